This design comes from an exercise in tuning for small area and a short achievable clock period on the open sky130 flow, not from production work. RTL that was checked went through simulation tests only; none was proved equivalent to the original. Order is by start time. A run may have started before the one above it ended, and the first run may already hold edits. Some runs may be left out. An edit can pass the tests and still lose a function that they never use. For runs 1 to 5, 12, 13 and 15, only the layout was checked, not whether the RTL still works. Power and IR drop assume default switching activity.

[flow/design.v]
module gte_unr_divide (
   input  wire        clk,
   input  wire        reset,
   input  wire        trigger,
   input  wire [15:0] lhs,
   input  wire [15:0] rhs,
   output reg  [16:0] result,
   output reg         div_error
);
   function [7:0] unr_table;
      input [8:0] idx;
      begin
         case (idx)
         9'd0: unr_table = 8'hFF;
         9'd1: unr_table = 8'hFD;
         9'd2: unr_table = 8'hFB;
         9'd3: unr_table = 8'hF9;
         9'd4: unr_table = 8'hF7;
         9'd5: unr_table = 8'hF5;
         9'd6: unr_table = 8'hF3;
         9'd7: unr_table = 8'hF1;
         9'd8: unr_table = 8'hEF;
         9'd9: unr_table = 8'hEE;
         9'd10: unr_table = 8'hEC;
         9'd11: unr_table = 8'hEA;
         9'd12: unr_table = 8'hE8;
         9'd13: unr_table = 8'hE6;
         9'd14: unr_table = 8'hE4;
         9'd15: unr_table = 8'hE3;
         9'd16: unr_table = 8'hE1;
         9'd17: unr_table = 8'hDF;
         9'd18: unr_table = 8'hDD;
         9'd19: unr_table = 8'hDC;
         9'd20: unr_table = 8'hDA;
         9'd21: unr_table = 8'hD8;
         9'd22: unr_table = 8'hD6;
         9'd23: unr_table = 8'hD5;
         9'd24: unr_table = 8'hD3;
         9'd25: unr_table = 8'hD1;
         9'd26: unr_table = 8'hD0;
         9'd27: unr_table = 8'hCE;
         9'd28: unr_table = 8'hCD;
         9'd29: unr_table = 8'hCB;
         9'd30: unr_table = 8'hC9;
         9'd31: unr_table = 8'hC8;
         9'd32: unr_table = 8'hC6;
         9'd33: unr_table = 8'hC5;
         9'd34: unr_table = 8'hC3;
         9'd35: unr_table = 8'hC1;
         9'd36: unr_table = 8'hC0;
         9'd37: unr_table = 8'hBE;
         9'd38: unr_table = 8'hBD;
         9'd39: unr_table = 8'hBB;
         9'd40: unr_table = 8'hBA;
         9'd41: unr_table = 8'hB8;
         9'd42: unr_table = 8'hB7;
         9'd43: unr_table = 8'hB5;
         9'd44: unr_table = 8'hB4;
         9'd45: unr_table = 8'hB2;
         9'd46: unr_table = 8'hB1;
         9'd47: unr_table = 8'hB0;
         9'd48: unr_table = 8'hAE;
         9'd49: unr_table = 8'hAD;
         9'd50: unr_table = 8'hAB;
         9'd51: unr_table = 8'hAA;
         9'd52: unr_table = 8'hA9;
         9'd53: unr_table = 8'hA7;
         9'd54: unr_table = 8'hA6;
         9'd55: unr_table = 8'hA4;
         9'd56: unr_table = 8'hA3;
         9'd57: unr_table = 8'hA2;
         9'd58: unr_table = 8'hA0;
         9'd59: unr_table = 8'h9F;
         9'd60: unr_table = 8'h9E;
         9'd61: unr_table = 8'h9C;
         9'd62: unr_table = 8'h9B;
         9'd63: unr_table = 8'h9A;
         9'd64: unr_table = 8'h99;
         9'd65: unr_table = 8'h97;
         9'd66: unr_table = 8'h96;
         9'd67: unr_table = 8'h95;
         9'd68: unr_table = 8'h94;
         9'd69: unr_table = 8'h92;
         9'd70: unr_table = 8'h91;
         9'd71: unr_table = 8'h90;
         9'd72: unr_table = 8'h8F;
         9'd73: unr_table = 8'h8D;
         9'd74: unr_table = 8'h8C;
         9'd75: unr_table = 8'h8B;
         9'd76: unr_table = 8'h8A;
         9'd77: unr_table = 8'h89;
         9'd78: unr_table = 8'h87;
         9'd79: unr_table = 8'h86;
         9'd80: unr_table = 8'h85;
         9'd81: unr_table = 8'h84;
         9'd82: unr_table = 8'h83;
         9'd83: unr_table = 8'h82;
         9'd84: unr_table = 8'h81;
         9'd85: unr_table = 8'h7F;
         9'd86: unr_table = 8'h7E;
         9'd87: unr_table = 8'h7D;
         9'd88: unr_table = 8'h7C;
         9'd89: unr_table = 8'h7B;
         9'd90: unr_table = 8'h7A;
         9'd91: unr_table = 8'h79;
         9'd92: unr_table = 8'h78;
         9'd93: unr_table = 8'h77;
         9'd94: unr_table = 8'h75;
         9'd95: unr_table = 8'h74;
         9'd96: unr_table = 8'h73;
         9'd97: unr_table = 8'h72;
         9'd98: unr_table = 8'h71;
         9'd99: unr_table = 8'h70;
         9'd100: unr_table = 8'h6F;
         9'd101: unr_table = 8'h6E;
         9'd102: unr_table = 8'h6D;
         9'd103: unr_table = 8'h6C;
         9'd104: unr_table = 8'h6B;
         9'd105: unr_table = 8'h6A;
         9'd106: unr_table = 8'h69;
         9'd107: unr_table = 8'h68;
         9'd108: unr_table = 8'h67;
         9'd109: unr_table = 8'h66;
         9'd110: unr_table = 8'h65;
         9'd111: unr_table = 8'h64;
         9'd112: unr_table = 8'h63;
         9'd113: unr_table = 8'h62;
         9'd114: unr_table = 8'h61;
         9'd115: unr_table = 8'h60;
         9'd116: unr_table = 8'h5F;
         9'd117: unr_table = 8'h5E;
         9'd118: unr_table = 8'h5D;
         9'd119: unr_table = 8'h5D;
         9'd120: unr_table = 8'h5C;
         9'd121: unr_table = 8'h5B;
         9'd122: unr_table = 8'h5A;
         9'd123: unr_table = 8'h59;
         9'd124: unr_table = 8'h58;
         9'd125: unr_table = 8'h57;
         9'd126: unr_table = 8'h56;
         9'd127: unr_table = 8'h55;
         9'd128: unr_table = 8'h54;
         9'd129: unr_table = 8'h53;
         9'd130: unr_table = 8'h53;
         9'd131: unr_table = 8'h52;
         9'd132: unr_table = 8'h51;
         9'd133: unr_table = 8'h50;
         9'd134: unr_table = 8'h4F;
         9'd135: unr_table = 8'h4E;
         9'd136: unr_table = 8'h4D;
         9'd137: unr_table = 8'h4D;
         9'd138: unr_table = 8'h4C;
         9'd139: unr_table = 8'h4B;
         9'd140: unr_table = 8'h4A;
         9'd141: unr_table = 8'h49;
         9'd142: unr_table = 8'h48;
         9'd143: unr_table = 8'h48;
         9'd144: unr_table = 8'h47;
         9'd145: unr_table = 8'h46;
         9'd146: unr_table = 8'h45;
         9'd147: unr_table = 8'h44;
         9'd148: unr_table = 8'h43;
         9'd149: unr_table = 8'h43;
         9'd150: unr_table = 8'h42;
         9'd151: unr_table = 8'h41;
         9'd152: unr_table = 8'h40;
         9'd153: unr_table = 8'h3F;
         9'd154: unr_table = 8'h3F;
         9'd155: unr_table = 8'h3E;
         9'd156: unr_table = 8'h3D;
         9'd157: unr_table = 8'h3C;
         9'd158: unr_table = 8'h3C;
         9'd159: unr_table = 8'h3B;
         9'd160: unr_table = 8'h3A;
         9'd161: unr_table = 8'h39;
         9'd162: unr_table = 8'h39;
         9'd163: unr_table = 8'h38;
         9'd164: unr_table = 8'h37;
         9'd165: unr_table = 8'h36;
         9'd166: unr_table = 8'h36;
         9'd167: unr_table = 8'h35;
         9'd168: unr_table = 8'h34;
         9'd169: unr_table = 8'h33;
         9'd170: unr_table = 8'h33;
         9'd171: unr_table = 8'h32;
         9'd172: unr_table = 8'h31;
         9'd173: unr_table = 8'h31;
         9'd174: unr_table = 8'h30;
         9'd175: unr_table = 8'h2F;
         9'd176: unr_table = 8'h2E;
         9'd177: unr_table = 8'h2E;
         9'd178: unr_table = 8'h2D;
         9'd179: unr_table = 8'h2C;
         9'd180: unr_table = 8'h2C;
         9'd181: unr_table = 8'h2B;
         9'd182: unr_table = 8'h2A;
         9'd183: unr_table = 8'h2A;
         9'd184: unr_table = 8'h29;
         9'd185: unr_table = 8'h28;
         9'd186: unr_table = 8'h28;
         9'd187: unr_table = 8'h27;
         9'd188: unr_table = 8'h26;
         9'd189: unr_table = 8'h26;
         9'd190: unr_table = 8'h25;
         9'd191: unr_table = 8'h24;
         9'd192: unr_table = 8'h24;
         9'd193: unr_table = 8'h23;
         9'd194: unr_table = 8'h22;
         9'd195: unr_table = 8'h22;
         9'd196: unr_table = 8'h21;
         9'd197: unr_table = 8'h20;
         9'd198: unr_table = 8'h20;
         9'd199: unr_table = 8'h1F;
         9'd200: unr_table = 8'h1E;
         9'd201: unr_table = 8'h1E;
         9'd202: unr_table = 8'h1D;
         9'd203: unr_table = 8'h1D;
         9'd204: unr_table = 8'h1C;
         9'd205: unr_table = 8'h1B;
         9'd206: unr_table = 8'h1B;
         9'd207: unr_table = 8'h1A;
         9'd208: unr_table = 8'h19;
         9'd209: unr_table = 8'h19;
         9'd210: unr_table = 8'h18;
         9'd211: unr_table = 8'h18;
         9'd212: unr_table = 8'h17;
         9'd213: unr_table = 8'h16;
         9'd214: unr_table = 8'h16;
         9'd215: unr_table = 8'h15;
         9'd216: unr_table = 8'h15;
         9'd217: unr_table = 8'h14;
         9'd218: unr_table = 8'h14;
         9'd219: unr_table = 8'h13;
         9'd220: unr_table = 8'h12;
         9'd221: unr_table = 8'h12;
         9'd222: unr_table = 8'h11;
         9'd223: unr_table = 8'h11;
         9'd224: unr_table = 8'h10;
         9'd225: unr_table = 8'h0F;
         9'd226: unr_table = 8'h0F;
         9'd227: unr_table = 8'h0E;
         9'd228: unr_table = 8'h0E;
         9'd229: unr_table = 8'h0D;
         9'd230: unr_table = 8'h0D;
         9'd231: unr_table = 8'h0C;
         9'd232: unr_table = 8'h0C;
         9'd233: unr_table = 8'h0B;
         9'd234: unr_table = 8'h0A;
         9'd235: unr_table = 8'h0A;
         9'd236: unr_table = 8'h09;
         9'd237: unr_table = 8'h09;
         9'd238: unr_table = 8'h08;
         9'd239: unr_table = 8'h08;
         9'd240: unr_table = 8'h07;
         9'd241: unr_table = 8'h07;
         9'd242: unr_table = 8'h06;
         9'd243: unr_table = 8'h06;
         9'd244: unr_table = 8'h05;
         9'd245: unr_table = 8'h05;
         9'd246: unr_table = 8'h04;
         9'd247: unr_table = 8'h04;
         9'd248: unr_table = 8'h03;
         9'd249: unr_table = 8'h03;
         9'd250: unr_table = 8'h02;
         9'd251: unr_table = 8'h02;
         9'd252: unr_table = 8'h01;
         9'd253: unr_table = 8'h01;
         9'd254: unr_table = 8'h00;
         9'd255: unr_table = 8'h00;
         9'd256: unr_table = 8'h00;
         default: unr_table = 8'h00;
         endcase
      end
   endfunction
   reg         trigger_1;
   reg         divError_1;
   reg  [15:0] lhs_1;
   reg  [15:0] rhs_1;
   reg  [3:0]  shiftcount;
   reg         trigger_2;
   reg         divError_2;
   reg  [15:0] lhs_2;
   reg  [3:0]  shiftcount_2;
   reg  [15:0] calc_rhs;
   reg         trigger_3;
   reg         divError_3;
   reg  [15:0] lhs_3;
   reg  [3:0]  shiftcount_3;
   reg  [7:0]  tableValue;
   reg  [16:0] divisor;
   reg         trigger_4;
   reg         divError_4;
   reg  [15:0] lhs_4;
   reg  [3:0]  shiftcount_4;
   reg  [16:0] divisor_4;
   reg  signed [10:0] calc_val_x;
   reg  signed [10:0] calc_val_xn;
   reg         trigger_5;
   reg         divError_5;
   reg  [15:0] lhs_5;
   reg  [3:0]  shiftcount_5;
   reg  signed [10:0] calc_val_x_5;
   reg  signed [19:0] calc_val_d;
   reg         trigger_6;
   reg         divError_6;
   reg  [31:0] calc_lhs;
   reg  [19:0] calc_val_r;
   reg  [3:0]  lz;
   integer     i;
   always @(*) begin
      lz = 4'd0;
      for (i = 0; i < 16; i = i + 1)
         if (rhs[i]) lz = 4'd15 - i[3:0];
   end
   wire [8:0]          tbl_idx    = ({1'b0, calc_rhs[14:0]} + 16'd64) >> 7;
   wire [10:0]         x_val      = {3'b000, tableValue} + 11'h101;
   wire signed [27:0]  var_calc_d = $signed(divisor_4) * calc_val_xn + 28'sd128;
   wire signed [30:0]  prod_r     = calc_val_x_5 * calc_val_d + 31'sd128;
   wire signed [27:0]  var_calc_r = {prod_r[30], prod_r[26:0]};
   wire [51:0]         prod_res   = calc_lhs * calc_val_r + 52'h8000;
   wire [31:0]         calc_result = prod_res[47:16];
   always @(posedge clk) begin
      lhs_1      <= lhs;
      divError_1 <= 1'b0;
      if (trigger) begin
         rhs_1      <= rhs;
         divError_1 <= ({rhs, 1'b0} <= {1'b0, lhs});
         shiftcount <= lz;
      end
      divError_2   <= divError_1;
      lhs_2        <= lhs_1;
      shiftcount_2 <= shiftcount;
      if (trigger_1)
         calc_rhs <= rhs_1 << shiftcount;
      divError_3   <= divError_2;
      lhs_3        <= lhs_2;
      shiftcount_3 <= shiftcount_2;
      if (trigger_2) begin
         tableValue <= unr_table(tbl_idx);
         divisor    <= {1'b0, 1'b1, calc_rhs[14:0]};
      end
      divError_4   <= divError_3;
      lhs_4        <= lhs_3;
      shiftcount_4 <= shiftcount_3;
      divisor_4    <= divisor;
      if (trigger_3) begin
         calc_val_x  <= $signed(x_val);
         calc_val_xn <= -$signed(x_val);
      end
      divError_5   <= divError_4;
      lhs_5        <= lhs_4;
      shiftcount_5 <= shiftcount_4;
      calc_val_x_5 <= calc_val_x;
      if (trigger_4)
         calc_val_d <= 20'sh20000 + var_calc_d[27:8];
      divError_6 <= divError_5;
      if (trigger_5) begin
         calc_val_r <= var_calc_r[27:8];
         calc_lhs   <= {16'd0, lhs_5} << shiftcount_5;
      end
      if (trigger_6) begin
         if (calc_result > 32'h1FFFF || divError_6)
            result <= 17'h1FFFF;
         else
            result <= calc_result[16:0];
      end
      if (reset) begin
         trigger_1 <= 1'b0;
         trigger_2 <= 1'b0;
         trigger_3 <= 1'b0;
         trigger_4 <= 1'b0;
         trigger_5 <= 1'b0;
         trigger_6 <= 1'b0;
         div_error <= 1'b0;
      end else begin
         trigger_1 <= trigger;
         trigger_2 <= trigger_1;
         trigger_3 <= trigger_2;
         trigger_4 <= trigger_3;
         trigger_5 <= trigger_4;
         trigger_6 <= trigger_5;
         div_error <= trigger_6 & divError_6;
      end
   end
endmodule
[flow/constraint.sdc]
create_clock -name core_clock -period 8.0 [get_ports {clk}]
set_input_delay 1.6000 -clock core_clock [delete_from_list [all_inputs] [get_ports {clk}]]
set_output_delay 1.6000 -clock core_clock [all_outputs]
set_load 0.01 [all_outputs]
[flow/run.sh]
#!/bin/bash
# synth_recipe.tcl (not shown) runs the flow's synth.tcl, then flattens the netlist and writes it again
# the make line also repeats each setting of config.mk as NAME=value (left out here)
make -C /OpenROAD-flow-scripts/flow DESIGN_CONFIG=/design/flow/config.mk WORK_HOME=/design/flow/orfs CLKGATE_MAP_FILE= SYNTH_SCRIPT=/design/flow/synth_recipe.tcl finish
[flow/config.mk]
export PLATFORM = sky130hd
export DESIGN_NAME = gte_unr_divide
export DESIGN_NICKNAME = gte_unr_divide
export VERILOG_FILES = /design/flow/design.v
export SDC_FILE = /design/flow/constraint.sdc
export NUM_CORES = 4
export LEC_CHECK = 0
export CAP_MARGIN = 20
export CORE_MARGIN = 2
export CORE_UTILIZATION = 40
export SLEW_MARGIN = 20
==> metrics.md, run 1 <==
| Metric | Value |
|---|---|
| Status | no timing/DRC/antenna violations |
| Total of max-cap violations | 0 |
| Reg2Reg Depth | 25 |
| Hold_buf cts | 0 |
| Post-layout min period | 7.748 ns |
| DRC | 0 |
| First-pass GRT wire length | 179.4 mm |
| Routed len/inst | 17.58 microns |
| M1 GR Usage | 0.2704 |
| Post-synthesis cell area | roughly 44,000 sq um |
| Pin count of the biggest net entering global routing | 53 |
| Critical-path top delay cell | edfxtp_1 |
| Clk root buf | clkbuf_16 |
| Post-Syn Instances | 4,672 |
| Register bit total from synthesis | ~300 |
| Slew Viols, Final | 0 |
| Area growth, synth to finish | 8.974% |
| Leak | around 0.023 uW |
| Final hold violations | 0 |
| Multi-input combinational cell area | ~32,000 sq um |
| N_diodes | 0 |
| WL final | 108.5 mm |
| Pwr per Cell Area | between 200 and 250 nW/um^2 |
| Post-Syn Area per Cell | between 9 and 10 sq um |
| Layout Nets | 5,861 |
| Min-delay src | shiftcount_3[2] |
| Clk Latency, worst-skew pair | around 0.59 ns |
| Die Ht | 336.9 microns |
| Max stage delay on crit path | 0.65 ns |
| Crit end category | flop |
| Peak supply drop | just over 300 uV |
| Core Rows | between 100 and 150 |
| Register area share after synthesis | 0.1722 |
| R2R Setup Slk | between 0.2 and 0.3 ns |
| Placed cell areas | 46,680 sq um |
| Final WS setup | 0.2522 ns |
| Worst-path clk slew | 0.06 ns |
| Synth Area in Compound Gates | 0.06541 |
| Clk sinks | 299 |
| Die Area | between 100,000 and 150,000 sq um |
| Number of fill cells in the layout | 10,690 |
| Fin Setup TNS | 0 ns |
| CTS buffer count | 35 |
| Final clock skew | 0.05113 ns |
| Initial antenna violation count | 1 |
| Critical Path Start Type | flop |
| FF/Latch Area | around 7600 sq um |
| CTS tree | done |
| Final Util | 0.4378 |
| Cell with the most instances after synthesis | inv_1 |
| Relative slew slack | 0.3327 |
| Antenna Violating Nets Remaining | 0 |
| Hold depth | 0 |
| Hpwl dp | 87.49 mm |
| Ys async rst share | 0 |
| Detailed Route Iter0 Violations | 2,099 |
| Simple-Gate Fraction of Synth Area | 0.1617 |
| Cell taking the most area after synthesis | fa_1 |
| Critical Path AT | 8.08 ns |
| Pre-antenna DRT Iters | 7 |
| Crit path required time | 8.33 ns |
| Synth Area in Adders | 0.4685 |
| CP max FO | 17 |
| Slew @ Worst Pin | 0.9995 ns |
| Ys Warns | 1 |
| Final setup fails | 0 |
| Core outline area | about 110,000 sq um |
| Cell area after layout | 48,320 sq um |
| Max H-tree Level | 2 |
| Routability Congestion | just under 0.9 |
| Place WS | -0.1873 ns |
| Largest family of logic cells by synthesized area | adder cells |
| Ports | 53 |
| Vias per cell | 5.024 |
| Hold endpoint | shiftcount_4[2] |
| Hold WC Path Type | flop to flop |
| Distinct cells, synth | 78 |
| CTS Buffer Depth | 3 |
| Tcrit/Tclk final | 0.9685 |
| Mux share of post-synthesis cell area | 0.01267 |
| Worst setup path category | flop to flop |
| Fmax achieved | 129.1 MHz |
| Synth Net Count | 5,876 |
| Initial Utilization | 0.4018 |
| GRT Max-Usage Layer | met2 |
| Top_reg_cell synth | edfxtp_1 |
| Commonest cells post-synth | inv_1 (937), fa_1 (819), nand2_1 (579) |
| Die X | 336.9 microns |
| Synth top area cells | fa_1 (37%), edfxtp_1 (11%), ha_1 (9.9%), inv_1 (7.9%), and2_1 (7.1%) |
| Total gr overflow | 0 |
| Vias | 31,010 |
| Vias in the first global route | 32,950 |
| Met2 Use GR | 0.3350 |
| Worst path most repeated cell | fa_1 |
| Ratio of cells with drive above 1 in the final layout | 0.05337 |
| GRT met3 Usage | 0.02910 |
| Worst reg2reg path endpoint | result[10] |
| PortBufs | 52 |
| XOR/XNOR Fraction of Synth Area | 0.01857 |
| Worst r2r src | calc_val_r[15] |
| EDFF count, synth | 165 |
| Synth top area share | 0.3698 |
| Total GRT Usage | 0.1994 |
| Hold WS | 0.2950 ns |
## stage by stage
stage	cells	power (uW)
after global placement	6068	8850
after global routing	6172	11610
final	6172	10580
after CTS	6153	10700
after detailed placement	6069	8876
after floorplan	4672	6935
## routing by layer
layer,wire (microns),vias to the layer above
met5,0,-
met4,2856,0
met3,6411,172
met2,52140,838
met1,47120,15680
li1,-,14320
## sequential cells by signal, summed over array words and instances (netlist names), 4 cells and up
name,flops
calc_val_d,20
calc_val_xn,11
shiftcount_2,4
shiftcount_4,4
shiftcount_3,4
lhs_3,16
lhs_5,16
calc_val_x_5,10
divisor_4,15
shiftcount_5,4
lhs_1,16
calc_rhs,15
result,17
lhs_2,16
divisor,15
calc_val_r,20
lhs_4,16
shiftcount,4
calc_val_x,9
tableValue,8
rhs_1,15
calc_lhs,31
## worst max-delay path: cells and delay by family (launching register included)
kind,cells,cell delay [ns]
AND/OR/NAND/NOR,7,1.57
adder cells (fa/ha/maj),8,3.79
buffers and inverters,6,0.70
XOR/XNOR,1,0.14
flip-flops,1,0.65
AO/OA/AOI/OAI,3,0.66
## what timing repair did
action / CTS / global route
buffers inserted: 20 / 19
gates resized for setup: 1 / 2
endpoints found under the hold margin: 0 / 0
setup endpoints to repair: 17 / 17
## cells by family (layout without fill, tap and decap cells)
logic type / count (synthesis) / count (layout)
AND/OR/NAND/NOR: 1432 / 1432
other: 1 / 1
AO/OA/AOI/OAI: 446 / 446
adder cells (fa/ha/maj): 1169 / 1169
buffers and inverters: 1186 / 1198
multiplexers: 45 / 45
XOR/XNOR: 94 / 94
flip-flops: 299 / 299
## cells in the final DEF, fill, tap and decap left out, types with 14 or more instances in the layout
| cell type | Yosys | layout |
|---|---|---|
| nor2_1 | 123 | 123 |
| ha_1 | 350 | 350 |
| nor3_1 | 41 | 40 |
| nand2_1 | 579 | 579 |
| clkbuf_16 | 0 | 36 |
| o21ai_0 | 85 | 84 |
| xor2_1 | 32 | 29 |
| a21o_1 | 35 | 35 |
| o21a_1 | 19 | 19 |
| xnor2_1 | 62 | 59 |
| a21oi_1 | 134 | 133 |
| inv_1 | 937 | 937 |
| nand3_1 | 50 | 50 |
| mux2i_1 | 28 | 28 |
| clkdlybuf4s50_1 | 0 | 52 |
| a211oi_1 | 28 | 28 |
| nand2b_1 | 30 | 30 |
| buf_4 | 1 | 132 |
| o211ai_1 | 25 | 25 |
| fa_1 | 819 | 819 |
| nor2b_1 | 25 | 25 |
| and3_1 | 14 | 14 |
| and2_1 | 502 | 502 |
| dfxtp_1 | 134 | 132 |
| edfxtp_1 | 165 | 165 |
| nand4_1 | 19 | 19 |
## power breakdown
group | switching, uW | internal, uW
logic | 4040 | 2850
clock network | 724 | 1030
registers | 98.3 | 1840
total | 4860 | 5720
## worst max-delay path by stage
stage | start | slack, ns | cells past startpoint | end
floorplan | calc_lhs[28] | 0.64 | 25 | result[12]
global placement | calc_lhs[18] | -0.17 | 24 | result[6]
detailed placement | calc_lhs[18] | -0.19 | 26 | result[15]
CTS | calc_lhs[16] | 0.05 | 22 | result[15]
global route | calc_val_r[8] | -0.008 | 27 | result[2]
finish | calc_val_r[15] | 0.25 | 25 | result[10]
## cell type report
| type | count | share of cell area |
|---|---|---|
| inverters | 939 | 0.07295 |
| repair buffers | 195 | 0.03584 |
| clock inverters | 24 | 0.006966 |
| multi-input cells | 3187 | 0.6682 |
| flip-flops and latches | 299 | 0.1581 |
| clock buffers | 40 | 0.01937 |
| well taps | 1488 | 0.03853 |
==> run 2, diff against run 1 <==
==> flow/design.v (replaced) <==
module gte_unr_divide (
   input  wire        clk,
   input  wire        reset,
   input  wire        trigger,
   input  wire [15:0] lhs,
   input  wire [15:0] rhs,
   output reg  [16:0] result,
   output reg         div_error
);
   function [9:0] unr_u;
      input [8:0] j;
      begin
         case (j)
         9'd0: unr_u = 10'h200;
         9'd1: unr_u = 10'h1FE;
         9'd2: unr_u = 10'h1FE;
         9'd3: unr_u = 10'h1FC;
         9'd4: unr_u = 10'h1FC;
         9'd5: unr_u = 10'h1FA;
         9'd6: unr_u = 10'h1FA;
         9'd7: unr_u = 10'h1F8;
         9'd8: unr_u = 10'h1F8;
         9'd9: unr_u = 10'h1F6;
         9'd10: unr_u = 10'h1F6;
         9'd11: unr_u = 10'h1F4;
         9'd12: unr_u = 10'h1F4;
         9'd13: unr_u = 10'h1F2;
         9'd14: unr_u = 10'h1F2;
         9'd15: unr_u = 10'h1F0;
         9'd16: unr_u = 10'h1F0;
         9'd17: unr_u = 10'h1EF;
         9'd18: unr_u = 10'h1EF;
         9'd19: unr_u = 10'h1ED;
         9'd20: unr_u = 10'h1ED;
         9'd21: unr_u = 10'h1EB;
         9'd22: unr_u = 10'h1EB;
         9'd23: unr_u = 10'h1E9;
         9'd24: unr_u = 10'h1E9;
         9'd25: unr_u = 10'h1E7;
         9'd26: unr_u = 10'h1E7;
         9'd27: unr_u = 10'h1E5;
         9'd28: unr_u = 10'h1E5;
         9'd29: unr_u = 10'h1E4;
         9'd30: unr_u = 10'h1E4;
         9'd31: unr_u = 10'h1E2;
         9'd32: unr_u = 10'h1E2;
         9'd33: unr_u = 10'h1E0;
         9'd34: unr_u = 10'h1E0;
         9'd35: unr_u = 10'h1DE;
         9'd36: unr_u = 10'h1DE;
         9'd37: unr_u = 10'h1DD;
         9'd38: unr_u = 10'h1DD;
         9'd39: unr_u = 10'h1DB;
         9'd40: unr_u = 10'h1DB;
         9'd41: unr_u = 10'h1D9;
         9'd42: unr_u = 10'h1D9;
         9'd43: unr_u = 10'h1D7;
         9'd44: unr_u = 10'h1D7;
         9'd45: unr_u = 10'h1D6;
         9'd46: unr_u = 10'h1D6;
         9'd47: unr_u = 10'h1D4;
         9'd48: unr_u = 10'h1D4;
         9'd49: unr_u = 10'h1D2;
         9'd50: unr_u = 10'h1D2;
         9'd51: unr_u = 10'h1D1;
         9'd52: unr_u = 10'h1D1;
         9'd53: unr_u = 10'h1CF;
         9'd54: unr_u = 10'h1CF;
         9'd55: unr_u = 10'h1CE;
         9'd56: unr_u = 10'h1CE;
         9'd57: unr_u = 10'h1CC;
         9'd58: unr_u = 10'h1CC;
         9'd59: unr_u = 10'h1CA;
         9'd60: unr_u = 10'h1CA;
         9'd61: unr_u = 10'h1C9;
         9'd62: unr_u = 10'h1C9;
         9'd63: unr_u = 10'h1C7;
         9'd64: unr_u = 10'h1C7;
         9'd65: unr_u = 10'h1C6;
         9'd66: unr_u = 10'h1C6;
         9'd67: unr_u = 10'h1C4;
         9'd68: unr_u = 10'h1C4;
         9'd69: unr_u = 10'h1C2;
         9'd70: unr_u = 10'h1C2;
         9'd71: unr_u = 10'h1C1;
         9'd72: unr_u = 10'h1C1;
         9'd73: unr_u = 10'h1BF;
         9'd74: unr_u = 10'h1BF;
         9'd75: unr_u = 10'h1BE;
         9'd76: unr_u = 10'h1BE;
         9'd77: unr_u = 10'h1BC;
         9'd78: unr_u = 10'h1BC;
         9'd79: unr_u = 10'h1BB;
         9'd80: unr_u = 10'h1BB;
         9'd81: unr_u = 10'h1B9;
         9'd82: unr_u = 10'h1B9;
         9'd83: unr_u = 10'h1B8;
         9'd84: unr_u = 10'h1B8;
         9'd85: unr_u = 10'h1B6;
         9'd86: unr_u = 10'h1B6;
         9'd87: unr_u = 10'h1B5;
         9'd88: unr_u = 10'h1B5;
         9'd89: unr_u = 10'h1B3;
         9'd90: unr_u = 10'h1B3;
         9'd91: unr_u = 10'h1B2;
         9'd92: unr_u = 10'h1B2;
         9'd93: unr_u = 10'h1B1;
         9'd94: unr_u = 10'h1B1;
         9'd95: unr_u = 10'h1AF;
         9'd96: unr_u = 10'h1AF;
         9'd97: unr_u = 10'h1AE;
         9'd98: unr_u = 10'h1AE;
         9'd99: unr_u = 10'h1AC;
         9'd100: unr_u = 10'h1AC;
         9'd101: unr_u = 10'h1AB;
         9'd102: unr_u = 10'h1AB;
         9'd103: unr_u = 10'h1AA;
         9'd104: unr_u = 10'h1AA;
         9'd105: unr_u = 10'h1A8;
         9'd106: unr_u = 10'h1A8;
         9'd107: unr_u = 10'h1A7;
         9'd108: unr_u = 10'h1A7;
         9'd109: unr_u = 10'h1A5;
         9'd110: unr_u = 10'h1A5;
         9'd111: unr_u = 10'h1A4;
         9'd112: unr_u = 10'h1A4;
         9'd113: unr_u = 10'h1A3;
         9'd114: unr_u = 10'h1A3;
         9'd115: unr_u = 10'h1A1;
         9'd116: unr_u = 10'h1A1;
         9'd117: unr_u = 10'h1A0;
         9'd118: unr_u = 10'h1A0;
         9'd119: unr_u = 10'h19F;
         9'd120: unr_u = 10'h19F;
         9'd121: unr_u = 10'h19D;
         9'd122: unr_u = 10'h19D;
         9'd123: unr_u = 10'h19C;
         9'd124: unr_u = 10'h19C;
         9'd125: unr_u = 10'h19B;
         9'd126: unr_u = 10'h19B;
         9'd127: unr_u = 10'h19A;
         9'd128: unr_u = 10'h19A;
         9'd129: unr_u = 10'h198;
         9'd130: unr_u = 10'h198;
         9'd131: unr_u = 10'h197;
         9'd132: unr_u = 10'h197;
         9'd133: unr_u = 10'h196;
         9'd134: unr_u = 10'h196;
         9'd135: unr_u = 10'h195;
         9'd136: unr_u = 10'h195;
         9'd137: unr_u = 10'h193;
         9'd138: unr_u = 10'h193;
         9'd139: unr_u = 10'h192;
         9'd140: unr_u = 10'h192;
         9'd141: unr_u = 10'h191;
         9'd142: unr_u = 10'h191;
         9'd143: unr_u = 10'h190;
         9'd144: unr_u = 10'h190;
         9'd145: unr_u = 10'h18E;
         9'd146: unr_u = 10'h18E;
         9'd147: unr_u = 10'h18D;
         9'd148: unr_u = 10'h18D;
         9'd149: unr_u = 10'h18C;
         9'd150: unr_u = 10'h18C;
         9'd151: unr_u = 10'h18B;
         9'd152: unr_u = 10'h18B;
         9'd153: unr_u = 10'h18A;
         9'd154: unr_u = 10'h18A;
         9'd155: unr_u = 10'h188;
         9'd156: unr_u = 10'h188;
         9'd157: unr_u = 10'h187;
         9'd158: unr_u = 10'h187;
         9'd159: unr_u = 10'h186;
         9'd160: unr_u = 10'h186;
         9'd161: unr_u = 10'h185;
         9'd162: unr_u = 10'h185;
         9'd163: unr_u = 10'h184;
         9'd164: unr_u = 10'h184;
         9'd165: unr_u = 10'h183;
         9'd166: unr_u = 10'h183;
         9'd167: unr_u = 10'h182;
         9'd168: unr_u = 10'h182;
         9'd169: unr_u = 10'h180;
         9'd170: unr_u = 10'h180;
         9'd171: unr_u = 10'h17F;
         9'd172: unr_u = 10'h17F;
         9'd173: unr_u = 10'h17E;
         9'd174: unr_u = 10'h17E;
         9'd175: unr_u = 10'h17D;
         9'd176: unr_u = 10'h17D;
         9'd177: unr_u = 10'h17C;
         9'd178: unr_u = 10'h17C;
         9'd179: unr_u = 10'h17B;
         9'd180: unr_u = 10'h17B;
         9'd181: unr_u = 10'h17A;
         9'd182: unr_u = 10'h17A;
         9'd183: unr_u = 10'h179;
         9'd184: unr_u = 10'h179;
         9'd185: unr_u = 10'h178;
         9'd186: unr_u = 10'h178;
         9'd187: unr_u = 10'h176;
         9'd188: unr_u = 10'h176;
         9'd189: unr_u = 10'h175;
         9'd190: unr_u = 10'h175;
         9'd191: unr_u = 10'h174;
         9'd192: unr_u = 10'h174;
         9'd193: unr_u = 10'h173;
         9'd194: unr_u = 10'h173;
         9'd195: unr_u = 10'h172;
         9'd196: unr_u = 10'h172;
         9'd197: unr_u = 10'h171;
         9'd198: unr_u = 10'h171;
         9'd199: unr_u = 10'h170;
         9'd200: unr_u = 10'h170;
         9'd201: unr_u = 10'h16F;
         9'd202: unr_u = 10'h16F;
         9'd203: unr_u = 10'h16E;
         9'd204: unr_u = 10'h16E;
         9'd205: unr_u = 10'h16D;
         9'd206: unr_u = 10'h16D;
         9'd207: unr_u = 10'h16C;
         9'd208: unr_u = 10'h16C;
         9'd209: unr_u = 10'h16B;
         9'd210: unr_u = 10'h16B;
         9'd211: unr_u = 10'h16A;
         9'd212: unr_u = 10'h16A;
         9'd213: unr_u = 10'h169;
         9'd214: unr_u = 10'h169;
         9'd215: unr_u = 10'h168;
         9'd216: unr_u = 10'h168;
         9'd217: unr_u = 10'h167;
         9'd218: unr_u = 10'h167;
         9'd219: unr_u = 10'h166;
         9'd220: unr_u = 10'h166;
         9'd221: unr_u = 10'h165;
         9'd222: unr_u = 10'h165;
         9'd223: unr_u = 10'h164;
         9'd224: unr_u = 10'h164;
         9'd225: unr_u = 10'h163;
         9'd226: unr_u = 10'h163;
         9'd227: unr_u = 10'h162;
         9'd228: unr_u = 10'h162;
         9'd229: unr_u = 10'h161;
         9'd230: unr_u = 10'h161;
         9'd231: unr_u = 10'h160;
         9'd232: unr_u = 10'h160;
         9'd233: unr_u = 10'h15F;
         9'd234: unr_u = 10'h15F;
         9'd235: unr_u = 10'h15E;
         9'd236: unr_u = 10'h15E;
         9'd237: unr_u = 10'h15E;
         9'd238: unr_u = 10'h15E;
         9'd239: unr_u = 10'h15D;
         9'd240: unr_u = 10'h15D;
         9'd241: unr_u = 10'h15C;
         9'd242: unr_u = 10'h15C;
         9'd243: unr_u = 10'h15B;
         9'd244: unr_u = 10'h15B;
         9'd245: unr_u = 10'h15A;
         9'd246: unr_u = 10'h15A;
         9'd247: unr_u = 10'h159;
         9'd248: unr_u = 10'h159;
         9'd249: unr_u = 10'h158;
         9'd250: unr_u = 10'h158;
         9'd251: unr_u = 10'h157;
         9'd252: unr_u = 10'h157;
         9'd253: unr_u = 10'h156;
         9'd254: unr_u = 10'h156;
         9'd255: unr_u = 10'h155;
         9'd256: unr_u = 10'h155;
         9'd257: unr_u = 10'h154;
         9'd258: unr_u = 10'h154;
         9'd259: unr_u = 10'h154;
         9'd260: unr_u = 10'h154;
         9'd261: unr_u = 10'h153;
         9'd262: unr_u = 10'h153;
         9'd263: unr_u = 10'h152;
         9'd264: unr_u = 10'h152;
         9'd265: unr_u = 10'h151;
         9'd266: unr_u = 10'h151;
         9'd267: unr_u = 10'h150;
         9'd268: unr_u = 10'h150;
         9'd269: unr_u = 10'h14F;
         9'd270: unr_u = 10'h14F;
         9'd271: unr_u = 10'h14E;
         9'd272: unr_u = 10'h14E;
         9'd273: unr_u = 10'h14E;
         9'd274: unr_u = 10'h14E;
         9'd275: unr_u = 10'h14D;
         9'd276: unr_u = 10'h14D;
         9'd277: unr_u = 10'h14C;
         9'd278: unr_u = 10'h14C;
         9'd279: unr_u = 10'h14B;
         9'd280: unr_u = 10'h14B;
         9'd281: unr_u = 10'h14A;
         9'd282: unr_u = 10'h14A;
         9'd283: unr_u = 10'h149;
         9'd284: unr_u = 10'h149;
         9'd285: unr_u = 10'h149;
         9'd286: unr_u = 10'h149;
         9'd287: unr_u = 10'h148;
         9'd288: unr_u = 10'h148;
         9'd289: unr_u = 10'h147;
         9'd290: unr_u = 10'h147;
         9'd291: unr_u = 10'h146;
         9'd292: unr_u = 10'h146;
         9'd293: unr_u = 10'h145;
         9'd294: unr_u = 10'h145;
         9'd295: unr_u = 10'h144;
         9'd296: unr_u = 10'h144;
         9'd297: unr_u = 10'h144;
         9'd298: unr_u = 10'h144;
         9'd299: unr_u = 10'h143;
         9'd300: unr_u = 10'h143;
         9'd301: unr_u = 10'h142;
         9'd302: unr_u = 10'h142;
         9'd303: unr_u = 10'h141;
         9'd304: unr_u = 10'h141;
         9'd305: unr_u = 10'h140;
         9'd306: unr_u = 10'h140;
         9'd307: unr_u = 10'h140;
         9'd308: unr_u = 10'h140;
         9'd309: unr_u = 10'h13F;
         9'd310: unr_u = 10'h13F;
         9'd311: unr_u = 10'h13E;
         9'd312: unr_u = 10'h13E;
         9'd313: unr_u = 10'h13D;
         9'd314: unr_u = 10'h13D;
         9'd315: unr_u = 10'h13D;
         9'd316: unr_u = 10'h13D;
         9'd317: unr_u = 10'h13C;
         9'd318: unr_u = 10'h13C;
         9'd319: unr_u = 10'h13B;
         9'd320: unr_u = 10'h13B;
         9'd321: unr_u = 10'h13A;
         9'd322: unr_u = 10'h13A;
         9'd323: unr_u = 10'h13A;
         9'd324: unr_u = 10'h13A;
         9'd325: unr_u = 10'h139;
         9'd326: unr_u = 10'h139;
         9'd327: unr_u = 10'h138;
         9'd328: unr_u = 10'h138;
         9'd329: unr_u = 10'h137;
         9'd330: unr_u = 10'h137;
         9'd331: unr_u = 10'h137;
         9'd332: unr_u = 10'h137;
         9'd333: unr_u = 10'h136;
         9'd334: unr_u = 10'h136;
         9'd335: unr_u = 10'h135;
         9'd336: unr_u = 10'h135;
         9'd337: unr_u = 10'h134;
         9'd338: unr_u = 10'h134;
         9'd339: unr_u = 10'h134;
         9'd340: unr_u = 10'h134;
         9'd341: unr_u = 10'h133;
         9'd342: unr_u = 10'h133;
         9'd343: unr_u = 10'h132;
         9'd344: unr_u = 10'h132;
         9'd345: unr_u = 10'h132;
         9'd346: unr_u = 10'h132;
         9'd347: unr_u = 10'h131;
         9'd348: unr_u = 10'h131;
         9'd349: unr_u = 10'h130;
         9'd350: unr_u = 10'h130;
         9'd351: unr_u = 10'h12F;
         9'd352: unr_u = 10'h12F;
         9'd353: unr_u = 10'h12F;
         9'd354: unr_u = 10'h12F;
         9'd355: unr_u = 10'h12E;
         9'd356: unr_u = 10'h12E;
         9'd357: unr_u = 10'h12D;
         9'd358: unr_u = 10'h12D;
         9'd359: unr_u = 10'h12D;
         9'd360: unr_u = 10'h12D;
         9'd361: unr_u = 10'h12C;
         9'd362: unr_u = 10'h12C;
         9'd363: unr_u = 10'h12B;
         9'd364: unr_u = 10'h12B;
         9'd365: unr_u = 10'h12B;
         9'd366: unr_u = 10'h12B;
         9'd367: unr_u = 10'h12A;
         9'd368: unr_u = 10'h12A;
         9'd369: unr_u = 10'h129;
         9'd370: unr_u = 10'h129;
         9'd371: unr_u = 10'h129;
         9'd372: unr_u = 10'h129;
         9'd373: unr_u = 10'h128;
         9'd374: unr_u = 10'h128;
         9'd375: unr_u = 10'h127;
         9'd376: unr_u = 10'h127;
         9'd377: unr_u = 10'h127;
         9'd378: unr_u = 10'h127;
         9'd379: unr_u = 10'h126;
         9'd380: unr_u = 10'h126;
         9'd381: unr_u = 10'h125;
         9'd382: unr_u = 10'h125;
         9'd383: unr_u = 10'h125;
         9'd384: unr_u = 10'h125;
         9'd385: unr_u = 10'h124;
         9'd386: unr_u = 10'h124;
         9'd387: unr_u = 10'h123;
         9'd388: unr_u = 10'h123;
         9'd389: unr_u = 10'h123;
         9'd390: unr_u = 10'h123;
         9'd391: unr_u = 10'h122;
         9'd392: unr_u = 10'h122;
         9'd393: unr_u = 10'h121;
         9'd394: unr_u = 10'h121;
         9'd395: unr_u = 10'h121;
         9'd396: unr_u = 10'h121;
         9'd397: unr_u = 10'h120;
         9'd398: unr_u = 10'h120;
         9'd399: unr_u = 10'h11F;
         9'd400: unr_u = 10'h11F;
         9'd401: unr_u = 10'h11F;
         9'd402: unr_u = 10'h11F;
         9'd403: unr_u = 10'h11E;
         9'd404: unr_u = 10'h11E;
         9'd405: unr_u = 10'h11E;
         9'd406: unr_u = 10'h11E;
         9'd407: unr_u = 10'h11D;
         9'd408: unr_u = 10'h11D;
         9'd409: unr_u = 10'h11C;
         9'd410: unr_u = 10'h11C;
         9'd411: unr_u = 10'h11C;
         9'd412: unr_u = 10'h11C;
         9'd413: unr_u = 10'h11B;
         9'd414: unr_u = 10'h11B;
         9'd415: unr_u = 10'h11A;
         9'd416: unr_u = 10'h11A;
         9'd417: unr_u = 10'h11A;
         9'd418: unr_u = 10'h11A;
         9'd419: unr_u = 10'h119;
         9'd420: unr_u = 10'h119;
         9'd421: unr_u = 10'h119;
         9'd422: unr_u = 10'h119;
         9'd423: unr_u = 10'h118;
         9'd424: unr_u = 10'h118;
         9'd425: unr_u = 10'h117;
         9'd426: unr_u = 10'h117;
         9'd427: unr_u = 10'h117;
         9'd428: unr_u = 10'h117;
         9'd429: unr_u = 10'h116;
         9'd430: unr_u = 10'h116;
         9'd431: unr_u = 10'h116;
         9'd432: unr_u = 10'h116;
         9'd433: unr_u = 10'h115;
         9'd434: unr_u = 10'h115;
         9'd435: unr_u = 10'h115;
         9'd436: unr_u = 10'h115;
         9'd437: unr_u = 10'h114;
         9'd438: unr_u = 10'h114;
         9'd439: unr_u = 10'h113;
         9'd440: unr_u = 10'h113;
         9'd441: unr_u = 10'h113;
         9'd442: unr_u = 10'h113;
         9'd443: unr_u = 10'h112;
         9'd444: unr_u = 10'h112;
         9'd445: unr_u = 10'h112;
         9'd446: unr_u = 10'h112;
         9'd447: unr_u = 10'h111;
         9'd448: unr_u = 10'h111;
         9'd449: unr_u = 10'h110;
         9'd450: unr_u = 10'h110;
         9'd451: unr_u = 10'h110;
         9'd452: unr_u = 10'h110;
         9'd453: unr_u = 10'h10F;
         9'd454: unr_u = 10'h10F;
         9'd455: unr_u = 10'h10F;
         9'd456: unr_u = 10'h10F;
         9'd457: unr_u = 10'h10E;
         9'd458: unr_u = 10'h10E;
         9'd459: unr_u = 10'h10E;
         9'd460: unr_u = 10'h10E;
         9'd461: unr_u = 10'h10D;
         9'd462: unr_u = 10'h10D;
         9'd463: unr_u = 10'h10D;
         9'd464: unr_u = 10'h10D;
         9'd465: unr_u = 10'h10C;
         9'd466: unr_u = 10'h10C;
         9'd467: unr_u = 10'h10B;
         9'd468: unr_u = 10'h10B;
         9'd469: unr_u = 10'h10B;
         9'd470: unr_u = 10'h10B;
         9'd471: unr_u = 10'h10A;
         9'd472: unr_u = 10'h10A;
         9'd473: unr_u = 10'h10A;
         9'd474: unr_u = 10'h10A;
         9'd475: unr_u = 10'h109;
         9'd476: unr_u = 10'h109;
         9'd477: unr_u = 10'h109;
         9'd478: unr_u = 10'h109;
         9'd479: unr_u = 10'h108;
         9'd480: unr_u = 10'h108;
         9'd481: unr_u = 10'h108;
         9'd482: unr_u = 10'h108;
         9'd483: unr_u = 10'h107;
         9'd484: unr_u = 10'h107;
         9'd485: unr_u = 10'h107;
         9'd486: unr_u = 10'h107;
         9'd487: unr_u = 10'h106;
         9'd488: unr_u = 10'h106;
         9'd489: unr_u = 10'h106;
         9'd490: unr_u = 10'h106;
         9'd491: unr_u = 10'h105;
         9'd492: unr_u = 10'h105;
         9'd493: unr_u = 10'h105;
         9'd494: unr_u = 10'h105;
         9'd495: unr_u = 10'h104;
         9'd496: unr_u = 10'h104;
         9'd497: unr_u = 10'h104;
         9'd498: unr_u = 10'h104;
         9'd499: unr_u = 10'h103;
         9'd500: unr_u = 10'h103;
         9'd501: unr_u = 10'h103;
         9'd502: unr_u = 10'h103;
         9'd503: unr_u = 10'h102;
         9'd504: unr_u = 10'h102;
         9'd505: unr_u = 10'h102;
         9'd506: unr_u = 10'h102;
         9'd507: unr_u = 10'h101;
         9'd508: unr_u = 10'h101;
         9'd509: unr_u = 10'h101;
         9'd510: unr_u = 10'h101;
         9'd511: unr_u = 10'h101;
         default: unr_u = 10'h000;
         endcase
      end
   endfunction
   reg  [3:0] z0;
   integer    i;
   always @(*) begin
      z0 = 4'd0;
      for (i = 0; i < 16; i = i + 1)
         if (rhs[i]) z0 = 4'd15 - i[3:0];
   end
   wire        err0 = ({1'b0, lhs} >= {rhs, 1'b0});
   wire [31:0] nsh0 = {16'd0, lhs} << z0;
   wire [31:0] dsh0 = {16'd0, rhs} << z0;
   reg         ve1;
   reg  [16:0] np1;
   reg  [14:0] dp1;
   always @(posedge clk) begin
      ve1 <= ~reset & trigger & err0;
      np1 <= nsh0[16:0];
      dp1 <= dsh0[14:0];
   end
   reg         ve2;
   reg  [16:0] np2;
   reg  [14:0] dp2;
   reg  [9:0]  u2;
   always @(posedge clk) begin
      ve2 <= ~reset & ve1;
      np2 <= np1;
      dp2 <= dp1;
      u2  <= unr_u(dp1[14:6]);
   end
   wire [16:0] tl2 = {1'b1, dp2} * u2;            
   wire [16:0] w2  = 17'h00080 - tl2;
   reg         ve3;
   reg  [16:0] np3;
   reg  [9:0]  u3;
   reg  [8:0]  dl3;
   always @(posedge clk) begin
      ve3 <= ~reset & ve2;
      np3 <= np2;
      u3  <= u2;
      dl3 <= w2[16:8];
   end
   wire signed [19:0] p3  = $signed(dl3) * $signed({1'b0, u3}) + 20'sd128;
   wire        [17:0] r3  = {u3, 8'd0} + {{6{p3[19]}}, p3[19:8]};
   reg         ve4;
   reg  [16:0] np4;
   reg  [16:0] rho4;
   always @(posedge clk) begin
      ve4  <= ~reset & ve3;
      np4  <= np3;
      rho4 <= {r3[17], r3[15:0]};                   
   end
   wire [25:0] a4 = np4 * rho4[7:0] + 26'h8000;
   reg         ve5;
   reg  [16:0] np5;
   reg  [8:0]  rh5;
   reg  [17:0] a5;
   always @(posedge clk) begin
      ve5 <= ~reset & ve4;
      np5 <= np4;
      rh5 <= rho4[16:8];
      a5  <= a4[25:8];
   end
   wire [26:0] t5 = np5 * rh5 + a5 + {np5, 8'd0};
   reg         ve6;
   reg  [17:0] s6;
   always @(posedge clk) begin
      ve6 <= ~reset & ve5;
      s6  <= t5[25:8];
   end
   always @(posedge clk) begin
      div_error <= ~reset & ve6;
      result    <= (s6[17] | ve6) ? 17'h1FFFF : s6[16:0];
   end
endmodule
==> metrics.md, run 2 <==
| Metric | Value |
|---|---|
| Last stage | synthesis (1_2_yosys) |
| Ys Warns | 1 (unchanged) |
| Tool error | ERROR: TCL interpreter returned an error: Source files actually used in the design: |
| Status | aborted with a tool error (was no timing/DRC/antenna violations) |
==> run 3, diff against run 2 <==
--- a/flow/config.mk
+++ b/flow/config.mk
@@ -9,3 +9,4 @@
 export CORE_MARGIN = 2
 export CORE_UTILIZATION = 40
 export SLEW_MARGIN = 20
+export SYNTH_MEMORY_MAX_BITS = 16384
==> metrics.md, run 3 <==
| Metric | Value |
|---|---|
| Tcrit/Tclk final | 0.9633 |
| CP max FO | 10 |
| Routability Congestion | a little under 0.9 |
| Slew Viols, Final | 0 |
| Post-Syn Instances | 2,658 |
| Cell with the most instances after synthesis | inv_1 |
| WL final | 54.73 mm |
| Max H-tree Level | 1 |
| Cell taking the most area after synthesis | fa_1 |
| Distinct cells, synth | 80 |
| Vias in the first global route | 18,770 |
| Clk root buf | clkbuf_16 |
| Commonest cells post-synth | inv_1 (383), fa_1 (363), nand2_1 (337) |
| Worst r2r src | u3[6] |
| N_diodes | 0 |
| Initial antenna violation count | 0 |
| PortBufs | between 50 and 60 |
| Core Rows | 90 |
| Relative slew slack | 0.3381 |
| Routed len/inst | 15.98 microns |
| Post-synthesis cell area | 24,520 sq um |
| Die X | 251.6 microns |
| Top_reg_cell synth | dfxtp_1 |
| Ports | 53 |
| Reg2Reg Depth | 26 |
| Detailed Route Iter0 Violations | about 1,100 |
| Synth Net Count | 3,292 |
| Min-delay src | np3[11] |
| Post-layout min period | about 7.7 ns |
| Worst Setup SP | u3[6] |
| EDFF count, synth | 0 |
| Final setup fails | 0 |
| Clk sinks | 230 |
| Total of max-cap violations | 0 |
| CP Depth | 26 |
| Fmax achieved | 129.8 MHz |
| Final hold violations | 0 |
| Worst-path clk slew | around 0.07 ns |
| Ys Warns | 1 (unchanged) |
| Hold WC Path Type | flop to flop |
| Commonest cells after routing, fill and taps aside | inv_1 (383), fa_1 (363), nand2_1 (337), and2_1 (252), ha_1 (236) |
| Hold WS | 0.3205 ns |
| Placed insts | 3,375 |
| Initial Utilization | 0.4056 |
| CTS Buffer Depth | 3 |
| Die Ht | ~250 microns |
| Core outline area | between 60,000 and 70,000 sq um |
| Post-Syn Area per Cell | 9.227 sq um |
| Worst reg2reg path endpoint | rho4[16] |
| Commonest non-fill, non-tap cell in the layout | inv_1 |
| Pre-antenna DRT Iters | 5 |
| Critical-path top delay cell | dfxtp_1 |
| Crit end category | flop |
| Final clock skew | 0.01657 ns |
| Antenna Violating Nets Remaining | 0 |
| Clk Latency, worst-skew pair | 0.56 ns |
| Number of fill cells in the layout | 5,815 |
| CTS tree | done |
| R2R Setup Slk | 0.29 ns |
| Die Area | 63,310 sq um |
| Setup crit end | rho4[16] |
| Crit path required time | 8.43 ns |
| Critical Path AT | 8.14 ns |
| CTS buffer count | 27 |
| Number of setup buffers added after CTS | 0 |
| Slew @ Worst Pin | 0.9929 ns |
| Worst setup path category | flop to flop |
| Total GRT Usage | 0.1766 |
| First-pass GRT wire length | 93.01 mm |
| Pin count of the biggest net entering global routing | 63 |
| Synth top area share | 0.2963 |
| Worst path most repeated cell | fa_1 |
| Synth top area cells | fa_1 (30%), dfxtp_1 (19%), ha_1 (12%), and2_1 (6.4%), inv_1 (5.9%) |
| Vias per cell | 5.174 |
| Total gr overflow | 0 |
| Register area share after synthesis | 0.1877 |
| Layout Nets | 3,256 |
| Fin Setup TNS | 0 ns |
| Critical Path Start Type | flop |
| Register bit total from synthesis | 230 |
| DRC | 0 |
| Critical path buffer and inverter count | 3 |
| Vias | 17,720 |
| Biggest regs | a5 (18), s6 (18) |
| Max stage delay on crit path | 0.56 ns |
| Hpwl dp | about 44 mm |
| Ys async rst share | 0 |
| Final Instance Count excl. Fillers | 3,425 |
| Cell family with most CP delay | adder cells |
| Area growth, synth to finish | 8.331% |
| Ratio of cells with drive above 1 in the final layout | 0.03746 |
| Status | no timing/DRC/antenna violations (was aborted with a tool error) |
run 3: per-stage QoR:
stage,util,cell area [sq um],setup WS [ns]
2_1_floorplan,-,24520,0.9425
3_3_place_gp,0.4236,25610,0.3656
3_5_place_dp,0.4236,25610,0.2211
4_1_cts,0.4390,26550,0.1393
5_1_grt,0.4394,26570,-0.1013
6_report,0.4394,26570,0.2939
run 3: worst min-delay path by stage:
stage	to	slack, ns	cells past startpoint
final	np4[11]	0.32	0
after global routing	dp2[5]	0.32	0
after CTS	np4[11]	0.32	0
after detailed placement	np2[10]	0.31	0
after global placement	np3[2]	0.31	0
after floorplan	dp2[0]	0.31	0
run 3: kinds of logic (layout without fill, tap and decap cells):
family	after synthesis	count (layout)	share of synthesized area
XOR/XNOR	79	79	0.02821
AND/OR/NAND/NOR	825	825	0.1666
flip-flops	230	230	0.1877
buffers and inverters	515	500	0.07959
adder cells (fa/ha/maj)	600	600	0.4171
multiplexers	46	46	0.02495
AO/OA/AOI/OAI	363	363	0.09576
run 3: worst reg2reg max path, delay by kind of cell, from the launching register on:
kind                     cells  cell delay, ns
flip-flops                   1            0.56
buffers and inverters        3            0.16
AO/OA/AOI/OAI               10            2.39
XOR/XNOR                     3            0.56
adder cells (fa/ha/maj)      7            3.21
AND/OR/NAND/NOR              3            0.70
run 3: timing repair:
item,in CTS,in global routing
hold buffers,0,0
resized for setup,0,2
setup endpoints to repair,0,1
endpoints found under the hold margin,0,0
run 3: metal layers:
| layer | vias to the layer above | global-route usage | wire length, microns |
|---|---|---|---|
| li1 | 8404 | - | - |
| met4 | 0 | 0.04507 | 1203 |
| met3 | 76 | 0.01630 | 1996 |
| met2 | 405 | 0.3193 | 27450 |
| met1 | 8836 | 0.2260 | 24070 |
| met5 | - | 0 | 0 |
run 3: cell type report:
class                           count  area [sq um]  share of cell area
Clock buffer                       34         721.9             0.02717
Clock inverter                     16         212.7            0.008006
Inverter                          386          1449             0.05454
Multi-Input combinational cell   1913         17990              0.6771
Sequential cell                   230          4607              0.1734
Tap cell                          782         978.4             0.03683
Timing Repair Buffer               64         610.6             0.02298
Power of run 3 is left out: the tool's default activity adds up to more than one toggle a clock period on the data nets, which glitch-free logic cannot reach.
==> run 4, diff against run 3 <==
--- a/flow/design.v
+++ b/flow/design.v
@@ -555,8 +555,7 @@
       dp2 <= dp1;
       u2  <= unr_u(dp1[14:6]);
    end
-   wire [16:0] tl2 = {1'b1, dp2} * u2;            
-   wire [16:0] w2  = 17'h00080 - tl2;
+   wire [16:0] w2  = 17'h00080 - {1'b1, dp2} * u2;    
    reg         ve3;
    reg  [16:0] np3;
    reg  [9:0]  u3;
@@ -567,8 +566,8 @@
       u3  <= u2;
       dl3 <= w2[16:8];
    end
-   wire signed [19:0] p3  = $signed(dl3) * $signed({1'b0, u3}) + 20'sd128;
-   wire        [17:0] r3  = {u3, 8'd0} + {{6{p3[19]}}, p3[19:8]};
+   wire [25:0] p3  = {u3, 16'd0} + dl3 * u3 - {u3 & {10{dl3[8]}}, 9'd0} + 26'd128;
+   wire [17:0] r3  = p3[25:8];
    reg         ve4;
    reg  [16:0] np4;
    reg  [16:0] rho4;
--- a/flow/config.mk
+++ b/flow/config.mk
@@ -8,5 +8,6 @@
 export CAP_MARGIN = 20
 export CORE_MARGIN = 2
 export CORE_UTILIZATION = 40
+export SETUP_SLACK_MARGIN = 2.5
 export SLEW_MARGIN = 20
 export SYNTH_MEMORY_MAX_BITS = 16384
==> metrics.md, run 4 <==
| Metric | Value |
|---|---|
| Status | no timing/DRC/antenna violations (unchanged) |
| Pre-antenna DRT Iters | 5 (unchanged) |
| Worst-path clk slew | 0.06 ns (was 0.07 ns) |
| Register area share after synthesis | 0.1806 (was 0.1877) |
| Vias | 18,960 (was 17,720) |
| Synth top area share | 0.2937 (was 0.2963) |
| Post-Syn Area per Cell | 8.905 sq um (was 9.227 sq um) |
| Max H-tree Level | 1 (unchanged) |
| Cell taking the most area after synthesis | fa_1 (unchanged) |
| Post-layout min period | 5.475 ns (was 7.706 ns) |
| Hold WC Path Type | flop to flop (unchanged) |
| Die Ht | 256.5 microns (was 251.6 microns) |
| Initial antenna violation count | 0 (unchanged) |
| Antenna Violating Nets Remaining | 0 (unchanged) |
| Slew Viols, Final | 0 (unchanged) |
| Final setup fails | 0 (unchanged) |
| Final Util | 0.4459 (was 0.4394) |
| Post-Syn Instances | 2,863 (was 2,658) |
| Hpwl dp | 44.60 mm (was 43.82 mm) |
| Synth Net Count | 3,513 (was 3,292) |
| First-pass GRT wire length | 98.08 mm (was 93.01 mm) |
| RSZ-0062 raised after global routing | yes |
| Die Area | 65,770 sq um (was 63,310 sq um) |
| Synth top area cells | fa_1 (29%), dfxtp_1 (18%), ha_1 (12%), inv_1 (7.8%), and2_1 (6.5%) (was fa_1 (30%), dfxtp_1 (19%), ha_1 (12%), and2_1 (6.4%), inv_1 (5.9%)) |
| Final clock skew | 0.01676 ns (was 0.01657 ns) |
| Distinct cells, synth | 67 (was 80) |
| Total GRT Usage | 0.1779 (was 0.1766) |
| Routed len/inst | 15.49 microns (was 15.98 microns) |
| Total gr overflow | 0 (unchanged) |
| DRC | 0 (unchanged) |
| Total of max-cap violations | 0 (unchanged) |
| Vias in the first global route | 20,030 (was 18,770) |
| Commonest non-fill, non-tap cell in the layout | inv_1 (unchanged) |
| Fmax achieved | 182.6 MHz (was 129.8 MHz) |
| Tcrit/Tclk final | 0.6844 (was 0.9633) |
| Vias per cell | 5.076 (was 5.174) |
| Die X | 256.5 microns (was 251.6 microns) |
| Worst setup path category | flop to flop (unchanged) |
| Crit path required time | 8.48 ns (was 8.43 ns) |
| Detailed Route Iter0 Violations | 1,077 (was 1,051) |
| Clk Latency, worst-skew pair | 0.55 ns (was 0.56 ns) |
| Ratio of cells with drive above 1 in the final layout | 0.06436 (was 0.03746) |
| Biggest regs | a5 (18), s6 (18) (unchanged) |
| EDFF count, synth | 0 (unchanged) |
| Post-synthesis cell area | 25,500 sq um (was 24,520 sq um) |
| Core Rows | 92 (was 90) |
| Fin Setup TNS | 0 ns (unchanged) |
| WL final | 57.88 mm (was 54.73 mm) |
| Hold_buf cts | 0 (unchanged) |
| CP max FO | 10 (unchanged) |
| CTS tree | done (unchanged) |
| Critical Path AT | 5.96 ns (was 8.14 ns) |
| CTS Buffer Depth | 3 (unchanged) |
| CTS buffer count | 26 (was 27) |
| Pin count of the biggest net entering global routing | 73 (was 63) |
| Routability Congestion | 0.9051 (was 0.8761) |
| Core outline area | 63,080 sq um (was 60,470 sq um) |
| Clk sinks | 230 (unchanged) |
| Ys Warns | 1 (unchanged) |
| Critical Path Start Type | flop (unchanged) |
| N_diodes | 0 (unchanged) |
| PortBufs | 52 (unchanged) |
| Clk root buf | clkbuf_16 (unchanged) |
| Ys async rst share | 0 (unchanged) |
| Register bit total from synthesis | 230 (unchanged) |
| Final hold violations | 0 (unchanged) |
| Crit end category | flop (unchanged) |
| Initial Utilization | 0.4042 (was 0.4056) |
| Number of fill cells in the layout | 6,150 (was 5,815) |
| Slew @ Worst Pin | 1.061 ns (was 0.9929 ns) |
| Commonest cells post-synth | inv_1 (531), fa_1 (374), nand2_1 (311) (was inv_1 (383), fa_1 (363), nand2_1 (337)) |
| Ports | 53 (unchanged) |
| Layout Nets | 3,520 (was 3,256) |
| Cell with the most instances after synthesis | inv_1 (unchanged) |
| Top_reg_cell synth | dfxtp_1 (unchanged) |
| Relative slew slack | 0.2918 (was 0.3381) |
| Area growth, synth to finish | 10.33% (was 8.331%) |
| Commonest cells after routing, fill and taps aside | inv_1 (527), fa_1 (372), nand2_1 (310), and2_1 (262), ha_1 (239) (was inv_1 (383), fa_1 (363), nand2_1 (337), and2_1 (252), ha_1 (236)) |
==> run 4: cell types whose count changed in the layout (fill, tap and decap cells not counted), moves of 10 or more <==
cell and delta:
nand2_1 -27, a21oi_1 -11, dfxtp_2 +24, mux2i_1 +24, inv_1 +144, and2_1 +10
dfxtp_4 +19, dfxtp_1 -43, nor2_1 +33, buf_4 +40, a31oi_1 +16
==> run 4: kinds of logic after synthesis <==
family                     count (synthesis)  share of synthesized area
and+or+nand+nor                          859                     0.1671
buffers and inverters                    661                    0.09776
adders and majority gates                616                     0.4123
AOI/OAI and AO/OA                        360                    0.08888
DFF                                      230                     0.1806
xor gates and xnor gates                  71                    0.02439
muxes                                     66                    0.02900
==> run 4: final timing paths <==
kind	from	slack [ns]	to	depth (start not counted)
hold reg to reg	rho4[15]	0.32	rh5[7]	0
hold / removal	rho4[15]	0.32	rh5[7]	0
setup reg to reg	np5[2]	2.52	s6[17]	17
setup / recovery	np5[2]	2.52	s6[17]	17
==> run 4: final cells by class <==
class / count / area (sq um) / share of cell area
well taps: 846 / 1059 / 0.03763
multi-input cells: 1972 / 18520 / 0.6583
repair buffers: 108 / 943.4 / 0.03354
inverters: 532 / 1997 / 0.07099
clock buffers: 36 / 759.5 / 0.02700
clock inverters: 12 / 143.9 / 0.005115
flip-flops and latches: 230 / 4708 / 0.1674
==> run 4: worst max-delay path: stages (launching register included) <==
cell and delay, ns:
dfxtp_4 0.38, and2_1 0.19, fa_1 0.48, fa_1 0.55, fa_1 0.44, fa_1 0.51
inv_2 0.04, fa_1 0.49, inv_2 0.05, ha_4 0.22, a21o_1 0.19, a2111o_1 0.42
a41oi_2 0.25, nand2_2 0.12, a32o_2 0.27, o41a_1 0.34, or4_1 0.40, nand3_1 0.07
==> run 4: what timing repair did <==
action | 4_1_cts | 5_1_grt
pin swaps | 11 | 17
resized for setup | 58 | 32
buffers inserted | 29 | 15
setup endpoints to repair | 18 | 20
==> run 4: layer usage <==
metal,vias up,GRT usage,share of wire
met1,9332,0.2268,0.44
met2,521,0.3219,0.50
met5,-,0,0
met3,93,0.02096,0.044
li1,9017,-,-
met4,0,0.03989,0.019
==> run 4: per-stage QoR <==
stage               setup slack (ns)  hold WS [ns]  cell area, sq um  cells
detailed placement             1.888        0.3121             26690   3644
floorplan                      2.505        0.3095             25560   2863
global route                   2.348        0.3264             28130   3736
CTS                            2.443        0.3211             27950   3721
finish                         2.525        0.3238             28130   3736
global placement               1.999        0.3099             26690   3644
Power of run 4 is left out for the same reason.
==> run 5, diff against run 4 <==
--- a/flow/config.mk
+++ b/flow/config.mk
@@ -8,6 +8,6 @@
 export CAP_MARGIN = 20
 export CORE_MARGIN = 2
 export CORE_UTILIZATION = 40
-export SETUP_SLACK_MARGIN = 2.5
+export SETUP_SLACK_MARGIN = 5
 export SLEW_MARGIN = 20
 export SYNTH_MEMORY_MAX_BITS = 16384
==> metrics.md, run 5 <==
| Metric | Value |
|---|---|
| Status | no timing/DRC/antenna violations (unchanged) |
| Final Util | 0.4947 (was 0.4459) |
| R2R Setup Slk | 2.54 ns (was 2.52 ns) |
| Hold_buf cts | 0 (unchanged) |
| Ys Warns | 1 (unchanged) |
| Final setup fails | 0 (unchanged) |
| First-pass GRT wire length | 106.9 mm (was 98.08 mm) |
| Critical path buffer and inverter count | 4 (was 2) |
| Layout Nets | 3,664 (was 3,520) |
| Max H-tree Level | 1 (unchanged) |
| Core outline area | 63,080 sq um (unchanged) |
| Pre-antenna DRT Iters | 6 (was 5) |
| Vias | 20,010 (was 18,960) |
| Critical Path Start Type | flop (unchanged) |
| N_diodes | 0 (unchanged) |
| Vias in the first global route | 21,270 (was 20,030) |
| Detailed Route Iter0 Violations | 1,439 (was 1,077) |
| Hpwl dp | 46.42 mm (was 44.60 mm) |
| Final hold violations | 0 (unchanged) |
| Die X | 256.5 microns (unchanged) |
| Cell with the most instances after synthesis | inv_1 (unchanged) |
| Worst-path clk slew | 0.07 ns (was 0.06 ns) |
| Area growth, synth to finish | 22.39% (was 10.33%) |
| Ports | 53 (unchanged) |
| CTS Buffer Depth | 3 (unchanged) |
| Total gr overflow | 0 (unchanged) |
| Crit path required time | 8.50 ns (was 8.48 ns) |
| Routed len/inst | 16.92 microns (was 15.49 microns) |
| DRC | 0 (unchanged) |
| Final clock skew | 0.02759 ns (was 0.01676 ns) |
| WL final | 65.66 mm (was 57.88 mm) |
| Fmax achieved | 183.3 MHz (was 182.6 MHz) |
| Max stage delay on crit path | 0.56 ns (was 0.55 ns) |
| CTS buffer count | 26 (unchanged) |
| CTS tree | done (unchanged) |
| Clk sinks | 230 (unchanged) |
| Critical Path AT | 5.95 ns (was 5.96 ns) |
| Ratio of cells with drive above 1 in the final layout | 0.2103 (was 0.06436) |
| Die Area | 65,770 sq um (unchanged) |
| CP max FO | 7 (was 10) |
| Pin count of the biggest net entering global routing | 73 (unchanged) |
| Relative slew slack | 0.3192 (was 0.2918) |
| Total GRT Usage | 0.1979 (was 0.1779) |
| Cell taking the most area after synthesis | fa_1 (unchanged) |
| Tcrit/Tclk final | 0.6819 (was 0.6844) |
| EDFF count, synth | 0 (unchanged) |
| Clk root buf | clkbuf_16 (unchanged) |
| Synth Net Count | 3,513 (unchanged) |
| Initial antenna violation count | 0 (unchanged) |
| Register area share after synthesis | 0.1806 (unchanged) |
| Number of fill cells in the layout | 5,767 (was 6,150) |
| Fin Setup TNS | 0 ns (unchanged) |
| Antenna Violating Nets Remaining | 0 (unchanged) |
| Worst setup path category | flop to flop (unchanged) |
| Routability Congestion | 0.8904 (was 0.9051) |
| Slew Viols, Final | 0 (unchanged) |
| Biggest regs | a5 (18), s6 (18) (unchanged) |
| Vias per cell | 5.157 (was 5.076) |
| PortBufs | 52 (unchanged) |
| Distinct cells, synth | 67 (unchanged) |
| Critical-path top delay cell | fa_2 (was fa_1) |
| Core Rows | 92 (unchanged) |
| Commonest cells after routing, fill and taps aside | inv_1 (500), fa_1 (362), nand2_1 (282), and2_1 (253), ha_1 (207) (was inv_1 (527), fa_1 (372), nand2_1 (310), and2_1 (262), ha_1 (239)) |
| Commonest non-fill, non-tap cell in the layout | inv_1 (unchanged) |
| Synth top area share | 0.2937 (unchanged) |
| Crit end category | flop (unchanged) |
| Clk Latency, worst-skew pair | 0.56 ns (was 0.55 ns) |
| Post-layout min period | 5.455 ns (was 5.475 ns) |
| Synth top area cells | fa_1 (29%), dfxtp_1 (18%), ha_1 (12%), inv_1 (7.8%), and2_1 (6.5%) (unchanged) |
| Hold WC Path Type | flop to flop (unchanged) |
| Ys async rst share | 0 (unchanged) |
| Initial Utilization | 0.4042 (unchanged) |
| Slew @ Worst Pin | 1.020 ns (was 1.061 ns) |
| Total of max-cap violations | 0 (unchanged) |
| Commonest cells post-synth | inv_1 (531), fa_1 (374), nand2_1 (311) (unchanged) |
| Cell family with most CP delay | adder cells (unchanged) |
| CP Cell Sequence | and2_4 > fa_1 > inv_2 > fa_2 > inv_2 > fa_2 > fa_1 > inv_1 > fa_1 > inv_2 > ha_4 > a21o_1 > a2111o_1 > a41oi_2 > nand2_2 > a32o_2 > o41a_1 > or4_1 > nand3_1 (was and2_1 > fa_1 > fa_1 > fa_1 > fa_1 > inv_2 > fa_1 > inv_2 > ha_4 > a21o_1 > a2111o_1 > a41oi_2 > nand2_2 > a32o_2 > o41a_1 > or4_1 > nand3_1) |
| Post-Syn Instances | 2,863 (unchanged) |
| Top_reg_cell synth | dfxtp_1 (unchanged) |
| RSZ-0062 raised after global routing | yes (unchanged) |
| Post-Syn Area per Cell | 8.905 sq um (unchanged) |
| Die Ht | 256.5 microns (unchanged) |
| Post-synthesis cell area | 25,500 sq um (unchanged) |
| Register bit total from synthesis | 230 (unchanged) |
## run 5: cell families (layout without fill, tap and decap cells)
logic type               Yosys count  in the layout  synth area share
AO/OA/AOI/OAI                    360            363           0.08888
XOR/XNOR                          71             71           0.02439
adder cells (fa/ha/maj)          616            616            0.4123
buffers and inverters            661            828           0.09776
flip-flops                       230            230            0.1806
multiplexers                      66             66           0.02900
AND/OR/NAND/NOR                  859            860            0.1671
## run 5: final cells by class
cell class | count | area (sq um) | share of cell area
inverters | 532 | 2003 | 0.06420
clock inverters | 17 | 231.5 | 0.007418
repair buffers | 248 | 2295 | 0.07354
flip-flops and latches | 230 | 4828 | 0.1547
multi-input cells | 1976 | 20080 | 0.6434
clock buffers | 31 | 709.4 | 0.02274
well taps | 846 | 1059 | 0.03392
## run 5: layer usage
metal	GRT usage	part of all wire	vias up
li1	-	-	9320
met1	0.2473	0.41	9865
met2	0.3485	0.50	652
met3	0.02679	0.053	172
met4	0.07187	0.036	0
met5	0	0	-
## run 5: stage by stage
stage / setup WS (ns) / cell area (sq um) / cells / hold slack, ns
global placement: 2.096 / 27100 / 3640 / 0.3112
detailed placement: 1.941 / 27100 / 3640 / 0.3121
global route: 2.404 / 31200 / 3880 / 0.3021
floorplan: 2.600 / 26300 / 2863 / 0.3095
CTS: 2.557 / 30380 / 3838 / 0.3028
finish: 2.545 / 31200 / 3880 / 0.3071
## run 5: worst paths after layout
check / to / from / cells after the start
setup / recovery: s6[17] / rh5[3] / 19
hold / removal: rh5[7] / rho4[15] / 0
hold reg to reg: rh5[7] / rho4[15] / 0
setup reg to reg: s6[17] / rh5[3] / 19
## run 5: timing repair
action / 4_1_cts / 5_1_grt
gates cloned: 6 / 0
buffers inserted: 144 / 42
pin swaps: 132 / 86
endpoints found under the setup margin: 108 / 107
resized for setup: 381 / 136
Power of run 5 is left out for the same reason.
==> run 6: too many edits to list; what changed since run 5 <==
flow/design.v: 601 -> 2760 lines; modules unchanged: 0
  gte_unr_divide: edited, 601 -> 2760 lines, shown in part
==> module gte_unr_divide as of run 6, first 106 of 2760 lines <==
module gte_unr_divide (
   input  wire        clk,
   input  wire        reset,
   input  wire        trigger,
   input  wire [15:0] lhs,
   input  wire [15:0] rhs,
   output reg  [16:0] result,
   output reg         div_error
);
   wire [9:0]  u1;
   wire tb_000;
   wire tb_001;
   wire tb_002;
   wire tb_003;
   wire tb_004;
   wire tb_005;
   wire tb_006;
   wire tb_007;
   wire tb_008;
   wire tb_009;
   wire tb_010;
   wire tb_011;
   wire tb_012;
   wire tb_013;
   wire tb_014;
   wire tb_015;
   wire tb_016;
   wire tb_017;
   wire tb_018;
   wire tb_019;
   wire tb_020;
   wire tb_021;
   wire tb_022;
   wire tb_023;
   wire tb_024;
   wire tb_025;
   wire tb_026;
   wire tb_027;
   wire tb_028;
   wire tb_029;
   wire tb_030;
   wire tb_031;
   wire tb_032;
   wire tb_033;
   wire tb_034;
   wire tb_035;
   wire tb_036;
   wire tb_037;
   wire tb_038;
   wire tb_039;
   wire tb_040;
   wire tb_041;
   wire tb_042;
   wire tb_043;
   wire tb_044;
   wire tb_045;
   wire tb_046;
   wire tb_047;
   wire tb_048;
   wire tb_049;
   wire tb_050;
   wire tb_051;
   wire tb_052;
   wire tb_053;
   wire tb_054;
   wire tb_055;
   wire tb_056;
   wire tb_057;
   wire tb_058;
   wire tb_059;
   wire tb_060;
   wire tb_061;
   wire tb_062;
   wire tb_063;
   wire tb_064;
   wire tb_065;
   wire tb_066;
   wire tb_067;
   wire tb_068;
   wire tb_069;
   wire tb_070;
   wire tb_071;
   wire tb_072;
   wire tb_073;
   wire tb_074;
   wire tb_075;
   wire tb_076;
   wire tb_077;
   wire tb_078;
   wire tb_079;
   wire tb_080;
   wire tb_081;
   wire tb_082;
   wire tb_083;
   wire tb_084;
   wire tb_085;
   wire tb_086;
   wire tb_087;
   wire tb_088;
   wire tb_089;
   wire tb_090;
   wire tb_091;
   wire tb_092;
   wire tb_093;
   wire tb_094;
   wire tb_095;
--- a/flow/config.mk
+++ b/flow/config.mk
@@ -8,6 +8,4 @@
 export CAP_MARGIN = 20
 export CORE_MARGIN = 2
 export CORE_UTILIZATION = 40
-export SETUP_SLACK_MARGIN = 5
 export SLEW_MARGIN = 20
-export SYNTH_MEMORY_MAX_BITS = 16384
==> metrics.md, run 6 <==
| Metric | Value |
|---|---|
| Worst-path clk slew | 0.06 ns (was 0.07 ns) |
| RSZ-0062 raised after global routing | no (was yes) |
| Hold depth | 0 (unchanged) |
| CTS buffer count | 35 (was 26) |
| CTS tree | done (unchanged) |
| Met2 Use GR | 0.3236 (was 0.3485) |
| Synth top area cells | dfxtp_1 (29%), fa_1 (14%), ha_1 (9.5%), a22oi_1 (7.7%), xnor2_1 (7.5%) (was fa_1 (29%), dfxtp_1 (18%), ha_1 (12%), inv_1 (7.8%), and2_1 (6.5%)) |
| Final hold violations | 0 (unchanged) |
| Ports | 53 (unchanged) |
| Max H-tree Level | 2 (was 1) |
| Routed len/inst | 17.58 microns (was 16.92 microns) |
| Register bit total from synthesis | 320 (was 230) |
| Routability Congestion | 0.8618 (was 0.8904) |
| Post-layout min period | 4.215 ns (was 5.455 ns) |
| Ys Warns | 1 (unchanged) |
| Hold_buf cts | 0 (unchanged) |
| Synth Net Count | 2,714 (was 3,513) |
| Pin count of the biggest net entering global routing | 60 (was 73) |
| Antenna Violating Nets Remaining | 0 (unchanged) |
| Vias | 16,650 (was 20,010) |
| Area growth, synth to finish | 9.295% (was 22.39%) |
| Final setup fails | 0 (unchanged) |
| CP max FO | 37 (was 7) |
| EDFF count, synth | 0 (unchanged) |
| Ys async rst share | 0 (unchanged) |
| FF/Latch Area | 6409 sq um (was 4828 sq um) |
| Post-Syn Area per Cell | 9.487 sq um (was 8.905 sq um) |
| Slew Viols, Final | 0 (unchanged) |
| Pre-antenna DRT Iters | 6 (unchanged) |
| Fmax achieved | 237.2 MHz (was 183.3 MHz) |
| Total of max-cap violations | 0 (unchanged) |
| Distinct cells, synth | 79 (was 67) |
| CTS Buffer Depth | 3 (unchanged) |
| Hold WC Path Type | flop to flop (unchanged) |
| Clk root buf | clkbuf_16 (unchanged) |
| Number of setup buffers added after CTS | 0 (was 144) |
| Cell taking the most area after synthesis | dfxtp_1 (was fa_1) |
| GRT Max-Usage Layer | met2 (unchanged) |
| Layout Nets | 2,627 (was 3,664) |
| Hold WS | 0.3173 ns (was 0.3071 ns) |
| PortBufs | 52 (unchanged) |
| Number of fill cells in the layout | 5,300 (was 5,767) |
| Status | no timing/DRC/antenna violations (unchanged) |
| Relative slew slack | 0.3288 (was 0.3192) |
| Vias per cell | 5.484 (was 5.157) |
| Total GRT Usage | 0.1867 (was 0.1979) |
| Register area share after synthesis | 0.2872 (was 0.1806) |
| GRT met3 Usage | 0.03020 (was 0.02679) |
| Core Rows | 86 (was 92) |
| Crit path required time | 8.39 ns (was 8.50 ns) |
| Crit end category | flop (unchanged) |
| N_diodes | 0 (unchanged) |
| Critical Path AT | 4.61 ns (was 5.95 ns) |
| Core outline area | 55,090 sq um (was 63,080 sq um) |
| Tcrit/Tclk final | 0.5269 (was 0.6819) |
| WL final | 53.36 mm (was 65.66 mm) |
| Cell with the most instances after synthesis | dfxtp_1 (was inv_1) |
| Worst setup path category | primary input to flop (was flop to flop) |
| Post-cts sizing count | 0 (was 381) |
| Slew @ Worst Pin | 1.005 ns (was 1.020 ns) |
| Die X | 240.1 microns (was 256.5 microns) |
| Ratio of cells with drive above 1 in the final layout | 0.04545 (was 0.2103) |
| DRC | 0 (unchanged) |
| Die Ht | 240.1 microns (was 256.5 microns) |
| R2R Setup Slk | 3.91 ns (was 2.54 ns) |
| Commonest cells post-synth | dfxtp_1 (320), a22oi_1 (228), inv_1 (197) (was inv_1 (531), fa_1 (374), nand2_1 (311)) |
| Post-Syn Instances | 2,351 (was 2,863) |
| Commonest non-fill, non-tap cell in the layout | dfxtp_1 (was inv_1) |
| Initial Utilization | 0.4048 (was 0.4042) |
| Commonest cells after routing, fill and taps aside | dfxtp_1 (318), a22oi_1 (228), inv_1 (197), xnor2_1 (190), ha_1 (170) (was inv_1 (500), fa_1 (362), nand2_1 (282), and2_1 (253), ha_1 (207)) |
| Critical-path top delay cell | clkdlybuf4s50_1 (was fa_2) |
| Post-synthesis cell area | 22,300 sq um (was 25,500 sq um) |
| Clk sinks | 320 (was 230) |
| First-pass GRT wire length | 87.56 mm (was 106.9 mm) |
| Max stage delay on crit path | 0.62 ns (was 0.56 ns) |
| Vias in the first global route | 16,990 (was 21,270) |
| CP Cell Sequence | clkdlybuf4s50_1 > nand2b_1 > a21oi_1 > o21ai_0 > a41oi_1 > a41oi_4 > buf_4 > mux2i_1 > a2bb2oi_1 > o21a_1 > o221ai_1 (was and2_4 > fa_1 > inv_2 > fa_2 > inv_2 > fa_2 > fa_1 > inv_1 > fa_1 > inv_2 > ha_4 > a21o_1 > a2111o_1 > a41oi_2 > nand2_2 > a32o_2 > o41a_1 > or4_1 > nand3_1) |
| Detailed Route Iter0 Violations | 1,041 (was 1,439) |
| Reg2Reg Depth | 10 (was 19) |
| Die Area | 57,660 sq um (was 65,770 sq um) |
| M1 GR Usage | 0.2355 (was 0.2473) |
| Final clock skew | 0.02392 ns (was 0.02759 ns) |
| Fin Setup TNS | 0 ns (unchanged) |
| Clk Latency, worst-skew pair | 0.56 ns (about the same) |
| Hpwl dp | 37.82 mm (was 46.42 mm) |
| Top_reg_cell synth | dfxtp_1 (unchanged) |
| Synth top area share | 0.2872 (was 0.2937) |
| Final Util | 0.4425 (was 0.4947) |
| Multi-input combinational cell area | 14,450 sq um (was 20,080 sq um) |
| Critical Path Start Type | primary input (was flop) |
| Total gr overflow | 0 (unchanged) |
| Initial antenna violation count | 0 (unchanged) |
==> run 6: cell count changes after synthesis, sizes merged, moves of 92 or more <==
cell / previous run / this run
inv: 531 / 198
a22oi: 8 / 228
xor2: 18 / 110
nand2: 311 / 140
fa: 374 / 158
xnor2: 53 / 191
and2: 266 / 7
==> run 6: routing by layer <==
layer,routed length [microns],vias up
met5,0,-
met2,26160,486
met3,2983,88
li1,-,7916
met1,23010,8158
met4,1217,0
==> run 6: kinds of logic after synthesis <==
| group | after synthesis | share of synthesized area |
|---|---|---|
| muxes | 63 | 0.03029 |
| buffers and inverters | 389 | 0.06648 |
| and+or+nand+nor | 353 | 0.07349 |
| xor gates and xnor gates | 301 | 0.1185 |
| adders and majority gates | 328 | 0.2372 |
| DFF | 320 | 0.2872 |
| AOI/OAI and AO/OA | 597 | 0.1868 |
==> run 6: metrics by stage <==
stage | std cells | setup slack, ns | instance area [sq um]
floorplan | 2351 | 4.427 | 22300
global placement | 2975 | 2.991 | 23140
detailed placement | 2975 | 3.266 | 23150
CTS | 3036 | 3.834 | 24380
global route | 3036 | 3.586 | 24380
finish | 3036 | 3.785 | 24380
==> run 6: worst paths after layout <==
check                 from        end
hold / removal       u3[2]  r4a_18_48
setup reg to reg  r6a_15_6  result[7]
setup / recovery    rhs[0]    dp1[14]
hold reg to reg      u3[2]  r4a_18_48
==> run 6: cell type report <==
class	instances	area share
Tap cell	748	0.03839
Timing Repair Buffer	63	0.02474
Multi-Input combinational cell	1642	0.5927
Inverter	202	0.03110
Sequential cell	320	0.2629
Clock inverter	15	0.008418
Clock buffer	46	0.04173
==> run 6: worst max-delay path, delay by kind of cell <==
| family | cells | cell delay [ns] |
|---|---|---|
| AO/OA/AOI/OAI | 7 | 1.38 |
| buffers and inverters | 2 | 1.08 |
| multiplexers | 1 | 0.35 |
| AND/OR/NAND/NOR | 1 | 0.17 |
Power of run 6 is left out for the same reason.
==> run 7, diff against run 6 <==
--- a/flow/config.mk
+++ b/flow/config.mk
@@ -8,4 +8,5 @@
 export CAP_MARGIN = 20
 export CORE_MARGIN = 2
 export CORE_UTILIZATION = 40
+export SETUP_SLACK_MARGIN = 5
 export SLEW_MARGIN = 20
==> metrics.md, run 7 <==
| Metric | Value |
|---|---|
| Met2 WL post-DR | 29.13 mm (was 26.16 mm) |
| Ports | 53 (unchanged) |
| Post-Syn Area per Cell | 9.487 sq um (unchanged) |
| Top_reg_cell synth | dfxtp_1 (unchanged) |
| Hpwl dp | 38.11 mm (was 37.82 mm) |
| Die Area | 57,660 sq um (unchanged) |
| Synth Area in Compound Gates | 0.1868 (unchanged) |
| Pin count of the biggest net entering global routing | 61 (was 60) |
| Wl on met1 | 24.39 mm (was 23.01 mm) |
| Core outline area | 55,090 sq um (unchanged) |
| First-pass GRT wire length | 92.14 mm (was 87.56 mm) |
| Highest Signal Layer | met4 (unchanged) |
| Place WS | 3.395 ns (was 3.266 ns) |
| Synth Net Count | 2,714 (unchanged) |
| Antenna Violating Nets Remaining | 0 (unchanged) |
| Simple-Gate Fraction of Synth Area | 0.07349 (unchanged) |
| Total of max-cap violations | 0 (unchanged) |
| Synth top area cells | dfxtp_1 (29%), fa_1 (14%), ha_1 (9.5%), a22oi_1 (7.7%), xnor2_1 (7.5%) (unchanged) |
| WL final | 59.17 mm (was 53.36 mm) |
| Die Ht | 240.1 microns (unchanged) |
| Initial antenna violation count | 0 (unchanged) |
| Max H-tree Level | 2 (unchanged) |
| Vias in the first global route | 17,690 (was 16,990) |
| Post-layout min period | 3.354 ns (was 4.215 ns) |
| Status | no timing/DRC/antenna violations (unchanged) |
| Final WS setup | 4.646 ns (was 3.785 ns) |
| Critical-path top delay cell | fa_1 (was clkdlybuf4s50_1) |
| Post-synthesis cell area | 22,300 sq um (unchanged) |
| Register area share after synthesis | 0.2872 (unchanged) |
| Relative slew slack | 0.4267 (was 0.3288) |
| N_diodes | 0 (unchanged) |
| Final setup fails | 0 (unchanged) |
| DRC | 0 (unchanged) |
| Distinct cells, synth | 79 (unchanged) |
| CTS Buffer Depth | 3 (unchanged) |
| CP Cell Sequence | inv_2 > fa_1 > inv_2 > ha_4 > a211o_1 > o221a_4 > a2111oi_4 > buf_4 > o21ai_4 > a21o_1 > a21o_1 > a21oi_2 > xnor2_1 > ha_2 > nor2_1 > mux2i_1 (was clkdlybuf4s50_1 > nand2b_1 > a21oi_1 > o21ai_0 > a41oi_1 > a41oi_4 > buf_4 > mux2i_1 > a2bb2oi_1 > o21a_1 > o221ai_1) |
| Worst-path clk slew | 0.06 ns (about the same) |
| EDFF count, synth | 0 (unchanged) |
| RSZ-0062 raised after global routing | yes (was no) |
| Tcrit/Tclk final | 0.4192 (was 0.5269) |
| Worst setup path category | flop to flop (was primary input to flop) |
| Fmax achieved | 298.2 MHz (was 237.2 MHz) |
| Vias | 17,680 (was 16,650) |
| Area growth, synth to finish | 22.85% (was 9.295%) |
| Hold WC Path Type | flop to flop (unchanged) |
| Commonest non-fill, non-tap cell in the layout | dfxtp_1 (unchanged) |
| Final hold violations | 0 (unchanged) |
| Crit path required time | 8.45 ns (was 8.39 ns) |
| Clk root buf | clkbuf_16 (unchanged) |
| Slew @ Worst Pin | 0.8539 ns (was 1.005 ns) |
| Cell with the most instances after synthesis | dfxtp_1 (unchanged) |
| Clk sinks | 320 (unchanged) |
| Synth top area share | 0.2872 (unchanged) |
| Clk Latency, worst-skew pair | 0.55 ns (was 0.56 ns) |
| Cell area after layout | 27,400 sq um (was 24,380 sq um) |
| Commonest cells after routing, fill and taps aside | dfxtp_1 (270), a22oi_1 (180), xnor2_1 (177), inv_1 (176), ha_1 (147) (was dfxtp_1 (318), a22oi_1 (228), inv_1 (197), xnor2_1 (190), ha_1 (170)) |
| Detailed Route Iter0 Violations | 1,153 (was 1,041) |
| Pre-antenna DRT Iters | 6 (unchanged) |
| Ratio of cells with drive above 1 in the final layout | 0.2245 (was 0.04545) |
| Final clock skew | 0.01454 ns (was 0.02392 ns) |
| Ys async rst share | 0 (unchanged) |
| Slew Viols, Final | 0 (unchanged) |
| CTS tree | done (unchanged) |
| Post-Syn Instances | 2,351 (unchanged) |
| Ys Warns | 1 (unchanged) |
| Largest family of logic cells by synthesized area | adder cells (unchanged) |
| Placed cell areas | 23,250 sq um (was 23,150 sq um) |
| Critical Path AT | 3.81 ns (was 4.61 ns) |
| Initial Utilization | 0.4048 (unchanged) |
| Met3 Wirelength | 3.708 mm (was 2.983 mm) |
| Vias per cell | 5.576 (was 5.484) |
| Crit end category | flop (unchanged) |
| XOR/XNOR Fraction of Synth Area | 0.1185 (unchanged) |
| Critical Path Start Type | flop (was primary input) |
| Fin Setup TNS | 0 ns (unchanged) |
| Mux share of post-synthesis cell area | 0.03029 (unchanged) |
| PortBufs | 52 (unchanged) |
| CP max FO | 4 (was 37) |
| Final Util | 0.4974 (was 0.4425) |
| Register bit total from synthesis | 320 (unchanged) |
| Layout Nets | 2,760 (was 2,627) |
| CTS buffer count | 35 (unchanged) |
| Max stage delay on crit path | 0.54 ns (was 0.62 ns) |
| Commonest cells post-synth | dfxtp_1 (320), a22oi_1 (228), inv_1 (197) (unchanged) |
| Hold_buf cts | 0 (unchanged) |
| Total gr overflow | 0 (unchanged) |
| Synth Area in Adders | 0.2372 (unchanged) |
| Die X | 240.1 microns (unchanged) |
| Total GRT Usage | 0.1960 (was 0.1867) |
| Routed len/inst | 18.66 microns (was 17.58 microns) |
| Routability Congestion | 0.8664 (was 0.8618) |
| Core Rows | 86 (unchanged) |
| Cell taking the most area after synthesis | dfxtp_1 (unchanged) |
==> run 7: cell counts after synthesis <==
No cell type changed its count.
==> run 7: path summary, 6_finish.rpt <==
kind / endpoint / slack, ns / from / cells after the start
worst min register to register: np5[6] / 0.32 / np4[6] / 0
worst min-delay path: np5[6] / 0.32 / np4[6] / 0
worst max register to register: rd5_t8 / 4.65 / r4a_5_11 / 16
worst max-delay path: rd5_t8 / 4.65 / r4a_5_11 / 16
==> run 7: through the flow <==
step,hold slack [ns],std cells
CTS,0.3251,3119
global placement,0.3101,2976
global route,0.3301,3171
floorplan,0.3096,2351
finish,0.3216,3171
detailed placement,0.3121,2976
==> run 7: worst max-delay path, delay by kind of cell (launching register included) <==
kind                       cells  cell delay (ns)
xor gates and xnor gates       1             0.14
DFF                            1             0.32
adders and majority gates      3             0.95
AOI/OAI and AO/OA              7             1.38
buffers and inverters          3             0.27
muxes                          1             0.16
and+or+nand+nor                1             0.05
==> run 7: logic make-up (layout without fill, tap and decap cells) <==
kind of cell | after synthesis | count (layout)
buf+inv | 389 | 456
flops | 320 | 320
mux | 63 | 63
simple gates | 353 | 354
xor+xnor | 301 | 301
compound gates | 597 | 601
fa+ha+maj | 328 | 328
==> run 7: layout make-up <==
| class | instances | area, sq um |
|---|---|---|
| clock buffers | 44 | 969.7 |
| clock inverters | 19 | 281.5 |
| fillers | 5035 | 27690 |
| inverters | 202 | 779.5 |
| multi-input cells | 1647 | 15860 |
| flip-flops and latches | 320 | 6554 |
| well taps | 748 | 935.9 |
| repair buffers | 190 | 2014 |
| repair inverters | 1 | 5.005 |
==> run 7: layer usage <==
layer / GRT usage / vias to the layer above
li1: - / 8211
met1: 0.2442 / 8654
met2: 0.3424 / 676
met3: 0.02721 / 142
met4: 0.07604 / 0
met5: 0 / -
==> run 7: timing repair <==
item	in CTS	in global routing
gates resized for setup	313	234
pin swaps	55	89
buffers inserted	68	51
setup endpoints to repair	134	126
cloned	12	1
Power of run 7 is left out for the same reason.
==> run 8, diff against run 7 <==
--- a/flow/config.mk
+++ b/flow/config.mk
@@ -8,5 +8,5 @@
 export CAP_MARGIN = 20
 export CORE_MARGIN = 2
 export CORE_UTILIZATION = 40
-export SETUP_SLACK_MARGIN = 5
+export SETUP_SLACK_MARGIN = 4.5
 export SLEW_MARGIN = 20
==> metrics.md, run 8 <==
| Metric | Value |
|---|---|
| Status | no timing/DRC/antenna violations (unchanged) |
| Routability Congestion | 0.8687 (was 0.8664) |
| N_diodes | 0 (unchanged) |
| Post-synthesis cell area | 22,300 sq um (unchanged) |
| Cell area after layout | 25,120 sq um (was 27,400 sq um) |
| Final clock skew | 0.04145 ns (was 0.01454 ns) |
| Placed cell areas | 23,150 sq um (was 23,250 sq um) |
| Clk root buf | clkbuf_16 (unchanged) |
| Met3 Wirelength | 2.989 mm (was 3.708 mm) |
| PortBufs | 52 (unchanged) |
| Critical Path AT | 3.87 ns (was 3.81 ns) |
| DRC | 0 (unchanged) |
| Area growth, synth to finish | 12.62% (was 22.85%) |
| Commonest non-fill, non-tap cell in the layout | dfxtp_1 (unchanged) |
| CTS Buffer Depth | 3 (unchanged) |
| Synth top area cells | dfxtp_1 (29%), fa_1 (14%), ha_1 (9.5%), a22oi_1 (7.7%), xnor2_1 (7.5%) (unchanged) |
| Post-layout min period | 3.461 ns (was 3.354 ns) |
| Synth Area in Compound Gates | 0.1868 (unchanged) |
| Simple-Gate Fraction of Synth Area | 0.07349 (unchanged) |
| Synth top area share | 0.2872 (unchanged) |
| First-pass GRT wire length | 89.04 mm (was 92.14 mm) |
| Worst Setup SP | rhs[6] (was r4a_5_11) |
| Register area share after synthesis | 0.2872 (unchanged) |
| Critical Path Start Type | primary input (was flop) |
| Fmax achieved | 288.9 MHz (was 298.2 MHz) |
| Min-delay src | np4[11] (was np4[6]) |
| Worst-path clk slew | 0.06 ns (about the same) |
| Cell family with most CP delay | buffers and inverters (was compound AO/OA/AOI/OAI gates) |
| Largest family of logic cells by synthesized area | adder cells (unchanged) |
| Distinct cells, synth | 79 (unchanged) |
| Initial Utilization | 0.4048 (unchanged) |
| Max stage delay on crit path | 0.52 ns (was 0.54 ns) |
| Ports | 53 (unchanged) |
| Cell with the most instances after synthesis | dfxtp_1 (unchanged) |
| Detailed Route Iter0 Violations | 1,078 (was 1,153) |
| Crit path required time | 8.41 ns (was 8.45 ns) |
| Critical-path top delay cell | clkdlybuf4s50_1 (was fa_1) |
| Synth Area in Adders | 0.2372 (unchanged) |
| Vias | 16,780 (was 17,680) |
| Die X | 240.1 microns (unchanged) |
| Total of max-cap violations | 0 (unchanged) |
| Hold WS | 0.2865 ns (was 0.3216 ns) |
| CTS tree | done (unchanged) |
| Hpwl dp | 37.99 mm (was 38.11 mm) |
| Post-Syn Instances | 2,351 (unchanged) |
| Tcrit/Tclk final | 0.4327 (was 0.4192) |
| Vias in the first global route | 17,080 (was 17,690) |
| Fin Setup TNS | 0 ns (unchanged) |
| Pre-antenna DRT Iters | 8 (was 6) |
| Met2 WL post-DR | 27.20 mm (was 29.13 mm) |
| Antenna Violating Nets Remaining | 0 (unchanged) |
| Relative slew slack | 0.3324 (was 0.4267) |
| RSZ-0062 raised after global routing | yes (unchanged) |
| Worst setup path category | primary input to flop (was flop to flop) |
| Post-Syn Area per Cell | 9.487 sq um (unchanged) |
| Pin count of the biggest net entering global routing | 60 (was 61) |
| Total GRT Usage | 0.1894 (was 0.1960) |
| CP Cell Sequence | clkdlybuf4s50_1 > inv_2 > a41oi_2 > a41oi_4 > buf_6 > buf_16 > mux2i_4 > mux2i_2 > mux2i_1 > o22ai_1 (was inv_2 > fa_1 > inv_2 > ha_4 > a211o_1 > o221a_4 > a2111oi_4 > buf_4 > o21ai_4 > a21o_1 > a21o_1 > a21oi_2 > xnor2_1 > ha_2 > nor2_1 > mux2i_1) |
| CTS buffer count | 36 (was 35) |
| Critical path buffer and inverter count | 4 (was 3) |
| Final hold violations | 0 (unchanged) |
| Core Rows | 86 (unchanged) |
| Clk sinks | 320 (unchanged) |
| Cell taking the most area after synthesis | dfxtp_1 (unchanged) |
| Max H-tree Level | 2 (unchanged) |
| Total gr overflow | 0 (unchanged) |
| WL final | 54.38 mm (was 59.17 mm) |
| Slew Viols, Final | 0 (unchanged) |
| R2R Setup Slk | 4.60 ns (was 4.65 ns) |
| Commonest cells after routing, fill and taps aside | dfxtp_1 (289), a22oi_1 (226), inv_1 (191), xnor2_1 (186), ha_1 (166) (was dfxtp_1 (270), a22oi_1 (180), xnor2_1 (177), inv_1 (176), ha_1 (147)) |
| Die Area | 57,660 sq um (unchanged) |
| Final setup fails | 0 (unchanged) |
| Ys Warns | 1 (unchanged) |
| Crit end category | flop (unchanged) |
| Ratio of cells with drive above 1 in the final layout | 0.09832 (was 0.2245) |
| Wl on met1 | 23.13 mm (was 24.39 mm) |
| Worst r2r src | rd5_o7 (was r4a_5_11) |
| Core outline area | 55,090 sq um (unchanged) |
| XOR/XNOR Fraction of Synth Area | 0.1185 (unchanged) |
| Commonest cells post-synth | dfxtp_1 (320), a22oi_1 (228), inv_1 (197) (unchanged) |
| Synth Net Count | 2,714 (unchanged) |
| Final Util | 0.4559 (was 0.4974) |
| Highest Signal Layer | met4 (unchanged) |
| EDFF count, synth | 0 (unchanged) |
| Slew @ Worst Pin | 1.000 ns (was 0.8539 ns) |
| Hold WC Path Type | flop to flop (unchanged) |
| Clk Latency, worst-skew pair | 0.58 ns (was 0.55 ns) |
| Initial antenna violation count | 0 (unchanged) |
| Vias per cell | 5.471 (was 5.576) |
| Routed len/inst | 17.73 microns (was 18.66 microns) |
| Mux share of post-synthesis cell area | 0.03029 (unchanged) |
| Top_reg_cell synth | dfxtp_1 (unchanged) |
| CP max FO | 9 (was 4) |
| Die Ht | 240.1 microns (unchanged) |
| Ys async rst share | 0 (unchanged) |
| Register bit total from synthesis | 320 (unchanged) |
| Layout Nets | 2,655 (was 2,760) |
[run 8: cell counts after synthesis]
No cell type changed its count.
[run 8: worst paths after layout]
check | endpoint | cells after the start
max | np1[8] | 10
min reg2reg | np5[11] | 0
max reg2reg | r6a_21_19 | 9
min | np5[11] | 0
[run 8: cell families (layout without fill, tap and decap cells)]
family / count (synthesis) / count (layout)
flops: 320 / 320
simple gates: 353 / 353
compound gates: 597 / 599
xor+xnor: 301 / 301
buf+inv: 389 / 355
fa+ha+maj: 328 / 328
mux: 63 / 63
[run 8: worst reg2reg max path: stages (launching register included)]
cell and delay, ns:
dfxtp_1 0.87, a22oi_1 0.23, xnor2_1 0.19, fa_1 0.55
inv_1 0.06, fa_1 0.37, inv_1 0.09, fa_1 0.43
inv_1 0.08, fa_1 0.41
[run 8: layout make-up]
class | instances | area (sq um)
sequential | 320 | 6445
fill | 5272 | 29970
multi-input combinational | 1644 | 14840
tap | 748 | 935.9
timing repair inverter | 1 | 5.005
inverter | 202 | 767.0
clock buffer | 46 | 998.5
clock inverter | 19 | 246.5
timing repair buffer | 87 | 877.1
[run 8: through the flow]
step | setup WS, ns | instances
after floorplan | 4.501 | 2351
after global placement | 3.124 | 2975
after detailed placement | 3.305 | 2975
after CTS | 4.437 | 3054
final | 4.539 | 3067
after global routing | 4.429 | 3067
[run 8: what timing repair did]
item / in CTS / in global routing
setup buffers: 10 / 12
pin swaps: 9 / 13
gates cloned: 4 / 1
hold buffers: 0 / 0
endpoints found under the setup margin: 80 / 77
gates resized for setup: 50 / 92
[run 8: routing by layer]
metal / vias up / GRT usage
met5: - / 0
li1: 8010 / -
met1: 8166 / 0.2390
met3: 84 / 0.02790
met2: 521 / 0.3313
met4: 0 / 0.06174
Power of run 8 is left out for the same reason.
==> run 9, diff against run 8 <==
==> flow/flow/run.sh (new file) <==
#!/bin/bash
# The standard ORFS layout (standard.sh: the standard flow's synthesis and flow), with two
# changes: the port buffers are buf_2 cells instead of the default choice, and
# the repair steps aim for a tighter setup margin.
set -euo pipefail
MARGIN=$(cat flow/margin.txt)
bash standard.sh "BUFFER_PORTS_ARGS=-buffer_cell sky130_fd_sc_hd__buf_2" "SETUP_SLACK_MARGIN=$MARGIN" finish > standard_make.log 2>&1
==> flow/flow/margin.txt (new file) <==
5
==> flow/standard.sh (new file) <==
#!/bin/bash
# synth_recipe.tcl (not shown) runs the flow's synth.tcl, then flattens the netlist and writes it again
# the make line also repeats each setting of config.mk as NAME=value (left out here)
make -C /OpenROAD-flow-scripts/flow DESIGN_CONFIG=/design/flow/config.mk WORK_HOME=/design/flow/orfs CLKGATE_MAP_FILE= SYNTH_SCRIPT=/design/flow/synth_recipe.tcl "${@:-finish}"
--- a/flow/config.mk
+++ b/flow/config.mk
@@ -8,5 +8,4 @@
 export CAP_MARGIN = 20
 export CORE_MARGIN = 2
 export CORE_UTILIZATION = 40
-export SETUP_SLACK_MARGIN = 4.5
 export SLEW_MARGIN = 20
removed: flow/run.sh
==> metrics.md, run 9 <==
| Metric | Value |
|---|---|
| Status | no timing/DRC/antenna violations (unchanged) |
| CP Cell Sequence | inv_2 > fa_1 > inv_2 > ha_4 > a211o_1 > o221a_4 > a2111oi_4 > buf_6 > o21ai_4 > a21o_1 > a21o_1 > a21oi_2 > xnor2_1 > ha_2 > nor2_1 > mux2i_1 (was clkdlybuf4s50_1 > inv_2 > a41oi_2 > a41oi_4 > buf_6 > buf_16 > mux2i_4 > mux2i_2 > mux2i_1 > o22ai_1) |
| Ratio of cells with drive above 1 in the final layout | 0.2002 (was 0.09832) |
| Placed cell areas | 22,980 sq um (was 23,150 sq um) |
| Total GRT Usage | 0.1920 (was 0.1894) |
| Slew @ Worst Pin | 0.8043 ns (was 1.000 ns) |
| Tcrit/Tclk final | 0.4217 (was 0.4327) |
| Clk Latency, worst-skew pair | 0.57 ns (was 0.58 ns) |
| Register bit total from synthesis | 320 (unchanged) |
| Pre-antenna DRT Iters | 5 (was 8) |
| PortBufs | 52 (unchanged) |
| Number of fill cells in the layout | 5,140 (was 5,272) |
| Slew Viols, Final | 0 (unchanged) |
| Critical path buffer and inverter count | 3 (was 4) |
| Met3 Wirelength | 3.059 mm (was 2.989 mm) |
| Cell family with most CP delay | compound AO/OA/AOI/OAI gates (was buffers and inverters) |
| CTS buffer count | 35 (was 36) |
| Final setup fails | 0 (unchanged) |
| Worst reg2reg path endpoint | rd5_t8 (was r6a_21_19) |
| DRC | 0 (unchanged) |
| Vias per cell | 5.558 (was 5.471) |
| Pin count of the biggest net entering global routing | 61 (was 60) |
| Die Area | 57,660 sq um (unchanged) |
| Antenna Violating Nets Remaining | 0 (unchanged) |
| Reg2Reg Depth | 16 (was 9) |
| Synth top area share | 0.2872 (unchanged) |
| Clk root buf | clkbuf_16 (unchanged) |
| Total gr overflow | 0 (unchanged) |
| Critical-path top delay cell | fa_1 (was clkdlybuf4s50_1) |
| Post-Syn Instances | 2,351 (unchanged) |
| Critical Path Start Type | flop (was primary input) |
| Synth top area cells | dfxtp_1 (29%), fa_1 (14%), ha_1 (9.5%), a22oi_1 (7.7%), xnor2_1 (7.5%) (unchanged) |
| Cell with the most instances after synthesis | dfxtp_1 (unchanged) |
| Commonest cells after routing, fill and taps aside | dfxtp_1 (273), a22oi_1 (214), xnor2_1 (181), inv_1 (181), ha_1 (150) (was dfxtp_1 (289), a22oi_1 (226), inv_1 (191), xnor2_1 (186), ha_1 (166)) |
| Area growth, synth to finish | 18.02% (was 12.62%) |
| Cell area after layout | 26,320 sq um (was 25,120 sq um) |
| Initial Utilization | 0.4048 (unchanged) |
| Hold WC Path Type | flop to flop (unchanged) |
| Multi-input combinational cell area | 15,630 sq um (was 14,840 sq um) |
| FF/Latch Area | 6485 sq um (was 6445 sq um) |
| Relative slew slack | 0.4630 (was 0.3324) |
| Commonest non-fill, non-tap cell in the layout | dfxtp_1 (unchanged) |
| Highest Signal Layer | met4 (unchanged) |
| Clk sinks | 320 (unchanged) |
| Ys Warns | 1 (unchanged) |
| Final Util | 0.4778 (was 0.4559) |
| Post-Syn Area per Cell | 9.487 sq um (unchanged) |
| Post-layout min period | 3.374 ns (was 3.461 ns) |
| R2R Setup Slk | 4.63 ns (was 4.60 ns) |
| Layout Nets | 2,709 (was 2,655) |
| Min-delay src | np4[13] (was np4[11]) |
| Final clock skew | 0.03324 ns (was 0.04145 ns) |
| Distinct cells, synth | 79 (unchanged) |
| RSZ-0062 raised after global routing | yes (unchanged) |
| Worst r2r src | r4a_5_13 (was rd5_o7) |
| Fin Setup TNS | 0 ns (unchanged) |
| Routability Congestion | 0.8710 (was 0.8687) |
| Hold endpoint | np5[13] (was np5[11]) |
| Wl on met1 | 23.54 mm (was 23.13 mm) |
| Die X | 240.1 microns (unchanged) |
| Synth Net Count | 2,714 (unchanged) |
| N_diodes | 0 (unchanged) |
| Fmax achieved | 296.4 MHz (was 288.9 MHz) |
| WL final | 55.48 mm (was 54.38 mm) |
| Detailed Route Iter0 Violations | 1,284 (was 1,078) |
| Max stage delay on crit path | 0.54 ns (was 0.52 ns) |
| Commonest cells post-synth | dfxtp_1 (320), a22oi_1 (228), inv_1 (197) (unchanged) |
| Ys async rst share | 0 (unchanged) |
| EDFF count, synth | 0 (unchanged) |
| Met2 WL post-DR | 27.23 mm (was 27.20 mm) |
| Routed len/inst | 17.78 microns (was 17.73 microns) |
| Core Rows | 86 (unchanged) |
| Register area share after synthesis | 0.2872 (unchanged) |
| Crit path required time | 8.48 ns (was 8.41 ns) |
| Final hold violations | 0 (unchanged) |
| CTS tree | done (unchanged) |
| Worst-path clk slew | 0.06 ns (about the same) |
| CTS Buffer Depth | 3 (unchanged) |
| Die Ht | 240.1 microns (unchanged) |
| Hold_buf cts | 0 (unchanged) |
| Hpwl dp | 38.26 mm (was 37.99 mm) |
| Vias | 17,350 (was 16,780) |
| Vias in the first global route | 17,460 (was 17,080) |
| Top_reg_cell synth | dfxtp_1 (unchanged) |
| Ports | 53 (unchanged) |
| Critical Path AT | 3.85 ns (was 3.87 ns) |
| Total of max-cap violations | 0 (unchanged) |
| Max H-tree Level | 2 (unchanged) |
| Worst setup path category | flop to flop (was primary input to flop) |
| Crit end category | flop (unchanged) |
| Core outline area | 55,090 sq um (unchanged) |
| First-pass GRT wire length | 90.65 mm (was 89.04 mm) |
| Initial antenna violation count | 0 (unchanged) |
| CP max FO | 4 (was 9) |
| Cell taking the most area after synthesis | dfxtp_1 (unchanged) |
| Post-synthesis cell area | 22,300 sq um (unchanged) |
| Hold depth | 0 (unchanged) |
==> run 9: cell types whose count changed in the layout (fill, tap and decap cells not counted), moves of 13 or more <==
cell,delta
buf_2,+49
clkdlybuf4s50_1,-38
buf_6,+25
o21ai_0,-24
buf_4,+22
dfxtp_1,-16
ha_1,-16
o21ai_1,+16
a21oi_1,-15
a21oi_2,+13
mux2i_1,-13
==> run 9: worst register-to-register path: stages, from the launching register on <==
cell and delay [ns]:
dfxtp_2 0.32, inv_2 0.03, fa_1 0.54, inv_2 0.05
ha_4 0.21, a211o_1 0.26, o221a_4 0.27, a2111oi_4 0.30
buf_6 0.17, o21ai_4 0.07, a21o_1 0.18, a21o_1 0.19
a21oi_2 0.17, xnor2_1 0.14, ha_2 0.20, nor2_1 0.04
mux2i_1 0.17
==> run 9: layout make-up <==
type	instances	share of cell area
timing repair inverter	1	0.0001901
clock inverter	23	0.01250
inverter	202	0.02976
multi-input combinational	1645	0.5938
tap	748	0.03555
timing repair buffer	141	0.04620
clock buffer	41	0.03565
sequential	320	0.2464
==> run 9: timing repair <==
| item | 4_1_cts | 5_1_grt |
|---|---|---|
| resized for setup | 201 | 156 |
| setup buffers | 43 | 27 |
| setup endpoints to repair | 127 | 120 |
| pin swaps | 55 | 61 |
| cloned | 8 | 3 |
==> run 9: how the worst max path moves through the flow <==
stage              from  endpoint  slack [ns]  depth (start not counted)
5_1_grt        r4a_4_10    rd5_t8        4.42                         16
3_5_place_dp    rhs[13]   np1[14]        3.82                          8
2_1_floorplan    rhs[0]   dp1[12]        4.71                         11
4_1_cts        r4a_5_13    rd5_t8        4.56                         16
6_report       r4a_5_13    rd5_t8        4.63                         16
3_3_place_gp    rhs[13]   np1[14]        3.83                          8
==> run 9: logic make-up (layout without fill, tap and decap cells) <==
family | after synthesis | count (layout) | synth area share
buf+inv | 389 | 408 | 0.06648
mux | 63 | 63 | 0.03029
compound gates | 597 | 599 | 0.1868
flops | 320 | 320 | 0.2872
xor+xnor | 301 | 301 | 0.1185
fa+ha+maj | 328 | 328 | 0.2372
simple gates | 353 | 354 | 0.07349
==> run 9: through the flow <==
| stage | worst slack (ns) | cells | hold slack [ns] |
|---|---|---|---|
| 6_report | 4.626 | 3121 | 0.3006 |
| 5_1_grt | 4.421 | 3121 | 0.3094 |
| 4_1_cts | 4.563 | 3091 | 0.3012 |
| 3_5_place_dp | 3.817 | 2976 | 0.3121 |
| 3_3_place_gp | 3.830 | 2976 | 0.3096 |
| 2_1_floorplan | 4.708 | 2351 | 0.3096 |
==> run 9: routing by layer <==
layer	vias up	GRT usage
li1	8104	-
met1	8523	0.2467
met2	602	0.3278
met3	117	0.02583
met4	0	0.07246
met5	-	0
Power of run 9 is left out for the same reason.
==> run 10, diff against run 9 <==
==> flow/run.sh (new file) <==
#!/bin/bash
# synth_recipe.tcl (not shown) runs the flow's synth.tcl, then flattens the netlist and writes it again
# the make line also repeats each setting of config.mk as NAME=value (left out here)
make -C /OpenROAD-flow-scripts/flow DESIGN_CONFIG=/design/flow/config.mk WORK_HOME=/design/flow/orfs CLKGATE_MAP_FILE= SYNTH_SCRIPT=/design/flow/synth_recipe.tcl finish
--- a/flow/config.mk
+++ b/flow/config.mk
@@ -5,7 +5,9 @@
 export SDC_FILE = /design/flow/constraint.sdc
 export NUM_CORES = 4
 export LEC_CHECK = 0
+export ABC_AREA = 1
 export CAP_MARGIN = 20
 export CORE_MARGIN = 2
 export CORE_UTILIZATION = 40
+export SETUP_SLACK_MARGIN = 4.5
 export SLEW_MARGIN = 20
removed: flow/flow/run.sh
removed: flow/flow/margin.txt
removed: flow/standard.sh
==> metrics.md, run 10 <==
| Metric | Value |
|---|---|
| Status | no timing/DRC/antenna violations (unchanged) |
| Post-Syn Area per Cell | 8.439 sq um (was 9.487 sq um) |
| Cell with the most instances after synthesis | inv_1 (was dfxtp_1) |
| Core outline area | 54,990 sq um (was 55,090 sq um) |
| Tcrit/Tclk final | 0.4344 (was 0.4217) |
| Pre-antenna DRT Iters | 5 (unchanged) |
| Critical Path Start Type | flop (unchanged) |
| Vias | 18,370 (was 17,350) |
| Commonest cells after routing, fill and taps aside | inv_1 (362), nand2_1 (321), dfxtp_1 (307), xor2_1 (265), o22ai_1 (235) (was dfxtp_1 (273), a22oi_1 (214), xnor2_1 (181), inv_1 (181), ha_1 (150)) |
| Placed insts | 3,338 (was 2,976) |
| Clk root buf | clkbuf_16 (unchanged) |
| DRC | 0 (unchanged) |
| Ys async rst share | 0 (unchanged) |
| Die X | 239.5 microns (was 240.1 microns) |
| Detailed Route Iter0 Violations | 1,608 (was 1,284) |
| First-pass GRT wire length | 93.12 mm (was 90.65 mm) |
| Relative slew slack | 0.4096 (was 0.4630) |
| Clk Latency, worst-skew pair | 0.56 ns (was 0.57 ns) |
| Antenna Violating Nets Remaining | 0 (unchanged) |
| Hold_buf cts | 0 (unchanged) |
| Ys Warns | 1 (unchanged) |
| Routed len/inst | 16.89 microns (was 17.78 microns) |
| Final Instance Count excl. Fillers | 3,442 (was 3,121) |
| Synth Net Count | 2,991 (was 2,714) |
| Worst reg2reg path endpoint | r6a_cy (was rd5_t8) |
| Post-layout min period | 3.475 ns (was 3.374 ns) |
| CTS Buffer Depth | 3 (unchanged) |
| Die Ht | 239.5 microns (was 240.1 microns) |
| Commonest cells post-synth | inv_1 (374), nand2_1 (321), dfxtp_1 (320) (was dfxtp_1 (320), a22oi_1 (228), inv_1 (197)) |
| R2R Setup Slk | 4.53 ns (was 4.63 ns) |
| Hold endpoint | np5[10] (was np5[13]) |
| Distinct cells, synth | 56 (was 79) |
| Final setup fails | 0 (unchanged) |
| Synth top area cells | dfxtp_1 (29%), fa_1 (14%), xor2_1 (10%), ha_1 (9.6%), o22ai_1 (6.7%) (was dfxtp_1 (29%), fa_1 (14%), ha_1 (9.5%), a22oi_1 (7.7%), xnor2_1 (7.5%)) |
| Reg2Reg Depth | 14 (was 16) |
| Post-Syn Instances | 2,628 (was 2,351) |
| Post-synthesis cell area | 22,180 sq um (was 22,300 sq um) |
| Core Rows | 86 (unchanged) |
| RSZ-0062 raised after global routing | yes (unchanged) |
| Final clock skew | 0.03263 ns (was 0.03324 ns) |
| Max stage delay on crit path | 0.50 ns (was 0.54 ns) |
| Slew @ Worst Pin | 0.8825 ns (was 0.8043 ns) |
| Initial antenna violation count | 0 (unchanged) |
| Worst path most repeated cell | fa_1 |
| Worst setup path category | flop to flop (unchanged) |
| Register bit total from synthesis | 320 (unchanged) |
| Vias per cell | 5.338 (was 5.558) |
| Cell taking the most area after synthesis | dfxtp_1 (unchanged) |
| Min-delay src | np4[10] (was np4[13]) |
| Critical-path top delay cell | fa_1 (unchanged) |
| Fmax achieved | 287.8 MHz (was 296.4 MHz) |
| Area growth, synth to finish | 13.18% (was 18.02%) |
| Top_reg_cell synth | dfxtp_1 (unchanged) |
| Fin Setup TNS | 0 ns (unchanged) |
| Slew Viols, Final | 0 (unchanged) |
| CTS tree | done (unchanged) |
| Total GRT Usage | 0.2016 (was 0.1920) |
| CP max FO | 4 (unchanged) |
| Synth top area share | 0.2888 (was 0.2872) |
| Commonest non-fill, non-tap cell in the layout | inv_1 (was dfxtp_1) |
| Total gr overflow | 0 (unchanged) |
| Final hold violations | 0 (unchanged) |
| Vias in the first global route | 17,870 (was 17,460) |
| Hpwl dp | 42.42 mm (was 38.26 mm) |
| Ratio of cells with drive above 1 in the final layout | 0.07498 (was 0.2002) |
| Register area share after synthesis | 0.2888 (was 0.2872) |
| Clk sinks | 320 (unchanged) |
| Hold depth | 0 (unchanged) |
| Max H-tree Level | 2 (unchanged) |
| Total of max-cap violations | 0 (unchanged) |
| Hold WC Path Type | flop to flop (unchanged) |
| CTS buffer count | 38 (was 35) |
| Final WS setup | 4.525 ns (was 4.626 ns) |
| Worst r2r src | rd5_o3 (was r4a_5_13) |
| Critical path buffer and inverter count | 3 (unchanged) |
| WL final | 58.15 mm (was 55.48 mm) |
| CP Cell Sequence | clkinvlp_4 > o22ai_2 > xor2_1 > fa_1 > fa_1 > fa_1 > inv_1 > ha_1 > nand2_1 > inv_1 > nand3_1 > nor3_2 > o21ai_1 > o2111ai_1 (was inv_2 > fa_1 > inv_2 > ha_4 > a211o_1 > o221a_4 > a2111oi_4 > buf_6 > o21ai_4 > a21o_1 > a21o_1 > a21oi_2 > xnor2_1 > ha_2 > nor2_1 > mux2i_1) |
| Initial Utilization | 0.4034 (was 0.4048) |
| Crit end category | flop (unchanged) |
| Layout Nets | 3,029 (was 2,709) |
| PortBufs | 52 (unchanged) |
| Place WS | 3.442 ns (was 3.817 ns) |
| Ports | 53 (unchanged) |
| Die Area | 57,350 sq um (was 57,660 sq um) |
| Pin count of the biggest net entering global routing | 35 (was 61) |
| Cell family with most CP delay | adder cells (was compound AO/OA/AOI/OAI gates) |
| Worst-path clk slew | 0.06 ns (about the same) |
| N_diodes | 0 (unchanged) |
| Routability Congestion | 0.9269 (was 0.8710) |
| Critical Path AT | 3.86 ns (was 3.85 ns) |
| EDFF count, synth | 0 (unchanged) |
| Crit path required time | 8.39 ns (was 8.48 ns) |
## run 10: cell types whose count changed after synthesis, sizes merged, moves of 22 or more
cell,change
a22oi,-228
buf,-22
clkbuf,-70
clkinv,+31
inv,+192
mux2i,-54
nand2,+190
nand3,+160
nor2,+28
o22ai,+234
xnor2,-167
xor2,+156
## run 10: logic make-up (layout without fill, tap and decap cells)
group           count (synthesis)  in the layout  share of synthesized area
simple gates                  665            668                     0.1304
buf+inv                       520            583                    0.08976
compound gates                503            503                     0.1366
fa+ha+maj                     328            328                     0.2385
flops                         320            320                     0.2888
xor+xnor                      290            290                     0.1149
mux                             2              2                   0.001015
## run 10: repair_timing
action / CTS / global route
endpoints found under the hold margin: 0 / 0
pin swaps: 0 / 2
setup buffers: 24 / 8
setup endpoints to repair: 57 / 58
gates cloned: 1 / 3
resized for setup: 47 / 34
## run 10: final cells by class
| cell class | instances | area [sq um] |
|---|---|---|
| Sequential cell | 320 | 6435 |
| Timing Repair Buffer | 89 | 800.8 |
| Timing Repair inverter | 1 | 7.507 |
| Tap cell | 748 | 935.9 |
| Clock buffer | 49 | 1074 |
| Inverter | 425 | 1709 |
| Fill cell | 5320 | 29880 |
| Multi-Input combinational cell | 1791 | 13910 |
| Clock inverter | 19 | 229.0 |
## run 10: how the worst max path moves through the flow
stage	endpoint	cells past startpoint	from	slack, ns
after floorplan	r6a_cy	14	rd5_n2	4.51
after global placement	dp1[14]	16	rhs[0]	3.47
after detailed placement	dp1[13]	16	rhs[0]	3.44
after CTS	r6a_cy	15	np5[10]	4.38
after global routing	r6a_cy	14	rd5_o3	4.38
final	r6a_cy	14	rd5_o3	4.53
## run 10: routing by layer
metal  share of wire  GRT usage  vias to the layer above
li1                -          -                     8763
met1            0.43     0.2641                     8672
met2            0.45     0.3267                      763
met3           0.068    0.03354                      176
met4           0.045    0.08958                        0
met5               0          0                        -
## run 10: worst reg2reg max path, cell delays in order, from the launching register on
cell and delay (ns):
dfxtp_1 0.38, clkinvlp_4 0.19, o22ai_2 0.21, xor2_1 0.19
fa_1 0.47, fa_1 0.49, fa_1 0.50, inv_1 0.04
ha_1 0.30, nand2_1 0.09, inv_1 0.06, nand3_1 0.09
nor3_2 0.05, o21ai_1 0.10, o2111ai_1 0.15
## run 10: through the flow
step / area [sq um] / utilization / hold WS (ns)
final: 25100 / 0.4565 / 0.3198
after global routing: 25100 / 0.4565 / 0.3287
after CTS: 24910 / 0.4529 / 0.3233
after detailed placement: 23280 / 0.4233 / 0.3121
after global placement: 23280 / 0.4233 / 0.3097
after floorplan: 22180 / - / 0.3096
Power of run 10 is left out for the same reason.
==> run 11, diff against run 10 <==
--- a/flow/config.mk
+++ b/flow/config.mk
@@ -5,9 +5,10 @@
 export SDC_FILE = /design/flow/constraint.sdc
 export NUM_CORES = 4
 export LEC_CHECK = 0
-export ABC_AREA = 1
 export CAP_MARGIN = 20
 export CORE_MARGIN = 2
-export CORE_UTILIZATION = 40
+export CORE_UTILIZATION = 65
+export CTS_CLUSTER_DIAMETER = 100
+export CTS_CLUSTER_SIZE = 25
 export SETUP_SLACK_MARGIN = 4.5
 export SLEW_MARGIN = 20
==> metrics.md, run 11 <==
| Metric | Value |
|---|---|
| R2R Setup Slk | 4.53 ns (about the same) |
| Top_reg_cell synth | dfxtp_1 (unchanged) |
| Worst-path clk slew | 0.10 ns (was 0.06 ns) |
| Final hold violations | 0 (unchanged) |
| Ys async rst share | 0 (unchanged) |
| DRC | 0 (unchanged) |
| Fmax achieved | 288.1 MHz (was 287.8 MHz) |
| Post-Syn Area per Cell | 9.487 sq um (was 8.439 sq um) |
| Fin Setup TNS | 0 ns (unchanged) |
| CTS tree | done (unchanged) |
| Crit end category | flop (unchanged) |
| WL final | 53.15 mm (was 58.15 mm) |
| Total of max-cap violations | 0 (unchanged) |
| Cell taking the most area after synthesis | dfxtp_1 (unchanged) |
| Slew @ Worst Pin | 1.021 ns (was 0.8825 ns) |
| Final clock skew | 0.01927 ns (was 0.03263 ns) |
| Total gr overflow | 0 (unchanged) |
| CTS Buffer Depth | 3 (unchanged) |
| Commonest cells after routing, fill and taps aside | dfxtp_1 (285), a22oi_1 (227), inv_1 (193), xnor2_1 (187), ha_1 (166) (was inv_1 (362), nand2_1 (321), dfxtp_1 (307), xor2_1 (265), o22ai_1 (235)) |
| CP max FO | 11 (was 4) |
| Antenna Violating Nets Remaining | 0 (unchanged) |
| EDFF count, synth | 0 (unchanged) |
| Clk root buf | clkbuf_16 (unchanged) |
| Vias in the first global route | 17,320 (was 17,870) |
| Reg2Reg Depth | 16 (was 14) |
| Worst r2r src | r4a_15_41 (was rd5_o3) |
| Critical Path Start Type | flop (unchanged) |
| CTS buffer count | 17 (was 38) |
| Clk Latency, worst-skew pair | 0.52 ns (was 0.56 ns) |
| Crit path required time | 8.44 ns (was 8.39 ns) |
| Post-Syn Instances | 2,351 (was 2,628) |
| Synth Net Count | 2,714 (was 2,991) |
| Register bit total from synthesis | 320 (unchanged) |
| Max stage delay on crit path | 0.42 ns (was 0.50 ns) |
| Worst setup path category | flop to flop (unchanged) |
| Routability Congestion | 0.8939 (was 0.9269) |
| Setup crit end | rd5_t8 (was r6a_cy) |
| Synth top area share | 0.2872 (was 0.2888) |
| Commonest non-fill, non-tap cell in the layout | dfxtp_1 (was inv_1) |
| Die Ht | 189.2 microns (was 239.5 microns) |
| Critical-path top delay cell | fa_1 (unchanged) |
| Layout Nets | 2,639 (was 3,029) |
| Hpwl dp | 37.11 mm (was 42.42 mm) |
| Vias | 17,020 (was 18,370) |
| Cell with the most instances after synthesis | dfxtp_1 (was inv_1) |
| Clk sinks | 320 (unchanged) |
| Pre-antenna DRT Iters | 6 (was 5) |
| Initial Utilization | 0.6618 (was 0.4034) |
| Status | no timing/DRC/antenna violations (unchanged) |
| Die X | 189.2 microns (was 239.5 microns) |
| Tcrit/Tclk final | 0.4339 (was 0.4344) |
| RSZ-0062 raised after global routing | yes (unchanged) |
| Post-layout min period | 3.471 ns (was 3.475 ns) |
| First-pass GRT wire length | 87.13 mm (was 93.12 mm) |
| Initial antenna violation count | 0 (unchanged) |
| Core outline area | 33,700 sq um (was 54,990 sq um) |
| Post-synthesis cell area | 22,300 sq um (was 22,180 sq um) |
| Ratio of cells with drive above 1 in the final layout | 0.08118 (was 0.07498) |
| Slew Viols, Final | 0 (unchanged) |
| Critical path buffer and inverter count | 2 (was 3) |
| Synth top area cells | dfxtp_1 (29%), fa_1 (14%), ha_1 (9.5%), a22oi_1 (7.7%), xnor2_1 (7.5%) (was dfxtp_1 (29%), fa_1 (14%), xor2_1 (10%), ha_1 (9.6%), o22ai_1 (6.7%)) |
| Number of fill cells in the layout | 2,640 (was 5,320) |
| Hold WC Path Type | flop to flop (unchanged) |
| Ys Warns | 1 (unchanged) |
| Relative slew slack | 0.3181 (was 0.4096) |
| Core Rows | 67 (was 86) |
| Final setup fails | 0 (unchanged) |
| Area growth, synth to finish | 7.270% (was 13.18%) |
| CP Cell Sequence | inv_1 > fa_1 > inv_1 > ha_1 > a21oi_1 > o21ai_0 > a221o_1 > a21oi_2 > o21ai_4 > a21o_1 > a21o_1 > a21oi_2 > xnor2_1 > ha_2 > nor2_1 > mux2i_1 (was clkinvlp_4 > o22ai_2 > xor2_1 > fa_1 > fa_1 > fa_1 > inv_1 > ha_1 > nand2_1 > inv_1 > nand3_1 > nor3_2 > o21ai_1 > o2111ai_1) |
| Worst Setup SP | r4a_15_41 (was rd5_o3) |
| Cell family with most CP delay | compound AO/OA/AOI/OAI gates (was adder cells) |
| Vias per cell | 6.241 (was 5.338) |
| CP Depth | 16 (was 14) |
| PortBufs | 52 (unchanged) |
| Commonest cells post-synth | dfxtp_1 (320), a22oi_1 (228), inv_1 (197) (was inv_1 (374), nand2_1 (321), dfxtp_1 (320)) |
| Max H-tree Level | 1 (was 2) |
| Detailed Route Iter0 Violations | 1,499 (was 1,608) |
| Worst reg2reg path endpoint | rd5_t8 (was r6a_cy) |
| Routed len/inst | 19.49 microns (was 16.89 microns) |
| Die Area | 35,810 sq um (was 57,350 sq um) |
| Register area share after synthesis | 0.2872 (was 0.2888) |
| Ports | 53 (unchanged) |
| Distinct cells, synth | 79 (was 56) |
| N_diodes | 0 (unchanged) |
| Critical Path AT | 3.91 ns (was 3.86 ns) |
| Pin count of the biggest net entering global routing | 60 (was 35) |
| Total GRT Usage | 0.2961 (was 0.2016) |
## run 11: cell types whose count changed in the layout (fill, tap and decap cells not counted), sizes merged, moves of 26 or more
cell and change:
clkbuf -28, clkinv -26, nor2 -28, xnor2 +167, mux2i +54, nand3 -161
nand2 -191, o22ai -234, a22oi +228, inv -190, xor2 -156
## run 11: area by class of cell
| cell class | count | area (sq um) | area share |
|---|---|---|---|
| inverter | 202 | 773.2 | 0.03232 |
| multi-input combinational | 1645 | 14770 | 0.6173 |
| sequential | 320 | 6450 | 0.2696 |
| tap | 448 | 560.5 | 0.02343 |
| clock buffer | 18 | 439.2 | 0.01836 |
| clock inverter | 4 | 48.80 | 0.002040 |
| timing repair inverter | 1 | 5.005 | 0.0002092 |
| timing repair buffer | 89 | 879.6 | 0.03676 |
## run 11: worst min-delay path by stage
stage                       start      end  slack [ns]  depth (start not counted)
after floorplan            dp1[0]   dp2[0]        0.31                          0
after global placement    np1[13]  np2[13]        0.31                          0
after detailed placement   dp1[0]   dp2[0]        0.31                          0
after CTS                  np3[7]   np4[7]        0.32                          0
after global routing      np4[11]  np5[11]        0.32                          0
final                     np4[11]  np5[11]        0.32                          0
## run 11: timing repair
action	in CTS	in global routing
buffers inserted	15	9
endpoints found under the setup margin	83	80
resized for setup	54	77
pin swaps	8	14
gates cloned	4	2
hold buffers	0	0
## run 11: metal layers
metal  track usage  part of all wire
met1        0.3815              0.41
met2        0.5134              0.49
met3       0.03689             0.064
met4        0.1055             0.031
met5             0                 0
## run 11: cell families (layout without fill, tap and decap cells)
family | after synthesis | after routing | synth area share
simple gates | 353 | 354 | 0.07349
mux | 63 | 63 | 0.03029
buf+inv | 389 | 314 | 0.06648
xor+xnor | 301 | 301 | 0.1185
flops | 320 | 320 | 0.2872
compound gates | 597 | 599 | 0.1868
fa+ha+maj | 328 | 328 | 0.2372
## run 11: through the flow
step	hold slack, ns	setup slack, ns	area (sq um)	cells	utilization
after detailed placement	0.3121	3.362	22780	2675	0.6759
after floorplan	0.3096	4.501	22310	2351	-
final	0.3153	4.529	23930	2727	0.7100
after CTS	0.3161	4.501	23620	2716	0.7009
after global routing	0.3219	4.397	23930	2727	0.7100
after global placement	0.3099	3.038	22770	2675	0.6756
Power of run 11 is left out for the same reason.
## Run 12: large edit since run 11, in outline
flow/design.v: 2760 -> 2790 lines; modules unchanged: 0
  gte_unr_divide: edited, 2760 -> 2790 lines, shown in part
==> module gte_unr_divide, changes in run 12, first 101 of 1740 lines <==
@@ -803,7 +803,6 @@
    reg         ve1, ve2, ve3, ve4, ve5, ve6;
    reg  [16:0] np1, np2, np3, np4, np5;
    reg  [14:0] dp1, dp2;
-   reg  [9:0]  u2, u3;
    reg  [17:0] s7;
    reg ud2_n0;
    reg ud2_o0;
@@ -1225,60 +1224,60 @@
    wire bp_244;
    wire bp_245;
    wire bp_246;
-   wire bs_247;
-   wire bc_248;
-   wire bs_249;
-   wire bc_250;
-   wire bs_251;
-   wire bc_252;
-   wire bs_253;
-   wire bc_254;
-   wire bs_255;
-   wire bc_256;
-   wire bs_257;
-   wire bc_258;
-   wire bs_259;
-   wire bc_260;
-   wire bs_261;
-   wire bc_262;
+   wire up_247;
+   wire un_248;
+   wire up_249;
+   wire un_250;
+   wire up_251;
+   wire un_252;
+   wire up_253;
+   wire un_254;
+   wire up_255;
+   wire un_256;
+   wire up_257;
+   wire un_258;
+   wire up_259;
+   wire un_260;
+   wire up_261;
+   wire un_262;
    wire bs_263;
-   wire bs_264;
-   wire bc_265;
-   wire bs_266;
-   wire bc_267;
-   wire bs_268;
-   wire bc_269;
-   wire bs_270;
-   wire bc_271;
-   wire bs_272;
-   wire bc_273;
-   wire bs_274;
-   wire bc_275;
-   wire bs_276;
-   wire bc_277;
-   wire bs_278;
-   wire bc_279;
+   wire bc_264;
+   wire bs_265;
+   wire bc_266;
+   wire bs_267;
+   wire bc_268;
+   wire bs_269;
+   wire bc_270;
+   wire bs_271;
+   wire bc_272;
+   wire bs_273;
+   wire bc_274;
+   wire bs_275;
+   wire bc_276;
+   wire bs_277;
+   wire bc_278;
+   wire bs_279;
    wire bs_280;
    wire bc_281;
    wire bs_282;
    wire bc_283;
    wire bs_284;
-   wire bs_285;
-   wire bc_286;
-   wire bs_287;
-   wire bc_288;
-   wire bs_289;
-   wire bc_290;
-   wire bs_291;
-   wire bc_292;
-   wire bs_293;
-   wire bc_294;
-   wire bs_295;
-   wire bc_296;
-   wire bs_297;
-   wire bc_298;
-   wire bs_299;
-   wire bc_300;
+   wire bc_285;
+   wire bs_286;
+   wire bc_287;
==> metrics.md, run 12 <==
| Metric | Value |
|---|---|
| Max H-tree Level | 1 (unchanged) |
| Hold depth | 0 (unchanged) |
| Synth top area cells | dfxtp_1 (28%), fa_1 (14%), ha_1 (9.4%), a22oi_1 (7.5%), xnor2_1 (7.4%) (was dfxtp_1 (29%), fa_1 (14%), ha_1 (9.5%), a22oi_1 (7.7%), xnor2_1 (7.5%)) |
| Routability Congestion | 0.9091 (was 0.8939) |
| Ports | 53 (unchanged) |
| CTS tree | done (unchanged) |
| Placed cell areas | 23,160 sq um (was 22,780 sq um) |
| CTS buffer count | 17 (unchanged) |
| Final hold violations | 0 (unchanged) |
| Area growth, synth to finish | 6.549% (was 7.270%) |
| Fmax achieved | 291.4 MHz (was 288.1 MHz) |
| Ys Warns | 1 (unchanged) |
| Initial Utilization | 0.6586 (was 0.6618) |
| Core outline area | 34,460 sq um (was 33,700 sq um) |
| Distinct cells, synth | 92 (was 79) |
| Detailed Route Iter0 Violations | 1,526 (was 1,499) |
| RSZ-0062 raised after global routing | no (was yes) |
| Layout Nets | 2,673 (was 2,639) |
| Vias per cell | 6.294 (was 6.241) |
| Max stage delay on crit path | 0.53 ns (was 0.42 ns) |
| Clk Latency, worst-skew pair | 0.53 ns (was 0.52 ns) |
| Total GRT Usage | 0.2984 (was 0.2961) |
| Cell area after layout | 24,180 sq um (was 23,930 sq um) |
| CP max FO | 17 (was 11) |
| Post-Syn Instances | 2,396 (was 2,351) |
| PortBufs | 52 (unchanged) |
| Crit end category | flop (unchanged) |
| Total of max-cap violations | 0 (unchanged) |
| Post-layout min period | 3.432 ns (was 3.471 ns) |
| Core Rows | 68 (was 67) |
| Post-Syn Area per Cell | 9.472 sq um (was 9.487 sq um) |
| Fin Setup TNS | 0 ns (unchanged) |
| Worst setup path category | primary input to flop (was flop to flop) |
| Initial antenna violation count | 0 (unchanged) |
| Die X | 190.9 microns (was 189.2 microns) |
| CP Cell Sequence | dlygate4sd2_1 > a221oi_4 > o41ai_4 > o41ai_4 > buf_4 > bufbuf_16 > nand2_1 > o21ai_1 > a21o_1 > a221o_1 (was inv_1 > fa_1 > inv_1 > ha_1 > a21oi_1 > o21ai_0 > a221o_1 > a21oi_2 > o21ai_4 > a21o_1 > a21o_1 > a21oi_2 > xnor2_1 > ha_2 > nor2_1 > mux2i_1) |
| Critical-path top delay cell | dlygate4sd2_1 (was fa_1) |
| CTS Buffer Depth | 3 (unchanged) |
| Vias | 17,430 (was 17,020) |
| Critical Path AT | 3.83 ns (was 3.91 ns) |
| Clk root buf | clkbuf_16 (unchanged) |
| Synth Net Count | 2,759 (was 2,714) |
| Synth top area share | 0.2761 (was 0.2872) |
| Hpwl dp | 38.43 mm (was 37.11 mm) |
| Slew @ Worst Pin | 1.078 ns (was 1.021 ns) |
| Die Area | 36,430 sq um (was 35,810 sq um) |
| Commonest non-fill, non-tap cell in the layout | dfxtp_1 (unchanged) |
| Clk sinks | 313 (was 320) |
| Cell with the most instances after synthesis | dfxtp_1 (unchanged) |
| Top_reg_cell synth | dfxtp_1 (unchanged) |
| Total gr overflow | 0 (unchanged) |
| Commonest cells after routing, fill and taps aside | dfxtp_1 (282), a22oi_1 (227), xnor2_1 (192), inv_1 (189), ha_1 (167) (was dfxtp_1 (285), a22oi_1 (227), inv_1 (193), xnor2_1 (187), ha_1 (166)) |
| Hold_buf cts | 0 (unchanged) |
| Cell taking the most area after synthesis | dfxtp_1 (unchanged) |
| Final setup fails | 0 (unchanged) |
| N_diodes | 0 (unchanged) |
| First-pass GRT wire length | 88.45 mm (was 87.13 mm) |
| Tcrit/Tclk final | 0.4290 (was 0.4339) |
| Relative slew slack | 0.2764 (was 0.3181) |
| Slew Viols, Final | 0 (unchanged) |
| Post-synthesis cell area | 22,700 sq um (was 22,300 sq um) |
| Pin count of the biggest net entering global routing | 64 (was 60) |
| Crit path required time | 8.40 ns (was 8.44 ns) |
| Vias in the first global route | 17,480 (was 17,320) |
| Routed len/inst | 19.54 microns (was 19.49 microns) |
| Final clock skew | 0.03059 ns (was 0.01927 ns) |
| WL final | 54.13 mm (was 53.15 mm) |
| Number of fill cells in the layout | 2,684 (was 2,640) |
| Status | no timing/DRC/antenna violations (unchanged) |
| Die Ht | 190.9 microns (was 189.2 microns) |
| Register bit total from synthesis | 313 (was 320) |
| DRC | 0 (unchanged) |
| Antenna Violating Nets Remaining | 0 (unchanged) |
| Ratio of cells with drive above 1 in the final layout | 0.07430 (was 0.08118) |
| Reg2Reg Depth | 12 (was 16) |
| Register area share after synthesis | 0.2761 (was 0.2872) |
| Hold WC Path Type | flop to flop (unchanged) |
| EDFF count, synth | 0 (unchanged) |
| Final Util | 0.7018 (was 0.7100) |
| Critical Path Start Type | primary input (was flop) |
| Pre-antenna DRT Iters | 6 (unchanged) |
| Worst-path clk slew | 0.10 ns (about the same) |
| Commonest cells post-synth | dfxtp_1 (313), a22oi_1 (227), xnor2_1 (193) (was dfxtp_1 (320), a22oi_1 (228), inv_1 (197)) |
| Ys async rst share | 0 (unchanged) |
| Worst path most repeated cell | o41ai_4 |
==> run 12: final timing paths <==
path               end  slack [ns]    from
max            dp1[14]        4.57  rhs[5]
min             np5[3]        0.30  np4[3]
min reg2reg     np5[3]        0.30  np4[3]
max reg2reg  r4a_13_36        4.62  r3a_cy
==> run 12: metrics by stage <==
| stage | hold slack, ns | std cells | setup WS (ns) |
|---|---|---|---|
| after floorplan | 0.3096 | 2396 | 4.493 |
| after global placement | 0.3096 | 2725 | 3.404 |
| after detailed placement | 0.3121 | 2725 | 3.367 |
| after CTS | 0.3124 | 2763 | 4.449 |
| after global routing | 0.3184 | 2770 | 4.498 |
| final | 0.3007 | 2770 | 4.568 |
==> run 12: metal layers <==
metal / vias up / share of wire / global-route usage
li1: 8103 / - / -
met1: 8481 / 0.41 / 0.3785
met2: 686 / 0.49 / 0.5302
met3: 163 / 0.056 / 0.02484
met4: 0 / 0.036 / 0.1088
met5: - / 0 / 0
==> run 12: repair_timing <==
action / in CTS / in global routing
resized for setup: 59 / 59
pin swaps: 5 / 9
buffers inserted: 12 / 7
cloned: 2 / 0
setup endpoints to repair: 68 / 86
==> run 12: area by class of cell <==
type	instances	area (sq um)	share of cell area
inverter	198	748.2	0.03094
tap	455	569.3	0.02354
clock buffer	18	439.2	0.01816
timing repair buffer	90	844.6	0.03493
sequential	313	6310	0.2609
multi-input combinational	1690	15220	0.6294
clock inverter	6	51.30	0.002121
==> run 12: cells by family after synthesis <==
kind of cell | after synthesis | synth area share
fa+ha+maj | 328 | 0.2331
compound gates | 601 | 0.1879
xor+xnor | 304 | 0.1181
buf+inv | 394 | 0.06803
mux | 77 | 0.03495
simple gates | 379 | 0.08181
flops | 313 | 0.2761
==> run 12: critical path, delay by kind of cell <==
kind	cells	cell delay, ns
AND/OR/NAND/NOR	1	0.10
AO/OA/AOI/OAI	6	1.15
buffers and inverters	3	0.98
Power of run 12 is left out for the same reason.
==> run 13, diff against run 12 <==
--- a/flow/config.mk
+++ b/flow/config.mk
@@ -7,8 +7,9 @@
 export LEC_CHECK = 0
 export CAP_MARGIN = 20
 export CORE_MARGIN = 2
-export CORE_UTILIZATION = 65
+export CORE_UTILIZATION = 70
 export CTS_CLUSTER_DIAMETER = 100
-export CTS_CLUSTER_SIZE = 25
+export CTS_CLUSTER_SIZE = 30
+export PLACE_DENSITY = 0.8
 export SETUP_SLACK_MARGIN = 4.5
 export SLEW_MARGIN = 20
==> metrics.md, run 13 <==
| Metric | Value |
|---|---|
| Status | no timing/DRC/antenna violations (unchanged) |
| Routability Congestion | 0.9243 (was 0.9091) |
| Die Ht | 184.1 microns (was 190.9 microns) |
| Core Rows | 65 (was 68) |
| Clk Latency, worst-skew pair | 0.52 ns (was 0.53 ns) |
| Hold WC Path Type | flop to flop (unchanged) |
| Ports | 53 (unchanged) |
| Number of fill cells in the layout | 2,184 (was 2,684) |
| Cell with the most instances after synthesis | dfxtp_1 (unchanged) |
| DRC | 0 (unchanged) |
| Layout Nets | 2,675 (was 2,673) |
| Total GRT Usage | 0.3248 (was 0.2984) |
| Synth top area share | 0.2761 (unchanged) |
| Pre-antenna DRT Iters | 6 (unchanged) |
| Ratio of cells with drive above 1 in the final layout | 0.08330 (was 0.07430) |
| Min-delay src | np4[13] (was np4[3]) |
| Cell taking the most area after synthesis | dfxtp_1 (unchanged) |
| Ys async rst share | 0 (unchanged) |
| Register area share after synthesis | 0.2761 (unchanged) |
| Critical Path AT | 3.90 ns (was 3.83 ns) |
| Commonest cells post-synth | dfxtp_1 (313), a22oi_1 (227), xnor2_1 (193) (unchanged) |
| CTS buffer count | 16 (was 17) |
| Distinct cells, synth | 92 (unchanged) |
| CP max FO | 11 (was 17) |
| Crit path required time | 8.38 ns (was 8.40 ns) |
| CTS tree | done (unchanged) |
| Crit end category | flop (unchanged) |
| CTS Buffer Depth | 3 (unchanged) |
| Hpwl dp | 38.72 mm (was 38.43 mm) |
| R2R Setup Slk | 4.48 ns (was 4.62 ns) |
| Register bit total from synthesis | 313 (unchanged) |
| Worst-path clk slew | 0.10 ns (about the same) |
| RSZ-0062 raised after global routing | yes (was no) |
| Vias | 17,820 (was 17,430) |
| First-pass GRT wire length | 89.67 mm (was 88.45 mm) |
| Final clock skew | 0.02258 ns (was 0.03059 ns) |
| PortBufs | 52 (unchanged) |
| Worst reg2reg path endpoint | r6a_cy (was r4a_13_36) |
| Hold_buf cts | 0 (unchanged) |
| Antenna Violating Nets Remaining | 0 (unchanged) |
| Worst Setup SP | rd5_n4 (was rhs[5]) |
| Initial antenna violation count | 1 (was 0) |
| WL final | 55.17 mm (was 54.13 mm) |
| Die Area | 33,880 sq um (was 36,430 sq um) |
| Area growth, synth to finish | 6.847% (was 6.549%) |
| Clk sinks | 313 (unchanged) |
| Vias per cell | 6.554 (was 6.294) |
| Final hold violations | 0 (unchanged) |
| Post-Syn Instances | 2,396 (unchanged) |
| Pin count of the biggest net entering global routing | 64 (unchanged) |
| Critical Path Start Type | flop (was primary input) |
| Reg2Reg Depth | 10 (was 12) |
| Top_reg_cell synth | dfxtp_1 (unchanged) |
| Slew Viols, Final | 0 (unchanged) |
| EDFF count, synth | 0 (unchanged) |
| Tcrit/Tclk final | 0.4400 (was 0.4290) |
| Die X | 184.1 microns (was 190.9 microns) |
| Core outline area | 31,720 sq um (was 34,460 sq um) |
| Commonest non-fill, non-tap cell in the layout | dfxtp_1 (unchanged) |
| Worst setup path category | flop to flop (was primary input to flop) |
| Max H-tree Level | 1 (unchanged) |
| Total gr overflow | 0 (unchanged) |
| Total of max-cap violations | 0 (unchanged) |
| Initial Utilization | 0.7155 (was 0.6586) |
| Fin Setup TNS | 0 ns (unchanged) |
| Fmax achieved | 284.1 MHz (was 291.4 MHz) |
| Slew @ Worst Pin | 1.080 ns (was 1.078 ns) |
| Post-synthesis cell area | 22,700 sq um (unchanged) |
| Post-layout min period | 3.520 ns (was 3.432 ns) |
| Setup crit end | r6a_cy (was dp1[14]) |
| N_diodes | 0 (unchanged) |
| Synth top area cells | dfxtp_1 (28%), fa_1 (14%), ha_1 (9.4%), a22oi_1 (7.5%), xnor2_1 (7.4%) (unchanged) |
| Final setup fails | 0 (unchanged) |
| Commonest cells after routing, fill and taps aside | dfxtp_1 (277), a22oi_1 (224), xnor2_1 (190), inv_1 (189), ha_1 (163) (was dfxtp_1 (282), a22oi_1 (227), xnor2_1 (192), inv_1 (189), ha_1 (167)) |
| Detailed Route Iter0 Violations | 1,651 (was 1,526) |
| Hold WS | 0.3305 ns (was 0.3007 ns) |
| Routed len/inst | 20.29 microns (was 19.54 microns) |
| Ys Warns | 1 (unchanged) |
| Post-Syn Area per Cell | 9.472 sq um (unchanged) |
| Relative slew slack | 0.2747 (was 0.2764) |
| Worst r2r src | rd5_n4 (was r3a_cy) |
| Final Util | 0.7645 (was 0.7018) |
| Vias in the first global route | 18,080 (was 17,480) |
| Clk root buf | clkbuf_16 (unchanged) |
| Synth Net Count | 2,759 (unchanged) |
-- run 13: changes by cell type in the layout (fill, tap and decap cells not counted), moves of 3 or more --
cell,change
a22oi_1,-3
a22oi_2,+3
ha_1,-4
dfxtp_2,+6
inv_6,-3
dfxtp_1,-5
-- run 13: repair_timing --
item | 4_1_cts | 5_1_grt
setup buffers | 14 | 11
resized for setup | 61 | 67
setup endpoints to repair | 72 | 58
gates cloned | 2 | 0
pin swaps | 6 | 17
endpoints found under the hold margin | 0 | 0
-- run 13: worst max-delay path, stage by stage (launching register included) --
cell,delay (ns)
dfxtp_2,0.63
inv_2,0.25
xnor2_1,0.26
fa_1,0.46
fa_1,0.50
fa_1,0.50
inv_1,0.04
ha_1,0.27
o21a_1,0.11
nor2_1,0.04
a31oi_1,0.31
-- run 13: cells by family (layout without fill, tap and decap cells) --
logic type | Yosys count | count (layout) | synth area share
DFF | 313 | 313 | 0.2761
and+or+nand+nor | 379 | 379 | 0.08181
AOI/OAI and AO/OA | 601 | 602 | 0.1879
muxes | 77 | 77 | 0.03495
xor gates and xnor gates | 304 | 304 | 0.1181
adders and majority gates | 328 | 328 | 0.2331
buffers and inverters | 394 | 314 | 0.06803
-- run 13: final cells by class --
cell class,count,area [sq um],share of cell area
clock buffer,17,425.4,0.01754
clock inverter,6,105.1,0.004334
timing repair buffer,93,875.8,0.03612
multi-input combinational,1690,15280,0.6301
tap,402,503.0,0.02074
sequential,313,6314,0.2604
inverter,198,748.2,0.03085
-- run 13: how the worst min path moves through the flow --
stage	to	slack [ns]	cells past startpoint
2_1_floorplan	dp2[0]	0.31	0
3_3_place_gp	np5[5]	0.31	0
3_5_place_dp	dp2[3]	0.31	0
4_1_cts	np5[2]	0.33	0
5_1_grt	np3[13]	0.33	0
6_report	np5[13]	0.33	0
-- run 13: metrics by stage --
stage	cell area (sq um)	setup slack (ns)	cells
6_report	24250	4.480	2719
5_1_grt	24250	4.438	2719
4_1_cts	23950	4.378	2708
3_5_place_dp	23070	3.350	2669
3_3_place_gp	23070	3.399	2669
2_1_floorplan	22720	4.493	2396
-- run 13: routing by layer --
| layer | vias up | global-route usage | wire length, microns |
|---|---|---|---|
| met5 | - | 0 | 0 |
| li1 | 8112 | - | - |
| met4 | 0 | 0.1456 | 2284 |
| met1 | 8569 | 0.4003 | 22000 |
| met2 | 928 | 0.5704 | 27000 |
| met3 | 211 | 0.04041 | 3887 |
Power of run 13 is left out for the same reason.
==> run 14, diff against run 13 <==
--- a/flow/design.v
+++ b/flow/design.v
@@ -361,435 +361,369 @@
    wire tb_350;
    wire tb_351;
    wire tb_352;
-   wire tb_353;
-   wire tb_354;
-   wire tb_355;
-   wire tb_356;
-   wire tb_357;
-   wire tb_358;
-   wire tb_359;
-   wire tb_360;
-   wire tb_361;
-   wire tb_362;
-   wire tb_363;
-   wire tb_364;
-   wire tb_365;
-   wire tb_366;
-   wire tb_367;
-   wire tb_368;
-   wire tb_369;
-   wire tb_370;
-   wire tb_371;
-   wire tb_372;
-   wire tb_373;
-   wire tb_374;
-   wire tb_375;
-   wire tb_376;
-   wire tb_377;
-   wire tb_378;
-   wire tb_379;
-   wire tb_380;
-   wire tb_381;
-   wire tb_382;
-   wire tb_383;
-   wire tb_384;
-   wire tb_385;
-   assign tb_098 = ~dp1[9];
-   assign tb_109 = ~dp1[10];
-   assign tb_120 = dp1[6] | dp1[7];
-   assign tb_131 = dp1[8] | tb_120;
-   assign tb_141 = dp1[9] | tb_131;
-   assign tb_152 = ~(dp1[10] | dp1[11]);
-   assign tb_163 = dp1[10] | dp1[11];
-   assign tb_174 = ~(dp1[12] | dp1[11]);
-   assign tb_185 = tb_152 & ~(dp1[12]);
-   assign tb_196 = ~(tb_141 | tb_163);
-   assign tb_207 = ~(dp1[13] | dp1[12]);
-   assign tb_218 = ~(tb_196 & tb_207);
-   assign u1[9] = ~(dp1[14] | tb_218);
+   assign tb_098 = ~dp1[14];
+   assign tb_109 = ~dp1[13];
+   assign tb_120 = ~dp1[10];
+   assign tb_131 = ~dp1[9];
+   assign tb_141 = ~dp1[8];
+   assign tb_152 = dp1[7] | dp1[6];
+   assign tb_163 = tb_141 & ~(tb_152);
+   assign tb_174 = ~(tb_163 & tb_131);
+   assign tb_185 = tb_120 & ~(tb_174);
+   assign tb_196 = ~(dp1[11] | dp1[12]);
+   assign tb_207 = ~tb_196;
+   assign tb_218 = tb_185 & ~(tb_207);
+   assign tb_228 = ~(tb_218 & tb_109);
+   assign u1[9] = tb_098 & ~(tb_228);
    assign u1[8] = ~u1[9];
-   assign tb_248 = dp1[6] & dp1[7];
-   assign tb_259 = ~(dp1[8] | tb_248);
-   assign tb_270 = dp1[9] & ~(tb_259);
-   assign tb_281 = dp1[10] | tb_270;
-   assign tb_292 = dp1[11] & tb_281;
-   assign tb_303 = dp1[12] | tb_292;
-   assign tb_314 = dp1[13] & tb_303;
-   assign tb_325 = ~(dp1[14] | tb_314);
-   assign u1[7] = tb_218 & tb_325;
-   assign tb_331 = dp1[8] & tb_120;
-   assign tb_332 = ~(dp1[8] & tb_120);
-   assign tb_333 = ~(tb_098 & tb_332);
-   assign tb_334 = dp1[10] & dp1[11];
-   assign tb_335 = dp1[10] & tb_333;
-   assign tb_336 = ~(tb_333 & tb_334);
-   assign tb_337 = ~(tb_207 & tb_336);
-   assign tb_338 = ~(dp1[14] & tb_337);
-   assign tb_339 = dp1[9] & tb_131;
-   assign tb_340 = dp1[10] | tb_339;
-   assign tb_341 = tb_163 | tb_339;
-   assign tb_342 = dp1[12] & tb_341;
-   assign tb_343 = dp1[12] ? tb_341 : tb_196;
-   assign tb_344 = dp1[13] | tb_343;
-   assign tb_345 = ~(tb_325 & tb_344);
-   assign u1[6] = tb_338 & tb_345;
-   assign tb_346 = ~(dp1[11] & tb_340);
-   assign tb_347 = dp1[12] & ~(tb_346);
-   assign tb_348 = tb_347 | ~(tb_314);
-   assign tb_349 = tb_334 | ~(dp1[12]);
-   assign tb_350 = ~(dp1[8] & tb_248);
-   assign tb_351 = ~(tb_098 & tb_350);
-   assign tb_352 = ~(dp1[10] & tb_351);
-   assign tb_353 = ~(tb_334 & tb_351);
-   assign tb_354 = dp1[12] & tb_353;
-   assign tb_355 = ~(tb_342 & tb_353);
-   assign tb_356 = ~(tb_098 & tb_259);
-   assign tb_357 = dp1[10] | tb_356;
-   assign tb_358 = ~(dp1[11] & tb_357);
-   assign tb_359 = ~(dp1[12] | tb_196);
-   assign tb_360 = ~(tb_358 & tb_359);
-   assign tb_361 = tb_355 & tb_360;
-   assign tb_362 = dp1[13] | tb_361;
-   assign tb_363 = tb_348 & tb_362;
-   assign tb_364 = dp1[14] | tb_363;
-   assign tb_365 = tb_098 | tb_350;
-   assign tb_366 = dp1[11] | ~(tb_365);
-   assign tb_367 = ~(tb_152 & tb_365);
-   assign tb_368 = ~(tb_185 & tb_365);
-   assign tb_369 = ~(dp1[13] & tb_368);
-   assign tb_370 = tb_338 | ~(tb_369);
-   assign u1[5] = ~(tb_364 & tb_370);
-   assign tb_371 = dp1[12] & tb_346;
-   assign tb_372 = ~(tb_341 & tb_371);
-   assign tb_373 = dp1[10] & tb_141;
-   assign tb_374 = ~(dp1[11] | tb_373);
-   assign tb_375 = tb_303 | tb_374;
-   assign tb_376 = dp1[13] & tb_375;
-   assign tb_377 = tb_372 & tb_376;
-   assign tb_378 = ~(tb_163 & tb_366);
-   assign tb_379 = ~(tb_340 & tb_378);
-   assign tb_380 = tb_354 & tb_379;
-   assign tb_381 = ~(dp1[13] | tb_380);
-   assign tb_382 = dp1[11] & ~(tb_335);
-   assign tb_383 = tb_335 | tb_358;
-   assign tb_384 = dp1[10] | tb_141;
-   assign tb_385 = ~(tb_374 & tb_384);
-   assign tb_000 = ~(tb_383 & tb_385);
-   assign tb_001 = dp1[12] | tb_000;
-   assign tb_002 = ~(tb_381 & tb_001);
-   assign tb_003 = ~(dp1[14] | tb_377);
-   assign tb_004 = ~(tb_002 & tb_003);
-   assign tb_005 = dp1[12] & ~(tb_378);
-   assign tb_006 = ~(dp1[9] & tb_331);
-   assign tb_007 = tb_109 & tb_006;
-   assign tb_008 = tb_152 & tb_006;
-   assign tb_009 = ~(dp1[12] | tb_008);
-   assign tb_010 = tb_336 & tb_009;
-   assign tb_011 = tb_005 | tb_010;
-   assign tb_012 = dp1[13] | tb_011;
-   assign tb_013 = tb_163 | tb_333;
-   assign tb_014 = ~(dp1[12] & tb_013);
-   assign tb_015 = tb_369 | ~(tb_014);
-   assign tb_016 = dp1[14] & tb_015;
-   assign tb_017 = ~(tb_012 & tb_016);
-   assign u1[4] = tb_004 & tb_017;
-   assign tb_018 = ~(dp1[10] ^ tb_339);
-   assign tb_019 = ~(dp1[10] & tb_006);
-   assign tb_020 = tb_019 | ~(tb_141);
-   assign tb_021 = tb_357 & tb_020;
-   assign tb_022 = dp1[12] ? tb_018 : tb_021;
-   assign tb_023 = dp1[11] | tb_022;
-   assign tb_024 = ~(dp1[10] & tb_270);
-   assign tb_025 = ~(tb_303 & tb_024);
-   assign tb_026 = tb_371 | tb_025;
-   assign tb_027 = dp1[13] & tb_023;
-   assign tb_028 = tb_026 & tb_027;
-   assign tb_029 = ~(dp1[9] ^ tb_259);
-   assign tb_030 = ~(tb_109 & tb_029);
-   assign tb_031 = ~(tb_335 & tb_365);
-   assign tb_032 = dp1[11] & tb_031;
-   assign tb_033 = ~(tb_030 & tb_032);
-   assign tb_034 = tb_141 & ~(tb_339);
-   assign tb_035 = ~(dp1[11] | tb_034);
-   assign tb_036 = ~(dp1[12] | tb_035);
-   assign tb_037 = tb_033 & tb_036;
-   assign tb_038 = ~(tb_292 & tb_352);
-   assign tb_039 = dp1[11] | tb_031;
-   assign tb_040 = tb_342 & tb_039;
-   assign tb_041 = ~(tb_038 & tb_040);
-   assign tb_042 = dp1[13] | ~(tb_041);
-   assign tb_043 = tb_037 | tb_042;
-   assign tb_044 = ~(dp1[14] | tb_028);
-   assign tb_045 = ~(tb_043 & tb_044);
-   assign tb_046 = ~(tb_382 & tb_384);
-   assign tb_047 = ~(tb_009 & tb_046);
-   assign tb_048 = ~(tb_381 & tb_047);
-   assign tb_049 = ~(tb_346 & tb_367);
-   assign tb_050 = dp1[12] | tb_049;
-   assign tb_051 = tb_014 | ~(tb_358);
-   assign tb_052 = dp1[13] & tb_051;
-   assign tb_053 = ~(tb_050 & tb_052);
-   assign tb_054 = dp1[14] & tb_053;
-   assign tb_055 = ~(tb_048 & tb_054);
-   assign u1[3] = ~(tb_045 & tb_055);
-   assign tb_056 = ~(tb_131 & tb_350);
-   assign tb_057 = ~(dp1[9] & tb_056);
-   assign tb_058 = ~(tb_098 & tb_331);
-   assign tb_059 = dp1[9] ? tb_056 : tb_331;
-   assign tb_060 = dp1[10] & ~(dp1[11]);
-   assign tb_061 = tb_098 ? tb_331 : tb_259;
-   assign tb_062 = dp1[10] | tb_061;
-   assign tb_063 = dp1[9] & tb_332;
-   assign tb_064 = tb_098 ? tb_056 : tb_332;
-   assign tb_065 = ~(dp1[10] & tb_064);
-   assign tb_066 = ~(tb_062 & tb_065);
-   assign tb_067 = ~(dp1[11] & tb_066);
-   assign tb_068 = dp1[12] & tb_067;
-   assign tb_069 = dp1[10] | tb_059;
-   assign tb_070 = ~(tb_109 ^ tb_059);
-   assign tb_071 = dp1[11] | tb_070;
-   assign tb_072 = ~(tb_068 & tb_071);
-   assign tb_073 = dp1[8] & ~(tb_120);
-   assign tb_074 = dp1[8] ^ tb_120;
-   assign tb_075 = ~tb_074;
-   assign tb_076 = dp1[9] | tb_074;
-   assign tb_077 = tb_057 & tb_076;
-   assign tb_078 = tb_109 | tb_077;
-   assign tb_079 = dp1[11] | ~(tb_074);
-   assign tb_080 = tb_060 | ~(tb_079);
-   assign tb_081 = ~(tb_078 & tb_080);
-   assign tb_082 = dp1[9] | tb_259;
-   assign tb_083 = tb_259 | tb_351;
-   assign tb_084 = tb_270 | ~(tb_083);
-   assign tb_085 = dp1[11] & ~(dp1[10]);
-   assign tb_086 = ~(tb_084 & tb_085);
-   assign tb_087 = ~(dp1[8] ^ tb_248);
-   assign tb_088 = dp1[9] ? tb_087 : tb_075;
-   assign tb_089 = tb_334 & tb_088;
-   assign tb_090 = ~(dp1[12] | tb_089);
-   assign tb_091 = tb_086 & tb_090;
-   assign tb_092 = ~(tb_081 & tb_091);
-   assign tb_093 = tb_072 & tb_092;
-   assign tb_094 = dp1[14] | tb_093;
-   assign tb_095 = tb_281 | ~(tb_141);
-   assign tb_096 = ~(tb_032 & tb_095);
-   assign tb_097 = ~(tb_333 & tb_007);
-   assign tb_099 = tb_333 & tb_008;
-   assign tb_100 = dp1[12] | ~(tb_352);
-   assign tb_101 = dp1[11] & ~(dp1[12]);
-   assign tb_102 = dp1[11] | tb_352;
-   assign tb_103 = ~(dp1[12] | tb_099);
-   assign tb_104 = tb_096 & tb_103;
-   assign tb_105 = ~(tb_102 & tb_104);
-   assign tb_106 = dp1[14] & tb_041;
-   assign tb_107 = tb_105 & tb_106;
-   assign tb_108 = ~(dp1[13] | tb_107);
-   assign tb_110 = ~(tb_094 & tb_108);
-   assign tb_111 = tb_098 ? tb_259 : tb_131;
-   assign tb_112 = ~(tb_109 & tb_111);
-   assign tb_113 = tb_174 & tb_112;
-   assign tb_114 = ~(tb_065 & tb_113);
-   assign tb_115 = tb_062 | ~(tb_101);
-   assign tb_116 = tb_349 | tb_034;
-   assign tb_117 = tb_334 & ~(tb_029);
-   assign tb_118 = ~(dp1[14] | tb_117);
-   assign tb_119 = tb_116 & tb_118;
-   assign tb_121 = tb_115 & tb_119;
-   assign tb_122 = ~(tb_114 & tb_121);
-   assign tb_123 = dp1[9] & tb_350;
-   assign tb_124 = tb_109 & tb_082;
-   assign tb_125 = tb_123 | ~(tb_124);
-   assign tb_126 = ~(tb_019 & tb_125);
-   assign tb_127 = ~(tb_174 & tb_126);
-   assign tb_128 = tb_356 ? dp1[10] : tb_085;
-   assign tb_129 = tb_014 | tb_128;
-   assign tb_130 = tb_346 | tb_100;
-   assign tb_132 = dp1[14] & tb_129;
-   assign tb_133 = tb_127 & tb_132;
-   assign tb_134 = ~(tb_130 & tb_133);
-   assign tb_135 = tb_122 & tb_134;
-   assign tb_136 = ~(dp1[13] & tb_135);
-   assign u1[2] = ~(tb_110 & tb_136);
-   assign tb_137 = tb_120 & ~(tb_248);
-   assign tb_138 = ~tb_137;
-   assign tb_139 = ~(tb_185 & tb_137);
-   assign tb_140 = tb_350 & ~(tb_074);
-   assign tb_142 = dp1[9] | tb_140;
-   assign tb_143 = dp1[9] & ~(tb_074);
-   assign tb_144 = ~(tb_350 & tb_143);
-   assign tb_145 = dp1[10] & tb_142;
-   assign tb_146 = ~(tb_144 & tb_145);
-   assign tb_147 = dp1[9] | tb_137;
-   assign tb_148 = tb_259 | tb_147;
-   assign tb_149 = tb_109 & tb_144;
-   assign tb_150 = ~(tb_148 & tb_149);
-   assign tb_151 = tb_146 & tb_150;
-   assign tb_153 = dp1[11] | tb_151;
-   assign tb_154 = ~(tb_098 & tb_087);
-   assign tb_155 = tb_154 | ~(tb_131);
-   assign tb_156 = tb_143 | ~(tb_155);
-   assign tb_157 = ~(tb_334 & tb_156);
-   assign tb_158 = ~(tb_120 & tb_259);
-   assign tb_159 = ~(tb_063 & tb_158);
-   assign tb_160 = tb_356 & tb_058;
-   assign tb_161 = ~(tb_159 & tb_160);
-   assign tb_162 = ~(tb_085 & tb_161);
-   assign tb_164 = tb_157 & tb_162;
-   assign tb_165 = dp1[12] & tb_164;
-   assign tb_166 = ~(tb_153 & tb_165);
-   assign tb_167 = tb_098 | tb_248;
-   assign tb_168 = ~(dp1[9] & tb_137);
-   assign tb_169 = tb_333 | ~(tb_158);
-   assign tb_170 = ~(tb_168 & tb_169);
-   assign tb_171 = ~(dp1[10] & tb_170);
-   assign tb_172 = ~(tb_123 & tb_158);
-   assign tb_173 = tb_109 & tb_172;
-   assign tb_175 = ~(tb_147 & tb_173);
-   assign tb_176 = dp1[11] & tb_175;
-   assign tb_177 = ~(tb_171 & tb_176);
-   assign tb_178 = tb_060 & tb_147;
-   assign tb_179 = tb_172 & tb_178;
-   assign tb_180 = ~(dp1[12] | tb_179);
-   assign tb_181 = ~(tb_177 & tb_180);
-   assign tb_182 = ~(tb_166 & tb_181);
-   assign tb_183 = tb_139 & tb_182;
-   assign tb_184 = dp1[13] | tb_183;
-   assign tb_186 = ~(tb_076 & tb_173);
-   assign tb_187 = tb_259 | tb_331;
-   assign tb_188 = ~(dp1[9] & tb_187);
-   assign tb_189 = dp1[9] ? tb_187 : tb_087;
-   assign tb_190 = ~(dp1[10] & tb_189);
-   assign tb_191 = tb_186 & tb_190;
-   assign tb_192 = ~(tb_109 & tb_156);
-   assign tb_193 = dp1[10] & tb_188;
-   assign tb_194 = ~(tb_155 & tb_193);
-   assign tb_195 = tb_192 & tb_194;
-   assign tb_197 = dp1[11] ? tb_191 : tb_195;
-   assign tb_198 = ~(tb_077 & tb_085);
-   assign tb_199 = tb_087 | ~(tb_334);
-   assign tb_200 = tb_079 & tb_199;
-   assign tb_201 = ~(tb_198 & tb_200);
-   assign tb_202 = dp1[12] ? tb_201 : tb_197;
-   assign tb_203 = dp1[13] & tb_202;
-   assign tb_204 = ~(dp1[14] | tb_203);
-   assign tb_205 = ~(tb_184 & tb_204);
-   assign tb_206 = ~(tb_270 & tb_350);
-   assign tb_208 = ~(tb_335 & tb_206);
-   assign tb_209 = tb_069 & tb_208;
-   assign tb_210 = dp1[11] | tb_209;
-   assign tb_211 = ~(tb_068 & tb_210);
-   assign tb_212 = ~(dp1[10] & tb_084);
-   assign tb_213 = tb_109 & ~(tb_143);
-   assign tb_214 = tb_058 & tb_213;
-   assign tb_215 = ~(dp1[11] | tb_214);
-   assign tb_216 = ~(tb_212 & tb_215);
-   assign tb_217 = ~(tb_334 & tb_059);
-   assign tb_219 = tb_085 & ~(tb_088);
-   assign tb_220 = ~(dp1[12] | tb_219);
-   assign tb_221 = tb_217 & tb_220;
-   assign tb_222 = ~(tb_216 & tb_221);
-   assign tb_223 = ~(tb_211 & tb_222);
-   assign tb_224 = dp1[13] | tb_223;
-   assign tb_225 = tb_098 ? tb_056 : tb_350;
-   assign tb_226 = ~(tb_057 & tb_124);
-   assign tb_227 = tb_352 | ~(tb_006);
-   assign tb_228 = ~(tb_226 & tb_227);
-   assign tb_229 = tb_334 & tb_225;
-   assign tb_230 = ~(dp1[12] | tb_229);
-   assign tb_231 = dp1[11] ? tb_112 : tb_228;
-   assign tb_232 = ~(tb_230 & tb_231);
-   assign tb_233 = ~(tb_163 & tb_029);
-   assign tb_234 = ~(dp1[12] & tb_233);
-   assign tb_235 = tb_099 | tb_234;
-   assign tb_236 = dp1[13] & tb_235;
-   assign tb_237 = ~(tb_232 & tb_236);
-   assign tb_238 = dp1[14] & tb_237;
-   assign tb_239 = ~(tb_224 & tb_238);
-   assign u1[1] = tb_205 & tb_239;
-   assign tb_240 = dp1[11] ? tb_175 : tb_138;
-   assign tb_241 = tb_137 | ~(tb_334);
-   assign tb_242 = tb_240 & tb_241;
-   assign tb_243 = tb_073 | tb_167;
-   assign tb_244 = tb_109 & tb_243;
-   assign tb_245 = tb_109 ? tb_243 : tb_144;
-   assign tb_246 = ~(tb_144 & tb_147);
-   assign tb_247 = ~(dp1[10] & tb_246);
-   assign tb_249 = ~(tb_147 & tb_244);
-   assign tb_250 = dp1[11] & tb_247;
-   assign tb_251 = ~(tb_249 & tb_250);
-   assign tb_252 = dp1[11] | ~(tb_148);
-   assign tb_253 = tb_252 | ~(tb_245);
-   assign tb_254 = ~(tb_251 & tb_253);
-   assign tb_255 = dp1[12] ? tb_242 : tb_254;
-   assign tb_256 = ~(dp1[13] & tb_255);
-   assign tb_257 = tb_351 | tb_074;
-   assign tb_258 = tb_206 & tb_257;
-   assign tb_260 = ~(tb_109 & tb_258);
-   assign tb_261 = ~(tb_145 & tb_243);
-   assign tb_262 = dp1[11] & tb_260;
-   assign tb_263 = ~(tb_261 & tb_262);
-   assign tb_264 = ~(tb_060 & tb_189);
-   assign tb_265 = dp1[9] ? tb_087 : tb_056;
-   assign tb_266 = ~(tb_152 & tb_265);
-   assign tb_267 = dp1[12] & tb_266;
-   assign tb_268 = tb_264 & tb_267;
-   assign tb_269 = ~(tb_263 & tb_268);
-   assign tb_271 = ~(tb_174 & tb_020);
-   assign tb_272 = ~(dp1[10] & tb_154);
-   assign tb_273 = tb_063 | tb_272;
-   assign tb_274 = tb_097 & tb_101;
-   assign tb_275 = ~(tb_273 & tb_274);
-   assign tb_276 = tb_271 & tb_275;
-   assign tb_277 = tb_269 & tb_276;
-   assign tb_278 = ~(dp1[13] | tb_277);
-   assign tb_279 = ~(dp1[14] | tb_278);
-   assign tb_280 = ~(tb_256 & tb_279);
-   assign tb_282 = tb_098 | tb_140;
-   assign tb_283 = tb_351 | ~(tb_158);
-   assign tb_284 = ~(tb_282 & tb_283);
-   assign tb_285 = ~(tb_152 & tb_284);
-   assign tb_286 = ~(tb_334 & tb_258);
-   assign tb_287 = tb_085 & ~(tb_143);
-   assign tb_288 = ~(tb_154 & tb_287);
-   assign tb_289 = tb_083 & tb_282;
-   assign tb_290 = ~(tb_060 & tb_289);
-   assign tb_291 = tb_285 & tb_286;
-   assign tb_293 = tb_290 & tb_291;
-   assign tb_294 = tb_288 & tb_293;
-   assign tb_295 = dp1[12] | tb_294;
-   assign tb_296 = dp1[10] | tb_087;
-   assign tb_297 = dp1[11] & tb_296;
-   assign tb_298 = ~(tb_212 & tb_297);
-   assign tb_299 = ~(tb_206 & tb_283);
-   assign tb_300 = ~(dp1[10] & tb_299);
-   assign tb_301 = ~(tb_080 & tb_300);
-   assign tb_302 = dp1[12] & tb_301;
-   assign tb_304 = ~(tb_298 & tb_302);
-   assign tb_305 = dp1[13] & tb_304;
-   assign tb_306 = ~(tb_295 & tb_305);
-   assign tb_307 = dp1[10] ? tb_243 : tb_144;
-   assign tb_308 = ~(tb_142 & tb_307);
-   assign tb_309 = ~(tb_160 & tb_173);
-   assign tb_310 = ~(tb_145 & tb_188);
-   assign tb_311 = dp1[11] | tb_308;
-   assign tb_312 = dp1[11] & tb_309;
-   assign tb_313 = ~(tb_310 & tb_312);
-   assign tb_315 = ~(tb_311 & tb_313);
-   assign tb_316 = ~(dp1[12] & tb_315);
-   assign tb_317 = ~(tb_146 & tb_249);
-   assign tb_318 = ~(tb_101 & tb_317);
-   assign tb_319 = ~(tb_168 & tb_257);
-   assign tb_320 = ~(tb_185 & tb_319);
-   assign tb_321 = ~(tb_148 & tb_172);
-   assign tb_322 = tb_060 & ~(dp1[12]);
-   assign tb_323 = tb_321 & tb_322;
-   assign tb_324 = ~(dp1[13] | tb_323);
-   assign tb_326 = tb_320 & tb_324;
-   assign tb_327 = tb_318 & tb_326;
-   assign tb_328 = ~(tb_316 & tb_327);
-   assign tb_329 = dp1[14] & tb_328;
-   assign tb_330 = ~(tb_306 & tb_329);
-   assign u1[0] = ~(tb_280 & tb_330);
+   assign tb_259 = dp1[7] & dp1[6];
+   assign tb_270 = tb_141 & ~(tb_259);
+   assign tb_281 = tb_270 | tb_131;
+   assign tb_292 = tb_281 & ~(dp1[10]);
+   assign tb_295 = dp1[11] & ~(tb_292);
+   assign tb_296 = tb_295 | dp1[12];
+   assign tb_297 = tb_296 & ~(tb_109);
+   assign tb_298 = tb_098 & ~(tb_297);
+   assign u1[7] = tb_298 & tb_228;
+   assign tb_299 = ~dp1[11];
+   assign tb_300 = ~(dp1[7] | dp1[6]);
+   assign tb_301 = tb_300 | tb_141;
+   assign tb_302 = tb_301 & ~(dp1[9]);
+   assign tb_303 = dp1[10] & ~(tb_302);
+   assign tb_304 = tb_303 & ~(tb_299);
+   assign tb_305 = ~(dp1[12] | dp1[13]);
+   assign tb_306 = tb_305 & ~(tb_304);
+   assign tb_307 = tb_306 | tb_098;
+   assign tb_308 = ~dp1[12];
+   assign tb_309 = tb_163 | tb_131;
+   assign tb_310 = ~(dp1[11] | dp1[10]);
+   assign tb_311 = ~tb_310;
+   assign tb_312 = tb_309 & ~(tb_311);
+   assign tb_313 = tb_312 | tb_308;
+   assign tb_314 = tb_218 | dp1[13];
+   assign tb_315 = tb_313 & ~(tb_314);
+   assign tb_316 = tb_298 & ~(tb_315);
+   assign u1[6] = tb_307 & ~(tb_316);
+   assign tb_317 = tb_270 & ~(dp1[9]);
+   assign tb_318 = tb_317 & ~(dp1[10]);
+   assign tb_319 = dp1[11] & ~(tb_318);
+   assign tb_320 = tb_218 | dp1[12];
+   assign tb_321 = tb_320 | tb_319;
+   assign tb_322 = tb_259 & ~(tb_141);
+   assign tb_323 = tb_163 | dp1[9];
+   assign tb_324 = tb_323 | tb_322;
+   assign tb_325 = tb_317 | tb_120;
+   assign tb_326 = tb_324 & ~(tb_325);
+   assign tb_327 = tb_326 & ~(tb_299);
+   assign tb_328 = dp1[12] & ~(tb_327);
+   assign tb_329 = tb_328 & ~(tb_312);
+   assign tb_330 = tb_321 & ~(tb_329);
+   assign tb_331 = tb_109 & ~(tb_330);
+   assign tb_332 = dp1[9] & ~(tb_163);
+   assign tb_333 = tb_120 & ~(tb_332);
+   assign tb_334 = ~(dp1[11] & dp1[12]);
+   assign tb_335 = tb_334 | tb_333;
+   assign tb_336 = ~(tb_335 & tb_297);
+   assign tb_337 = tb_336 & ~(tb_331);
+   assign tb_338 = tb_098 & ~(tb_337);
+   assign tb_339 = tb_322 & ~(tb_131);
+   assign tb_340 = ~(tb_339 | tb_311);
+   assign tb_341 = tb_340 & ~(dp1[12]);
+   assign tb_342 = dp1[13] & ~(tb_341);
+   assign tb_343 = ~(tb_342 | tb_307);
+   assign u1[5] = tb_343 | tb_338;
+   assign tb_344 = tb_299 & ~(tb_339);
+   assign tb_345 = tb_311 & ~(tb_344);
+   assign tb_346 = ~(tb_345 | tb_333);
+   assign tb_347 = tb_328 & ~(tb_346);
+   assign tb_348 = tb_347 | dp1[13];
+   assign tb_349 = dp1[9] & ~(tb_301);
+   assign tb_350 = tb_349 | tb_120;
+   assign tb_351 = tb_174 & ~(tb_350);
+   assign tb_352 = tb_351 | dp1[11];
+   assign tb_000 = dp1[10] & ~(tb_309);
+   assign tb_001 = tb_000 | tb_352;
+   assign tb_002 = tb_001 | tb_185;
+   assign tb_003 = tb_319 & ~(tb_303);
+   assign tb_004 = tb_003 | dp1[12];
+   assign tb_005 = tb_004 | ~(tb_002);
+   assign tb_006 = tb_005 & ~(tb_348);
+   assign tb_007 = tb_296 | ~(tb_001);
+   assign tb_008 = dp1[11] & ~(tb_333);
+   assign tb_009 = ~(tb_008 | tb_313);
+   assign tb_010 = tb_009 | tb_109;
+   assign tb_011 = tb_007 & ~(tb_010);
+   assign tb_012 = tb_011 | dp1[14];
+   assign tb_013 = tb_012 | tb_006;
+   assign tb_014 = tb_310 & ~(tb_349);
+   assign tb_015 = tb_014 | dp1[12];
+   assign tb_016 = ~(tb_015 | tb_304);
+   assign tb_017 = tb_345 & ~(tb_308);
+   assign tb_018 = tb_017 | dp1[13];
+   assign tb_019 = tb_018 | tb_016;
+   assign tb_020 = tb_302 & ~(tb_311);
+   assign tb_021 = dp1[12] & ~(tb_020);
+   assign tb_022 = tb_342 & ~(tb_021);
+   assign tb_023 = tb_022 | tb_098;
+   assign tb_024 = tb_019 & ~(tb_023);
+   assign u1[4] = tb_013 & ~(tb_024);
+   assign tb_025 = ~tb_302;
+   assign tb_026 = tb_322 | tb_309;
+   assign tb_027 = tb_120 & ~(tb_026);
+   assign tb_028 = tb_025 & ~(tb_027);
+   assign tb_029 = tb_131 & ~(tb_259);
+   assign tb_030 = tb_270 ? tb_152 : tb_301;
+   assign tb_031 = tb_029 & ~(tb_030);
+   assign tb_032 = ~(tb_322 | tb_270);
+   assign tb_033 = tb_032 & ~(tb_131);
+   assign tb_034 = tb_033 | tb_031;
+   assign tb_035 = tb_350 & ~(tb_034);
+   assign tb_036 = tb_035 | tb_028;
+   assign tb_037 = dp1[11] & ~(dp1[12]);
+   assign tb_038 = ~tb_037;
+   assign tb_039 = tb_038 | tb_339;
+   assign tb_040 = tb_036 & ~(tb_039);
+   assign tb_041 = tb_040 & ~(tb_317);
+   assign tb_042 = ~(tb_309 & tb_174);
+   assign tb_043 = tb_196 & ~(tb_042);
+   assign tb_044 = tb_326 | ~(tb_295);
+   assign tb_045 = tb_344 & tb_303;
+   assign tb_046 = tb_045 | tb_313;
+   assign tb_047 = tb_044 & ~(tb_046);
+   assign tb_048 = tb_047 | dp1[13];
+   assign tb_049 = tb_048 | tb_043;
+   assign tb_050 = tb_049 | tb_041;
+   assign tb_051 = tb_308 & ~(tb_318);
+   assign tb_052 = tb_051 & ~(tb_351);
+   assign tb_053 = ~(tb_000 | tb_333);
+   assign tb_054 = dp1[12] & ~(tb_053);
+   assign tb_055 = tb_054 | dp1[11];
+   assign tb_056 = tb_055 | tb_052;
+   assign tb_057 = dp1[10] & ~(tb_281);
+   assign tb_058 = tb_057 | ~(tb_008);
+   assign tb_059 = tb_296 & ~(tb_058);
+   assign tb_060 = tb_059 | tb_109;
+   assign tb_061 = tb_056 & ~(tb_060);
+   assign tb_062 = tb_061 | dp1[14];
+   assign tb_063 = tb_050 & ~(tb_062);
+   assign tb_064 = tb_030 & ~(dp1[10]);
+   assign tb_065 = ~(tb_064 | tb_015);
+   assign tb_066 = tb_065 & ~(tb_003);
+   assign tb_067 = tb_066 | tb_348;
+   assign tb_068 = tb_340 | dp1[12];
+   assign tb_069 = tb_068 | tb_008;
+   assign tb_070 = tb_021 & ~(tb_319);
+   assign tb_071 = tb_070 | tb_109;
+   assign tb_072 = tb_069 & ~(tb_071);
+   assign tb_073 = tb_072 | tb_098;
+   assign tb_074 = tb_067 & ~(tb_073);
+   assign u1[3] = tb_074 | tb_063;
+   assign tb_075 = tb_030 | tb_001;
+   assign tb_076 = ~(tb_026 & tb_303);
+   assign tb_077 = tb_299 & ~(tb_076);
+   assign tb_078 = ~tb_030;
+   assign tb_079 = ~tb_032;
+   assign tb_080 = tb_131 ? tb_078 : tb_079;
+   assign tb_081 = ~(dp1[11] & dp1[10]);
+   assign tb_082 = ~(tb_081 | tb_080);
+   assign tb_083 = tb_032 | tb_299;
+   assign tb_084 = tb_292 & ~(tb_083);
+   assign tb_085 = tb_084 | tb_082;
+   assign tb_086 = tb_085 | tb_077;
+   assign tb_087 = tb_086 | ~(tb_075);
+   assign tb_088 = ~(tb_087 & tb_305);
+   assign tb_089 = tb_281 & ~(tb_302);
+   assign tb_090 = tb_089 | dp1[10];
+   assign tb_091 = tb_350 | ~(tb_324);
+   assign tb_092 = tb_091 & tb_090;
+   assign tb_093 = dp1[11] & ~(tb_092);
+   assign tb_094 = dp1[12] & ~(tb_093);
+   assign tb_095 = tb_310 & ~(tb_028);
+   assign tb_096 = tb_077 | dp1[13];
+   assign tb_097 = tb_096 | tb_095;
+   assign tb_099 = tb_094 & ~(tb_097);
+   assign tb_100 = tb_042 | tb_308;
+   assign tb_101 = tb_100 | tb_008;
+   assign tb_102 = tb_281 & ~(tb_317);
+   assign tb_103 = tb_037 & ~(tb_302);
+   assign tb_104 = tb_081 & ~(tb_103);
+   assign tb_105 = tb_102 & ~(tb_104);
+   assign tb_106 = tb_101 & ~(tb_105);
+   assign tb_107 = tb_317 | tb_332;
+   assign tb_108 = tb_107 & ~(dp1[10]);
+   assign tb_110 = tb_091 & ~(tb_108);
+   assign tb_111 = tb_196 & ~(tb_110);
+   assign tb_112 = tb_106 & ~(tb_111);
+   assign tb_113 = dp1[13] & ~(tb_112);
+   assign tb_114 = tb_113 | dp1[14];
+   assign tb_115 = tb_114 | tb_099;
+   assign tb_116 = tb_088 & ~(tb_115);
+   assign tb_117 = tb_120 & ~(tb_302);
+   assign tb_118 = tb_349 | ~(tb_117);
+   assign tb_119 = tb_326 | tb_207;
+   assign tb_121 = tb_118 & ~(tb_119);
+   assign tb_122 = tb_121 | tb_040;
+   assign tb_123 = tb_122 | tb_048;
+   assign tb_124 = tb_079 & ~(tb_090);
+   assign tb_125 = tb_350 & ~(tb_124);
+   assign tb_126 = dp1[11] ? tb_333 : tb_125;
+   assign tb_127 = tb_327 | dp1[12];
+   assign tb_128 = tb_127 | tb_126;
+   assign tb_129 = tb_318 | ~(tb_325);
+   assign tb_130 = tb_021 & ~(tb_129);
+   assign tb_132 = tb_130 | tb_109;
+   assign tb_133 = tb_128 & ~(tb_132);
+   assign tb_134 = tb_133 | tb_098;
+   assign tb_135 = tb_123 & ~(tb_134);
+   assign u1[2] = tb_135 | tb_116;
+   assign tb_136 = dp1[8] ? tb_300 : tb_259;
+   assign tb_137 = tb_027 & ~(tb_136);
+   assign tb_138 = tb_137 | tb_299;
+   assign tb_139 = tb_120 ? tb_030 : tb_032;
+   assign tb_140 = tb_139 | tb_138;
+   assign tb_142 = tb_140 & ~(tb_295);
+   assign tb_143 = tb_259 | tb_300;
+   assign tb_144 = ~(tb_143 & tb_131);
+   assign tb_145 = dp1[8] & ~(tb_143);
+   assign tb_146 = tb_332 & ~(tb_145);
+   assign tb_147 = tb_146 | tb_031;
+   assign tb_148 = tb_144 & ~(tb_147);
+   assign tb_149 = tb_148 | tb_079;
+   assign tb_150 = tb_141 & ~(tb_143);
+   assign tb_151 = tb_150 | tb_322;
+   assign tb_153 = tb_131 ? tb_136 : tb_151;
+   assign tb_154 = dp1[10] ? tb_149 : tb_153;
+   assign tb_155 = tb_154 | tb_142;
+   assign tb_156 = ~(tb_148 | tb_322);
+   assign tb_157 = ~(tb_156 & dp1[10]);
+   assign tb_158 = tb_157 | tb_150;
+   assign tb_159 = tb_156 | dp1[10];
+   assign tb_160 = ~(tb_159 & tb_299);
+   assign tb_161 = tb_158 & ~(tb_160);
+   assign tb_162 = tb_155 & ~(tb_161);
+   assign tb_164 = tb_308 & ~(tb_162);
+   assign tb_165 = tb_299 & ~(tb_030);
+   assign tb_166 = tb_165 | tb_308;
+   assign tb_167 = tb_140 & ~(tb_166);
+   assign tb_168 = tb_167 | tb_109;
+   assign tb_169 = tb_168 | tb_164;
+   assign tb_170 = tb_153 & ~(dp1[10]);
+   assign tb_171 = ~(tb_170 | tb_138);
+   assign tb_172 = ~(tb_171 & tb_157);
+   assign tb_173 = dp1[12] & ~(tb_318);
+   assign tb_175 = tb_173 & ~(tb_147);
+   assign tb_176 = tb_334 & ~(tb_175);
+   assign tb_177 = tb_176 | dp1[13];
+   assign tb_178 = tb_172 & ~(tb_177);
+   assign tb_179 = ~tb_143;
+   assign tb_180 = tb_179 & ~(tb_057);
+   assign tb_181 = tb_180 | tb_345;
+   assign tb_182 = tb_131 ? tb_179 : tb_151;
+   assign tb_183 = ~(tb_091 | tb_317);
+   assign tb_184 = dp1[10] & ~(tb_183);
+   assign tb_186 = ~(tb_184 & tb_182);
+   assign tb_187 = ~(tb_184 | tb_182);
+   assign tb_188 = tb_187 | tb_299;
+   assign tb_189 = tb_186 & ~(tb_188);
+   assign tb_190 = tb_181 & ~(tb_189);
+   assign tb_191 = tb_305 & ~(tb_190);
+   assign tb_192 = tb_191 | tb_178;
+   assign tb_193 = tb_169 & ~(tb_192);
+   assign tb_194 = tb_193 | dp1[14];
+   assign tb_195 = tb_120 & ~(tb_080);
+   assign tb_197 = tb_076 & ~(tb_195);
+   assign tb_198 = ~(tb_129 | tb_027);
+   assign tb_199 = tb_198 | tb_184;
+   assign tb_200 = tb_270 & ~(tb_199);
+   assign tb_201 = tb_197 & ~(tb_200);
+   assign tb_202 = tb_299 & ~(tb_201);
+   assign tb_203 = tb_094 & ~(tb_202);
+   assign tb_204 = tb_197 | tb_299;
+   assign tb_205 = tb_345 | tb_185;
+   assign tb_206 = ~(tb_205 | tb_139);
+   assign tb_208 = tb_206 | dp1[12];
+   assign tb_209 = tb_204 & ~(tb_208);
+   assign tb_210 = tb_209 | dp1[13];
+   assign tb_211 = tb_210 | tb_203;
+   assign tb_212 = tb_199 | tb_207;
+   assign tb_213 = ~(tb_102 & tb_311);
+   assign tb_214 = tb_014 & ~(tb_302);
+   assign tb_215 = tb_214 | tb_308;
+   assign tb_216 = tb_213 & ~(tb_215);
+   assign tb_217 = ~(tb_037 & tb_026);
+   assign tb_219 = tb_110 & ~(tb_217);
+   assign tb_220 = tb_219 | tb_109;
+   assign tb_221 = tb_220 | tb_216;
+   assign tb_222 = tb_212 & ~(tb_221);
+   assign tb_223 = tb_222 | tb_098;
+   assign tb_224 = tb_211 & ~(tb_223);
+   assign u1[1] = tb_194 & ~(tb_224);
+   assign tb_225 = tb_149 & ~(tb_120);
+   assign tb_226 = tb_225 & ~(tb_034);
+   assign tb_227 = tb_147 & ~(tb_226);
+   assign tb_229 = tb_227 | tb_345;
+   assign tb_230 = ~(tb_147 & dp1[10]);
+   assign tb_231 = tb_153 ? dp1[10] : tb_230;
+   assign tb_232 = dp1[11] & ~(tb_231);
+   assign tb_233 = tb_232 | tb_308;
+   assign tb_234 = tb_229 & ~(tb_233);
+   assign tb_235 = tb_031 | tb_120;
+   assign tb_236 = tb_235 | tb_182;
+   assign tb_237 = tb_031 & ~(dp1[10]);
+   assign tb_238 = tb_237 | tb_137;
+   assign tb_239 = tb_236 & ~(tb_238);
+   assign tb_240 = tb_196 & ~(tb_239);
+   assign tb_241 = ~(tb_182 | tb_146);
+   assign tb_242 = tb_137 | dp1[10];
+   assign tb_243 = ~(tb_242 | tb_241);
+   assign tb_244 = tb_243 | ~(tb_230);
+   assign tb_245 = tb_244 & ~(tb_038);
+   assign tb_246 = tb_245 | tb_240;
+   assign tb_247 = tb_246 | tb_234;
+   assign tb_248 = tb_159 | tb_146;
+   assign tb_249 = ~(tb_157 | tb_163);
+   assign tb_250 = tb_249 | tb_345;
+   assign tb_251 = tb_248 & ~(tb_250);
+   assign tb_252 = tb_034 & ~(tb_117);
+   assign tb_253 = tb_252 | tb_299;
+   assign tb_254 = tb_159 & ~(tb_253);
+   assign tb_255 = tb_254 | dp1[12];
+   assign tb_256 = tb_255 | tb_251;
+   assign tb_257 = tb_064 | dp1[11];
+   assign tb_258 = tb_257 | tb_226;
+   assign tb_260 = tb_079 & ~(tb_057);
+   assign tb_261 = dp1[11] & ~(tb_260);
+   assign tb_262 = tb_261 | tb_308;
+   assign tb_263 = tb_258 & ~(tb_262);
+   assign tb_264 = tb_256 & ~(tb_263);
+   assign tb_265 = tb_109 ? tb_247 : tb_264;
+   assign tb_266 = tb_325 | ~(tb_091);
+   assign tb_267 = ~(tb_118 & dp1[11]);
+   assign tb_268 = tb_266 & ~(tb_267);
+   assign tb_269 = tb_352 & ~(tb_268);
+   assign tb_271 = tb_269 | dp1[12];
+   assign tb_272 = ~(tb_230 | tb_153);
+   assign tb_273 = tb_035 | tb_299;
+   assign tb_274 = tb_273 | tb_272;
+   assign tb_275 = tb_195 | dp1[11];
+   assign tb_276 = tb_149 & ~(tb_275);
+   assign tb_277 = tb_276 | tb_308;
+   assign tb_278 = tb_274 & ~(tb_277);
+   assign tb_279 = tb_271 & ~(tb_278);
+   assign tb_280 = dp1[12] & ~(tb_143);
+   assign tb_282 = tb_308 & ~(tb_317);
+   assign tb_283 = tb_282 & ~(tb_244);
+   assign tb_284 = tb_283 | tb_280;
+   assign tb_285 = tb_182 | dp1[10];
+   assign tb_286 = dp1[10] & ~(tb_143);
+   assign tb_287 = tb_286 | tb_308;
+   assign tb_288 = tb_285 & ~(tb_287);
+   assign tb_289 = tb_241 ? tb_120 : tb_242;
+   assign tb_290 = tb_308 & ~(tb_289);
+   assign tb_291 = tb_290 | tb_288;
+   assign tb_293 = tb_299 ? tb_284 : tb_291;
+   assign tb_294 = tb_109 ? tb_279 : tb_293;
+   assign u1[0] = dp1[14] ? tb_265 : tb_294;
    reg  [3:0] z0;
    integer    i;
    always @(*) begin
--- a/flow/config.mk
+++ b/flow/config.mk
@@ -7,9 +7,8 @@
 export LEC_CHECK = 0
 export CAP_MARGIN = 20
 export CORE_MARGIN = 2
-export CORE_UTILIZATION = 70
+export CORE_UTILIZATION = 65
 export CTS_CLUSTER_DIAMETER = 100
-export CTS_CLUSTER_SIZE = 30
-export PLACE_DENSITY = 0.8
+export CTS_CLUSTER_SIZE = 25
 export SETUP_SLACK_MARGIN = 4.5
 export SLEW_MARGIN = 20
==> metrics.md, run 14 <==
| Metric | Value |
|---|---|
| CP Cell Sequence | clkdlybuf4s50_1 > inv_1 > nor2_1 > a221o_2 > clkbuf_16 > or3b_2 > nor2_1 > a21oi_1 > a21oi_1 (was inv_2 > xnor2_1 > fa_1 > fa_1 > fa_1 > inv_1 > ha_1 > o21a_1 > nor2_1 > a31oi_1) |
| Cell taking the most area after synthesis | dfxtp_1 (unchanged) |
| Routed len/inst | 20.14 microns (was 20.29 microns) |
| Final WS setup | 4.582 ns (was 4.480 ns) |
| Post-Syn Instances | 2,324 (was 2,396) |
| Die X | 188.9 microns (was 184.1 microns) |
| Fmax achieved | 292.6 MHz (was 284.1 MHz) |
| Slew @ Worst Pin | 0.9553 ns (was 1.080 ns) |
| Post-layout min period | 3.418 ns (was 3.520 ns) |
| Worst setup path category | primary input to flop (was flop to flop) |
| Total gr overflow | 0 (unchanged) |
| RSZ-0062 raised after global routing | yes (unchanged) |
| Die Ht | 188.9 microns (was 184.1 microns) |
| EDFF count, synth | 0 (unchanged) |
| Max stage delay on crit path | 0.53 ns (was 0.63 ns) |
| Total GRT Usage | 0.2991 (was 0.3248) |
| CTS tree | done (unchanged) |
| Register bit total from synthesis | 313 (unchanged) |
| WL final | 54.62 mm (was 55.17 mm) |
| Distinct cells, synth | 83 (was 92) |
| Final hold violations | 0 (unchanged) |
| Top_reg_cell synth | dfxtp_1 (unchanged) |
| CTS buffer count | 17 (was 16) |
| Critical path buffer and inverter count | 3 (was 2) |
| Max H-tree Level | 1 (unchanged) |
| Post-Syn Area per Cell | 9.562 sq um (was 9.472 sq um) |
| Commonest cells after routing, fill and taps aside | dfxtp_1 (284), a22oi_1 (225), xnor2_1 (191), inv_1 (189), ha_1 (164) (was dfxtp_1 (277), a22oi_1 (224), xnor2_1 (190), inv_1 (189), ha_1 (163)) |
| Initial antenna violation count | 0 (was 1) |
| CP max FO | 16 (was 11) |
| Slew Viols, Final | 0 (unchanged) |
| Place WS | 3.320 ns (was 3.350 ns) |
| Core Rows | 67 (was 65) |
| Hold_buf cts | 0 (unchanged) |
| Reg2Reg Depth | 14 (was 10) |
| Fin Setup TNS | 0 ns (unchanged) |
| Initial Utilization | 0.6610 (was 0.7155) |
| Cell with the most instances after synthesis | dfxtp_1 (unchanged) |
| Synth Net Count | 2,686 (was 2,759) |
| CP Depth | 9 (was 10) |
| Final clock skew | 0.01609 ns (was 0.02258 ns) |
| Ratio of cells with drive above 1 in the final layout | 0.08529 (was 0.08330) |
| Ys async rst share | 0 (unchanged) |
| Commonest cells post-synth | dfxtp_1 (313), a22oi_1 (226), xnor2_1 (194) (was dfxtp_1 (313), a22oi_1 (227), xnor2_1 (193)) |
| DRC | 0 (unchanged) |
| Detailed Route Iter0 Violations | 1,597 (was 1,651) |
| Final setup fails | 0 (unchanged) |
| Area growth, synth to finish | 7.843% (was 6.847%) |
| Critical Path AT | 3.85 ns (was 3.90 ns) |
| Critical Path Start Type | primary input (was flop) |
| Clk root buf | clkbuf_16 (unchanged) |
| Critical-path top delay cell | clkdlybuf4s50_1 (was dfxtp_2) |
| Tcrit/Tclk final | 0.4273 (was 0.4400) |
| Pin count of the biggest net entering global routing | 49 (was 64) |
| Pre-antenna DRT Iters | 6 (unchanged) |
| Post-synthesis cell area | 22,220 sq um (was 22,700 sq um) |
| Vias | 17,230 (was 17,820) |
| R2R Setup Slk | 4.61 ns (was 4.48 ns) |
| Register area share after synthesis | 0.2820 (was 0.2761) |
| Relative slew slack | 0.3586 (was 0.2747) |
| CTS Buffer Depth | 3 (unchanged) |
| Routability Congestion | 0.9877 (was 0.9243) |
| Ys Warns | 1 (unchanged) |
| Hpwl dp | 38.07 mm (was 38.72 mm) |
| FF/Latch Area | 6315 sq um (was 6314 sq um) |
| Vias in the first global route | 17,140 (was 18,080) |
| Cell family with most CP delay | buffers and inverters (was adder cells) |
| Worst-path clk slew | 0.09 ns (was 0.10 ns) |
| Hold WC Path Type | flop to flop (unchanged) |
| First-pass GRT wire length | 87.04 mm (was 89.67 mm) |
| Multi-input combinational cell area | 14,860 sq um (was 15,280 sq um) |
| Synth top area cells | dfxtp_1 (28%), fa_1 (14%), ha_1 (9.5%), xnor2_1 (7.6%), a22oi_1 (7.6%) (was dfxtp_1 (28%), fa_1 (14%), ha_1 (9.4%), a22oi_1 (7.5%), xnor2_1 (7.4%)) |
| Total of max-cap violations | 0 (unchanged) |
| Ports | 53 (unchanged) |
| Layout Nets | 2,621 (was 2,675) |
| PortBufs | 52 (unchanged) |
| Clk Latency, worst-skew pair | 0.51 ns (was 0.52 ns) |
| Commonest non-fill, non-tap cell in the layout | dfxtp_1 (unchanged) |
| Synth top area share | 0.2820 (was 0.2761) |
| Clk sinks | 313 (unchanged) |
| Crit path required time | 8.43 ns (was 8.38 ns) |
| Number of fill cells in the layout | 2,533 (was 2,184) |
| Core outline area | 33,620 sq um (was 31,720 sq um) |
| Vias per cell | 6.355 (was 6.554) |
| Antenna Violating Nets Remaining | 0 (unchanged) |
| Hold depth | 0 (unchanged) |
| Crit end category | flop (unchanged) |
| Die Area | 35,680 sq um (was 33,880 sq um) |
| Status | no timing/DRC/antenna violations (unchanged) |
[run 14: cell types whose count changed after synthesis, sizes merged, moves of 6 or more]
cell,change
o21ai,-17
nor2,+15
nor3,-13
nand3,-10
nand2b,-9
a211oi,-8
a221oi,-8
clkbuf,-8
a21oi,+7
nand2,-7
or3,-7
a21o,+6
o211ai,-6
[run 14: metrics by stage]
step / area (sq um) / util / std cells / hold WS [ns]
floorplan: 22230 / - / 2324 / 0.3096
global placement: 22750 / 0.6767 / 2660 / 0.3104
detailed placement: 22750 / 0.6767 / 2660 / 0.3121
CTS: 23520 / 0.6997 / 2697 / 0.3217
global route: 23960 / 0.7128 / 2711 / 0.3244
finish: 23960 / 0.7129 / 2712 / 0.3198
[run 14: cell families after synthesis]
group	after synthesis	synth area share
mux	76	0.03688
buf+inv	381	0.06532
fa+ha+maj	327	0.2375
compound gates	575	0.1828
flops	313	0.2820
simple gates	343	0.07342
xor+xnor	309	0.1221
[run 14: routing by layer]
layer / vias to the layer above / GRT usage / part of all wire
met1: 8375 / 0.3826 / 0.40
met3: 171 / 0.03800 / 0.074
met4: 0 / 0.1097 / 0.036
met5: - / 0 / 0
li1: 7852 / - / -
met2: 836 / 0.5204 / 0.49
[run 14: what timing repair did]
action	in CTS	in global routing
buffers inserted	13	12
gates resized for setup	53	83
endpoints found under the setup margin	83	93
gates cloned	1	2
pin swaps	7	19
[run 14: cell type report]
type,instances,share of cell area
Multi-Input combinational cell,1630,0.6201
Timing Repair Buffer,100,0.04114
Inverter,197,0.03101
Tap cell,448,0.02339
Antenna cell,1,0.0001044
Sequential cell,313,0.2635
Clock buffer,18,0.01791
Clock inverter,5,0.002872
[run 14: final timing paths]
path | startpoint | to
setup / recovery | rhs[14] | np1[12]
hold / removal | np3[0] | np4[0]
setup reg to reg | r4a_12_34 | rd5_t8
hold reg to reg | np3[0] | np4[0]
[run 14: worst register-to-register path: cells and delay by family (launching register included)]
family | cells | cell delay (ns)
XOR/XNOR | 1 | 0.13
AO/OA/AOI/OAI | 6 | 1.37
adder cells (fa/ha/maj) | 3 | 1.04
flip-flops | 1 | 0.33
AND/OR/NAND/NOR | 3 | 0.32
multiplexers | 1 | 0.12
Power of run 14 is left out for the same reason.
==> run 15, diff against run 14 <==
==> flow/design.v: back to that of run 12 <==
==> flow/flow/run.sh (new file) <==
#!/bin/bash
set -euo pipefail
bash standard.sh "BUFFER_PORTS_ARGS=-buffer_cell sky130_fd_sc_hd__buf_2" finish > standard_make.log 2>&1
==> flow/standard.sh (new file) <==
#!/bin/bash
# synth_recipe.tcl (not shown) runs the flow's synth.tcl, then flattens the netlist and writes it again
# the make line also repeats each setting of config.mk as NAME=value (left out here)
make -C /OpenROAD-flow-scripts/flow DESIGN_CONFIG=/design/flow/config.mk WORK_HOME=/design/flow/orfs CLKGATE_MAP_FILE= SYNTH_SCRIPT=/design/flow/synth_recipe.tcl "${@:-finish}"
removed: flow/run.sh
==> metrics.md, run 15 <==
| Metric | Value |
|---|---|
| CTS buffer count | 17 (unchanged) |
| Register area share after synthesis | 0.2761 (was 0.2820) |
| Hpwl dp | 37.95 mm (was 38.07 mm) |
| Hold_buf cts | 0 (unchanged) |
| Commonest cells post-synth | dfxtp_1 (313), a22oi_1 (227), xnor2_1 (193) (was dfxtp_1 (313), a22oi_1 (226), xnor2_1 (194)) |
| Die Ht | 190.9 microns (was 188.9 microns) |
| Synth Net Count | 2,759 (was 2,686) |
| Status | no timing/DRC/antenna violations (unchanged) |
| Final hold violations | 0 (unchanged) |
| CP Cell Sequence | fa_2 > ha_2 > a21o_1 > a21oi_2 > nor2b_1 > o21a_1 > o41a_1 > xnor2_4 > buf_6 > o21ai_2 > xnor2_1 > ha_1 > inv_2 > fa_1 (was clkdlybuf4s50_1 > inv_1 > nor2_1 > a221o_2 > clkbuf_16 > or3b_2 > nor2_1 > a21oi_1 > a21oi_1) |
| Final clock skew | 0.01889 ns (was 0.01609 ns) |
| Crit path required time | 8.40 ns (was 8.43 ns) |
| Commonest non-fill, non-tap cell in the layout | dfxtp_1 (unchanged) |
| Routability Congestion | 0.9217 (was 0.9877) |
| Initial Utilization | 0.6586 (was 0.6610) |
| Hold WC Path Type | flop to flop (unchanged) |
| Distinct cells, synth | 92 (was 83) |
| Area growth, synth to finish | 5.133% (was 7.843%) |
| Die Area | 36,430 sq um (was 35,680 sq um) |
| Post-Syn Area per Cell | 9.472 sq um (was 9.562 sq um) |
| WL final | 53.64 mm (was 54.62 mm) |
| Crit end category | flop (unchanged) |
| Critical Path AT | 3.82 ns (was 3.85 ns) |
| Max H-tree Level | 1 (unchanged) |
| EDFF count, synth | 0 (unchanged) |
| Antenna Violating Nets Remaining | 0 (unchanged) |
| Core Rows | 68 (was 67) |
| Max stage delay on crit path | 0.45 ns (was 0.53 ns) |
| Highest Signal Layer | met4 (unchanged) |
| Routed len/inst | 19.39 microns (was 20.14 microns) |
| Synth top area share | 0.2761 (was 0.2820) |
| Top_reg_cell synth | dfxtp_1 (unchanged) |
| Total gr overflow | 0 (unchanged) |
| Critical Path Start Type | flop (was primary input) |
| Pre-antenna DRT Iters | 8 (was 6) |
| Clk sinks | 313 (unchanged) |
| Commonest cells after routing, fill and taps aside | dfxtp_1 (279), a22oi_1 (225), xnor2_1 (190), inv_1 (189), ha_1 (165) (was dfxtp_1 (284), a22oi_1 (225), xnor2_1 (191), inv_1 (189), ha_1 (164)) |
| Post-layout min period | 3.411 ns (was 3.418 ns) |
| Cell taking the most area after synthesis | dfxtp_1 (unchanged) |
| Initial antenna violation count | 1 (was 0) |
| Vias | 17,170 (was 17,230) |
| Worst setup path category | flop to flop (was primary input to flop) |
| Slew Viols, Final | 0 (unchanged) |
| Fmax achieved | 293.2 MHz (was 292.6 MHz) |
| Pin count of the biggest net entering global routing | 64 (was 49) |
| Placed cell areas | 22,880 sq um (was 22,750 sq um) |
| Cell family with most CP delay | adder cells (was buffers and inverters) |
| Clk Latency, worst-skew pair | 0.52 ns (was 0.51 ns) |
| Hold WS | 0.3280 ns (was 0.3198 ns) |
| Clk root buf | clkbuf_16 (unchanged) |
| RSZ-0062 raised after global routing | yes (unchanged) |
| Total GRT Usage | 0.2949 (was 0.2991) |
| Layout Nets | 2,671 (was 2,621) |
| Vias per cell | 6.206 (was 6.355) |
| Fin Setup TNS | 0 ns (unchanged) |
| Min-delay src | np4[15] (was np3[0]) |
| Final setup fails | 0 (unchanged) |
| Ratio of cells with drive above 1 in the final layout | 0.09476 (was 0.08529) |
| Vias in the first global route | 17,530 (was 17,140) |
| Ports | 53 (unchanged) |
| Critical path buffer and inverter count | 2 (was 3) |
| Slew @ Worst Pin | 1.092 ns (was 0.9553 ns) |
| Critical-path top delay cell | o41a_1 (was clkdlybuf4s50_1) |
| Synth top area cells | dfxtp_1 (28%), fa_1 (14%), ha_1 (9.4%), a22oi_1 (7.5%), xnor2_1 (7.4%) (was dfxtp_1 (28%), fa_1 (14%), ha_1 (9.5%), xnor2_1 (7.6%), a22oi_1 (7.6%)) |
| Ys async rst share | 0 (unchanged) |
| N_diodes | 0 (was 1) |
| Worst-path clk slew | 0.09 ns (about the same) |
| CTS Buffer Depth | 3 (unchanged) |
| Ys Warns | 1 (unchanged) |
| Wl on met1 | 22.51 mm (was 21.97 mm) |
| Cell area after layout | 23,860 sq um (was 23,960 sq um) |
| CTS tree | done (unchanged) |
| Met2 WL post-DR | 26.58 mm (was 26.66 mm) |
| Worst Setup SP | r3a_cy (was rhs[14]) |
| Register bit total from synthesis | 313 (unchanged) |
| Total of max-cap violations | 0 (unchanged) |
| CP max FO | 4 (was 16) |
| Cell with the most instances after synthesis | dfxtp_1 (unchanged) |
| Relative slew slack | 0.2668 (was 0.3586) |
| Post-synthesis cell area | 22,700 sq um (was 22,220 sq um) |
| Die X | 190.9 microns (was 188.9 microns) |
| Detailed Route Iter0 Violations | 1,461 (was 1,597) |
| Core outline area | 34,460 sq um (was 33,620 sq um) |
| Tcrit/Tclk final | 0.4264 (was 0.4273) |
| Worst r2r src | r3a_cy (was r4a_12_34) |
| Post-Syn Instances | 2,396 (was 2,324) |
| First-pass GRT wire length | 87.82 mm (was 87.04 mm) |
| Met3 Wirelength | 2.782 mm (was 4.034 mm) |
| PortBufs | 52 (unchanged) |
| DRC | 0 (unchanged) |
| Number of fill cells in the layout | 2,738 (was 2,533) |
-- run 15: cell count changes after synthesis, sizes merged, moves of 8 or more --
cell | previous run | this run
nand3 | 18 | 28
a211oi | 5 | 13
nand2b | 16 | 25
o21ai | 79 | 96
nor3 | 23 | 36
a221oi | 2 | 10
clkbuf | 139 | 147
nor2 | 92 | 77
-- run 15: cell families after synthesis --
logic type | after synthesis | share of synthesized area
buf+inv | 394 | 0.06803
flops | 313 | 0.2761
mux | 77 | 0.03495
compound gates | 601 | 0.1879
fa+ha+maj | 328 | 0.2331
xor+xnor | 304 | 0.1181
simple gates | 379 | 0.08181
-- run 15: cell type report --
cell class	count	area (sq um)	area share
clock buffers	17	425.4	0.01783
clock inverters	5	71.32	0.002989
inverters	198	752.0	0.03152
multi-input cells	1691	15180	0.6363
flip-flops and latches	313	6309	0.2644
well taps	455	569.3	0.02386
repair buffers	87	551.8	0.02313
-- run 15: per-stage QoR --
stage | std cells | setup slack (ns) | utilization
floorplan | 2396 | 4.493 | -
global placement | 2722 | 3.964 | 0.6639
detailed placement | 2722 | 3.856 | 0.6639
CTS | 2749 | 4.422 | 0.6814
global route | 2766 | 4.446 | 0.6924
finish | 2766 | 4.589 | 0.6924
-- run 15: final timing paths --
path | to | slack (ns) | depth (start not counted)
max | r4a_9_24 | 4.59 | 14
min | np5[15] | 0.33 | 0
max reg2reg | r4a_9_24 | 4.59 | 14
min reg2reg | np5[15] | 0.33 | 0
-- run 15: repair_timing --
| item | CTS | global route |
|---|---|---|
| setup endpoints to repair | 46 | 77 |
| buffers inserted | 5 | 15 |
| gates resized for setup | 21 | 64 |
| pin swaps | 2 | 17 |
| cloned | 0 | 2 |
-- run 15: layer usage --
| layer | vias up | track usage |
|---|---|---|
| met5 | - | 0 |
| met4 | 0 | 0.1199 |
| met3 | 130 | 0.03128 |
| met2 | 587 | 0.5118 |
| met1 | 8343 | 0.3752 |
| li1 | 8105 | - |
Power of run 15 is left out for the same reason.
==> run 16, diff against run 15 <==
==> flow/design.v: back to that of run 14 <==
==> metrics.md, run 16 <==
| Metric | Value |
|---|---|
| Register area share after synthesis | 0.2820 (was 0.2761) |
| Clk root buf | clkbuf_16 (unchanged) |
| Antenna Violating Nets Remaining | 0 (unchanged) |
| Final clock skew | 0.03140 ns (was 0.01889 ns) |
| Slew Viols, Final | 0 (unchanged) |
| RSZ-0062 raised after global routing | yes (unchanged) |
| Hold_buf cts | 0 (unchanged) |
| Register bit total from synthesis | 313 (unchanged) |
| Detailed Route Iter0 Violations | 1,302 (was 1,461) |
| Cell taking the most area after synthesis | dfxtp_1 (unchanged) |
| Crit path required time | 8.45 ns (was 8.40 ns) |
| Distinct cells, synth | 83 (was 92) |
| First-pass GRT wire length | 85.43 mm (was 87.82 mm) |
| Synth Net Count | 2,686 (was 2,759) |
| WL final | 52.46 mm (was 53.64 mm) |
| R2R Setup Slk | 4.58 ns (was 4.59 ns) |
| Routability Congestion | 0.9682 (was 0.9217) |
| EDFF count, synth | 0 (unchanged) |
| Slew @ Worst Pin | 0.9232 ns (was 1.092 ns) |
| Final setup fails | 0 (unchanged) |
| Clk Latency, worst-skew pair | 0.51 ns (was 0.52 ns) |
| Ys Warns | 1 (unchanged) |
| DRC | 0 (unchanged) |
| Vias | 16,650 (was 17,170) |
| Initial Utilization | 0.6610 (was 0.6586) |
| Met2 Use GR | 0.4925 (was 0.5118) |
| Total of max-cap violations | 0 (unchanged) |
| Pin count of the biggest net entering global routing | 49 (was 64) |
| Tcrit/Tclk final | 0.4278 (was 0.4264) |
| CTS buffer count | 17 (unchanged) |
| Die Ht | 188.9 microns (was 190.9 microns) |
| Layout Nets | 2,608 (was 2,671) |
| Critical Path Start Type | flop (unchanged) |
| CTS Buffer Depth | 3 (unchanged) |
| Reg2Reg Depth | 14 (unchanged) |
| Clk sinks | 313 (unchanged) |
| Routed len/inst | 19.46 microns (was 19.39 microns) |
| Cell with the most instances after synthesis | dfxtp_1 (unchanged) |
| Core Rows | 67 (was 68) |
| N_diodes | 0 (unchanged) |
| Post-Syn Instances | 2,324 (was 2,396) |
| Critical Path AT | 3.87 ns (was 3.82 ns) |
| Commonest cells after routing, fill and taps aside | dfxtp_1 (287), a22oi_1 (223), xnor2_1 (191), inv_1 (191), ha_1 (164) (was dfxtp_1 (279), a22oi_1 (225), xnor2_1 (190), inv_1 (189), ha_1 (165)) |
| Commonest non-fill, non-tap cell in the layout | dfxtp_1 (unchanged) |
| Worst setup path category | flop to flop (unchanged) |
| Max H-tree Level | 1 (unchanged) |
| Pre-antenna DRT Iters | 6 (was 8) |
| Hpwl dp | 37.76 mm (was 37.95 mm) |
| Vias in the first global route | 16,660 (was 17,530) |
| Min-delay src | np4[7] (was np4[15]) |
| Area growth, synth to finish | 5.361% (was 5.133%) |
| GRT Max-Usage Layer | met2 (unchanged) |
| Total gr overflow | 0 (unchanged) |
| Core outline area | 33,620 sq um (was 34,460 sq um) |
| Post-layout min period | 3.422 ns (was 3.411 ns) |
| Final Instance Count excl. Fillers | 2,696 (was 2,766) |
| Commonest cells post-synth | dfxtp_1 (313), a22oi_1 (226), xnor2_1 (194) (was dfxtp_1 (313), a22oi_1 (227), xnor2_1 (193)) |
| Setup crit end | rd5_t8 (was r4a_9_24) |
| Crit end category | flop (unchanged) |
| Worst reg2reg path endpoint | rd5_t8 (was r4a_9_24) |
| Post-synthesis cell area | 22,220 sq um (was 22,700 sq um) |
| Initial antenna violation count | 0 (was 1) |
| PortBufs | 52 (unchanged) |
| Synth top area cells | dfxtp_1 (28%), fa_1 (14%), ha_1 (9.5%), xnor2_1 (7.6%), a22oi_1 (7.6%) (was dfxtp_1 (28%), fa_1 (14%), ha_1 (9.4%), a22oi_1 (7.5%), xnor2_1 (7.4%)) |
| Die Area | 35,680 sq um (was 36,430 sq um) |
| Vias per cell | 6.177 (was 6.206) |
| Synth top area share | 0.2820 (was 0.2761) |
| Fin Setup TNS | 0 ns (unchanged) |
| Ys async rst share | 0 (unchanged) |
| Hold WC Path Type | flop to flop (unchanged) |
| Post-Syn Area per Cell | 9.562 sq um (was 9.472 sq um) |
| CP max FO | 8 (was 4) |
| Top_reg_cell synth | dfxtp_1 (unchanged) |
| Total GRT Usage | 0.2932 (was 0.2949) |
| Status | no timing/DRC/antenna violations (unchanged) |
| Fmax achieved | 292.2 MHz (was 293.2 MHz) |
| Relative slew slack | 0.3801 (was 0.2668) |
| Placed insts | 2,658 (was 2,722) |
| Die X | 188.9 microns (was 190.9 microns) |
| M1 GR Usage | 0.3861 (was 0.3752) |
| Worst Setup SP | r4a_10_26 (was r3a_cy) |
| Worst-path clk slew | 0.10 ns (was 0.09 ns) |
| Worst r2r src | r4a_10_26 (was r3a_cy) |
| GRT met3 Usage | 0.03763 (was 0.03128) |
| Ratio of cells with drive above 1 in the final layout | 0.09208 (was 0.09476) |
| Final hold violations | 0 (unchanged) |
| Ports | 53 (unchanged) |
| CTS tree | done (unchanged) |
## run 16: layer usage
metal  up-vias  part of all wire
met2       686              0.47
met5         -                 0
met1      7998              0.42
met4         0             0.039
met3       145             0.065
li1       7823                 -
## run 16: what timing repair did
action | 4_1_cts | 5_1_grt
setup endpoints to repair | 60 | 80
endpoints found under the hold margin | 0 | 0
setup buffers | 12 | 5
resized for setup | 26 | 55
pin swaps | 6 | 7
## run 16: area by class of cell
class                      instances  area (sq um)
multi-input combinational       1630         14760
tap                              448         560.5
clock inverter                     4         67.56
timing repair buffer              87         545.5
clock buffer                      17         425.4
inverter                         197         743.2
fill                            2661         10200
sequential                       313          6306
## run 16: logic make-up after synthesis
logic type / share of synthesized area
XOR/XNOR: 0.1221
AO/OA/AOI/OAI: 0.1828
flip-flops: 0.2820
multiplexers: 0.03688
AND/OR/NAND/NOR: 0.07342
adder cells (fa/ha/maj): 0.2375
buffers and inverters: 0.06532
## run 16: worst min path at each step
stage          endpoint  depth (start not counted)
3_5_place_dp     np3[9]                          0
3_3_place_gp     np2[7]                          0
2_1_floorplan    dp2[0]                          0
4_1_cts          np5[5]                          0
6_report         np5[7]                          0
5_1_grt         np5[11]                          0
## run 16: per-stage QoR
step                cell area, sq um  utilization  setup WS, ns  hold slack, ns
floorplan                      22230            -         4.505          0.3096
global placement               22470       0.6686         3.893          0.3099
detailed placement             22470       0.6686         3.849          0.3121
CTS                            23160       0.6889         4.453          0.3299
global route                   23410       0.6965         4.411          0.3314
finish                         23410       0.6965         4.578          0.3252
## run 16: critical path, cell delays in order (launching register included)
cell	delay, ns
dfxtp_1	0.33
fa_1	0.58
ha_4	0.24
a21o_1	0.18
a221o_1	0.37
a221oi_2	0.33
o31ai_4	0.18
a31o_4	0.28
nand3_2	0.09
a31oi_4	0.10
a21oi_2	0.17
xnor2_1	0.13
ha_1	0.18
nor2_1	0.05
mux2i_1	0.14
Power of run 16 is left out for the same reason.
==> run 17, diff against run 16 <==
--- a/flow/config.mk
+++ b/flow/config.mk
@@ -10,5 +10,5 @@
 export CORE_UTILIZATION = 65
 export CTS_CLUSTER_DIAMETER = 100
 export CTS_CLUSTER_SIZE = 25
-export SETUP_SLACK_MARGIN = 4.5
+export SETUP_SLACK_MARGIN = 4.7
 export SLEW_MARGIN = 20
==> metrics.md, run 17 <==
| Metric | Value |
|---|---|
| Initial Utilization | 0.6610 (unchanged) |
| Die X | 188.9 microns (unchanged) |
| Simple-Gate Fraction of Synth Area | 0.07342 (unchanged) |
| Hold_buf cts | 0 (unchanged) |
| Core Rows | 67 (unchanged) |
| Status | no timing/DRC/antenna violations (unchanged) |
| First-pass GRT wire length | 87.86 mm (was 85.43 mm) |
| Crit end category | flop (unchanged) |
| Final clock skew | 0.02855 ns (was 0.03140 ns) |
| Ports | 53 (unchanged) |
| Register area share after synthesis | 0.2820 (unchanged) |
| CTS buffer count | 17 (unchanged) |
| Synth top area share | 0.2820 (unchanged) |
| Synth Area in Adders | 0.2375 (unchanged) |
| Post-Syn Instances | 2,324 (unchanged) |
| CTS tree | done (unchanged) |
| Detailed Route Iter0 Violations | 1,513 (was 1,302) |
| Tcrit/Tclk final | 0.4271 (was 0.4278) |
| Slew Viols, Final | 0 (unchanged) |
| Post-synthesis cell area | 22,220 sq um (unchanged) |
| Pin count of the biggest net entering global routing | 49 (unchanged) |
| CP max FO | 3 (was 8) |
| DRC | 0 (unchanged) |
| Antenna Violating Nets Remaining | 0 (unchanged) |
| RSZ-0062 raised after global routing | yes (unchanged) |
| Worst setup path category | flop to flop (unchanged) |
| Crit path required time | 8.40 ns (was 8.45 ns) |
| Hold WS | 0.3180 ns (was 0.3252 ns) |
| Vias | 16,990 (was 16,650) |
| Fmax achieved | 292.7 MHz (was 292.2 MHz) |
| N_diodes | 0 (unchanged) |
| Synth Area in Compound Gates | 0.1828 (unchanged) |
| CTS Buffer Depth | 3 (unchanged) |
| Post-Syn Area per Cell | 9.562 sq um (unchanged) |
| Cell family with most CP delay | compound AO/OA/AOI/OAI gates (unchanged) |
| Max H-tree Level | 1 (unchanged) |
| Critical Path Start Type | flop (unchanged) |
| XOR/XNOR Fraction of Synth Area | 0.1221 (unchanged) |
| Total of max-cap violations | 0 (unchanged) |
| Routability Congestion | 0.9135 (was 0.9682) |
| Vias in the first global route | 16,960 (was 16,660) |
| Critical-path top delay cell | fa_1 (unchanged) |
| Slew @ Worst Pin | 0.8987 ns (was 0.9232 ns) |
| Synth top area cells | dfxtp_1 (28%), fa_1 (14%), ha_1 (9.5%), xnor2_1 (7.6%), a22oi_1 (7.6%) (unchanged) |
| Ratio of cells with drive above 1 in the final layout | 0.1332 (was 0.09208) |
| Largest family of logic cells by synthesized area | adder cells (unchanged) |
| CP Cell Sequence | fa_1 > ha_4 > a21o_1 > a221o_1 > a221oi_2 > o31ai_4 > a31o_4 > nand3_4 > a31oi_4 > a21oi_2 > xnor2_1 > ha_1 > nor2b_1 > mux2i_1 (was fa_1 > ha_4 > a21o_1 > a221o_1 > a221oi_2 > o31ai_4 > a31o_4 > nand3_2 > a31oi_4 > a21oi_2 > xnor2_1 > ha_1 > nor2_1 > mux2i_1) |
| Total gr overflow | 0 (unchanged) |
| Total GRT Usage | 0.3029 (was 0.2932) |
| Hold WC Path Type | flop to flop (unchanged) |
| Die Area | 35,680 sq um (unchanged) |
| Critical Path AT | 3.81 ns (was 3.87 ns) |
| Final hold violations | 0 (unchanged) |
| Hpwl dp | 37.97 mm (was 37.76 mm) |
| Top_reg_cell synth | dfxtp_1 (unchanged) |
| Cell taking the most area after synthesis | dfxtp_1 (unchanged) |
| Die Ht | 188.9 microns (unchanged) |
| EDFF count, synth | 0 (unchanged) |
| Cell area after layout | 24,160 sq um (was 23,410 sq um) |
| Post-layout min period | 3.416 ns (was 3.422 ns) |
| Max stage delay on crit path | 0.60 ns (was 0.58 ns) |
| Commonest cells post-synth | dfxtp_1 (313), a22oi_1 (226), xnor2_1 (194) (unchanged) |
| Worst-path clk slew | 0.10 ns (about the same) |
| Fin Setup TNS | 0 ns (unchanged) |
| Synth Net Count | 2,686 (unchanged) |
| Ys async rst share | 0 (unchanged) |
| Ys Warns | 1 (unchanged) |
| Commonest cells after routing, fill and taps aside | dfxtp_1 (278), a22oi_1 (219), xnor2_1 (188), inv_1 (185), fa_1 (156) (was dfxtp_1 (287), a22oi_1 (223), xnor2_1 (191), inv_1 (191), ha_1 (164)) |
| Placed cell areas | 22,500 sq um (was 22,470 sq um) |
| Final setup fails | 0 (unchanged) |
| PortBufs | 52 (unchanged) |
| WL final | 55.39 mm (was 52.46 mm) |
| Pre-antenna DRT Iters | 5 (was 6) |
| Final Util | 0.7186 (was 0.6965) |
| Distinct cells, synth | 83 (unchanged) |
| Layout Nets | 2,626 (was 2,608) |
| Mux share of post-synthesis cell area | 0.03688 (unchanged) |
| Area growth, synth to finish | 8.711% (was 5.361%) |
| Cell with the most instances after synthesis | dfxtp_1 (unchanged) |
| Commonest non-fill, non-tap cell in the layout | dfxtp_1 (unchanged) |
| Critical path buffer and inverter count | 0 (unchanged) |
| Register bit total from synthesis | 313 (unchanged) |
| Clk sinks | 313 (unchanged) |
| Clk root buf | clkbuf_16 (unchanged) |
| Initial antenna violation count | 0 (unchanged) |
| Routed len/inst | 20.40 microns (was 19.46 microns) |
| Core outline area | 33,620 sq um (unchanged) |
| Vias per cell | 6.259 (was 6.177) |
| Relative slew slack | 0.3965 (was 0.3801) |
| Clk Latency, worst-skew pair | 0.52 ns (was 0.51 ns) |
==> run 17: worst paths after layout <==
| path | depth (start not counted) | slack, ns | from | to |
|---|---|---|---|---|
| worst max-delay path | 14 | 4.58 | r4a_10_28 | rd5_t8 |
| worst min-delay path | 0 | 0.32 | np4[12] | np5[12] |
| worst max register to register | 14 | 4.58 | r4a_10_28 | rd5_t8 |
| worst min register to register | 0 | 0.32 | np4[12] | np5[12] |
==> run 17: layout make-up <==
cell class                      instances  area (sq um)
Inverter                              197         748.2
Timing Repair Buffer                  105         825.8
Multi-Input combinational cell       1630         15180
Sequential cell                       313          6347
Clock inverter                          4         51.30
Tap cell                              448         560.5
Fill cell                            2516          9459
Clock buffer                           18         439.2
==> run 17: routing by layer <==
metal,global-route usage,part of all wire,vias to the layer above
met3,0.04430,0.066,137
li1,-,-,7861
met1,0.3885,0.41,8287
met5,0,0,-
met2,0.5240,0.49,707
met4,0.1055,0.032,0
==> run 17: cells by family after synthesis <==
| family | count (synthesis) |
|---|---|
| compound gates | 575 |
| buf+inv | 381 |
| simple gates | 343 |
| fa+ha+maj | 327 |
| flops | 313 |
| xor+xnor | 309 |
| mux | 76 |
==> run 17: timing repair <==
| action | in CTS | in global routing |
|---|---|---|
| cloned | 1 | 3 |
| endpoints found under the setup margin | 104 | 93 |
| gates resized for setup | 83 | 122 |
| endpoints found under the hold margin | 0 | 0 |
| setup buffers | 15 | 15 |
| pin swaps | 16 | 48 |
==> run 17: worst reg2reg max path: cells and delay by family, from the launching register on <==
family | cells | cell delay [ns]
AOI/OAI and AO/OA | 7 | 1.56
adders and majority gates | 3 | 1.04
DFF | 1 | 0.34
and+or+nand+nor | 2 | 0.21
xor gates and xnor gates | 1 | 0.10
muxes | 1 | 0.08
==> run 17: stage by stage <==
stage               setup slack [ns]  std cells
floorplan                      4.526       2324
global placement               3.884       2659
detailed placement             3.860       2659
CTS                            4.658       2697
global route                   4.515       2715
finish                         4.584       2715
Power of run 17 is left out for the same reason.
==> run 18, diff against run 17 <==
--- a/flow/config.mk
+++ b/flow/config.mk
@@ -10,5 +10,5 @@
 export CORE_UTILIZATION = 65
 export CTS_CLUSTER_DIAMETER = 100
 export CTS_CLUSTER_SIZE = 25
-export SETUP_SLACK_MARGIN = 4.7
+export SETUP_SLACK_MARGIN = 4.3
 export SLEW_MARGIN = 20
==> metrics.md, run 18 <==
| Metric | Value |
|---|---|
| Vias | 16,770 (was 16,990) |
| Synth top area share | 0.2820 (unchanged) |
| Worst path most repeated cell | fa_1 |
| CTS buffer count | 17 (unchanged) |
| Ratio of cells with drive above 1 in the final layout | 0.07267 (was 0.1332) |
| Max H-tree Level | 1 (unchanged) |
| Worst reg2reg path endpoint | r6a_15_7 (was rd5_t8) |
| Commonest non-fill, non-tap cell in the layout | dfxtp_1 (unchanged) |
| Post-Syn Area per Cell | 9.562 sq um (unchanged) |
| Post-layout min period | 3.666 ns (was 3.416 ns) |
| Final Util | 0.6880 (was 0.7186) |
| Synth Net Count | 2,686 (unchanged) |
| Crit path required time | 8.39 ns (was 8.40 ns) |
| Distinct cells, synth | 83 (unchanged) |
| Worst r2r src | np5[13] (was r4a_10_28) |
| CP Cell Sequence | a22oi_1 > xnor2_1 > fa_1 > inv_1 > fa_1 > fa_1 > inv_1 > fa_1 (was fa_1 > ha_4 > a21o_1 > a221o_1 > a221oi_2 > o31ai_4 > a31o_4 > nand3_4 > a31oi_4 > a21oi_2 > xnor2_1 > ha_1 > nor2b_1 > mux2i_1) |
| Slew Viols, Final | 0 (unchanged) |
| Final setup fails | 0 (unchanged) |
| Final hold violations | 0 (unchanged) |
| RSZ-0062 raised after global routing | yes (unchanged) |
| Post-synthesis cell area | 22,220 sq um (unchanged) |
| EDFF count, synth | 0 (unchanged) |
| Synth top area cells | dfxtp_1 (28%), fa_1 (14%), ha_1 (9.5%), xnor2_1 (7.6%), a22oi_1 (7.6%) (unchanged) |
| Critical Path AT | 4.05 ns (was 3.81 ns) |
| Initial antenna violation count | 1 (was 0) |
| Hpwl dp | 37.62 mm (was 37.97 mm) |
| Register area share after synthesis | 0.2820 (unchanged) |
| Core outline area | 33,620 sq um (unchanged) |
| Hold depth | 0 (unchanged) |
| Hold endpoint | np5[4] (was np5[12]) |
| Crit end category | flop (unchanged) |
| Critical path buffer and inverter count | 2 (was 0) |
| Cell with the most instances after synthesis | dfxtp_1 (unchanged) |
| Die X | 188.9 microns (unchanged) |
| Number of fill cells in the layout | 2,676 (was 2,516) |
| Routed len/inst | 19.51 microns (was 20.40 microns) |
| Clk sinks | 313 (unchanged) |
| Worst-path clk slew | 0.09 ns (was 0.10 ns) |
| Top_reg_cell synth | dfxtp_1 (unchanged) |
| Final clock skew | 0.01700 ns (was 0.02855 ns) |
| Min-delay src | np4[4] (was np4[12]) |
| Commonest cells post-synth | dfxtp_1 (313), a22oi_1 (226), xnor2_1 (194) (unchanged) |
| Vias in the first global route | 16,660 (was 16,960) |
| Fin Setup TNS | 0 ns (unchanged) |
| Ys Warns | 1 (unchanged) |
| WL final | 52.51 mm (was 55.39 mm) |
| CTS Buffer Depth | 3 (unchanged) |
| Cell family with most CP delay | adder cells (was compound AO/OA/AOI/OAI gates) |
| Clk Latency, worst-skew pair | 0.51 ns (was 0.52 ns) |
| Commonest cells after routing, fill and taps aside | dfxtp_1 (301), a22oi_1 (226), xnor2_1 (192), inv_1 (191), ha_1 (167) (was dfxtp_1 (278), a22oi_1 (219), xnor2_1 (188), inv_1 (185), fa_1 (156)) |
| Ys async rst share | 0 (unchanged) |
| Tcrit/Tclk final | 0.4583 (was 0.4271) |
| Routability Congestion | 0.9634 (was 0.9135) |
| Multi-input combinational cell area | 14,580 sq um (was 15,180 sq um) |
| CP max FO | 18 (was 3) |
| Die Ht | 188.9 microns (unchanged) |
| Pre-antenna DRT Iters | 6 (was 5) |
| Ports | 53 (unchanged) |
| Critical Path Start Type | flop (unchanged) |
| Fmax achieved | 272.7 MHz (was 292.7 MHz) |
| Hold WS | 0.3219 ns (was 0.3180 ns) |
| R2R Setup Slk | 4.33 ns (was 4.58 ns) |
| Vias per cell | 6.231 (was 6.259) |
| Cell taking the most area after synthesis | dfxtp_1 (unchanged) |
| Slew @ Worst Pin | 1.094 ns (was 0.8987 ns) |
| Worst setup path category | flop to flop (unchanged) |
| Register bit total from synthesis | 313 (unchanged) |
| Post-Syn Instances | 2,324 (unchanged) |
| DRC | 0 (unchanged) |
| Detailed Route Iter0 Violations | 1,650 (was 1,513) |
| First-pass GRT wire length | 85.46 mm (was 87.86 mm) |
| Clk root buf | clkbuf_16 (unchanged) |
| Area growth, synth to finish | 4.082% (was 8.711%) |
| Total of max-cap violations | 0 (unchanged) |
| CTS tree | done (unchanged) |
| FF/Latch Area | 6281 sq um (was 6347 sq um) |
| Core Rows | 67 (unchanged) |
| Pin count of the biggest net entering global routing | 49 (unchanged) |
| PortBufs | 52 (unchanged) |
| Total GRT Usage | 0.2938 (was 0.3029) |
| Reg2Reg Depth | 8 (was 14) |
| Layout Nets | 2,603 (was 2,626) |
| Critical-path top delay cell | dfxtp_1 (was fa_1) |
| Hold WC Path Type | flop to flop (unchanged) |
| Die Area | 35,680 sq um (unchanged) |
| N_diodes | 0 (unchanged) |
| Initial Utilization | 0.6610 (unchanged) |
| Max stage delay on crit path | 0.97 ns (was 0.60 ns) |
| Antenna Violating Nets Remaining | 0 (unchanged) |
| Status | no timing/DRC/antenna violations (unchanged) |
| Relative slew slack | 0.2699 (was 0.3965) |
| Total gr overflow | 0 (unchanged) |
-- run 18: cell counts after synthesis --
No cell type changed its count.
-- run 18: worst register-to-register path, stage by stage (launching register included) --
cell,delay (ns)
dfxtp_1,0.97
a22oi_1,0.24
xnor2_1,0.22
fa_1,0.58
inv_1,0.07
fa_1,0.42
fa_1,0.55
inv_1,0.06
fa_1,0.43
-- run 18: worst max-delay path by stage --
stage / from / to / slack, ns / cells after the start
global placement: rhs[0] / np1[12] / 3.86 / 9
detailed placement: rhs[0] / dp1[14] / 3.78 / 11
floorplan: rd5_n2 / r6a_cy / 4.38 / 11
finish: np5[13] / r6a_15_7 / 4.33 / 8
global route: r4a_9_23 / rd5_t8 / 4.11 / 14
CTS: r6a_22_20 / result[14] / 4.30 / 10
-- run 18: area by class of cell --
cell class,count,area share
flip-flops and latches,313,0.2716
multi-input cells,1630,0.6302
repair buffers,82,0.02153
clock inverters,4,0.001948
clock buffers,17,0.01839
inverters,197,0.03213
well taps,448,0.02424
-- run 18: through the flow --
step | cell area [sq um] | instances | worst slack [ns]
6_report | 23130 | 2691 | 4.334
3_5_place_dp | 22470 | 2657 | 3.779
2_1_floorplan | 22220 | 2324 | 4.381
3_3_place_gp | 22470 | 2657 | 3.864
4_1_cts | 22990 | 2682 | 4.304
5_1_grt | 23130 | 2691 | 4.111
-- run 18: logic make-up (layout without fill, tap and decap cells) --
kind of cell    count (synthesis)  count (layout)  synth area share
flops                         313             313            0.2820
mux                            76              76           0.03688
fa+ha+maj                     327             327            0.2375
buf+inv                       381             300           0.06532
xor+xnor                      309             309            0.1221
compound gates                575             575            0.1828
simple gates                  343             343           0.07342
-- run 18: what timing repair did --
item                                   in CTS  in global routing
pin swaps                                   0                  4
buffers inserted                            4                  9
setup endpoints to repair                  28                 42
gates resized for setup                     6                 19
hold buffers                                0                  0
cloned                                      0                  0
endpoints found under the hold margin       0                  0
-- run 18: per-layer routing --
layer / routed length, microns / part of all wire / track usage
met4: 1753 / 0.033 / 0.1037
met3: 3917 / 0.075 / 0.04022
met5: 0 / 0 / 0
met1: 21870 / 0.42 / 0.3891
met2: 24970 / 0.48 / 0.4952
Power of run 18 is left out for the same reason.
==> run 19, diff against run 18 <==
--- a/flow/config.mk
+++ b/flow/config.mk
@@ -10,5 +10,5 @@
 export CORE_UTILIZATION = 65
 export CTS_CLUSTER_DIAMETER = 100
 export CTS_CLUSTER_SIZE = 25
-export SETUP_SLACK_MARGIN = 4.3
+export SETUP_SLACK_MARGIN = 4.0
 export SLEW_MARGIN = 20
==> metrics.md, run 19 <==
| Metric | Value |
|---|---|
| Synth Net Count | 2,686 (unchanged) |
| Ys Warns | 1 (unchanged) |
| Worst setup path category | flop to flop (unchanged) |
| First-pass GRT wire length | 85.38 mm (was 85.46 mm) |
| Vias per cell | 6.258 (was 6.231) |
| Synth top area share | 0.2820 (unchanged) |
| Ratio of cells with drive above 1 in the final layout | 0.05785 (was 0.07267) |
| CP Depth | 7 (was 8) |
| PortBufs | 52 (unchanged) |
| Crit path required time | 8.39 ns (about the same) |
| Critical path buffer and inverter count | 2 (unchanged) |
| Core outline area | 33,620 sq um (unchanged) |
| Max H-tree Level | 1 (unchanged) |
| Relative slew slack | 0.3026 (was 0.2699) |
| Initial antenna violation count | 1 (unchanged) |
| Routability Congestion | 0.9634 (unchanged) |
| Final clock skew | 0.01822 ns (was 0.01700 ns) |
| Synth top area cells | dfxtp_1 (28%), fa_1 (14%), ha_1 (9.5%), xnor2_1 (7.6%), a22oi_1 (7.6%) (unchanged) |
| Vias in the first global route | 16,630 (was 16,660) |
| CP max FO | 13 (was 18) |
| Critical Path Start Type | flop (unchanged) |
| Pin count of the biggest net entering global routing | 49 (unchanged) |
| CP Cell Sequence | inv_1 > xnor2_1 > fa_1 > fa_1 > fa_1 > inv_1 > fa_1 (was a22oi_1 > xnor2_1 > fa_1 > inv_1 > fa_1 > fa_1 > inv_1 > fa_1) |
| Die Ht | 188.9 microns (unchanged) |
| Critical Path AT | 4.17 ns (was 4.05 ns) |
| N_diodes | 0 (unchanged) |
| Register area share after synthesis | 0.2820 (unchanged) |
| Cell with the most instances after synthesis | dfxtp_1 (unchanged) |
| Number of fill cells in the layout | 2,684 (was 2,676) |
| Ys async rst share | 0 (unchanged) |
| Clk sinks | 313 (unchanged) |
| CTS tree | done (unchanged) |
| Die X | 188.9 microns (unchanged) |
| Critical-path top delay cell | dfxtp_1 (unchanged) |
| Clk root buf | clkbuf_16 (unchanged) |
| Routed len/inst | 19.54 microns (was 19.51 microns) |
| Hold WC Path Type | flop to flop (unchanged) |
| Clk Latency, worst-skew pair | 0.51 ns (about the same) |
| Total gr overflow | 0 (unchanged) |
| FF/Latch Area | 6266 sq um (was 6281 sq um) |
| Area growth, synth to finish | 3.328% (was 4.082%) |
| Post-Syn Area per Cell | 9.562 sq um (unchanged) |
| Pre-antenna DRT Iters | 9 (was 6) |
| WL final | 52.33 mm (was 52.51 mm) |
| Reg2Reg Depth | 7 (was 8) |
| Final setup fails | 0 (unchanged) |
| Post-Syn Instances | 2,324 (unchanged) |
| Final Util | 0.6830 (was 0.6880) |
| Slew @ Worst Pin | 1.045 ns (was 1.094 ns) |
| Core Rows | 67 (unchanged) |
| Top_reg_cell synth | dfxtp_1 (unchanged) |
| Final hold violations | 0 (unchanged) |
| Fmax achieved | 264.4 MHz (was 272.7 MHz) |
| Tcrit/Tclk final | 0.4727 (was 0.4583) |
| Cell area after layout | 22,960 sq um (was 23,130 sq um) |
| Layout Nets | 2,590 (was 2,603) |
| Register bit total from synthesis | 313 (unchanged) |
| Cell taking the most area after synthesis | dfxtp_1 (unchanged) |
| Worst path most repeated cell | fa_1 (unchanged) |
| CTS buffer count | 17 (unchanged) |
| Distinct cells, synth | 83 (unchanged) |
| Cell family with most CP delay | adder cells (unchanged) |
| Vias | 16,760 (was 16,770) |
| Fin Setup TNS | 0 ns (unchanged) |
| Ports | 53 (unchanged) |
| Die Area | 35,680 sq um (unchanged) |
| DRC | 0 (unchanged) |
| Status | no timing/DRC/antenna violations (unchanged) |
| Commonest cells after routing, fill and taps aside | dfxtp_1 (313), a22oi_1 (226), xnor2_1 (193), inv_1 (192), ha_1 (169) (was dfxtp_1 (301), a22oi_1 (226), xnor2_1 (192), inv_1 (191), ha_1 (167)) |
| Antenna Violating Nets Remaining | 0 (unchanged) |
| Hpwl dp | 37.62 mm (unchanged) |
| Placed cell areas | 22,470 sq um (unchanged) |
| RSZ-0062 raised after global routing | no (was yes) |
| Detailed Route Iter0 Violations | 1,504 (was 1,650) |
| Total GRT Usage | 0.2936 (was 0.2938) |
| Commonest cells post-synth | dfxtp_1 (313), a22oi_1 (226), xnor2_1 (194) (unchanged) |
| Hold depth | 0 (unchanged) |
| Commonest non-fill, non-tap cell in the layout | dfxtp_1 (unchanged) |
| Multi-input combinational cell area | 14,540 sq um (was 14,580 sq um) |
| Slew Viols, Final | 0 (unchanged) |
| Hold_buf cts | 0 (unchanged) |
| Post-layout min period | 3.782 ns (was 3.666 ns) |
| Initial Utilization | 0.6610 (unchanged) |
| Worst-path clk slew | 0.09 ns (about the same) |
| EDFF count, synth | 0 (unchanged) |
| Post-synthesis cell area | 22,220 sq um (unchanged) |
| Total of max-cap violations | 0 (unchanged) |
| CTS Buffer Depth | 3 (unchanged) |
| Crit end category | flop (unchanged) |
| Max stage delay on crit path | 0.77 ns (was 0.97 ns) |
## run 19: cell counts after synthesis
Identical to the previous run, type by type.
## run 19: worst paths after layout
kind	start	end	slack (ns)
setup reg to reg	rd5_n7	r6a_16_9	4.22
hold / removal	np4[4]	np5[4]	0.33
hold reg to reg	np4[4]	np5[4]	0.33
setup / recovery	rd5_n7	r6a_16_9	4.22
## run 19: routing by layer
layer / track usage / routed length, microns / up-vias
met1: 0.3892 / 21580 / 8036
met3: 0.04022 / 4027 / 137
met5: 0 / 0 / -
li1: - / - / 7784
met4: 0.1064 / 1782 / 0
met2: 0.4931 / 24940 / 801
## run 19: cell families after synthesis
logic type,after synthesis,synth area share
xor+xnor,309,0.1221
flops,313,0.2820
simple gates,343,0.07342
buf+inv,381,0.06532
fa+ha+maj,327,0.2375
mux,76,0.03688
compound gates,575,0.1828
## run 19: per-stage QoR
stage	instances	setup slack (ns)	hold WS (ns)
floorplan	2324	4.381	0.3096
global placement	2657	3.864	0.3096
detailed placement	2657	3.779	0.3121
CTS	2678	4.228	0.3277
global route	2678	4.025	0.3367
finish	2678	4.218	0.3267
## run 19: timing repair
item	in CTS	in global routing
buffers inserted	0	0
pin swaps	0	0
endpoints found under the setup margin	3	6
endpoints found under the hold margin	0	0
gates resized for setup	1	3
## run 19: final cells by class
class / count / area share
clock inverter: 4 / 0.001962
tap: 448 / 0.02441
clock buffer: 17 / 0.01853
multi-input combinational: 1630 / 0.6331
inverter: 197 / 0.03221
timing repair buffer: 69 / 0.01689
sequential: 313 / 0.2729
## run 19: worst reg2reg max path, stage by stage, from the launching register on
cell     delay, ns
dfxtp_1       0.77
inv_1         0.58
xnor2_1       0.40
fa_1          0.47
fa_1          0.44
fa_1          0.54
inv_1         0.05
fa_1          0.42
Power of run 19 is left out for the same reason.
==> run 20, diff against run 19 <==
--- a/flow/design.v
+++ b/flow/design.v
@@ -1270,8 +1270,8 @@
    wire rdt_356;
    wire rdo_357;
    wire rdt_358;
-   wire cp_359;
-   wire cp_360;
+   wire rdo_359;
+   wire rdt_360;
    wire cp_361;
    wire cp_362;
    wire cp_363;
@@ -1440,10 +1440,10 @@
    wire cp_526;
    wire cp_527;
    wire cp_528;
-   wire cs_529;
-   wire cs_530;
+   wire cp_529;
+   wire cp_530;
    wire cs_531;
-   wire cc_532;
+   wire cs_532;
    wire cs_533;
    wire cc_534;
    wire cs_535;
@@ -1513,8 +1513,8 @@
    wire cs_599;
    wire cc_600;
    wire cs_601;
-   wire cs_602;
-   wire cc_603;
+   wire cc_602;
+   wire cs_603;
    wire cs_604;
    wire cc_605;
    wire cs_606;
@@ -1600,8 +1600,8 @@
    wire cs_686;
    wire cc_687;
    wire cs_688;
-   wire cs_689;
-   wire cc_690;
+   wire cc_689;
+   wire cs_690;
    wire cs_691;
    wire cc_692;
    wire cs_693;
@@ -1655,8 +1655,8 @@
    wire cs_741;
    wire cc_742;
    wire cs_743;
-   wire cs_744;
-   wire cc_745;
+   wire cc_744;
+   wire cs_745;
    wire cs_746;
    wire cc_747;
    wire cs_748;
@@ -1718,7 +1718,9 @@
    wire cs_804;
    wire cc_805;
    wire cs_806;
-   wire [12:0] r6alc_807;
+   wire cc_807;
+   wire cs_808;
+   wire [12:0] r6alc_809;
    assign udo_1 = u1[0] ^ 1'b0;
    assign udt_2 = (u1[1] & ~u1[0] & ~1'b0) | (~u1[1] & u1[0] & 1'b0);
    assign udo_3 = u1[2] ^ u1[1];
@@ -2077,455 +2079,457 @@
    assign rdt_356 = (p4[23] & ~p4[22] & ~p4[21]) | (~p4[23] & p4[22] & p4[21]);
    assign rdo_357 = p4[24] ^ p4[23];
    assign rdt_358 = (p4[24] & p4[23]) | p4[25];
-   assign cp_359 = (((rd5_o0 & np5[0]) | (rd5_t0 & 1'b0)) ^ rd5_n0);
-   assign cp_360 = (((rd5_o0 & np5[1]) | (rd5_t0 & np5[0])) ^ rd5_n0);
-   assign cp_361 = (((rd5_o0 & np5[2]) | (rd5_t0 & np5[1])) ^ rd5_n0);
-   assign cp_362 = (((rd5_o0 & np5[3]) | (rd5_t0 & np5[2])) ^ rd5_n0);
-   assign cp_363 = (((rd5_o0 & np5[4]) | (rd5_t0 & np5[3])) ^ rd5_n0);
-   assign cp_364 = (((rd5_o0 & np5[5]) | (rd5_t0 & np5[4])) ^ rd5_n0);
-   assign cp_365 = (((rd5_o0 & np5[6]) | (rd5_t0 & np5[5])) ^ rd5_n0);
-   assign cp_366 = (((rd5_o0 & np5[7]) | (rd5_t0 & np5[6])) ^ rd5_n0);
-   assign cp_367 = (((rd5_o0 & np5[8]) | (rd5_t0 & np5[7])) ^ rd5_n0);
-   assign cp_368 = (((rd5_o0 & np5[9]) | (rd5_t0 & np5[8])) ^ rd5_n0);
-   assign cp_369 = (((rd5_o0 & np5[10]) | (rd5_t0 & np5[9])) ^ rd5_n0);
-   assign cp_370 = (((rd5_o0 & np5[11]) | (rd5_t0 & np5[10])) ^ rd5_n0);
-   assign cp_371 = (((rd5_o0 & np5[12]) | (rd5_t0 & np5[11])) ^ rd5_n0);
-   assign cp_372 = (((rd5_o0 & np5[13]) | (rd5_t0 & np5[12])) ^ rd5_n0);
-   assign cp_373 = (((rd5_o0 & np5[14]) | (rd5_t0 & np5[13])) ^ rd5_n0);
-   assign cp_374 = (((rd5_o0 & np5[15]) | (rd5_t0 & np5[14])) ^ rd5_n0);
-   assign cp_375 = (((rd5_o0 & np5[16]) | (rd5_t0 & np5[15])) ^ rd5_n0);
-   assign cp_376 = (((rd5_o0 & 1'b0) | (rd5_t0 & np5[16])) ^ rd5_n0);
-   assign cp_377 = ~(rd5_n0);
-   assign cp_378 = (((rd5_o1 & np5[0]) | (rd5_t1 & 1'b0)) ^ rd5_n1);
-   assign cp_379 = (((rd5_o1 & np5[1]) | (rd5_t1 & np5[0])) ^ rd5_n1);
-   assign cp_380 = (((rd5_o1 & np5[2]) | (rd5_t1 & np5[1])) ^ rd5_n1);
-   assign cp_381 = (((rd5_o1 & np5[3]) | (rd5_t1 & np5[2])) ^ rd5_n1);
-   assign cp_382 = (((rd5_o1 & np5[4]) | (rd5_t1 & np5[3])) ^ rd5_n1);
-   assign cp_383 = (((rd5_o1 & np5[5]) | (rd5_t1 & np5[4])) ^ rd5_n1);
-   assign cp_384 = (((rd5_o1 & np5[6]) | (rd5_t1 & np5[5])) ^ rd5_n1);
-   assign cp_385 = (((rd5_o1 & np5[7]) | (rd5_t1 & np5[6])) ^ rd5_n1);
-   assign cp_386 = (((rd5_o1 & np5[8]) | (rd5_t1 & np5[7])) ^ rd5_n1);
-   assign cp_387 = (((rd5_o1 & np5[9]) | (rd5_t1 & np5[8])) ^ rd5_n1);
-   assign cp_388 = (((rd5_o1 & np5[10]) | (rd5_t1 & np5[9])) ^ rd5_n1);
-   assign cp_389 = (((rd5_o1 & np5[11]) | (rd5_t1 & np5[10])) ^ rd5_n1);
-   assign cp_390 = (((rd5_o1 & np5[12]) | (rd5_t1 & np5[11])) ^ rd5_n1);
-   assign cp_391 = (((rd5_o1 & np5[13]) | (rd5_t1 & np5[12])) ^ rd5_n1);
-   assign cp_392 = (((rd5_o1 & np5[14]) | (rd5_t1 & np5[13])) ^ rd5_n1);
-   assign cp_393 = (((rd5_o1 & np5[15]) | (rd5_t1 & np5[14])) ^ rd5_n1);
-   assign cp_394 = (((rd5_o1 & np5[16]) | (rd5_t1 & np5[15])) ^ rd5_n1);
-   assign cp_395 = (((rd5_o1 & 1'b0) | (rd5_t1 & np5[16])) ^ rd5_n1);
-   assign cp_396 = ~(rd5_n1);
-   assign cp_397 = (((rd5_o2 & np5[0]) | (rd5_t2 & 1'b0)) ^ rd5_n2);
-   assign cp_398 = (((rd5_o2 & np5[1]) | (rd5_t2 & np5[0])) ^ rd5_n2);
-   assign cp_399 = (((rd5_o2 & np5[2]) | (rd5_t2 & np5[1])) ^ rd5_n2);
-   assign cp_400 = (((rd5_o2 & np5[3]) | (rd5_t2 & np5[2])) ^ rd5_n2);
-   assign cp_401 = (((rd5_o2 & np5[4]) | (rd5_t2 & np5[3])) ^ rd5_n2);
-   assign cp_402 = (((rd5_o2 & np5[5]) | (rd5_t2 & np5[4])) ^ rd5_n2);
-   assign cp_403 = (((rd5_o2 & np5[6]) | (rd5_t2 & np5[5])) ^ rd5_n2);
-   assign cp_404 = (((rd5_o2 & np5[7]) | (rd5_t2 & np5[6])) ^ rd5_n2);
-   assign cp_405 = (((rd5_o2 & np5[8]) | (rd5_t2 & np5[7])) ^ rd5_n2);
-   assign cp_406 = (((rd5_o2 & np5[9]) | (rd5_t2 & np5[8])) ^ rd5_n2);
-   assign cp_407 = (((rd5_o2 & np5[10]) | (rd5_t2 & np5[9])) ^ rd5_n2);
-   assign cp_408 = (((rd5_o2 & np5[11]) | (rd5_t2 & np5[10])) ^ rd5_n2);
-   assign cp_409 = (((rd5_o2 & np5[12]) | (rd5_t2 & np5[11])) ^ rd5_n2);
-   assign cp_410 = (((rd5_o2 & np5[13]) | (rd5_t2 & np5[12])) ^ rd5_n2);
-   assign cp_411 = (((rd5_o2 & np5[14]) | (rd5_t2 & np5[13])) ^ rd5_n2);
-   assign cp_412 = (((rd5_o2 & np5[15]) | (rd5_t2 & np5[14])) ^ rd5_n2);
-   assign cp_413 = (((rd5_o2 & np5[16]) | (rd5_t2 & np5[15])) ^ rd5_n2);
-   assign cp_414 = (((rd5_o2 & 1'b0) | (rd5_t2 & np5[16])) ^ rd5_n2);
-   assign cp_415 = ~(rd5_n2);
-   assign cp_416 = (((rd5_o3 & np5[0]) | (rd5_t3 & 1'b0)) ^ rd5_n3);
-   assign cp_417 = (((rd5_o3 & np5[1]) | (rd5_t3 & np5[0])) ^ rd5_n3);
-   assign cp_418 = (((rd5_o3 & np5[2]) | (rd5_t3 & np5[1])) ^ rd5_n3);
-   assign cp_419 = (((rd5_o3 & np5[3]) | (rd5_t3 & np5[2])) ^ rd5_n3);
-   assign cp_420 = (((rd5_o3 & np5[4]) | (rd5_t3 & np5[3])) ^ rd5_n3);
-   assign cp_421 = (((rd5_o3 & np5[5]) | (rd5_t3 & np5[4])) ^ rd5_n3);
-   assign cp_422 = (((rd5_o3 & np5[6]) | (rd5_t3 & np5[5])) ^ rd5_n3);
-   assign cp_423 = (((rd5_o3 & np5[7]) | (rd5_t3 & np5[6])) ^ rd5_n3);
-   assign cp_424 = (((rd5_o3 & np5[8]) | (rd5_t3 & np5[7])) ^ rd5_n3);
-   assign cp_425 = (((rd5_o3 & np5[9]) | (rd5_t3 & np5[8])) ^ rd5_n3);
-   assign cp_426 = (((rd5_o3 & np5[10]) | (rd5_t3 & np5[9])) ^ rd5_n3);
-   assign cp_427 = (((rd5_o3 & np5[11]) | (rd5_t3 & np5[10])) ^ rd5_n3);
-   assign cp_428 = (((rd5_o3 & np5[12]) | (rd5_t3 & np5[11])) ^ rd5_n3);
-   assign cp_429 = (((rd5_o3 & np5[13]) | (rd5_t3 & np5[12])) ^ rd5_n3);
-   assign cp_430 = (((rd5_o3 & np5[14]) | (rd5_t3 & np5[13])) ^ rd5_n3);
-   assign cp_431 = (((rd5_o3 & np5[15]) | (rd5_t3 & np5[14])) ^ rd5_n3);
-   assign cp_432 = (((rd5_o3 & np5[16]) | (rd5_t3 & np5[15])) ^ rd5_n3);
-   assign cp_433 = (((rd5_o3 & 1'b0) | (rd5_t3 & np5[16])) ^ rd5_n3);
-   assign cp_434 = ~(rd5_n3);
-   assign cp_435 = (((rd5_o4 & np5[0]) | (rd5_t4 & 1'b0)) ^ rd5_n4);
-   assign cp_436 = (((rd5_o4 & np5[1]) | (rd5_t4 & np5[0])) ^ rd5_n4);
-   assign cp_437 = (((rd5_o4 & np5[2]) | (rd5_t4 & np5[1])) ^ rd5_n4);
-   assign cp_438 = (((rd5_o4 & np5[3]) | (rd5_t4 & np5[2])) ^ rd5_n4);
-   assign cp_439 = (((rd5_o4 & np5[4]) | (rd5_t4 & np5[3])) ^ rd5_n4);
-   assign cp_440 = (((rd5_o4 & np5[5]) | (rd5_t4 & np5[4])) ^ rd5_n4);
-   assign cp_441 = (((rd5_o4 & np5[6]) | (rd5_t4 & np5[5])) ^ rd5_n4);
-   assign cp_442 = (((rd5_o4 & np5[7]) | (rd5_t4 & np5[6])) ^ rd5_n4);
-   assign cp_443 = (((rd5_o4 & np5[8]) | (rd5_t4 & np5[7])) ^ rd5_n4);
-   assign cp_444 = (((rd5_o4 & np5[9]) | (rd5_t4 & np5[8])) ^ rd5_n4);
-   assign cp_445 = (((rd5_o4 & np5[10]) | (rd5_t4 & np5[9])) ^ rd5_n4);
-   assign cp_446 = (((rd5_o4 & np5[11]) | (rd5_t4 & np5[10])) ^ rd5_n4);
-   assign cp_447 = (((rd5_o4 & np5[12]) | (rd5_t4 & np5[11])) ^ rd5_n4);
-   assign cp_448 = (((rd5_o4 & np5[13]) | (rd5_t4 & np5[12])) ^ rd5_n4);
-   assign cp_449 = (((rd5_o4 & np5[14]) | (rd5_t4 & np5[13])) ^ rd5_n4);
-   assign cp_450 = (((rd5_o4 & np5[15]) | (rd5_t4 & np5[14])) ^ rd5_n4);
-   assign cp_451 = (((rd5_o4 & np5[16]) | (rd5_t4 & np5[15])) ^ rd5_n4);
-   assign cp_452 = (((rd5_o4 & 1'b0) | (rd5_t4 & np5[16])) ^ rd5_n4);
-   assign cp_453 = ~(rd5_n4);
-   assign cp_454 = (((rd5_o5 & np5[0]) | (rd5_t5 & 1'b0)) ^ rd5_n5);
-   assign cp_455 = (((rd5_o5 & np5[1]) | (rd5_t5 & np5[0])) ^ rd5_n5);
-   assign cp_456 = (((rd5_o5 & np5[2]) | (rd5_t5 & np5[1])) ^ rd5_n5);
-   assign cp_457 = (((rd5_o5 & np5[3]) | (rd5_t5 & np5[2])) ^ rd5_n5);
-   assign cp_458 = (((rd5_o5 & np5[4]) | (rd5_t5 & np5[3])) ^ rd5_n5);
-   assign cp_459 = (((rd5_o5 & np5[5]) | (rd5_t5 & np5[4])) ^ rd5_n5);
-   assign cp_460 = (((rd5_o5 & np5[6]) | (rd5_t5 & np5[5])) ^ rd5_n5);
-   assign cp_461 = (((rd5_o5 & np5[7]) | (rd5_t5 & np5[6])) ^ rd5_n5);
-   assign cp_462 = (((rd5_o5 & np5[8]) | (rd5_t5 & np5[7])) ^ rd5_n5);
-   assign cp_463 = (((rd5_o5 & np5[9]) | (rd5_t5 & np5[8])) ^ rd5_n5);
-   assign cp_464 = (((rd5_o5 & np5[10]) | (rd5_t5 & np5[9])) ^ rd5_n5);
-   assign cp_465 = (((rd5_o5 & np5[11]) | (rd5_t5 & np5[10])) ^ rd5_n5);
-   assign cp_466 = (((rd5_o5 & np5[12]) | (rd5_t5 & np5[11])) ^ rd5_n5);
-   assign cp_467 = (((rd5_o5 & np5[13]) | (rd5_t5 & np5[12])) ^ rd5_n5);
-   assign cp_468 = (((rd5_o5 & np5[14]) | (rd5_t5 & np5[13])) ^ rd5_n5);
-   assign cp_469 = (((rd5_o5 & np5[15]) | (rd5_t5 & np5[14])) ^ rd5_n5);
-   assign cp_470 = (((rd5_o5 & np5[16]) | (rd5_t5 & np5[15])) ^ rd5_n5);
-   assign cp_471 = (((rd5_o5 & 1'b0) | (rd5_t5 & np5[16])) ^ rd5_n5);
-   assign cp_472 = ~(rd5_n5);
-   assign cp_473 = (((rd5_o6 & np5[0]) | (rd5_t6 & 1'b0)) ^ rd5_n6);
-   assign cp_474 = (((rd5_o6 & np5[1]) | (rd5_t6 & np5[0])) ^ rd5_n6);
-   assign cp_475 = (((rd5_o6 & np5[2]) | (rd5_t6 & np5[1])) ^ rd5_n6);
-   assign cp_476 = (((rd5_o6 & np5[3]) | (rd5_t6 & np5[2])) ^ rd5_n6);
-   assign cp_477 = (((rd5_o6 & np5[4]) | (rd5_t6 & np5[3])) ^ rd5_n6);
-   assign cp_478 = (((rd5_o6 & np5[5]) | (rd5_t6 & np5[4])) ^ rd5_n6);
-   assign cp_479 = (((rd5_o6 & np5[6]) | (rd5_t6 & np5[5])) ^ rd5_n6);
-   assign cp_480 = (((rd5_o6 & np5[7]) | (rd5_t6 & np5[6])) ^ rd5_n6);
-   assign cp_481 = (((rd5_o6 & np5[8]) | (rd5_t6 & np5[7])) ^ rd5_n6);
-   assign cp_482 = (((rd5_o6 & np5[9]) | (rd5_t6 & np5[8])) ^ rd5_n6);
-   assign cp_483 = (((rd5_o6 & np5[10]) | (rd5_t6 & np5[9])) ^ rd5_n6);
-   assign cp_484 = (((rd5_o6 & np5[11]) | (rd5_t6 & np5[10])) ^ rd5_n6);
-   assign cp_485 = (((rd5_o6 & np5[12]) | (rd5_t6 & np5[11])) ^ rd5_n6);
-   assign cp_486 = (((rd5_o6 & np5[13]) | (rd5_t6 & np5[12])) ^ rd5_n6);
-   assign cp_487 = (((rd5_o6 & np5[14]) | (rd5_t6 & np5[13])) ^ rd5_n6);
-   assign cp_488 = (((rd5_o6 & np5[15]) | (rd5_t6 & np5[14])) ^ rd5_n6);
-   assign cp_489 = (((rd5_o6 & np5[16]) | (rd5_t6 & np5[15])) ^ rd5_n6);
-   assign cp_490 = (((rd5_o6 & 1'b0) | (rd5_t6 & np5[16])) ^ rd5_n6);
-   assign cp_491 = ~(rd5_n6);
-   assign cp_492 = (((rd5_o7 & np5[0]) | (rd5_t7 & 1'b0)) ^ rd5_n7);
-   assign cp_493 = (((rd5_o7 & np5[1]) | (rd5_t7 & np5[0])) ^ rd5_n7);
-   assign cp_494 = (((rd5_o7 & np5[2]) | (rd5_t7 & np5[1])) ^ rd5_n7);
-   assign cp_495 = (((rd5_o7 & np5[3]) | (rd5_t7 & np5[2])) ^ rd5_n7);
-   assign cp_496 = (((rd5_o7 & np5[4]) | (rd5_t7 & np5[3])) ^ rd5_n7);
-   assign cp_497 = (((rd5_o7 & np5[5]) | (rd5_t7 & np5[4])) ^ rd5_n7);
-   assign cp_498 = (((rd5_o7 & np5[6]) | (rd5_t7 & np5[5])) ^ rd5_n7);
-   assign cp_499 = (((rd5_o7 & np5[7]) | (rd5_t7 & np5[6])) ^ rd5_n7);
-   assign cp_500 = (((rd5_o7 & np5[8]) | (rd5_t7 & np5[7])) ^ rd5_n7);
-   assign cp_501 = (((rd5_o7 & np5[9]) | (rd5_t7 & np5[8])) ^ rd5_n7);
-   assign cp_502 = (((rd5_o7 & np5[10]) | (rd5_t7 & np5[9])) ^ rd5_n7);
-   assign cp_503 = (((rd5_o7 & np5[11]) | (rd5_t7 & np5[10])) ^ rd5_n7);
-   assign cp_504 = (((rd5_o7 & np5[12]) | (rd5_t7 & np5[11])) ^ rd5_n7);
-   assign cp_505 = (((rd5_o7 & np5[13]) | (rd5_t7 & np5[12])) ^ rd5_n7);
-   assign cp_506 = (((rd5_o7 & np5[14]) | (rd5_t7 & np5[13])) ^ rd5_n7);
-   assign cp_507 = (((rd5_o7 & np5[15]) | (rd5_t7 & np5[14])) ^ rd5_n7);
-   assign cp_508 = (((rd5_o7 & np5[16]) | (rd5_t7 & np5[15])) ^ rd5_n7);
-   assign cp_509 = (((rd5_o7 & 1'b0) | (rd5_t7 & np5[16])) ^ rd5_n7);
-   assign cp_510 = ~(rd5_n7);
-   assign cp_511 = ((rd5_o8 & np5[0]) | (rd5_t8 & 1'b0));
-   assign cp_512 = ((rd5_o8 & np5[1]) | (rd5_t8 & np5[0]));
-   assign cp_513 = ((rd5_o8 & np5[2]) | (rd5_t8 & np5[1]));
-   assign cp_514 = ((rd5_o8 & np5[3]) | (rd5_t8 & np5[2]));
-   assign cp_515 = ((rd5_o8 & np5[4]) | (rd5_t8 & np5[3]));
-   assign cp_516 = ((rd5_o8 & np5[5]) | (rd5_t8 & np5[4]));
-   assign cp_517 = ((rd5_o8 & np5[6]) | (rd5_t8 & np5[5]));
-   assign cp_518 = ((rd5_o8 & np5[7]) | (rd5_t8 & np5[6]));
-   assign cp_519 = ((rd5_o8 & np5[8]) | (rd5_t8 & np5[7]));
-   assign cp_520 = ((rd5_o8 & np5[9]) | (rd5_t8 & np5[8]));
-   assign cp_521 = ((rd5_o8 & np5[10]) | (rd5_t8 & np5[9]));
-   assign cp_522 = ((rd5_o8 & np5[11]) | (rd5_t8 & np5[10]));
-   assign cp_523 = ((rd5_o8 & np5[12]) | (rd5_t8 & np5[11]));
-   assign cp_524 = ((rd5_o8 & np5[13]) | (rd5_t8 & np5[12]));
-   assign cp_525 = ((rd5_o8 & np5[14]) | (rd5_t8 & np5[13]));
-   assign cp_526 = ((rd5_o8 & np5[15]) | (rd5_t8 & np5[14]));
-   assign cp_527 = ((rd5_o8 & np5[16]) | (rd5_t8 & np5[15]));
-   assign cp_528 = ((rd5_o8 & 1'b0) | (rd5_t8 & np5[16]));
-   assign cs_529 = ~(cp_377);
-   assign cs_530 = ~(cp_395);
-   assign cs_531 = cp_369 ^ cp_386;
-   assign cc_532 = cp_369 & cp_386;
-   assign cs_533 = cp_370 ^ cp_387;
-   assign cc_534 = cp_370 & cp_387;
-   assign cs_535 = cp_371 ^ cp_388 ^ cp_405;
-   assign cc_536 = (cp_371 & cp_388) | (cp_371 & cp_405) | (cp_388 & cp_405);
-   assign cs_537 = cp_422 ^ cp_439;
-   assign cc_538 = cp_422 & cp_439;
-   assign cs_539 = cp_372 ^ cp_389 ^ cp_406;
-   assign cc_540 = (cp_372 & cp_389) | (cp_372 & cp_406) | (cp_389 & cp_406);
-   assign cs_541 = cp_423 ^ cp_440;
-   assign cc_542 = cp_423 & cp_440;
-   assign cs_543 = cp_373 ^ cp_390 ^ cp_407;
-   assign cc_544 = (cp_373 & cp_390) | (cp_373 & cp_407) | (cp_390 & cp_407);
-   assign cs_545 = cp_424 ^ cp_441 ^ cp_458;
-   assign cc_546 = (cp_424 & cp_441) | (cp_424 & cp_458) | (cp_441 & cp_458);
-   assign cs_547 = cp_475 ^ cp_492;
-   assign cc_548 = cp_475 & cp_492;
-   assign cs_549 = ~(cp_374 ^ cp_391);
-   assign cc_550 = cp_374 | cp_391;
-   assign cs_551 = cp_408 ^ cp_425 ^ cp_442;
-   assign cc_552 = (cp_408 & cp_425) | (cp_408 & cp_442) | (cp_425 & cp_442);
-   assign cs_553 = cp_459 ^ cp_476 ^ cp_493;
-   assign cc_554 = (cp_459 & cp_476) | (cp_459 & cp_493) | (cp_476 & cp_493);
-   assign cs_555 = cp_375 ^ cp_392 ^ cp_409;
-   assign cc_556 = (cp_375 & cp_392) | (cp_375 & cp_409) | (cp_392 & cp_409);
-   assign cs_557 = cp_426 ^ cp_443 ^ cp_460;
-   assign cc_558 = (cp_426 & cp_443) | (cp_426 & cp_460) | (cp_443 & cp_460);
-   assign cs_559 = cp_477 ^ cp_494 ^ cp_511;
-   assign cc_560 = (cp_477 & cp_494) | (cp_477 & cp_511) | (cp_494 & cp_511);
-   assign cs_561 = cp_376 ^ cp_393 ^ cp_410;
-   assign cc_562 = (cp_376 & cp_393) | (cp_376 & cp_410) | (cp_393 & cp_410);
-   assign cs_563 = cp_427 ^ cp_444 ^ cp_461;
-   assign cc_564 = (cp_427 & cp_444) | (cp_427 & cp_461) | (cp_444 & cp_461);
-   assign cs_565 = cp_478 ^ cp_495 ^ cp_512;
-   assign cc_566 = (cp_478 & cp_495) | (cp_478 & cp_512) | (cp_495 & cp_512);
-   assign cs_567 = cp_394 ^ cp_411 ^ cp_428;
-   assign cc_568 = (cp_394 & cp_411) | (cp_394 & cp_428) | (cp_411 & cp_428);
-   assign cs_569 = cp_445 ^ cp_462 ^ cp_479;
-   assign cc_570 = (cp_445 & cp_462) | (cp_445 & cp_479) | (cp_462 & cp_479);
-   assign cs_571 = cp_496 ^ cp_513 ^ cs_529;
-   assign cc_572 = (cp_496 & cp_513) | (cp_496 & cs_529) | (cp_513 & cs_529);
-   assign cs_573 = cp_377 ^ cp_412 ^ cp_429;
-   assign cc_574 = (cp_377 & cp_412) | (cp_377 & cp_429) | (cp_412 & cp_429);
-   assign cs_575 = cp_446 ^ cp_463 ^ cp_480;
-   assign cc_576 = (cp_446 & cp_463) | (cp_446 & cp_480) | (cp_463 & cp_480);
-   assign cs_577 = cp_497 ^ cp_514 ^ cs_530;
-   assign cc_578 = (cp_497 & cp_514) | (cp_497 & cs_530) | (cp_514 & cs_530);
-   assign cs_579 = cp_395 ^ cp_396 ^ cp_413;
-   assign cc_580 = (cp_395 & cp_396) | (cp_395 & cp_413) | (cp_396 & cp_413);
-   assign cs_581 = cp_430 ^ cp_447 ^ cp_464;
-   assign cc_582 = (cp_430 & cp_447) | (cp_430 & cp_464) | (cp_447 & cp_464);
-   assign cs_583 = cp_481 ^ cp_498 ^ cp_515;
-   assign cc_584 = (cp_481 & cp_498) | (cp_481 & cp_515) | (cp_498 & cp_515);
-   assign cs_585 = ~(cp_414 ^ cp_431);
-   assign cc_586 = cp_414 | cp_431;
-   assign cs_587 = cp_448 ^ cp_465 ^ cp_482;
-   assign cc_588 = (cp_448 & cp_465) | (cp_448 & cp_482) | (cp_465 & cp_482);
-   assign cs_589 = cp_499 ^ cp_516;
-   assign cc_590 = cp_499 & cp_516;
-   assign cs_591 = cp_415 ^ cp_432 ^ cp_449;
-   assign cc_592 = (cp_415 & cp_432) | (cp_415 & cp_449) | (cp_432 & cp_449);
-   assign cs_593 = cp_466 ^ cp_483 ^ cp_500;
-   assign cc_594 = (cp_466 & cp_483) | (cp_466 & cp_500) | (cp_483 & cp_500);
-   assign cs_595 = ~(cp_433 ^ cp_450);
-   assign cc_596 = cp_433 | cp_450;
-   assign cs_597 = cp_467 ^ cp_484;
-   assign cc_598 = cp_467 & cp_484;
-   assign cs_599 = cp_434 ^ cp_451 ^ cp_468;
-   assign cc_600 = (cp_434 & cp_451) | (cp_434 & cp_468) | (cp_451 & cp_468);
-   assign cs_601 = ~(cp_452);
-   assign cs_602 = cp_365 ^ cp_382;
-   assign cc_603 = cp_365 & cp_382;
-   assign cs_604 = cp_366 ^ cp_383;
-   assign cc_605 = cp_366 & cp_383;
-   assign cs_606 = cp_367 ^ cp_384 ^ cp_401;
-   assign cc_607 = (cp_367 & cp_384) | (cp_367 & cp_401) | (cp_384 & cp_401);
-   assign cs_608 = cp_418 ^ cp_435;
-   assign cc_609 = cp_418 & cp_435;
-   assign cs_610 = cp_368 ^ cp_385 ^ cp_402;
-   assign cc_611 = (cp_368 & cp_385) | (cp_368 & cp_402) | (cp_385 & cp_402);
-   assign cs_612 = cp_419 ^ cp_436;
-   assign cc_613 = cp_419 & cp_436;
-   assign cs_614 = cp_403 ^ cp_420 ^ cp_437;
-   assign cc_615 = (cp_403 & cp_420) | (cp_403 & cp_437) | (cp_420 & cp_437);
-   assign cs_616 = cp_454 ^ rd5_n5 ^ cs_531;
-   assign cc_617 = (cp_454 & rd5_n5) | (cp_454 & cs_531) | (rd5_n5 & cs_531);
-   assign cs_618 = cp_404 ^ cp_421 ^ cp_438;
-   assign cc_619 = (cp_404 & cp_421) | (cp_404 & cp_438) | (cp_421 & cp_438);
-   assign cs_620 = cp_455 ^ cc_532 ^ cs_533;
-   assign cc_621 = (cp_455 & cc_532) | (cp_455 & cs_533) | (cc_532 & cs_533);
-   assign cs_622 = cp_456 ^ cp_473 ^ rd5_n6;
-   assign cc_623 = (cp_456 & cp_473) | (cp_456 & rd5_n6) | (cp_473 & rd5_n6);
-   assign cs_624 = cc_534 ^ cs_537 ^ cs_535;
-   assign cc_625 = (cc_534 & cs_537) | (cc_534 & cs_535) | (cs_537 & cs_535);
-   assign cs_626 = cp_457 ^ cp_474 ^ cc_538;
-   assign cc_627 = (cp_457 & cp_474) | (cp_457 & cc_538) | (cp_474 & cc_538);
-   assign cs_628 = cs_541 ^ cc_536 ^ cs_539;
-   assign cc_629 = (cs_541 & cc_536) | (cs_541 & cs_539) | (cc_536 & cs_539);
-   assign cs_630 = rd5_n7 ^ cc_542 ^ cs_547;
-   assign cc_631 = (rd5_n7 & cc_542) | (rd5_n7 & cs_547) | (cc_542 & cs_547);
-   assign cs_632 = cc_540 ^ cs_543 ^ cs_545;
-   assign cc_633 = (cc_540 & cs_543) | (cc_540 & cs_545) | (cs_543 & cs_545);
-   assign cs_634 = cc_548 ^ cs_549 ^ cc_544;
-   assign cc_635 = (cc_548 & cs_549) | (cc_548 & cc_544) | (cs_549 & cc_544);
-   assign cs_636 = cc_546 ^ cs_551 ^ cs_553;
-   assign cc_637 = (cc_546 & cs_551) | (cc_546 & cs_553) | (cs_551 & cs_553);
-   assign cs_638 = cc_550 ^ cc_552 ^ cc_554;
-   assign cc_639 = (cc_550 & cc_552) | (cc_550 & cc_554) | (cc_552 & cc_554);
-   assign cs_640 = cs_555 ^ cs_557 ^ cs_559;
-   assign cc_641 = (cs_555 & cs_557) | (cs_555 & cs_559) | (cs_557 & cs_559);
-   assign cs_642 = cc_556 ^ cc_558 ^ cc_560;
-   assign cc_643 = (cc_556 & cc_558) | (cc_556 & cc_560) | (cc_558 & cc_560);
-   assign cs_644 = cs_561 ^ cs_563 ^ cs_565;
-   assign cc_645 = (cs_561 & cs_563) | (cs_561 & cs_565) | (cs_563 & cs_565);
-   assign cs_646 = cc_562 ^ cc_564 ^ cc_566;
-   assign cc_647 = (cc_562 & cc_564) | (cc_562 & cc_566) | (cc_564 & cc_566);
-   assign cs_648 = cs_567 ^ cs_569 ^ cs_571;
-   assign cc_649 = (cs_567 & cs_569) | (cs_567 & cs_571) | (cs_569 & cs_571);
-   assign cs_650 = cc_568 ^ cc_570 ^ cc_572;
-   assign cc_651 = (cc_568 & cc_570) | (cc_568 & cc_572) | (cc_570 & cc_572);
-   assign cs_652 = cs_573 ^ cs_575 ^ cs_577;
-   assign cc_653 = (cs_573 & cs_575) | (cs_573 & cs_577) | (cs_575 & cs_577);
-   assign cs_654 = cc_574 ^ cc_576 ^ cc_578;
-   assign cc_655 = (cc_574 & cc_576) | (cc_574 & cc_578) | (cc_576 & cc_578);
-   assign cs_656 = cs_579 ^ cs_581 ^ cs_583;
-   assign cc_657 = (cs_579 & cs_581) | (cs_579 & cs_583) | (cs_581 & cs_583);
-   assign cs_658 = cs_585 ^ cs_589 ^ cc_580;
-   assign cc_659 = (cs_585 & cs_589) | (cs_585 & cc_580) | (cs_589 & cc_580);
-   assign cs_660 = cc_582 ^ cc_584 ^ cs_587;
-   assign cc_661 = (cc_582 & cc_584) | (cc_582 & cs_587) | (cc_584 & cs_587);
-   assign cs_662 = cp_517 ^ cc_586 ^ cc_590;
-   assign cc_663 = (cp_517 & cc_586) | (cp_517 & cc_590) | (cc_586 & cc_590);
-   assign cs_664 = cc_588 ^ cs_591 ^ cs_593;
-   assign cc_665 = (cc_588 & cs_591) | (cc_588 & cs_593) | (cs_591 & cs_593);
-   assign cs_666 = cp_501 ^ cp_518 ^ cs_595;
-   assign cc_667 = (cp_501 & cp_518) | (cp_501 & cs_595) | (cp_518 & cs_595);
-   assign cs_668 = cs_597 ^ cc_592 ^ cc_594;
-   assign cc_669 = (cs_597 & cc_592) | (cs_597 & cc_594) | (cc_592 & cc_594);
-   assign cs_670 = cp_485 ^ cp_502 ^ cp_519;
-   assign cc_671 = (cp_485 & cp_502) | (cp_485 & cp_519) | (cp_502 & cp_519);
-   assign cs_672 = cc_596 ^ cc_598 ^ cs_599;
-   assign cc_673 = (cc_596 & cc_598) | (cc_596 & cs_599) | (cc_598 & cs_599);
-   assign cs_674 = cp_469 ^ cp_486 ^ cp_503;
-   assign cc_675 = (cp_469 & cp_486) | (cp_469 & cp_503) | (cp_486 & cp_503);
-   assign cs_676 = cp_520 ^ cs_601 ^ cc_600;
-   assign cc_677 = (cp_520 & cs_601) | (cp_520 & cc_600) | (cs_601 & cc_600);
-   assign cs_678 = cp_452 ^ cp_453 ^ cp_470;
-   assign cc_679 = (cp_452 & cp_453) | (cp_452 & cp_470) | (cp_453 & cp_470);
-   assign cs_680 = cp_487 ^ cp_504 ^ cp_521;
-   assign cc_681 = (cp_487 & cp_504) | (cp_487 & cp_521) | (cp_504 & cp_521);
-   assign cs_682 = ~(cp_471 ^ cp_488);
-   assign cc_683 = cp_471 | cp_488;
-   assign cs_684 = cp_505 ^ cp_522;
-   assign cc_685 = cp_505 & cp_522;
-   assign cs_686 = cp_472 ^ cp_489 ^ cp_506;
-   assign cc_687 = (cp_472 & cp_489) | (cp_472 & cp_506) | (cp_489 & cp_506);
-   assign cs_688 = ~(cp_490);
-   assign cs_689 = cp_363 ^ cp_380;
-   assign cc_690 = cp_363 & cp_380;
-   assign cs_691 = cp_364 ^ cp_381;
-   assign cc_692 = cp_364 & cp_381;
-   assign cs_693 = cp_399 ^ cp_416 ^ rd5_n3;
-   assign cc_694 = (cp_399 & cp_416) | (cp_399 & rd5_n3) | (cp_416 & rd5_n3);
-   assign cs_695 = cp_400 ^ cp_417 ^ cc_603;
-   assign cc_696 = (cp_400 & cp_417) | (cp_400 & cc_603) | (cp_417 & cc_603);
-   assign cs_697 = rd5_n4 ^ cc_605 ^ cs_608;
-   assign cc_698 = (rd5_n4 & cc_605) | (rd5_n4 & cs_608) | (cc_605 & cs_608);
-   assign cs_699 = cc_609 ^ cs_612 ^ cc_607;
-   assign cc_700 = (cc_609 & cs_612) | (cc_609 & cc_607) | (cs_612 & cc_607);
-   assign cs_701 = cc_613 ^ cc_611 ^ cs_614;
-   assign cc_702 = (cc_613 & cc_611) | (cc_613 & cs_614) | (cc_611 & cs_614);
-   assign cs_703 = cc_615 ^ cs_618 ^ cc_617;
-   assign cc_704 = (cc_615 & cs_618) | (cc_615 & cc_617) | (cs_618 & cc_617);
-   assign cs_705 = cc_619 ^ cs_622 ^ cc_621;
-   assign cc_706 = (cc_619 & cs_622) | (cc_619 & cc_621) | (cs_622 & cc_621);
-   assign cs_707 = cc_623 ^ cs_626 ^ cc_625;
-   assign cc_708 = (cc_623 & cs_626) | (cc_623 & cc_625) | (cs_626 & cc_625);
-   assign cs_709 = cc_627 ^ cs_630 ^ cc_629;
-   assign cc_710 = (cc_627 & cs_630) | (cc_627 & cc_629) | (cs_630 & cc_629);
-   assign cs_711 = cc_631 ^ cc_633 ^ cs_634;
-   assign cc_712 = (cc_631 & cc_633) | (cc_631 & cs_634) | (cc_633 & cs_634);
-   assign cs_713 = cc_635 ^ cc_637 ^ cs_638;
-   assign cc_714 = (cc_635 & cc_637) | (cc_635 & cs_638) | (cc_637 & cs_638);
-   assign cs_715 = cc_639 ^ cc_641 ^ cs_642;
-   assign cc_716 = (cc_639 & cc_641) | (cc_639 & cs_642) | (cc_641 & cs_642);
-   assign cs_717 = cc_643 ^ cc_645 ^ cs_646;
-   assign cc_718 = (cc_643 & cc_645) | (cc_643 & cs_646) | (cc_645 & cs_646);
-   assign cs_719 = cc_647 ^ cc_649 ^ cs_650;
-   assign cc_720 = (cc_647 & cc_649) | (cc_647 & cs_650) | (cc_649 & cs_650);
-   assign cs_721 = cc_651 ^ cc_653 ^ cs_654;
-   assign cc_722 = (cc_651 & cc_653) | (cc_651 & cs_654) | (cc_653 & cs_654);
-   assign cs_723 = cc_655 ^ cc_657 ^ cs_658;
-   assign cc_724 = (cc_655 & cc_657) | (cc_655 & cs_658) | (cc_657 & cs_658);
-   assign cs_725 = cs_662 ^ cc_659 ^ cc_661;
-   assign cc_726 = (cs_662 & cc_659) | (cs_662 & cc_661) | (cc_659 & cc_661);
-   assign cs_727 = cc_663 ^ cs_666 ^ cc_665;
-   assign cc_728 = (cc_663 & cs_666) | (cc_663 & cc_665) | (cs_666 & cc_665);
-   assign cs_729 = cs_670 ^ cc_667 ^ cc_669;
-   assign cc_730 = (cs_670 & cc_667) | (cs_670 & cc_669) | (cc_667 & cc_669);
-   assign cs_731 = cc_671 ^ cs_674 ^ cc_673;
-   assign cc_732 = (cc_671 & cs_674) | (cc_671 & cc_673) | (cs_674 & cc_673);
-   assign cs_733 = cc_675 ^ cs_678 ^ cs_680;
-   assign cc_734 = (cc_675 & cs_678) | (cc_675 & cs_680) | (cs_678 & cs_680);
-   assign cs_735 = cs_682 ^ cs_684 ^ cc_679;
-   assign cc_736 = (cs_682 & cs_684) | (cs_682 & cc_679) | (cs_684 & cc_679);
-   assign cs_737 = cp_523 ^ cc_683 ^ cc_685;
-   assign cc_738 = (cp_523 & cc_683) | (cp_523 & cc_685) | (cc_683 & cc_685);
-   assign cs_739 = cp_507 ^ cp_524 ^ cs_688;
-   assign cc_740 = (cp_507 & cp_524) | (cp_507 & cs_688) | (cp_524 & cs_688);
-   assign cs_741 = cp_490 ^ cp_491 ^ cp_508;
-   assign cc_742 = (cp_490 & cp_491) | (cp_490 & cp_508) | (cp_491 & cp_508);
-   assign cs_743 = ~(cp_509);
-   assign cs_744 = cp_361 ^ cp_378;
-   assign cc_745 = cp_361 & cp_378;
-   assign cs_746 = cp_362 ^ cp_379;
-   assign cc_747 = cp_362 & cp_379;
-   assign cs_748 = cp_397 ^ rd5_n2 ^ cs_689;
-   assign cc_749 = (cp_397 & rd5_n2) | (cp_397 & cs_689) | (rd5_n2 & cs_689);
-   assign cs_750 = cp_398 ^ cc_690 ^ cs_691;
-   assign cc_751 = (cp_398 & cc_690) | (cp_398 & cs_691) | (cc_690 & cs_691);
-   assign cs_752 = cc_692 ^ cs_602 ^ cs_693;
-   assign cc_753 = (cc_692 & cs_602) | (cc_692 & cs_693) | (cs_602 & cs_693);
-   assign cs_754 = cs_604 ^ cc_694 ^ cs_695;
-   assign cc_755 = (cs_604 & cc_694) | (cs_604 & cs_695) | (cc_694 & cs_695);
+   assign rdo_359 = p4[24] & ~p4[23];
+   assign rdt_360 = ~p4[24] | p4[23];
+   assign cp_361 = (((rd5_o0 & np5[0]) | (rd5_t0 & 1'b0)) ^ rd5_n0);
+   assign cp_362 = (((rd5_o0 & np5[1]) | (rd5_t0 & np5[0])) ^ rd5_n0);
+   assign cp_363 = (((rd5_o0 & np5[2]) | (rd5_t0 & np5[1])) ^ rd5_n0);
+   assign cp_364 = (((rd5_o0 & np5[3]) | (rd5_t0 & np5[2])) ^ rd5_n0);
+   assign cp_365 = (((rd5_o0 & np5[4]) | (rd5_t0 & np5[3])) ^ rd5_n0);
+   assign cp_366 = (((rd5_o0 & np5[5]) | (rd5_t0 & np5[4])) ^ rd5_n0);
+   assign cp_367 = (((rd5_o0 & np5[6]) | (rd5_t0 & np5[5])) ^ rd5_n0);
+   assign cp_368 = (((rd5_o0 & np5[7]) | (rd5_t0 & np5[6])) ^ rd5_n0);
+   assign cp_369 = (((rd5_o0 & np5[8]) | (rd5_t0 & np5[7])) ^ rd5_n0);
+   assign cp_370 = (((rd5_o0 & np5[9]) | (rd5_t0 & np5[8])) ^ rd5_n0);
+   assign cp_371 = (((rd5_o0 & np5[10]) | (rd5_t0 & np5[9])) ^ rd5_n0);
+   assign cp_372 = (((rd5_o0 & np5[11]) | (rd5_t0 & np5[10])) ^ rd5_n0);
+   assign cp_373 = (((rd5_o0 & np5[12]) | (rd5_t0 & np5[11])) ^ rd5_n0);
+   assign cp_374 = (((rd5_o0 & np5[13]) | (rd5_t0 & np5[12])) ^ rd5_n0);
+   assign cp_375 = (((rd5_o0 & np5[14]) | (rd5_t0 & np5[13])) ^ rd5_n0);
+   assign cp_376 = (((rd5_o0 & np5[15]) | (rd5_t0 & np5[14])) ^ rd5_n0);
+   assign cp_377 = (((rd5_o0 & np5[16]) | (rd5_t0 & np5[15])) ^ rd5_n0);
+   assign cp_378 = (((rd5_o0 & 1'b0) | (rd5_t0 & np5[16])) ^ rd5_n0);
+   assign cp_379 = ~(rd5_n0);
+   assign cp_380 = (((rd5_o1 & np5[0]) | (rd5_t1 & 1'b0)) ^ rd5_n1);
+   assign cp_381 = (((rd5_o1 & np5[1]) | (rd5_t1 & np5[0])) ^ rd5_n1);
+   assign cp_382 = (((rd5_o1 & np5[2]) | (rd5_t1 & np5[1])) ^ rd5_n1);
+   assign cp_383 = (((rd5_o1 & np5[3]) | (rd5_t1 & np5[2])) ^ rd5_n1);
+   assign cp_384 = (((rd5_o1 & np5[4]) | (rd5_t1 & np5[3])) ^ rd5_n1);
+   assign cp_385 = (((rd5_o1 & np5[5]) | (rd5_t1 & np5[4])) ^ rd5_n1);
+   assign cp_386 = (((rd5_o1 & np5[6]) | (rd5_t1 & np5[5])) ^ rd5_n1);
+   assign cp_387 = (((rd5_o1 & np5[7]) | (rd5_t1 & np5[6])) ^ rd5_n1);
+   assign cp_388 = (((rd5_o1 & np5[8]) | (rd5_t1 & np5[7])) ^ rd5_n1);
+   assign cp_389 = (((rd5_o1 & np5[9]) | (rd5_t1 & np5[8])) ^ rd5_n1);
+   assign cp_390 = (((rd5_o1 & np5[10]) | (rd5_t1 & np5[9])) ^ rd5_n1);
+   assign cp_391 = (((rd5_o1 & np5[11]) | (rd5_t1 & np5[10])) ^ rd5_n1);
+   assign cp_392 = (((rd5_o1 & np5[12]) | (rd5_t1 & np5[11])) ^ rd5_n1);
+   assign cp_393 = (((rd5_o1 & np5[13]) | (rd5_t1 & np5[12])) ^ rd5_n1);
+   assign cp_394 = (((rd5_o1 & np5[14]) | (rd5_t1 & np5[13])) ^ rd5_n1);
+   assign cp_395 = (((rd5_o1 & np5[15]) | (rd5_t1 & np5[14])) ^ rd5_n1);
+   assign cp_396 = (((rd5_o1 & np5[16]) | (rd5_t1 & np5[15])) ^ rd5_n1);
+   assign cp_397 = (((rd5_o1 & 1'b0) | (rd5_t1 & np5[16])) ^ rd5_n1);
+   assign cp_398 = ~(rd5_n1);
+   assign cp_399 = (((rd5_o2 & np5[0]) | (rd5_t2 & 1'b0)) ^ rd5_n2);
+   assign cp_400 = (((rd5_o2 & np5[1]) | (rd5_t2 & np5[0])) ^ rd5_n2);
+   assign cp_401 = (((rd5_o2 & np5[2]) | (rd5_t2 & np5[1])) ^ rd5_n2);
+   assign cp_402 = (((rd5_o2 & np5[3]) | (rd5_t2 & np5[2])) ^ rd5_n2);
+   assign cp_403 = (((rd5_o2 & np5[4]) | (rd5_t2 & np5[3])) ^ rd5_n2);
+   assign cp_404 = (((rd5_o2 & np5[5]) | (rd5_t2 & np5[4])) ^ rd5_n2);
+   assign cp_405 = (((rd5_o2 & np5[6]) | (rd5_t2 & np5[5])) ^ rd5_n2);
+   assign cp_406 = (((rd5_o2 & np5[7]) | (rd5_t2 & np5[6])) ^ rd5_n2);
+   assign cp_407 = (((rd5_o2 & np5[8]) | (rd5_t2 & np5[7])) ^ rd5_n2);
+   assign cp_408 = (((rd5_o2 & np5[9]) | (rd5_t2 & np5[8])) ^ rd5_n2);
+   assign cp_409 = (((rd5_o2 & np5[10]) | (rd5_t2 & np5[9])) ^ rd5_n2);
+   assign cp_410 = (((rd5_o2 & np5[11]) | (rd5_t2 & np5[10])) ^ rd5_n2);
+   assign cp_411 = (((rd5_o2 & np5[12]) | (rd5_t2 & np5[11])) ^ rd5_n2);
+   assign cp_412 = (((rd5_o2 & np5[13]) | (rd5_t2 & np5[12])) ^ rd5_n2);
+   assign cp_413 = (((rd5_o2 & np5[14]) | (rd5_t2 & np5[13])) ^ rd5_n2);
+   assign cp_414 = (((rd5_o2 & np5[15]) | (rd5_t2 & np5[14])) ^ rd5_n2);
+   assign cp_415 = (((rd5_o2 & np5[16]) | (rd5_t2 & np5[15])) ^ rd5_n2);
+   assign cp_416 = (((rd5_o2 & 1'b0) | (rd5_t2 & np5[16])) ^ rd5_n2);
+   assign cp_417 = ~(rd5_n2);
+   assign cp_418 = (((rd5_o3 & np5[0]) | (rd5_t3 & 1'b0)) ^ rd5_n3);
+   assign cp_419 = (((rd5_o3 & np5[1]) | (rd5_t3 & np5[0])) ^ rd5_n3);
+   assign cp_420 = (((rd5_o3 & np5[2]) | (rd5_t3 & np5[1])) ^ rd5_n3);
+   assign cp_421 = (((rd5_o3 & np5[3]) | (rd5_t3 & np5[2])) ^ rd5_n3);
+   assign cp_422 = (((rd5_o3 & np5[4]) | (rd5_t3 & np5[3])) ^ rd5_n3);
+   assign cp_423 = (((rd5_o3 & np5[5]) | (rd5_t3 & np5[4])) ^ rd5_n3);
+   assign cp_424 = (((rd5_o3 & np5[6]) | (rd5_t3 & np5[5])) ^ rd5_n3);
+   assign cp_425 = (((rd5_o3 & np5[7]) | (rd5_t3 & np5[6])) ^ rd5_n3);
+   assign cp_426 = (((rd5_o3 & np5[8]) | (rd5_t3 & np5[7])) ^ rd5_n3);
+   assign cp_427 = (((rd5_o3 & np5[9]) | (rd5_t3 & np5[8])) ^ rd5_n3);
+   assign cp_428 = (((rd5_o3 & np5[10]) | (rd5_t3 & np5[9])) ^ rd5_n3);
+   assign cp_429 = (((rd5_o3 & np5[11]) | (rd5_t3 & np5[10])) ^ rd5_n3);
+   assign cp_430 = (((rd5_o3 & np5[12]) | (rd5_t3 & np5[11])) ^ rd5_n3);
+   assign cp_431 = (((rd5_o3 & np5[13]) | (rd5_t3 & np5[12])) ^ rd5_n3);
+   assign cp_432 = (((rd5_o3 & np5[14]) | (rd5_t3 & np5[13])) ^ rd5_n3);
+   assign cp_433 = (((rd5_o3 & np5[15]) | (rd5_t3 & np5[14])) ^ rd5_n3);
+   assign cp_434 = (((rd5_o3 & np5[16]) | (rd5_t3 & np5[15])) ^ rd5_n3);
+   assign cp_435 = (((rd5_o3 & 1'b0) | (rd5_t3 & np5[16])) ^ rd5_n3);
+   assign cp_436 = ~(rd5_n3);
+   assign cp_437 = (((rd5_o4 & np5[0]) | (rd5_t4 & 1'b0)) ^ rd5_n4);
+   assign cp_438 = (((rd5_o4 & np5[1]) | (rd5_t4 & np5[0])) ^ rd5_n4);
+   assign cp_439 = (((rd5_o4 & np5[2]) | (rd5_t4 & np5[1])) ^ rd5_n4);
+   assign cp_440 = (((rd5_o4 & np5[3]) | (rd5_t4 & np5[2])) ^ rd5_n4);
+   assign cp_441 = (((rd5_o4 & np5[4]) | (rd5_t4 & np5[3])) ^ rd5_n4);
+   assign cp_442 = (((rd5_o4 & np5[5]) | (rd5_t4 & np5[4])) ^ rd5_n4);
+   assign cp_443 = (((rd5_o4 & np5[6]) | (rd5_t4 & np5[5])) ^ rd5_n4);
+   assign cp_444 = (((rd5_o4 & np5[7]) | (rd5_t4 & np5[6])) ^ rd5_n4);
+   assign cp_445 = (((rd5_o4 & np5[8]) | (rd5_t4 & np5[7])) ^ rd5_n4);
+   assign cp_446 = (((rd5_o4 & np5[9]) | (rd5_t4 & np5[8])) ^ rd5_n4);
+   assign cp_447 = (((rd5_o4 & np5[10]) | (rd5_t4 & np5[9])) ^ rd5_n4);
+   assign cp_448 = (((rd5_o4 & np5[11]) | (rd5_t4 & np5[10])) ^ rd5_n4);
+   assign cp_449 = (((rd5_o4 & np5[12]) | (rd5_t4 & np5[11])) ^ rd5_n4);
+   assign cp_450 = (((rd5_o4 & np5[13]) | (rd5_t4 & np5[12])) ^ rd5_n4);
+   assign cp_451 = (((rd5_o4 & np5[14]) | (rd5_t4 & np5[13])) ^ rd5_n4);
+   assign cp_452 = (((rd5_o4 & np5[15]) | (rd5_t4 & np5[14])) ^ rd5_n4);
+   assign cp_453 = (((rd5_o4 & np5[16]) | (rd5_t4 & np5[15])) ^ rd5_n4);
+   assign cp_454 = (((rd5_o4 & 1'b0) | (rd5_t4 & np5[16])) ^ rd5_n4);
+   assign cp_455 = ~(rd5_n4);
+   assign cp_456 = (((rd5_o5 & np5[0]) | (rd5_t5 & 1'b0)) ^ rd5_n5);
+   assign cp_457 = (((rd5_o5 & np5[1]) | (rd5_t5 & np5[0])) ^ rd5_n5);
+   assign cp_458 = (((rd5_o5 & np5[2]) | (rd5_t5 & np5[1])) ^ rd5_n5);
+   assign cp_459 = (((rd5_o5 & np5[3]) | (rd5_t5 & np5[2])) ^ rd5_n5);
+   assign cp_460 = (((rd5_o5 & np5[4]) | (rd5_t5 & np5[3])) ^ rd5_n5);
+   assign cp_461 = (((rd5_o5 & np5[5]) | (rd5_t5 & np5[4])) ^ rd5_n5);
+   assign cp_462 = (((rd5_o5 & np5[6]) | (rd5_t5 & np5[5])) ^ rd5_n5);
+   assign cp_463 = (((rd5_o5 & np5[7]) | (rd5_t5 & np5[6])) ^ rd5_n5);
+   assign cp_464 = (((rd5_o5 & np5[8]) | (rd5_t5 & np5[7])) ^ rd5_n5);
+   assign cp_465 = (((rd5_o5 & np5[9]) | (rd5_t5 & np5[8])) ^ rd5_n5);
+   assign cp_466 = (((rd5_o5 & np5[10]) | (rd5_t5 & np5[9])) ^ rd5_n5);
+   assign cp_467 = (((rd5_o5 & np5[11]) | (rd5_t5 & np5[10])) ^ rd5_n5);
+   assign cp_468 = (((rd5_o5 & np5[12]) | (rd5_t5 & np5[11])) ^ rd5_n5);
+   assign cp_469 = (((rd5_o5 & np5[13]) | (rd5_t5 & np5[12])) ^ rd5_n5);
+   assign cp_470 = (((rd5_o5 & np5[14]) | (rd5_t5 & np5[13])) ^ rd5_n5);
+   assign cp_471 = (((rd5_o5 & np5[15]) | (rd5_t5 & np5[14])) ^ rd5_n5);
+   assign cp_472 = (((rd5_o5 & np5[16]) | (rd5_t5 & np5[15])) ^ rd5_n5);
+   assign cp_473 = (((rd5_o5 & 1'b0) | (rd5_t5 & np5[16])) ^ rd5_n5);
+   assign cp_474 = ~(rd5_n5);
+   assign cp_475 = (((rd5_o6 & np5[0]) | (rd5_t6 & 1'b0)) ^ rd5_n6);
+   assign cp_476 = (((rd5_o6 & np5[1]) | (rd5_t6 & np5[0])) ^ rd5_n6);
+   assign cp_477 = (((rd5_o6 & np5[2]) | (rd5_t6 & np5[1])) ^ rd5_n6);
+   assign cp_478 = (((rd5_o6 & np5[3]) | (rd5_t6 & np5[2])) ^ rd5_n6);
+   assign cp_479 = (((rd5_o6 & np5[4]) | (rd5_t6 & np5[3])) ^ rd5_n6);
+   assign cp_480 = (((rd5_o6 & np5[5]) | (rd5_t6 & np5[4])) ^ rd5_n6);
+   assign cp_481 = (((rd5_o6 & np5[6]) | (rd5_t6 & np5[5])) ^ rd5_n6);
+   assign cp_482 = (((rd5_o6 & np5[7]) | (rd5_t6 & np5[6])) ^ rd5_n6);
+   assign cp_483 = (((rd5_o6 & np5[8]) | (rd5_t6 & np5[7])) ^ rd5_n6);
+   assign cp_484 = (((rd5_o6 & np5[9]) | (rd5_t6 & np5[8])) ^ rd5_n6);
+   assign cp_485 = (((rd5_o6 & np5[10]) | (rd5_t6 & np5[9])) ^ rd5_n6);
+   assign cp_486 = (((rd5_o6 & np5[11]) | (rd5_t6 & np5[10])) ^ rd5_n6);
+   assign cp_487 = (((rd5_o6 & np5[12]) | (rd5_t6 & np5[11])) ^ rd5_n6);
+   assign cp_488 = (((rd5_o6 & np5[13]) | (rd5_t6 & np5[12])) ^ rd5_n6);
+   assign cp_489 = (((rd5_o6 & np5[14]) | (rd5_t6 & np5[13])) ^ rd5_n6);
+   assign cp_490 = (((rd5_o6 & np5[15]) | (rd5_t6 & np5[14])) ^ rd5_n6);
+   assign cp_491 = (((rd5_o6 & np5[16]) | (rd5_t6 & np5[15])) ^ rd5_n6);
+   assign cp_492 = (((rd5_o6 & 1'b0) | (rd5_t6 & np5[16])) ^ rd5_n6);
+   assign cp_493 = ~(rd5_n6);
+   assign cp_494 = (((rd5_o7 & np5[0]) | (rd5_t7 & 1'b0)) ^ rd5_n7);
+   assign cp_495 = (((rd5_o7 & np5[1]) | (rd5_t7 & np5[0])) ^ rd5_n7);
+   assign cp_496 = (((rd5_o7 & np5[2]) | (rd5_t7 & np5[1])) ^ rd5_n7);
+   assign cp_497 = (((rd5_o7 & np5[3]) | (rd5_t7 & np5[2])) ^ rd5_n7);
+   assign cp_498 = (((rd5_o7 & np5[4]) | (rd5_t7 & np5[3])) ^ rd5_n7);
+   assign cp_499 = (((rd5_o7 & np5[5]) | (rd5_t7 & np5[4])) ^ rd5_n7);
+   assign cp_500 = (((rd5_o7 & np5[6]) | (rd5_t7 & np5[5])) ^ rd5_n7);
+   assign cp_501 = (((rd5_o7 & np5[7]) | (rd5_t7 & np5[6])) ^ rd5_n7);
+   assign cp_502 = (((rd5_o7 & np5[8]) | (rd5_t7 & np5[7])) ^ rd5_n7);
+   assign cp_503 = (((rd5_o7 & np5[9]) | (rd5_t7 & np5[8])) ^ rd5_n7);
+   assign cp_504 = (((rd5_o7 & np5[10]) | (rd5_t7 & np5[9])) ^ rd5_n7);
+   assign cp_505 = (((rd5_o7 & np5[11]) | (rd5_t7 & np5[10])) ^ rd5_n7);
+   assign cp_506 = (((rd5_o7 & np5[12]) | (rd5_t7 & np5[11])) ^ rd5_n7);
+   assign cp_507 = (((rd5_o7 & np5[13]) | (rd5_t7 & np5[12])) ^ rd5_n7);
+   assign cp_508 = (((rd5_o7 & np5[14]) | (rd5_t7 & np5[13])) ^ rd5_n7);
+   assign cp_509 = (((rd5_o7 & np5[15]) | (rd5_t7 & np5[14])) ^ rd5_n7);
+   assign cp_510 = (((rd5_o7 & np5[16]) | (rd5_t7 & np5[15])) ^ rd5_n7);
+   assign cp_511 = (((rd5_o7 & 1'b0) | (rd5_t7 & np5[16])) ^ rd5_n7);
+   assign cp_512 = ~(rd5_n7);
+   assign cp_513 = ((rd5_o8 & np5[0]) | (rd5_t8 & 1'b0));
+   assign cp_514 = ((rd5_o8 & np5[1]) | (rd5_t8 & np5[0]));
+   assign cp_515 = ((rd5_o8 & np5[2]) | (rd5_t8 & np5[1]));
+   assign cp_516 = ((rd5_o8 & np5[3]) | (rd5_t8 & np5[2]));
+   assign cp_517 = ((rd5_o8 & np5[4]) | (rd5_t8 & np5[3]));
+   assign cp_518 = ((rd5_o8 & np5[5]) | (rd5_t8 & np5[4]));
+   assign cp_519 = ((rd5_o8 & np5[6]) | (rd5_t8 & np5[5]));
+   assign cp_520 = ((rd5_o8 & np5[7]) | (rd5_t8 & np5[6]));
+   assign cp_521 = ((rd5_o8 & np5[8]) | (rd5_t8 & np5[7]));
+   assign cp_522 = ((rd5_o8 & np5[9]) | (rd5_t8 & np5[8]));
+   assign cp_523 = ((rd5_o8 & np5[10]) | (rd5_t8 & np5[9]));
+   assign cp_524 = ((rd5_o8 & np5[11]) | (rd5_t8 & np5[10]));
+   assign cp_525 = ((rd5_o8 & np5[12]) | (rd5_t8 & np5[11]));
+   assign cp_526 = ((rd5_o8 & np5[13]) | (rd5_t8 & np5[12]));
+   assign cp_527 = ((rd5_o8 & np5[14]) | (rd5_t8 & np5[13]));
+   assign cp_528 = ((rd5_o8 & np5[15]) | (rd5_t8 & np5[14]));
+   assign cp_529 = ((rd5_o8 & np5[16]) | (rd5_t8 & np5[15]));
+   assign cp_530 = ((rd5_o8 & 1'b0) | (rd5_t8 & np5[16]));
+   assign cs_531 = ~(cp_379);
+   assign cs_532 = ~(cp_397);
+   assign cs_533 = cp_371 ^ cp_388;
+   assign cc_534 = cp_371 & cp_388;
+   assign cs_535 = cp_372 ^ cp_389;
+   assign cc_536 = cp_372 & cp_389;
+   assign cs_537 = cp_373 ^ cp_390 ^ cp_407;
+   assign cc_538 = (cp_373 & cp_390) | (cp_373 & cp_407) | (cp_390 & cp_407);
+   assign cs_539 = cp_424 ^ cp_441;
+   assign cc_540 = cp_424 & cp_441;
+   assign cs_541 = cp_374 ^ cp_391 ^ cp_408;
+   assign cc_542 = (cp_374 & cp_391) | (cp_374 & cp_408) | (cp_391 & cp_408);
+   assign cs_543 = cp_425 ^ cp_442;
+   assign cc_544 = cp_425 & cp_442;
+   assign cs_545 = cp_375 ^ cp_392 ^ cp_409;
+   assign cc_546 = (cp_375 & cp_392) | (cp_375 & cp_409) | (cp_392 & cp_409);
+   assign cs_547 = cp_426 ^ cp_443 ^ cp_460;
+   assign cc_548 = (cp_426 & cp_443) | (cp_426 & cp_460) | (cp_443 & cp_460);
+   assign cs_549 = cp_477 ^ cp_494;
+   assign cc_550 = cp_477 & cp_494;
+   assign cs_551 = ~(cp_376 ^ cp_393);
+   assign cc_552 = cp_376 | cp_393;
+   assign cs_553 = cp_410 ^ cp_427 ^ cp_444;
+   assign cc_554 = (cp_410 & cp_427) | (cp_410 & cp_444) | (cp_427 & cp_444);
+   assign cs_555 = cp_461 ^ cp_478 ^ cp_495;
+   assign cc_556 = (cp_461 & cp_478) | (cp_461 & cp_495) | (cp_478 & cp_495);
+   assign cs_557 = cp_377 ^ cp_394 ^ cp_411;
+   assign cc_558 = (cp_377 & cp_394) | (cp_377 & cp_411) | (cp_394 & cp_411);
+   assign cs_559 = cp_428 ^ cp_445 ^ cp_462;
+   assign cc_560 = (cp_428 & cp_445) | (cp_428 & cp_462) | (cp_445 & cp_462);
+   assign cs_561 = cp_479 ^ cp_496 ^ cp_513;
+   assign cc_562 = (cp_479 & cp_496) | (cp_479 & cp_513) | (cp_496 & cp_513);
+   assign cs_563 = cp_378 ^ cp_395 ^ cp_412;
+   assign cc_564 = (cp_378 & cp_395) | (cp_378 & cp_412) | (cp_395 & cp_412);
+   assign cs_565 = cp_429 ^ cp_446 ^ cp_463;
+   assign cc_566 = (cp_429 & cp_446) | (cp_429 & cp_463) | (cp_446 & cp_463);
+   assign cs_567 = cp_480 ^ cp_497 ^ cp_514;
+   assign cc_568 = (cp_480 & cp_497) | (cp_480 & cp_514) | (cp_497 & cp_514);
+   assign cs_569 = cp_396 ^ cp_413 ^ cp_430;
+   assign cc_570 = (cp_396 & cp_413) | (cp_396 & cp_430) | (cp_413 & cp_430);
+   assign cs_571 = cp_447 ^ cp_464 ^ cp_481;
+   assign cc_572 = (cp_447 & cp_464) | (cp_447 & cp_481) | (cp_464 & cp_481);
+   assign cs_573 = cp_498 ^ cp_515 ^ cs_531;
+   assign cc_574 = (cp_498 & cp_515) | (cp_498 & cs_531) | (cp_515 & cs_531);
+   assign cs_575 = cp_379 ^ cp_414 ^ cp_431;
+   assign cc_576 = (cp_379 & cp_414) | (cp_379 & cp_431) | (cp_414 & cp_431);
+   assign cs_577 = cp_448 ^ cp_465 ^ cp_482;
+   assign cc_578 = (cp_448 & cp_465) | (cp_448 & cp_482) | (cp_465 & cp_482);
+   assign cs_579 = cp_499 ^ cp_516 ^ cs_532;
+   assign cc_580 = (cp_499 & cp_516) | (cp_499 & cs_532) | (cp_516 & cs_532);
+   assign cs_581 = cp_397 ^ cp_398 ^ cp_415;
+   assign cc_582 = (cp_397 & cp_398) | (cp_397 & cp_415) | (cp_398 & cp_415);
+   assign cs_583 = cp_432 ^ cp_449 ^ cp_466;
+   assign cc_584 = (cp_432 & cp_449) | (cp_432 & cp_466) | (cp_449 & cp_466);
+   assign cs_585 = cp_483 ^ cp_500 ^ cp_517;
+   assign cc_586 = (cp_483 & cp_500) | (cp_483 & cp_517) | (cp_500 & cp_517);
+   assign cs_587 = ~(cp_416 ^ cp_433);
+   assign cc_588 = cp_416 | cp_433;
+   assign cs_589 = cp_450 ^ cp_467 ^ cp_484;
+   assign cc_590 = (cp_450 & cp_467) | (cp_450 & cp_484) | (cp_467 & cp_484);
+   assign cs_591 = cp_501 ^ cp_518;
+   assign cc_592 = cp_501 & cp_518;
+   assign cs_593 = cp_417 ^ cp_434 ^ cp_451;
+   assign cc_594 = (cp_417 & cp_434) | (cp_417 & cp_451) | (cp_434 & cp_451);
+   assign cs_595 = cp_468 ^ cp_485 ^ cp_502;
+   assign cc_596 = (cp_468 & cp_485) | (cp_468 & cp_502) | (cp_485 & cp_502);
+   assign cs_597 = ~(cp_435 ^ cp_452);
+   assign cc_598 = cp_435 | cp_452;
+   assign cs_599 = cp_469 ^ cp_486;
+   assign cc_600 = cp_469 & cp_486;
+   assign cs_601 = cp_436 ^ cp_453 ^ cp_470;
+   assign cc_602 = (cp_436 & cp_453) | (cp_436 & cp_470) | (cp_453 & cp_470);
+   assign cs_603 = ~(cp_454);
+   assign cs_604 = cp_367 ^ cp_384;
+   assign cc_605 = cp_367 & cp_384;
+   assign cs_606 = cp_368 ^ cp_385;
+   assign cc_607 = cp_368 & cp_385;
+   assign cs_608 = cp_369 ^ cp_386 ^ cp_403;
+   assign cc_609 = (cp_369 & cp_386) | (cp_369 & cp_403) | (cp_386 & cp_403);
+   assign cs_610 = cp_420 ^ cp_437;
+   assign cc_611 = cp_420 & cp_437;
+   assign cs_612 = cp_370 ^ cp_387 ^ cp_404;
+   assign cc_613 = (cp_370 & cp_387) | (cp_370 & cp_404) | (cp_387 & cp_404);
+   assign cs_614 = cp_421 ^ cp_438;
+   assign cc_615 = cp_421 & cp_438;
+   assign cs_616 = cp_405 ^ cp_422 ^ cp_439;
+   assign cc_617 = (cp_405 & cp_422) | (cp_405 & cp_439) | (cp_422 & cp_439);
+   assign cs_618 = cp_456 ^ rd5_n5 ^ cs_533;
+   assign cc_619 = (cp_456 & rd5_n5) | (cp_456 & cs_533) | (rd5_n5 & cs_533);
+   assign cs_620 = cp_406 ^ cp_423 ^ cp_440;
+   assign cc_621 = (cp_406 & cp_423) | (cp_406 & cp_440) | (cp_423 & cp_440);
+   assign cs_622 = cp_457 ^ cc_534 ^ cs_535;
+   assign cc_623 = (cp_457 & cc_534) | (cp_457 & cs_535) | (cc_534 & cs_535);
+   assign cs_624 = cp_458 ^ cp_475 ^ rd5_n6;
+   assign cc_625 = (cp_458 & cp_475) | (cp_458 & rd5_n6) | (cp_475 & rd5_n6);
+   assign cs_626 = cc_536 ^ cs_539 ^ cs_537;
+   assign cc_627 = (cc_536 & cs_539) | (cc_536 & cs_537) | (cs_539 & cs_537);
+   assign cs_628 = cp_459 ^ cp_476 ^ cc_540;
+   assign cc_629 = (cp_459 & cp_476) | (cp_459 & cc_540) | (cp_476 & cc_540);
+   assign cs_630 = cs_543 ^ cc_538 ^ cs_541;
+   assign cc_631 = (cs_543 & cc_538) | (cs_543 & cs_541) | (cc_538 & cs_541);
+   assign cs_632 = rd5_n7 ^ cc_544 ^ cs_549;
+   assign cc_633 = (rd5_n7 & cc_544) | (rd5_n7 & cs_549) | (cc_544 & cs_549);
+   assign cs_634 = cc_542 ^ cs_545 ^ cs_547;
+   assign cc_635 = (cc_542 & cs_545) | (cc_542 & cs_547) | (cs_545 & cs_547);
+   assign cs_636 = cc_550 ^ cs_551 ^ cc_546;
+   assign cc_637 = (cc_550 & cs_551) | (cc_550 & cc_546) | (cs_551 & cc_546);
+   assign cs_638 = cc_548 ^ cs_553 ^ cs_555;
+   assign cc_639 = (cc_548 & cs_553) | (cc_548 & cs_555) | (cs_553 & cs_555);
+   assign cs_640 = cc_552 ^ cc_554 ^ cc_556;
+   assign cc_641 = (cc_552 & cc_554) | (cc_552 & cc_556) | (cc_554 & cc_556);
+   assign cs_642 = cs_557 ^ cs_559 ^ cs_561;
+   assign cc_643 = (cs_557 & cs_559) | (cs_557 & cs_561) | (cs_559 & cs_561);
+   assign cs_644 = cc_558 ^ cc_560 ^ cc_562;
+   assign cc_645 = (cc_558 & cc_560) | (cc_558 & cc_562) | (cc_560 & cc_562);
+   assign cs_646 = cs_563 ^ cs_565 ^ cs_567;
+   assign cc_647 = (cs_563 & cs_565) | (cs_563 & cs_567) | (cs_565 & cs_567);
+   assign cs_648 = cc_564 ^ cc_566 ^ cc_568;
+   assign cc_649 = (cc_564 & cc_566) | (cc_564 & cc_568) | (cc_566 & cc_568);
+   assign cs_650 = cs_569 ^ cs_571 ^ cs_573;
+   assign cc_651 = (cs_569 & cs_571) | (cs_569 & cs_573) | (cs_571 & cs_573);
+   assign cs_652 = cc_570 ^ cc_572 ^ cc_574;
+   assign cc_653 = (cc_570 & cc_572) | (cc_570 & cc_574) | (cc_572 & cc_574);
+   assign cs_654 = cs_575 ^ cs_577 ^ cs_579;
+   assign cc_655 = (cs_575 & cs_577) | (cs_575 & cs_579) | (cs_577 & cs_579);
+   assign cs_656 = cc_576 ^ cc_578 ^ cc_580;
+   assign cc_657 = (cc_576 & cc_578) | (cc_576 & cc_580) | (cc_578 & cc_580);
+   assign cs_658 = cs_581 ^ cs_583 ^ cs_585;
+   assign cc_659 = (cs_581 & cs_583) | (cs_581 & cs_585) | (cs_583 & cs_585);
+   assign cs_660 = cs_587 ^ cs_591 ^ cc_582;
+   assign cc_661 = (cs_587 & cs_591) | (cs_587 & cc_582) | (cs_591 & cc_582);
+   assign cs_662 = cc_584 ^ cc_586 ^ cs_589;
+   assign cc_663 = (cc_584 & cc_586) | (cc_584 & cs_589) | (cc_586 & cs_589);
+   assign cs_664 = cp_519 ^ cc_588 ^ cc_592;
+   assign cc_665 = (cp_519 & cc_588) | (cp_519 & cc_592) | (cc_588 & cc_592);
+   assign cs_666 = cc_590 ^ cs_593 ^ cs_595;
+   assign cc_667 = (cc_590 & cs_593) | (cc_590 & cs_595) | (cs_593 & cs_595);
+   assign cs_668 = cp_503 ^ cp_520 ^ cs_597;
+   assign cc_669 = (cp_503 & cp_520) | (cp_503 & cs_597) | (cp_520 & cs_597);
+   assign cs_670 = cs_599 ^ cc_594 ^ cc_596;
+   assign cc_671 = (cs_599 & cc_594) | (cs_599 & cc_596) | (cc_594 & cc_596);
+   assign cs_672 = cp_487 ^ cp_504 ^ cp_521;
+   assign cc_673 = (cp_487 & cp_504) | (cp_487 & cp_521) | (cp_504 & cp_521);
+   assign cs_674 = cc_598 ^ cc_600 ^ cs_601;
+   assign cc_675 = (cc_598 & cc_600) | (cc_598 & cs_601) | (cc_600 & cs_601);
+   assign cs_676 = cp_471 ^ cp_488 ^ cp_505;
+   assign cc_677 = (cp_471 & cp_488) | (cp_471 & cp_505) | (cp_488 & cp_505);
+   assign cs_678 = cp_522 ^ cs_603 ^ cc_602;
+   assign cc_679 = (cp_522 & cs_603) | (cp_522 & cc_602) | (cs_603 & cc_602);
+   assign cs_680 = cp_454 ^ cp_455 ^ cp_472;
+   assign cc_681 = (cp_454 & cp_455) | (cp_454 & cp_472) | (cp_455 & cp_472);
+   assign cs_682 = cp_489 ^ cp_506 ^ cp_523;
+   assign cc_683 = (cp_489 & cp_506) | (cp_489 & cp_523) | (cp_506 & cp_523);
+   assign cs_684 = ~(cp_473 ^ cp_490);
+   assign cc_685 = cp_473 | cp_490;
+   assign cs_686 = cp_507 ^ cp_524;
+   assign cc_687 = cp_507 & cp_524;
+   assign cs_688 = cp_474 ^ cp_491 ^ cp_508;
+   assign cc_689 = (cp_474 & cp_491) | (cp_474 & cp_508) | (cp_491 & cp_508);
+   assign cs_690 = ~(cp_492);
+   assign cs_691 = cp_365 ^ cp_382;
+   assign cc_692 = cp_365 & cp_382;
+   assign cs_693 = cp_366 ^ cp_383;
+   assign cc_694 = cp_366 & cp_383;
+   assign cs_695 = cp_401 ^ cp_418 ^ rd5_n3;
+   assign cc_696 = (cp_401 & cp_418) | (cp_401 & rd5_n3) | (cp_418 & rd5_n3);
+   assign cs_697 = cp_402 ^ cp_419 ^ cc_605;
+   assign cc_698 = (cp_402 & cp_419) | (cp_402 & cc_605) | (cp_419 & cc_605);
+   assign cs_699 = rd5_n4 ^ cc_607 ^ cs_610;
+   assign cc_700 = (rd5_n4 & cc_607) | (rd5_n4 & cs_610) | (cc_607 & cs_610);
+   assign cs_701 = cc_611 ^ cs_614 ^ cc_609;
+   assign cc_702 = (cc_611 & cs_614) | (cc_611 & cc_609) | (cs_614 & cc_609);
+   assign cs_703 = cc_615 ^ cc_613 ^ cs_616;
+   assign cc_704 = (cc_615 & cc_613) | (cc_615 & cs_616) | (cc_613 & cs_616);
+   assign cs_705 = cc_617 ^ cs_620 ^ cc_619;
+   assign cc_706 = (cc_617 & cs_620) | (cc_617 & cc_619) | (cs_620 & cc_619);
+   assign cs_707 = cc_621 ^ cs_624 ^ cc_623;
+   assign cc_708 = (cc_621 & cs_624) | (cc_621 & cc_623) | (cs_624 & cc_623);
+   assign cs_709 = cc_625 ^ cs_628 ^ cc_627;
+   assign cc_710 = (cc_625 & cs_628) | (cc_625 & cc_627) | (cs_628 & cc_627);
+   assign cs_711 = cc_629 ^ cs_632 ^ cc_631;
+   assign cc_712 = (cc_629 & cs_632) | (cc_629 & cc_631) | (cs_632 & cc_631);
+   assign cs_713 = cc_633 ^ cc_635 ^ cs_636;
+   assign cc_714 = (cc_633 & cc_635) | (cc_633 & cs_636) | (cc_635 & cs_636);
+   assign cs_715 = cc_637 ^ cc_639 ^ cs_640;
+   assign cc_716 = (cc_637 & cc_639) | (cc_637 & cs_640) | (cc_639 & cs_640);
+   assign cs_717 = cc_641 ^ cc_643 ^ cs_644;
+   assign cc_718 = (cc_641 & cc_643) | (cc_641 & cs_644) | (cc_643 & cs_644);
+   assign cs_719 = cc_645 ^ cc_647 ^ cs_648;
+   assign cc_720 = (cc_645 & cc_647) | (cc_645 & cs_648) | (cc_647 & cs_648);
+   assign cs_721 = cc_649 ^ cc_651 ^ cs_652;
+   assign cc_722 = (cc_649 & cc_651) | (cc_649 & cs_652) | (cc_651 & cs_652);
+   assign cs_723 = cc_653 ^ cc_655 ^ cs_656;
+   assign cc_724 = (cc_653 & cc_655) | (cc_653 & cs_656) | (cc_655 & cs_656);
+   assign cs_725 = cc_657 ^ cc_659 ^ cs_660;
+   assign cc_726 = (cc_657 & cc_659) | (cc_657 & cs_660) | (cc_659 & cs_660);
+   assign cs_727 = cs_664 ^ cc_661 ^ cc_663;
+   assign cc_728 = (cs_664 & cc_661) | (cs_664 & cc_663) | (cc_661 & cc_663);
+   assign cs_729 = cc_665 ^ cs_668 ^ cc_667;
+   assign cc_730 = (cc_665 & cs_668) | (cc_665 & cc_667) | (cs_668 & cc_667);
+   assign cs_731 = cs_672 ^ cc_669 ^ cc_671;
+   assign cc_732 = (cs_672 & cc_669) | (cs_672 & cc_671) | (cc_669 & cc_671);
+   assign cs_733 = cc_673 ^ cs_676 ^ cc_675;
+   assign cc_734 = (cc_673 & cs_676) | (cc_673 & cc_675) | (cs_676 & cc_675);
+   assign cs_735 = cc_677 ^ cs_680 ^ cs_682;
+   assign cc_736 = (cc_677 & cs_680) | (cc_677 & cs_682) | (cs_680 & cs_682);
+   assign cs_737 = cs_684 ^ cs_686 ^ cc_681;
+   assign cc_738 = (cs_684 & cs_686) | (cs_684 & cc_681) | (cs_686 & cc_681);
+   assign cs_739 = cp_525 ^ cc_685 ^ cc_687;
+   assign cc_740 = (cp_525 & cc_685) | (cp_525 & cc_687) | (cc_685 & cc_687);
+   assign cs_741 = cp_509 ^ cp_526 ^ cs_690;
+   assign cc_742 = (cp_509 & cp_526) | (cp_509 & cs_690) | (cp_526 & cs_690);
+   assign cs_743 = cp_492 ^ cp_493 ^ cp_510;
+   assign cc_744 = (cp_492 & cp_493) | (cp_492 & cp_510) | (cp_493 & cp_510);
+   assign cs_745 = ~(cp_511);
+   assign cs_746 = cp_363 ^ cp_380;
+   assign cc_747 = cp_363 & cp_380;
+   assign cs_748 = cp_364 ^ cp_381;
+   assign cc_749 = cp_364 & cp_381;
+   assign cs_750 = cp_399 ^ rd5_n2 ^ cs_691;
+   assign cc_751 = (cp_399 & rd5_n2) | (cp_399 & cs_691) | (rd5_n2 & cs_691);
+   assign cs_752 = cp_400 ^ cc_692 ^ cs_693;
+   assign cc_753 = (cp_400 & cc_692) | (cp_400 & cs_693) | (cc_692 & cs_693);
+   assign cs_754 = cc_694 ^ cs_604 ^ cs_695;
+   assign cc_755 = (cc_694 & cs_604) | (cc_694 & cs_695) | (cs_604 & cs_695);
    assign cs_756 = cs_606 ^ cc_696 ^ cs_697;
    assign cc_757 = (cs_606 & cc_696) | (cs_606 & cs_697) | (cc_696 & cs_697);
-   assign cs_758 = cs_610 ^ cc_698 ^ cs_699;
-   assign cc_759 = (cs_610 & cc_698) | (cs_610 & cs_699) | (cc_698 & cs_699);
-   assign cs_760 = cs_616 ^ cc_700 ^ cs_701;
-   assign cc_761 = (cs_616 & cc_700) | (cs_616 & cs_701) | (cc_700 & cs_701);
-   assign cs_762 = cs_620 ^ cc_702 ^ cs_703;
-   assign cc_763 = (cs_620 & cc_702) | (cs_620 & cs_703) | (cc_702 & cs_703);
-   assign cs_764 = cs_624 ^ cc_704 ^ cs_705;
-   assign cc_765 = (cs_624 & cc_704) | (cs_624 & cs_705) | (cc_704 & cs_705);
-   assign cs_766 = cs_628 ^ cc_706 ^ cs_707;
-   assign cc_767 = (cs_628 & cc_706) | (cs_628 & cs_707) | (cc_706 & cs_707);
-   assign cs_768 = cs_632 ^ cc_708 ^ cs_709;
-   assign cc_769 = (cs_632 & cc_708) | (cs_632 & cs_709) | (cc_708 & cs_709);
-   assign cs_770 = cs_636 ^ cc_710 ^ cs_711;
-   assign cc_771 = (cs_636 & cc_710) | (cs_636 & cs_711) | (cc_710 & cs_711);
-   assign cs_772 = cs_640 ^ cc_712 ^ cs_713;
-   assign cc_773 = (cs_640 & cc_712) | (cs_640 & cs_713) | (cc_712 & cs_713);
-   assign cs_774 = cs_644 ^ cc_714 ^ cs_715;
-   assign cc_775 = (cs_644 & cc_714) | (cs_644 & cs_715) | (cc_714 & cs_715);
-   assign cs_776 = cs_648 ^ cc_716 ^ cs_717;
-   assign cc_777 = (cs_648 & cc_716) | (cs_648 & cs_717) | (cc_716 & cs_717);
-   assign cs_778 = cs_652 ^ cc_718 ^ cs_719;
-   assign cc_779 = (cs_652 & cc_718) | (cs_652 & cs_719) | (cc_718 & cs_719);
-   assign cs_780 = cs_656 ^ cc_720 ^ cs_721;
-   assign cc_781 = (cs_656 & cc_720) | (cs_656 & cs_721) | (cc_720 & cs_721);
-   assign cs_782 = cs_660 ^ cc_722 ^ cs_723;
-   assign cc_783 = (cs_660 & cc_722) | (cs_660 & cs_723) | (cc_722 & cs_723);
-   assign cs_784 = cs_664 ^ cc_724 ^ cs_725;
-   assign cc_785 = (cs_664 & cc_724) | (cs_664 & cs_725) | (cc_724 & cs_725);
-   assign cs_786 = cs_668 ^ cc_726 ^ cs_727;
-   assign cc_787 = (cs_668 & cc_726) | (cs_668 & cs_727) | (cc_726 & cs_727);
-   assign cs_788 = cs_672 ^ cc_728 ^ cs_729;
-   assign cc_789 = (cs_672 & cc_728) | (cs_672 & cs_729) | (cc_728 & cs_729);
-   assign cs_790 = cs_676 ^ cc_730 ^ cs_731;
-   assign cc_791 = (cs_676 & cc_730) | (cs_676 & cs_731) | (cc_730 & cs_731);
-   assign cs_792 = cc_677 ^ cs_733 ^ cc_732;
-   assign cc_793 = (cc_677 & cs_733) | (cc_677 & cc_732) | (cs_733 & cc_732);
-   assign cs_794 = cc_681 ^ cc_734 ^ cs_735;
-   assign cc_795 = (cc_681 & cc_734) | (cc_681 & cs_735) | (cc_734 & cs_735);
-   assign cs_796 = cs_686 ^ cs_737 ^ cc_736;
-   assign cc_797 = (cs_686 & cs_737) | (cs_686 & cc_736) | (cs_737 & cc_736);
-   assign cs_798 = cc_687 ^ cs_739 ^ cc_738;
-   assign cc_799 = (cc_687 & cs_739) | (cc_687 & cc_738) | (cs_739 & cc_738);
-   assign cs_800 = cp_525 ^ cc_740 ^ cs_741;
-   assign cc_801 = (cp_525 & cc_740) | (cp_525 & cs_741) | (cc_740 & cs_741);
-   assign cs_802 = cp_526 ^ cs_743 ^ cc_742;
-   assign cc_803 = (cp_526 & cs_743) | (cp_526 & cc_742) | (cs_743 & cc_742);
-   assign cs_804 = cp_509 ^ cp_510 ^ cp_527;
-   assign cc_805 = (cp_509 & cp_510) | (cp_509 & cp_527) | (cp_510 & cp_527);
-   assign cs_806 = ~(cp_528);
-   assign r6alc_807 = {1'b0, cc_761, cc_759, cc_757, cc_755, cc_753, cc_751, cc_749, cc_747, cc_745, cs_744, cp_360, cp_359} + {1'b0, cs_762, cs_760, cs_758, cs_756, cs_754, cs_752, cs_750, cs_748, cs_746, rd5_n1, 1'b0, rd5_n0};
+   assign cs_758 = cs_608 ^ cc_698 ^ cs_699;
+   assign cc_759 = (cs_608 & cc_698) | (cs_608 & cs_699) | (cc_698 & cs_699);
+   assign cs_760 = cs_612 ^ cc_700 ^ cs_701;
+   assign cc_761 = (cs_612 & cc_700) | (cs_612 & cs_701) | (cc_700 & cs_701);
+   assign cs_762 = cs_618 ^ cc_702 ^ cs_703;
+   assign cc_763 = (cs_618 & cc_702) | (cs_618 & cs_703) | (cc_702 & cs_703);
+   assign cs_764 = cs_622 ^ cc_704 ^ cs_705;
+   assign cc_765 = (cs_622 & cc_704) | (cs_622 & cs_705) | (cc_704 & cs_705);
+   assign cs_766 = cs_626 ^ cc_706 ^ cs_707;
+   assign cc_767 = (cs_626 & cc_706) | (cs_626 & cs_707) | (cc_706 & cs_707);
+   assign cs_768 = cs_630 ^ cc_708 ^ cs_709;
+   assign cc_769 = (cs_630 & cc_708) | (cs_630 & cs_709) | (cc_708 & cs_709);
+   assign cs_770 = cs_634 ^ cc_710 ^ cs_711;
+   assign cc_771 = (cs_634 & cc_710) | (cs_634 & cs_711) | (cc_710 & cs_711);
+   assign cs_772 = cs_638 ^ cc_712 ^ cs_713;
+   assign cc_773 = (cs_638 & cc_712) | (cs_638 & cs_713) | (cc_712 & cs_713);
+   assign cs_774 = cs_642 ^ cc_714 ^ cs_715;
+   assign cc_775 = (cs_642 & cc_714) | (cs_642 & cs_715) | (cc_714 & cs_715);
+   assign cs_776 = cs_646 ^ cc_716 ^ cs_717;
+   assign cc_777 = (cs_646 & cc_716) | (cs_646 & cs_717) | (cc_716 & cs_717);
+   assign cs_778 = cs_650 ^ cc_718 ^ cs_719;
+   assign cc_779 = (cs_650 & cc_718) | (cs_650 & cs_719) | (cc_718 & cs_719);
+   assign cs_780 = cs_654 ^ cc_720 ^ cs_721;
+   assign cc_781 = (cs_654 & cc_720) | (cs_654 & cs_721) | (cc_720 & cs_721);
+   assign cs_782 = cs_658 ^ cc_722 ^ cs_723;
+   assign cc_783 = (cs_658 & cc_722) | (cs_658 & cs_723) | (cc_722 & cs_723);
+   assign cs_784 = cs_662 ^ cc_724 ^ cs_725;
+   assign cc_785 = (cs_662 & cc_724) | (cs_662 & cs_725) | (cc_724 & cs_725);
+   assign cs_786 = cs_666 ^ cc_726 ^ cs_727;
+   assign cc_787 = (cs_666 & cc_726) | (cs_666 & cs_727) | (cc_726 & cs_727);
+   assign cs_788 = cs_670 ^ cc_728 ^ cs_729;
+   assign cc_789 = (cs_670 & cc_728) | (cs_670 & cs_729) | (cc_728 & cs_729);
+   assign cs_790 = cs_674 ^ cc_730 ^ cs_731;
+   assign cc_791 = (cs_674 & cc_730) | (cs_674 & cs_731) | (cc_730 & cs_731);
+   assign cs_792 = cs_678 ^ cc_732 ^ cs_733;
+   assign cc_793 = (cs_678 & cc_732) | (cs_678 & cs_733) | (cc_732 & cs_733);
+   assign cs_794 = cc_679 ^ cs_735 ^ cc_734;
+   assign cc_795 = (cc_679 & cs_735) | (cc_679 & cc_734) | (cs_735 & cc_734);
+   assign cs_796 = cc_683 ^ cc_736 ^ cs_737;
+   assign cc_797 = (cc_683 & cc_736) | (cc_683 & cs_737) | (cc_736 & cs_737);
+   assign cs_798 = cs_688 ^ cs_739 ^ cc_738;
+   assign cc_799 = (cs_688 & cs_739) | (cs_688 & cc_738) | (cs_739 & cc_738);
+   assign cs_800 = cc_689 ^ cs_741 ^ cc_740;
+   assign cc_801 = (cc_689 & cs_741) | (cc_689 & cc_740) | (cs_741 & cc_740);
+   assign cs_802 = cp_527 ^ cc_742 ^ cs_743;
+   assign cc_803 = (cp_527 & cc_742) | (cp_527 & cs_743) | (cc_742 & cs_743);
+   assign cs_804 = cp_528 ^ cs_745 ^ cc_744;
+   assign cc_805 = (cp_528 & cs_745) | (cp_528 & cc_744) | (cs_745 & cc_744);
+   assign cs_806 = cp_511 ^ cp_512 ^ cp_529;
+   assign cc_807 = (cp_511 & cp_512) | (cp_511 & cp_529) | (cp_512 & cp_529);
+   assign cs_808 = ~(cp_530);
+   assign r6alc_809 = {1'b0, cc_763, cc_761, cc_759, cc_757, cc_755, cc_753, cc_751, cc_749, cc_747, cs_746, cp_362, cp_361} + {1'b0, cs_764, cs_762, cs_760, cs_758, cs_756, cs_754, cs_752, cs_750, cs_748, rd5_n1, 1'b0, rd5_n0};
    wire [16:0] w3 = {r3a_16_16, r3a_15_14, r3a_14_12, r3a_13_10, r3a_12_8, r3a_11_6, r3a_10_4, r3a_9_2, r3a_8_0, 1'b0, 1'b0, 1'b0, 1'b0, 1'b0, 1'b0, 1'b0, 1'b0} + {r3a_16_17, r3a_15_15, r3a_14_13, r3a_13_11, r3a_12_9, r3a_11_7, r3a_10_5, r3a_9_3, r3a_8_1, 1'b0, 1'b0, 1'b0, 1'b0, 1'b0, 1'b0, 1'b0, 1'b0} + {r3a_cy, 8'd0};
    wire [9:0] urec3 = {ud3_t4, ud3_o4, up_261, up_259, up_257, up_255, up_253, up_251, up_249, up_247} - {1'b0, 1'b0, un_262, un_260, un_258, un_256, un_254, un_252, un_250, un_248};
    wire [25:0] p4 = {r4a_24_54, r4a_23_53, r4a_22_52, r4a_21_51, r4a_20_50, r4a_19_49, r4a_18_48, bc_332, bc_330, bc_328, bc_326, bc_324, bc_322, bc_320, bc_318, bc_316, bc_314, bc_312, bc_310, bc_308, bc_306, bc_304, bc_302, bs_301, r4a_1_2, r4a_0_0} + {bs_340, bs_339, bs_338, bs_337, bs_336, bs_335, bs_334, bs_333, bs_331, bs_329, bs_327, bs_325, bs_323, bs_321, bs_319, bs_317, bs_315, bs_313, bs_311, bs_309, bs_307, bs_305, bs_303, r4a_2_5, 1'b0, r4a_0_1};
@@ -2671,53 +2675,53 @@
       rd5_n7 <= p4[23];
       rd5_o7 <= rdo_355;
       rd5_t7 <= rdt_356;
-      rd5_o8 <= rdo_357;
-      rd5_t8 <= rdt_358;
-      r6a_cy <= r6alc_807[12];
-      r6a_12_0 <= cc_763;
-      r6a_12_1 <= cs_764;
-      r6a_13_2 <= cc_765;
-      r6a_13_3 <= cs_766;
-      r6a_14_4 <= cc_767;
-      r6a_14_5 <= cs_768;
-      r6a_15_6 <= cc_769;
-      r6a_15_7 <= cs_770;
-      r6a_16_8 <= cc_771;
-      r6a_16_9 <= cs_772;
-      r6a_17_10 <= cc_773;
-      r6a_17_11 <= cs_774;
-      r6a_18_12 <= cc_775;
-      r6a_18_13 <= cs_776;
-      r6a_19_14 <= cc_777;
-      r6a_19_15 <= cs_778;
-      r6a_20_16 <= cc_779;
-      r6a_20_17 <= cs_780;
-      r6a_21_18 <= cc_781;
-      r6a_21_19 <= cs_782;
-      r6a_22_20 <= cc_783;
-      r6a_22_21 <= cs_784;
-      r6a_23_22 <= cc_785;
-      r6a_23_23 <= cs_786;
-      r6a_24_24 <= cc_787;
-      r6a_24_25 <= cs_788;
-      r6a_25_26 <= cc_789;
-      r6a_25_27 <= cs_790;
-      r6a_26_28 <= cc_791;
-      r6a_26_29 <= cs_792;
-      r6a_27_30 <= cc_793;
-      r6a_27_31 <= cs_794;
-      r6a_28_32 <= cc_795;
-      r6a_28_33 <= cs_796;
-      r6a_29_34 <= cc_797;
-      r6a_29_35 <= cs_798;
-      r6a_30_36 <= cc_799;
-      r6a_30_37 <= cs_800;
-      r6a_31_38 <= cc_801;
-      r6a_31_39 <= cs_802;
-      r6a_32_40 <= cc_803;
-      r6a_32_41 <= cs_804;
-      r6a_33_42 <= cc_805;
-      r6a_33_43 <= cs_806;
+      rd5_o8 <= rdo_359;
+      rd5_t8 <= rdt_360;
+      r6a_cy <= r6alc_809[12];
+      r6a_12_0 <= cc_765;
+      r6a_12_1 <= cs_766;
+      r6a_13_2 <= cc_767;
+      r6a_13_3 <= cs_768;
+      r6a_14_4 <= cc_769;
+      r6a_14_5 <= cs_770;
+      r6a_15_6 <= cc_771;
+      r6a_15_7 <= cs_772;
+      r6a_16_8 <= cc_773;
+      r6a_16_9 <= cs_774;
+      r6a_17_10 <= cc_775;
+      r6a_17_11 <= cs_776;
+      r6a_18_12 <= cc_777;
+      r6a_18_13 <= cs_778;
+      r6a_19_14 <= cc_779;
+      r6a_19_15 <= cs_780;
+      r6a_20_16 <= cc_781;
+      r6a_20_17 <= cs_782;
+      r6a_21_18 <= cc_783;
+      r6a_21_19 <= cs_784;
+      r6a_22_20 <= cc_785;
+      r6a_22_21 <= cs_786;
+      r6a_23_22 <= cc_787;
+      r6a_23_23 <= cs_788;
+      r6a_24_24 <= cc_789;
+      r6a_24_25 <= cs_790;
+      r6a_25_26 <= cc_791;
+      r6a_25_27 <= cs_792;
+      r6a_26_28 <= cc_793;
+      r6a_26_29 <= cs_794;
+      r6a_27_30 <= cc_795;
+      r6a_27_31 <= cs_796;
+      r6a_28_32 <= cc_797;
+      r6a_28_33 <= cs_798;
+      r6a_29_34 <= cc_799;
+      r6a_29_35 <= cs_800;
+      r6a_30_36 <= cc_801;
+      r6a_30_37 <= cs_802;
+      r6a_31_38 <= cc_803;
+      r6a_31_39 <= cs_804;
+      r6a_32_40 <= cc_805;
+      r6a_32_41 <= cs_806;
+      r6a_33_42 <= cc_807;
+      r6a_33_43 <= cs_808;
       div_error <= ~reset & ve6;
       result    <= (s6[33] | ve6) ? 17'h1FFFF : s6[32:16];
    end
--- a/flow/config.mk
+++ b/flow/config.mk
@@ -10,5 +10,5 @@
 export CORE_UTILIZATION = 65
 export CTS_CLUSTER_DIAMETER = 100
 export CTS_CLUSTER_SIZE = 25
-export SETUP_SLACK_MARGIN = 4.0
+export SETUP_SLACK_MARGIN = 4.5
 export SLEW_MARGIN = 20
==> metrics.md, run 20 <==
| Metric | Value |
|---|---|
| Status | no timing/DRC/antenna violations (unchanged) |
| Place WS | 3.781 ns (was 3.779 ns) |
| Crit path required time | 8.39 ns (about the same) |
| Cell with the most instances after synthesis | dfxtp_1 (unchanged) |
| Detailed Route Iter0 Violations | 1,437 (was 1,504) |
| Post-layout min period | 3.395 ns (was 3.782 ns) |
| Post-Syn Area per Cell | 9.608 sq um (was 9.562 sq um) |
| Tcrit/Tclk final | 0.4244 (was 0.4727) |
| Simple-Gate Fraction of Synth Area | 0.08293 (was 0.07342) |
| Ratio of cells with drive above 1 in the final layout | 0.09360 (was 0.05785) |
| Post-Syn Instances | 2,338 (was 2,324) |
| Commonest cells post-synth | dfxtp_1 (312), a22oi_1 (222), xnor2_1 (193) (was dfxtp_1 (313), a22oi_1 (226), xnor2_1 (194)) |
| Register area share after synthesis | 0.2780 (was 0.2820) |
| Vias | 17,180 (was 16,760) |
| Worst-path clk slew | 0.09 ns (about the same) |
| Final WS setup | 4.605 ns (was 4.218 ns) |
| Hold_buf cts | 0 (unchanged) |
| WL final | 55.21 mm (was 52.33 mm) |
| Core outline area | 34,290 sq um (was 33,620 sq um) |
| Initial antenna violation count | 0 (was 1) |
| Synth Net Count | 2,698 (was 2,686) |
| Antenna Violating Nets Remaining | 0 (unchanged) |
| Max H-tree Level | 1 (unchanged) |
| Ys async rst share | 0 (unchanged) |
| Total of max-cap violations | 0 (unchanged) |
| Cell taking the most area after synthesis | dfxtp_1 (unchanged) |
| Commonest cells after routing, fill and taps aside | dfxtp_1 (280), a22oi_1 (220), xnor2_1 (189), inv_1 (184), ha_1 (162) (was dfxtp_1 (313), a22oi_1 (226), xnor2_1 (193), inv_1 (192), ha_1 (169)) |
| Post-synthesis cell area | 22,460 sq um (was 22,220 sq um) |
| Synth Area in Adders | 0.2338 (was 0.2375) |
| First-pass GRT wire length | 88.93 mm (was 85.38 mm) |
| DRC | 0 (unchanged) |
| CP max FO | 5 (was 13) |
| Cell area after layout | 23,520 sq um (was 22,960 sq um) |
| Register bit total from synthesis | 312 (was 313) |
| Synth Area in Compound Gates | 0.1873 (was 0.1828) |
| Clk Latency, worst-skew pair | 0.52 ns (was 0.51 ns) |
| Reg2Reg Depth | 15 (was 7) |
| Vias per cell | 6.315 (was 6.258) |
| Die X | 189.9 microns (was 188.9 microns) |
| Core Rows | 68 (was 67) |
| Min-delay src | dp1[1] (was np4[4]) |
| Slew @ Worst Pin | 1.074 ns (was 1.045 ns) |
| Commonest non-fill, non-tap cell in the layout | dfxtp_1 (unchanged) |
| PortBufs | 52 (unchanged) |
| Hold WC Path Type | flop to flop (unchanged) |
| Ys Warns | 1 (unchanged) |
| Worst reg2reg path endpoint | r4a_9_24 (was r6a_16_9) |
| Fmax achieved | 294.5 MHz (was 264.4 MHz) |
| Pre-antenna DRT Iters | 6 (was 9) |
| Mux share of post-synthesis cell area | 0.03810 (was 0.03688) |
| CTS Buffer Depth | 3 (unchanged) |
| Layout Nets | 2,622 (was 2,590) |
| Hpwl dp | 39.53 mm (was 37.62 mm) |
| Hold WS | 0.3163 ns (was 0.3267 ns) |
| Pin count of the biggest net entering global routing | 46 (was 49) |
| Die Area | 36,060 sq um (was 35,680 sq um) |
| Distinct cells, synth | 97 (was 83) |
| Fin Setup TNS | 0 ns (unchanged) |
| Worst setup path category | flop to flop (unchanged) |
| Worst r2r src | r3a_cy (was rd5_n7) |
| Slew Viols, Final | 0 (unchanged) |
| Die Ht | 189.9 microns (was 188.9 microns) |
| Final hold violations | 0 (unchanged) |
| Final clock skew | 0.01285 ns (was 0.01822 ns) |
| Clk root buf | clkbuf_16 (unchanged) |
| RSZ-0062 raised after global routing | yes (was no) |
| Hold depth | 0 (unchanged) |
| Relative slew slack | 0.2789 (was 0.3026) |
| Initial Utilization | 0.6552 (was 0.6610) |
| R2R Setup Slk | 4.60 ns (was 4.22 ns) |
| Synth top area share | 0.2780 (was 0.2820) |
| Final setup fails | 0 (unchanged) |
| Vias in the first global route | 17,200 (was 16,630) |
| Largest family of logic cells by synthesized area | adder cells (unchanged) |
| EDFF count, synth | 0 (unchanged) |
| Top_reg_cell synth | dfxtp_1 (unchanged) |
| Total gr overflow | 0 (unchanged) |
| Area growth, synth to finish | 4.684% (was 3.328%) |
| CTS buffer count | 17 (unchanged) |
| Ports | 53 (unchanged) |
| Crit end category | flop (unchanged) |
| Hold endpoint | dp2[1] (was np5[4]) |
| Routability Congestion | 0.9319 (was 0.9634) |
| Routed len/inst | 20.30 microns (was 19.54 microns) |
| Synth top area cells | dfxtp_1 (28%), fa_1 (14%), ha_1 (9.3%), xnor2_1 (7.5%), a22oi_1 (7.4%) (was dfxtp_1 (28%), fa_1 (14%), ha_1 (9.5%), xnor2_1 (7.6%), a22oi_1 (7.6%)) |
| Placed cell areas | 22,740 sq um (was 22,470 sq um) |
| Clk sinks | 312 (was 313) |
| Critical Path AT | 3.79 ns (was 4.17 ns) |
| N_diodes | 0 (unchanged) |
| XOR/XNOR Fraction of Synth Area | 0.1170 (was 0.1221) |
| Critical Path Start Type | flop (unchanged) |
| CTS tree | done (unchanged) |
| Total GRT Usage | 0.3052 (was 0.2936) |
run 20: cell types whose count changed after synthesis, sizes merged, moves of 6 or more:
cell and delta:
buf +6, inv -6, xor2 -7, clkbuf -15, nor2 -16, nand2b +14
a211oi +9, mux2i +10, o21ai +12, o211ai +7
run 20: area by class of cell:
class | instances | area (sq um)
fillers | 2697 | 10770
inverters | 190 | 724.4
clock inverters | 4 | 52.55
flip-flops and latches | 312 | 6289
clock buffers | 18 | 429.2
multi-input cells | 1661 | 14960
well taps | 455 | 569.3
repair buffers | 80 | 490.5
run 20: kinds of logic after synthesis:
family	count (synthesis)
compound gates	592
xor+xnor	300
fa+ha+maj	325
buf+inv	365
flops	312
mux	84
simple gates	360
run 20: worst max-delay path, cell delays in order, from the launching register on:
cell      delay [ns]
dfxtp_1         0.33
fa_1            0.42
ha_1            0.21
inv_1           0.07
fa_2            0.20
inv_1           0.04
a21o_1          0.17
a21oi_2         0.20
o21bai_1        0.13
a21oi_2         0.21
xnor2_2         0.20
a22oi_1         0.13
xor2_1          0.18
ha_1            0.30
inv_1           0.05
fa_1            0.45
run 20: how the worst max path moves through the flow:
stage,to,from
floorplan,r6a_cy,rd5_n3
global placement,dp1[14],rhs[0]
detailed placement,np1[13],rhs[0]
CTS,r6a_cy,np5[7]
global route,r4a_9_24,r3a_cy
finish,r4a_9_24,r3a_cy
run 20: metal layers:
layer	track usage	part of all wire
met1	0.3863	0.41
met2	0.5277	0.49
met3	0.03708	0.062
met4	0.1294	0.041
met5	0	0
run 20: per-stage QoR:
step,utilization,std cells
3_5_place_dp,0.6632,2685
2_1_floorplan,-,2338
3_3_place_gp,0.6624,2684
4_1_cts,0.6804,2712
5_1_grt,0.6858,2720
6_report,0.6858,2720
run 20: what timing repair did:
action,in CTS,in global routing
gates cloned,0,0
endpoints found under the setup margin,44,41
pin swaps,1,8
setup buffers,5,8
gates resized for setup,16,47
Power of run 20 is left out for the same reason.
==> run 21, diff against run 20 <==
--- a/flow/config.mk
+++ b/flow/config.mk
@@ -10,5 +10,5 @@
 export CORE_UTILIZATION = 65
 export CTS_CLUSTER_DIAMETER = 100
 export CTS_CLUSTER_SIZE = 25
-export SETUP_SLACK_MARGIN = 4.5
+export SETUP_SLACK_MARGIN = 4.6
 export SLEW_MARGIN = 20
==> metrics.md, run 21 <==
| Metric | Value |
|---|---|
| Status | no timing/DRC/antenna violations (unchanged) |
| Min-delay src | np4[7] (was dp1[1]) |
| Post-Syn Area per Cell | 9.608 sq um (unchanged) |
| Commonest cells post-synth | dfxtp_1 (312), a22oi_1 (222), xnor2_1 (193) (unchanged) |
| Core Rows | 68 (unchanged) |
| CP max FO | 4 (was 5) |
| Worst Setup SP | r3a_10_4 (was r3a_cy) |
| Area growth, synth to finish | 5.397% (was 4.684%) |
| Post-Syn Instances | 2,338 (unchanged) |
| Commonest cells after routing, fill and taps aside | dfxtp_1 (276), a22oi_1 (220), xnor2_1 (188), inv_1 (184), ha_1 (161) (was dfxtp_1 (280), a22oi_1 (220), xnor2_1 (189), inv_1 (184), ha_1 (162)) |
| Worst-path clk slew | 0.10 ns (was 0.09 ns) |
| Final WS setup | 4.670 ns (was 4.605 ns) |
| Die Area | 36,060 sq um (unchanged) |
| Worst setup path category | flop to flop (unchanged) |
| CTS buffer count | 17 (unchanged) |
| Detailed Route Iter0 Violations | 1,345 (was 1,437) |
| Clk root buf | clkbuf_16 (unchanged) |
| Hold WC Path Type | flop to flop (unchanged) |
| Ports | 53 (unchanged) |
| Routability Congestion | 0.9259 (was 0.9319) |
| Antenna Violating Nets Remaining | 0 (unchanged) |
| Post-layout min period | 3.330 ns (was 3.395 ns) |
| Commonest non-fill, non-tap cell in the layout | dfxtp_1 (unchanged) |
| Fmax achieved | 300.3 MHz (was 294.5 MHz) |
| Register bit total from synthesis | 312 (unchanged) |
| Register area share after synthesis | 0.2780 (unchanged) |
| CTS Buffer Depth | 3 (unchanged) |
| Ratio of cells with drive above 1 in the final layout | 0.1013 (was 0.09360) |
| Vias per cell | 6.325 (was 6.315) |
| Routed len/inst | 20.17 microns (was 20.30 microns) |
| Total of max-cap violations | 0 (unchanged) |
| Max H-tree Level | 1 (unchanged) |
| Ys async rst share | 0 (unchanged) |
| Clk sinks | 312 (unchanged) |
| Pin count of the biggest net entering global routing | 46 (unchanged) |
| Critical Path Start Type | flop (unchanged) |
| Final clock skew | 0.02443 ns (was 0.01285 ns) |
| Critical Path AT | 3.73 ns (was 3.79 ns) |
| Relative slew slack | 0.4338 (was 0.2789) |
| Layout Nets | 2,627 (was 2,622) |
| Worst r2r src | r3a_10_4 (was r3a_cy) |
| Vias | 17,240 (was 17,180) |
| Crit end category | flop (unchanged) |
| Synth Net Count | 2,698 (unchanged) |
| Place WS | 3.770 ns (was 3.781 ns) |
| Cell taking the most area after synthesis | dfxtp_1 (unchanged) |
| Synth top area cells | dfxtp_1 (28%), fa_1 (14%), ha_1 (9.3%), xnor2_1 (7.5%), a22oi_1 (7.4%) (unchanged) |
| Clk Latency, worst-skew pair | 0.52 ns (about the same) |
| Vias in the first global route | 17,130 (was 17,200) |
| Number of fill cells in the layout | 2,694 (was 2,697) |
| Multi-input combinational cell area | 15,070 sq um (was 14,960 sq um) |
| N_diodes | 0 (unchanged) |
| Hpwl dp | 38.81 mm (was 39.53 mm) |
| Final hold violations | 0 (unchanged) |
| Final setup fails | 0 (unchanged) |
| First-pass GRT wire length | 88.22 mm (was 88.93 mm) |
| DRC | 0 (unchanged) |
| Die X | 189.9 microns (unchanged) |
| Initial antenna violation count | 0 (unchanged) |
| PortBufs | 52 (unchanged) |
| Crit path required time | 8.40 ns (was 8.39 ns) |
| WL final | 54.97 mm (was 55.21 mm) |
| Placed cell areas | 22,730 sq um (was 22,740 sq um) |
| Hold_buf cts | 0 (unchanged) |
| CTS tree | done (unchanged) |
| Top_reg_cell synth | dfxtp_1 (unchanged) |
| Distinct cells, synth | 97 (unchanged) |
| Total GRT Usage | 0.3028 (was 0.3052) |
| Pre-antenna DRT Iters | 6 (unchanged) |
| Fin Setup TNS | 0 ns (unchanged) |
| FF/Latch Area | 6301 sq um (was 6289 sq um) |
| Slew @ Worst Pin | 0.8481 ns (was 1.074 ns) |
| Ys Warns | 1 (unchanged) |
| Synth top area share | 0.2780 (unchanged) |
| Hold WS | 0.3292 ns (was 0.3163 ns) |
| EDFF count, synth | 0 (unchanged) |
| Slew Viols, Final | 0 (unchanged) |
| Post-synthesis cell area | 22,460 sq um (unchanged) |
| Initial Utilization | 0.6552 (unchanged) |
| Cell with the most instances after synthesis | dfxtp_1 (unchanged) |
| Cell area after layout | 23,680 sq um (was 23,520 sq um) |
| Core outline area | 34,290 sq um (unchanged) |
| Die Ht | 189.9 microns (unchanged) |
| Tcrit/Tclk final | 0.4163 (was 0.4244) |
| RSZ-0062 raised after global routing | yes (unchanged) |
| Total gr overflow | 0 (unchanged) |
==> run 21: cell counts after synthesis <==
Identical to the previous run, type by type.
==> run 21: metal layers <==
metal  global-route usage  vias to the layer above  wire [microns]
met5                    0                        -               0
met4               0.1047                        0            1791
met3              0.03265                      156            3562
met2               0.5347                      747           27130
met1               0.3862                     8392           22480
li1                     -                     7941               -
==> run 21: final cells by class <==
type                       instances  area share
clock buffer                      19     0.01828
multi-input combinational       1662      0.6364
tap                              455     0.02404
inverter                         190     0.03060
clock inverter                     3    0.002061
timing repair buffer              84     0.02251
sequential                       312      0.2661
==> run 21: stage by stage <==
stage	cells	utilization
6_report	2725	0.6905
5_1_grt	2725	0.6905
4_1_cts	2717	0.6830
3_5_place_dp	2684	0.6630
3_3_place_gp	2683	0.6622
2_1_floorplan	2338	-
==> run 21: logic make-up (layout without fill, tap and decap cells) <==
| logic type | after synthesis | in the layout | share of synthesized area |
|---|---|---|---|
| AO/OA/AOI/OAI | 592 | 593 | 0.1873 |
| flip-flops | 312 | 312 | 0.2780 |
| buffers and inverters | 365 | 296 | 0.06283 |
| XOR/XNOR | 300 | 300 | 0.1170 |
| adder cells (fa/ha/maj) | 325 | 325 | 0.2338 |
| multiplexers | 84 | 84 | 0.03810 |
| AND/OR/NAND/NOR | 360 | 360 | 0.08294 |
==> run 21: critical path, cell delays in order, from the launching register on <==
cell	delay [ns]
dfxtp_1	0.32
ha_1	0.32
ha_1	0.30
a21o_1	0.17
a21oi_2	0.14
nor2b_1	0.07
o21a_1	0.22
o41ai_4	0.36
xnor2_2	0.21
o21ai_2	0.12
xnor2_1	0.16
ha_1	0.32
inv_1	0.08
fa_1	0.42
==> run 21: repair_timing <==
| action | CTS | global route |
|---|---|---|
| gates cloned | 1 | 0 |
| endpoints found under the setup margin | 69 | 95 |
| pin swaps | 5 | 13 |
| hold endpoints to repair | 0 | 0 |
| buffers inserted | 10 | 8 |
| resized for setup | 42 | 47 |
==> run 21: path summary, 6_finish.rpt <==
path,endpoint,slack [ns],cells after the start
worst max register to register,r4a_9_24,4.67,13
worst min register to register,np5[7],0.33,0
worst max-delay path,r4a_9_24,4.67,13
worst min-delay path,np5[7],0.33,0
Power of run 21 is left out for the same reason.
==> run 22, diff against run 21 <==
--- a/flow/config.mk
+++ b/flow/config.mk
@@ -12,3 +12,4 @@
 export CTS_CLUSTER_SIZE = 25
 export SETUP_SLACK_MARGIN = 4.6
 export SLEW_MARGIN = 20
+export TNS_END_PERCENT = 5
==> metrics.md, run 22 <==
| Metric | Value |
|---|---|
| Worst Setup SP | rd5_t5 (was r3a_10_4) |
| Vias per cell | 6.347 (was 6.325) |
| First-pass GRT wire length | 88.95 mm (was 88.22 mm) |
| Max stage delay on crit path | 0.97 ns (was 0.42 ns) |
| Worst reg2reg path endpoint | r6a_19_15 (was r4a_9_24) |
| Die Area | 36,060 sq um (unchanged) |
| Synth top area cells | dfxtp_1 (28%), fa_1 (14%), ha_1 (9.3%), xnor2_1 (7.5%), a22oi_1 (7.4%) (unchanged) |
| Worst-path clk slew | 0.10 ns (about the same) |
| GRT Max-Usage Layer | met2 (unchanged) |
| Clk sinks | 312 (unchanged) |
| Final hold violations | 0 (unchanged) |
| Worst r2r src | rd5_t5 (was r3a_10_4) |
| Crit end category | flop (unchanged) |
| Vias | 17,300 (was 17,240) |
| Hold_buf cts | 0 (unchanged) |
| Placed insts | 2,686 (was 2,684) |
| Post-Syn Instances | 2,338 (unchanged) |
| Routability Congestion | 0.9471 (was 0.9259) |
| CP Cell Sequence | a22oi_1 > xnor2_1 > fa_1 > fa_1 > inv_1 > fa_1 > inv_1 > fa_1 (was ha_1 > ha_1 > a21o_1 > a21oi_2 > nor2b_1 > o21a_1 > o41ai_4 > xnor2_2 > o21ai_2 > xnor2_1 > ha_1 > inv_1 > fa_1) |
| DRC | 0 (unchanged) |
| XOR/XNOR Fraction of Synth Area | 0.1170 (unchanged) |
| Critical-path top delay cell | dfxtp_1 (was fa_1) |
| Commonest non-fill, non-tap cell in the layout | dfxtp_1 (unchanged) |
| Worst path most repeated cell | fa_1 (was ha_1) |
| Commonest cells post-synth | dfxtp_1 (312), a22oi_1 (222), xnor2_1 (193) (unchanged) |
| Post-synthesis cell area | 22,460 sq um (unchanged) |
| Core Rows | 68 (unchanged) |
| Status | no timing/DRC/antenna violations (unchanged) |
| Slew @ Worst Pin | 0.9785 ns (was 0.8481 ns) |
| Cell area after layout | 23,600 sq um (was 23,680 sq um) |
| CTS buffer count | 17 (unchanged) |
| Ports | 53 (unchanged) |
| CTS Buffer Depth | 3 (unchanged) |
| Clk Latency, worst-skew pair | 0.51 ns (was 0.52 ns) |
| Critical path buffer and inverter count | 2 (was 1) |
| Cell with the most instances after synthesis | dfxtp_1 (unchanged) |
| Total of max-cap violations | 0 (unchanged) |
| Final Instance Count excl. Fillers | 2,726 (was 2,725) |
| Commonest cells after routing, fill and taps aside | dfxtp_1 (284), a22oi_1 (221), xnor2_1 (187), inv_1 (184), ha_1 (163) (was dfxtp_1 (276), a22oi_1 (220), xnor2_1 (188), inv_1 (184), ha_1 (161)) |
| Cell taking the most area after synthesis | dfxtp_1 (unchanged) |
| Die Ht | 189.9 microns (unchanged) |
| Register bit total from synthesis | 312 (unchanged) |
| Die X | 189.9 microns (unchanged) |
| Tcrit/Tclk final | 0.4311 (was 0.4163) |
| Hpwl dp | 39.45 mm (was 38.81 mm) |
| Reg2Reg Depth | 8 (was 13) |
| Ys async rst share | 0 (unchanged) |
| Setup crit end | r6a_19_15 (was r4a_9_24) |
| WL final | 55.48 mm (was 54.97 mm) |
| Worst setup path category | flop to flop (unchanged) |
| Max H-tree Level | 1 (unchanged) |
| Post-layout min period | 3.449 ns (was 3.330 ns) |
| Register area share after synthesis | 0.2780 (unchanged) |
| Detailed Route Iter0 Violations | 1,635 (was 1,345) |
| Ratio of cells with drive above 1 in the final layout | 0.09555 (was 0.1013) |
| CTS tree | done (unchanged) |
| Simple-Gate Fraction of Synth Area | 0.08293 (unchanged) |
| Relative slew slack | 0.3468 (was 0.4338) |
| Top_reg_cell synth | dfxtp_1 (unchanged) |
| Post-Syn Area per Cell | 9.608 sq um (unchanged) |
| Pre-antenna DRT Iters | 6 (unchanged) |
| Met2 Use GR | 0.5368 (was 0.5347) |
| Synth Net Count | 2,698 (unchanged) |
| Largest family of logic cells by synthesized area | adder cells (unchanged) |
| Vias in the first global route | 17,420 (was 17,130) |
| Antenna Violating Nets Remaining | 0 (unchanged) |
| Hold WS | 0.3291 ns (was 0.3292 ns) |
| Area growth, synth to finish | 5.052% (was 5.397%) |
| Placed cell areas | 22,730 sq um (about the same) |
| Core outline area | 34,290 sq um (unchanged) |
| Layout Nets | 2,629 (was 2,627) |
| Clk root buf | clkbuf_16 (unchanged) |
| Initial Utilization | 0.6552 (unchanged) |
| EDFF count, synth | 0 (unchanged) |
| CP Depth | 8 (was 13) |
| PortBufs | 52 (unchanged) |
| Distinct cells, synth | 97 (unchanged) |
| Critical Path Start Type | flop (unchanged) |
| Hold WC Path Type | flop to flop (unchanged) |
| Cell family with most CP delay | adder cells (unchanged) |
| Final clock skew | 0.01501 ns (was 0.02443 ns) |
| Total gr overflow | 0 (unchanged) |
| Critical Path AT | 3.84 ns (was 3.73 ns) |
| GRT met3 Usage | 0.03616 (was 0.03265) |
| M1 GR Usage | 0.3816 (was 0.3862) |
| Initial antenna violation count | 0 (unchanged) |
| Mux share of post-synthesis cell area | 0.03810 (unchanged) |
| Synth top area share | 0.2780 (unchanged) |
| Slew Viols, Final | 0 (unchanged) |
| Synth Area in Compound Gates | 0.1873 (unchanged) |
| Synth Area in Adders | 0.2338 (unchanged) |
| Fmax achieved | 289.9 MHz (was 300.3 MHz) |
| R2R Setup Slk | 4.55 ns (was 4.67 ns) |
| RSZ-0062 raised after global routing | yes (unchanged) |
| Crit path required time | 8.39 ns (was 8.40 ns) |
| Fin Setup TNS | 0 ns (unchanged) |
| Ys Warns | 1 (unchanged) |
| CP max FO | 18 (was 4) |
| Routed len/inst | 20.35 microns (was 20.17 microns) |
| Total GRT Usage | 0.3052 (was 0.3028) |
| N_diodes | 0 (unchanged) |
| Final setup fails | 0 (unchanged) |
| Pin count of the biggest net entering global routing | 46 (unchanged) |
## run 22: cell count changes in the layout (fill, tap and decap cells not counted), moves of 2 or more
cell	change
dfxtp_1	+8
dfxtp_2	-11
buf_4	+2
clkinv_8	-2
ha_1	+2
dfxtp_4	+3
## run 22: kinds of logic after synthesis
logic type               Yosys count
AND/OR/NAND/NOR                  360
buffers and inverters            365
AO/OA/AOI/OAI                    592
adder cells (fa/ha/maj)          325
flip-flops                       312
XOR/XNOR                         300
multiplexers                      84
## run 22: routing by layer
metal	wire [microns]	share of wire	up-vias
li1	-	-	7953
met1	22600	0.41	8469
met2	27480	0.50	703
met3	3343	0.060	178
met4	2054	0.037	0
met5	0	0	-
## run 22: metrics by stage
step	setup WS, ns	util
5_1_grt	4.462	0.6883
2_1_floorplan	4.570	-
4_1_cts	4.443	0.6810
3_3_place_gp	3.644	0.6628
3_5_place_dp	3.612	0.6628
6_report	4.551	0.6883
## run 22: timing repair
item	4_1_cts	5_1_grt
setup endpoints to repair	74	96
cloned	1	0
pin swaps	3	9
setup buffers	8	10
gates resized for setup	20	50
## run 22: cell type report
type	count	area, sq um
timing repair buffer	86	540.5
clock inverter	3	43.79
multi-input combinational	1662	15000
sequential	312	6299
inverter	190	716.9
tap	455	569.3
fill	2679	10690
clock buffer	18	429.2
## run 22: how the worst min path moves through the flow
stage | startpoint | cells past startpoint | to
floorplan | dp1[0] | 0 | dp2[0]
global placement | np4[8] | 0 | np5[8]
detailed placement | np2[1] | 0 | np3[1]
CTS | np4[6] | 0 | np5[6]
global route | np4[0] | 0 | np5[0]
finish | np4[10] | 0 | np5[10]
Power of run 22 is left out for the same reason.
==> run 23, diff against run 22 <==
--- a/flow/config.mk
+++ b/flow/config.mk
@@ -12,4 +12,4 @@
 export CTS_CLUSTER_SIZE = 25
 export SETUP_SLACK_MARGIN = 4.6
 export SLEW_MARGIN = 20
-export TNS_END_PERCENT = 5
+export TNS_END_PERCENT = 30
==> metrics.md, run 23 <==
| Metric | Value |
|---|---|
| Placed insts | 2,686 (unchanged) |
| Die X | 189.9 microns (unchanged) |
| Routability Congestion | 0.9471 (unchanged) |
| Slew @ Worst Pin | 0.8832 ns (was 0.9785 ns) |
| Critical Path AT | 3.82 ns (was 3.84 ns) |
| Max stage delay on crit path | 0.68 ns (was 0.97 ns) |
| Initial antenna violation count | 0 (unchanged) |
| Final clock skew | 0.01618 ns (was 0.01501 ns) |
| Hold WS | 0.3291 ns (about the same) |
| Distinct cells, synth | 97 (unchanged) |
| Crit path required time | 8.38 ns (was 8.39 ns) |
| CP Cell Sequence | inv_2 > xnor2_1 > fa_1 > fa_1 > fa_1 > inv_1 > ha_1 > o21a_1 > nor2_1 > a31oi_1 (was a22oi_1 > xnor2_1 > fa_1 > fa_1 > inv_1 > fa_1 > inv_1 > fa_1) |
| Post-synthesis cell area | 22,460 sq um (unchanged) |
| Vias per cell | 6.395 (was 6.347) |
| Post-layout min period | 3.442 ns (was 3.449 ns) |
| Critical Path Start Type | flop (unchanged) |
| Ports | 53 (unchanged) |
| Total GRT Usage | 0.3059 (was 0.3052) |
| N_diodes | 0 (unchanged) |
| Crit end category | flop (unchanged) |
| Total gr overflow | 0 (unchanged) |
| Max H-tree Level | 1 (unchanged) |
| CTS buffer count | 17 (unchanged) |
| Die Ht | 189.9 microns (unchanged) |
| WL final | 55.64 mm (was 55.48 mm) |
| Top_reg_cell synth | dfxtp_1 (unchanged) |
| Final hold violations | 0 (unchanged) |
| Final WS setup | 4.558 ns (was 4.551 ns) |
| Routed len/inst | 20.40 microns (was 20.35 microns) |
| Post-Syn Area per Cell | 9.608 sq um (unchanged) |
| Ratio of cells with drive above 1 in the final layout | 0.1021 (was 0.09555) |
| Commonest cells after routing, fill and taps aside | dfxtp_1 (279), a22oi_1 (220), xnor2_1 (187), inv_1 (184), ha_1 (160) (was dfxtp_1 (284), a22oi_1 (221), xnor2_1 (187), inv_1 (184), ha_1 (163)) |
| Slew Viols, Final | 0 (unchanged) |
| Hpwl dp | 39.45 mm (unchanged) |
| Detailed Route Iter0 Violations | 1,564 (was 1,635) |
| Pin count of the biggest net entering global routing | 46 (unchanged) |
| Die Area | 36,060 sq um (unchanged) |
| Antenna Violating Nets Remaining | 0 (unchanged) |
| Clk Latency, worst-skew pair | 0.51 ns (about the same) |
| Cell with the most instances after synthesis | dfxtp_1 (unchanged) |
| Hold_buf cts | 0 (unchanged) |
| Worst path most repeated cell | fa_1 (unchanged) |
| Tcrit/Tclk final | 0.4303 (was 0.4311) |
| Core Rows | 68 (unchanged) |
| Cell taking the most area after synthesis | dfxtp_1 (unchanged) |
| Ys Warns | 1 (unchanged) |
| Post-Syn Instances | 2,338 (unchanged) |
| First-pass GRT wire length | 89.18 mm (was 88.95 mm) |
| Status | no timing/DRC/antenna violations (unchanged) |
| Clk sinks | 312 (unchanged) |
| Worst-path clk slew | 0.10 ns (about the same) |
| Place WS | 3.612 ns (unchanged) |
| Final setup fails | 0 (unchanged) |
| Commonest non-fill, non-tap cell in the layout | dfxtp_1 (unchanged) |
| Core outline area | 34,290 sq um (unchanged) |
| Initial Utilization | 0.6552 (unchanged) |
| Fmax achieved | 290.5 MHz (was 289.9 MHz) |
| Vias | 17,440 (was 17,300) |
| Commonest cells post-synth | dfxtp_1 (312), a22oi_1 (222), xnor2_1 (193) (unchanged) |
| Area growth, synth to finish | 5.241% (was 5.052%) |
| CTS Buffer Depth | 3 (unchanged) |
| Relative slew slack | 0.4104 (was 0.3468) |
| Register bit total from synthesis | 312 (unchanged) |
| Pre-antenna DRT Iters | 6 (unchanged) |
| Total of max-cap violations | 0 (unchanged) |
| Register area share after synthesis | 0.2780 (unchanged) |
| CTS tree | done (unchanged) |
| Final Instance Count excl. Fillers | 2,727 (was 2,726) |
| Synth top area cells | dfxtp_1 (28%), fa_1 (14%), ha_1 (9.3%), xnor2_1 (7.5%), a22oi_1 (7.4%) (unchanged) |
| EDFF count, synth | 0 (unchanged) |
| Clk root buf | clkbuf_16 (unchanged) |
| Critical-path top delay cell | dfxtp_2 (was dfxtp_1) |
| Vias in the first global route | 17,450 (was 17,420) |
| Synth Net Count | 2,698 (unchanged) |
| PortBufs | 52 (unchanged) |
| Worst setup path category | flop to flop (unchanged) |
| RSZ-0062 raised after global routing | yes (unchanged) |
| Fin Setup TNS | 0 ns (unchanged) |
| CP max FO | 12 (was 18) |
| Hold WC Path Type | flop to flop (unchanged) |
| Layout Nets | 2,630 (was 2,629) |
| Ys async rst share | 0 (unchanged) |
| DRC | 0 (unchanged) |
| Synth top area share | 0.2780 (unchanged) |
## run 23: cell count changes in the layout (fill, tap and decap cells not counted), moves of 2 or more
cell | previous run | this run
dfxtp_2 | 21 | 33
dfxtp_4 | 7 | 0
dfxtp_1 | 284 | 279
ha_1 | 163 | 160
buf_4 | 32 | 34
ha_2 | 4 | 6
## run 23: worst paths after layout
kind                  end  depth (start not counted)  slack [ns]  startpoint
hold reg to reg   np5[10]                          0        0.33     np4[10]
hold / removal    np5[10]                          0        0.33     np4[10]
setup reg to reg   r6a_cy                         10        4.56      rd5_n4
setup / recovery   r6a_cy                         10        4.56      rd5_n4
## run 23: logic make-up after synthesis
family | count (synthesis) | synth area share
adders and majority gates | 325 | 0.2338
muxes | 84 | 0.03810
and+or+nand+nor | 360 | 0.08294
buffers and inverters | 365 | 0.06283
xor gates and xnor gates | 300 | 0.1170
DFF | 312 | 0.2780
AOI/OAI and AO/OA | 592 | 0.1873
## run 23: worst max-delay path: cells and delay by family (launching register included)
kind / cells / cell delay [ns]
adder cells (fa/ha/maj): 4 / 1.76
flip-flops: 1 / 0.68
buffers and inverters: 2 / 0.34
XOR/XNOR: 1 / 0.26
AO/OA/AOI/OAI: 2 / 0.16
AND/OR/NAND/NOR: 1 / 0.10
## run 23: repair_timing
item / CTS / global route
setup endpoints to repair: 74 / 92
gates resized for setup: 33 / 47
gates cloned: 1 / 0
pin swaps: 4 / 8
hold endpoints to repair: 0 / 0
buffers inserted: 13 / 6
## run 23: layer usage
layer  vias to the layer above  track usage  part of all wire
li1                       7960            -                 -
met5                         -            0                 0
met1                      8542       0.3810              0.40
met2                       765       0.5394              0.50
met3                       172      0.03745             0.067
met4                         0       0.1225             0.035
## run 23: cell type report
type	instances	area, sq um
Multi-Input combinational cell	1662	15060
Fill cell	2684	10650
Clock inverter	3	43.79
Inverter	190	716.9
Sequential cell	312	6287
Clock buffer	18	429.2
Tap cell	455	569.3
Timing Repair Buffer	87	535.5
## run 23: metrics by stage
stage,util,area (sq um)
6_report,0.6895,23640
3_3_place_gp,0.6628,22730
5_1_grt,0.6895,23640
3_5_place_dp,0.6628,22730
4_1_cts,0.6828,23410
2_1_floorplan,-,22470
Power of run 23 is left out for the same reason.

==> re-timing with driven ports <==
In the flow no input, the clock included, has a driving cell. The finished layouts below were timed again as built, in two steps.
Step 1: set_driving_cell puts a clkbuf_16 on clk and a buf_2 on each other input, an assumption about the parent block.
Step 2 times the ports against the registers' clock, not the clock port: input delays grow and output delays shrink by t, the midpoint of the rising clock arrivals with the driver on.
Three values: no drivers, after step 1, after step 2; two values: the first two.
run	shift t [ns]	setup WS [ns]	cell pins on the clock port's net
run 1	0.634	0.252 / 0.252 / 0.252	1
run 3	0.611	0.294 / 0.294 / 0.294	1
run 4	0.599	2.525 / 2.525 / 2.525	1
run 5	0.603	2.545 / 2.545 / 2.545	1
run 6	0.605	3.785 / 3.819 / 3.214	1
run 7	0.600	4.646 / 4.646 / 4.282	1
run 8	0.609	4.539 / 4.567 / 3.958	1
run 9	0.605	4.626 / 4.626 / 4.188	1
run 10	0.598	4.525 / 4.525 / 4.121	1
run 11	0.565	4.529 / 4.529 / 4.039	1
run 12	0.577	4.568 / 4.609 / 4.032	1
run 13	0.566	4.480 / 4.480 / 4.043	1
run 14	0.559	4.582 / 4.609 / 4.058	1
run 15	0.569	4.589 / 4.589 / 4.087	1
run 16	0.555	4.578 / 4.578 / 4.088	1
run 17	0.566	4.584 / 4.584 / 4.205	1
run 18	0.556	4.334 / 4.334 / 3.937	1
run 19	0.553	4.218 / 4.218 / 3.787	1
run 20	0.563	4.605 / 4.605 / 4.186	1
run 21	0.565	4.670 / 4.670 / 4.168	1
run 22	0.559	4.551 / 4.551 / 4.179	1
run 23	0.560	4.558 / 4.558 / 4.277	1
After both steps setup and hold are still met in every run listed. The setup slack of run 8, which loses most, moves by +0.028 ns with the drivers and by -0.581 ns with both steps.
